Background: an optimization exercise with open tools, aiming at small area. Do not read the settings as production practice.
Where RTL was checked, it was by simulation tests only, not by an equivalence proof against the original.
The runs stand in the order in which they began. Some may have run side by side, so a run need not build on the results above it, and the first need not be the original design.
The series may have gaps, and a smaller design here may also do less where the tests do not look.
The RTL of runs 12 to 16, 18, 19, 33, 38, 39 and 42 was laid out without a check of its function.

[design/flow/run.sh]
#!/bin/bash
# synth_recipe.tcl (not shown) runs the flow's synth.tcl, then flattens the netlist and writes it again
# the make line also repeats each setting of config.mk as NAME=value (left out here)
make -C /OpenROAD-flow-scripts/flow DESIGN_CONFIG=/design/flow/config.mk WORK_HOME=/design/flow/orfs CLKGATE_MAP_FILE= SYNTH_SCRIPT=/design/flow/synth_recipe.tcl finish
[design/flow/config.mk]
export PLATFORM = sky130hd
export DESIGN_NAME = AudioEffects
export DESIGN_NICKNAME = AudioEffects
export VERILOG_FILES = /design/flow/design.v
export SDC_FILE = /design/flow/constraint.sdc
export NUM_CORES = 4
export LEC_CHECK = 0
export CAP_MARGIN = 20
export CORE_MARGIN = 2
export CORE_UTILIZATION = 40
export SLEW_MARGIN = 20
[design/flow/design.v]
module AudioADC(
input clk, 
input rst, 
input AUD_BCLK, 
input AUD_ADCLRCK, 
input AUD_ADCDAT, 
output reg done, 
output reg [31:0]data 
);
parameter 
START = 4'd0,
WAIT = 4'd1,
BITS = 4'd2,
DONE = 4'd3,
BAD = 4'd4;
reg [3:0]s;
reg [3:0]ns;
reg [4:0]countADCBits;
reg [31:0]tempData;
always @ (posedge AUD_BCLK or negedge rst)
begin
	if(rst == 0)
		begin
			s <= START;
			countADCBits <= 5'd31;
		end
	else
		begin
			s <= ns;
			case(s)
				BITS:
					begin
						countADCBits <= countADCBits - 5'd1;
						tempData[countADCBits] <= AUD_ADCDAT;
					end	
				DONE:
					begin
						countADCBits <= 5'd31;
						data <= tempData;
					end
			endcase
		end
end
always @ (*)
begin
	done = 1'b0;
	case (s)
		START:
			begin
				ns = WAIT;
			end
		WAIT:
			begin
				ns = WAIT;
				if(AUD_ADCLRCK == 1)
					ns = BITS;
			end
		BITS:
			begin
				ns = BITS;
				if(countADCBits == 0)
					ns = DONE;
			end
		DONE:
			begin
				done = 1'b1;
				ns = WAIT;
			end
		BAD:
			begin
				ns = BAD;
			end
		default:
			begin
				ns = BAD;
			end
	endcase
end
endmodule
module AudioDAC(
input clk, 
input rst, 
input AUD_BCLK, 
input AUD_DACLRCK, 
input [31:0]data, 
output reg done, 
output reg AUD_DACDAT 
);
parameter 
START = 4'd0,
WAIT = 4'd1,
BITS = 4'd2,
DONE = 4'd3,
BAD = 4'd4;
reg [3:0]s;
reg [3:0]ns;
reg [4:0]countDACBits;
reg [31:0]dataCopy;
always @ (posedge AUD_BCLK or negedge rst)
begin
	if(rst == 0)
		begin
			s <= START;
			countDACBits <= 5'd31;
		end
	else
		begin
			s <= ns;
			case(s)
				WAIT:
					begin
						if(AUD_DACLRCK == 1)
							dataCopy <= data;
					end
				BITS:
					begin
						countDACBits <= countDACBits - 5'd1;
					end	
				DONE:
					begin
						countDACBits <= 5'd31;
					end
			endcase
		end
end
always @ (*)
begin
	done = 1'b0;
	case (s)
		START:
			begin
				ns = WAIT;
			end
		WAIT:
			begin
				ns = WAIT;
				if(AUD_DACLRCK == 1)
					ns = BITS;
			end
		BITS:
			begin
				ns = BITS;
				if(countDACBits == 0)
					ns = DONE;
			end
		DONE:
			begin
				done = 1'b1;
				ns = WAIT;
			end
		BAD:
			begin
				ns = BAD;
			end
		default:
			begin
				ns = BAD;
			end
	endcase
end
always @ (*)
begin
	AUD_DACDAT = dataCopy[countDACBits];
end
endmodule
module LowPassFilter(
input clk,
input rst,
input AUD_BCLK,
input AUD_DACLRCK,
input AUD_ADCLRCK,
input [31:0]audioIn,
output reg [31:0]audioOut
);
reg [31:0]lastAudioIn;
wire signed [31:0]leftAudio = { {16{audioIn[31]}}, audioIn[31:16]};
reg signed [256:0]delayedLeft;
reg signed [31:0]filtLeft;
wire signed [31:0]rightAudio = { {16{audioIn[15]}}, audioIn[15:0]};
reg signed [256:0]delayedRight;
reg signed [31:0]filtRight;
parameter n0 = 32'd00834,
			 n1 = 32'd12265,
			 n2 = 32'd22513,
			 n3 = 32'd37552,
			 n4 = 32'd39715,
			 den = 32'd10000;
wire		 b0 = n0/den;
wire		 b1 = n1/den;
wire		 b2 = n2/den;
wire		 b3 = n3/den;
wire		 b4 = n4/den;
always @(*)
begin
	audioOut[31:16] = filtLeft[15:0];
	audioOut[15:0] =  filtRight[15:0];
end
always @(posedge AUD_BCLK)
begin
	if (AUD_DACLRCK == 1)
		begin
			delayedLeft[255:224] <= delayedLeft[223:192];  
			delayedRight[255:224] <= delayedRight[223:192];
			delayedLeft[223:192] <= delayedLeft[191:160];  
			delayedRight[223:192] <= delayedRight[191:160];
			delayedLeft[191:160] <= delayedLeft[159:128];  
			delayedRight[191:160] <= delayedRight[159:128];
			delayedLeft[159:128] <= delayedLeft[127:96];  
			delayedRight[159:128] <= delayedRight[127:96];
			delayedLeft[127:96] <= delayedLeft[95:64];  
			delayedRight[127:96] <= delayedRight[95:64];
			delayedLeft[95:64] <= delayedLeft[63:32];  
			delayedRight[95:64] <= delayedRight[63:32];
			delayedLeft[63:32] <= delayedLeft[31:0];  
			delayedRight[63:32] <= delayedRight[31:0];
			delayedLeft[31:0] <= leftAudio;  
			delayedRight[31:0] <= rightAudio;
		end
end
always @(posedge AUD_BCLK)
begin
	if (AUD_DACLRCK == 1)
		begin
			filtLeft <= (b0*$signed(leftAudio) + b1*$signed(delayedLeft[31:0]) + b2*$signed(delayedLeft[63:32]) + b3*$signed(delayedLeft[95:64]) + b4*$signed(delayedLeft[127:96]) + b3*$signed(delayedLeft[159:128]) + b2*$signed(delayedLeft[191:160]) + b1*$signed(delayedLeft[223:192]) + b0*$signed(delayedLeft[255:224]));			
			filtRight <= (b0*$signed(rightAudio) + b1*$signed(delayedRight[31:0]) + b2*$signed(delayedRight[63:32]) + b3*$signed(delayedRight[95:64]) + b4*$signed(delayedRight[127:96]) + b3*$signed(delayedRight[159:128]) + b2*$signed(delayedRight[191:160]) + b1*$signed(delayedRight[223:192]) + b0*$signed(delayedRight[255:224]));
		end
end
endmodule
module HighPassFilter(
input clk,
input rst,
input AUD_BCLK,
input AUD_DACLRCK,
input AUD_ADCLRCK,
input [31:0]audioIn,
output reg [31:0]audioOut
);
reg [31:0]lastAudioIn;
wire signed [31:0]leftAudio = { {16{audioIn[31]}}, audioIn[31:16]};
reg signed [256:0]delayedLeft;
reg signed [31:0]filtLeft;
wire signed [31:0]rightAudio = { {16{audioIn[15]}}, audioIn[15:0]};
reg signed [256:0]delayedRight;
reg signed [31:0]filtRight;
parameter n0 = 32'd17706,
			 n1 = 32'd43962,
			 n2 = 32'd39260,
			 n3 = 32'd04301,
			 n4 = 32'd32463,
			 den = 32'd10000;
wire		 b0 = n0/den;
wire		 b1 = n1/den;
wire		 b2 = n2/den;
wire		 b3 = n3/den;
wire		 b4 = n4/den;
always @(*)
begin
	audioOut[31:16] = filtLeft[15:0];
	audioOut[15:0] =  filtRight[15:0];
end
always @(posedge AUD_BCLK)
begin
	if (AUD_DACLRCK == 1)
		begin
			delayedLeft[255:224] <= delayedLeft[223:192];  
			delayedRight[255:224] <= delayedRight[223:192];
			delayedLeft[223:192] <= delayedLeft[191:160];  
			delayedRight[223:192] <= delayedRight[191:160];
			delayedLeft[191:160] <= delayedLeft[159:128];  
			delayedRight[191:160] <= delayedRight[159:128];
			delayedLeft[159:128] <= delayedLeft[127:96];  
			delayedRight[159:128] <= delayedRight[127:96];
			delayedLeft[127:96] <= delayedLeft[95:64];  
			delayedRight[127:96] <= delayedRight[95:64];
			delayedLeft[95:64] <= delayedLeft[63:32];  
			delayedRight[95:64] <= delayedRight[63:32];
			delayedLeft[63:32] <= delayedLeft[31:0];  
			delayedRight[63:32] <= delayedRight[31:0];
			delayedLeft[31:0] <= leftAudio;  
			delayedRight[31:0] <= rightAudio;
		end
end
always @(posedge AUD_BCLK)
begin
	if (AUD_DACLRCK == 1)
		begin
			filtLeft <= (b1*$signed(delayedLeft[31:0]) - b0*$signed(leftAudio) - b2*$signed(delayedLeft[63:32]) - b3*$signed(delayedLeft[95:64]) + b4*$signed(delayedLeft[127:96]) - b3*$signed(delayedLeft[159:128]) - b2*$signed(delayedLeft[191:160]) + b1*$signed(delayedLeft[223:192]) - b0*$signed(delayedLeft[255:224]));			
			filtRight <= (b1*$signed(delayedRight[31:0]) - b0*$signed(rightAudio) - b2*$signed(delayedRight[63:32]) - b3*$signed(delayedRight[95:64]) + b4*$signed(delayedRight[127:96]) - b3*$signed(delayedRight[159:128]) - b2*$signed(delayedRight[191:160]) + b1*$signed(delayedRight[223:192]) - b0*$signed(delayedRight[255:224]));
		end
end
endmodule
module COMB(
input clk,
input rst,
input AUD_BCLK,
input AUD_DACLRCK,
input AUD_ADCLRCK,
input [31:0]audioIn,
output reg [31:0]audioOut
);
reg [31:0]lastAudioIn;
wire signed [31:0]leftAudio = { {16{audioIn[31]}}, audioIn[31:16]};
reg signed [256:0]delayedLeft;
reg signed [31:0]filtLeft;
wire signed [31:0]rightAudio = { {16{audioIn[15]}}, audioIn[15:0]};
reg signed [256:0]delayedRight;
reg signed [31:0]filtRight;
always @(*)
begin
	audioOut[31:16] = filtLeft[15:0];
	audioOut[15:0] =  filtRight[15:0];
end
always @(posedge AUD_BCLK)
begin
	if (AUD_DACLRCK == 1)
		begin
			delayedLeft[255:224] <= delayedLeft[223:192];  
			delayedRight[255:224] <= delayedRight[223:192];
			delayedLeft[223:192] <= delayedLeft[191:160];  
			delayedRight[223:192] <= delayedRight[191:160];
			delayedLeft[191:160] <= delayedLeft[159:128];  
			delayedRight[191:160] <= delayedRight[159:128];
			delayedLeft[159:128] <= delayedLeft[127:96];  
			delayedRight[159:128] <= delayedRight[127:96];
			delayedLeft[127:96] <= delayedLeft[95:64];  
			delayedRight[127:96] <= delayedRight[95:64];
			delayedLeft[95:64] <= delayedLeft[63:32];  
			delayedRight[95:64] <= delayedRight[63:32];
			delayedLeft[63:32] <= delayedLeft[31:0];  
			delayedRight[63:32] <= delayedRight[31:0];
			delayedLeft[31:0] <= leftAudio;  
			delayedRight[31:0] <= rightAudio;
		end
end
always @(posedge AUD_BCLK)
begin
	if (AUD_DACLRCK == 1)
		begin
			filtLeft <= ($signed(leftAudio) - $signed(delayedLeft[255:224]));			
			filtRight <= ($signed(rightAudio) - $signed(delayedRight[255:224]));
		end
end
endmodule
module MAVG(
input clk,
input rst,
input AUD_BCLK,
input AUD_DACLRCK,
input AUD_ADCLRCK,
input [31:0]audioIn,
output reg [31:0]audioOut
);
reg [31:0]lastAudioIn;
wire signed [31:0]leftAudio = { {16{audioIn[31]}}, audioIn[31:16]};
reg signed [256:0]delayedLeft;
reg signed [31:0]filtLeft;
wire signed [31:0]rightAudio = { {16{audioIn[15]}}, audioIn[15:0]};
reg signed [256:0]delayedRight;
reg signed [31:0]filtRight;
always @(*)
begin
	audioOut[31:16] = filtLeft[15:0];
	audioOut[15:0] =  filtRight[15:0];
end
always @(posedge AUD_BCLK)
begin
	if (AUD_DACLRCK == 1)
		begin
			delayedLeft[255:224] <= delayedLeft[223:192];  
			delayedRight[255:224] <= delayedRight[223:192];
			delayedLeft[223:192] <= delayedLeft[191:160];  
			delayedRight[223:192] <= delayedRight[191:160];
			delayedLeft[191:160] <= delayedLeft[159:128];  
			delayedRight[191:160] <= delayedRight[159:128];
			delayedLeft[159:128] <= delayedLeft[127:96];  
			delayedRight[159:128] <= delayedRight[127:96];
			delayedLeft[127:96] <= delayedLeft[95:64];  
			delayedRight[127:96] <= delayedRight[95:64];
			delayedLeft[95:64] <= delayedLeft[63:32];  
			delayedRight[95:64] <= delayedRight[63:32];
			delayedLeft[63:32] <= delayedLeft[31:0];  
			delayedRight[63:32] <= delayedRight[31:0];
			delayedLeft[31:0] <= leftAudio;  
			delayedRight[31:0] <= rightAudio;
		end
end
always @(posedge AUD_BCLK)
begin
	if (AUD_DACLRCK == 1)
		begin
			filtLeft <= ($signed(leftAudio) + $signed(delayedLeft[31:0]) + $signed(delayedLeft[63:32]) + $signed(delayedLeft[95:64]) + $signed(delayedLeft[127:96]) + $signed(delayedLeft[159:128]) + $signed(delayedLeft[191:160]) + $signed(delayedLeft[223:192]) + $signed(delayedLeft[255:224]))/$signed(32'd8);			
			filtRight <= ($signed(rightAudio) + $signed(delayedRight[31:0]) + $signed(delayedRight[63:32]) + $signed(delayedRight[95:64]) + $signed(delayedRight[127:96]) + $signed(delayedRight[159:128]) + $signed(delayedRight[191:160]) + $signed(delayedRight[223:192]) + $signed(delayedRight[255:224]))/$signed(32'd8);
		end
end
endmodule
module AudioEffects(
input AUD_BCLK,
input rst,
input sw1,
input sw2,
input sw3,
input sw4,
input sw5,
input AUD_ADCDAT,
input AUD_ADCLRCK,
input AUD_DACLRCK,
output AUD_DACDAT
);
wire DACDone;
wire ADCDone;
wire [31:0]currentADCData;
reg [31:0]currentDACData;
wire AUD_DACDATOUT;
AudioDAC myDAC(
.clk(AUD_BCLK),
.rst(rst),
.AUD_BCLK(AUD_BCLK),
.AUD_DACLRCK(AUD_DACLRCK),
.data(currentDACData),
.done(DACDone),
.AUD_DACDAT(AUD_DACDATOUT)
);
assign AUD_DACDAT = (sw1 == 1'b1) ? AUD_DACDATOUT : 1'b0;
AudioADC myADC(
.clk(AUD_BCLK),
.rst(rst),
.AUD_BCLK(AUD_BCLK),
.AUD_ADCLRCK(AUD_ADCLRCK),
.AUD_ADCDAT(AUD_ADCDAT),
.done(ADCDone),
.data(currentADCData)
);
wire [31:0]MAVGAudioOut;
MAVG myMAVG(
.clk(AUD_BCLK),
.rst(rst),
.AUD_BCLK(AUD_BCLK),
.AUD_DACLRCK(AUD_DACLRCK),
.AUD_ADCLRCK(AUD_ADCLRCK),
.audioIn(currentADCData),
.audioOut(MAVGAudioOut)
);
wire [31:0]COMBAudioOut;
COMB mycomb(
.clk(AUD_BCLK),
.rst(rst),
.AUD_BCLK(AUD_BCLK),
.AUD_DACLRCK(AUD_DACLRCK),
.AUD_ADCLRCK(AUD_ADCLRCK),
.audioIn(currentADCData),
.audioOut(COMBAudioOut)
);
wire [31:0]lowPassFilterAudioOut;
LowPassFilter lowPassFilter(
.clk(AUD_BCLK),
.rst(rst),
.AUD_BCLK(AUD_BCLK),
.AUD_DACLRCK(AUD_DACLRCK),
.AUD_ADCLRCK(AUD_ADCLRCK),
.audioIn(currentADCData),
.audioOut(lowPassFilterAudioOut)
);
wire [31:0]highPassFilterAudioOut;
HighPassFilter highPassFilter(
.clk(AUD_BCLK),
.rst(rst),
.AUD_BCLK(AUD_BCLK),
.AUD_DACLRCK(AUD_DACLRCK),
.AUD_ADCLRCK(AUD_ADCLRCK),
.audioIn(currentADCData),
.audioOut(highPassFilterAudioOut)
);
always @ (*)
begin
	currentDACData = currentADCData;
	case({sw5, sw4, sw3, sw2})
		4'b1000: currentDACData = lowPassFilterAudioOut;
		4'b0100: currentDACData = highPassFilterAudioOut;
		4'b0010: currentDACData = COMBAudioOut;
		4'b0001: currentDACData = MAVGAudioOut;
		default: currentDACData = currentADCData;
	endcase
end
endmodule
[design/flow/constraint.sdc]
create_clock -name core_clock -period 10.0 [get_ports {AUD_BCLK}]
set_input_delay 2.0000 -clock core_clock [delete_from_list [all_inputs] [get_ports {AUD_BCLK}]]
set_output_delay 2.0000 -clock core_clock [all_outputs]
set_load 0.01 [all_outputs]
==> run_results.csv, run 1 <==
group,metric,value,unit
clock_network,cts.clk_slew.worst_paths,60,ps
yosys,yosysTopAreaCell,"edfxtp_1",
worst_setup_path,crit_path_end_kind,"flip-flop",
detailed_routing,wl_per_cell,19.08,um
worst_setup_path,worst_setup_path_start_kind,"flip-flop",
clock_network,clk_latency,620,ps
clock_network,h-tree-depth,2,
yosys,synth_nets,3061,
yosys,synth-simple-area-share,5.463,%
detailed_routing,routed_wl,69650,um
placement,port_buffers,10,
yosys,synthMuxAreaShare,1.294,%
global_route,grt_usage,17.09,%
yosys,synth.top_cell.area_share,43.85,%
floorplan,io_pins,11,
global_route,grt_pass1_vias,20150,
final_layout,fillCellCount,7382,
timing,fin_crit,7017,ps
worst_setup_path,path_class,"flip-flop to flip-flop",
clock_network,ctsRootBufferMaster,"clkbuf_16",
timing,final-setup-viol-count,0,
clock_network,cts_tree,"done",
clock_network,clock-sinks,496,
yosys,avgSynthCellArea,13.18,um^2
yosys,ys_top_cells_by_count,"490 x inv_1, 480 x edfxtp_1, 410 x fa_1, 147 x ha_1, 121 x nor2_1",
detailed_routing,vias,18560,
yosys,synth_cell_type_count,72,
detailed_routing,dr.pass1.iters,5,
yosys,ys_seq_area_share,45.11,%
detailed_routing,drtIter0Drc,1194,
timing,slew_viol_final,0,
worst_setup_path,worstPathRequired,10350,ps
timing,tightestPinTransition,1091,ps
yosys,synth_xor_area_share,4.313,%
outcome,outcome,"finished clean",
floorplan,die_area,84480,um^2
detailed_routing,ant_nets,0,
yosys,synth_area_leaders,"edfxtp_1 44%, fa_1 25%, ha_1 5.6%",
placement,place_congestion,0.8446,
global_route,grt_pass1_wl,114300,um
clock_network,cts_buffer_depth,3,
clock_network,post_cts.repair.setup_buffers,0,
clock_network,cts_hold_buffers,0,
yosys,yosysWarnings,7,
timing,max_freq,142.5,MHz
timing,rsz0062_at_grt,"false",
placement,hpwl,53000,um
floorplan,die_y,290.7,um
clock_network,cts_buffers,54,
final_layout,drive_gt1_share,6.393,%
final_layout,area_delta_synth_final,9.814,%
worst_hold_path,hold_path.class,"flip-flop to flip-flop",
timing,setup_tns,0,ps
yosys,synth_cells,2494,
final_layout,multiInputGateArea,16100,um^2
worst_setup_path,rrSetupSlack,2980,ps
timing,hold_violations,0,
yosys,synth_async_sr_flop_share,3.226,%
global_route,grt-ovfl-total,0,
final_layout,nets,3103,
floorplan,num_rows,105,
detailed_routing,drc_errors,0,
yosys,yosys.area_share.adder,30.57,%
worst_setup_path,path_max_fanout,5,
global_route,antenna_found_initial,1,
worst_setup_path,cp_data_arrival_time,7370,ps
yosys,syn_area,32870,um^2
timing,fin_skew,26.53,ps
floorplan,die_w,290.7,um
yosys,ys_ff_latch,496,
yosys,synth-edff-count,480,
floorplan,core_area,81720,um^2
flow_run,cap_violations,0,
floorplan,start_util,40.22,%
yosys,synth_top_family_by_area,"adder cells",
timing,slew_headroom,26.57,%
yosys,ys.flop_type,"edfxtp_1",
yosys,post-synth-top-count-cell,"inv_1",
timing,post-route-period-util,70.17,%
yosys,synth_compound_area_share,7.229,%
final_layout,regArea,14830,um^2
final_layout,antenna_cells,0,
global_route,grt_max_degree,154,
detailed_routing,drt-vias-per-instance,5.082,
clock_network,cts_resized,0,
==> final timing paths <==
check	from	end	cells past startpoint
worst max-delay path	myADC.data[23]	myMAVG.filtLeft[15]	25
worst min-delay path	myADC.tempData[11]	myADC.data[11]	0
worst max register to register	myADC.data[23]	myMAVG.filtLeft[15]	25
worst min register to register	myADC.tempData[11]	myADC.data[11]	0
max in group asynchronous	rst	myDAC.countDACBits[4]	2
min in group asynchronous	rst	myDAC.s[2]	2
==> metal layers <==
layer	share of wire, %	vias to the layer above	wire length (um)	track usage (%)
li1	-	8505	-	-
met4	2.0	2	1404	3.791
met5	0.019	-	13	0
met1	46	9571	32350	24.97
met2	47	385	32890	27.52
met3	4.3	93	2993	2.011
==> worst max-delay path: stages (launching register included) <==
cell,delay (ps)
edfxtp_1,510
inv_1,110
fa_1,540
inv_1,50
fa_1,450
fa_1,500
inv_1,50
fa_1,470
inv_1,40
ha_1,350
a21oi_1,410
o211ai_2,190
a21oi_1,350
o21ai_1,150
a31o_2,260
a21o_1,190
a21oi_1,150
o211ai_1,90
a21oi_1,190
ha_1,200
and3_1,200
nand3b_1,130
nor3_1,440
nor4b_2,380
nand3_1,140
xnor3_1,190
==> registers in the layout, summed over array words and instances (netlist names), 32 cells and up <==
register and count:
myMAVG.delayedRight 128, highPassFilter.delayedLeft 127, myDAC.dataCopy 32, myADC.data 32, myADC.tempData 32
==> layout by cell type (no fill, tap or decap), types with 22 or more instances in the layout <==
| cell | netlist | layout |
|---|---|---|
| a21oi_1 | 82 | 82 |
| a22oi_1 | 65 | 65 |
| a31oi_1 | 37 | 37 |
| clkbuf_16 | 0 | 55 |
| edfxtp_1 | 480 | 480 |
| fa_1 | 410 | 410 |
| ha_1 | 147 | 147 |
| inv_1 | 490 | 490 |
| nand2_1 | 61 | 61 |
| nand3_1 | 40 | 40 |
| nor2_1 | 121 | 121 |
| nor2b_1 | 22 | 22 |
| nor3_1 | 38 | 38 |
| o21ai_0 | 69 | 69 |
| xnor2_1 | 114 | 114 |
| xor2_1 | 39 | 39 |
==> cell type report <==
| cell class | instances | share of cell area (%) |
|---|---|---|
| flip-flops and latches | 496 | 41.08 |
| well taps | 1070 | 3.709 |
| multi-input cells | 1472 | 44.61 |
| repair buffers | 22 | 0.5754 |
| clock inverters | 27 | 0.8042 |
| clock buffers | 74 | 4.122 |
| inverters | 490 | 5.096 |
==> cell families after synthesis <==
group / Yosys count
compound gates: 367
xor+xnor: 157
fa+ha+maj: 557
buf+inv: 526
flops: 496
mux: 28
simple gates: 363
==> stage by stage <==
stage	instances	setup WS [ps]	cell area [um^2]	util [%]	hold WS (ps)
2_1_floorplan	2494	4006	32870	-	419.5
3_3_place_gp	3550	3206	34320	41.99	410.4
3_5_place_dp	3550	3026	34320	41.99	432.0
4_1_cts	3651	3000	36090	44.17	443.3
5_1_grt	3651	2521	36090	44.17	452.1
6_report	3651	2983	36090	44.17	442.9
Power of run 1 is not shown: the default activity estimate is doubtful for this run.
## Run 2: large edit since run 1, in outline
design/flow/design.v: 484 -> 726 lines; modules unchanged: 0
  AudioADC: edited, 79 -> 37 lines
  AudioDAC: edited, 86 -> 43 lines, not shown
  FxCore: new, 591 lines, shown in part
  AudioEffects: edited, 89 -> 55 lines, not shown
  removed: LowPassFilter, HighPassFilter, COMB, MAVG
==> module AudioADC as of run 2 <==
module AudioADC(
input AUD_BCLK,
input rst,
input AUD_ADCLRCK,
input AUD_ADCDAT,
output reg [31:0] data
);
localparam START = 2'd0, WAIT = 2'd1, BITS = 2'd2, DONE = 2'd3;
reg [1:0] s;
reg [4:0] count;
reg [31:0] shift;
always @(posedge AUD_BCLK or negedge rst)
begin
	if (rst == 0)
		begin
			s <= START;
			count <= 5'd31;
		end
	else
		case (s)
			START: s <= WAIT;
			WAIT:  if (AUD_ADCLRCK) s <= BITS;
			BITS:
				begin
					count <= count - 5'd1;  
					if (count == 5'd0) s <= DONE;
				end
			DONE:  s <= WAIT;
		endcase
end
always @(posedge AUD_BCLK)
begin
	shift <= {shift[30:0], AUD_ADCDAT};
	if (s == DONE)
		data <= shift;
end
endmodule
==> module FxCore as of run 2, first 138 of 591 lines <==
module FxCore(
input [143:0] x,
input lpf,
input hpf,
input comb,
input mavg,
output [15:0] y
);
wire [15:0] u0 = {~x[15], x[14:0]};
wire [15:0] u1 = {~x[31], x[30:16]};
wire [15:0] u2 = {~x[47], x[46:32]};
wire [15:0] u3 = {~x[63], x[62:48]};
wire [15:0] u4 = {~x[79], x[78:64]};
wire [15:0] u5 = {~x[95], x[94:80]};
wire [15:0] u6 = {~x[111], x[110:96]};
wire [15:0] u7 = {~x[127], x[126:112]};
wire [15:0] u8 = {~x[143], x[142:128]};
wire ncomb = ~comb;
wire hs1;
wire hc2;
wire fs3;
wire fc4;
wire fs5;
wire fc6;
wire fs7;
wire fc8;
wire fs9;
wire fc10;
wire fs11;
wire fc12;
wire fs13;
wire fc14;
wire fs15;
wire fc16;
wire fs17;
wire fc18;
wire fs19;
wire fc20;
wire fs21;
wire fc22;
wire fs23;
wire fc24;
wire fs25;
wire fc26;
wire fs27;
wire fc28;
wire fs29;
wire fc30;
wire fs31;
wire fc32;
wire hs33;
wire hc34;
wire fs35;
wire fc36;
wire fs37;
wire fc38;
wire fs39;
wire fc40;
wire fs41;
wire fc42;
wire fs43;
wire fc44;
wire fs45;
wire fc46;
wire fs47;
wire fc48;
wire fs49;
wire fc50;
wire fs51;
wire fc52;
wire fs53;
wire fc54;
wire fs55;
wire fc56;
wire fs57;
wire fc58;
wire fs59;
wire fc60;
wire fs61;
wire fc62;
wire fs63;
wire fc64;
wire hs65;
wire hc66;
wire fs67;
wire fc68;
wire fs69;
wire fc70;
wire fs71;
wire fc72;
wire fs73;
wire fc74;
wire fs75;
wire fc76;
wire fs77;
wire fc78;
wire fs79;
wire fc80;
wire fs81;
wire fc82;
wire fs83;
wire fc84;
wire fs85;
wire fc86;
wire fs87;
wire fc88;
wire fs89;
wire fc90;
wire fs91;
wire fc92;
wire fs93;
wire fc94;
wire fs95;
wire fc96;
wire hs97;
wire hc98;
wire fs99;
wire fc100;
wire fs101;
wire fc102;
wire fs103;
wire fc104;
wire fs105;
wire fc106;
wire fs107;
wire fc108;
wire fs109;
wire fc110;
wire fs111;
wire fc112;
wire fs113;
wire fc114;
wire fs115;
wire fc116;
wire fs117;
wire fc118;
wire fs119;
wire fc120;
==> run 2 against run 1 <==
- the layout now fails its checks (setup timing)
- sequential share of layout area is 14 points higher
- critical path depth increased by 10
- global-route usage decreased by 2.2 points
- cell area shrank 38%
- die area fell by 41%
- non-clock buffer count up 58
- final cell count decreased by 49%
- worst setup slack worse by 4000 ps
- first-iteration DRC count decreased by 56%
- register-to-register slack got worse by 4000 ps
- critical path type is now input pin to flip-flop
- critical endpoint is now myDAC.dataCopy[21]
==> run_results.csv, run 2 <==
group,metric,value,unit
worst_setup_path,worstRegToRegCells,39,
timing,hold_violations,0,
global_route,grt-ovfl-total,0,
yosys,yosys.area_share.adder,15.69,%
clock_network,cts_hold_buffers,0,
global_route,grtUsageMet2,22.73,%
floorplan,die_w,222.9,um
timing,setup_slack,-976.7,ps
final_layout,largest_reg_flops,160,
global_route,grt_pass1_wl,57070,um
timing,setup_tns,-27720,ps
worst_setup_path,r2r_start,"myDAC.loadLo",
final_layout,antenna_cells,0,
yosys,synth_area_leaders,"edfxtp_1 58%, fa_1 13%, mux2i_1 6.1%",
timing,slew_headroom,33.30,%
timing,hold_slack,344.8,ps
worst_setup_path,path_max_fanout,4,
timing,slew_viol_final,0,
final_layout,reg.largest.list,"lineR: 160 flops, lineL: 144 flops",
global_route,grt_util_met1,22.08,%
detailed_routing,routed_wl,35570,um
worst_setup_path,slowest_stage,"fa_1",
timing,fin_crit,10980,ps
timing,post-route-period-util,109.8,%
worst_setup_path,r2r-end,"myDAC.dataCopy[21]",
final_layout,nets,1398,
yosys,ys_ff_latch,419,
final_layout,final_common_cell,"edfxtp_1",
clock_network,h-tree-depth,2,
yosys,avgSynthCellArea,16.76,um^2
worst_setup_path,critPathMostFrequentCell,"fa_2",
worst_setup_path,worstPathRequired,10310,ps
final_layout,top_register,"lineR",
detailed_routing,drtIter0Drc,531,
flow_run,cap_violations,0,
yosys,synth_cell_type_count,53,
timing,fin_skew,28.35,ps
clock_network,cts_buffer_depth,3,
timing,max_freq,91.10,MHz
yosys,yosysWarnings,3,
global_route,busiest_layer,"met2",
timing,rsz0062_at_grt,"true",
timing,final-setup-viol-count,32,
clock_network,clock-sinks,419,
outcome,check.faults,"setup timing",
global_route,grt_max_degree,109,
yosys,synth_top_family_by_area,"adder cells",
floorplan,core_area,47550,um^2
yosys,synth_async_sr_flop_share,3.341,%
yosys,ys_top_cells_by_count,"368 x edfxtp_1, 129 x fa_1, 117 x mux2i_1, 69 x inv_1, 60 x nor2_1",
yosys,synth_cells,1143,
global_route,use_met3,3.042,%
final_layout,drive_gt1_share,21.65,%
yosys,synth_compound_area_share,3.416,%
worst_setup_path,max_stage_delay,550,ps
clock_network,cts.clk_slew.worst_paths,60,ps
floorplan,start_util,40.29,%
clock_network,ctsRootBufferMaster,"clkbuf_16",
floorplan,num_rows,80,
yosys,syn_area,19160,um^2
worst_hold_path,holdPathStages,0,
final_layout,layout_common_cells,"368 x edfxtp_1, 116 x mux2i_1, 111 x fa_1",
yosys,synthMuxAreaShare,10.30,%
detailed_routing,dr.pass1.iters,5,
timing,tightestPinTransition,1001,ps
worst_setup_path,path_class,"input pin to flip-flop",
detailed_routing,drc_errors,0,
worst_setup_path,crit_buf_inv,5,
worst_setup_path,cp_top_family,"adder cells",
worst_setup_path,crit_path_end_kind,"flip-flop",
worst_hold_path,holdCritStartpoint,"myADC.shift[17]",
yosys,ys_seq_area_share,63.44,%
clock_network,clk_latency,590,ps
worst_setup_path,rrSetupSlack,-970,ps
floorplan,die_area,49660,um^2
yosys,synth.top_cell.area_share,57.68,%
yosys,synth_nets,1315,
global_route,grt_usage,14.91,%
yosys,ys.flop_type,"edfxtp_1",
detailed_routing,ant_nets,0,
outcome,outcome,"finished with violations",
worst_setup_path,cp_data_arrival_time,11290,ps
final_layout,area_delta_synth_final,15.94,%
yosys,post-synth-top-count-cell,"edfxtp_1",
worst_hold_path,hold_path.class,"flip-flop to flip-flop",
worst_setup_path,worst_setup_path_start_kind,"input pin",
clock_network,cts_tree,"done",
global_route,grt_pass1_vias,10130,
floorplan,io_pins,11,
placement,port_buffers,10,
global_route,antenna_found_initial,1,
yosys,synth-simple-area-share,3.775,%
yosys,synth_xor_area_share,0.9143,%
yosys,synth-edff-count,368,
floorplan,die_y,222.9,um
detailed_routing,drt-vias-per-instance,4.959,
final_layout,fillCellCount,4090,
detailed_routing,wl_per_cell,18.96,um
yosys,yosysTopAreaCell,"edfxtp_1",
detailed_routing,vias,9304,
worst_hold_path,min_to,"myADC.shift[18]",
placement,hpwl,23560,um
clock_network,cts_buffers,44,
placement,place_congestion,0.8069,
==> run 2: changes by cell type after synthesis, sizes merged, moves of 61 or more <==
cell	previous run	this run
mux2i	2	120
ha	147	33
xnor2	116	6
a22oi	65	1
nor2	121	60
fa	410	129
inv	490	70
edfxtp	480	368
o21ai	86	9
==> run 2: logic make-up (layout without fill, tap and decap cells) <==
| logic type | after synthesis | count (layout) |
|---|---|---|
| DFF | 419 | 419 |
| adders and majority gates | 163 | 163 |
| muxes | 179 | 179 |
| and+or+nand+nor | 150 | 150 |
| xor gates and xnor gates | 20 | 20 |
| buffers and inverters | 113 | 231 |
| AOI/OAI and AO/OA | 99 | 99 |
==> run 2: layout make-up <==
| type | instances | area, um^2 | area share, % |
|---|---|---|---|
| sequential | 419 | 12160 | 54.73 |
| inverter | 70 | 262.8 | 1.183 |
| tap | 615 | 769.5 | 3.464 |
| timing repair buffer | 80 | 720.7 | 3.245 |
| clock buffer | 60 | 1251 | 5.633 |
| clock inverter | 21 | 215.2 | 0.9688 |
| multi-input combinational | 611 | 6835 | 30.77 |
==> run 2: metal layers <==
metal / part of all wire (%) / wire [um]
met5: 0 / 0
met4: 1.7 / 609
met3: 4.2 / 1483
met2: 46 / 16230
met1: 48 / 17240
==> run 2: how the worst max path moves through the flow <==
| stage | slack [ps] | cells past startpoint | end | startpoint |
|---|---|---|---|---|
| after global placement | -1950 | 35 | myDAC.dataCopy[21] | sw2 |
| after global routing | -1300 | 39 | myDAC.dataCopy[9] | myDAC.loadLo |
| after CTS | -1000 | 38 | myDAC.dataCopy[9] | myDAC.loadLo |
| final | -980 | 35 | myDAC.dataCopy[21] | sw2 |
| after detailed placement | -2120 | 35 | myDAC.dataCopy[21] | sw2 |
| after floorplan | -1230 | 36 | myDAC.dataCopy[21] | sw3 |
==> run 2: metrics by stage <==
stage / cell area, um^2 / utilization (%) / setup slack, ps / instances
after detailed placement: 20370 / 42.85 / -2118 / 1777
after floorplan: 19310 / - / -1235 / 1143
after global routing: 22210 / 46.72 / -1300 / 1876
after global placement: 20370 / 42.85 / -1947 / 1777
after CTS: 22110 / 46.50 / -998.1 / 1869
final: 22210 / 46.72 / -976.7 / 1876
==> run 2: what timing repair did <==
item / 4_1_cts / 5_1_grt
gates resized for setup: 43 / 11
setup buffers: 10 / 7
gates cloned: 1 / 0
setup endpoints to repair: 32 / 32
pin swaps: 14 / 9
Power of run 2 is left out: the tool's default activity adds up to more than one toggle a clock period on the data nets, which glitch-free logic cannot reach.
==> inputs of run 3 (changes only) <==
--- a/design/flow/design.v
+++ b/design/flow/design.v
@@ -659,10 +659,3 @@
 assign sb = {fc272, fc270, fc268, fc266, fc264, fc262, fc260, fc258, fc256, fc254, fc252, fc250, fc248, fc246, fc244, fc242, fc240, fc238, hc236, comb};
-wire [20:0] cc;
-wire [19:0] s;
-assign cc[0] = 1'b0;
-genvar gi;
-generate for (gi = 0; gi < 20; gi = gi + 1) begin : rca
-	assign s[gi] = sa[gi] ^ sb[gi] ^ cc[gi];
-	assign cc[gi+1] = (sa[gi] & sb[gi]) | (cc[gi] & (sa[gi] ^ sb[gi]));
-end endgenerate
+wire [19:0] s = sa + sb;
 wire negfrac = s[19] & (s[2:0] != 3'd0);
==> run 3 against run 2 <==
- now clean on timing, DRC and antenna
- die area up 4.2%
- via count increased by 8.8%
- critical path depth decreased by 10
- clock skew fell by 3.4 ps
- critical endpoint is now myDAC.dataCopy[15]
- first-iteration DRC count rose by 31%
==> run_results.csv, run 3 <==
group,metric,value,unit
outcome,outcome,"finished clean",
worst_setup_path,path_max_fanout,16,
detailed_routing,dr.pass1.iters,5,
worst_setup_path,r2r_start,"myDAC.loadLo",
clock_network,cts.clk_slew.worst_paths,60,ps
clock_network,cts_tree,"done",
timing,rsz0062_at_grt,"false",
timing,fin_skew,24.97,ps
clock_network,clk_latency,580,ps
yosys,ys_ff_latch,419,
final_layout,nets,1509,
worst_setup_path,path_class,"input pin to flip-flop",
yosys,synth_async_sr_flop_share,3.341,%
placement,postPlaceCellArea,20890,um^2
detailed_routing,wl_per_cell,18.08,um
worst_setup_path,crit_start,"sw4",
yosys,ys_top_cells_by_count,"368 x edfxtp_1, 147 x inv_1, 112 x fa_1, 104 x mux2_2, 61 x mux2i_1",
floorplan,die_y,227.5,um
final_layout,largest_reg_flops,160,
worst_setup_path,cp_data_arrival_time,8710,ps
detailed_routing,vias,10130,
timing,post-route-period-util,84.01,%
final_layout,multiInputGateArea,7099,um^2
detailed_routing,drc_errors,0,
yosys,synth-edff-count,368,
final_layout,reg.largest.list,"lineR: 160 flops, lineL: 144 flops",
global_route,grt_max_degree,99,
final_layout,final_area,22310,um^2
final_layout,antenna_cells,0,
placement,place_congestion,0.8208,
final_layout,fillCellCount,4289,
clock_network,cts_resized,0,
timing,fin_crit,8401,ps
worst_setup_path,worstPathRequired,10310,ps
yosys,post-synth-top-count-cell,"edfxtp_1",
detailed_routing,drtIter0Drc,695,
timing,tightestPinTransition,1068,ps
timing,setup_tns,0,ps
yosys,syn_area,19970,um^2
final_layout,final_common_cell,"edfxtp_1",
timing,hold_violations,0,
timing,slew_headroom,28.79,%
yosys,synth_nets,1480,
clock_network,clock-sinks,419,
floorplan,die_w,227.5,um
yosys,synth_cell_type_count,68,
worst_setup_path,crit_path_end_kind,"flip-flop",
clock_network,h-tree-depth,2,
clock_network,post_cts.repair.setup_buffers,0,
final_layout,drive_gt1_share,16.78,%
detailed_routing,routed_wl,36780,um
detailed_routing,drt-vias-per-instance,4.976,
floorplan,core_area,49150,um^2
global_route,antenna_found_initial,0,
clock_network,cts_buffer_depth,3,
yosys,synth.top_cell.area_share,55.33,%
yosys,synth_area_leaders,"edfxtp_1 55%, fa_1 11%, mux2_2 5.9%",
clock_network,ctsRootBufferMaster,"clkbuf_16",
final_layout,layout_common_cells,"368 x edfxtp_1, 147 x inv_1, 112 x fa_1",
yosys,avgSynthCellArea,15.26,um^2
worst_setup_path,worstSetupEndpoint,"myDAC.dataCopy[15]",
yosys,synth_cells,1309,
yosys,yosysWarnings,3,
global_route,grt_usage,14.93,%
global_route,grt_pass1_wl,58640,um
final_layout,area_delta_synth_final,11.72,%
timing,max_freq,119.0,MHz
flow_run,cap_violations,0,
clock_network,cts_hold_buffers,0,
floorplan,start_util,40.63,%
placement,port_buffers,10,
worst_hold_path,hold_path.class,"flip-flop to flip-flop",
final_layout,top_register,"lineR",
final_layout,regArea,12160,um^2
global_route,grt_pass1_vias,10610,
floorplan,num_rows,81,
worst_setup_path,worstRegToRegCells,28,
floorplan,io_pins,11,
placement,hpwl,25190,um
yosys,yosysTopAreaCell,"edfxtp_1",
yosys,ys.flop_type,"edfxtp_1",
timing,slew_viol_final,0,
worst_setup_path,r2r-end,"myDAC.dataCopy[15]",
timing,final-setup-viol-count,0,
global_route,grt-ovfl-total,0,
detailed_routing,ant_nets,0,
worst_setup_path,worst_setup_path_start_kind,"input pin",
yosys,ys_seq_area_share,60.86,%
clock_network,cts_buffers,44,
worst_hold_path,holdCritStartpoint,"myADC.shift[3]",
floorplan,die_area,51730,um^2
worst_setup_path,rrSetupSlack,1720,ps
run 3: changes by cell type after synthesis, sizes merged, moves of 19 or more:
cell	delta
and2	-19
inv	+77
mux2	+52
mux2i	-59
nand2	+28
nand2b	+33
nor2	-20
o21ai	+27
run 3: worst max-delay path, cell delays in order:
cell and delay (ps):
clkdlybuf4s50_1 510, mux2_2 440, inv_1 380, buf_4 290, o221ai_1 300, ha_1 320
fa_1 500, inv_1 50, fa_1 470, inv_1 40, ha_1 350, a21o_1 170
a21oi_1 230, a31oi_1 140, o41ai_1 440, nor2b_1 90, o21a_1 180, nor3_1 250
ha_1 280, nand3_2 140, nor4_4 360, and4_4 310, nand4_1 130, xnor2_1 170
o221ai_1 150
run 3: cell type report:
type / instances / area share, %
clock buffer: 65 / 5.838
timing repair buffer: 27 / 1.099
multi-input combinational: 698 / 31.82
tap: 664 / 3.724
clock inverter: 14 / 0.5384
sequential: 419 / 54.49
inverter: 148 / 2.490
run 3: kinds of logic (layout without fill, tap and decap cells):
family          after synthesis  in the layout  synth area share, %
compound gates              148            148                4.855
xor+xnor                     36             36                1.823
fa+ha+maj                   161            161                14.30
buf+inv                     192            254                3.671
flops                       419            419                60.86
mux                         175            175                10.05
simple gates                178            178                4.448
run 3: how the worst min path moves through the flow:
stage,slack [ps],end,cells after the start
CTS,350,myADC.shift[4],0
detailed placement,330,myADC.shift[23],0
finish,350,myADC.shift[4],0
global placement,330,myADC.shift[20],0
global route,350,myADC.shift[4],0
floorplan,330,myADC.shift[10],0
run 3: stage by stage:
| step | setup slack, ps | utilization, % | instances | hold slack [ps] |
|---|---|---|---|---|
| 3_5_place_dp | 1023 | 42.50 | 1956 | 333.8 |
| 3_3_place_gp | 1082 | 42.50 | 1956 | 331.0 |
| 6_report | 1599 | 45.39 | 2035 | 346.8 |
| 2_1_floorplan | 1498 | - | 1309 | 326.5 |
| 4_1_cts | 1622 | 45.39 | 2035 | 348.6 |
| 5_1_grt | 1068 | 45.39 | 2035 | 346.4 |
run 3: per-layer routing:
metal  vias up  part of all wire (%)  global-route usage, %
met4         0                   2.3                  5.060
met1      5133                    49                  21.75
met3        54                   3.6                  2.284
met5         -                     0                      0
li1       4751                     -                      -
met2       188                    46                  22.91
Power of run 3 is left out for the same reason.
==> inputs of run 4 (changes only) <==
--- a/design/flow/design.v
+++ b/design/flow/design.v
@@ -5,3 +5,4 @@
 input AUD_ADCDAT,
-output reg [31:0] data
+output reg [15:0] dataL,
+output reg [15:0] dataR
 );
@@ -11,2 +12,3 @@
 reg [31:0] shift;
+reg doneD;
 always @(posedge AUD_BCLK or negedge rst)
@@ -33,4 +35,7 @@
 	shift <= {shift[30:0], AUD_ADCDAT};
+	doneD <= (s == DONE);
 	if (s == DONE)
-		data <= shift;
+		dataL <= shift[31:16];
+	if (doneD)
+		dataR <= shift[16:1];
 end
@@ -659,5 +664,33 @@
 assign sb = {fc272, fc270, fc268, fc266, fc264, fc262, fc260, fc258, fc256, fc254, fc252, fc250, fc248, fc246, fc244, fc242, fc240, fc238, hc236, comb};
-wire [19:0] s = sa + sb;
+wire [20:0] cc;
+wire [19:0] s0;
+wire [19:0] s;
+wire [20:10] ones;    
+assign cc[0] = 1'b0;
+assign cc[10] = 1'b0;
+genvar gi;
+generate for (gi = 0; gi < 20; gi = gi + 1) begin : rca
+	assign s0[gi] = sa[gi] ^ sb[gi] ^ cc[gi];
+	if (gi != 10 - 1)
+		assign cc[gi+1] = (sa[gi] & sb[gi]) | (cc[gi] & (sa[gi] ^ sb[gi]));
+end endgenerate
+wire clo = (sa[10-1] & sb[10-1]) | (cc[10-1] & (sa[10-1] ^ sb[10-1]));
+assign ones[10] = 1'b1;
+generate for (gi = 0; gi < 20; gi = gi + 1) begin : inc
+	if (gi < 10)
+		assign s[gi] = s0[gi];
+	else begin
+		assign ones[gi+1] = ones[gi] & s0[gi];
+		assign s[gi] = s0[gi] ^ (clo & ones[gi]);
+	end
+end endgenerate
 wire negfrac = s[19] & (s[2:0] != 3'd0);
-wire [15:0] avg = s[18:3] + negfrac;
+wire [16:0] aones;   
+wire [15:0] avg;
+assign aones[0] = 1'b1;
+genvar ai;
+generate for (ai = 0; ai < 16; ai = ai + 1) begin : div
+	assign aones[ai+1] = aones[ai] & s[ai+3];
+	assign avg[ai] = s[ai+3] ^ (negfrac & aones[ai]);
+end endgenerate
 assign y = mavg ? avg : s[15:0];
@@ -677,3 +710,3 @@
 );
-wire [31:0] adcData;
+wire [15:0] adcL, adcR;
 wire dacLoad;
@@ -686,13 +719,15 @@
 .AUD_ADCDAT(AUD_ADCDAT),
-.data(adcData)
+.dataL(adcL),
+.dataR(adcR)
 );
-reg [143:0] lineL;    
-reg [159:0] lineR;    
+reg [143:0] lineL;
+reg [143:0] lineR;
+reg shiftR;
 always @(posedge AUD_BCLK)
 begin
+	shiftR <= AUD_DACLRCK;
 	if (AUD_DACLRCK == 1)
-		begin
-			lineL <= {lineL[127:0], adcData[31:16]};
-			lineR <= {lineR[143:0], adcData[15:0]};
-		end
+		lineL <= {lineL[127:0], adcL};
+	if (shiftR == 1)
+		lineR <= {lineR[127:0], adcR};
 end
@@ -703,4 +738,4 @@
 wire isFx = (sel == 4'b1000) | (sel == 4'b0100) | (sel == 4'b0010) | (sel == 4'b0001);
-wire [143:0] x = phase ? lineR[159:16] : lineL;
-wire [15:0] dflt = phase ? lineR[15:0] : adcData[31:16];
+wire [143:0] x = phase ? lineR : lineL;
+wire [15:0] dflt = phase ? adcR : adcL;
 wire [15:0] fx;
==> run 4 against run 3 <==
- count of clock-buffer cells in the layout is 8 lower
- cell area decreased by 4.5%
- core utilization is 0.47 points higher
- worst hold slack got worse by 21 ps
- non-clock buffer count rose by 25
- worst setup slack got worse by 1100 ps
- synthesized area down 5.9%
- first-iteration DRC count fell by 8.6%
- die area is 5.8% lower
- register-to-register slack got worse by 950 ps
- via count shrank 7.5%
- routed wire length shrank 2.1%
- critical path type unchanged
==> run_results.csv, run 4 <==
group,metric,value,unit
placement,place_congestion,0.7676,
final_layout,final_common_cell,"edfxtp_1",
worst_setup_path,slowest_stage,"fa_1",
global_route,antenna_found_initial,0,
detailed_routing,drt-vias-per-instance,5.071,
global_route,grt_usage,15.57,%
worst_setup_path,rrSetupSlack,770,ps
global_route,grt_pass1_wl,57770,um
yosys,synth.top_cell.area_share,56.26,%
timing,setup_tns,0,ps
yosys,syn_area,18790,um^2
clock_network,cts_hold_buffers,0,
final_layout,fillCellCount,4021,
timing,rsz0062_at_grt,"false",
floorplan,die_w,220.7,um
timing,slew_headroom,28.82,%
clock_network,clock-sinks,405,
worst_setup_path,worstRegToRegCells,27,
clock_network,cts_resized,0,
floorplan,core_area,46460,um^2
clock_network,post_cts.repair.setup_buffers,0,
yosys,yosysWarnings,3,
clock_network,ctsRootBufferMaster,"clkbuf_16",
timing,setup_slack,513.5,ps
worst_setup_path,path_class,"input pin to flip-flop",
worst_hold_path,hold_path.class,"flip-flop to flip-flop",
yosys,ys.flop_type,"edfxtp_1",
final_layout,drive_gt1_share,15.40,%
final_layout,area_delta_synth_final,13.40,%
floorplan,die_y,220.7,um
timing,max_freq,105.4,MHz
detailed_routing,drc_errors,0,
yosys,synth_cell_type_count,54,
worst_setup_path,worstPathRequired,10320,ps
detailed_routing,ant_nets,0,
yosys,synth_nets,1320,
global_route,grt_max_degree,81,
yosys,synth-edff-count,352,
floorplan,num_rows,79,
final_layout,final_area,21310,um^2
timing,tightestPinTransition,1068,ps
clock_network,cts.clk_slew.worst_paths,60,ps
placement,dpl_worst_slack,-72.04,ps
clock_network,cts_buffers,44,
placement,postPlaceCellArea,19840,um^2
timing,slew_viol_final,0,
worst_setup_path,r2r-end,"myDAC.dataCopy[28]",
worst_setup_path,crit_start,"sw3",
detailed_routing,wl_per_cell,19.50,um
yosys,synth_area_leaders,"edfxtp_1 56%, fa_1 14%, mux2i_1 5.6%",
timing,final-setup-viol-count,0,
final_layout,antenna_cells,0,
detailed_routing,routed_wl,36010,um
detailed_routing,dr.pass1.iters,5,
timing,hold_violations,0,
worst_setup_path,crit_path_end_kind,"flip-flop",
flow_run,cap_violations,0,
timing,fin_skew,12.24,ps
final_layout,layout_common_cells,"352 x edfxtp_1, 128 x fa_1, 103 x mux2i_1",
final_layout,utilization,45.86,%
detailed_routing,vias,9367,
worst_setup_path,path_max_fanout,10,
yosys,yosysTopAreaCell,"edfxtp_1",
clock_network,clk_latency,560,ps
floorplan,io_pins,11,
global_route,grt_pass1_vias,10020,
global_route,grt-ovfl-total,0,
worst_setup_path,critPathMostFrequentCell,"fa_1",
worst_setup_path,cp_data_arrival_time,9810,ps
worst_setup_path,worst_setup_path_start_kind,"input pin",
floorplan,start_util,40.44,%
final_layout,reg.largest.list,"lineL: 144 flops, lineR: 144 flops",
placement,hpwl,24330,um
worst_setup_path,max_stage_delay,540,ps
worst_setup_path,r2r_start,"myDAC.loadLo",
yosys,synth_cells,1150,
clock_network,cts_buffer_depth,3,
yosys,ys_seq_area_share,62.35,%
yosys,ys_top_cells_by_count,"352 x edfxtp_1, 128 x fa_1, 105 x mux2i_1, 74 x inv_1, 49 x mux2_2",
yosys,post-synth-top-count-cell,"edfxtp_1",
clock_network,h-tree-depth,2,
yosys,avgSynthCellArea,16.34,um^2
timing,post-route-period-util,94.87,%
floorplan,die_area,48720,um^2
detailed_routing,drtIter0Drc,635,
yosys,synth_async_sr_flop_share,3.457,%
clock_network,cts_tree,"done",
timing,fin_crit,9487,ps
worst_setup_path,worstSetupEndpoint,"myDAC.dataCopy[28]",
outcome,outcome,"finished clean",
final_layout,nets,1374,
yosys,ys_ff_latch,405,
placement,port_buffers,10,
-- run 4: changes by cell type in the layout (fill, tap and decap cells not counted), sizes merged, moves of 16 or more --
cell / previous run / this run
inv: 149 / 74
mux2: 104 / 50
mux2i: 61 / 105
nand2b: 35 / 8
buf: 18 / 43
nand2: 57 / 35
and2: 3 / 23
ha: 49 / 32
edfxtp: 368 / 352
fa: 112 / 128
-- run 4: worst min path at each step --
stage / startpoint / to / slack [ps] / depth (start not counted)
final: myADC.shift[0] / myADC.shift[1] / 330 / 0
after global routing: myADC.shift[0] / myADC.shift[1] / 350 / 0
after CTS: myADC.shift[0] / myADC.shift[1] / 330 / 0
after detailed placement: myADC.shift[0] / myADC.shift[1] / 310 / 0
after global placement: myADC.shift[0] / myADC.shift[1] / 310 / 0
after floorplan: myADC.shift[0] / myADC.shift[1] / 310 / 0
-- run 4: logic make-up after synthesis --
logic type | after synthesis | synth area share [%]
AND/OR/NAND/NOR | 161 | 4.382
XOR/XNOR | 21 | 0.9789
AO/OA/AOI/OAI | 120 | 4.176
adder cells (fa/ha/maj) | 160 | 15.77
buffers and inverters | 118 | 2.537
flip-flops | 405 | 62.35
multiplexers | 165 | 9.810
-- run 4: routing by layer --
layer	vias up	track usage [%]	wire, um
li1	4320	-	-
met1	4843	22.90	17380
met2	151	23.78	16390
met3	53	2.323	1343
met4	0	5.133	897
met5	-	0	0
-- run 4: metrics by stage --
stage,hold slack [ps],std cells
after floorplan,309.6,1150
after CTS,325.8,1847
after detailed placement,312.1,1765
final,326.2,1847
after global routing,347.0,1847
after global placement,312.5,1765
-- run 4: layout make-up --
cell class,instances,area (um^2),share of cell area (%)
Clock buffer,57,1254,5.884
Multi-Input combinational cell,627,6616,31.05
Inverter,74,277.8,1.304
Tap cell,607,759.5,3.565
Clock inverter,25,210.2,0.9866
Timing Repair Buffer,52,466.7,2.191
Sequential cell,405,11720,55.02
-- run 4: critical path, delay by kind of cell --
family | cells | cell delay (ps)
AOI/OAI and AO/OA | 4 | 760
xor gates and xnor gates | 1 | 240
adders and majority gates | 12 | 4980
buffers and inverters | 7 | 1040
muxes | 1 | 180
and+or+nand+nor | 2 | 590
Power of run 4 is left out for the same reason.
==> inputs of run 5 (changes only) <==
--- a/design/flow/config.mk
+++ b/design/flow/config.mk
@@ -10,2 +10,3 @@
 export CORE_UTILIZATION = 40
+export CTS_BUF_LIST = sky130_fd_sc_hd__clkbuf_4 sky130_fd_sc_hd__clkbuf_8
 export SLEW_MARGIN = 20
==> run 5 against run 4 <==
- sequential cell count unchanged
- final cell count up 2.3%
- synthesized area unchanged
- highest routed layer unchanged
==> run_results.csv, run 5 <==
group,metric,value,unit
clock_network,h-tree-depth,3,
yosys,synth_top_family_by_area,"adder cells",
clock_network,cts_tree,"done",
yosys,yosysTopAreaCell,"edfxtp_1",
yosys,synthMuxAreaShare,9.810,%
timing,hold_violations,0,
timing,hold_slack,326.3,ps
final_layout,area_delta_synth_final,12.93,%
outcome,outcome,"finished clean",
placement,dpl_worst_slack,-72.04,ps
clock_network,clock-sinks,405,
yosys,synth_compound_area_share,4.176,%
global_route,grt_usage,15.72,%
timing,post-route-period-util,94.36,%
clock_network,cts.clk_slew.worst_paths,60,ps
clock_network,cts_buffers,70,
worst_setup_path,crit_path_end_kind,"flip-flop",
clock_network,cts_resized,0,
yosys,synth-edff-count,352,
worst_setup_path,max_stage_delay,540,ps
clock_network,ctsRootBufferMaster,"clkbuf_8",
timing,fin_skew,25.41,ps
yosys,ys.flop_type,"edfxtp_1",
clock_network,post_cts.repair.setup_buffers,0,
timing,tightestPinTransition,1054,ps
detailed_routing,routed_wl,36220,um
floorplan,die_w,220.7,um
detailed_routing,drt-vias-per-instance,5.040,
floorplan,die_y,220.7,um
yosys,synth_cell_type_count,54,
global_route,grtUsageMet2,23.77,%
worst_setup_path,path_class,"input pin to flip-flop",
global_route,antenna_found_initial,0,
detailed_routing,ant_nets,0,
timing,rsz0062_at_grt,"false",
final_layout,drive_gt1_share,18.49,%
yosys,yosysWarnings,3,
detailed_routing,wl_per_cell,19.17,um
worst_setup_path,slowest_stage,"fa_1",
yosys,synth_xor_area_share,0.9790,%
final_layout,final_common_cell,"edfxtp_1",
clock_network,cts_hold_buffers,0,
final_layout,final_cells,1889,
final_layout,nets,1400,
timing,max_freq,106.0,MHz
floorplan,io_pins,11,
placement,hpwl,24330,um
timing,slew_headroom,29.64,%
yosys,synth-simple-area-share,4.382,%
global_route,grt_pass1_vias,10280,
flow_run,cap_violations,0,
clock_network,clk_latency,600,ps
final_layout,reg.largest.list,"lineL: 144 flops, lineR: 144 flops",
worst_hold_path,hold_path.class,"flip-flop to flip-flop",
detailed_routing,drtIter0Drc,726,
timing,setup_tns,0,ps
yosys,synth_nets,1320,
yosys,synth.top_cell.area_share,56.26,%
floorplan,num_rows,79,
yosys,ys_top_cells_by_count,"352 x edfxtp_1, 128 x fa_1, 105 x mux2i_1, 74 x inv_1, 49 x mux2_2",
floorplan,die_area,48720,um^2
global_route,busiest_layer,"met2",
yosys,synth_async_sr_flop_share,3.457,%
yosys,avgSynthCellArea,16.34,um^2
final_layout,layout_common_cells,"352 x edfxtp_1, 128 x fa_1, 103 x mux2i_1",
yosys,ys_seq_area_share,62.35,%
detailed_routing,vias,9520,
worst_setup_path,cp_data_arrival_time,9800,ps
placement,port_buffers,10,
final_layout,antenna_cells,0,
timing,final-setup-viol-count,0,
timing,fin_crit,9436,ps
final_layout,fillCellCount,4036,
worst_setup_path,worst_setup_path_start_kind,"input pin",
global_route,use_met3,2.804,%
placement,place_congestion,0.7676,
yosys,synth_cells,1150,
global_route,grt_util_met1,22.67,%
timing,setup_slack,564.3,ps
timing,slew_viol_final,0,
placement,dp_cells,1765,
worst_setup_path,path_max_fanout,10,
global_route,grt_pass1_wl,58160,um
clock_network,cts_buffer_depth,3,
yosys,syn_area,18790,um^2
detailed_routing,dr.pass1.iters,5,
yosys,ys_ff_latch,405,
detailed_routing,drc_errors,0,
global_route,grt-ovfl-total,0,
yosys,post-synth-top-count-cell,"edfxtp_1",
yosys,synth_area_leaders,"edfxtp_1 56%, fa_1 14%, mux2i_1 5.6%",
global_route,grt_max_degree,81,
floorplan,core_area,46460,um^2
worst_setup_path,critPathMostFrequentCell,"fa_1",
worst_setup_path,crit_buf_inv,7,
worst_setup_path,worstPathRequired,10360,ps
floorplan,start_util,40.44,%
worst_setup_path,cp_top_family,"adder cells",
yosys,yosys.area_share.adder,15.77,%
-- run 5: layout make-up --
cell class                      instances  area, um^2  share of cell area, %
Sequential cell                       405       11720                  55.24
Multi-Input combinational cell        627        6616                  31.18
Clock buffer                           99        1237                  5.832
Tap cell                              607       759.5                  3.579
Timing Repair Buffer                   52       466.7                  2.200
Inverter                               74       277.8                  1.309
Clock inverter                         25       138.9                 0.6546
-- run 5: final timing paths --
check                               start                 end  slack [ps]  cells past startpoint
max                                   sw3  myDAC.dataCopy[28]         560                     27
min                        myADC.shift[0]      myADC.shift[1]         330                      0
max reg2reg                  myDAC.loadLo  myDAC.dataCopy[28]         770                     27
min reg2reg                myADC.shift[0]      myADC.shift[1]         330                      0
max in group asynchronous             rst          myDAC.s[0]        7740                      1
min in group asynchronous             rst          myADC.s[1]        1820                      1
-- run 5: per-stage QoR --
step / utilization [%] / instance area [um^2]
floorplan: - / 18790
global placement: 42.70 / 19840
detailed placement: 42.70 / 19840
CTS: 45.67 / 21220
global route: 45.67 / 21220
finish: 45.67 / 21220
-- run 5: cell families after synthesis --
| group | after synthesis |
|---|---|
| simple gates | 161 |
| compound gates | 120 |
| flops | 405 |
| mux | 165 |
| xor+xnor | 21 |
| fa+ha+maj | 160 |
| buf+inv | 118 |
-- run 5: layer usage --
layer	up-vias	share of wire (%)
li1	4380	-
met5	-	0
met3	75	4.3
met4	0	3.0
met2	192	46
met1	4873	47
-- run 5: worst register-to-register path, delay by kind of cell (launching register included) --
kind            cells  cell delay, ps
compound gates      2             460
simple gates        3             760
xor+xnor            1             240
buf+inv             6             830
flops               1             640
mux                 1             290
fa+ha+maj          14            5790
Power of run 5 is left out for the same reason.
==> inputs of run 6 (changes only) <==
--- a/design/flow/design.v
+++ b/design/flow/design.v
@@ -54,3 +54,4 @@
 reg [4:0] count;
-reg [31:0] dataCopy;
+reg [31:0] sr;
+reg msb;
 assign load = (s == WAIT) & AUD_DACLRCK;
@@ -79,7 +80,11 @@
 	if (load)
-		dataCopy[31:16] <= half;
-	if (loadLo)
-		dataCopy[15:0] <= half;
+		msb <= half[15];
+	if (load)
+		sr <= {half, sr[14:0], sr[31]};
+	else if (loadLo)
+		sr <= {sr[30:16], half, sr[31]};
+	else
+		sr <= {sr[30:0], sr[31]};
 end
-assign AUD_DACDAT = dataCopy[count];
+assign AUD_DACDAT = (s == BITS) ? sr[31] : msb;
 endmodule
@@ -87,2 +92,3 @@
 input [143:0] x,
+input [15:0] dflt,
 input lpf,
@@ -381,3 +387,3 @@
 wire [19:0] sb;
-wire [15:0] p = comb ? u0 : u4;
+wire [15:0] p = comb ? u0 : (lpf | hpf | mavg) ? u4 : {~dflt[15], dflt[14:0]};
 wire [17:0] qa = {18{lpf | mavg}} & oa;
@@ -737,8 +743,8 @@
 wire [3:0] sel = phase ? selD : {sw5, sw4, sw3, sw2};
-wire isFx = (sel == 4'b1000) | (sel == 4'b0100) | (sel == 4'b0010) | (sel == 4'b0001);
 wire [143:0] x = phase ? lineR : lineL;
 wire [15:0] dflt = phase ? adcR : adcL;
-wire [15:0] fx;
-FxCore core(.x(x), .lpf(sel[3]), .hpf(sel[2]), .comb(sel[1]), .mavg(sel[0]), .y(fx));
-wire [15:0] half = isFx ? fx : dflt;
+wire [15:0] half;
+FxCore core(.x(x), .dflt(dflt),
+	.lpf(sel == 4'b1000), .hpf(sel == 4'b0100), .comb(sel == 4'b0010), .mavg(sel == 4'b0001),
+	.y(half));
 AudioDAC myDAC(
--- a/design/flow/config.mk
+++ b/design/flow/config.mk
@@ -10,3 +10,2 @@
 export CORE_UTILIZATION = 40
-export CTS_BUF_LIST = sky130_fd_sc_hd__clkbuf_4 sky130_fd_sc_hd__clkbuf_8
 export SLEW_MARGIN = 20
==> run 6 against run 5 <==
- sequential cell count up 1
- maximum frequency is 2.6% lower
- core utilization rose by 0.66 points
- cell area is 1.9% higher
- register-to-register slack better by 190 ps
- critical endpoint is now myDAC.sr[16]
==> run_results.csv, run 6 <==
group,metric,value,unit
outcome,outcome,"finished clean",
timing,final-setup-viol-count,0,
worst_setup_path,cp_data_arrival_time,10150,ps
placement,port_buffers,10,
floorplan,die_y,221.6,um
timing,slew_headroom,35.30,%
yosys,ys_top_cells_by_count,"321 x edfxtp_1, 141 x mux2i_1, 128 x fa_1, 76 x inv_1, 71 x dfxtp_1",
worst_setup_path,worstPathRequired,10460,ps
yosys,syn_area,18950,um^2
placement,dp_cells,1865,
detailed_routing,drtIter0Drc,812,
floorplan,die_w,221.6,um
yosys,ys.flop_type,"edfxtp_1",
final_layout,final_cells,1944,
final_layout,area_delta_synth_final,14.11,%
placement,postPlaceCellArea,20160,um^2
final_layout,final_common_cell,"edfxtp_1",
clock_network,cts_buffer_depth,3,
clock_network,cts_tree,"done",
detailed_routing,dr.pass1.iters,5,
yosys,synth_cells,1223,
global_route,grt_usage,15.94,%
floorplan,die_area,49120,um^2
yosys,ys_ff_latch,406,
placement,place_congestion,0.7994,
detailed_routing,drt-vias-per-instance,5.111,
clock_network,cts.clk_slew.worst_paths,60,ps
clock_network,cts_hold_buffers,0,
worst_setup_path,crit_path_end_kind,"flip-flop",
worst_setup_path,crit_start,"sw2",
global_route,grt_max_degree,60,
timing,hold_slack,336.5,ps
final_layout,nets,1476,
floorplan,io_pins,11,
yosys,avgSynthCellArea,15.49,um^2
final_layout,antenna_cells,0,
worst_setup_path,max_stage_delay,500,ps
detailed_routing,ant_nets,0,
yosys,ys_seq_area_share,60.30,%
timing,max_freq,103.3,MHz
yosys,post-synth-top-count-cell,"edfxtp_1",
global_route,grt_pass1_wl,60380,um
yosys,synth_async_sr_flop_share,3.448,%
clock_network,cts_buffers,43,
flow_run,cap_violations,0,
worst_setup_path,slowest_stage,"fa_1",
final_layout,final_area,21620,um^2
worst_setup_path,worst_setup_path_start_kind,"input pin",
yosys,yosysTopAreaCell,"edfxtp_1",
worst_setup_path,r2r_start,"myDAC.loadLo",
timing,setup_slack,315.8,ps
yosys,synth_nets,1394,
final_layout,layout_common_cells,"321 x edfxtp_1, 140 x mux2i_1, 125 x fa_1",
yosys,yosysWarnings,3,
timing,hold_violations,0,
worst_setup_path,rrSetupSlack,960,ps
final_layout,drive_gt1_share,16.38,%
timing,post-route-period-util,96.84,%
clock_network,clock-sinks,406,
clock_network,ctsRootBufferMaster,"clkbuf_16",
global_route,grt_pass1_vias,10600,
detailed_routing,wl_per_cell,19.64,um
floorplan,num_rows,79,
yosys,synth-edff-count,321,
yosys,synth_area_leaders,"edfxtp_1 51%, fa_1 14%, dfxtp_1 7.5%",
timing,slew_viol_final,0,
yosys,synth_cell_type_count,66,
worst_setup_path,r2r-end,"myDAC.sr[16]",
floorplan,start_util,40.61,%
timing,fin_skew,16.74,ps
detailed_routing,drc_errors,0,
clock_network,clk_latency,580,ps
worst_setup_path,path_max_fanout,4,
clock_network,h-tree-depth,2,
placement,hpwl,26400,um
final_layout,fillCellCount,4045,
final_layout,reg.largest.list,"lineL: 144 flops, lineR: 144 flops",
worst_setup_path,worstSetupEndpoint,"myDAC.sr[16]",
global_route,antenna_found_initial,0,
timing,fin_crit,9684,ps
worst_setup_path,worstRegToRegCells,29,
floorplan,core_area,46650,um^2
placement,dpl_worst_slack,-664.8,ps
timing,tightestPinTransition,969.1,ps
worst_setup_path,critPathMostFrequentCell,"fa_1",
yosys,synth.top_cell.area_share,50.88,%
detailed_routing,routed_wl,38180,um
global_route,grt-ovfl-total,0,
detailed_routing,vias,9935,
worst_setup_path,path_class,"input pin to flip-flop",
worst_hold_path,hold_path.class,"flip-flop to flip-flop",
## run 6: final cells by class
class,count,area [um^2],area share [%]
flip-flops and latches,406,11430,52.88
multi-input cells,689,7041,32.57
clock buffers,63,1220,5.643
well taps,607,759.5,3.513
repair buffers,88,719.4,3.328
inverters,77,289.0,1.337
clock inverters,14,158.9,0.7350
## run 6: kinds of logic (layout without fill, tap and decap cells)
group	after synthesis	count (layout)	synth area share [%]
flops	406	406	60.30
simple gates	199	199	5.330
mux	177	177	9.708
fa+ha+maj	161	161	15.70
compound gates	129	129	4.973
buf+inv	128	242	2.926
xor+xnor	23	23	1.063
## run 6: how the worst min path moves through the flow
stage                     depth (start not counted)      startpoint              to  slack [ps]
final                                             0  myADC.shift[0]  myADC.shift[1]         340
after floorplan                                   0  myADC.shift[0]  myADC.shift[1]         310
after global placement                            0  myADC.shift[0]  myADC.shift[1]         320
after global routing                              0  myADC.shift[0]  myADC.shift[1]         340
after CTS                                         0  myADC.shift[0]  myADC.shift[1]         340
after detailed placement                          0  myADC.shift[0]  myADC.shift[1]         330
## run 6: critical path: cells and delay by family
kind | cells | cell delay, ps
multiplexers | 1 | 210
adder cells (fa/ha/maj) | 13 | 4950
AND/OR/NAND/NOR | 9 | 1400
AO/OA/AOI/OAI | 3 | 740
buffers and inverters | 4 | 810
## run 6: metrics by stage
step / setup TNS (ps) / utilization [%]
2_1_floorplan: 0 / -
3_3_place_gp: -12860 / 43.21
3_5_place_dp: -15130 / 43.21
4_1_cts: 0 / 46.17
5_1_grt: -8.182 / 46.34
6_report: 0 / 46.34
## run 6: layer usage
layer / routed length (um) / vias up / global-route usage [%]
li1: - / 4633 / -
met1: 18620 / 5013 / 23.63
met2: 16900 / 231 / 23.82
met3: 1736 / 58 / 2.478
met4: 916 / 0 / 5.732
met5: 0 / - / 0
## run 6: repair_timing
action	in CTS	in global routing
resized for setup	2	21
pin swaps	1	9
buffers inserted	0	2
setup endpoints to repair	1	31
hold endpoints to repair	0	0
Power of run 6 is left out for the same reason.
==> inputs of run 7 (changes only) <==
--- a/design/flow/config.mk
+++ b/design/flow/config.mk
@@ -10,2 +10,5 @@
 export CORE_UTILIZATION = 40
+export CTS_BUF_LIST = sky130_fd_sc_hd__clkbuf_8
+export CTS_CLUSTER_DIAMETER = 50
+export CTS_CLUSTER_SIZE = 20
 export SLEW_MARGIN = 20
==> run 7 against run 6 <==
- final cell count down 0.15%
- critical path depth unchanged
- count of clock-buffer cells in the layout down 21
- die area unchanged
- sequential share of layout area up 1.1 points
- clock skew up 16 ps
- global-route usage down 0.17 points
- highest routed layer unchanged
- register-to-register slack about the same
==> run_results.csv, run 7 <==
group,metric,value,unit
floorplan,num_rows,79,
final_layout,area_delta_synth_final,11.81,%
yosys,synth_nets,1394,
final_layout,regArea,11430,um^2
worst_setup_path,worst_setup_path_start_kind,"input pin",
final_layout,antenna_cells,0,
timing,slew_headroom,33.22,%
yosys,syn_area,18950,um^2
final_layout,fillCellCount,4086,
placement,port_buffers,10,
worst_setup_path,cp_data_arrival_time,10180,ps
floorplan,die_y,221.6,um
placement,hpwl,26400,um
timing,fin_crit,9659,ps
worst_setup_path,crit_buf_inv,4,
clock_network,h-tree-depth,2,
detailed_routing,ant_nets,0,
worst_setup_path,critPathMostFrequentCell,"fa_1",
clock_network,cts.clk_slew.worst_paths,100,ps
yosys,synth_cell_type_count,66,
worst_setup_path,max_stage_delay,500,ps
timing,setup_tns,0,ps
yosys,synth_cells,1223,
yosys,ys_ff_latch,406,
final_layout,layout_common_cells,"321 x edfxtp_1, 140 x mux2i_1, 127 x fa_1",
timing,final-setup-viol-count,0,
global_route,grt_usage,15.77,%
detailed_routing,top_layer,"met4",
timing,slew_viol_final,0,
global_route,grt-ovfl-total,0,
clock_network,cts_tree,"done",
timing,post-route-period-util,96.59,%
floorplan,io_pins,11,
global_route,antenna_found_initial,0,
yosys,avgSynthCellArea,15.49,um^2
clock_network,cts_buffers,41,
yosys,synth.top_cell.area_share,50.88,%
floorplan,die_w,221.6,um
detailed_routing,met3_length,1838,um
yosys,ys_seq_area_share,60.30,%
flow_run,cap_violations,0,
yosys,synth-edff-count,321,
clock_network,ctsRootBufferMaster,"clkbuf_8",
detailed_routing,routed_wl,37880,um
final_layout,multiInputGateArea,7023,um^2
timing,rsz0062_at_grt,"false",
final_layout,drive_gt1_share,16.79,%
detailed_routing,dr.pass1.iters,7,
detailed_routing,wl_met1,18660,um
final_layout,reg.largest.list,"lineL: 144 flops, lineR: 144 flops",
final_layout,nets,1473,
detailed_routing,drc_errors,0,
placement,place_congestion,0.7994,
worst_setup_path,path_max_fanout,4,
yosys,ys_top_cells_by_count,"321 x edfxtp_1, 141 x mux2i_1, 128 x fa_1, 76 x inv_1, 71 x dfxtp_1",
worst_setup_path,crit_path_end_kind,"flip-flop",
yosys,synth_area_leaders,"edfxtp_1 51%, fa_1 14%, dfxtp_1 7.5%",
timing,fin_skew,32.63,ps
yosys,synth_async_sr_flop_share,3.448,%
detailed_routing,drt-vias-per-instance,5.097,
global_route,grt_max_degree,60,
global_route,grt_pass1_wl,59910,um
worst_hold_path,hold_path.class,"flip-flop to flip-flop",
final_layout,final_common_cell,"edfxtp_1",
timing,tightestPinTransition,1000,ps
timing,max_freq,103.5,MHz
detailed_routing,wl_met2,16490,um
yosys,post-synth-top-count-cell,"edfxtp_1",
yosys,yosysTopAreaCell,"edfxtp_1",
outcome,outcome,"finished clean",
clock_network,clk_latency,650,ps
yosys,yosysWarnings,3,
worst_setup_path,rrSetupSlack,970,ps
detailed_routing,wl_per_cell,19.52,um
floorplan,start_util,40.61,%
worst_setup_path,cp_top_family,"adder cells",
global_route,grt_pass1_vias,10530,
floorplan,die_area,49120,um^2
clock_network,clock-sinks,406,
worst_setup_path,path_class,"input pin to flip-flop",
worst_setup_path,worstPathRequired,10520,ps
detailed_routing,vias,9893,
clock_network,cts_hold_buffers,0,
clock_network,cts_buffer_depth,3,
floorplan,core_area,46650,um^2
yosys,ys.flop_type,"edfxtp_1",
detailed_routing,drtIter0Drc,786,
worst_setup_path,slowest_stage,"fa_1",
timing,hold_violations,0,
run 7: final timing paths:
| path | cells after the start | start | to |
|---|---|---|---|
| setup / recovery | 30 | sw2 | myDAC.sr[16] |
| min in group asynchronous | 1 | rst | myDAC.s[1] |
| max in group asynchronous | 1 | rst | myADC.s[0] |
| setup reg to reg | 29 | myDAC.loadLo | myDAC.sr[16] |
| hold reg to reg | 0 | myADC.shift[18] | myADC.shift[19] |
| hold / removal | 0 | myADC.shift[18] | myADC.shift[19] |
run 7: routing by layer:
layer,track usage [%],vias up
met3,2.995,54
met1,23.54,5021
li1,-,4613
met4,4.686,0
met5,0,-
met2,23.43,205
run 7: logic make-up (layout without fill, tap and decap cells):
| family | after synthesis | in the layout | share of synthesized area [%] |
|---|---|---|---|
| AOI/OAI and AO/OA | 129 | 129 | 4.973 |
| xor gates and xnor gates | 23 | 23 | 1.063 |
| adders and majority gates | 161 | 161 | 15.70 |
| buffers and inverters | 128 | 239 | 2.926 |
| DFF | 406 | 406 | 60.30 |
| muxes | 177 | 177 | 9.708 |
| and+or+nand+nor | 199 | 199 | 5.330 |
run 7: area by class of cell:
type | instances | area share, %
Multi-Input combinational cell | 689 | 33.15
Tap cell | 607 | 3.585
Timing Repair Buffer | 87 | 3.414
Clock buffer | 42 | 2.729
Inverter | 77 | 1.364
Sequential cell | 406 | 53.96
Clock inverter | 33 | 1.796
run 7: stage by stage:
stage,instance area [um^2],util [%],setup WS (ps),hold slack [ps],instances
floorplan,18950,-,223.7,309.6,1223
global placement,20160,43.21,-575.2,321.1,1865
detailed placement,20160,43.21,-664.8,325.9,1865
CTS,21120,45.26,42.45,329.4,1940
global route,21180,45.41,0.7745,347.4,1941
finish,21180,45.41,341.2,348.3,1941
run 7: repair_timing:
action / 4_1_cts / 5_1_grt
setup buffers: 0 / 1
resized for setup: 0 / 20
setup endpoints to repair: 0 / 32
Power of run 7 is left out for the same reason.
==> inputs of run 8 (changes only) <==
--- a/design/flow/config.mk
+++ b/design/flow/config.mk
@@ -10,5 +10,4 @@
 export CORE_UTILIZATION = 40
-export CTS_BUF_LIST = sky130_fd_sc_hd__clkbuf_8
-export CTS_CLUSTER_DIAMETER = 50
-export CTS_CLUSTER_SIZE = 20
+export CTS_BUF_LIST = sky130_fd_sc_hd__clkbuf_16
+export CTS_CLUSTER_SIZE = 30
 export SLEW_MARGIN = 20
==> run 8 against run 7 <==
- sequential share of layout area shrank 0.97 points
- critical path depth down 1
- routed wire length grew 0.77%
- count of clock-buffer cells in the layout grew 2
- via count up 0.39%
- worst setup slack worse by 14 ps
- synthesized cell count unchanged
- non-clock buffer count grew 1
- die area stayed put
- synthesized area unchanged
- sequential cell count unchanged
- final cell count grew 0.15%
- critical path type unchanged
- largest cell class unchanged
==> run_results.csv, run 8 <==
group,metric,value,unit
worst_setup_path,slowest_stage,"fa_1",
floorplan,start_util,40.61,%
placement,place_congestion,0.7994,
detailed_routing,vias,9932,
floorplan,die_area,49120,um^2
yosys,synth_cells,1223,
final_layout,fillCellCount,4049,
worst_setup_path,path_class,"input pin to flip-flop",
placement,port_buffers,10,
worst_setup_path,worst_setup_path_start_kind,"input pin",
timing,post-route-period-util,96.73,%
detailed_routing,top_layer,"met4",
detailed_routing,drt-vias-per-instance,5.109,
detailed_routing,ant_nets,0,
yosys,ys.flop_type,"edfxtp_1",
detailed_routing,met3_length,1786,um
detailed_routing,drtIter0Drc,788,
detailed_routing,wl_met2,16840,um
worst_hold_path,hold_path.class,"flip-flop to flip-flop",
worst_setup_path,critPathMostFrequentCell,"fa_1",
worst_setup_path,rrSetupSlack,960,ps
global_route,grt_pass1_wl,60330,um
timing,slew_viol_final,0,
final_layout,antenna_cells,0,
placement,hpwl,26400,um
yosys,avgSynthCellArea,15.49,um^2
clock_network,cts.clk_slew.worst_paths,60,ps
clock_network,cts_buffer_depth,3,
final_layout,area_delta_synth_final,13.86,%
final_layout,multiInputGateArea,7041,um^2
floorplan,die_y,221.6,um
floorplan,num_rows,79,
yosys,ys_ff_latch,406,
yosys,post-synth-top-count-cell,"edfxtp_1",
yosys,synth-edff-count,321,
yosys,ys_seq_area_share,60.30,%
detailed_routing,wl_met1,18620,um
floorplan,io_pins,11,
worst_setup_path,worstPathRequired,10460,ps
detailed_routing,dr.pass1.iters,6,
final_layout,layout_common_cells,"321 x edfxtp_1, 140 x mux2i_1, 125 x fa_1",
timing,fin_skew,16.96,ps
floorplan,die_w,221.6,um
placement,postPlaceCellArea,20160,um^2
yosys,yosysTopAreaCell,"edfxtp_1",
clock_network,cts_tree,"done",
timing,max_freq,103.4,MHz
final_layout,nets,1476,
timing,setup_tns,0,ps
outcome,outcome,"finished clean",
yosys,synth_nets,1394,
yosys,syn_area,18950,um^2
final_layout,reg.largest.list,"lineL: 144 flops, lineR: 144 flops",
final_layout,final_common_cell,"edfxtp_1",
detailed_routing,drc_errors,0,
detailed_routing,wl_per_cell,19.63,um
clock_network,clock-sinks,406,
global_route,grt_usage,15.93,%
timing,tightestPinTransition,959.5,ps
timing,fin_crit,9673,ps
clock_network,clk_latency,580,ps
global_route,grt-ovfl-total,0,
worst_setup_path,max_stage_delay,520,ps
yosys,synth_cell_type_count,66,
timing,slew_headroom,35.94,%
global_route,grt_max_degree,60,
floorplan,core_area,46650,um^2
yosys,synth.top_cell.area_share,50.88,%
clock_network,cts_buffers,43,
worst_setup_path,path_max_fanout,4,
global_route,antenna_found_initial,0,
worst_setup_path,crit_path_end_kind,"flip-flop",
timing,final-setup-viol-count,0,
clock_network,h-tree-depth,2,
timing,hold_violations,0,
yosys,synth_area_leaders,"edfxtp_1 51%, fa_1 14%, dfxtp_1 7.5%",
final_layout,final_area,21570,um^2
yosys,ys_top_cells_by_count,"321 x edfxtp_1, 141 x mux2i_1, 128 x fa_1, 76 x inv_1, 71 x dfxtp_1",
yosys,synth_async_sr_flop_share,3.448,%
final_layout,drive_gt1_share,15.93,%
final_layout,regArea,11430,um^2
flow_run,cap_violations,0,
clock_network,ctsRootBufferMaster,"clkbuf_16",
global_route,grt_pass1_vias,10590,
worst_setup_path,cp_data_arrival_time,10140,ps
yosys,yosysWarnings,3,
detailed_routing,routed_wl,38170,um
run 8: cell counts after synthesis:
No cell type changed its count.
run 8: per-layer routing:
layer  vias up  GRT usage, %
li1       4634             -
met1      5004         23.62
met2       236         23.80
met3        58         2.478
met4         0         5.732
met5         -             0
run 8: worst paths after layout:
path | end | cells past startpoint | from
hold / removal | myADC.shift[1] | 0 | myADC.shift[0]
setup / recovery | myDAC.sr[16] | 29 | sw2
min in group asynchronous | myADC.s[1] | 1 | rst
max in group asynchronous | myDAC.s[0] | 1 | rst
hold reg to reg | myADC.shift[1] | 0 | myADC.shift[0]
setup reg to reg | myDAC.sr[16] | 29 | myDAC.loadLo
run 8: logic make-up after synthesis:
group                      share of synthesized area (%)
buffers and inverters                              2.926
AOI/OAI and AO/OA                                  4.973
xor gates and xnor gates                           1.063
DFF                                                60.30
muxes                                              9.708
adders and majority gates                          15.70
and+or+nand+nor                                    5.330
run 8: metrics by stage:
step	util [%]	std cells	hold WS, ps	setup WS (ps)
6_report	46.23	1944	337.3	327.1
5_1_grt	46.23	1944	338.3	-8.182
4_1_cts	46.07	1942	340.9	50.65
3_5_place_dp	43.21	1865	325.9	-664.8
3_3_place_gp	43.21	1865	321.1	-575.2
2_1_floorplan	-	1223	309.6	223.7
run 8: cell type report:
class / instances / share of cell area [%]
Sequential cell: 406 / 52.99
Multi-Input combinational cell: 689 / 32.64
Clock buffer: 44 / 5.104
Tap cell: 607 / 3.521
Timing Repair Buffer: 88 / 3.335
Inverter: 77 / 1.340
Clock inverter: 33 / 1.067
run 8: worst max-delay path: cells and delay by family:
family | cells | cell delay [ps]
AO/OA/AOI/OAI | 3 | 720
adder cells (fa/ha/maj) | 12 | 4970
buffers and inverters | 4 | 800
multiplexers | 1 | 210
AND/OR/NAND/NOR | 9 | 1400
run 8: what timing repair did:
item / CTS / global route
gates resized for setup: 2 / 21
hold buffers: 0 / 0
setup endpoints to repair: 1 / 31
pin swaps: 1 / 9
gates cloned: 0 / 0
setup buffers: 0 / 2
Power of run 8 is left out for the same reason.
==> inputs of run 9 (changes only) <==
--- a/design/flow/config.mk
+++ b/design/flow/config.mk
@@ -9,5 +9,3 @@
 export CORE_MARGIN = 2
-export CORE_UTILIZATION = 40
-export CTS_BUF_LIST = sky130_fd_sc_hd__clkbuf_16
-export CTS_CLUSTER_SIZE = 30
+export CORE_UTILIZATION = 60
 export SLEW_MARGIN = 20
==> run 9 against run 8 <==
- clock skew up 0.51 ps
- routed wire length up 0.30%
- highest routed layer unchanged
- still clean
- register-to-register slack worse by 50 ps
- final cell count down 9.8%
==> run_results.csv, run 9 <==
group,metric,value,unit
placement,hpwl,27020,um
worst_setup_path,crit_path_end_kind,"flip-flop",
yosys,synth.top_cell.area_share,50.88,%
worst_hold_path,hold_path.class,"flip-flop to flip-flop",
timing,fin_crit,9671,ps
worst_setup_path,critPathMostFrequentCell,"fa_1",
placement,place_congestion,0.8076,
worst_setup_path,crit_start,"sw2",
outcome,outcome,"finished clean",
floorplan,die_w,181.7,um
worst_setup_path,path_class,"input pin to flip-flop",
clock_network,cts_tree,"done",
final_layout,utilization,68.91,%
detailed_routing,dr.pass1.iters,6,
worst_hold_path,holdPathStages,0,
clock_network,h-tree-depth,2,
yosys,yosysWarnings,3,
yosys,synth_cells,1223,
global_route,grt_max_degree,57,
final_layout,multiInputGateArea,7054,um^2
clock_network,clock-sinks,406,
global_route,antenna_found_initial,1,
floorplan,num_rows,65,
timing,fin_skew,17.47,ps
global_route,grt_pass1_wl,60580,um
detailed_routing,drt-vias-per-instance,5.724,
final_layout,reg.largest.list,"lineL: 144 flops, lineR: 144 flops",
final_layout,fillCellCount,2186,
yosys,ys_ff_latch,406,
clock_network,ctsRootBufferMaster,"clkbuf_16",
worst_setup_path,max_stage_delay,540,ps
worst_setup_path,cp_data_arrival_time,10100,ps
clock_network,cts_hold_buffers,0,
worst_setup_path,r2r_start,"myDAC.loadLo",
clock_network,cts_buffer_depth,3,
yosys,synth_async_sr_flop_share,3.448,%
worst_setup_path,worstRegToRegCells,27,
detailed_routing,drc_errors,0,
timing,post-route-period-util,96.71,%
yosys,synth_nets,1394,
timing,slew_headroom,29.08,%
clock_network,cts_buffers,44,
yosys,post-synth-top-count-cell,"edfxtp_1",
global_route,grt-ovfl-total,0,
final_layout,final_common_cell,"edfxtp_1",
floorplan,core_area,31310,um^2
final_layout,final_area,21580,um^2
worst_hold_path,holdCritStartpoint,"myADC.shift[0]",
yosys,syn_area,18950,um^2
yosys,yosysTopAreaCell,"edfxtp_1",
final_layout,drive_gt1_share,17.83,%
worst_hold_path,min_to,"myADC.shift[1]",
worst_setup_path,crit_buf_inv,6,
worst_setup_path,rrSetupSlack,910,ps
worst_setup_path,cp_top_family,"adder cells",
worst_setup_path,path_max_fanout,4,
global_route,grt_usage,24.27,%
yosys,ys_seq_area_share,60.30,%
yosys,synth_cell_type_count,66,
worst_setup_path,worst_setup_path_start_kind,"input pin",
detailed_routing,ant_nets,0,
clock_network,cts.clk_slew.worst_paths,60,ps
final_layout,regArea,11430,um^2
detailed_routing,routed_wl,38290,um
yosys,ys_top_cells_by_count,"321 x edfxtp_1, 141 x mux2i_1, 128 x fa_1, 76 x inv_1, 71 x dfxtp_1",
flow_run,cap_violations,0,
final_layout,nets,1487,
timing,slew_viol_final,0,
floorplan,start_util,60.51,%
placement,port_buffers,10,
clock_network,clk_latency,550,ps
final_layout,area_delta_synth_final,13.89,%
floorplan,io_pins,11,
floorplan,die_y,181.7,um
yosys,synth_area_leaders,"edfxtp_1 51%, fa_1 14%, dfxtp_1 7.5%",
final_layout,antenna_cells,0,
final_layout,layout_common_cells,"321 x edfxtp_1, 141 x mux2i_1, 122 x fa_1",
worst_setup_path,worstPathRequired,10430,ps
timing,tightestPinTransition,1062,ps
floorplan,die_area,33010,um^2
yosys,synth-edff-count,321,
timing,hold_violations,0,
timing,max_freq,103.4,MHz
worst_setup_path,r2r-end,"myDAC.sr[19]",
timing,final-setup-viol-count,0,
worst_setup_path,slowest_stage,"fa_1",
placement,postPlaceCellArea,19960,um^2
yosys,ys.flop_type,"edfxtp_1",
yosys,avgSynthCellArea,15.49,um^2
global_route,grt_pass1_vias,10670,
detailed_routing,vias,10040,
detailed_routing,drtIter0Drc,789,
detailed_routing,wl_per_cell,21.83,um
-- run 9: cell counts after synthesis --
Identical to the previous run, type by type.
-- run 9: worst max path at each step --
stage / end / depth (start not counted) / slack, ps
5_1_grt: myDAC.sr[16] / 32 / -5
3_5_place_dp: myDAC.sr[15] / 27 / -780
4_1_cts: myDAC.sr[27] / 31 / 8
2_1_floorplan: myDAC.sr[16] / 31 / 220
6_report: myDAC.sr[16] / 32 / 330
3_3_place_gp: myDAC.sr[30] / 26 / -660
-- run 9: layer usage --
layer | global-route usage [%] | vias to the layer above | wire, um
met1 | 35.75 | 5082 | 17560
met2 | 38.74 | 241 | 18150
met3 | 3.349 | 68 | 1675
met4 | 6.374 | 0 | 896
li1 | - | 4649 | -
met5 | 0 | - | 0
-- run 9: through the flow --
step | hold WS, ps | cells | TNS (ps) | worst slack, ps
after floorplan | 309.6 | 1223 | 0 | 223.7
after global placement | 317.1 | 1665 | -17660 | -658.5
after detailed placement | 316.4 | 1665 | -20960 | -776.0
after CTS | 326.5 | 1751 | 0 | 7.805
after global routing | 328.2 | 1754 | -4.865 | -4.865
final | 326.9 | 1754 | 0 | 328.9
-- run 9: cell type report --
class	instances	area share (%)
flip-flops and latches	406	52.98
multi-input cells	689	32.69
clock buffers	67	6.118
repair buffers	98	3.769
well taps	402	2.331
inverters	77	1.340
clock inverters	15	0.7712
-- run 9: cells by family (layout without fill, tap and decap cells) --
group,count (synthesis),count (layout),synth area share [%]
mux,177,177,9.708
compound gates,129,129,4.973
xor+xnor,23,23,1.063
fa+ha+maj,161,161,15.70
simple gates,199,199,5.330
flops,406,406,60.30
buf+inv,128,257,2.926
-- run 9: repair_timing --
item | 4_1_cts | 5_1_grt
setup buffers | 4 | 3
gates resized for setup | 5 | 27
pin swaps | 5 | 11
setup endpoints to repair | 32 | 32
-- run 9: worst reg2reg max path: stages, from the launching register on --
cell	delay [ps]
dfxtp_4	730
buf_12	380
mux2_2	480
fa_1	540
inv_1	50
fa_1	550
nor2_1	50
a221o_1	270
ha_1	320
fa_1	500
inv_1	60
fa_1	560
fa_1	170
inv_1	50
fa_1	380
fa_1	420
fa_1	410
fa_1	400
fa_1	410
fa_1	410
fa_2	370
and4_2	260
and4_4	180
buf_4	150
o211ai_1	380
xnor2_1	180
mux2i_1	200
o21ai_0	90
Power of run 9 is left out for the same reason.
==> inputs of run 10 (changes only) <==
--- a/design/flow/config.mk
+++ b/design/flow/config.mk
@@ -9,3 +9,4 @@
 export CORE_MARGIN = 2
-export CORE_UTILIZATION = 60
+export CORE_UTILIZATION = 40
+export GPL_TIMING_DRIVEN = 0
 export SLEW_MARGIN = 20
==> run 10 against run 9 <==
- still clean on timing, DRC and antenna
- cell area increased by 0.78%
- routed wire length increased by 9.0%
- count of clock-buffer cells in the layout decreased by 8
- worst hold slack got worse by 0.55 ps
- global-route usage decreased by 6.9 points
- worst setup slack got worse by 0.58 ps
- core utilization decreased by 22 points
- sequential cell count unchanged
- via count increased by 1.1%
- non-clock buffer count decreased by 21
- critical endpoint is now myDAC.sr[6]
- largest cell class unchanged
- highest routed layer unchanged
==> run_results.csv, run 10 <==
group,metric,value,unit
timing,rsz0062_at_grt,"false",
final_layout,nets,1468,
final_layout,reg.largest.list,"lineL: 144 flops, lineR: 144 flops",
final_layout,fillCellCount,4087,
placement,hpwl,28380,um
final_layout,drive_gt1_share,15.83,%
detailed_routing,ant_nets,0,
worst_setup_path,crit_path_end_kind,"flip-flop",
worst_setup_path,path_class,"flip-flop to flip-flop",
worst_setup_path,critPathMostFrequentCell,"fa_1",
placement,postPlaceCellArea,19910,um^2
worst_setup_path,path_max_fanout,10,
clock_network,h-tree-depth,2,
yosys,synth_area_leaders,"edfxtp_1 51%, fa_1 14%, dfxtp_1 7.5%",
timing,slew_headroom,28.03,%
worst_hold_path,hold_path.class,"flip-flop to flip-flop",
global_route,grt_pass1_wl,64630,um
timing,hold_violations,0,
yosys,synth_async_sr_flop_share,3.448,%
detailed_routing,routed_wl,41720,um
final_layout,antenna_cells,0,
clock_network,ctsRootBufferMaster,"clkbuf_16",
yosys,ys_top_cells_by_count,"321 x edfxtp_1, 141 x mux2i_1, 128 x fa_1, 76 x inv_1, 71 x dfxtp_1",
detailed_routing,drc_errors,0,
timing,fin_crit,9672,ps
yosys,yosysTopAreaCell,"edfxtp_1",
floorplan,die_w,221.6,um
final_layout,final_common_cell,"edfxtp_1",
global_route,grt_pass1_vias,10700,
yosys,synth.top_cell.area_share,50.88,%
global_route,grt_max_degree,95,
clock_network,clock-sinks,406,
final_layout,area_delta_synth_final,14.78,%
timing,post-route-period-util,96.72,%
placement,place_congestion,0.8335,
yosys,synth-edff-count,321,
yosys,post-synth-top-count-cell,"edfxtp_1",
detailed_routing,met3_length,2524,um
yosys,syn_area,18950,um^2
yosys,synth_nets,1394,
worst_setup_path,max_stage_delay,840,ps
timing,tightestPinTransition,1079,ps
yosys,avgSynthCellArea,15.49,um^2
yosys,synth_cells,1223,
placement,port_buffers,10,
final_layout,layout_common_cells,"321 x edfxtp_1, 140 x mux2i_1, 122 x fa_1",
floorplan,core_area,46650,um^2
worst_setup_path,worst_setup_path_start_kind,"flip-flop",
floorplan,start_util,40.61,%
floorplan,die_area,49120,um^2
detailed_routing,top_layer,"met4",
worst_setup_path,worstPathRequired,10460,ps
yosys,ys_ff_latch,406,
yosys,yosysWarnings,3,
timing,hold_slack,326.3,ps
floorplan,io_pins,11,
floorplan,num_rows,79,
clock_network,cts_buffers,46,
clock_network,clk_latency,590,ps
final_layout,final_cells,1940,
global_route,antenna_found_initial,0,
floorplan,die_y,221.6,um
worst_setup_path,slowest_stage,"buf_1",
yosys,ys.flop_type,"edfxtp_1",
detailed_routing,wl_met2,19060,um
flow_run,cap_violations,0,
clock_network,cts_buffer_depth,3,
clock_network,cts.clk_slew.worst_paths,60,ps
timing,fin_skew,21.64,ps
placement,dp_cells,1843,
detailed_routing,wl_met1,19050,um
detailed_routing,drtIter0Drc,726,
global_route,grt_usage,17.40,%
detailed_routing,vias,10150,
timing,final-setup-viol-count,0,
yosys,ys_seq_area_share,60.30,%
clock_network,cts_tree,"done",
outcome,outcome,"finished clean",
clock_network,cts_hold_buffers,0,
detailed_routing,drt-vias-per-instance,5.232,
timing,slew_viol_final,0,
global_route,grt-ovfl-total,0,
yosys,synth_cell_type_count,66,
worst_setup_path,cp_data_arrival_time,10130,ps
final_layout,final_area,21750,um^2
detailed_routing,wl_per_cell,21.50,um
detailed_routing,dr.pass1.iters,6,
timing,max_freq,103.4,MHz
-- run 10: cells by family (layout without fill, tap and decap cells) --
kind of cell,after synthesis,count (layout),synth area share (%)
xor gates and xnor gates,23,23,1.063
and+or+nand+nor,199,199,5.330
adders and majority gates,161,161,15.70
muxes,177,177,9.708
DFF,406,406,60.30
buffers and inverters,128,238,2.926
AOI/OAI and AO/OA,129,129,4.973
-- run 10: layout make-up --
class / instances / area [um^2] / share of cell area [%]
Timing Repair Buffer: 28 / 325.3 / 1.496
Multi-Input combinational cell: 689 / 7081 / 32.56
Tap cell: 607 / 759.5 / 3.493
Inverter: 77 / 289.0 / 1.329
Clock buffer: 59 / 1282 / 5.898
Buffer: 49 / 312.8 / 1.438
Sequential cell: 406 / 11430 / 52.55
Clock inverter: 25 / 267.8 / 1.231
-- run 10: worst paths after layout --
path / slack (ps) / end / start / cells after the start
max reg2reg: 330 / myDAC.sr[6] / myDAC.loadLo / 30
min: 330 / myADC.shift[1] / myADC.shift[0] / 0
max in group asynchronous: 7790 / myADC.s[1] / rst / 1
max: 330 / myDAC.sr[6] / myDAC.loadLo / 30
min in group asynchronous: 1820 / myDAC.s[0] / rst / 1
min reg2reg: 330 / myADC.shift[1] / myADC.shift[0] / 0
-- run 10: worst max-delay path, delay by kind of cell (launching register included) --
family,cells,cell delay (ps)
AO/OA/AOI/OAI,3,590
multiplexers,2,720
adder cells (fa/ha/maj),14,5580
flip-flops,1,350
buffers and inverters,8,1820
AND/OR/NAND/NOR,3,500
-- run 10: what timing repair did --
item                       in CTS  in global routing
setup endpoints to repair      32                 32
setup buffers                  10                  5
gates resized for setup        35                 27
pin swaps                       7                  8
-- run 10: layer usage --
layer  vias to the layer above  track usage [%]
li1                       4617                -
met1                      5194            24.33
met2                       271            27.00
met3                        69            4.055
met4                         0            5.514
met5                         -                0
-- run 10: stage by stage --
step / utilization (%) / setup slack, ps / setup TNS [ps]
2_1_floorplan: - / 223.7 / 0
3_3_place_gp: 42.45 / -1678 / -48510
3_5_place_dp: 42.67 / -1769 / -51460
4_1_cts: 46.40 / 3.318 / 0
5_1_grt: 46.61 / 8.932 / 0
6_report: 46.61 / 328.3 / 0
Power of run 10 is left out for the same reason.
==> inputs of run 11 (changes only) <==
--- a/design/flow/config.mk
+++ b/design/flow/config.mk
@@ -10,3 +10,5 @@
 export CORE_UTILIZATION = 40
-export GPL_TIMING_DRIVEN = 0
+export CTS_BUF_LIST = sky130_fd_sc_hd__clkbuf_16
+export CTS_CLUSTER_DIAMETER = 100
+export CTS_CLUSTER_SIZE = 24
 export SLEW_MARGIN = 20
==> run 11 against run 10 <==
- clock skew is 4.9 ps lower
- register-to-register slack gained 680 ps
- count of clock-buffer cells in the layout down 37
- sequential share of layout area is 2.2 points higher
- die area unchanged
- worst setup slack better by 25 ps
- synthesized cell count unchanged
- core utilization down 1.8 points
- maximum frequency grew 0.26%
- routed wire length is 9.5% lower
- final cell count decreased by 1.9%
- critical path type is now input pin to flip-flop
==> run_results.csv, run 11 <==
group,metric,value,unit
floorplan,core_area,46650,um^2
clock_network,cts_tree,"done",
global_route,grt_max_degree,60,
clock_network,clock-sinks,406,
floorplan,die_area,49120,um^2
timing,fin_skew,16.71,ps
detailed_routing,ant_nets,0,
yosys,post-synth-top-count-cell,"edfxtp_1",
clock_network,cts_buffers,21,
worst_setup_path,crit_path_end_kind,"flip-flop",
final_layout,nets,1453,
detailed_routing,routed_wl,37730,um
final_layout,layout_common_cells,"321 x edfxtp_1, 140 x mux2i_1, 124 x fa_1",
timing,post-route-period-util,96.47,%
placement,place_congestion,0.7994,
yosys,ys_top_cells_by_count,"321 x edfxtp_1, 141 x mux2i_1, 128 x fa_1, 76 x inv_1, 71 x dfxtp_1",
global_route,grt-ovfl-total,0,
final_layout,utilization,44.78,%
worst_setup_path,cp_data_arrival_time,10090,ps
placement,dpl_worst_slack,-664.8,ps
yosys,synth_xor_area_share,1.063,%
floorplan,start_util,40.61,%
floorplan,die_w,221.6,um
clock_network,h-tree-depth,1,
yosys,synth_area_leaders,"edfxtp_1 51%, fa_1 14%, dfxtp_1 7.5%",
clock_network,cts_buffer_depth,3,
final_layout,reg.largest.list,"lineL: 144 flops, lineR: 144 flops",
final_layout,final_area,20890,um^2
floorplan,num_rows,79,
timing,hold_violations,0,
yosys,ys_ff_latch,406,
yosys,yosysWarnings,3,
yosys,synth.top_cell.area_share,50.88,%
yosys,ys.flop_type,"edfxtp_1",
placement,hpwl,26400,um
worst_setup_path,critPathMostFrequentCell,"fa_1",
floorplan,io_pins,11,
yosys,synth_top_family_by_area,"adder cells",
timing,rsz0062_at_grt,"false",
yosys,avgSynthCellArea,15.49,um^2
global_route,antenna_found_initial,0,
outcome,outcome,"finished clean",
yosys,synthMuxAreaShare,9.708,%
yosys,synth_cells,1223,
placement,postPlaceCellArea,20160,um^2
worst_hold_path,hold_path.class,"flip-flop to flip-flop",
detailed_routing,dr.pass1.iters,6,
timing,fin_crit,9647,ps
clock_network,clk_latency,560,ps
yosys,synth_async_sr_flop_share,3.448,%
worst_setup_path,worstRegToRegCells,29,
timing,slew_viol_final,0,
placement,port_buffers,10,
detailed_routing,drt-vias-per-instance,5.158,
worst_setup_path,worstPathRequired,10440,ps
worst_setup_path,slowest_stage,"fa_1",
yosys,synth_cell_type_count,66,
yosys,yosys.area_share.adder,15.70,%
floorplan,die_y,221.6,um
final_layout,drive_gt1_share,14.34,%
detailed_routing,wl_per_cell,19.82,um
timing,final-setup-viol-count,0,
yosys,synth_nets,1394,
global_route,grt_pass1_wl,59430,um
yosys,synth_compound_area_share,4.973,%
timing,slew_headroom,32.88,%
clock_network,ctsRootBufferMaster,"clkbuf_16",
final_layout,area_delta_synth_final,10.28,%
worst_hold_path,holdPathStages,0,
timing,setup_slack,353.4,ps
timing,max_freq,103.7,MHz
detailed_routing,vias,9821,
yosys,syn_area,18950,um^2
yosys,yosysTopAreaCell,"edfxtp_1",
timing,setup_tns,0,ps
final_layout,final_common_cell,"edfxtp_1",
detailed_routing,drc_errors,0,
yosys,synth-edff-count,321,
global_route,grt_usage,15.49,%
worst_setup_path,path_max_fanout,4,
final_layout,fillCellCount,4092,
yosys,ys_seq_area_share,60.30,%
clock_network,cts.clk_slew.worst_paths,100,ps
worst_setup_path,path_class,"input pin to flip-flop",
worst_setup_path,worst_setup_path_start_kind,"input pin",
global_route,grt_pass1_vias,10290,
worst_setup_path,max_stage_delay,520,ps
yosys,synth-simple-area-share,5.330,%
final_layout,antenna_cells,0,
flow_run,cap_violations,0,
detailed_routing,drtIter0Drc,826,
timing,tightestPinTransition,1005,ps
## run 11: changes by cell type in the layout (fill, tap and decap cells not counted), moves of 5 or more
cell	previous run	this run
clkbuf_16	48	22
clkbuf_2	6	0
clkinv_2	8	0
clkbuf_1	21	0
clkinvlp_4	5	0
inv_1	75	87
buf_4	13	71
buf_2	15	0
## run 11: final cells by class
class | count | area [um^2] | area share (%)
flip-flops and latches | 406 | 11430 | 54.71
multi-input cells | 689 | 7059 | 33.79
well taps | 607 | 759.5 | 3.635
repair buffers | 87 | 723.2 | 3.462
clock buffers | 22 | 550.5 | 2.635
inverters | 77 | 289.0 | 1.383
clock inverters | 16 | 80.08 | 0.3833
## run 11: metrics by stage
| stage | std cells | hold slack [ps] |
|---|---|---|
| global placement | 1865 | 321.1 |
| detailed placement | 1865 | 325.9 |
| finish | 1904 | 344.9 |
| global route | 1904 | 347.2 |
| floorplan | 1223 | 309.6 |
| CTS | 1903 | 348.7 |
## run 11: worst paths after layout
path	start	endpoint	slack, ps
worst max-delay path	sw2	myDAC.sr[16]	350
worst min-delay path	myADC.shift[0]	myADC.shift[1]	340
worst max register to register	myDAC.loadLo	myDAC.sr[16]	1010
worst min register to register	myADC.shift[0]	myADC.shift[1]	340
max in group asynchronous	rst	myDAC.s[0]	7780
min in group asynchronous	rst	myADC.s[1]	1830
## run 11: repair_timing
| action | 4_1_cts | 5_1_grt |
|---|---|---|
| endpoints found under the setup margin | 7 | 31 |
| hold buffers | 0 | 0 |
| pin swaps | 0 | 9 |
| hold endpoints to repair | 0 | 0 |
| buffers inserted | 0 | 1 |
| resized for setup | 2 | 28 |
## run 11: critical path: cells and delay by family
family | cells | cell delay [ps]
compound gates | 3 | 720
fa+ha+maj | 12 | 4930
buf+inv | 4 | 810
mux | 1 | 210
simple gates | 9 | 1380
## run 11: cells by family after synthesis
| group | Yosys count |
|---|---|
| and+or+nand+nor | 199 |
| DFF | 406 |
| adders and majority gates | 161 |
| muxes | 177 |
| buffers and inverters | 128 |
| xor gates and xnor gates | 23 |
| AOI/OAI and AO/OA | 129 |
## run 11: per-layer routing
metal | routed length (um) | GRT usage (%)
met1 | 18930 | 23.76
met2 | 16550 | 23.61
met3 | 1491 | 1.908
met4 | 757 | 3.400
met5 | 0 | 0
Power of run 11 is left out for the same reason.
==> inputs of run 12 (changes only) <==
--- a/design/flow/design.v
+++ b/design/flow/design.v
@@ -743,3 +743,10 @@
 wire [3:0] sel = phase ? selD : {sw5, sw4, sw3, sw2};
-wire [143:0] x = phase ? lineR : lineL;
+reg [8:0] phaseX;
+always @(posedge AUD_BCLK)
+	phaseX <= {9{dacLoad}};
+wire [143:0] x;
+genvar k;
+generate for (k = 0; k < 9; k = k + 1) begin : chsel
+	assign x[16*k+15:16*k] = phaseX[k] ? lineR[16*k+15:16*k] : lineL[16*k+15:16*k];
+end endgenerate
 wire [15:0] dflt = phase ? adcR : adcL;
==> run 12 against run 11 <==
- via count unchanged
- core utilization unchanged
- maximum frequency unchanged
- non-clock buffer count unchanged
==> run_results.csv, run 12 <==
group,metric,value,unit
timing,post-route-period-util,96.47,%
final_layout,utilization,44.78,%
placement,place_congestion,0.7994,
worst_setup_path,slowest_stage,"fa_1",
placement,postPlaceCellArea,20160,um^2
worst_setup_path,cp_top_family,"adder cells",
detailed_routing,routed_wl,37730,um
final_layout,final_common_cell,"edfxtp_1",
timing,slew_headroom,32.88,%
yosys,synth_compound_area_share,4.973,%
yosys,yosysWarnings,3,
global_route,grt_usage,15.49,%
worst_setup_path,worst_setup_path_start_kind,"input pin",
yosys,synth_xor_area_share,1.063,%
floorplan,start_util,40.61,%
yosys,syn_area,18950,um^2
timing,fin_skew,16.71,ps
global_route,grt-ovfl-total,0,
yosys,ys.flop_type,"edfxtp_1",
clock_network,cts_buffers,21,
worst_setup_path,crit_buf_inv,4,
timing,max_freq,103.7,MHz
placement,hpwl,26400,um
detailed_routing,drc_errors,0,
yosys,synth_cell_type_count,66,
detailed_routing,ant_nets,0,
detailed_routing,dr.pass1.iters,6,
floorplan,die_y,221.6,um
yosys,synth_top_family_by_area,"adder cells",
worst_hold_path,holdCritStartpoint,"myADC.shift[0]",
clock_network,ctsRootBufferMaster,"clkbuf_16",
worst_setup_path,r2r_start,"myDAC.loadLo",
worst_setup_path,critPathMostFrequentCell,"fa_1",
worst_setup_path,cp_data_arrival_time,10090,ps
detailed_routing,wl_per_cell,19.82,um
global_route,grt_max_degree,60,
floorplan,die_area,49120,um^2
yosys,synth-edff-count,321,
floorplan,die_w,221.6,um
final_layout,antenna_cells,0,
final_layout,final_area,20890,um^2
clock_network,cts.clk_slew.worst_paths,100,ps
yosys,avgSynthCellArea,15.49,um^2
yosys,synth.top_cell.area_share,50.88,%
worst_setup_path,path_class,"input pin to flip-flop",
yosys,yosys.area_share.adder,15.70,%
yosys,synth_cells,1223,
timing,fin_crit,9647,ps
yosys,ys_top_cells_by_count,"321 x edfxtp_1, 141 x mux2i_1, 128 x fa_1, 76 x inv_1, 71 x dfxtp_1",
yosys,synth_area_leaders,"edfxtp_1 51%, fa_1 14%, dfxtp_1 7.5%",
yosys,yosysTopAreaCell,"edfxtp_1",
global_route,antenna_found_initial,0,
flow_run,cap_violations,0,
clock_network,cts_hold_buffers,0,
final_layout,reg.largest.list,"lineL: 144 flops, lineR: 144 flops",
placement,port_buffers,10,
worst_setup_path,r2r-end,"myDAC.sr[16]",
timing,slew_viol_final,0,
floorplan,num_rows,79,
worst_hold_path,hold_path.class,"flip-flop to flip-flop",
timing,rsz0062_at_grt,"false",
floorplan,core_area,46650,um^2
worst_setup_path,worstPathRequired,10440,ps
yosys,synthMuxAreaShare,9.708,%
yosys,synth_nets,1394,
clock_network,cts_tree,"done",
final_layout,layout_common_cells,"321 x edfxtp_1, 140 x mux2i_1, 124 x fa_1",
timing,final-setup-viol-count,0,
yosys,synth-simple-area-share,5.330,%
clock_network,clk_latency,560,ps
yosys,ys_ff_latch,406,
yosys,ys_seq_area_share,60.30,%
final_layout,fillCellCount,4092,
yosys,post-synth-top-count-cell,"edfxtp_1",
detailed_routing,vias,9821,
worst_hold_path,holdPathStages,0,
clock_network,clock-sinks,406,
timing,hold_violations,0,
worst_setup_path,crit_path_end_kind,"flip-flop",
global_route,grt_pass1_vias,10290,
worst_hold_path,min_to,"myADC.shift[1]",
clock_network,h-tree-depth,1,
outcome,outcome,"finished clean",
global_route,grt_pass1_wl,59430,um
floorplan,io_pins,11,
clock_network,cts_buffer_depth,3,
final_layout,area_delta_synth_final,10.28,%
final_layout,nets,1453,
worst_setup_path,rrSetupSlack,1010,ps
worst_setup_path,max_stage_delay,520,ps
final_layout,drive_gt1_share,14.34,%
worst_setup_path,worstRegToRegCells,29,
yosys,synth_async_sr_flop_share,3.448,%
detailed_routing,drt-vias-per-instance,5.158,
detailed_routing,drtIter0Drc,826,
worst_setup_path,path_max_fanout,4,
timing,tightestPinTransition,1005,ps
-- run 12: cell counts in the layout (fill, tap and decap cells not counted) --
No cell type changed its count.
-- run 12: area by class of cell --
cell class / count / area [um^2] / area share [%]
repair buffers: 87 / 723.2 / 3.462
flip-flops and latches: 406 / 11430 / 54.71
clock inverters: 16 / 80.08 / 0.3833
clock buffers: 22 / 550.5 / 2.635
well taps: 607 / 759.5 / 3.635
inverters: 77 / 289.0 / 1.383
multi-input cells: 689 / 7059 / 33.79
-- run 12: per-layer routing --
| layer | wire (um) | share of wire (%) | vias up | global-route usage [%] |
|---|---|---|---|---|
| met3 | 1491 | 4.0 | 38 | 1.908 |
| met5 | 0 | 0 | - | 0 |
| li1 | - | - | 4554 | - |
| met4 | 757 | 2.0 | 0 | 3.400 |
| met2 | 16550 | 44 | 197 | 23.61 |
| met1 | 18930 | 50 | 5032 | 23.76 |
-- run 12: cells by family (layout without fill, tap and decap cells) --
| logic type | count (synthesis) | after routing |
|---|---|---|
| AOI/OAI and AO/OA | 129 | 129 |
| xor gates and xnor gates | 23 | 23 |
| adders and majority gates | 161 | 161 |
| buffers and inverters | 128 | 202 |
| DFF | 406 | 406 |
| muxes | 177 | 177 |
| and+or+nand+nor | 199 | 199 |
-- run 12: worst register-to-register path, delay by kind of cell (launching register included) --
family	cells	cell delay [ps]
compound gates	1	200
fa+ha+maj	15	5790
buf+inv	4	950
flops	1	540
mux	2	440
simple gates	7	940
-- run 12: how the worst max path moves through the flow --
| stage | start | endpoint | slack [ps] | depth (start not counted) |
|---|---|---|---|---|
| after floorplan | sw4 | myDAC.sr[16] | 220 | 31 |
| after global placement | sw4 | myDAC.sr[16] | -580 | 31 |
| after detailed placement | sw4 | myDAC.sr[16] | -660 | 30 |
| after CTS | sw3 | myDAC.sr[16] | 20 | 30 |
| after global routing | sw2 | myDAC.sr[16] | 20 | 31 |
| final | sw2 | myDAC.sr[16] | 350 | 29 |
-- run 12: per-stage QoR --
| step | instances | setup TNS (ps) | hold WS [ps] | setup slack, ps |
|---|---|---|---|---|
| 2_1_floorplan | 1223 | 0 | 309.6 | 223.7 |
| 3_3_place_gp | 1865 | -12860 | 321.1 | -575.2 |
| 3_5_place_dp | 1865 | -15130 | 325.9 | -664.8 |
| 4_1_cts | 1903 | 0 | 348.7 | 20.26 |
| 5_1_grt | 1904 | 0 | 347.2 | 24.99 |
| 6_report | 1904 | 0 | 344.9 | 353.4 |
-- run 12: what timing repair did --
item                                    in CTS  in global routing
pin swaps                                    0                  9
setup buffers                                0                  1
resized for setup                            2                 28
endpoints found under the setup margin       7                 31
Power of run 12 is left out for the same reason.
==> inputs of run 13 (changes only) <==
--- a/design/flow/design.v
+++ b/design/flow/design.v
@@ -673,5 +673,5 @@
 wire [19:0] s;
-wire [20:10] ones;    
+wire [20:13] ones;    
 assign cc[0] = 1'b0;
-assign cc[10] = 1'b0;
+assign cc[13] = 1'b0;
 genvar gi;
@@ -679,9 +679,9 @@
 	assign s0[gi] = sa[gi] ^ sb[gi] ^ cc[gi];
-	if (gi != 10 - 1)
+	if (gi != 13 - 1)
 		assign cc[gi+1] = (sa[gi] & sb[gi]) | (cc[gi] & (sa[gi] ^ sb[gi]));
 end endgenerate
-wire clo = (sa[10-1] & sb[10-1]) | (cc[10-1] & (sa[10-1] ^ sb[10-1]));
-assign ones[10] = 1'b1;
+wire clo = (sa[13-1] & sb[13-1]) | (cc[13-1] & (sa[13-1] ^ sb[13-1]));
+assign ones[13] = 1'b1;
 generate for (gi = 0; gi < 20; gi = gi + 1) begin : inc
-	if (gi < 10)
+	if (gi < 13)
 		assign s[gi] = s0[gi];
@@ -743,10 +743,3 @@
 wire [3:0] sel = phase ? selD : {sw5, sw4, sw3, sw2};
-reg [8:0] phaseX;
-always @(posedge AUD_BCLK)
-	phaseX <= {9{dacLoad}};
-wire [143:0] x;
-genvar k;
-generate for (k = 0; k < 9; k = k + 1) begin : chsel
-	assign x[16*k+15:16*k] = phaseX[k] ? lineR[16*k+15:16*k] : lineL[16*k+15:16*k];
-end endgenerate
+wire [143:0] x = phase ? lineR : lineL;
 wire [15:0] dflt = phase ? adcR : adcL;
==> run 13 against run 12 <==
- synthesized cell count down 4.3%
- die area shrank 1.3%
- worst setup slack worse by 76 ps
- non-clock buffer count is 28 lower
- maximum frequency shrank 0.78%
- final cell count is 4.1% lower
- count of clock-buffer cells in the layout down 1
- sequential share of layout area rose by 1.3 points
- register-to-register slack lost 400 ps
- still clean on timing, DRC and antenna
- via count down 6.3%
- core utilization fell by 0.75 points
==> run_results.csv, run 13 <==
group,metric,value,unit
detailed_routing,ant_nets,0,
timing,max_freq,102.9,MHz
yosys,synth_xor_area_share,1.077,%
yosys,avgSynthCellArea,15.97,um^2
global_route,antenna_found_initial,0,
floorplan,io_pins,11,
yosys,synth.top_cell.area_share,51.56,%
yosys,syn_area,18700,um^2
final_layout,fillCellCount,4033,
worst_setup_path,cp_data_arrival_time,10160,ps
final_layout,antenna_cells,0,
floorplan,die_area,48480,um^2
floorplan,die_w,220.2,um
floorplan,die_y,220.2,um
detailed_routing,drc_errors,0,
detailed_routing,wl_per_cell,19.57,um
yosys,yosysTopAreaCell,"edfxtp_1",
timing,slew_viol_final,0,
yosys,synth-simple-area-share,4.939,%
final_layout,drive_gt1_share,13.86,%
yosys,ys_top_cells_by_count,"321 x edfxtp_1, 128 x fa_1, 108 x mux2i_1, 79 x nand2_1, 72 x inv_1",
clock_network,clk_latency,540,ps
yosys,synth_area_leaders,"edfxtp_1 52%, fa_1 14%, dfxtp_1 7.6%",
yosys,yosysWarnings,3,
yosys,synth_cells,1171,
yosys,synthMuxAreaShare,9.758,%
worst_setup_path,path_max_fanout,4,
yosys,synth-edff-count,321,
yosys,ys_ff_latch,406,
detailed_routing,vias,9206,
placement,hpwl,24690,um
final_layout,nets,1376,
timing,final-setup-viol-count,0,
clock_network,h-tree-depth,1,
clock_network,cts_hold_buffers,0,
floorplan,start_util,40.33,%
clock_network,clock-sinks,406,
outcome,outcome,"finished clean",
timing,post-route-period-util,97.23,%
clock_network,ctsRootBufferMaster,"clkbuf_16",
clock_network,cts_buffers,20,
floorplan,core_area,46360,um^2
global_route,grt_usage,15.18,%
yosys,synth_nets,1342,
timing,fin_skew,13.36,ps
final_layout,final_area,20410,um^2
worst_setup_path,max_stage_delay,570,ps
yosys,synth_async_sr_flop_share,3.448,%
clock_network,cts_tree,"done",
yosys,ys.flop_type,"edfxtp_1",
final_layout,reg.largest.list,"lineL: 144 flops, lineR: 144 flops",
clock_network,cts.clk_slew.worst_paths,100,ps
worst_setup_path,path_class,"input pin to flip-flop",
yosys,synth_cell_type_count,64,
timing,slew_headroom,34.08,%
worst_hold_path,hold_path.class,"flip-flop to flip-flop",
floorplan,num_rows,79,
detailed_routing,drtIter0Drc,789,
clock_network,cts_buffer_depth,3,
worst_setup_path,crit_path_end_kind,"flip-flop",
detailed_routing,routed_wl,35730,um
global_route,grt_pass1_wl,56640,um
global_route,grt_max_degree,64,
placement,port_buffers,10,
detailed_routing,dr.pass1.iters,5,
worst_setup_path,critPathMostFrequentCell,"fa_2",
worst_setup_path,slowest_stage,"fa_1",
detailed_routing,drt-vias-per-instance,5.042,
worst_setup_path,worst_setup_path_start_kind,"input pin",
yosys,synth_compound_area_share,4.424,%
yosys,ys_seq_area_share,61.10,%
global_route,grt-ovfl-total,0,
final_layout,regArea,11430,um^2
final_layout,area_delta_synth_final,9.175,%
timing,tightestPinTransition,987.5,ps
final_layout,final_common_cell,"edfxtp_1",
placement,postPlaceCellArea,19750,um^2
flow_run,cap_violations,0,
timing,fin_crit,9723,ps
final_layout,layout_common_cells,"321 x edfxtp_1, 118 x fa_1, 106 x mux2i_1",
worst_setup_path,worstPathRequired,10440,ps
final_layout,multiInputGateArea,6868,um^2
yosys,post-synth-top-count-cell,"edfxtp_1",
yosys,yosys.area_share.adder,15.98,%
timing,hold_violations,0,
global_route,grt_pass1_vias,9849,
placement,place_congestion,0.8024,
yosys,synth_top_family_by_area,"adder cells",
[run 13: kinds of logic (layout without fill, tap and decap cells)]
| family | Yosys count | count (layout) |
|---|---|---|
| flops | 406 | 406 |
| buf+inv | 120 | 168 |
| compound gates | 116 | 116 |
| xor+xnor | 23 | 23 |
| mux | 158 | 158 |
| simple gates | 186 | 186 |
| fa+ha+maj | 162 | 162 |
[run 13: what timing repair did]
| item | 4_1_cts | 5_1_grt |
|---|---|---|
| setup endpoints to repair | 32 | 32 |
| gates resized for setup | 6 | 14 |
| cloned | 0 | 0 |
| setup buffers | 0 | 1 |
| pin swaps | 2 | 10 |
[run 13: area by class of cell]
class | instances | share of cell area [%]
tap | 607 | 3.721
multi-input combinational | 645 | 33.65
inverter | 73 | 1.361
sequential | 406 | 56.00
timing repair buffer | 59 | 2.348
clock buffer | 21 | 2.575
clock inverter | 15 | 0.3433
[run 13: through the flow]
step                setup TNS (ps)  utilization, %  cells  worst slack [ps]  hold WS, ps
floorplan                   -464.9               -   1171            -112.1        309.6
global placement            -17360           42.60   1789            -713.8        317.5
detailed placement          -23090           42.60   1789            -882.6        318.2
CTS                              0           43.94   1825             18.37        340.9
global route               -0.4441           44.03   1826           -0.4441        345.3
finish                           0           44.03   1826             277.1        337.4
[run 13: worst paths after layout]
kind,startpoint,end,slack (ps),depth (start not counted)
worst max-delay path,sw4,myDAC.sr[16],280,32
min in group asynchronous,rst,myADC.s[1],1850,1
worst min-delay path,myADC.shift[0],myADC.shift[1],340,0
worst max register to register,myDAC.loadLo,myDAC.sr[16],610,26
max in group asynchronous,rst,myDAC.s[1],7760,1
worst min register to register,myADC.shift[0],myADC.shift[1],340,0
[run 13: per-layer routing]
| layer | share of wire (%) | GRT usage (%) | routed length (um) |
|---|---|---|---|
| met5 | 0 | 0 | 0 |
| met4 | 1.5 | 2.819 | 521 |
| met2 | 47 | 24.46 | 16730 |
| met1 | 48 | 22.23 | 17320 |
| met3 | 3.3 | 2.076 | 1164 |
[run 13: worst max-delay path: cells and delay by family]
family                     cells  cell delay (ps)
AOI/OAI and AO/OA              5              880
adders and majority gates     15             5620
buffers and inverters          6              640
muxes                          3              530
and+or+nand+nor                3              480
Power of run 13 is not shown: the default activity estimate is doubtful for this run.
==> inputs of run 14 (changes only) <==
--- a/design/flow/design.v
+++ b/design/flow/design.v
@@ -671,22 +671,8 @@
 wire [20:0] cc;
-wire [19:0] s0;
 wire [19:0] s;
-wire [20:13] ones;    
 assign cc[0] = 1'b0;
-assign cc[13] = 1'b0;
 genvar gi;
 generate for (gi = 0; gi < 20; gi = gi + 1) begin : rca
-	assign s0[gi] = sa[gi] ^ sb[gi] ^ cc[gi];
-	if (gi != 13 - 1)
-		assign cc[gi+1] = (sa[gi] & sb[gi]) | (cc[gi] & (sa[gi] ^ sb[gi]));
-end endgenerate
-wire clo = (sa[13-1] & sb[13-1]) | (cc[13-1] & (sa[13-1] ^ sb[13-1]));
-assign ones[13] = 1'b1;
-generate for (gi = 0; gi < 20; gi = gi + 1) begin : inc
-	if (gi < 13)
-		assign s[gi] = s0[gi];
-	else begin
-		assign ones[gi+1] = ones[gi] & s0[gi];
-		assign s[gi] = s0[gi] ^ (clo & ones[gi]);
-	end
+	assign s[gi] = sa[gi] ^ sb[gi] ^ cc[gi];
+	assign cc[gi+1] = (sa[gi] & sb[gi]) | (cc[gi] & (sa[gi] ^ sb[gi]));
 end endgenerate
==> run 14 against run 13 <==
- the layout now fails its checks (setup timing)
- core utilization grew 1.5 points
- non-clock buffer count grew 60
- synthesized cell count shrank 0.51%
==> run_results.csv, run 14 <==
group,metric,value,unit
outcome,outcome,"finished with violations",
outcome,check.faults,"setup timing",
yosys,ys_top_cells_by_count,"321 x edfxtp_1, 129 x fa_1, 122 x mux2i_1, 71 x dfxtp_1, 69 x inv_1",
worst_hold_path,holdCritStartpoint,"myADC.shift[0]",
yosys,ys_ff_latch,406,
timing,fin_crit,11430,ps
worst_setup_path,rrSetupSlack,-900,ps
detailed_routing,drt-vias-per-instance,5.087,
detailed_routing,drtIter0Drc,715,
clock_network,clk_latency,560,ps
timing,tightestPinTransition,1080,ps
clock_network,clock-sinks,406,
yosys,ys.flop_type,"edfxtp_1",
timing,slew_headroom,27.91,%
worst_setup_path,critPathMostFrequentCell,"fa_2",
clock_network,cts.clk_slew.worst_paths,90,ps
yosys,avgSynthCellArea,15.97,um^2
worst_setup_path,worstRegToRegCells,35,
timing,slew_viol_final,0,
final_layout,final_common_cell,"edfxtp_1",
flow_run,cap_violations,0,
detailed_routing,routed_wl,37040,um
global_route,grt-ovfl-total,0,
timing,final-setup-viol-count,32,
clock_network,ctsRootBufferMaster,"clkbuf_16",
placement,port_buffers,10,
clock_network,h-tree-depth,1,
worst_setup_path,r2r-end,"myDAC.sr[13]",
detailed_routing,wl_per_cell,19.69,um
floorplan,num_rows,79,
floorplan,die_w,219.7,um
worst_setup_path,path_max_fanout,4,
worst_setup_path,r2r_start,"myDAC.loadLo",
global_route,grt_max_degree,66,
yosys,yosysTopAreaCell,"edfxtp_1",
yosys,yosysWarnings,3,
timing,rsz0062_at_grt,"true",
floorplan,io_pins,11,
yosys,post-synth-top-count-cell,"edfxtp_1",
global_route,grt_usage,15.64,%
worst_setup_path,crit_path_end_kind,"flip-flop",
timing,hold_slack,333.7,ps
final_layout,antenna_cells,0,
final_layout,layout_common_cells,"321 x edfxtp_1, 119 x mux2i_1, 111 x fa_1",
worst_hold_path,holdPathStages,0,
clock_network,cts_tree,"done",
yosys,synth_nets,1335,
timing,setup_slack,-1432,ps
placement,hpwl,25240,um
detailed_routing,vias,9568,
timing,post-route-period-util,114.3,%
global_route,grt_pass1_wl,58040,um
yosys,ys_seq_area_share,61.41,%
floorplan,core_area,46260,um^2
final_layout,reg.largest.list,"lineL: 144 flops, lineR: 144 flops",
yosys,synth_cell_type_count,65,
global_route,antenna_found_initial,0,
detailed_routing,drc_errors,0,
worst_setup_path,slowest_stage,"or4b_4",
timing,setup_tns,-40930,ps
yosys,syn_area,18600,um^2
final_layout,drive_gt1_share,21.04,%
timing,fin_skew,21.96,ps
clock_network,cts_buffer_depth,3,
timing,max_freq,87.47,MHz
yosys,synth.top_cell.area_share,51.82,%
worst_setup_path,cp_data_arrival_time,11900,ps
yosys,synth_async_sr_flop_share,3.448,%
detailed_routing,ant_nets,0,
yosys,synth_cells,1165,
detailed_routing,dr.pass1.iters,6,
final_layout,area_delta_synth_final,13.16,%
worst_setup_path,path_class,"input pin to flip-flop",
final_layout,nets,1430,
placement,place_congestion,0.7793,
floorplan,die_area,48250,um^2
worst_hold_path,min_to,"myADC.shift[1]",
worst_hold_path,hold_path.class,"flip-flop to flip-flop",
worst_setup_path,max_stage_delay,540,ps
floorplan,die_y,219.7,um
clock_network,cts_buffers,21,
yosys,synth-edff-count,321,
worst_setup_path,worst_setup_path_start_kind,"input pin",
global_route,grt_pass1_vias,10060,
timing,hold_violations,0,
floorplan,start_util,40.21,%
worst_setup_path,worstPathRequired,10470,ps
yosys,synth_area_leaders,"edfxtp_1 52%, fa_1 14%, dfxtp_1 7.6%",
==> run 14: changes by cell type in the layout (fill, tap and decap cells not counted), moves of 11 or more <==
cell,before,now
and2_1,26,1
o21ai_0,35,18
mux2i_1,106,119
o21a_1,13,2
buf_4,47,99
a221oi_1,0,12
mux4_2,16,2
nand2_1,79,50
nor2b_1,3,25
a221oi_2,0,12
o21ai_1,6,19
==> run 14: what timing repair did <==
action	CTS	global route
buffers inserted	4	5
hold buffers	0	0
gates resized for setup	38	32
endpoints found under the setup margin	32	32
pin swaps	17	19
==> run 14: worst max path at each step <==
stage	from	end	slack, ps
finish	sw3	myDAC.sr[13]	-1430
CTS	sw3	myDAC.sr[13]	-1430
global route	sw3	myDAC.sr[29]	-1700
floorplan	sw3	myDAC.sr[13]	-1600
detailed placement	sw4	myDAC.sr[13]	-2390
global placement	sw4	myDAC.sr[13]	-2250
==> run 14: through the flow <==
stage	cell area (um^2)	cells	util, %	setup slack [ps]
floorplan	18720	1165	-	-1604
global placement	20130	1836	43.52	-2248
detailed placement	20130	1836	43.52	-2389
CTS	20850	1876	45.07	-1425
global route	21050	1881	45.51	-1701
finish	21050	1881	45.51	-1432
==> run 14: cells by family after synthesis <==
group,after synthesis,share of synthesized area [%]
buffers and inverters,119,2.690
muxes,158,8.865
xor gates and xnor gates,19,0.8945
adders and majority gates,160,15.97
and+or+nand+nor,178,4.997
DFF,406,61.41
AOI/OAI and AO/OA,125,5.179
==> run 14: per-layer routing <==
| metal | GRT usage [%] | vias to the layer above | share of wire, % |
|---|---|---|---|
| li1 | - | 4434 | - |
| met1 | 23.06 | 4949 | 48 |
| met2 | 25.17 | 146 | 47 |
| met3 | 1.781 | 39 | 3.3 |
| met4 | 3.065 | 0 | 1.7 |
| met5 | 0 | - | 0 |
==> run 14: layout make-up <==
type	instances	area, um^2
Fill cell	4068	25210
Sequential cell	406	11430
Multi-Input combinational cell	640	7003
Timing Repair Buffer	119	970.9
Tap cell	607	759.5
Clock buffer	21	525.5
Inverter	72	270.3
Clock inverter	16	91.34
==> run 14: critical path: cells and delay by family <==
kind,cells,cell delay (ps)
adder cells (fa/ha/maj),20,7120
AND/OR/NAND/NOR,4,1380
AO/OA/AOI/OAI,3,600
buffers and inverters,7,570
multiplexers,2,260
Power of run 14 is not shown: the default activity estimate is doubtful for this run.
==> inputs of run 15 (changes only) <==
--- a/design/flow/design.v
+++ b/design/flow/design.v
@@ -671,8 +671,22 @@
 wire [20:0] cc;
+wire [19:0] s0;
 wire [19:0] s;
+wire [20:15] ones;    
 assign cc[0] = 1'b0;
+assign cc[15] = 1'b0;
 genvar gi;
 generate for (gi = 0; gi < 20; gi = gi + 1) begin : rca
-	assign s[gi] = sa[gi] ^ sb[gi] ^ cc[gi];
-	assign cc[gi+1] = (sa[gi] & sb[gi]) | (cc[gi] & (sa[gi] ^ sb[gi]));
+	assign s0[gi] = sa[gi] ^ sb[gi] ^ cc[gi];
+	if (gi != 15 - 1)
+		assign cc[gi+1] = (sa[gi] & sb[gi]) | (cc[gi] & (sa[gi] ^ sb[gi]));
+end endgenerate
+wire clo = (sa[15-1] & sb[15-1]) | (cc[15-1] & (sa[15-1] ^ sb[15-1]));
+assign ones[15] = 1'b1;
+generate for (gi = 0; gi < 20; gi = gi + 1) begin : inc
+	if (gi < 15)
+		assign s[gi] = s0[gi];
+	else begin
+		assign ones[gi+1] = ones[gi] & s0[gi];
+		assign s[gi] = s0[gi] ^ (clo & ones[gi]);
+	end
 end endgenerate
==> run 15 against run 14 <==
- highest routed layer unchanged
- global-route usage decreased by 0.75 points
- cell area is 1.7% lower
- worst hold slack got worse by 1.0 ps
- register-to-register slack improved by 730 ps
- largest cell class unchanged
- final cell count down 1.8%
- critical path depth is 2 lower
- the layout still fails its checks (setup timing)
- die area up 0.34%
- via count shrank 3.6%
- first-iteration DRC count is 5.9% lower
- synthesized area up 0.35%
- core utilization down 0.80 points
- clock skew decreased by 1.9 ps
==> run_results.csv, run 15 <==
group,metric,value,unit
timing,slew_viol_final,0,
timing,post-route-period-util,104.5,%
clock_network,cts_tree,"done",
timing,hold_violations,0,
global_route,antenna_found_initial,0,
final_layout,area_delta_synth_final,10.80,%
worst_setup_path,path_max_fanout,4,
floorplan,num_rows,79,
final_layout,reg.largest.list,"lineL: 144 flops, lineR: 144 flops",
placement,port_buffers,10,
timing,rsz0062_at_grt,"true",
floorplan,start_util,40.35,%
worst_setup_path,crit_buf_inv,4,
final_layout,utilization,44.71,%
final_layout,multiInputGateArea,6922,um^2
yosys,ys_top_cells_by_count,"321 x edfxtp_1, 128 x fa_1, 109 x mux2i_1, 73 x inv_1, 71 x dfxtp_1",
worst_setup_path,worst_setup_path_start_kind,"input pin",
worst_setup_path,critPathMostFrequentCell,"fa_2",
yosys,yosysTopAreaCell,"edfxtp_1",
final_layout,nets,1397,
yosys,synth_async_sr_flop_share,3.448,%
clock_network,ctsRootBufferMaster,"clkbuf_16",
timing,fin_skew,20.05,ps
clock_network,cts_buffer_depth,3,
clock_network,clk_latency,560,ps
final_layout,final_common_cell,"edfxtp_1",
placement,dp_cells,1803,
yosys,synth_nets,1338,
final_layout,layout_common_cells,"321 x edfxtp_1, 114 x fa_1, 108 x mux2i_1",
worst_hold_path,holdPathStages,0,
clock_network,cts_hold_buffers,0,
global_route,grt_pass1_wl,55860,um
global_route,grt_pass1_vias,9882,
worst_setup_path,cp_data_arrival_time,10940,ps
yosys,post-synth-top-count-cell,"edfxtp_1",
outcome,check.faults,"setup timing",
timing,setup_tns,-6381,ps
yosys,synth_area_leaders,"edfxtp_1 52%, fa_1 14%, dfxtp_1 7.6%",
detailed_routing,vias,9222,
worst_setup_path,crit_path_end_kind,"flip-flop",
yosys,ys.flop_type,"edfxtp_1",
yosys,ys_seq_area_share,61.19,%
yosys,yosysWarnings,3,
placement,place_congestion,0.7955,
timing,final-setup-viol-count,32,
outcome,outcome,"finished with violations",
floorplan,die_area,48410,um^2
yosys,ys_ff_latch,406,
clock_network,clock-sinks,406,
worst_setup_path,cp_top_family,"adder cells",
yosys,avgSynthCellArea,16.00,um^2
detailed_routing,ant_nets,0,
clock_network,h-tree-depth,1,
clock_network,cts.clk_slew.worst_paths,90,ps
final_layout,drive_gt1_share,17.41,%
detailed_routing,dr.pass1.iters,5,
global_route,grt_max_degree,79,
final_layout,antenna_cells,0,
floorplan,die_y,220.0,um
yosys,synth.top_cell.area_share,51.64,%
detailed_routing,drc_errors,0,
worst_setup_path,crit_cells,34,
floorplan,core_area,46260,um^2
clock_network,cts_buffers,21,
yosys,synth_cell_type_count,72,
detailed_routing,drt-vias-per-instance,4.990,
worst_setup_path,worstPathRequired,10480,ps
worst_setup_path,worstRegToRegCells,31,
placement,hpwl,24300,um
worst_setup_path,slowest_stage,"or4_4",
final_layout,final_cells,1848,
yosys,syn_area,18670,um^2
timing,tightestPinTransition,1090,ps
detailed_routing,drtIter0Drc,673,
floorplan,die_w,220.0,um
global_route,grt-ovfl-total,0,
final_layout,fillCellCount,4110,
timing,slew_headroom,27.32,%
timing,hold_slack,332.7,ps
yosys,synth-edff-count,321,
yosys,synth_cells,1167,
detailed_routing,wl_per_cell,18.91,um
worst_setup_path,max_stage_delay,530,ps
floorplan,io_pins,11,
timing,fin_crit,10450,ps
final_layout,regArea,11430,um^2
global_route,grt_usage,14.89,%
timing,max_freq,95.66,MHz
worst_setup_path,path_class,"input pin to flip-flop",
flow_run,cap_violations,0,
detailed_routing,routed_wl,34940,um
worst_hold_path,hold_path.class,"flip-flop to flip-flop",
timing,setup_slack,-453.4,ps
-- run 15: cell count changes in the layout (fill, tap and decap cells not counted), moves of 9 or more --
| cell | delta |
|---|---|
| mux2i_1 | -11 |
| a221oi_2 | -11 |
| o21ai_1 | -14 |
| nor2_1 | +14 |
| nor2b_1 | -23 |
| o21ai_0 | +22 |
| a221oi_1 | -12 |
| and2_1 | +23 |
| buf_4 | -35 |
| mux4_2 | +14 |
| nand2_1 | +16 |
| nand2b_1 | -9 |
-- run 15: timing repair --
action / 4_1_cts / 5_1_grt
gates resized for setup: 38 / 8
buffers inserted: 5 / 2
endpoints found under the setup margin: 32 / 32
pin swaps: 10 / 2
-- run 15: worst paths after layout --
kind	to	start	slack, ps
worst max-delay path	myDAC.sr[31]	sw3	-450
worst min-delay path	myADC.shift[1]	myADC.shift[0]	330
worst max register to register	myDAC.sr[31]	myDAC.loadLo	-170
worst min register to register	myADC.shift[1]	myADC.shift[0]	330
max in group asynchronous	myDAC.s[1]	rst	7740
min in group asynchronous	myADC.s[0]	rst	1840
-- run 15: area by class of cell --
cell class / count / share of cell area, %
clock inverter: 17 / 0.5384
clock buffer: 21 / 2.541
inverter: 75 / 1.373
tap: 607 / 3.672
sequential: 406 / 55.27
timing repair buffer: 77 / 3.140
multi-input combinational: 645 / 33.46
-- run 15: cell families after synthesis --
kind of cell             count (synthesis)  share of synthesized area (%)
AO/OA/AOI/OAI                          115                          4.115
flip-flops                             406                          61.19
XOR/XNOR                                22                          1.032
AND/OR/NAND/NOR                        189                          5.261
adder cells (fa/ha/maj)                161                          15.94
multiplexers                           158                          9.765
buffers and inverters                  116                          2.694
-- run 15: metal layers --
metal	wire length, um	up-vias	track usage (%)
li1	-	4328	-
met1	17150	4740	22.28
met2	16060	125	23.27
met3	1166	29	2.112
met4	562	0	2.908
met5	0	-	0
-- run 15: through the flow --
stage,instance area (um^2),setup WS (ps)
after floorplan,18750,-801.3
after global placement,19870,-1365
after detailed placement,19900,-1471
after CTS,20640,-406.1
after global routing,20680,-776.7
final,20680,-453.4
-- run 15: worst register-to-register path, delay by kind of cell (launching register included) --
kind	cells	cell delay, ps
mux	1	390
fa+ha+maj	20	7300
xor+xnor	1	120
simple gates	4	1230
compound gates	2	360
buf+inv	3	240
flops	1	440
Power of run 15 is not shown: the default activity estimate is doubtful for this run.
==> inputs of run 16 (changes only) <==
--- a/design/flow/design.v
+++ b/design/flow/design.v
@@ -92,3 +92,2 @@
 input [143:0] x,
-input [15:0] dflt,
 input lpf,
@@ -387,3 +386,3 @@
 wire [19:0] sb;
-wire [15:0] p = comb ? u0 : (lpf | hpf | mavg) ? u4 : {~dflt[15], dflt[14:0]};
+wire [15:0] p = comb ? u0 : u4;
 wire [17:0] qa = {18{lpf | mavg}} & oa;
@@ -670,8 +669,8 @@
 assign sb = {fc272, fc270, fc268, fc266, fc264, fc262, fc260, fc258, fc256, fc254, fc252, fc250, fc248, fc246, fc244, fc242, fc240, fc238, hc236, comb};
-wire [20:0] cc;
-wire [19:0] s0;
+wire [20:0] cc;    
+wire [19:0] s0;    
 wire [19:0] s;
-wire [20:15] ones;    
 assign cc[0] = 1'b0;
-assign cc[15] = 1'b0;
+assign cc[7] = 1'b0;
+assign cc[13] = 1'b0;
 genvar gi;
@@ -679,14 +678,20 @@
 	assign s0[gi] = sa[gi] ^ sb[gi] ^ cc[gi];
-	if (gi != 15 - 1)
+	if (gi != 6 && gi != 12)
 		assign cc[gi+1] = (sa[gi] & sb[gi]) | (cc[gi] & (sa[gi] ^ sb[gi]));
 end endgenerate
-wire clo = (sa[15-1] & sb[15-1]) | (cc[15-1] & (sa[15-1] ^ sb[15-1]));
-assign ones[15] = 1'b1;
-generate for (gi = 0; gi < 20; gi = gi + 1) begin : inc
-	if (gi < 15)
-		assign s[gi] = s0[gi];
-	else begin
-		assign ones[gi+1] = ones[gi] & s0[gi];
-		assign s[gi] = s0[gi] ^ (clo & ones[gi]);
-	end
+assign s[6:0] = s0[6:0];
+wire cin7 = (sa[6] & sb[6]) | (cc[6] & (sa[6] ^ sb[6]));
+wire [13:7] ones7;   
+assign ones7[7] = 1'b1;
+generate for (gi = 7; gi < 13; gi = gi + 1) begin : inc7
+	assign ones7[gi+1] = ones7[gi] & s0[gi];
+	assign s[gi] = s0[gi] ^ (cin7 & ones7[gi]);
+end endgenerate
+wire cout13 = (sa[12] & sb[12]) | (cc[12] & (sa[12] ^ sb[12]));
+wire cin13 = cout13 | (cin7 & ones7[13]);
+wire [20:13] ones13;   
+assign ones13[13] = 1'b1;
+generate for (gi = 13; gi < 20; gi = gi + 1) begin : inc13
+	assign ones13[gi+1] = ones13[gi] & s0[gi];
+	assign s[gi] = s0[gi] ^ (cin13 & ones13[gi]);
 end endgenerate
@@ -745,6 +750,6 @@
 wire [15:0] dflt = phase ? adcR : adcL;
-wire [15:0] half;
-FxCore core(.x(x), .dflt(dflt),
-	.lpf(sel == 4'b1000), .hpf(sel == 4'b0100), .comb(sel == 4'b0010), .mavg(sel == 4'b0001),
-	.y(half));
+wire isFx = (sel == 4'b1000) | (sel == 4'b0100) | (sel == 4'b0010) | (sel == 4'b0001);
+wire [15:0] fx;
+FxCore core(.x(x), .lpf(sel[3]), .hpf(sel[2]), .comb(sel[1]), .mavg(sel[0]), .y(fx));
+wire [15:0] half = isFx ? fx : dflt;
 AudioDAC myDAC(
==> run 16 against run 15 <==
- cell area is 1.4% lower
- critical endpoint is now myDAC.msb
- clock skew about the same
- worst hold slack improved by 19 ps
- maximum frequency grew 14%
- register-to-register slack improved by 1200 ps
- now clean on timing, DRC and antenna
==> run_results.csv, run 16 <==
group,metric,value,unit
yosys,synth_nets,1433,
yosys,avgSynthCellArea,15.03,um^2
detailed_routing,drc_errors,0,
floorplan,core_area,46650,um^2
final_layout,fillCellCount,4200,
global_route,antenna_found_initial,0,
floorplan,die_w,221.6,um
yosys,post-synth-top-count-cell,"edfxtp_1",
timing,rsz0062_at_grt,"false",
final_layout,multiInputGateArea,7014,um^2
yosys,ys_top_cells_by_count,"321 x edfxtp_1, 127 x fa_1, 118 x mux2i_1, 79 x inv_1, 71 x dfxtp_1",
final_layout,reg.largest.list,"lineL: 144 flops, lineR: 144 flops",
placement,place_congestion,0.8331,
yosys,yosysTopAreaCell,"edfxtp_1",
global_route,grt_max_degree,77,
detailed_routing,dr.pass1.iters,5,
timing,fin_crit,9160,ps
timing,post-route-period-util,91.60,%
timing,max_freq,109.2,MHz
floorplan,start_util,40.58,%
timing,hold_violations,0,
worst_setup_path,cp_data_arrival_time,9420,ps
detailed_routing,wl_per_cell,19.23,um
clock_network,h-tree-depth,1,
clock_network,cts.clk_slew.worst_paths,90,ps
clock_network,cts_buffer_depth,3,
worst_hold_path,hold_path.class,"flip-flop to flip-flop",
yosys,synth_cell_type_count,68,
floorplan,die_area,49090,um^2
detailed_routing,drt-vias-per-instance,5.186,
worst_setup_path,worst_setup_path_start_kind,"input pin",
placement,port_buffers,10,
worst_setup_path,path_class,"input pin to flip-flop",
timing,tightestPinTransition,1009,ps
clock_network,clock-sinks,406,
global_route,grt_pass1_vias,10120,
final_layout,drive_gt1_share,9.240,%
floorplan,num_rows,79,
final_layout,final_common_cell,"edfxtp_1",
clock_network,cts_hold_buffers,0,
yosys,ys.flop_type,"edfxtp_1",
timing,slew_viol_final,0,
outcome,outcome,"finished clean",
yosys,synth_area_leaders,"edfxtp_1 51%, fa_1 13%, dfxtp_1 7.5%",
detailed_routing,routed_wl,36240,um
detailed_routing,drtIter0Drc,789,
clock_network,ctsRootBufferMaster,"clkbuf_16",
yosys,yosysWarnings,3,
placement,hpwl,25430,um
yosys,synth_cells,1260,
worst_setup_path,crit_path_end_kind,"flip-flop",
worst_setup_path,path_max_fanout,6,
detailed_routing,ant_nets,0,
final_layout,regArea,11430,um^2
timing,slew_headroom,32.55,%
floorplan,io_pins,11,
timing,final-setup-viol-count,0,
final_layout,nets,1441,
clock_network,cts_buffers,20,
global_route,grt-ovfl-total,0,
yosys,synth.top_cell.area_share,50.91,%
clock_network,cts_tree,"done",
final_layout,area_delta_synth_final,7.765,%
yosys,ys_seq_area_share,60.34,%
clock_network,cts_resized,0,
flow_run,cap_violations,0,
worst_setup_path,worstPathRequired,10260,ps
final_layout,antenna_cells,0,
clock_network,post_cts.repair.setup_buffers,0,
detailed_routing,vias,9770,
clock_network,clk_latency,550,ps
timing,fin_skew,19.56,ps
yosys,ys_ff_latch,406,
yosys,synth-edff-count,321,
global_route,grt_usage,14.97,%
global_route,grt_pass1_wl,58290,um
floorplan,die_y,221.6,um
yosys,synth_async_sr_flop_share,3.448,%
final_layout,layout_common_cells,"321 x edfxtp_1, 127 x fa_1, 116 x mux2i_1",
yosys,syn_area,18930,um^2
timing,setup_tns,0,ps
==> run 16: critical path, cell delays in order <==
cell,delay [ps]
clkdlybuf4s50_1,440
mux2i_2,240
clkinv_1,230
a211oi_1,280
a21oi_1,100
fa_1,530
fa_1,560
inv_1,60
fa_1,540
inv_1,50
ha_1,200
fa_1,380
fa_1,380
fa_1,380
fa_1,390
fa_1,520
a41oi_2,340
inv_1,90
ha_1,210
xor2_1,290
nor3_1,80
and4_1,220
maj3_1,450
mux2i_1,320
a22oi_1,140
==> run 16: path summary, 6_finish.rpt <==
check | from | slack, ps | to | cells past startpoint
worst max-delay path | sw3 | 840 | myDAC.msb | 25
min in group asynchronous | rst | 1820 | myDAC.s[0] | 1
worst min register to register | myADC.shift[29] | 350 | myADC.shift[30] | 0
max in group asynchronous | rst | 7800 | myADC.s[0] | 1
worst min-delay path | myADC.shift[29] | 350 | myADC.shift[30] | 0
worst max register to register | myDAC.loadLo | 1020 | myDAC.msb | 26
==> run 16: logic make-up (layout without fill, tap and decap cells) <==
group           count (synthesis)  in the layout  synth area share, %
compound gates                182            182                6.258
flops                         406            406                60.34
buf+inv                       132            149                2.703
simple gates                  197            197                5.174
xor+xnor                       16             16               0.7402
fa+ha+maj                     164            164                15.86
mux                           163            163                8.928
==> run 16: cell type report <==
type                       instances  area share [%]
clock buffer                      20           2.453
clock inverter                    11          0.2637
inverter                          80           1.472
multi-input combinational        722           34.38
sequential                       406           56.03
tap                              607           3.722
timing repair buffer              38           1.686
==> run 16: routing by layer <==
metal | global-route usage, % | part of all wire [%]
met1 | 23.66 | 51
met2 | 21.89 | 43
met3 | 1.948 | 4.0
met4 | 3.466 | 2.2
met5 | 0 | 0
==> run 16: metrics by stage <==
step / std cells / hold WS [ps] / setup slack (ps) / area [um^2] / util (%)
global placement: 1852 / 332.0 / 391.0 / 19820 / 42.49
detailed placement: 1852 / 334.4 / 233.9 / 19820 / 42.49
finish: 1884 / 351.7 / 840.5 / 20400 / 43.73
CTS: 1883 / 352.2 / 852.5 / 20380 / 43.67
global route: 1884 / 356.0 / 547.0 / 20400 / 43.73
floorplan: 1260 / 309.6 / 1000 / 18930 / -
Power of run 16 is left out: the tool's default activity adds up to more than one toggle a clock period on the data nets, which glitch-free logic cannot reach.
==> inputs of run 17 (changes only) <==
--- a/design/flow/design.v
+++ b/design/flow/design.v
@@ -92,2 +92,3 @@
 input [143:0] x,
+input [15:0] dflt,
 input lpf,
@@ -386,3 +387,3 @@
 wire [19:0] sb;
-wire [15:0] p = comb ? u0 : u4;
+wire [15:0] p = comb ? u0 : (lpf | hpf | mavg) ? u4 : {~dflt[15], dflt[14:0]};
 wire [17:0] qa = {18{lpf | mavg}} & oa;
@@ -750,6 +751,6 @@
 wire [15:0] dflt = phase ? adcR : adcL;
-wire isFx = (sel == 4'b1000) | (sel == 4'b0100) | (sel == 4'b0010) | (sel == 4'b0001);
-wire [15:0] fx;
-FxCore core(.x(x), .lpf(sel[3]), .hpf(sel[2]), .comb(sel[1]), .mavg(sel[0]), .y(fx));
-wire [15:0] half = isFx ? fx : dflt;
+wire [15:0] half;
+FxCore core(.x(x), .dflt(dflt),
+	.lpf(sel == 4'b1000), .hpf(sel == 4'b0100), .comb(sel == 4'b0010), .mavg(sel == 4'b0001),
+	.y(half));
 AudioDAC myDAC(
==> run 17 against run 16 <==
- sequential cell count is the same
- clock skew decreased by 0.90 ps
- routed wire length down 5.7%
- first-iteration DRC count is 11% lower
- core utilization is 0.062 points higher
- global-route usage shrank 0.52 points
- cell area shrank 0.28%
- synthesized area down 0.75%
- worst hold slack worse by 0.68 ps
- via count is 4.1% lower
- sequential share of layout area is 0.16 points higher
- die area is 0.73% lower
- critical endpoint is now myDAC.sr[31]
==> run_results.csv, run 17 <==
group,metric,value,unit
detailed_routing,dr.pass1.iters,5,
clock_network,cts.clk_slew.worst_paths,100,ps
timing,max_freq,105.2,MHz
timing,slew_viol_final,0,
yosys,post-synth-top-count-cell,"edfxtp_1",
clock_network,ctsRootBufferMaster,"clkbuf_16",
timing,rsz0062_at_grt,"false",
worst_setup_path,worst_setup_path_start_kind,"input pin",
floorplan,start_util,40.45,%
worst_setup_path,cp_data_arrival_time,9940,ps
detailed_routing,vias,9366,
detailed_routing,routed_wl,34190,um
floorplan,die_area,48730,um^2
yosys,syn_area,18790,um^2
yosys,avgSynthCellArea,15.66,um^2
timing,fin_crit,9502,ps
timing,tightestPinTransition,1085,ps
detailed_routing,ant_nets,0,
yosys,synth_nets,1372,
final_layout,final_common_cell,"edfxtp_1",
detailed_routing,drt-vias-per-instance,5.076,
clock_network,cts_tree,"done",
final_layout,area_delta_synth_final,8.270,%
timing,post-route-period-util,95.02,%
worst_setup_path,slowest_stage,"fa_1",
yosys,synth.top_cell.area_share,51.30,%
outcome,outcome,"finished clean",
placement,place_congestion,0.7788,
global_route,grt-ovfl-total,0,
detailed_routing,drc_errors,0,
final_layout,nets,1395,
worst_setup_path,crit_path_end_kind,"flip-flop",
clock_network,cts_buffers,20,
yosys,synth_cells,1200,
detailed_routing,drtIter0Drc,706,
yosys,ys_top_cells_by_count,"321 x edfxtp_1, 127 x fa_1, 106 x mux2i_1, 81 x nand2_1, 75 x inv_1",
floorplan,die_w,220.7,um
worst_setup_path,path_class,"input pin to flip-flop",
clock_network,clock-sinks,406,
yosys,synth_area_leaders,"edfxtp_1 51%, fa_1 14%, dfxtp_1 7.6%",
yosys,ys_ff_latch,406,
detailed_routing,wl_per_cell,18.53,um
yosys,yosysTopAreaCell,"edfxtp_1",
flow_run,cap_violations,0,
worst_setup_path,cp_top_family,"adder cells",
final_layout,layout_common_cells,"321 x edfxtp_1, 127 x fa_1, 106 x mux2i_1",
yosys,synth_async_sr_flop_share,3.448,%
clock_network,post_cts.repair.setup_buffers,0,
worst_setup_path,crit_buf_inv,3,
yosys,ys.flop_type,"edfxtp_1",
placement,port_buffers,10,
worst_setup_path,worstPathRequired,10440,ps
timing,slew_headroom,27.60,%
worst_setup_path,critPathMostFrequentCell,"fa_1",
clock_network,clk_latency,540,ps
global_route,grt_max_degree,79,
timing,hold_violations,0,
worst_hold_path,hold_path.class,"flip-flop to flip-flop",
floorplan,die_y,220.7,um
timing,hold_slack,351.0,ps
yosys,synth-edff-count,321,
clock_network,cts_hold_buffers,0,
yosys,synth_cell_type_count,73,
worst_setup_path,max_stage_delay,550,ps
final_layout,fillCellCount,4173,
global_route,grt_pass1_vias,9720,
floorplan,core_area,46460,um^2
final_layout,reg.largest.list,"lineL: 144 flops, lineR: 144 flops",
timing,final-setup-viol-count,0,
clock_network,cts_buffer_depth,3,
floorplan,io_pins,11,
floorplan,num_rows,79,
placement,hpwl,23930,um
yosys,yosysWarnings,3,
worst_setup_path,path_max_fanout,8,
timing,fin_skew,18.66,ps
global_route,grt_pass1_wl,55060,um
global_route,antenna_found_initial,0,
clock_network,h-tree-depth,1,
final_layout,drive_gt1_share,11.08,%
global_route,grt_usage,14.45,%
clock_network,cts_resized,0,
final_layout,utilization,43.79,%
yosys,ys_seq_area_share,60.79,%
-- run 17: layer usage --
metal  track usage (%)  share of wire [%]  up-vias
li1                  -                  -     4366
met1             22.43                 50     4844
met2             21.94                 45      128
met3             1.938                3.6       28
met4             2.467                1.4        0
met5                 0                  0        -
-- run 17: final cells by class --
cell class | instances | area [um^2] | share of cell area, %
Clock inverter | 15 | 56.30 | 0.2767
Clock buffer | 21 | 525.5 | 2.583
Inverter | 76 | 285.3 | 1.402
Antenna cell | 1 | 2.502 | 0.01230
Sequential cell | 406 | 11430 | 56.18
Tap cell | 607 | 759.5 | 3.733
Timing Repair Buffer | 48 | 411.6 | 2.023
Multi-Input combinational cell | 671 | 6874 | 33.79
-- run 17: path summary, 6_finish.rpt --
| kind | startpoint | end | slack (ps) | cells after the start |
|---|---|---|---|---|
| setup / recovery | sw5 | myDAC.sr[31] | 500 | 27 |
| hold / removal | myADC.shift[3] | myADC.shift[4] | 350 | 0 |
| setup reg to reg | myDAC.loadLo | myDAC.sr[31] | 1300 | 25 |
| hold reg to reg | myADC.shift[3] | myADC.shift[4] | 350 | 0 |
| max in group asynchronous | rst | myDAC.s[1] | 7740 | 1 |
| min in group asynchronous | rst | myADC.s[1] | 1860 | 1 |
-- run 17: stage by stage --
stage | setup TNS (ps) | cell area (um^2) | setup WS, ps | cells
floorplan | 0 | 18790 | 300.4 | 1200
global placement | 0 | 19760 | 26.12 | 1808
detailed placement | -962.7 | 19760 | -138.3 | 1808
CTS | 0 | 20340 | 430.7 | 1844
global route | 0 | 20340 | 30.01 | 1844
finish | 0 | 20350 | 497.7 | 1845
-- run 17: logic make-up after synthesis --
kind of cell / share of synthesized area, %
AO/OA/AOI/OAI: 4.488
XOR/XNOR: 1.112
adder cells (fa/ha/maj): 15.86
buffers and inverters: 2.710
flip-flops: 60.79
multiplexers: 9.601
AND/OR/NAND/NOR: 5.440
Power of run 17 is not shown: the default activity estimate is doubtful for this run.
==> inputs of run 18 (changes only) <==
--- a/design/flow/design.v
+++ b/design/flow/design.v
@@ -92,3 +92,2 @@
 input [143:0] x,
-input [15:0] dflt,
 input lpf,
@@ -387,3 +386,3 @@
 wire [19:0] sb;
-wire [15:0] p = comb ? u0 : (lpf | hpf | mavg) ? u4 : {~dflt[15], dflt[14:0]};
+wire [15:0] p = comb ? u0 : u4;
 wire [17:0] qa = {18{lpf | mavg}} & oa;
@@ -751,6 +750,6 @@
 wire [15:0] dflt = phase ? adcR : adcL;
-wire [15:0] half;
-FxCore core(.x(x), .dflt(dflt),
-	.lpf(sel == 4'b1000), .hpf(sel == 4'b0100), .comb(sel == 4'b0010), .mavg(sel == 4'b0001),
-	.y(half));
+wire isFx = (sel == 4'b1000) | (sel == 4'b0100) | (sel == 4'b0010) | (sel == 4'b0001);
+wire [15:0] fx;
+FxCore core(.x(x), .lpf(sel[3]), .hpf(sel[2]), .comb(sel[1]), .mavg(sel[0]), .y(fx));
+wire [15:0] half = isFx ? fx : dflt;
 AudioDAC myDAC(
--- a/design/flow/config.mk
+++ b/design/flow/config.mk
@@ -7,2 +7,3 @@
 export LEC_CHECK = 0
+export ABC_AREA = 1
 export CAP_MARGIN = 20
==> run 18 against run 17 <==
- via count increased by 10%
- core utilization down 0.17 points
- non-clock buffer count down 15
- count of clock-buffer cells in the layout unchanged
- worst setup slack improved by 710 ps
==> run_results.csv, run 18 <==
group,metric,value,unit
outcome,outcome,"finished clean",
worst_setup_path,crit_buf_inv,4,
final_layout,reg.largest.list,"lineL: 144 flops, lineR: 144 flops",
floorplan,die_y,221.5,um
detailed_routing,drtIter0Drc,875,
floorplan,start_util,40.55,%
final_layout,layout_common_cells,"321 x edfxtp_1, 316 x nand2_1, 157 x inv_1",
timing,slew_viol_final,0,
clock_network,cts_buffers,20,
yosys,yosysTopAreaCell,"edfxtp_1",
timing,rsz0062_at_grt,"false",
global_route,grt_pass1_vias,10720,
final_layout,nets,1645,
timing,final-setup-viol-count,0,
worst_setup_path,worst_setup_path_start_kind,"input pin",
yosys,yosysWarnings,3,
global_route,grt_usage,15.53,%
clock_network,cts_resized,0,
floorplan,die_area,49050,um^2
worst_setup_path,crit_path_end_kind,"flip-flop",
global_route,grt-ovfl-total,0,
detailed_routing,drt-vias-per-instance,4.940,
worst_setup_path,r2r_start,"myDAC.loadLo",
worst_hold_path,holdPathStages,0,
yosys,ys_ff_latch,406,
worst_hold_path,min_to,"myADC.shift[1]",
clock_network,h-tree-depth,1,
detailed_routing,dr.pass1.iters,6,
clock_network,post_cts.repair.setup_buffers,0,
worst_setup_path,critPathMostFrequentCell,"fa_1",
detailed_routing,drc_errors,0,
final_layout,area_delta_synth_final,7.566,%
worst_setup_path,cp_data_arrival_time,9240,ps
clock_network,cts.clk_slew.worst_paths,100,ps
timing,fin_skew,24.97,ps
yosys,post-synth-top-count-cell,"edfxtp_1",
yosys,synth_cell_type_count,43,
yosys,avgSynthCellArea,12.89,um^2
placement,hpwl,25510,um
clock_network,cts_tree,"done",
clock_network,clock-sinks,406,
yosys,yosys.area_share.adder,15.82,%
yosys,syn_area,18920,um^2
placement,port_buffers,10,
worst_setup_path,max_stage_delay,540,ps
floorplan,core_area,46650,um^2
worst_hold_path,hold_path.class,"flip-flop to flip-flop",
yosys,synth-edff-count,321,
worst_setup_path,worstPathRequired,10450,ps
yosys,synth_async_sr_flop_share,3.448,%
detailed_routing,wl_per_cell,17.79,um
yosys,ys_seq_area_share,60.38,%
yosys,synth_nets,1641,
worst_setup_path,crit_cells,32,
yosys,ys.flop_type,"edfxtp_1",
worst_setup_path,worstRegToRegCells,33,
worst_setup_path,r2r-end,"myDAC.sr[16]",
worst_setup_path,rrSetupSlack,1540,ps
timing,hold_violations,0,
clock_network,cts_hold_buffers,0,
floorplan,num_rows,79,
detailed_routing,ant_nets,0,
worst_hold_path,holdCritStartpoint,"myADC.shift[0]",
detailed_routing,routed_wl,37240,um
yosys,synth_xor_area_share,0.6944,%
clock_network,cts_buffer_depth,3,
floorplan,io_pins,11,
final_layout,antenna_cells,0,
worst_setup_path,cp_top_family,"adder cells",
final_layout,drive_gt1_share,6.864,%
detailed_routing,vias,10340,
floorplan,die_w,221.5,um
yosys,synthMuxAreaShare,4.603,%
worst_setup_path,path_class,"input pin to flip-flop",
timing,setup_tns,0,ps
timing,fin_crit,8789,ps
global_route,grt_pass1_wl,60070,um
final_layout,final_common_cell,"edfxtp_1",
global_route,antenna_found_initial,0,
timing,post-route-period-util,87.89,%
timing,slew_headroom,28.45,%
yosys,synth_cells,1468,
timing,tightestPinTransition,1072,ps
yosys,synth.top_cell.area_share,50.95,%
worst_setup_path,slowest_stage,"fa_1",
clock_network,ctsRootBufferMaster,"clkbuf_16",
flow_run,cap_violations,0,
yosys,synth-simple-area-share,10.32,%
worst_setup_path,path_max_fanout,9,
yosys,synth_compound_area_share,4.120,%
yosys,synth_top_family_by_area,"adder cells",
clock_network,clk_latency,560,ps
global_route,grt_max_degree,80,
timing,max_freq,113.8,MHz
yosys,ys_top_cells_by_count,"321 x edfxtp_1, 316 x nand2_1, 143 x inv_1, 127 x fa_1, 87 x mux2i_1",
yosys,synth_area_leaders,"edfxtp_1 51%, fa_1 13%, dfxtp_1 7.5%",
placement,place_congestion,0.8196,
-- run 18: changes by cell type in the layout (fill, tap and decap cells not counted), sizes merged, moves of 25 or more --
| cell | delta |
|---|---|
| inv | +73 |
| mux2 | -34 |
| nor2 | +47 |
| nand2 | +240 |
| and2 | -25 |
| nand3 | +25 |
-- run 18: final cells by class --
type,count,area (um^2)
clock buffer,21,525.5
tap,607,759.5
clock inverter,15,56.30
sequential,406,11430
inverter,148,555.5
multi-input combinational,863,6736
fill,4290,26300
timing repair buffer,33,286.5
-- run 18: stage by stage --
| stage | hold WS (ps) | setup slack (ps) | util, % | instances | cell area, um^2 |
|---|---|---|---|---|---|
| after floorplan | 309.6 | 1282 | - | 1468 | 18920 |
| after global placement | 313.6 | 723.1 | 42.37 | 2057 | 19770 |
| after detailed placement | 314.3 | 605.4 | 42.37 | 2057 | 19770 |
| after CTS | 336.6 | 1228 | 43.62 | 2093 | 20350 |
| after global routing | 354.3 | 725.9 | 43.62 | 2093 | 20350 |
| final | 333.6 | 1211 | 43.62 | 2093 | 20350 |
-- run 18: layer usage --
metal | vias to the layer above | track usage (%) | wire [um]
met2 | 197 | 24.46 | 17040
met3 | 43 | 1.766 | 1509
met1 | 5165 | 23.18 | 18010
met5 | - | 0 | 0
li1 | 4935 | - | -
met4 | 0 | 3.596 | 680
-- run 18: worst max path at each step --
stage	startpoint	to	slack (ps)
after CTS	sw3	myDAC.sr[16]	1230
final	sw2	myDAC.sr[16]	1210
after global routing	sw3	myDAC.sr[16]	730
after detailed placement	sw3	myDAC.sr[16]	610
after floorplan	sw2	myDAC.msb	1280
after global placement	sw3	myDAC.sr[16]	720
-- run 18: cell families after synthesis --
group / count (synthesis)
and+or+nand+nor: 469
DFF: 406
buffers and inverters: 199
adders and majority gates: 163
AOI/OAI and AO/OA: 129
muxes: 87
xor gates and xnor gates: 15
Power of run 18 is not shown: default switching activity piles up to over one toggle a cycle in this logic, so the estimate is an artifact.
==> inputs of run 19 (changes only) <==
--- a/design/flow/design.v
+++ b/design/flow/design.v
@@ -92,2 +92,3 @@
 input [143:0] x,
+input [15:0] dflt,
 input lpf,
@@ -386,3 +387,3 @@
 wire [19:0] sb;
-wire [15:0] p = comb ? u0 : u4;
+wire [15:0] p = comb ? u0 : (lpf | hpf | mavg) ? u4 : {~dflt[15], dflt[14:0]};
 wire [17:0] qa = {18{lpf | mavg}} & oa;
@@ -673,4 +674,3 @@
 assign cc[0] = 1'b0;
-assign cc[7] = 1'b0;
-assign cc[13] = 1'b0;
+assign cc[12] = 1'b0;
 genvar gi;
@@ -678,20 +678,12 @@
 	assign s0[gi] = sa[gi] ^ sb[gi] ^ cc[gi];
-	if (gi != 6 && gi != 12)
+	if (gi != 11)
 		assign cc[gi+1] = (sa[gi] & sb[gi]) | (cc[gi] & (sa[gi] ^ sb[gi]));
 end endgenerate
-assign s[6:0] = s0[6:0];
-wire cin7 = (sa[6] & sb[6]) | (cc[6] & (sa[6] ^ sb[6]));
-wire [13:7] ones7;   
-assign ones7[7] = 1'b1;
-generate for (gi = 7; gi < 13; gi = gi + 1) begin : inc7
-	assign ones7[gi+1] = ones7[gi] & s0[gi];
-	assign s[gi] = s0[gi] ^ (cin7 & ones7[gi]);
-end endgenerate
-wire cout13 = (sa[12] & sb[12]) | (cc[12] & (sa[12] ^ sb[12]));
-wire cin13 = cout13 | (cin7 & ones7[13]);
-wire [20:13] ones13;   
-assign ones13[13] = 1'b1;
-generate for (gi = 13; gi < 20; gi = gi + 1) begin : inc13
-	assign ones13[gi+1] = ones13[gi] & s0[gi];
-	assign s[gi] = s0[gi] ^ (cin13 & ones13[gi]);
+assign s[11:0] = s0[11:0];
+wire cin12 = (sa[11] & sb[11]) | (cc[11] & (sa[11] ^ sb[11]));
+wire [20:12] ones12;   
+assign ones12[12] = 1'b1;
+generate for (gi = 12; gi < 20; gi = gi + 1) begin : inc12
+	assign ones12[gi+1] = ones12[gi] & s0[gi];
+	assign s[gi] = s0[gi] ^ (cin12 & ones12[gi]);
 end endgenerate
@@ -750,6 +742,6 @@
 wire [15:0] dflt = phase ? adcR : adcL;
-wire isFx = (sel == 4'b1000) | (sel == 4'b0100) | (sel == 4'b0010) | (sel == 4'b0001);
-wire [15:0] fx;
-FxCore core(.x(x), .lpf(sel[3]), .hpf(sel[2]), .comb(sel[1]), .mavg(sel[0]), .y(fx));
-wire [15:0] half = isFx ? fx : dflt;
+wire [15:0] half;
+FxCore core(.x(x), .dflt(dflt),
+	.lpf(sel == 4'b1000), .hpf(sel == 4'b0100), .comb(sel == 4'b0010), .mavg(sel == 4'b0001),
+	.y(half));
 AudioDAC myDAC(
==> run 19 against run 18 <==
- still clean on timing, DRC and antenna
- register-to-register slack got worse by 610 ps
- die area decreased by 1.4%
- synthesized area decreased by 1.4%
- routed wire length decreased by 4.1%
- core utilization increased by 0.46 points
- non-clock buffer count increased by 38
- worst hold slack improved by 11 ps
- clock skew increased by 17 ps
- worst setup slack got worse by 770 ps
- critical endpoint is now myDAC.sr[14]
- highest routed layer unchanged
==> run_results.csv, run 19 <==
group,metric,value,unit
outcome,outcome,"finished clean",
global_route,grt_max_degree,74,
timing,slew_headroom,28.49,%
placement,place_congestion,0.8125,
detailed_routing,drtIter0Drc,771,
global_route,antenna_found_initial,0,
floorplan,die_y,220.0,um
worst_setup_path,crit_path_end_kind,"flip-flop",
clock_network,cts_buffer_depth,3,
timing,post-route-period-util,95.62,%
clock_network,cts_tree,"done",
clock_network,ctsRootBufferMaster,"clkbuf_16",
yosys,ys_top_cells_by_count,"321 x edfxtp_1, 277 x nand2_1, 128 x fa_1, 127 x inv_1, 101 x mux2i_1",
global_route,grt-ovfl-total,0,
detailed_routing,vias,10100,
clock_network,clk_latency,560,ps
worst_setup_path,worstPathRequired,10450,ps
final_layout,antenna_cells,0,
worst_setup_path,cp_data_arrival_time,10020,ps
worst_setup_path,slowest_stage,"fa_1",
yosys,ys.flop_type,"edfxtp_1",
worst_setup_path,path_max_fanout,5,
floorplan,die_area,48380,um^2
yosys,yosysWarnings,3,
detailed_routing,drt-vias-per-instance,4.888,
floorplan,num_rows,79,
yosys,synth_cells,1401,
final_layout,reg.largest.list,"lineL: 144 flops, lineR: 144 flops",
yosys,syn_area,18660,um^2
clock_network,h-tree-depth,1,
yosys,synth_area_leaders,"edfxtp_1 52%, fa_1 14%, dfxtp_1 7.6%",
timing,fin_crit,9562,ps
placement,hpwl,24680,um
clock_network,cts.clk_slew.worst_paths,100,ps
clock_network,cts_hold_buffers,0,
flow_run,cap_violations,0,
timing,slew_viol_final,0,
final_layout,nets,1617,
yosys,synth.top_cell.area_share,51.67,%
timing,max_freq,104.6,MHz
detailed_routing,dr.pass1.iters,5,
yosys,avgSynthCellArea,13.32,um^2
yosys,yosysTopAreaCell,"edfxtp_1",
global_route,grt_usage,15.37,%
timing,fin_skew,41.83,ps
yosys,ys_ff_latch,406,
yosys,synth_async_sr_flop_share,3.448,%
timing,hold_violations,0,
timing,tightestPinTransition,1073,ps
placement,postPlaceCellArea,19760,um^2
final_layout,final_area,20390,um^2
final_layout,final_common_cell,"edfxtp_1",
final_layout,layout_common_cells,"321 x edfxtp_1, 275 x nand2_1, 141 x inv_1",
worst_setup_path,critPathMostFrequentCell,"fa_2",
worst_setup_path,max_stage_delay,570,ps
yosys,post-synth-top-count-cell,"edfxtp_1",
yosys,synth_cell_type_count,45,
yosys,synth_nets,1572,
floorplan,die_w,220.0,um
clock_network,clock-sinks,406,
worst_setup_path,worst_setup_path_start_kind,"input pin",
final_layout,drive_gt1_share,9.589,%
clock_network,cts_buffers,20,
yosys,synth-edff-count,321,
detailed_routing,ant_nets,0,
floorplan,start_util,40.33,%
worst_setup_path,path_class,"input pin to flip-flop",
floorplan,io_pins,11,
yosys,ys_seq_area_share,61.23,%
floorplan,core_area,46260,um^2
worst_hold_path,hold_path.class,"flip-flop to flip-flop",
timing,final-setup-viol-count,0,
detailed_routing,routed_wl,35710,um
global_route,grt_pass1_vias,10580,
global_route,grt_pass1_wl,57730,um
final_layout,area_delta_synth_final,9.309,%
detailed_routing,wl_per_cell,17.28,um
detailed_routing,drc_errors,0,
clock_network,post_cts.repair.setup_buffers,0,
placement,port_buffers,10,
run 19: cells by family (layout without fill, tap and decap cells):
| family | after synthesis | count (layout) | share of synthesized area [%] |
|---|---|---|---|
| AND/OR/NAND/NOR | 428 | 428 | 9.477 |
| buffers and inverters | 184 | 243 | 3.930 |
| adder cells (fa/ha/maj) | 161 | 161 | 15.95 |
| flip-flops | 406 | 406 | 61.23 |
| AO/OA/AOI/OAI | 107 | 107 | 3.333 |
| XOR/XNOR | 14 | 14 | 0.6573 |
| multiplexers | 101 | 101 | 5.419 |
run 19: worst max-delay path: cells and delay by family:
kind,cells,cell delay (ps)
simple gates,10,1000
compound gates,4,570
fa+ha+maj,15,5400
xor+xnor,2,290
buf+inv,6,730
run 19: layout make-up:
cell class / count / area, um^2
fill: 4215 / 25870
sequential: 406 / 11430
multi-input combinational: 811 / 6546
tap: 607 / 759.5
timing repair buffer: 71 / 559.3
clock buffer: 21 / 525.5
inverter: 136 / 514.2
clock inverter: 15 / 56.30
run 19: worst paths after layout:
path                                    to  cells after the start  slack (ps)             from
max                           myDAC.sr[14]                     37         440              sw2
min                        myADC.shift[23]                      0         340  myADC.shift[22]
max reg2reg                    myDAC.sr[3]                     33         930     myDAC.loadLo
min reg2reg                myADC.shift[23]                      0         340  myADC.shift[22]
max in group asynchronous       myADC.s[1]                      1        7800              rst
min in group asynchronous       myADC.s[0]                      1        1820              rst
run 19: timing repair:
action                     4_1_cts  5_1_grt
hold endpoints to repair         0        0
setup endpoints to repair        0       32
gates resized for setup          0       17
run 19: through the flow:
| step | setup WS (ps) | hold WS [ps] | std cells | setup TNS (ps) | util, % |
|---|---|---|---|---|---|
| floorplan | 159.4 | 309.6 | 1401 | 0 | - |
| global placement | -439.9 | 333.6 | 2031 | -10980 | 42.72 |
| detailed placement | -550.1 | 336.6 | 2031 | -14920 | 42.72 |
| CTS | 43.58 | 340.6 | 2067 | 0 | 43.98 |
| global route | -17.51 | 361.7 | 2067 | -51.78 | 44.08 |
| finish | 437.7 | 344.6 | 2067 | 0 | 44.08 |
run 19: per-layer routing:
metal,GRT usage (%),wire length (um),up-vias
li1,-,-,4825
met1,22.28,16830,5073
met2,24.93,16890,163
met3,2.264,1431,42
met4,2.662,554,0
met5,0,0,-
Power of run 19 is not shown: the default activity estimate is doubtful for this run.
==> inputs of run 20 (changes only) <==
--- a/design/flow/design.v
+++ b/design/flow/design.v
@@ -674,3 +674,4 @@
 assign cc[0] = 1'b0;
-assign cc[12] = 1'b0;
+assign cc[7] = 1'b0;
+assign cc[13] = 1'b0;
 genvar gi;
@@ -678,12 +679,20 @@
 	assign s0[gi] = sa[gi] ^ sb[gi] ^ cc[gi];
-	if (gi != 11)
+	if (gi != 6 && gi != 12)
 		assign cc[gi+1] = (sa[gi] & sb[gi]) | (cc[gi] & (sa[gi] ^ sb[gi]));
 end endgenerate
-assign s[11:0] = s0[11:0];
-wire cin12 = (sa[11] & sb[11]) | (cc[11] & (sa[11] ^ sb[11]));
-wire [20:12] ones12;   
-assign ones12[12] = 1'b1;
-generate for (gi = 12; gi < 20; gi = gi + 1) begin : inc12
-	assign ones12[gi+1] = ones12[gi] & s0[gi];
-	assign s[gi] = s0[gi] ^ (cin12 & ones12[gi]);
+assign s[6:0] = s0[6:0];
+wire cin7 = (sa[6] & sb[6]) | (cc[6] & (sa[6] ^ sb[6]));
+wire [13:7] ones7;   
+assign ones7[7] = 1'b1;
+generate for (gi = 7; gi < 13; gi = gi + 1) begin : inc7
+	assign ones7[gi+1] = ones7[gi] & s0[gi];
+	assign s[gi] = s0[gi] ^ (cin7 & ones7[gi]);
+end endgenerate
+wire cout13 = (sa[12] & sb[12]) | (cc[12] & (sa[12] ^ sb[12]));
+wire cin13 = cout13 | (cin7 & ones7[13]);
+wire [20:13] ones13;   
+assign ones13[13] = 1'b1;
+generate for (gi = 13; gi < 20; gi = gi + 1) begin : inc13
+	assign ones13[gi+1] = ones13[gi] & s0[gi];
+	assign s[gi] = s0[gi] ^ (cin13 & ones13[gi]);
 end endgenerate
==> run 20 against run 19 <==
- sequential share of layout area up 0.71 points
- routed wire length up 2.1%
- sequential cell count unchanged
- worst hold slack worse by 4.0 ps
- critical path type unchanged
==> run_results.csv, run 20 <==
group,metric,value,unit
yosys,ys_seq_area_share,60.94,%
yosys,ys.flop_type,"edfxtp_1",
yosys,yosysWarnings,3,
timing,fin_crit,8967,ps
yosys,ys_top_cells_by_count,"321 x edfxtp_1, 287 x nand2_1, 132 x inv_1, 127 x fa_1, 99 x mux2i_1",
yosys,avgSynthCellArea,13.15,um^2
timing,tightestPinTransition,1048,ps
clock_network,cts_hold_buffers,0,
clock_network,h-tree-depth,1,
yosys,synth_nets,1597,
flow_run,cap_violations,0,
global_route,grt_pass1_wl,57900,um
yosys,post-synth-top-count-cell,"edfxtp_1",
final_layout,drive_gt1_share,6.037,%
timing,final-setup-viol-count,0,
worst_setup_path,crit_buf_inv,5,
worst_setup_path,r2r-end,"myDAC.sr[16]",
yosys,ys_ff_latch,406,
worst_setup_path,max_stage_delay,560,ps
clock_network,clk_latency,560,ps
timing,post-route-period-util,89.67,%
timing,max_freq,111.5,MHz
detailed_routing,routed_wl,36460,um
worst_setup_path,crit_cells,35,
worst_setup_path,worst_setup_path_start_kind,"input pin",
floorplan,num_rows,79,
final_layout,layout_common_cells,"321 x edfxtp_1, 287 x nand2_1, 144 x inv_1",
final_layout,antenna_cells,0,
worst_setup_path,cp_data_arrival_time,9420,ps
worst_setup_path,crit_start,"sw4",
clock_network,cts_tree,"done",
floorplan,die_y,220.5,um
final_layout,final_common_cell,"edfxtp_1",
global_route,grt_usage,15.47,%
yosys,synth-edff-count,321,
global_route,grt-ovfl-total,0,
placement,place_congestion,0.8428,
yosys,synth_cells,1425,
timing,fin_skew,24.50,ps
worst_hold_path,hold_path.class,"flip-flop to flip-flop",
timing,setup_tns,0,ps
final_layout,reg.largest.list,"lineL: 144 flops, lineR: 144 flops",
worst_setup_path,worstSetupEndpoint,"myDAC.sr[16]",
worst_setup_path,path_class,"input pin to flip-flop",
detailed_routing,drt-vias-per-instance,4.904,
timing,slew_viol_final,0,
clock_network,clock-sinks,406,
detailed_routing,vias,10040,
detailed_routing,dr.pass1.iters,5,
clock_network,cts_buffer_depth,3,
clock_network,cts_resized,0,
yosys,synth_area_leaders,"edfxtp_1 51%, fa_1 14%, dfxtp_1 7.6%",
worst_setup_path,worstPathRequired,10450,ps
yosys,synth.top_cell.area_share,51.42,%
clock_network,post_cts.repair.setup_buffers,0,
final_layout,nets,1598,
outcome,outcome,"finished clean",
detailed_routing,drtIter0Drc,741,
yosys,yosysTopAreaCell,"edfxtp_1",
worst_setup_path,path_max_fanout,19,
detailed_routing,wl_per_cell,17.80,um
clock_network,cts_buffers,21,
yosys,synth_async_sr_flop_share,3.448,%
yosys,synth_cell_type_count,40,
placement,hpwl,25020,um
clock_network,cts.clk_slew.worst_paths,90,ps
final_layout,area_delta_synth_final,7.429,%
timing,slew_headroom,30.03,%
worst_setup_path,r2r_start,"myDAC.loadLo",
detailed_routing,drc_errors,0,
worst_setup_path,critPathMostFrequentCell,"fa_1",
worst_setup_path,cp_top_family,"adder cells",
worst_setup_path,worstRegToRegCells,36,
global_route,grt_max_degree,94,
floorplan,die_w,220.5,um
detailed_routing,ant_nets,0,
floorplan,die_area,48610,um^2
floorplan,core_area,46360,um^2
timing,rsz0062_at_grt,"false",
placement,port_buffers,10,
floorplan,io_pins,11,
yosys,syn_area,18750,um^2
global_route,antenna_found_initial,0,
worst_setup_path,slowest_stage,"fa_1",
worst_setup_path,rrSetupSlack,1380,ps
timing,hold_violations,0,
floorplan,start_util,40.44,%
global_route,grt_pass1_vias,10280,
final_layout,fillCellCount,4206,
worst_setup_path,crit_path_end_kind,"flip-flop",
clock_network,ctsRootBufferMaster,"clkbuf_16",
## run 20: cell types whose count changed after synthesis, sizes merged, moves of 3 or more
cell	change
nand3	+17
inv	+6
o21ai	+7
nor2	-6
xor2	-3
nand4	-4
nand2	+11
## run 20: cells by family after synthesis
logic type | synth area share (%)
buffers and inverters | 4.045
flip-flops | 60.94
XOR/XNOR | 0.6074
multiplexers | 5.286
AO/OA/AOI/OAI | 3.311
AND/OR/NAND/NOR | 9.912
adder cells (fa/ha/maj) | 15.90
## run 20: how the worst min path moves through the flow
stage | endpoint | cells after the start | start
floorplan | myADC.shift[1] | 0 | myADC.shift[0]
global placement | myADC.shift[1] | 0 | myADC.shift[0]
detailed placement | myADC.shift[1] | 0 | myADC.shift[0]
CTS | myADC.shift[1] | 0 | myADC.shift[0]
global route | myADC.shift[1] | 0 | myADC.shift[0]
finish | myADC.shift[1] | 0 | myADC.shift[0]
## run 20: area by class of cell
class / count / area [um^2] / share of cell area (%)
clock buffer: 21 / 525.5 / 2.610
multi-input combinational: 828 / 6564 / 32.59
tap: 607 / 759.5 / 3.771
timing repair buffer: 26 / 234.0 / 1.162
inverter: 143 / 539.3 / 2.678
sequential: 406 / 11430 / 56.76
clock inverter: 17 / 85.08 / 0.4225
## run 20: routing by layer
layer  wire length, um  track usage [%]  vias up
met4               544            2.886        0
met5                 0                0        -
met2             16870            24.83      155
met3              1249            2.144       32
met1             17800            22.70     5045
li1                  -                -     4811
## run 20: metrics by stage
stage / std cells / utilization [%] / hold WS (ps) / area [um^2] / setup WS (ps)
floorplan: 1425 / - / 309.6 / 18750 / 1517
global placement: 2010 / 42.12 / 318.5 / 19530 / 597.7
detailed placement: 2010 / 42.12 / 321.9 / 19530 / 444.2
CTS: 2048 / 43.44 / 343.9 / 20140 / 1016
global route: 2048 / 43.44 / 357.7 / 20140 / 537.2
finish: 2048 / 43.44 / 340.6 / 20140 / 1033
Power of run 20 is not shown: the default activity estimate is doubtful for this run.
==> inputs of run 21 (changes only) <==
--- a/design/flow/config.mk
+++ b/design/flow/config.mk
@@ -12,4 +12,4 @@
 export CTS_BUF_LIST = sky130_fd_sc_hd__clkbuf_16
-export CTS_CLUSTER_DIAMETER = 100
-export CTS_CLUSTER_SIZE = 24
+export CTS_CLUSTER_DIAMETER = 110
+export CTS_CLUSTER_SIZE = 30
 export SLEW_MARGIN = 20
==> run 21 against run 20 <==
- final cell count shrank 0.44%
- sequential share of layout area grew 0.30 points
- die area is the same
- largest cell class unchanged
==> run_results.csv, run 21 <==
group,metric,value,unit
outcome,outcome,"finished clean",
clock_network,cts_resized,0,
clock_network,cts_buffer_depth,3,
clock_network,ctsRootBufferMaster,"clkbuf_16",
floorplan,die_w,220.5,um
worst_hold_path,hold_path.class,"flip-flop to flip-flop",
global_route,grt-ovfl-total,0,
floorplan,num_rows,79,
clock_network,cts_buffers,17,
final_layout,final_area,20030,um^2
detailed_routing,drtIter0Drc,792,
clock_network,cts_hold_buffers,0,
timing,slew_viol_final,0,
final_layout,reg.largest.list,"lineL: 144 flops, lineR: 144 flops",
yosys,synth.top_cell.area_share,51.42,%
clock_network,clock-sinks,406,
floorplan,core_area,46360,um^2
global_route,grt_pass1_vias,10290,
final_layout,drive_gt1_share,5.587,%
timing,fin_crit,8974,ps
clock_network,cts_tree,"done",
yosys,syn_area,18750,um^2
global_route,grt_max_degree,94,
yosys,ys_top_cells_by_count,"321 x edfxtp_1, 287 x nand2_1, 132 x inv_1, 127 x fa_1, 99 x mux2i_1",
clock_network,post_cts.repair.setup_buffers,0,
final_layout,nets,1594,
timing,hold_violations,0,
final_layout,antenna_cells,0,
timing,post-route-period-util,89.74,%
placement,place_congestion,0.8428,
timing,max_freq,111.4,MHz
yosys,synth_cell_type_count,40,
floorplan,start_util,40.44,%
placement,postPlaceCellArea,19530,um^2
yosys,yosysWarnings,3,
detailed_routing,dr.pass1.iters,5,
worst_setup_path,path_max_fanout,19,
timing,slew_headroom,30.04,%
clock_network,clk_latency,540,ps
global_route,grt_pass1_wl,57610,um
worst_setup_path,slowest_stage,"fa_1",
yosys,synth_area_leaders,"edfxtp_1 51%, fa_1 14%, dfxtp_1 7.6%",
worst_setup_path,crit_buf_inv,6,
yosys,synth_cells,1425,
global_route,grt_usage,15.41,%
yosys,synth-edff-count,321,
yosys,post-synth-top-count-cell,"edfxtp_1",
worst_setup_path,crit_path_end_kind,"flip-flop",
yosys,ys.flop_type,"edfxtp_1",
detailed_routing,drt-vias-per-instance,4.913,
clock_network,h-tree-depth,1,
timing,tightestPinTransition,1048,ps
detailed_routing,ant_nets,0,
floorplan,die_area,48610,um^2
worst_setup_path,cp_top_family,"adder cells",
timing,setup_slack,1026,ps
floorplan,io_pins,11,
timing,final-setup-viol-count,0,
floorplan,die_y,220.5,um
timing,hold_slack,347.3,ps
timing,setup_tns,0,ps
detailed_routing,vias,10020,
global_route,antenna_found_initial,0,
placement,hpwl,25020,um
clock_network,cts.clk_slew.worst_paths,100,ps
placement,port_buffers,10,
detailed_routing,drc_errors,0,
worst_setup_path,critPathMostFrequentCell,"fa_1",
worst_setup_path,cp_data_arrival_time,9280,ps
worst_setup_path,worstPathRequired,10300,ps
yosys,avgSynthCellArea,13.15,um^2
final_layout,layout_common_cells,"321 x edfxtp_1, 287 x nand2_1, 142 x inv_1",
placement,dpl_worst_slack,444.2,ps
yosys,ys_seq_area_share,60.94,%
worst_setup_path,path_class,"input pin to flip-flop",
detailed_routing,wl_per_cell,17.78,um
worst_setup_path,max_stage_delay,550,ps
yosys,yosysTopAreaCell,"edfxtp_1",
timing,rsz0062_at_grt,"false",
final_layout,final_common_cell,"edfxtp_1",
worst_setup_path,worst_setup_path_start_kind,"input pin",
yosys,synth_async_sr_flop_share,3.448,%
timing,fin_skew,18.97,ps
yosys,synth_nets,1597,
yosys,ys_ff_latch,406,
flow_run,cap_violations,0,
final_layout,area_delta_synth_final,6.862,%
detailed_routing,routed_wl,36250,um
==> run 21: worst register-to-register path, delay by kind of cell, from the launching register on <==
kind | cells | cell delay [ps]
fa+ha+maj | 10 | 3990
simple gates | 15 | 2030
buf+inv | 6 | 1060
flops | 1 | 830
compound gates | 2 | 320
xor+xnor | 1 | 160
==> run 21: metrics by stage <==
step	util, %	cells
after floorplan	-	1425
after global placement	42.12	2010
after detailed placement	42.12	2010
after CTS	43.21	2039
after global routing	43.21	2039
final	43.21	2039
==> run 21: cell type report <==
type / count / area [um^2]
Clock buffer: 17 / 425.4
Clock inverter: 12 / 78.83
Fill cell: 4216 / 26330
Inverter: 143 / 539.3
Multi-Input combinational cell: 828 / 6564
Sequential cell: 406 / 11430
Tap cell: 607 / 759.5
Timing Repair Buffer: 26 / 234.0
==> run 21: final timing paths <==
check                               start              to  slack (ps)  cells after the start
setup / recovery                      sw4       myDAC.msb        1030                     33
hold / removal             myADC.shift[0]  myADC.shift[1]         350                      0
setup reg to reg             myDAC.loadLo       myDAC.msb        1370                     34
hold reg to reg            myADC.shift[0]  myADC.shift[1]         350                      0
max in group asynchronous             rst      myADC.s[0]        7760                      1
min in group asynchronous             rst      myDAC.s[0]        1840                      1
==> run 21: cell families after synthesis <==
kind of cell | Yosys count | share of synthesized area [%]
multiplexers | 99 | 5.286
buffers and inverters | 191 | 4.045
flip-flops | 406 | 60.94
AND/OR/NAND/NOR | 445 | 9.912
adder cells (fa/ha/maj) | 162 | 15.90
AO/OA/AOI/OAI | 109 | 3.311
XOR/XNOR | 13 | 0.6074
==> run 21: metal layers <==
metal  vias to the layer above  track usage (%)  share of wire [%]
met5                         -                0                  0
li1                       4795                -                  -
met3                        33            2.048                3.5
met2                       171            24.86                 46
met4                         0            2.841                1.5
met1                      5018            22.57                 49
Power of run 21 is not shown: the default activity estimate is doubtful for this run.
==> inputs of run 22 (changes only) <==
--- a/design/flow/config.mk
+++ b/design/flow/config.mk
@@ -12,4 +12,5 @@
 export CTS_BUF_LIST = sky130_fd_sc_hd__clkbuf_16
-export CTS_CLUSTER_DIAMETER = 110
-export CTS_CLUSTER_SIZE = 30
+export CTS_CLUSTER_DIAMETER = 100
+export CTS_CLUSTER_SIZE = 24
+export PLACE_DENSITY = 0.75
 export SLEW_MARGIN = 20
==> run 22 against run 21 <==
- via count up 2.1%
- worst setup slack worse by 110 ps
- register-to-register slack about the same
- die area stayed put
- global-route usage is 0.59 points lower
- count of clock-buffer cells in the layout is 3 higher
- non-clock buffer count unchanged
- routed wire length down 3.7%
- worst hold slack gained 3.4 ps
- maximum frequency shrank 1.2%
==> run_results.csv, run 22 <==
group,metric,value,unit
floorplan,io_pins,11,
detailed_routing,drtIter0Drc,1153,
clock_network,clk_latency,550,ps
timing,fin_crit,9088,ps
yosys,avgSynthCellArea,13.15,um^2
clock_network,cts_hold_buffers,0,
floorplan,start_util,40.44,%
detailed_routing,routed_wl,34920,um
clock_network,cts.clk_slew.worst_paths,90,ps
yosys,synth-edff-count,321,
timing,hold_violations,0,
floorplan,core_area,46360,um^2
global_route,grt_usage,14.82,%
worst_setup_path,crit_start,"sw5",
worst_setup_path,slowest_stage,"fa_1",
final_layout,reg.largest.list,"lineL: 144 flops, lineR: 144 flops",
global_route,grt_pass1_wl,56720,um
clock_network,cts_buffer_depth,3,
worst_hold_path,holdCritStartpoint,"myADC.shift[2]",
worst_setup_path,cp_data_arrival_time,9390,ps
floorplan,die_area,48610,um^2
clock_network,cts_buffers,20,
placement,hpwl,24040,um
final_layout,layout_common_cells,"321 x edfxtp_1, 287 x nand2_1, 146 x inv_1",
timing,slew_viol_final,0,
yosys,synth_nets,1597,
placement,place_congestion,0.8551,
worst_setup_path,cp_top_family,"adder cells",
yosys,synth.top_cell.area_share,51.42,%
final_layout,final_common_cell,"edfxtp_1",
worst_setup_path,crit_buf_inv,7,
outcome,outcome,"finished clean",
yosys,syn_area,18750,um^2
floorplan,die_y,220.5,um
yosys,ys_ff_latch,406,
worst_setup_path,crit_path_end_kind,"flip-flop",
clock_network,cts_resized,0,
worst_setup_path,max_stage_delay,560,ps
detailed_routing,wl_per_cell,17.07,um
worst_hold_path,hold_path.class,"flip-flop to flip-flop",
worst_setup_path,path_max_fanout,11,
timing,slew_headroom,36.41,%
yosys,yosysWarnings,3,
yosys,synth_area_leaders,"edfxtp_1 51%, fa_1 14%, dfxtp_1 7.6%",
worst_setup_path,path_class,"input pin to flip-flop",
final_layout,fillCellCount,4147,
clock_network,clock-sinks,406,
clock_network,cts_tree,"done",
yosys,synth_async_sr_flop_share,3.448,%
yosys,ys_top_cells_by_count,"321 x edfxtp_1, 287 x nand2_1, 132 x inv_1, 127 x fa_1, 99 x mux2i_1",
timing,max_freq,110.0,MHz
final_layout,nets,1597,
global_route,grt_max_degree,82,
timing,setup_tns,0,ps
final_layout,regArea,11430,um^2
detailed_routing,drt-vias-per-instance,4.999,
yosys,post-synth-top-count-cell,"edfxtp_1",
timing,final-setup-viol-count,0,
final_layout,antenna_cells,0,
worst_setup_path,critPathMostFrequentCell,"fa_1",
yosys,ys_seq_area_share,60.94,%
detailed_routing,drc_errors,0,
final_layout,multiInputGateArea,6566,um^2
floorplan,num_rows,79,
timing,rsz0062_at_grt,"false",
clock_network,ctsRootBufferMaster,"clkbuf_16",
yosys,synth_cell_type_count,40,
placement,port_buffers,10,
detailed_routing,vias,10230,
worst_setup_path,worst_setup_path_start_kind,"input pin",
yosys,yosysTopAreaCell,"edfxtp_1",
floorplan,die_w,220.5,um
timing,fin_skew,21.90,ps
yosys,ys.flop_type,"edfxtp_1",
yosys,synth_cells,1425,
timing,tightestPinTransition,953.9,ps
clock_network,post_cts.repair.setup_buffers,0,
detailed_routing,ant_nets,0,
final_layout,drive_gt1_share,5.768,%
global_route,grt_pass1_vias,10720,
detailed_routing,dr.pass1.iters,5,
global_route,grt-ovfl-total,0,
flow_run,cap_violations,0,
global_route,antenna_found_initial,0,
worst_setup_path,worstPathRequired,10300,ps
clock_network,h-tree-depth,1,
timing,post-route-period-util,90.88,%
worst_setup_path,r2r_start,"myDAC.loadLo",
final_layout,area_delta_synth_final,7.195,%
-- run 22: cell counts after synthesis --
No cell type changed its count.
-- run 22: final cells by class --
| class | count | area share, % |
|---|---|---|
| clock buffers | 20 | 2.491 |
| clock inverters | 16 | 0.3611 |
| inverters | 143 | 2.684 |
| multi-input cells | 828 | 32.68 |
| flip-flops and latches | 406 | 56.89 |
| well taps | 607 | 3.780 |
| repair buffers | 26 | 1.121 |
-- run 22: path summary, 6_finish.rpt --
kind	to	slack [ps]	cells after the start
min	myADC.shift[3]	350	0
max reg2reg	myDAC.msb	1380	34
max	myDAC.msb	910	34
min reg2reg	myADC.shift[3]	350	0
max in group asynchronous	myDAC.s[1]	7770	1
min in group asynchronous	myADC.s[0]	1830	1
-- run 22: layer usage --
layer	vias up	global-route usage [%]	routed length (um)
met2	299	23.98	16270
met4	0	2.931	602
met3	35	2.213	2227
li1	4805	-	-
met1	5088	21.40	15820
met5	-	0	0
-- run 22: per-stage QoR --
step / util, % / worst slack, ps / instances / area, um^2 / hold WS [ps]
after floorplan: - / 1517 / 1425 / 18750 / 309.6
after global placement: 42.10 / 622.2 / 2010 / 19520 / 332.3
after detailed placement: 42.10 / 358.0 / 2010 / 19520 / 334.1
after CTS: 43.34 / 939.1 / 2046 / 20090 / 353.7
after global routing: 43.35 / 503.0 / 2046 / 20090 / 359.3
final: 43.35 / 912.1 / 2046 / 20090 / 350.6
-- run 22: logic make-up (layout without fill, tap and decap cells) --
family | count (synthesis) | in the layout | share of synthesized area [%]
xor gates and xnor gates | 13 | 13 | 0.6074
muxes | 99 | 99 | 5.286
buffers and inverters | 191 | 205 | 4.045
adders and majority gates | 162 | 162 | 15.90
AOI/OAI and AO/OA | 109 | 109 | 3.311
DFF | 406 | 406 | 60.94
and+or+nand+nor | 445 | 445 | 9.912
Power of run 22 is not shown: the default activity estimate is doubtful for this run.
==> inputs of run 23 (changes only) <==
==> design/flow/flow/run.sh (new file) <==
#!/bin/bash
# Standard layout with two changes: clock tree without dummy loads, and
# ports buffered with buf_2 cells.  Each tool's output is in orfs/logs;
# standard.sh's own output goes to standard.log.
set -e
cp standard.sh standard_sh.log
export CTS_ARGS="-sink_clustering_enable -repair_clock_nets -sink_clustering_size 24 -sink_clustering_max_diameter 100 -buf_list sky130_fd_sc_hd__clkbuf_16 -dont_use_dummy_load"
export BUFFER_PORTS_ARGS="-buffer_cell sky130_fd_sc_hd__buf_2"
bash standard.sh > standard.log 2>&1
==> design/flow/standard.sh (new file) <==
#!/bin/bash
# synth_recipe.tcl (not shown) runs the flow's synth.tcl, then flattens the netlist and writes it again
# the make line also repeats each setting of config.mk as NAME=value (left out here)
make -C /OpenROAD-flow-scripts/flow DESIGN_CONFIG=/design/flow/config.mk WORK_HOME=/design/flow/orfs CLKGATE_MAP_FILE= SYNTH_SCRIPT=/design/flow/synth_recipe.tcl "${@:-finish}"
--- a/design/flow/config.mk
+++ b/design/flow/config.mk
@@ -14,3 +14,2 @@
 export CTS_CLUSTER_SIZE = 24
-export PLACE_DENSITY = 0.75
 export SLEW_MARGIN = 20
removed: design/flow/run.sh
==> run 23 against run 22 <==
- critical path depth down 3
- die area unchanged
- non-clock buffer count up 3
- worst setup slack better by 530 ps
- global-route usage up 0.44 points
==> run_results.csv, run 23 <==
group,metric,value,unit
outcome,outcome,"finished clean",
clock_network,cts.clk_slew.worst_paths,90,ps
worst_setup_path,crit_path_end_kind,"flip-flop",
placement,port_buffers,10,
floorplan,die_y,220.5,um
floorplan,die_area,48610,um^2
final_layout,layout_common_cells,"321 x edfxtp_1, 287 x nand2_1, 132 x inv_1",
final_layout,nets,1601,
final_layout,drive_gt1_share,6.587,%
clock_network,cts_tree,"done",
yosys,synthMuxAreaShare,5.286,%
final_layout,final_area,20020,um^2
global_route,grt-ovfl-total,0,
timing,post-route-period-util,85.62,%
yosys,ys_ff_latch,406,
final_layout,antenna_cells,0,
timing,final-setup-viol-count,0,
yosys,synth_area_leaders,"edfxtp_1 51%, fa_1 14%, dfxtp_1 7.6%",
worst_setup_path,critPathMostFrequentCell,"fa_1",
flow_run,cap_violations,0,
final_layout,fillCellCount,4232,
floorplan,die_w,220.5,um
floorplan,num_rows,79,
placement,hpwl,24970,um
yosys,yosys.area_share.adder,15.90,%
floorplan,io_pins,11,
yosys,synth_cell_type_count,40,
worst_setup_path,path_class,"input pin to flip-flop",
final_layout,multiInputGateArea,6564,um^2
global_route,grt_pass1_wl,57470,um
detailed_routing,drc_errors,0,
floorplan,core_area,46360,um^2
timing,tightestPinTransition,1021,ps
clock_network,cts_buffer_depth,3,
yosys,synth_xor_area_share,0.6074,%
detailed_routing,dr.pass1.iters,5,
clock_network,clk_latency,560,ps
clock_network,cts_resized,0,
timing,setup_tns,0,ps
detailed_routing,vias,10050,
yosys,synth_compound_area_share,3.311,%
yosys,synth_nets,1597,
global_route,grt_usage,15.25,%
final_layout,area_delta_synth_final,6.788,%
yosys,post-synth-top-count-cell,"edfxtp_1",
clock_network,cts_hold_buffers,0,
detailed_routing,drtIter0Drc,760,
global_route,antenna_found_initial,1,
timing,rsz0062_at_grt,"false",
yosys,synth_top_family_by_area,"adder cells",
placement,postPlaceCellArea,19490,um^2
final_layout,reg.largest.list,"lineL: 144 flops, lineR: 144 flops",
detailed_routing,wl_per_cell,17.64,um
timing,max_freq,116.8,MHz
worst_setup_path,slowest_stage,"fa_1",
timing,fin_skew,32.84,ps
timing,hold_violations,0,
global_route,grt_max_degree,64,
yosys,synth-simple-area-share,9.912,%
yosys,synth.top_cell.area_share,51.42,%
global_route,grt_pass1_vias,10380,
timing,slew_headroom,31.82,%
placement,place_congestion,0.8535,
worst_setup_path,worst_setup_path_start_kind,"input pin",
detailed_routing,drt-vias-per-instance,4.942,
yosys,synth-edff-count,321,
yosys,synth_cells,1425,
worst_setup_path,path_max_fanout,14,
floorplan,start_util,40.44,%
timing,slew_viol_final,0,
yosys,ys.flop_type,"edfxtp_1",
clock_network,post_cts.repair.setup_buffers,0,
clock_network,h-tree-depth,1,
detailed_routing,ant_nets,0,
worst_setup_path,cp_data_arrival_time,9000,ps
yosys,ys_seq_area_share,60.94,%
final_layout,final_common_cell,"edfxtp_1",
worst_setup_path,worstPathRequired,10440,ps
yosys,yosysTopAreaCell,"edfxtp_1",
worst_hold_path,hold_path.class,"flip-flop to flip-flop",
timing,hold_slack,335.3,ps
timing,fin_crit,8562,ps
worst_setup_path,max_stage_delay,540,ps
yosys,yosysWarnings,3,
yosys,avgSynthCellArea,13.15,um^2
yosys,ys_top_cells_by_count,"321 x edfxtp_1, 287 x nand2_1, 132 x inv_1, 127 x fa_1, 99 x mux2i_1",
clock_network,cts_buffers,21,
clock_network,ctsRootBufferMaster,"clkbuf_16",
final_layout,regArea,11430,um^2
yosys,syn_area,18750,um^2
clock_network,clock-sinks,406,
yosys,synth_async_sr_flop_share,3.448,%
detailed_routing,routed_wl,35880,um
[run 23: cell types whose count changed in the layout (fill, tap and decap cells not counted), moves of 4 or more]
cell	change
buf_4	+4
inv_1	-14
buf_2	+9
clkdlybuf4s50_1	-9
[run 23: final cells by class]
| cell class | instances | share of cell area, % |
|---|---|---|
| multi-input cells | 828 | 32.79 |
| repair buffers | 29 | 0.9938 |
| inverters | 143 | 2.694 |
| flip-flops and latches | 406 | 57.10 |
| well taps | 607 | 3.794 |
| clock buffers | 21 | 2.625 |
[run 23: worst max-delay path, delay by kind of cell]
kind / cells / cell delay [ps]
AO/OA/AOI/OAI: 3 / 660
adder cells (fa/ha/maj): 10 / 4070
buffers and inverters: 6 / 750
AND/OR/NAND/NOR: 12 / 1500
[run 23: metrics by stage]
stage               utilization, %  setup slack [ps]  instances
CTS                          43.18              1425       2034
detailed placement           42.05             836.7       2013
finish                       43.18              1438       2034
floorplan                        -              1517       1425
global placement             42.05              1006       2013
global route                 43.18             991.5       2034
[run 23: final timing paths]
| check | startpoint | endpoint | slack (ps) | cells past startpoint |
|---|---|---|---|---|
| max in group asynchronous | rst | myADC.count[4] | 8380 | 1 |
| worst min-delay path | myADC.shift[0] | myADC.shift[1] | 340 | 0 |
| worst min register to register | myADC.shift[0] | myADC.shift[1] | 340 | 0 |
| worst max-delay path | sw4 | myDAC.sr[16] | 1440 | 31 |
| worst max register to register | myDAC.loadLo | myDAC.sr[16] | 1540 | 26 |
| min in group asynchronous | rst | myDAC.s[1] | 1330 | 1 |
[run 23: cells by family (layout without fill, tap and decap cells)]
group	count (synthesis)	in the layout
mux	99	99
flops	406	406
fa+ha+maj	162	162
simple gates	445	445
compound gates	109	109
buf+inv	191	193
xor+xnor	13	13
[run 23: metal layers]
| metal | vias to the layer above | part of all wire (%) | global-route usage [%] |
|---|---|---|---|
| met1 | 5057 | 48 | 22.07 |
| met3 | 36 | 4.1 | 2.488 |
| li1 | 4800 | - | - |
| met4 | 0 | 1.6 | 2.908 |
| met2 | 160 | 46 | 24.51 |
| met5 | - | 0 | 0 |
Power of run 23 is not shown: the default activity estimate is doubtful for this run.
==> inputs of run 24 (changes only) <==
==> design/flow/flow/run.sh (replaced) <==
#!/bin/bash
# Standard layout with two changes: clock tree without dummy loads, and
# ports buffered with buf_1 cells.  Each tool's output is in orfs/logs;
# standard.sh's own output goes to standard.log.
set -e
cp standard.sh standard_sh.log
export CTS_ARGS="-sink_clustering_enable -repair_clock_nets -sink_clustering_size 30 -sink_clustering_max_diameter 110 -buf_list sky130_fd_sc_hd__clkbuf_16 -dont_use_dummy_load"
export BUFFER_PORTS_ARGS="-buffer_cell sky130_fd_sc_hd__buf_1"
bash standard.sh > standard.log 2>&1
--- a/design/flow/config.mk
+++ b/design/flow/config.mk
@@ -12,4 +12,4 @@
 export CTS_BUF_LIST = sky130_fd_sc_hd__clkbuf_16
-export CTS_CLUSTER_DIAMETER = 100
-export CTS_CLUSTER_SIZE = 24
+export CTS_CLUSTER_DIAMETER = 110
+export CTS_CLUSTER_SIZE = 30
 export SLEW_MARGIN = 20
==> run 24 against run 23 <==
- still clean
- maximum frequency is 1.0% lower
- sequential cell count unchanged
- worst setup slack got worse by 87 ps
- first-iteration DRC count rose by 17%
- worst hold slack gained 9.9 ps
- core utilization decreased by 0.27 points
- synthesized area did not move
- non-clock buffer count decreased by 3
- count of clock-buffer cells in the layout shrank 4
- largest cell class unchanged
- highest routed layer unchanged
==> run_results.csv, run 24 <==
group,metric,value,unit
floorplan,die_y,220.5,um
worst_setup_path,critPathMostFrequentCell,"fa_1",
clock_network,cts_hold_buffers,0,
final_layout,antenna_cells,0,
final_layout,drive_gt1_share,5.493,%
yosys,avgSynthCellArea,13.15,um^2
detailed_routing,drtIter0Drc,890,
final_layout,layout_common_cells,"321 x edfxtp_1, 287 x nand2_1, 132 x inv_1",
clock_network,clock-sinks,406,
global_route,antenna_found_initial,1,
outcome,outcome,"finished clean",
clock_network,post_cts.repair.setup_buffers,0,
worst_setup_path,crit_path_end_kind,"flip-flop",
global_route,grt_max_degree,75,
yosys,synth.top_cell.area_share,51.42,%
detailed_routing,ant_nets,0,
placement,hpwl,25360,um
timing,fin_skew,33.90,ps
global_route,grt_pass1_vias,10450,
yosys,synth-edff-count,321,
detailed_routing,drc_errors,0,
final_layout,final_area,19890,um^2
clock_network,cts_tree,"done",
clock_network,cts.clk_slew.worst_paths,120,ps
yosys,ys_top_cells_by_count,"321 x edfxtp_1, 287 x nand2_1, 132 x inv_1, 127 x fa_1, 99 x mux2i_1",
timing,post-route-period-util,86.49,%
worst_hold_path,hold_path.class,"flip-flop to flip-flop",
timing,slew_viol_final,0,
timing,rsz0062_at_grt,"false",
worst_setup_path,max_stage_delay,540,ps
timing,tightestPinTransition,1048,ps
placement,place_congestion,0.8573,
timing,fin_crit,8649,ps
timing,slew_headroom,30.15,%
placement,port_buffers,10,
timing,hold_slack,345.1,ps
yosys,synth_area_leaders,"edfxtp_1 51%, fa_1 14%, dfxtp_1 7.6%",
timing,hold_violations,0,
clock_network,cts_buffers,17,
yosys,ys_ff_latch,406,
yosys,synth_nets,1597,
worst_setup_path,worstPathRequired,10460,ps
final_layout,nets,1594,
detailed_routing,routed_wl,36380,um
floorplan,io_pins,11,
yosys,synth_async_sr_flop_share,3.448,%
global_route,grt_pass1_wl,58530,um
detailed_routing,dr.pass1.iters,7,
yosys,synth_cells,1425,
timing,setup_tns,0,ps
yosys,post-synth-top-count-cell,"edfxtp_1",
timing,final-setup-viol-count,0,
floorplan,core_area,46360,um^2
clock_network,ctsRootBufferMaster,"clkbuf_16",
worst_setup_path,path_max_fanout,12,
floorplan,start_util,40.44,%
final_layout,area_delta_synth_final,6.121,%
yosys,ys.flop_type,"edfxtp_1",
worst_setup_path,cp_data_arrival_time,9110,ps
floorplan,die_w,220.5,um
global_route,grt_usage,15.52,%
clock_network,h-tree-depth,1,
global_route,grt-ovfl-total,0,
worst_setup_path,slowest_stage,"fa_1",
worst_setup_path,path_class,"input pin to flip-flop",
placement,postPlaceCellArea,19470,um^2
timing,max_freq,115.6,MHz
detailed_routing,vias,10100,
final_layout,reg.largest.list,"lineL: 144 flops, lineR: 144 flops",
clock_network,cts_buffer_depth,3,
worst_setup_path,worst_setup_path_start_kind,"input pin",
yosys,synth_cell_type_count,40,
clock_network,cts_resized,0,
yosys,syn_area,18750,um^2
floorplan,num_rows,79,
final_layout,final_common_cell,"edfxtp_1",
floorplan,die_area,48610,um^2
flow_run,cap_violations,0,
yosys,yosysTopAreaCell,"edfxtp_1",
detailed_routing,wl_per_cell,17.95,um
yosys,ys_seq_area_share,60.94,%
clock_network,clk_latency,550,ps
detailed_routing,drt-vias-per-instance,4.982,
yosys,yosysWarnings,3,
[run 24: cell counts after synthesis]
Identical to the previous run, type by type.
[run 24: layout make-up]
class / count / area, um^2
clock buffer: 17 / 425.4
fill: 4238 / 26470
inverter: 143 / 539.3
multi-input combinational: 828 / 6564
sequential: 406 / 11430
tap: 607 / 759.5
timing repair buffer: 26 / 173.9
[run 24: path summary, 6_finish.rpt]
path,to,from,cells past startpoint,slack [ps]
hold / removal,myADC.shift[1],myADC.shift[0],0,350
setup / recovery,myDAC.sr[16],sw4,35,1350
hold reg to reg,myADC.shift[1],myADC.shift[0],0,350
setup reg to reg,myDAC.sr[16],myDAC.loadLo,36,1460
max in group asynchronous,myDAC.s[0],rst,1,8070
min in group asynchronous,myADC.s[1],rst,1,1470
[run 24: metrics by stage]
step	cells	util, %	setup WS [ps]
final	2027	42.91	1351
after global routing	2027	42.91	801.4
after detailed placement	2010	41.99	775.3
after CTS	2027	42.91	1364
after global placement	2010	41.99	929.5
after floorplan	1425	-	1517
[run 24: per-layer routing]
layer | part of all wire [%] | vias to the layer above | global-route usage (%)
li1 | - | 4779 | -
met1 | 47 | 5104 | 22.69
met2 | 47 | 187 | 25.34
met3 | 4.4 | 28 | 1.993
met4 | 1.2 | 0 | 2.394
met5 | 0 | - | 0
[run 24: cells by family (layout without fill, tap and decap cells)]
kind of cell             count (synthesis)  after routing  synth area share (%)
XOR/XNOR                                13             13                0.6074
AO/OA/AOI/OAI                          109            109                 3.311
multiplexers                            99             99                 5.286
flip-flops                             406            406                 60.94
adder cells (fa/ha/maj)                162            162                 15.90
AND/OR/NAND/NOR                        445            445                 9.912
buffers and inverters                  191            186                 4.045
[run 24: worst max-delay path: cells and delay by family]
| family | cells | cell delay [ps] |
|---|---|---|
| fa+ha+maj | 10 | 3990 |
| simple gates | 17 | 2000 |
| buf+inv | 5 | 580 |
| compound gates | 2 | 370 |
| xor+xnor | 1 | 160 |
Power of run 24 is not shown: the default activity estimate is doubtful for this run.
==> inputs of run 25 (changes only) <==
--- a/design/flow/config.mk
+++ b/design/flow/config.mk
@@ -8,3 +8,3 @@
 export ABC_AREA = 1
-export CAP_MARGIN = 20
+export CAP_MARGIN = 5
 export CORE_MARGIN = 2
@@ -14,2 +14,2 @@
 export CTS_CLUSTER_SIZE = 30
-export SLEW_MARGIN = 20
+export SLEW_MARGIN = 5
==> run 25 against run 24 <==
- still clean
- via count unchanged
- sequential cell count unchanged
- worst hold slack unchanged
- cell area unchanged
==> run_results.csv, run 25 <==
group,metric,value,unit
final_layout,fillCellCount,4238,
worst_setup_path,rrSetupSlack,1460,ps
clock_network,ctsRootBufferMaster,"clkbuf_16",
yosys,ys_ff_latch,406,
worst_setup_path,worstRegToRegCells,36,
global_route,grt-ovfl-total,0,
final_layout,reg.largest.list,"lineL: 144 flops, lineR: 144 flops",
final_layout,nets,1594,
worst_setup_path,worst_setup_path_start_kind,"input pin",
global_route,grt_usage,15.52,%
yosys,synth_nets,1597,
worst_setup_path,crit_path_end_kind,"flip-flop",
worst_setup_path,path_class,"input pin to flip-flop",
timing,slew_viol_final,0,
global_route,grt_pass1_vias,10450,
flow_run,cap_violations,0,
timing,fin_crit,8649,ps
detailed_routing,drt-vias-per-instance,4.982,
final_layout,drive_gt1_share,5.493,%
worst_setup_path,cp_data_arrival_time,9110,ps
worst_setup_path,slowest_stage,"fa_1",
final_layout,multiInputGateArea,6564,um^2
timing,setup_tns,0,ps
timing,rsz0062_at_grt,"false",
worst_setup_path,path_max_fanout,12,
yosys,avgSynthCellArea,13.15,um^2
yosys,yosysTopAreaCell,"edfxtp_1",
worst_setup_path,critPathMostFrequentCell,"fa_1",
clock_network,cts_tree,"done",
outcome,outcome,"finished clean",
floorplan,io_pins,11,
clock_network,h-tree-depth,1,
final_layout,final_common_cell,"edfxtp_1",
timing,tightestPinTransition,1048,ps
global_route,antenna_found_initial,1,
floorplan,die_area,48610,um^2
timing,max_freq,115.6,MHz
clock_network,cts_hold_buffers,0,
timing,final-setup-viol-count,0,
floorplan,core_area,46360,um^2
yosys,synth-edff-count,321,
timing,fin_skew,33.90,ps
floorplan,num_rows,79,
worst_hold_path,min_to,"myADC.shift[1]",
clock_network,clock-sinks,406,
yosys,synth_async_sr_flop_share,3.448,%
timing,post-route-period-util,86.49,%
detailed_routing,ant_nets,0,
worst_setup_path,worstPathRequired,10460,ps
yosys,syn_area,18750,um^2
detailed_routing,drc_errors,0,
detailed_routing,wl_per_cell,17.95,um
global_route,grt_pass1_wl,58530,um
detailed_routing,vias,10100,
worst_setup_path,max_stage_delay,540,ps
final_layout,area_delta_synth_final,6.121,%
final_layout,regArea,11430,um^2
clock_network,post_cts.repair.setup_buffers,0,
worst_hold_path,hold_path.class,"flip-flop to flip-flop",
placement,hpwl,25360,um
yosys,ys_seq_area_share,60.94,%
floorplan,die_y,220.5,um
yosys,ys_top_cells_by_count,"321 x edfxtp_1, 287 x nand2_1, 132 x inv_1, 127 x fa_1, 99 x mux2i_1",
yosys,synth_area_leaders,"edfxtp_1 51%, fa_1 14%, dfxtp_1 7.6%",
clock_network,cts_buffer_depth,3,
worst_hold_path,holdCritStartpoint,"myADC.shift[0]",
clock_network,clk_latency,550,ps
worst_hold_path,holdPathStages,0,
yosys,synth_cell_type_count,40,
worst_setup_path,r2r_start,"myDAC.loadLo",
worst_setup_path,r2r-end,"myDAC.sr[16]",
detailed_routing,dr.pass1.iters,7,
final_layout,antenna_cells,0,
floorplan,die_w,220.5,um
timing,slew_headroom,30.15,%
yosys,synth.top_cell.area_share,51.42,%
floorplan,start_util,40.44,%
yosys,synth_cells,1425,
yosys,ys.flop_type,"edfxtp_1",
yosys,post-synth-top-count-cell,"edfxtp_1",
placement,place_congestion,0.8573,
clock_network,cts.clk_slew.worst_paths,120,ps
yosys,yosysWarnings,3,
detailed_routing,drtIter0Drc,890,
clock_network,cts_resized,0,
global_route,grt_max_degree,75,
timing,hold_slack,345.1,ps
final_layout,layout_common_cells,"321 x edfxtp_1, 287 x nand2_1, 132 x inv_1",
clock_network,cts_buffers,17,
timing,hold_violations,0,
placement,port_buffers,10,
detailed_routing,routed_wl,36380,um
==> run 25: stage by stage <==
stage / cells / setup slack (ps) / area (um^2) / utilization [%]
final: 2027 / 1351 / 19890 / 42.91
after global routing: 2027 / 801.4 / 19890 / 42.91
after CTS: 2027 / 1364 / 19890 / 42.91
after detailed placement: 2010 / 775.3 / 19470 / 41.99
after global placement: 2010 / 929.5 / 19470 / 41.99
after floorplan: 1425 / 1517 / 18750 / -
==> run 25: cells by family (layout without fill, tap and decap cells) <==
logic type,count (synthesis),in the layout,synth area share (%)
AND/OR/NAND/NOR,445,445,9.912
buffers and inverters,191,186,4.045
flip-flops,406,406,60.94
multiplexers,99,99,5.286
AO/OA/AOI/OAI,109,109,3.311
adder cells (fa/ha/maj),162,162,15.90
XOR/XNOR,13,13,0.6074
==> run 25: how the worst max path moves through the flow <==
stage	from	end	slack, ps	cells after the start
after floorplan	sw4	myDAC.msb	1520	34
after global placement	sw4	myDAC.sr[16]	930	34
after detailed placement	sw5	myDAC.sr[16]	780	36
after CTS	sw5	myDAC.sr[16]	1360	36
after global routing	myDAC.loadLo	myDAC.sr[16]	800	36
final	sw4	myDAC.sr[16]	1350	35
==> run 25: critical path: cells and delay by family <==
kind            cells  cell delay [ps]
compound gates      2              370
xor+xnor            1              160
fa+ha+maj          10             3990
buf+inv             5              580
simple gates       17             2000
==> run 25: cell type report <==
| class | count | area share [%] |
|---|---|---|
| flip-flops and latches | 406 | 57.46 |
| multi-input cells | 828 | 33.00 |
| well taps | 607 | 3.818 |
| inverters | 143 | 2.711 |
| clock buffers | 17 | 2.139 |
| repair buffers | 26 | 0.8743 |
==> run 25: per-layer routing <==
layer	GRT usage, %	share of wire [%]	up-vias
li1	-	-	4779
met1	22.69	47	5104
met2	25.34	47	187
met3	1.993	4.4	28
met4	2.394	1.2	0
met5	0	0	-
Power of run 25 is not shown: the default activity estimate is doubtful for this run.
==> inputs of run 26 (changes only) <==
==> design/flow/flow/run.sh (replaced) <==
#!/bin/bash
# Own layout flow: the standard flow (standard.sh) with three changes.
#  - Synthesis is synth_recipe.tcl unchanged except that its ABC call (the
#    mapping of the logic between the registers to cells, after the
#    registers are mapped) uses the area-oriented script abc_amap.script.
#  - The clock tree is built without dummy loads, from clusters of up to
#    24 sinks.
#  - The ports are buffered with buf_1 cells.
# standard.sh's output goes to standard.log, each ORFS step's to orfs/logs.
set -euo pipefail
here=$(pwd)
{
  echo 'proc abc {args} {'
  echo '  set i [lsearch $args -script]'
  echo "  if {\$i >= 0} { lset args [expr {\$i + 1}] $here/flow/abc_amap.script }"
  echo '  yosys abc {*}$args'
  echo '}'
  cat synth_recipe.tcl
} > flow/area_synth.tcl
grep -q 'SYNTH_SCRIPT=' standard.sh
sed "s#SYNTH_SCRIPT=[^ ]*#SYNTH_SCRIPT=$here/flow/area_synth.tcl#" standard.sh > flow/standard_area.sh
export CTS_ARGS="-sink_clustering_enable -repair_clock_nets -sink_clustering_size 24 -sink_clustering_max_diameter 100 -buf_list sky130_fd_sc_hd__clkbuf_16 -dont_use_dummy_load"
export BUFFER_PORTS_ARGS="-buffer_cell sky130_fd_sc_hd__buf_1"
bash flow/standard_area.sh > standard.log 2>&1
==> design/flow/flow/abc_amap.script (new file) <==
strash
dch
amap
topo
==> design/flow/flow/area_synth.tcl (new file) <==
proc abc {args} {
  set i [lsearch $args -script]
  if {$i >= 0} { lset args [expr {$i + 1}] /design/flow/flow/abc_amap.script }
  yosys abc {*}$args
}
proc synth {args} { yosys synth -nofsm -noshare {*}$args }
source $::env(SCRIPTS_DIR)/synth.tcl
# left out here: clear keep_hierarchy, flatten, clean up, hide names made inside functions, write 1_2_yosys.v
==> design/flow/flow/standard_area.sh (new file) <==
#!/bin/bash
# The standard flow's own layout of this design, on the ORFS make targets given (by default finish). After
# finish it leaves the final layout's DEF at /design/flow/out/final.def.
set -euo pipefail
make -C /OpenROAD-flow-scripts/flow DESIGN_CONFIG=/design/flow/config.mk WORK_HOME=/design/flow/orfs CLKGATE_MAP_FILE= SYNTH_SCRIPT=/design/flow/flow/area_synth.tcl ABC_AREA=1 CAP_MARGIN=20 CORE_MARGIN=2 CORE_UTILIZATION=40 CTS_BUF_LIST=sky130_fd_sc_hd__clkbuf_16 CTS_CLUSTER_DIAMETER=100 CTS_CLUSTER_SIZE=24 SLEW_MARGIN=20 "${@:-finish}"
if [[ -f /design/flow/orfs/results/sky130hd/AudioEffects/base/6_final.odb ]]; then
  : # left out here: write the final layout as DEF
fi
--- a/design/flow/config.mk
+++ b/design/flow/config.mk
@@ -8,3 +8,3 @@
 export ABC_AREA = 1
-export CAP_MARGIN = 5
+export CAP_MARGIN = 20
 export CORE_MARGIN = 2
@@ -12,4 +12,4 @@
 export CTS_BUF_LIST = sky130_fd_sc_hd__clkbuf_16
-export CTS_CLUSTER_DIAMETER = 110
-export CTS_CLUSTER_SIZE = 30
-export SLEW_MARGIN = 5
+export CTS_CLUSTER_DIAMETER = 100
+export CTS_CLUSTER_SIZE = 24
+export SLEW_MARGIN = 20
==> run 26 against run 25 <==
- sequential share of layout area is 1.2 points higher
- non-clock buffer count up 31
- sequential cell count unchanged
- final cell count fell by 12%
- via count is 4.2% lower
- critical endpoint unchanged
==> run_results.csv, run 26 <==
group,metric,value,unit
detailed_routing,dr.pass1.iters,7,
detailed_routing,drt-vias-per-instance,5.437,
global_route,grt-ovfl-total,0,
yosys,synth_cells,1116,
floorplan,die_area,45710,um^2
timing,final-setup-viol-count,0,
worst_hold_path,hold_path.class,"flip-flop to flip-flop",
final_layout,final_common_cell,"edfxtp_1",
clock_network,cts_hold_buffers,0,
floorplan,num_rows,76,
placement,place_congestion,0.7878,
worst_setup_path,cp_top_family,"adder cells",
clock_network,cts_tree,"done",
timing,post-route-period-util,94.44,%
placement,hpwl,23880,um
timing,setup_slack,556.4,ps
final_layout,layout_common_cells,"321 x edfxtp_1, 120 x fa_1, 114 x o22ai_1",
detailed_routing,vias,9672,
worst_setup_path,path_max_fanout,13,
yosys,synth_nets,1288,
worst_setup_path,crit_path_end_kind,"flip-flop",
final_layout,fillCellCount,3784,
worst_setup_path,path_class,"input pin to flip-flop",
detailed_routing,drtIter0Drc,845,
final_layout,area_delta_synth_final,10.74,%
clock_network,clock-sinks,406,
flow_run,cap_violations,0,
global_route,grt_pass1_wl,57020,um
floorplan,die_y,213.8,um
clock_network,cts_buffers,20,
yosys,yosysTopAreaCell,"edfxtp_1",
timing,slew_viol_final,0,
timing,tightestPinTransition,1005,ps
yosys,syn_area,17610,um^2
yosys,ys.flop_type,"edfxtp_1",
final_layout,nets,1368,
timing,hold_violations,0,
final_layout,antenna_cells,0,
yosys,ys_top_cells_by_count,"321 x edfxtp_1, 127 x fa_1, 119 x o22ai_1, 102 x clkinv_1, 71 x dfxtp_1",
yosys,synth.top_cell.area_share,54.75,%
global_route,antenna_found_initial,0,
yosys,post-synth-top-count-cell,"edfxtp_1",
floorplan,start_util,40.69,%
floorplan,core_area,43270,um^2
yosys,avgSynthCellArea,15.78,um^2
worst_setup_path,rrSetupSlack,710,ps
timing,slew_headroom,32.76,%
detailed_routing,ant_nets,0,
worst_setup_path,max_stage_delay,540,ps
floorplan,io_pins,11,
clock_network,cts.clk_slew.worst_paths,90,ps
placement,dpl_worst_slack,-77.76,ps
detailed_routing,drc_errors,0,
final_layout,reg.largest.list,"lineL: 144 flops, lineR: 144 flops",
outcome,outcome,"finished clean",
global_route,grt_pass1_vias,10170,
final_layout,drive_gt1_share,9.883,%
placement,port_buffers,10,
timing,setup_tns,0,ps
worst_setup_path,crit_buf_inv,7,
yosys,yosysWarnings,3,
detailed_routing,routed_wl,35600,um
worst_setup_path,slowest_stage,"fa_1",
worst_setup_path,critPathMostFrequentCell,"fa_1",
clock_network,ctsRootBufferMaster,"clkbuf_16",
timing,max_freq,105.9,MHz
floorplan,die_w,213.8,um
yosys,ys_seq_area_share,64.88,%
global_route,grt_max_degree,80,
timing,fin_crit,9444,ps
yosys,ys_ff_latch,406,
clock_network,h-tree-depth,1,
timing,fin_skew,22.27,ps
clock_network,clk_latency,540,ps
yosys,synth_area_leaders,"edfxtp_1 55%, fa_1 14%, dfxtp_1 8.1%",
worst_setup_path,worst_setup_path_start_kind,"input pin",
clock_network,cts_buffer_depth,3,
worst_setup_path,worstPathRequired,10440,ps
yosys,synth-edff-count,321,
global_route,grt_usage,16.00,%
worst_setup_path,cp_data_arrival_time,9880,ps
yosys,synth_async_sr_flop_share,3.448,%
detailed_routing,wl_per_cell,20.01,um
yosys,synth_cell_type_count,36,
-- run 26: repair_timing --
item / 4_1_cts / 5_1_grt
setup endpoints to repair: 0 / 8
hold endpoints to repair: 0 / 0
setup buffers: 0 / 8
resized for setup: 0 / 7
-- run 26: cell type report --
| class | instances | area, um^2 | area share [%] |
|---|---|---|---|
| timing repair buffer | 57 | 435.4 | 2.233 |
| inverter | 102 | 420.4 | 2.156 |
| sequential | 406 | 11430 | 58.62 |
| clock buffer | 20 | 500.5 | 2.567 |
| tap | 585 | 732.0 | 3.754 |
| multi-input combinational | 609 | 5979 | 30.67 |
-- run 26: layer usage --
layer  global-route usage, %  vias up  routed length [um]
met1                   24.08     5029               17110
met5                       0        -                   0
li1                        -     4442                   -
met2                   25.32      165               16780
met3                   1.963       36                1158
met4                   2.850        0                 558
-- run 26: worst paths after layout --
kind,start,to,cells past startpoint
setup reg to reg,myDAC.loadLo,myDAC.sr[16],28
hold reg to reg,myADC.shift[0],myADC.shift[1],0
max in group asynchronous,rst,myDAC.s[1],1
setup / recovery,sw2,myDAC.sr[16],33
hold / removal,myADC.shift[0],myADC.shift[1],0
min in group asynchronous,rst,myADC.s[0],1
-- run 26: per-stage QoR --
step                      hold slack [ps]  util [%]  instance area [um^2]  instances
final                               333.6     45.07                 19500       1779
after CTS                           336.7     44.83                 19400       1770
after detailed placement            321.7     43.67                 18900       1750
after global placement              311.3     43.67                 18900       1750
after floorplan                     309.6         -                 17780       1116
after global routing                339.8     45.07                 19500       1779
-- run 26: logic make-up (layout without fill, tap and decap cells) --
family | after synthesis | in the layout | synth area share, %
XOR/XNOR | 1 | 1 | 0.04975
AO/OA/AOI/OAI | 313 | 313 | 12.46
flip-flops | 406 | 406 | 64.88
AND/OR/NAND/NOR | 132 | 133 | 3.511
adder cells (fa/ha/maj) | 162 | 162 | 16.93
buffers and inverters | 102 | 179 | 2.175
Power of run 26 is not shown: the default activity estimate is doubtful for this run.
==> inputs of run 27 (changes only) <==
removed: design/flow/flow/area_synth.tcl
removed: design/flow/flow/standard_area.sh
==> run 27 against run 26 <==
- global-route usage unchanged
- non-clock buffer count unchanged
- count of clock-buffer cells in the layout did not move
- sequential share of layout area stayed put
- sequential cell count is the same
- critical path depth did not move
- worst hold slack unchanged
- routed wire length unchanged
- synthesized area stayed put
- critical path type unchanged
==> run_results.csv, run 27 <==
group,metric,value,unit
outcome,outcome,"finished clean",
worst_setup_path,path_max_fanout,13,
timing,fin_skew,22.27,ps
floorplan,die_y,213.8,um
yosys,synth.top_cell.area_share,54.75,%
floorplan,start_util,40.69,%
floorplan,die_area,45710,um^2
timing,final-setup-viol-count,0,
final_layout,nets,1368,
detailed_routing,drt-vias-per-instance,5.437,
final_layout,final_common_cell,"edfxtp_1",
yosys,ys_ff_latch,406,
detailed_routing,vias,9672,
global_route,grt_pass1_wl,57020,um
worst_hold_path,hold_path.class,"flip-flop to flip-flop",
timing,tightestPinTransition,1005,ps
clock_network,clock-sinks,406,
timing,slew_viol_final,0,
timing,fin_crit,9444,ps
timing,post-route-period-util,94.44,%
timing,slew_headroom,32.76,%
timing,hold_violations,0,
final_layout,regArea,11430,um^2
global_route,grt-ovfl-total,0,
placement,place_congestion,0.7878,
yosys,synth_cell_type_count,36,
yosys,post-synth-top-count-cell,"edfxtp_1",
clock_network,cts_buffers,20,
yosys,synth_area_leaders,"edfxtp_1 55%, fa_1 14%, dfxtp_1 8.1%",
worst_setup_path,crit_path_end_kind,"flip-flop",
worst_setup_path,slowest_stage,"fa_1",
timing,hold_slack,333.6,ps
clock_network,clk_latency,540,ps
final_layout,reg.largest.list,"lineL: 144 flops, lineR: 144 flops",
final_layout,area_delta_synth_final,10.74,%
global_route,grt_pass1_vias,10170,
clock_network,cts_tree,"done",
worst_setup_path,path_class,"input pin to flip-flop",
timing,max_freq,105.9,MHz
worst_setup_path,worst_setup_path_start_kind,"input pin",
floorplan,die_w,213.8,um
placement,port_buffers,10,
floorplan,num_rows,76,
detailed_routing,dr.pass1.iters,7,
global_route,grt_usage,16.00,%
yosys,yosysTopAreaCell,"edfxtp_1",
worst_setup_path,worstPathRequired,10440,ps
yosys,synth_async_sr_flop_share,3.448,%
worst_setup_path,max_stage_delay,540,ps
clock_network,cts_hold_buffers,0,
floorplan,io_pins,11,
placement,hpwl,23880,um
detailed_routing,drc_errors,0,
clock_network,h-tree-depth,1,
final_layout,antenna_cells,0,
yosys,ys.flop_type,"edfxtp_1",
flow_run,cap_violations,0,
yosys,synth_nets,1288,
detailed_routing,ant_nets,0,
yosys,synth_cells,1116,
detailed_routing,routed_wl,35600,um
worst_setup_path,critPathMostFrequentCell,"fa_1",
detailed_routing,drtIter0Drc,845,
worst_setup_path,cp_data_arrival_time,9880,ps
yosys,syn_area,17610,um^2
placement,dpl_worst_slack,-77.76,ps
floorplan,core_area,43270,um^2
final_layout,multiInputGateArea,5979,um^2
yosys,synth-edff-count,321,
clock_network,ctsRootBufferMaster,"clkbuf_16",
final_layout,layout_common_cells,"321 x edfxtp_1, 120 x fa_1, 114 x o22ai_1",
detailed_routing,wl_per_cell,20.01,um
timing,setup_slack,556.4,ps
final_layout,final_cells,1779,
final_layout,drive_gt1_share,9.883,%
clock_network,cts_buffer_depth,3,
global_route,antenna_found_initial,0,
yosys,yosysWarnings,3,
yosys,avgSynthCellArea,15.78,um^2
placement,dp_cells,1750,
yosys,ys_top_cells_by_count,"321 x edfxtp_1, 127 x fa_1, 119 x o22ai_1, 102 x clkinv_1, 71 x dfxtp_1",
global_route,grt_max_degree,80,
final_layout,fillCellCount,3784,
clock_network,cts.clk_slew.worst_paths,90,ps
yosys,ys_seq_area_share,64.88,%
==> run 27: cell counts in the layout (fill, tap and decap cells not counted) <==
Identical to the previous run, type by type.
==> run 27: metrics by stage <==
stage | util [%] | setup TNS (ps) | area, um^2
finish | 45.07 | 0 | 19500
global route | 45.07 | -0.7478 | 19500
CTS | 44.83 | 0 | 19400
detailed placement | 43.67 | -147.4 | 18900
global placement | 43.67 | 0 | 18900
floorplan | - | -22870 | 17780
==> run 27: critical path: cells and delay by family <==
family | cells | cell delay, ps
buffers and inverters | 7 | 650
AOI/OAI and AO/OA | 8 | 1210
and+or+nand+nor | 9 | 2480
adders and majority gates | 9 | 3510
==> run 27: routing by layer <==
| metal | track usage [%] | part of all wire (%) | up-vias | routed length, um |
|---|---|---|---|---|
| met5 | 0 | 0 | - | 0 |
| met4 | 2.850 | 1.6 | 0 | 558 |
| met3 | 1.963 | 3.3 | 36 | 1158 |
| met2 | 25.32 | 47 | 165 | 16780 |
| met1 | 24.08 | 48 | 5029 | 17110 |
| li1 | - | - | 4442 | - |
==> run 27: area by class of cell <==
cell class,count,area share [%]
well taps,585,3.754
flip-flops and latches,406,58.62
repair buffers,57,2.233
clock buffers,20,2.567
inverters,102,2.156
multi-input cells,609,30.67
==> run 27: logic make-up after synthesis <==
logic type | after synthesis | share of synthesized area [%]
compound gates | 313 | 12.46
simple gates | 132 | 3.511
fa+ha+maj | 162 | 16.93
buf+inv | 102 | 2.175
xor+xnor | 1 | 0.04975
flops | 406 | 64.88
==> run 27: path summary, 6_finish.rpt <==
check	startpoint	endpoint	slack, ps	cells past startpoint
min	myADC.shift[0]	myADC.shift[1]	330	0
min reg2reg	myADC.shift[0]	myADC.shift[1]	330	0
max	sw2	myDAC.sr[16]	560	33
max in group asynchronous	rst	myDAC.s[1]	8030	1
min in group asynchronous	rst	myADC.s[0]	1500	1
max reg2reg	myDAC.loadLo	myDAC.sr[16]	710	28
==> run 27: what timing repair did <==
item / 4_1_cts / 5_1_grt
setup buffers: 0 / 8
gates resized for setup: 0 / 7
endpoints found under the setup margin: 0 / 8
Power of run 27 is not shown: the default activity estimate is doubtful for this run.
==> inputs of run 28 (changes only) <==
--- a/design/flow/design.v
+++ b/design/flow/design.v
@@ -47,2 +47,3 @@
 input [15:0] half,
+input inv,
 output load,
@@ -56,2 +57,3 @@
 reg msb;
+reg invert;
 assign load = (s == WAIT) & AUD_DACLRCK;
@@ -80,3 +82,6 @@
 	if (load)
-		msb <= half[15];
+		begin
+			msb <= half[15];
+			invert <= inv;
+		end
 	if (load)
@@ -88,7 +93,9 @@
 end
-assign AUD_DACDAT = (s == BITS) ? sr[31] : msb;
+assign AUD_DACDAT = ((s == BITS) ? sr[31] : msb) ^ invert;
 endmodule
 module FxCore(
-input [143:0] x,
+input [143:0] xl,
+input [143:0] xr,
 input [15:0] dflt,
+input chR,
 input lpf,
@@ -99,2 +106,6 @@
 );
+wire ncomb = ~comb;
+wire useO = lpf | mavg;           
+wire useE = hpf | mavg;           
+wire [143:0] x = chR ? xr : xl;
 wire [15:0] u0 = {~x[15], x[14:0]};
@@ -108,3 +119,3 @@
 wire [15:0] u8 = {~x[143], x[142:128]};
-wire ncomb = ~comb;
+wire [15:0] ud = {~dflt[15], dflt[14:0]};
 wire hs1;
@@ -245,28 +256,28 @@
 wire fc132;
-wire hs133;
-wire hc134;
+wire fs133;
+wire fc134;
 wire fs135;
 wire fc136;
-wire hs137;
-wire hc138;
+wire fs137;
+wire fc138;
 wire fs139;
 wire fc140;
-wire hs141;
-wire hc142;
+wire fs141;
+wire fc142;
 wire fs143;
 wire fc144;
-wire hs145;
-wire hc146;
+wire fs145;
+wire fc146;
 wire fs147;
 wire fc148;
-wire hs149;
-wire hc150;
+wire fs149;
+wire fc150;
 wire fs151;
 wire fc152;
-wire hs153;
-wire hc154;
+wire fs153;
+wire fc154;
 wire fs155;
 wire fc156;
-wire hs157;
-wire hc158;
+wire fs157;
+wire fc158;
 wire fs159;
@@ -283,18 +294,18 @@
 wire hc170;
-wire fs171;
-wire fc172;
-wire hs173;
-wire hc174;
+wire hs171;
+wire hc172;
+wire fs173;
+wire fc174;
 wire fs175;
 wire fc176;
-wire hs177;
-wire hc178;
+wire fs177;
+wire fc178;
 wire fs179;
 wire fc180;
-wire hs181;
-wire hc182;
+wire fs181;
+wire fc182;
 wire fs183;
 wire fc184;
-wire hs185;
-wire hc186;
+wire fs185;
+wire fc186;
 wire fs187;
@@ -305,10 +316,10 @@
 wire fc192;
-wire hs193;
-wire hc194;
+wire fs193;
+wire fc194;
 wire fs195;
 wire fc196;
-wire hs197;
-wire hc198;
-wire hs199;
-wire hc200;
+wire fs197;
+wire fc198;
+wire fs199;
+wire fc200;
 wire fs201;
@@ -319,4 +330,4 @@
 wire fc206;
-wire fs207;
-wire fc208;
+wire hs207;
+wire hc208;
 wire fs209;
@@ -347,4 +358,4 @@
 wire fc234;
-wire hs235;
-wire hc236;
+wire fs235;
+wire fc236;
 wire fs237;
@@ -357,37 +368,9 @@
 wire fc244;
-wire fs245;
-wire fc246;
-wire fs247;
-wire fc248;
-wire fs249;
-wire fc250;
-wire fs251;
-wire fc252;
-wire fs253;
-wire fc254;
-wire fs255;
-wire fc256;
-wire fs257;
-wire fc258;
-wire fs259;
-wire fc260;
-wire fs261;
-wire fc262;
-wire fs263;
-wire fc264;
-wire fs265;
-wire fc266;
-wire fs267;
-wire fc268;
-wire fs269;
-wire fc270;
-wire fs271;
-wire fc272;
 wire [19:0] sa;
 wire [19:0] sb;
-wire [15:0] p = comb ? u0 : (lpf | hpf | mavg) ? u4 : {~dflt[15], dflt[14:0]};
-wire [17:0] qa = {18{lpf | mavg}} & oa;
-wire [17:0] qb = {18{lpf | mavg}} & ob;
-wire [17:0] ra = {{2{mavg}} & ea[17:16], ({16{mavg}} & ea[15:0]) | ({16{hpf}} & ~ea[15:0]) | ({16{comb}} & ~u8)};
-wire [17:0] rb = {{2{mavg}} & eb[17:16], ({16{mavg}} & eb[15:0]) | ({16{hpf}} & ~eb[15:0])};
+wire [17:0] qa = {18{useO}} & oa;
+wire [17:0] qb = {18{useO}} & ob;
+wire [17:0] ra = {{2{useE}} & ea[17:16], ({16{useE}} & ea[15:0]) | ({16{comb}} & ~u8)};
+wire [17:0] rb = {18{useE}} & eb;
+wire [15:0] p = ((lpf | hpf | mavg) ? u4 : comb ? u0 : ud) ^ {16{hpf}};
 assign hs1 = u1[0] ^ u3[0];
@@ -528,144 +511,116 @@
 assign fc132 = (p[1] & qa[1]) | (qb[1] & (p[1] ^ qa[1]));
-assign hs133 = ra[1] ^ rb[1];
-assign hc134 = ra[1] & rb[1];
-assign fs135 = p[2] ^ qa[2] ^ qb[2];
-assign fc136 = (p[2] & qa[2]) | (qb[2] & (p[2] ^ qa[2]));
-assign hs137 = ra[2] ^ rb[2];
-assign hc138 = ra[2] & rb[2];
-assign fs139 = p[3] ^ qa[3] ^ qb[3];
-assign fc140 = (p[3] & qa[3]) | (qb[3] & (p[3] ^ qa[3]));
-assign hs141 = ra[3] ^ rb[3];
-assign hc142 = ra[3] & rb[3];
-assign fs143 = p[4] ^ qa[4] ^ qb[4];
-assign fc144 = (p[4] & qa[4]) | (qb[4] & (p[4] ^ qa[4]));
-assign hs145 = ra[4] ^ rb[4];
-assign hc146 = ra[4] & rb[4];
-assign fs147 = p[5] ^ qa[5] ^ qb[5];
-assign fc148 = (p[5] & qa[5]) | (qb[5] & (p[5] ^ qa[5]));
-assign hs149 = ra[5] ^ rb[5];
-assign hc150 = ra[5] & rb[5];
-assign fs151 = p[6] ^ qa[6] ^ qb[6];
-assign fc152 = (p[6] & qa[6]) | (qb[6] & (p[6] ^ qa[6]));
-assign hs153 = ra[6] ^ rb[6];
-assign hc154 = ra[6] & rb[6];
-assign fs155 = p[7] ^ qa[7] ^ qb[7];
-assign fc156 = (p[7] & qa[7]) | (qb[7] & (p[7] ^ qa[7]));
-assign hs157 = ra[7] ^ rb[7];
-assign hc158 = ra[7] & rb[7];
-assign fs159 = p[8] ^ qa[8] ^ qb[8];
-assign fc160 = (p[8] & qa[8]) | (qb[8] & (p[8] ^ qa[8]));
-assign hs161 = ra[8] ^ rb[8];
-assign hc162 = ra[8] & rb[8];
-assign fs163 = p[9] ^ qa[9] ^ qb[9];
-assign fc164 = (p[9] & qa[9]) | (qb[9] & (p[9] ^ qa[9]));
-assign hs165 = ra[9] ^ rb[9];
-assign hc166 = ra[9] & rb[9];
-assign fs167 = p[10] ^ qa[10] ^ qb[10];
-assign fc168 = (p[10] & qa[10]) | (qb[10] & (p[10] ^ qa[10]));
-assign hs169 = ra[10] ^ rb[10];
-assign hc170 = ra[10] & rb[10];
-assign fs171 = p[11] ^ qa[11] ^ qb[11];
-assign fc172 = (p[11] & qa[11]) | (qb[11] & (p[11] ^ qa[11]));
-assign hs173 = ra[11] ^ rb[11];
-assign hc174 = ra[11] & rb[11];
-assign fs175 = p[12] ^ qa[12] ^ qb[12];
-assign fc176 = (p[12] & qa[12]) | (qb[12] & (p[12] ^ qa[12]));
-assign hs177 = ra[12] ^ rb[12];
-assign hc178 = ra[12] & rb[12];
-assign fs179 = p[13] ^ qa[13] ^ qb[13];
-assign fc180 = (p[13] & qa[13]) | (qb[13] & (p[13] ^ qa[13]));
-assign hs181 = ra[13] ^ rb[13];
-assign hc182 = ra[13] & rb[13];
-assign fs183 = p[14] ^ qa[14] ^ qb[14];
-assign fc184 = (p[14] & qa[14]) | (qb[14] & (p[14] ^ qa[14]));
-assign hs185 = ra[14] ^ rb[14];
-assign hc186 = ra[14] & rb[14];
-assign fs187 = p[15] ^ qa[15] ^ qb[15];
-assign fc188 = (p[15] & qa[15]) | (qb[15] & (p[15] ^ qa[15]));
-assign fs189 = ra[15] ^ rb[15] ^ ncomb;
-assign fc190 = (ra[15] & rb[15]) | (ncomb & (ra[15] ^ rb[15]));
-assign fs191 = qa[16] ^ qb[16] ^ ra[16];
-assign fc192 = (qa[16] & qb[16]) | (ra[16] & (qa[16] ^ qb[16]));
-assign hs193 = rb[16] ^ 1'b1;
-assign hc194 = rb[16] & 1'b1;
-assign fs195 = qa[17] ^ qb[17] ^ ra[17];
-assign fc196 = (qa[17] & qb[17]) | (ra[17] & (qa[17] ^ qb[17]));
-assign hs197 = rb[17] ^ 1'b1;
-assign hc198 = rb[17] & 1'b1;
-assign hs199 = fs129 ^ ra[0];
-assign hc200 = fs129 & ra[0];
-assign fs201 = fs131 ^ hs133 ^ hpf;
-assign fc202 = (fs131 & hs133) | (hpf & (fs131 ^ hs133));
-assign fs203 = fs135 ^ hs137 ^ fc132;
-assign fc204 = (fs135 & hs137) | (fc132 & (fs135 ^ hs137));
-assign fs205 = fs139 ^ hs141 ^ fc136;
-assign fc206 = (fs139 & hs141) | (fc136 & (fs139 ^ hs141));
-assign fs207 = fs143 ^ hs145 ^ fc140;
-assign fc208 = (fs143 & hs145) | (fc140 & (fs143 ^ hs145));
-assign fs209 = fs147 ^ hs149 ^ fc144;
-assign fc210 = (fs147 & hs149) | (fc144 & (fs147 ^ hs149));
-assign fs211 = fs151 ^ hs153 ^ fc148;
-assign fc212 = (fs151 & hs153) | (fc148 & (fs151 ^ hs153));
-assign fs213 = fs155 ^ hs157 ^ fc152;
-assign fc214 = (fs155 & hs157) | (fc152 & (fs155 ^ hs157));
-assign fs215 = fs159 ^ hs161 ^ fc156;
-assign fc216 = (fs159 & hs161) | (fc156 & (fs159 ^ hs161));
-assign fs217 = fs163 ^ hs165 ^ fc160;
-assign fc218 = (fs163 & hs165) | (fc160 & (fs163 ^ hs165));
-assign fs219 = fs167 ^ hs169 ^ fc164;
-assign fc220 = (fs167 & hs169) | (fc164 & (fs167 ^ hs169));
-assign fs221 = fs171 ^ hs173 ^ fc168;
-assign fc222 = (fs171 & hs173) | (fc168 & (fs171 ^ hs173));
-assign fs223 = fs175 ^ hs177 ^ fc172;
-assign fc224 = (fs175 & hs177) | (fc172 & (fs175 ^ hs177));
-assign fs225 = fs179 ^ hs181 ^ fc176;
-assign fc226 = (fs179 & hs181) | (fc176 & (fs179 ^ hs181));
-assign fs227 = fs183 ^ hs185 ^ fc180;
-assign fc228 = (fs183 & hs185) | (fc180 & (fs183 ^ hs185));
-assign fs229 = fs187 ^ fs189 ^ fc184;
-assign fc230 = (fs187 & fs189) | (fc184 & (fs187 ^ fs189));
-assign fs231 = fs191 ^ hs193 ^ fc188;
-assign fc232 = (fs191 & hs193) | (fc188 & (fs191 ^ hs193));
-assign fs233 = fs195 ^ hs197 ^ fc192;
-assign fc234 = (fs195 & hs197) | (fc192 & (fs195 ^ hs197));
-assign hs235 = hs199 ^ rb[0];
-assign hc236 = hs199 & rb[0];
-assign fs237 = fs201 ^ fc130 ^ hc200;
-assign fc238 = (fs201 & fc130) | (hc200 & (fs201 ^ fc130));
-assign fs239 = fs203 ^ hc134 ^ fc202;
-assign fc240 = (fs203 & hc134) | (fc202 & (fs203 ^ hc134));
-assign fs241 = fs205 ^ hc138 ^ fc204;
-assign fc242 = (fs205 & hc138) | (fc204 & (fs205 ^ hc138));
-assign fs243 = fs207 ^ hc142 ^ fc206;
-assign fc244 = (fs207 & hc142) | (fc206 & (fs207 ^ hc142));
-assign fs245 = fs209 ^ hc146 ^ fc208;
-assign fc246 = (fs209 & hc146) | (fc208 & (fs209 ^ hc146));
-assign fs247 = fs211 ^ hc150 ^ fc210;
-assign fc248 = (fs211 & hc150) | (fc210 & (fs211 ^ hc150));
-assign fs249 = fs213 ^ hc154 ^ fc212;
-assign fc250 = (fs213 & hc154) | (fc212 & (fs213 ^ hc154));
-assign fs251 = fs215 ^ hc158 ^ fc214;
-assign fc252 = (fs215 & hc158) | (fc214 & (fs215 ^ hc158));
-assign fs253 = fs217 ^ hc162 ^ fc216;
-assign fc254 = (fs217 & hc162) | (fc216 & (fs217 ^ hc162));
-assign fs255 = fs219 ^ hc166 ^ fc218;
-assign fc256 = (fs219 & hc166) | (fc218 & (fs219 ^ hc166));
-assign fs257 = fs221 ^ hc170 ^ fc220;
-assign fc258 = (fs221 & hc170) | (fc220 & (fs221 ^ hc170));
-assign fs259 = fs223 ^ hc174 ^ fc222;
-assign fc260 = (fs223 & hc174) | (fc222 & (fs223 ^ hc174));
-assign fs261 = fs225 ^ hc178 ^ fc224;
-assign fc262 = (fs225 & hc178) | (fc224 & (fs225 ^ hc178));
-assign fs263 = fs227 ^ hc182 ^ fc226;
-assign fc264 = (fs227 & hc182) | (fc226 & (fs227 ^ hc182));
-assign fs265 = fs229 ^ hc186 ^ fc228;
-assign fc266 = (fs229 & hc186) | (fc228 & (fs229 ^ hc186));
-assign fs267 = fs231 ^ fc190 ^ fc230;
-assign fc268 = (fs231 & fc190) | (fc230 & (fs231 ^ fc190));
-assign fs269 = fs233 ^ hc194 ^ fc232;
-assign fc270 = (fs233 & hc194) | (fc232 & (fs233 ^ hc194));
-assign fs271 = fc196 ^ hc198 ^ fc234;
-assign fc272 = (fc196 & hc198) | (fc234 & (fc196 ^ hc198));
-assign sa = {1'b1, fs271, fs269, fs267, fs265, fs263, fs261, fs259, fs257, fs255, fs253, fs251, fs249, fs247, fs245, fs243, fs241, fs239, fs237, hs235};
-assign sb = {fc272, fc270, fc268, fc266, fc264, fc262, fc260, fc258, fc256, fc254, fc252, fc250, fc248, fc246, fc244, fc242, fc240, fc238, hc236, comb};
+assign fs133 = p[2] ^ qa[2] ^ qb[2];
+assign fc134 = (p[2] & qa[2]) | (qb[2] & (p[2] ^ qa[2]));
+assign fs135 = p[3] ^ qa[3] ^ qb[3];
+assign fc136 = (p[3] & qa[3]) | (qb[3] & (p[3] ^ qa[3]));
+assign fs137 = p[4] ^ qa[4] ^ qb[4];
+assign fc138 = (p[4] & qa[4]) | (qb[4] & (p[4] ^ qa[4]));
+assign fs139 = p[5] ^ qa[5] ^ qb[5];
+assign fc140 = (p[5] & qa[5]) | (qb[5] & (p[5] ^ qa[5]));
+assign fs141 = p[6] ^ qa[6] ^ qb[6];
+assign fc142 = (p[6] & qa[6]) | (qb[6] & (p[6] ^ qa[6]));
+assign fs143 = p[7] ^ qa[7] ^ qb[7];
+assign fc144 = (p[7] & qa[7]) | (qb[7] & (p[7] ^ qa[7]));
+assign fs145 = p[8] ^ qa[8] ^ qb[8];
+assign fc146 = (p[8] & qa[8]) | (qb[8] & (p[8] ^ qa[8]));
+assign fs147 = p[9] ^ qa[9] ^ qb[9];
+assign fc148 = (p[9] & qa[9]) | (qb[9] & (p[9] ^ qa[9]));
+assign fs149 = p[10] ^ qa[10] ^ qb[10];
+assign fc150 = (p[10] & qa[10]) | (qb[10] & (p[10] ^ qa[10]));
+assign fs151 = p[11] ^ qa[11] ^ qb[11];
+assign fc152 = (p[11] & qa[11]) | (qb[11] & (p[11] ^ qa[11]));
+assign fs153 = p[12] ^ qa[12] ^ qb[12];
+assign fc154 = (p[12] & qa[12]) | (qb[12] & (p[12] ^ qa[12]));
+assign fs155 = p[13] ^ qa[13] ^ qb[13];
+assign fc156 = (p[13] & qa[13]) | (qb[13] & (p[13] ^ qa[13]));
+assign fs157 = p[14] ^ qa[14] ^ qb[14];
+assign fc158 = (p[14] & qa[14]) | (qb[14] & (p[14] ^ qa[14]));
+assign fs159 = p[15] ^ qa[15] ^ qb[15];
+assign fc160 = (p[15] & qa[15]) | (qb[15] & (p[15] ^ qa[15]));
+assign hs161 = ra[15] ^ rb[15];
+assign hc162 = ra[15] & rb[15];
+assign fs163 = qa[16] ^ qb[16] ^ ra[16];
+assign fc164 = (qa[16] & qb[16]) | (ra[16] & (qa[16] ^ qb[16]));
+assign hs165 = rb[16] ^ 1'b1;
+assign hc166 = rb[16] & 1'b1;
+assign fs167 = qa[17] ^ qb[17] ^ ra[17];
+assign fc168 = (qa[17] & qb[17]) | (ra[17] & (qa[17] ^ qb[17]));
+assign hs169 = rb[17] ^ 1'b1;
+assign hc170 = rb[17] & 1'b1;
+assign hs171 = fs129 ^ ra[0];
+assign hc172 = fs129 & ra[0];
+assign fs173 = fs131 ^ ra[1] ^ rb[1];
+assign fc174 = (fs131 & ra[1]) | (rb[1] & (fs131 ^ ra[1]));
+assign fs175 = fs133 ^ ra[2] ^ rb[2];
+assign fc176 = (fs133 & ra[2]) | (rb[2] & (fs133 ^ ra[2]));
+assign fs177 = fs135 ^ ra[3] ^ rb[3];
+assign fc178 = (fs135 & ra[3]) | (rb[3] & (fs135 ^ ra[3]));
+assign fs179 = fs137 ^ ra[4] ^ rb[4];
+assign fc180 = (fs137 & ra[4]) | (rb[4] & (fs137 ^ ra[4]));
+assign fs181 = fs139 ^ ra[5] ^ rb[5];
+assign fc182 = (fs139 & ra[5]) | (rb[5] & (fs139 ^ ra[5]));
+assign fs183 = fs141 ^ ra[6] ^ rb[6];
+assign fc184 = (fs141 & ra[6]) | (rb[6] & (fs141 ^ ra[6]));
+assign fs185 = fs143 ^ ra[7] ^ rb[7];
+assign fc186 = (fs143 & ra[7]) | (rb[7] & (fs143 ^ ra[7]));
+assign fs187 = fs145 ^ ra[8] ^ rb[8];
+assign fc188 = (fs145 & ra[8]) | (rb[8] & (fs145 ^ ra[8]));
+assign fs189 = fs147 ^ ra[9] ^ rb[9];
+assign fc190 = (fs147 & ra[9]) | (rb[9] & (fs147 ^ ra[9]));
+assign fs191 = fs149 ^ ra[10] ^ rb[10];
+assign fc192 = (fs149 & ra[10]) | (rb[10] & (fs149 ^ ra[10]));
+assign fs193 = fs151 ^ ra[11] ^ rb[11];
+assign fc194 = (fs151 & ra[11]) | (rb[11] & (fs151 ^ ra[11]));
+assign fs195 = fs153 ^ ra[12] ^ rb[12];
+assign fc196 = (fs153 & ra[12]) | (rb[12] & (fs153 ^ ra[12]));
+assign fs197 = fs155 ^ ra[13] ^ rb[13];
+assign fc198 = (fs155 & ra[13]) | (rb[13] & (fs155 ^ ra[13]));
+assign fs199 = fs157 ^ ra[14] ^ rb[14];
+assign fc200 = (fs157 & ra[14]) | (rb[14] & (fs157 ^ ra[14]));
+assign fs201 = fs159 ^ hs161 ^ ncomb;
+assign fc202 = (fs159 & hs161) | (ncomb & (fs159 ^ hs161));
+assign fs203 = fs163 ^ hs165 ^ fc160;
+assign fc204 = (fs163 & hs165) | (fc160 & (fs163 ^ hs165));
+assign fs205 = fs167 ^ hs169 ^ fc164;
+assign fc206 = (fs167 & hs169) | (fc164 & (fs167 ^ hs169));
+assign hs207 = hs171 ^ rb[0];
+assign hc208 = hs171 & rb[0];
+assign fs209 = fs173 ^ fc130 ^ hc172;
+assign fc210 = (fs173 & fc130) | (hc172 & (fs173 ^ fc130));
+assign fs211 = fs175 ^ fc132 ^ fc174;
+assign fc212 = (fs175 & fc132) | (fc174 & (fs175 ^ fc132));
+assign fs213 = fs177 ^ fc134 ^ fc176;
+assign fc214 = (fs177 & fc134) | (fc176 & (fs177 ^ fc134));
+assign fs215 = fs179 ^ fc136 ^ fc178;
+assign fc216 = (fs179 & fc136) | (fc178 & (fs179 ^ fc136));
+assign fs217 = fs181 ^ fc138 ^ fc180;
+assign fc218 = (fs181 & fc138) | (fc180 & (fs181 ^ fc138));
+assign fs219 = fs183 ^ fc140 ^ fc182;
+assign fc220 = (fs183 & fc140) | (fc182 & (fs183 ^ fc140));
+assign fs221 = fs185 ^ fc142 ^ fc184;
+assign fc222 = (fs185 & fc142) | (fc184 & (fs185 ^ fc142));
+assign fs223 = fs187 ^ fc144 ^ fc186;
+assign fc224 = (fs187 & fc144) | (fc186 & (fs187 ^ fc144));
+assign fs225 = fs189 ^ fc146 ^ fc188;
+assign fc226 = (fs189 & fc146) | (fc188 & (fs189 ^ fc146));
+assign fs227 = fs191 ^ fc148 ^ fc190;
+assign fc228 = (fs191 & fc148) | (fc190 & (fs191 ^ fc148));
+assign fs229 = fs193 ^ fc150 ^ fc192;
+assign fc230 = (fs193 & fc150) | (fc192 & (fs193 ^ fc150));
+assign fs231 = fs195 ^ fc152 ^ fc194;
+assign fc232 = (fs195 & fc152) | (fc194 & (fs195 ^ fc152));
+assign fs233 = fs197 ^ fc154 ^ fc196;
+assign fc234 = (fs197 & fc154) | (fc196 & (fs197 ^ fc154));
+assign fs235 = fs199 ^ fc156 ^ fc198;
+assign fc236 = (fs199 & fc156) | (fc198 & (fs199 ^ fc156));
+assign fs237 = fs201 ^ fc158 ^ fc200;
+assign fc238 = (fs201 & fc158) | (fc200 & (fs201 ^ fc158));
+assign fs239 = fs203 ^ hc162 ^ fc202;
+assign fc240 = (fs203 & hc162) | (fc202 & (fs203 ^ hc162));
+assign fs241 = fs205 ^ hc166 ^ fc204;
+assign fc242 = (fs205 & hc166) | (fc204 & (fs205 ^ hc166));
+assign fs243 = fc168 ^ hc170 ^ fc206;
+assign fc244 = (fc168 & hc170) | (fc206 & (fc168 ^ hc170));
+assign sa = {1'b1, fs243, fs241, fs239, fs237, fs235, fs233, fs231, fs229, fs227, fs225, fs223, fs221, fs219, fs217, fs215, fs213, fs211, fs209, hs207};
+assign sb = {fc244, fc242, fc240, fc238, fc236, fc234, fc232, fc230, fc228, fc226, fc224, fc222, fc220, fc218, fc216, fc214, fc212, fc210, hc208, comb};
 wire [20:0] cc;    
@@ -749,7 +704,10 @@
 wire [3:0] sel = phase ? selD : {sw5, sw4, sw3, sw2};
-wire [143:0] x = phase ? lineR : lineL;
 wire [15:0] dflt = phase ? adcR : adcL;
+wire lpf  = (sel == 4'b1000);
+wire hpf  = (sel == 4'b0100);
+wire comb = (sel == 4'b0010);
+wire mavg = (sel == 4'b0001);
 wire [15:0] half;
-FxCore core(.x(x), .dflt(dflt),
-	.lpf(sel == 4'b1000), .hpf(sel == 4'b0100), .comb(sel == 4'b0010), .mavg(sel == 4'b0001),
+FxCore core(.xl(lineL), .xr(lineR), .dflt(dflt), .chR(phase),
+	.lpf(lpf), .hpf(hpf), .comb(comb), .mavg(mavg),
 	.y(half));
@@ -760,2 +718,3 @@
 .half(half),
+.inv(hpf),
 .load(dacLoad),
==> design/flow/flow/area_synth.tcl (new file) <==
proc abc {args} {
  set i [lsearch $args -script]
  if {$i >= 0} { lset args [expr {$i + 1}] /design/flow/flow/abc_amap.script }
  yosys abc {*}$args
}
proc synth {args} { yosys synth -nofsm -noshare {*}$args }
source $::env(SCRIPTS_DIR)/synth.tcl
# left out here: clear keep_hierarchy, flatten, clean up, hide names made inside functions, write 1_2_yosys.v
==> design/flow/flow/standard_area.sh (new file) <==
#!/bin/bash
# The standard flow's own layout of this design, on the ORFS make targets given (by default finish). After
# finish it leaves the final layout's DEF at /design/flow/out/final.def.
set -euo pipefail
make -C /OpenROAD-flow-scripts/flow DESIGN_CONFIG=/design/flow/config.mk WORK_HOME=/design/flow/orfs CLKGATE_MAP_FILE= SYNTH_SCRIPT=/design/flow/flow/area_synth.tcl ABC_AREA=1 CAP_MARGIN=20 CORE_MARGIN=2 CORE_UTILIZATION=40 CTS_BUF_LIST=sky130_fd_sc_hd__clkbuf_16 CTS_CLUSTER_DIAMETER=100 CTS_CLUSTER_SIZE=24 SLEW_MARGIN=20 "${@:-finish}"
if [[ -f /design/flow/orfs/results/sky130hd/AudioEffects/base/6_final.odb ]]; then
  : # left out here: write the final layout as DEF
fi
==> run 28 against run 27 <==
- still clean
- core utilization down 0.64 points
- critical path depth up 5
- worst setup slack improved by 170 ps
- count of clock-buffer cells in the layout is the same
- synthesized cell count grew 4.3%
- routed wire length is 3.2% lower
- final cell count grew 1.2%
- sequential share of layout area increased by 1.0 points
- cell area decreased by 1.4%
- via count is 0.62% lower
- critical path type unchanged
- critical endpoint unchanged
- largest cell class unchanged
==> run_results.csv, run 28 <==
group,metric,value,unit
yosys,syn_area,17590,um^2
timing,rsz0062_at_grt,"false",
worst_setup_path,max_stage_delay,520,ps
worst_setup_path,rrSetupSlack,790,ps
yosys,post-synth-top-count-cell,"edfxtp_1",
global_route,grt_usage,15.72,%
worst_setup_path,crit_path_end_kind,"flip-flop",
detailed_routing,routed_wl,34450,um
clock_network,post_cts.repair.setup_buffers,0,
detailed_routing,wl_per_cell,19.13,um
final_layout,antenna_cells,0,
detailed_routing,drtIter0Drc,766,
timing,slew_headroom,31.14,%
global_route,grt_pass1_wl,55840,um
floorplan,die_y,213.7,um
final_layout,nets,1376,
final_layout,drive_gt1_share,7.155,%
worst_setup_path,worstRegToRegCells,39,
worst_setup_path,worstSetupEndpoint,"myDAC.sr[16]",
clock_network,cts_hold_buffers,0,
yosys,synth_nets,1322,
floorplan,num_rows,76,
global_route,antenna_found_initial,0,
yosys,ys_ff_latch,407,
worst_setup_path,crit_buf_inv,7,
yosys,avgSynthCellArea,15.11,um^2
detailed_routing,drt-vias-per-instance,5.337,
worst_setup_path,cp_data_arrival_time,9680,ps
worst_setup_path,r2r_start,"myDAC.loadLo",
final_layout,area_delta_synth_final,9.252,%
floorplan,die_area,45680,um^2
worst_hold_path,hold_path.class,"flip-flop to flip-flop",
yosys,synth.top_cell.area_share,54.96,%
yosys,ys_top_cells_by_count,"322 x edfxtp_1, 145 x o22ai_1, 138 x clkinv_1, 126 x fa_1, 71 x dfxtp_1",
floorplan,die_w,213.7,um
final_layout,reg.largest.list,"lineL: 144 flops, lineR: 144 flops",
clock_network,clock-sinks,407,
clock_network,cts_tree,"done",
timing,fin_crit,9271,ps
timing,max_freq,107.9,MHz
worst_setup_path,worstPathRequired,10410,ps
final_layout,final_common_cell,"edfxtp_1",
clock_network,cts.clk_slew.worst_paths,90,ps
outcome,outcome,"finished clean",
placement,place_congestion,0.8253,
timing,tightestPinTransition,1033,ps
timing,hold_violations,0,
yosys,yosysWarnings,3,
timing,fin_skew,22.35,ps
timing,slew_viol_final,0,
detailed_routing,vias,9612,
floorplan,start_util,40.66,%
detailed_routing,ant_nets,0,
clock_network,cts_buffers,20,
detailed_routing,drc_errors,0,
worst_setup_path,r2r-end,"myDAC.sr[16]",
global_route,grt_max_degree,167,
timing,post-route-period-util,92.71,%
global_route,grt_pass1_vias,9983,
clock_network,ctsRootBufferMaster,"clkbuf_16",
yosys,ys.flop_type,"edfxtp_1",
placement,port_buffers,10,
worst_setup_path,slowest_stage,"fa_1",
floorplan,io_pins,11,
detailed_routing,dr.pass1.iters,5,
yosys,synth_area_leaders,"edfxtp_1 55%, fa_1 14%, dfxtp_1 8.1%",
worst_setup_path,cp_top_family,"adder cells",
yosys,synth_cells,1164,
final_layout,layout_common_cells,"322 x edfxtp_1, 144 x o22ai_1, 129 x clkinv_1",
timing,setup_tns,0,ps
yosys,synth-edff-count,322,
worst_setup_path,crit_cells,38,
floorplan,core_area,43270,um^2
clock_network,h-tree-depth,1,
timing,hold_slack,334.4,ps
yosys,yosysTopAreaCell,"edfxtp_1",
worst_setup_path,critPathMostFrequentCell,"fa_1",
flow_run,cap_violations,0,
clock_network,cts_buffer_depth,3,
global_route,grt-ovfl-total,0,
worst_setup_path,worst_setup_path_start_kind,"input pin",
yosys,synth_async_sr_flop_share,3.440,%
yosys,synth_cell_type_count,31,
worst_setup_path,path_max_fanout,6,
yosys,ys_seq_area_share,65.10,%
worst_setup_path,crit_start,"sw3",
timing,final-setup-viol-count,0,
clock_network,clk_latency,540,ps
placement,hpwl,22360,um
worst_setup_path,path_class,"input pin to flip-flop",
==> run 28: area by class of cell <==
class / instances / area, um^2
clock buffers: 20 / 500.5
flip-flops and latches: 407 / 11460
repair buffers: 32 / 244.0
fillers: 3839 / 24050
multi-input cells: 619 / 5719
well taps: 585 / 732.0
inverters: 138 / 564.3
==> run 28: worst min path at each step <==
| stage | from | endpoint | cells after the start |
|---|---|---|---|
| floorplan | myADC.shift[0] | myADC.shift[1] | 0 |
| global placement | myADC.shift[0] | myADC.shift[1] | 0 |
| detailed placement | myADC.shift[0] | myADC.shift[1] | 0 |
| CTS | myADC.shift[0] | myADC.shift[1] | 0 |
| finish | myADC.shift[0] | myADC.shift[1] | 0 |
| global route | myADC.shift[0] | myADC.shift[1] | 0 |
==> run 28: metrics by stage <==
step | utilization (%) | instances | instance area, um^2 | worst slack, ps
3_5_place_dp | 43.26 | 1781 | 18720 | -22.50
6_report | 44.42 | 1801 | 19220 | 728.5
3_3_place_gp | 43.26 | 1781 | 18720 | 214.3
4_1_cts | 44.42 | 1801 | 19220 | 557.4
5_1_grt | 44.42 | 1801 | 19220 | 34.25
2_1_floorplan | - | 1164 | 17730 | -709.3
==> run 28: cell families after synthesis <==
logic type / count (synthesis) / share of synthesized area, %
AOI/OAI and AO/OA: 316 / 12.10
buffers and inverters: 138 / 2.944
xor gates and xnor gates: 1 / 0.04979
DFF: 407 / 65.10
and+or+nand+nor: 154 / 3.904
adders and majority gates: 148 / 15.90
==> run 28: timing repair <==
| action | in CTS | in global routing |
|---|---|---|
| endpoints found under the hold margin | 0 | 0 |
| setup endpoints to repair | 0 | 1 |
| gates resized for setup | 0 | 1 |
==> run 28: routing by layer <==
layer  vias to the layer above  wire length [um]  part of all wire, %  global-route usage (%)
li1                       4459                 -                    -                       -
met1                      4885             16400                   48                   23.43
met2                       230             15880                   46                   24.84
met3                        38              1443                  4.2                   1.963
met4                         0               726                  2.1                   3.472
met5                         -                 0                    0                       0
==> run 28: worst register-to-register path, delay by kind of cell, from the launching register on <==
| family | cells | cell delay (ps) |
|---|---|---|
| DFF | 1 | 650 |
| adders and majority gates | 11 | 4070 |
| and+or+nand+nor | 15 | 1970 |
| buffers and inverters | 6 | 790 |
| AOI/OAI and AO/OA | 7 | 1580 |
Power of run 28 is not shown: the default activity estimate is doubtful for this run.
==> inputs of run 29 (changes only) <==
removed: design/flow/flow/area_synth.tcl
removed: design/flow/flow/standard_area.sh
==> run 29 against run 28 <==
- still clean on timing, DRC and antenna
- cell area unchanged
- core utilization unchanged
- maximum frequency is the same
- routed wire length unchanged
- sequential cell count unchanged
- non-clock buffer count unchanged
- first-iteration DRC count unchanged
- sequential share of layout area is the same
- critical path depth is the same
- critical path type unchanged
==> run_results.csv, run 29 <==
group,metric,value,unit
placement,dp_cells,1781,
clock_network,clk_latency,540,ps
final_layout,drive_gt1_share,7.155,%
detailed_routing,ant_nets,0,
worst_setup_path,rrSetupSlack,790,ps
yosys,synth_cells,1164,
final_layout,reg.largest.list,"lineL: 144 flops, lineR: 144 flops",
yosys,synth_area_leaders,"edfxtp_1 55%, fa_1 14%, dfxtp_1 8.1%",
worst_setup_path,worstPathRequired,10410,ps
floorplan,num_rows,76,
worst_setup_path,critPathMostFrequentCell,"fa_1",
yosys,yosys.area_share.adder,15.90,%
yosys,synth_compound_area_share,12.10,%
timing,fin_crit,9271,ps
yosys,syn_area,17590,um^2
worst_setup_path,worst_setup_path_start_kind,"input pin",
final_layout,antenna_cells,0,
detailed_routing,drt-vias-per-instance,5.337,
yosys,synth_async_sr_flop_share,3.440,%
final_layout,utilization,44.42,%
clock_network,post_cts.repair.setup_buffers,0,
floorplan,core_area,43270,um^2
timing,setup_slack,728.5,ps
yosys,synth_top_family_by_area,"adder cells",
floorplan,io_pins,11,
final_layout,regArea,11460,um^2
final_layout,final_common_cell,"edfxtp_1",
timing,post-route-period-util,92.71,%
final_layout,nets,1376,
yosys,synth.top_cell.area_share,54.96,%
timing,tightestPinTransition,1033,ps
placement,hpwl,22360,um
worst_hold_path,holdPathStages,0,
worst_setup_path,r2r_start,"myDAC.loadLo",
clock_network,clock-sinks,407,
yosys,synthMuxAreaShare,0,%
timing,max_freq,107.9,MHz
yosys,ys_seq_area_share,65.10,%
clock_network,cts_buffer_depth,3,
placement,port_buffers,10,
global_route,grt_pass1_wl,55840,um
worst_hold_path,hold_path.class,"flip-flop to flip-flop",
placement,place_congestion,0.8253,
timing,final-setup-viol-count,0,
worst_setup_path,path_class,"input pin to flip-flop",
timing,slew_viol_final,0,
detailed_routing,vias,9612,
final_layout,fillCellCount,3839,
final_layout,area_delta_synth_final,9.252,%
clock_network,ctsRootBufferMaster,"clkbuf_16",
yosys,synth-edff-count,322,
placement,dpl_worst_slack,-22.50,ps
worst_hold_path,holdCritStartpoint,"myADC.shift[0]",
final_layout,layout_common_cells,"322 x edfxtp_1, 144 x o22ai_1, 129 x clkinv_1",
yosys,synth_xor_area_share,0.04978,%
yosys,synth_cell_type_count,31,
yosys,avgSynthCellArea,15.11,um^2
detailed_routing,routed_wl,34450,um
clock_network,h-tree-depth,1,
worst_setup_path,path_max_fanout,6,
clock_network,cts.clk_slew.worst_paths,90,ps
floorplan,die_area,45680,um^2
detailed_routing,wl_per_cell,19.13,um
floorplan,die_w,213.7,um
worst_setup_path,crit_path_end_kind,"flip-flop",
timing,fin_skew,22.35,ps
worst_setup_path,crit_buf_inv,7,
worst_setup_path,cp_data_arrival_time,9680,ps
timing,slew_headroom,31.14,%
yosys,ys_ff_latch,407,
yosys,ys_top_cells_by_count,"322 x edfxtp_1, 145 x o22ai_1, 138 x clkinv_1, 126 x fa_1, 71 x dfxtp_1",
flow_run,cap_violations,0,
yosys,yosysWarnings,3,
worst_setup_path,cp_top_family,"adder cells",
clock_network,cts_tree,"done",
timing,hold_violations,0,
clock_network,cts_buffers,20,
yosys,ys.flop_type,"edfxtp_1",
yosys,yosysTopAreaCell,"edfxtp_1",
yosys,synth_nets,1322,
worst_setup_path,slowest_stage,"fa_1",
floorplan,start_util,40.66,%
yosys,post-synth-top-count-cell,"edfxtp_1",
detailed_routing,drtIter0Drc,766,
worst_setup_path,max_stage_delay,520,ps
detailed_routing,dr.pass1.iters,5,
clock_network,cts_hold_buffers,0,
global_route,grt_pass1_vias,9983,
detailed_routing,drc_errors,0,
global_route,antenna_found_initial,0,
global_route,grt_max_degree,167,
worst_setup_path,crit_cells,38,
final_layout,final_cells,1801,
final_layout,multiInputGateArea,5719,um^2
global_route,grt-ovfl-total,0,
worst_hold_path,min_to,"myADC.shift[1]",
worst_setup_path,r2r-end,"myDAC.sr[16]",
worst_setup_path,worstRegToRegCells,39,
timing,rsz0062_at_grt,"false",
floorplan,die_y,213.7,um
global_route,grt_usage,15.72,%
yosys,synth-simple-area-share,3.904,%
outcome,outcome,"finished clean",
==> run 29: layout make-up <==
cell class	count	area share (%)
Tap cell	585	3.808
Inverter	138	2.936
Sequential cell	407	59.63
Multi-Input combinational cell	619	29.76
Clock buffer	20	2.604
Timing Repair Buffer	32	1.269
==> run 29: kinds of logic after synthesis <==
family	Yosys count
and+or+nand+nor	154
DFF	407
AOI/OAI and AO/OA	316
buffers and inverters	138
adders and majority gates	148
xor gates and xnor gates	1
==> run 29: metrics by stage <==
| stage | area [um^2] | hold WS [ps] | setup TNS (ps) |
|---|---|---|---|
| final | 19220 | 334.4 | 0 |
| after global routing | 19220 | 342.7 | 0 |
| after CTS | 19220 | 339.4 | 0 |
| after detailed placement | 18720 | 316.5 | -22.50 |
| after global placement | 18720 | 316.0 | 0 |
| after floorplan | 17730 | 309.6 | -11030 |
==> run 29: how the worst max path moves through the flow <==
stage	start	to
5_1_grt	sw4	myDAC.sr[16]
3_3_place_gp	sw3	myDAC.sr[16]
6_report	sw3	myDAC.sr[16]
4_1_cts	sw3	myDAC.sr[16]
2_1_floorplan	sw4	myDAC.sr[16]
3_5_place_dp	sw3	myDAC.sr[16]
==> run 29: metal layers <==
metal | up-vias | wire, um | global-route usage [%]
li1 | 4459 | - | -
met1 | 4885 | 16400 | 23.43
met2 | 230 | 15880 | 24.84
met3 | 38 | 1443 | 1.963
met4 | 0 | 726 | 3.472
met5 | - | 0 | 0
==> run 29: timing repair <==
| action | in CTS | in global routing |
|---|---|---|
| hold endpoints to repair | 0 | 0 |
| setup endpoints to repair | 0 | 1 |
| gates resized for setup | 0 | 1 |
Power of run 29 is not shown: the default activity estimate is doubtful for this run.
==> inputs of run 30 (changes only) <==
==> design/flow/design.v: back to that of run 17 <==
==> design/flow/flow/area_synth.tcl (new file) <==
proc abc {args} {
  set i [lsearch $args -script]
  if {$i >= 0} { lset args [expr {$i + 1}] /design/flow/flow/abc_amap.script }
  yosys abc {*}$args
}
proc synth {args} { yosys synth -nofsm -noshare {*}$args }
source $::env(SCRIPTS_DIR)/synth.tcl
# left out here: clear keep_hierarchy, flatten, clean up, hide names made inside functions, write 1_2_yosys.v
==> design/flow/flow/standard_area.sh (new file) <==
#!/bin/bash
# The standard flow's own layout of this design, on the ORFS make targets given (by default finish). After
# finish it leaves the final layout's DEF at /design/flow/out/final.def.
set -euo pipefail
make -C /OpenROAD-flow-scripts/flow DESIGN_CONFIG=/design/flow/config.mk WORK_HOME=/design/flow/orfs CLKGATE_MAP_FILE= SYNTH_SCRIPT=/design/flow/flow/area_synth.tcl ABC_AREA=1 CAP_MARGIN=20 CORE_MARGIN=2 CORE_UTILIZATION=40 CTS_BUF_LIST=sky130_fd_sc_hd__clkbuf_16 CTS_CLUSTER_DIAMETER=100 CTS_CLUSTER_SIZE=24 GPL_TIMING_DRIVEN=0 SLEW_MARGIN=20 "${@:-finish}"
if [[ -f /design/flow/orfs/results/sky130hd/AudioEffects/base/6_final.odb ]]; then
  : # left out here: write the final layout as DEF
fi
--- a/design/flow/config.mk
+++ b/design/flow/config.mk
@@ -14,2 +14,3 @@
 export CTS_CLUSTER_SIZE = 24
+export GPL_TIMING_DRIVEN = 0
 export SLEW_MARGIN = 20
==> run 30 against run 29 <==
- synthesized area barely moved
- global-route usage barely moved
- die area barely moved
- synthesized cell count fell by 4.1%
- critical path type unchanged
- highest routed layer unchanged
==> run_results.csv, run 30 <==
group,metric,value,unit
yosys,synth_nets,1288,
detailed_routing,ant_nets,0,
global_route,grt-ovfl-total,0,
yosys,synth_async_sr_flop_share,3.448,%
timing,slew_viol_final,0,
worst_setup_path,critPathMostFrequentCell,"fa_2",
worst_setup_path,cp_top_family,"adder cells",
global_route,grt_pass1_wl,56240,um
placement,place_congestion,0.7331,
placement,hpwl,22130,um
yosys,synth_cells,1116,
outcome,outcome,"finished clean",
detailed_routing,routed_wl,36270,um
yosys,post-synth-top-count-cell,"edfxtp_1",
clock_network,cts_buffer_depth,3,
final_layout,drive_gt1_share,11.64,%
detailed_routing,drtIter0Drc,684,
yosys,synth_xor_area_share,0.04974,%
placement,port_buffers,10,
detailed_routing,vias,9669,
yosys,avgSynthCellArea,15.78,um^2
yosys,synth-edff-count,321,
worst_setup_path,crit_buf_inv,9,
timing,hold_violations,0,
clock_network,clock-sinks,406,
timing,post-route-period-util,97.74,%
final_layout,nets,1368,
floorplan,die_y,213.8,um
global_route,grt_usage,15.72,%
flow_run,cap_violations,0,
worst_setup_path,crit_path_end_kind,"flip-flop",
clock_network,cts_tree,"done",
floorplan,num_rows,76,
timing,rsz0062_at_grt,"true",
worst_setup_path,path_class,"input pin to flip-flop",
timing,final-setup-viol-count,0,
clock_network,cts.clk_slew.worst_paths,100,ps
worst_setup_path,cp_data_arrival_time,10180,ps
timing,slew_headroom,32.58,%
worst_hold_path,hold_path.class,"flip-flop to flip-flop",
clock_network,cts_buffers,20,
clock_network,clk_latency,550,ps
worst_setup_path,max_stage_delay,580,ps
yosys,yosysWarnings,3,
yosys,yosys.area_share.adder,16.93,%
detailed_routing,wl_per_cell,20.39,um
clock_network,h-tree-depth,1,
final_layout,reg.largest.list,"lineL: 144 flops, lineR: 144 flops",
timing,tightestPinTransition,1008,ps
yosys,synth-simple-area-share,3.511,%
detailed_routing,drc_errors,0,
clock_network,ctsRootBufferMaster,"clkbuf_16",
worst_setup_path,worst_setup_path_start_kind,"input pin",
floorplan,core_area,43270,um^2
final_layout,area_delta_synth_final,12.75,%
floorplan,die_area,45710,um^2
timing,fin_crit,9774,ps
yosys,ys_ff_latch,406,
detailed_routing,drt-vias-per-instance,5.435,
yosys,synth_area_leaders,"edfxtp_1 55%, fa_1 14%, dfxtp_1 8.1%",
final_layout,layout_common_cells,"321 x edfxtp_1, 118 x fa_1, 113 x o22ai_1",
floorplan,start_util,40.69,%
yosys,synthMuxAreaShare,0,%
timing,max_freq,102.3,MHz
yosys,ys.flop_type,"edfxtp_1",
placement,postPlaceCellArea,18870,um^2
yosys,synth.top_cell.area_share,54.75,%
global_route,antenna_found_initial,0,
final_layout,final_area,19850,um^2
yosys,ys_top_cells_by_count,"321 x edfxtp_1, 127 x fa_1, 119 x o22ai_1, 102 x clkinv_1, 71 x dfxtp_1",
floorplan,die_w,213.8,um
floorplan,io_pins,11,
yosys,synth_top_family_by_area,"adder cells",
worst_setup_path,worstPathRequired,10410,ps
final_layout,antenna_cells,0,
worst_setup_path,slowest_stage,"or4_4",
final_layout,final_common_cell,"edfxtp_1",
yosys,synth_compound_area_share,12.46,%
yosys,ys_seq_area_share,64.88,%
timing,fin_skew,20.92,ps
yosys,yosysTopAreaCell,"edfxtp_1",
yosys,synth_cell_type_count,36,
detailed_routing,dr.pass1.iters,4,
global_route,grt_pass1_vias,9970,
global_route,grt_max_degree,154,
yosys,syn_area,17610,um^2
worst_setup_path,path_max_fanout,6,
run 30: cell count changes after synthesis, moves of 4 or more:
cell      previous run  this run
o22ai_1            145       119
or2_0                2         6
a21oi_1             34        13
nor2_1              61        33
o22a_1              58        45
a22oi_1              4        15
clkinv_1           138       102
a22o_1              17        12
o221ai_1             0         4
o21ai_0             36        48
o32ai_1              6        18
ha_1                22        35
a221oi_1            12        28
nand2b_1             1         6
run 30: cell families after synthesis:
family	count (synthesis)
fa+ha+maj	162
xor+xnor	1
simple gates	132
flops	406
compound gates	313
buf+inv	102
run 30: per-layer routing:
layer  up-vias  track usage (%)  wire [um]
met5         -                0          0
met3        25            2.065       1506
met4         0            2.227        423
li1       4446                -          -
met2       173            24.78      16840
met1      5025            23.90      17500
run 30: worst reg2reg max path, delay by kind of cell, from the launching register on:
kind            cells  cell delay (ps)
fa+ha+maj          12             4800
flops               1              600
simple gates        8             2500
compound gates      5              780
buf+inv             4              800
run 30: repair_timing:
item / 4_1_cts / 5_1_grt
setup buffers: 6 / 21
pin swaps: 2 / 16
cloned: 1 / 5
hold endpoints to repair: 0 / 0
setup endpoints to repair: 32 / 29
resized for setup: 10 / 23
hold buffers: 0 / 0
run 30: worst paths after layout:
check                                 from              end  slack (ps)  cells after the start
setup / recovery                       sw2     myDAC.sr[16]         230                     37
hold / removal             myADC.shift[20]  myADC.shift[21]         350                      0
setup reg to reg              myDAC.loadLo     myDAC.sr[16]         410                     29
hold reg to reg            myADC.shift[20]  myADC.shift[21]         350                      0
max in group asynchronous              rst       myDAC.s[0]        8030                      1
min in group asynchronous              rst       myADC.s[0]        1490                      1
run 30: stage by stage:
stage	setup TNS [ps]	worst slack [ps]	utilization, %	hold WS [ps]	std cells
after floorplan	-22870	-1067	-	309.6	1116
after CTS	0	45.32	45.08	351.1	1753
after global placement	-147340	-4869	42.88	330.8	1711
final	0	225.6	45.88	349.8	1779
after global routing	-114.2	-106.6	45.88	360.7	1779
after detailed placement	-38430	-1545	43.61	334.1	1726
run 30: area by class of cell:
type / instances / area, um^2
Clock buffer: 20 / 500.5
Timing Repair Buffer: 53 / 609.3
Multi-Input combinational cell: 610 / 6087
Tap cell: 585 / 732.0
Timing Repair inverter: 3 / 33.78
Fill cell: 3774 / 23420
Inverter: 102 / 456.7
Sequential cell: 406 / 11430
Power of run 30 is not shown: the default activity estimate is doubtful for this run.
==> inputs of run 31 (changes only) <==
==> design/flow/design.v: back to that of run 28 <==
==> design/flow/flow/abc_amap.script (replaced) <==
strash
dch
amap
topo
stime -c
buffer -c
upsize -c
dnsize -c
==> design/flow/flow/standard_area.sh (replaced) <==
#!/bin/bash
# The standard flow's own layout of this design, on the ORFS make targets given (by default finish). After
# finish it leaves the final layout's DEF at /design/flow/out/final.def.
set -euo pipefail
make -C /OpenROAD-flow-scripts/flow DESIGN_CONFIG=/design/flow/config.mk WORK_HOME=/design/flow/orfs CLKGATE_MAP_FILE= SYNTH_SCRIPT=/design/flow/flow/area_synth.tcl ABC_AREA=1 CAP_MARGIN=20 CORE_MARGIN=2 CORE_UTILIZATION=40 CTS_BUF_LIST=sky130_fd_sc_hd__clkbuf_16 CTS_CLUSTER_DIAMETER=100 CTS_CLUSTER_SIZE=24 SLEW_MARGIN=20 "${@:-finish}"
if [[ -f /design/flow/orfs/results/sky130hd/AudioEffects/base/6_final.odb ]]; then
  : # left out here: write the final layout as DEF
fi
--- a/design/flow/config.mk
+++ b/design/flow/config.mk
@@ -14,3 +14,2 @@
 export CTS_CLUSTER_SIZE = 24
-export GPL_TIMING_DRIVEN = 0
 export SLEW_MARGIN = 20
==> run 31 against run 30 <==
- die area rose by 1.9%
- core utilization shrank 2.3 points
- first-iteration DRC count grew 15%
- synthesized area rose by 1.9%
- clock skew grew 24 ps
- count of clock-buffer cells in the layout unchanged
==> run_results.csv, run 31 <==
group,metric,value,unit
worst_setup_path,crit_path_end_kind,"flip-flop",
final_layout,antenna_cells,0,
clock_network,cts_buffers,20,
floorplan,io_pins,11,
worst_setup_path,slowest_stage,"or4bb_1",
floorplan,start_util,40.57,%
clock_network,ctsRootBufferMaster,"clkbuf_16",
clock_network,h-tree-depth,1,
worst_setup_path,r2r_start,"myDAC.loadLo",
timing,tightestPinTransition,1096,ps
global_route,grt_max_degree,132,
global_route,grt_pass1_wl,56680,um
detailed_routing,wl_per_cell,19.24,um
floorplan,die_y,215.8,um
yosys,ys.flop_type,"edfxtp_1",
yosys,ys_seq_area_share,63.85,%
worst_setup_path,path_max_fanout,4,
final_layout,final_common_cell,"edfxtp_1",
clock_network,cts.clk_slew.worst_paths,100,ps
clock_network,cts_resized,0,
global_route,antenna_found_initial,0,
final_layout,fillCellCount,3973,
yosys,synth-edff-count,322,
clock_network,cts_tree,"done",
yosys,yosysTopAreaCell,"edfxtp_1",
final_layout,nets,1383,
detailed_routing,vias,9699,
yosys,synth_area_leaders,"edfxtp_1 54%, fa_1 14%, dfxtp_1 7.9%",
global_route,grt-ovfl-total,0,
worst_hold_path,holdCritStartpoint,"myADC.shift[6]",
timing,final-setup-viol-count,0,
detailed_routing,drt-vias-per-instance,5.344,
timing,hold_violations,0,
timing,max_freq,107.6,MHz
yosys,ys_ff_latch,407,
worst_setup_path,max_stage_delay,590,ps
worst_setup_path,cp_data_arrival_time,9670,ps
clock_network,cts_buffer_depth,3,
clock_network,clk_latency,550,ps
yosys,yosysWarnings,3,
final_layout,area_delta_synth_final,7.554,%
worst_setup_path,r2r-end,"myDAC.sr[16]",
global_route,grt_usage,15.21,%
yosys,post-synth-top-count-cell,"edfxtp_1",
clock_network,post_cts.repair.setup_buffers,0,
yosys,avgSynthCellArea,14.69,um^2
worst_setup_path,worstRegToRegCells,33,
placement,place_congestion,0.7914,
detailed_routing,drtIter0Drc,787,
worst_setup_path,worstPathRequired,10380,ps
timing,slew_headroom,26.93,%
floorplan,num_rows,77,
yosys,synth_cell_type_count,47,
detailed_routing,routed_wl,34930,um
timing,rsz0062_at_grt,"false",
flow_run,cap_violations,0,
detailed_routing,dr.pass1.iters,5,
yosys,synth.top_cell.area_share,53.90,%
global_route,grt_pass1_vias,10150,
final_layout,layout_common_cells,"322 x edfxtp_1, 143 x o22ai_1, 131 x inv_1",
detailed_routing,ant_nets,0,
timing,fin_crit,9291,ps
worst_setup_path,critPathMostFrequentCell,"fa_1",
placement,hpwl,22790,um
yosys,synth_async_sr_flop_share,3.440,%
yosys,ys_top_cells_by_count,"322 x edfxtp_1, 143 x o22ai_1, 132 x inv_1, 126 x fa_1, 71 x dfxtp_1",
yosys,syn_area,17940,um^2
final_layout,utilization,43.63,%
worst_setup_path,crit_buf_inv,8,
worst_hold_path,hold_path.class,"flip-flop to flip-flop",
yosys,synth_nets,1379,
final_layout,reg.largest.list,"lineL: 144 flops, lineR: 144 flops",
worst_setup_path,path_class,"input pin to flip-flop",
worst_setup_path,cp_top_family,"adder cells",
timing,setup_tns,0,ps
floorplan,core_area,44220,um^2
clock_network,cts_hold_buffers,0,
floorplan,die_w,215.8,um
clock_network,clock-sinks,407,
floorplan,die_area,46560,um^2
final_layout,regArea,11460,um^2
placement,port_buffers,10,
yosys,synth_cells,1221,
final_layout,multiInputGateArea,5754,um^2
timing,post-route-period-util,92.91,%
worst_setup_path,worst_setup_path_start_kind,"input pin",
worst_hold_path,min_to,"myADC.shift[7]",
final_layout,drive_gt1_share,7.604,%
timing,fin_skew,44.79,ps
worst_setup_path,rrSetupSlack,1440,ps
outcome,outcome,"finished clean",
timing,slew_viol_final,0,
detailed_routing,drc_errors,0,
worst_hold_path,holdPathStages,0,
==> run 31: worst max-delay path by stage <==
stage,startpoint,to,slack (ps),cells past startpoint
CTS,sw4,myDAC.sr[16],770,36
floorplan,sw4,myDAC.sr[16],50,34
global route,sw4,myDAC.sr[16],60,36
detailed placement,sw4,myDAC.sr[16],220,36
global placement,sw4,myDAC.sr[16],330,36
finish,sw4,myDAC.sr[16],710,34
==> run 31: per-stage QoR <==
step,setup slack (ps),cell area [um^2],hold WS (ps),std cells
final,709.0,19290,325.3,1815
after global placement,325.0,18770,320.5,1794
after floorplan,46.29,17940,309.6,1221
after global routing,61.05,19290,334.0,1815
after detailed placement,220.8,18770,320.5,1794
after CTS,768.9,19270,328.0,1814
==> run 31: cell type report <==
cell class / count / share of cell area (%)
Sequential cell: 407 / 59.40
Multi-Input combinational cell: 619 / 29.82
Tap cell: 592 / 3.839
Inverter: 138 / 2.698
Clock buffer: 20 / 2.594
Timing Repair Buffer: 39 / 1.641
==> run 31: logic make-up after synthesis <==
family | after synthesis | synth area share, %
flip-flops | 407 | 63.85
AO/OA/AOI/OAI | 316 | 12.00
buffers and inverters | 195 | 4.129
AND/OR/NAND/NOR | 154 | 4.373
adder cells (fa/ha/maj) | 148 | 15.60
XOR/XNOR | 1 | 0.04883
==> run 31: routing by layer <==
metal	part of all wire (%)	up-vias	GRT usage, %
met2	46	206	24.03
met1	48	4994	22.65
met3	3.7	46	1.734
met4	2.2	0	3.563
met5	0	-	0
li1	-	4453	-
Power of run 31 is not shown: the default activity estimate is doubtful for this run.
==> inputs of run 32 (changes only) <==
==> design/flow/flow/abc_amap.script (replaced) <==
strash
dc2
dch
amap
topo
==> run 32 against run 31 <==
- non-clock buffer count is 67 higher
- register-to-register slack got worse by 1100 ps
- critical path type unchanged
- first-iteration DRC count decreased by 3.8%
- maximum frequency down 5.2%
- routed wire length increased by 0.13%
- worst hold slack better by 19 ps
- core utilization up 3.1 points
- cell area grew 4.7%
- critical endpoint is now myDAC.sr[31]
==> run_results.csv, run 32 <==
group,metric,value,unit
yosys,synth_cell_type_count,33,
floorplan,io_pins,11,
detailed_routing,drtIter0Drc,757,
timing,rsz0062_at_grt,"true",
placement,place_congestion,0.7864,
clock_network,cts.clk_slew.worst_paths,100,ps
global_route,grt_max_degree,77,
final_layout,antenna_cells,0,
timing,fin_skew,69.35,ps
worst_setup_path,path_class,"input pin to flip-flop",
timing,slew_headroom,32.93,%
detailed_routing,drt-vias-per-instance,5.196,
worst_setup_path,worstPathRequired,10450,ps
yosys,avgSynthCellArea,15.07,um^2
yosys,ys_top_cells_by_count,"322 x edfxtp_1, 134 x clkinv_1, 127 x o22ai_1, 126 x fa_1, 88 x nor2_1",
detailed_routing,dr.pass1.iters,4,
floorplan,num_rows,76,
placement,port_buffers,10,
detailed_routing,drc_errors,0,
yosys,ys_ff_latch,407,
floorplan,start_util,40.69,%
timing,final-setup-viol-count,0,
global_route,antenna_found_initial,0,
yosys,ys_seq_area_share,65.07,%
placement,hpwl,23970,um
final_layout,nets,1455,
yosys,post-synth-top-count-cell,"edfxtp_1",
detailed_routing,routed_wl,34970,um
timing,fin_crit,9796,ps
worst_setup_path,worstRegToRegCells,55,
final_layout,final_common_cell,"edfxtp_1",
placement,postPlaceCellArea,19230,um^2
clock_network,ctsRootBufferMaster,"clkbuf_16",
worst_hold_path,hold_path.class,"flip-flop to flip-flop",
yosys,yosysTopAreaCell,"edfxtp_1",
yosys,synth.top_cell.area_share,54.93,%
detailed_routing,vias,9768,
clock_network,clock-sinks,407,
yosys,yosysWarnings,3,
floorplan,die_y,213.8,um
timing,hold_slack,344.3,ps
worst_setup_path,r2r-end,"myDAC.sr[31]",
flow_run,cap_violations,0,
timing,max_freq,102.1,MHz
yosys,synth_area_leaders,"edfxtp_1 55%, fa_1 14%, dfxtp_1 8.1%",
yosys,synth_cells,1168,
worst_setup_path,worst_setup_path_start_kind,"input pin",
yosys,ys.flop_type,"edfxtp_1",
final_layout,layout_common_cells,"322 x edfxtp_1, 123 x o22ai_1, 113 x fa_1",
clock_network,h-tree-depth,1,
clock_network,clk_latency,560,ps
timing,hold_violations,0,
worst_setup_path,max_stage_delay,510,ps
worst_setup_path,r2r_start,"myDAC.loadLo",
global_route,grt_usage,15.94,%
final_layout,final_area,20200,um^2
yosys,synth_nets,1326,
worst_setup_path,rrSetupSlack,370,ps
global_route,grt_pass1_wl,56570,um
final_layout,utilization,46.68,%
final_layout,drive_gt1_share,17.61,%
timing,post-route-period-util,97.96,%
worst_setup_path,slowest_stage,"fa_1",
clock_network,cts_buffers,21,
worst_hold_path,min_to,"myADC.shift[2]",
clock_network,cts_tree,"done",
worst_hold_path,holdPathStages,0,
yosys,synth-edff-count,322,
worst_setup_path,path_max_fanout,4,
global_route,grt-ovfl-total,0,
floorplan,die_area,45700,um^2
worst_hold_path,holdCritStartpoint,"myADC.shift[1]",
yosys,syn_area,17600,um^2
final_layout,area_delta_synth_final,14.74,%
floorplan,core_area,43270,um^2
timing,slew_viol_final,0,
global_route,grt_pass1_vias,10170,
timing,tightestPinTransition,1006,ps
final_layout,reg.largest.list,"lineL: 144 flops, lineR: 144 flops",
detailed_routing,wl_per_cell,18.60,um
worst_setup_path,cp_data_arrival_time,10250,ps
final_layout,fillCellCount,3797,
final_layout,final_cells,1880,
yosys,synth_async_sr_flop_share,3.440,%
clock_network,cts_buffer_depth,3,
worst_setup_path,crit_path_end_kind,"flip-flop",
placement,dp_cells,1832,
outcome,outcome,"finished clean",
floorplan,die_w,213.8,um
detailed_routing,ant_nets,0,
run 32: cell count changes in the layout (fill, tap and decap cells not counted), sizes merged, moves of 3 or more:
| cell | previous run | this run |
|---|---|---|
| clkinv | 4 | 119 |
| a31oi | 3 | 0 |
| o21ai | 36 | 28 |
| o22a | 58 | 70 |
| a211oi | 0 | 12 |
| buf | 38 | 104 |
| inv | 134 | 15 |
| nor2 | 61 | 88 |
| a221oi | 12 | 1 |
| o22ai | 145 | 127 |
run 32: routing by layer:
layer	vias up	routed length [um]	GRT usage (%)
met5	-	0	0
met4	0	493	2.778
met3	35	1201	2.387
met2	144	16500	25.67
met1	5007	16780	23.35
li1	4582	-	-
run 32: worst max path at each step:
stage,to,cells past startpoint,from
floorplan,myDAC.sr[16],58,sw5
global placement,myDAC.sr[16],58,sw2
detailed placement,myDAC.sr[16],55,sw3
CTS,myDAC.sr[16],59,sw3
global route,myDAC.sr[16],55,sw5
finish,myDAC.sr[31],59,sw3
run 32: kinds of logic after synthesis:
kind of cell	share of synthesized area (%)
adder cells (fa/ha/maj)	15.89
buffers and inverters	2.857
XOR/XNOR	0.04976
flip-flops	65.07
AND/OR/NAND/NOR	4.322
AO/OA/AOI/OAI	11.81
run 32: worst max-delay path: cells and delay by family:
kind	cells	cell delay, ps
buffers and inverters	19	1410
AOI/OAI and AO/OA	9	1310
and+or+nand+nor	22	2170
adders and majority gates	9	3310
run 32: final cells by class:
| type | instances | area (um^2) | area share [%] |
|---|---|---|---|
| sequential | 407 | 11460 | 56.74 |
| multi-input combinational | 627 | 6018 | 29.80 |
| timing repair buffer | 106 | 882.1 | 4.367 |
| tap | 585 | 732.0 | 3.624 |
| inverter | 134 | 579.3 | 2.868 |
| clock buffer | 21 | 525.5 | 2.602 |
run 32: per-stage QoR:
| stage | setup TNS (ps) | worst slack (ps) |
|---|---|---|
| floorplan | -7384 | -920.8 |
| global route | -871.7 | -276.2 |
| CTS | 0 | 3.269 |
| global placement | -3764 | -606.1 |
| detailed placement | -5724 | -784.3 |
| finish | 0 | 204.0 |
run 32: what timing repair did:
action                     4_1_cts  5_1_grt
resized for setup               11       69
pin swaps                       25       29
hold buffers                     0        0
setup buffers                   15       13
setup endpoints to repair        5       11
Power of run 32 is not shown: the default activity estimate is doubtful for this run.
==> inputs of run 33 (changes only) <==
--- a/design/flow/design.v
+++ b/design/flow/design.v
@@ -98,3 +98,2 @@
 input [143:0] xr,
-input [15:0] dflt,
 input chR,
@@ -119,3 +118,2 @@
 wire [15:0] u8 = {~x[143], x[142:128]};
-wire [15:0] ud = {~dflt[15], dflt[14:0]};
 wire hs1;
@@ -374,3 +372,3 @@
 wire [17:0] rb = {18{useE}} & eb;
-wire [15:0] p = ((lpf | hpf | mavg) ? u4 : comb ? u0 : ud) ^ {16{hpf}};
+wire [15:0] p = (comb ? u0 : u4) ^ {16{hpf}};
 assign hs1 = u1[0] ^ u3[0];
@@ -705,10 +703,9 @@
 wire [15:0] dflt = phase ? adcR : adcL;
-wire lpf  = (sel == 4'b1000);
-wire hpf  = (sel == 4'b0100);
-wire comb = (sel == 4'b0010);
-wire mavg = (sel == 4'b0001);
-wire [15:0] half;
-FxCore core(.xl(lineL), .xr(lineR), .dflt(dflt), .chR(phase),
-	.lpf(lpf), .hpf(hpf), .comb(comb), .mavg(mavg),
-	.y(half));
+wire isFx = (sel == 4'b1000) | (sel == 4'b0100) | (sel == 4'b0010) | (sel == 4'b0001);
+wire hpf = (sel == 4'b0100);
+wire [15:0] fx;
+FxCore core(.xl(lineL), .xr(lineR), .chR(phase),
+	.lpf(sel[3]), .hpf(sel[2]), .comb(sel[1]), .mavg(sel[0]),
+	.y(fx));
+wire [15:0] half = isFx ? fx : dflt;
 AudioDAC myDAC(
==> design/flow/flow/abc_amap.script (replaced) <==
strash
dch
amap
topo
==> run 33 against run 32 <==
- still clean on timing, DRC and antenna
- global-route usage down 0.060 points
- first-iteration DRC count up 28%
- register-to-register slack better by 170 ps
- synthesized cell count up 0.94%
- via count down 0.19%
==> run_results.csv, run 33 <==
group,metric,value,unit
clock_network,cts.clk_slew.worst_paths,90,ps
timing,post-route-period-util,95.02,%
floorplan,io_pins,11,
clock_network,cts_buffers,20,
final_layout,drive_gt1_share,6.200,%
floorplan,die_w,214.0,um
timing,slew_viol_final,0,
yosys,post-synth-top-count-cell,"edfxtp_1",
yosys,synth.top_cell.area_share,54.83,%
yosys,synth-edff-count,322,
floorplan,start_util,40.76,%
floorplan,die_area,45780,um^2
flow_run,cap_violations,0,
yosys,ys_top_cells_by_count,"322 x edfxtp_1, 143 x o22ai_1, 140 x clkinv_1, 126 x fa_1, 71 x dfxtp_1",
yosys,synth_xor_area_share,0.09933,%
timing,setup_slack,498.0,ps
yosys,synth_cells,1179,
final_layout,layout_common_cells,"322 x edfxtp_1, 139 x o22ai_1, 138 x clkinv_1",
detailed_routing,wl_met2,16390,um
global_route,grt_max_degree,127,
yosys,synth_compound_area_share,11.88,%
worst_setup_path,slowest_stage,"fa_1",
worst_setup_path,worst_setup_path_start_kind,"input pin",
clock_network,clk_latency,550,ps
worst_setup_path,cp_top_family,"adder cells",
clock_network,h-tree-depth,1,
detailed_routing,routed_wl,36450,um
yosys,synth_async_sr_flop_share,3.440,%
global_route,grt-ovfl-total,0,
yosys,avgSynthCellArea,14.96,um^2
detailed_routing,drc_errors,0,
detailed_routing,met3_length,1943,um
global_route,grt_pass1_vias,10020,
floorplan,num_rows,76,
final_layout,final_common_cell,"edfxtp_1",
worst_setup_path,max_stage_delay,550,ps
global_route,antenna_found_initial,1,
worst_hold_path,hold_path.class,"flip-flop to flip-flop",
timing,final-setup-viol-count,0,
yosys,synth_area_leaders,"edfxtp_1 55%, fa_1 14%, dfxtp_1 8.1%",
timing,fin_skew,47.65,ps
yosys,ys_seq_area_share,64.95,%
timing,fin_crit,9502,ps
detailed_routing,wl_per_cell,19.95,um
placement,hpwl,24120,um
worst_setup_path,critPathMostFrequentCell,"fa_1",
timing,tightestPinTransition,1034,ps
final_layout,final_cells,1827,
detailed_routing,wl_met1,17380,um
final_layout,reg.largest.list,"lineL: 144 flops, lineR: 144 flops",
placement,place_congestion,0.9007,
yosys,yosys.area_share.adder,15.94,%
timing,hold_slack,321.6,ps
global_route,grt_usage,15.88,%
yosys,synth_nets,1338,
timing,hold_violations,0,
detailed_routing,dr.pass1.iters,5,
worst_setup_path,path_class,"input pin to flip-flop",
yosys,synth_top_family_by_area,"adder cells",
clock_network,cts_tree,"done",
worst_setup_path,crit_path_end_kind,"flip-flop",
global_route,grt_pass1_wl,57510,um
floorplan,core_area,43270,um^2
yosys,ys_ff_latch,407,
placement,dp_cells,1801,
detailed_routing,drt-vias-per-instance,5.336,
detailed_routing,drtIter0Drc,966,
yosys,ys.flop_type,"edfxtp_1",
final_layout,area_delta_synth_final,9.543,%
clock_network,ctsRootBufferMaster,"clkbuf_16",
worst_setup_path,path_max_fanout,13,
timing,max_freq,105.2,MHz
detailed_routing,vias,9749,
timing,slew_headroom,31.09,%
yosys,yosysTopAreaCell,"edfxtp_1",
detailed_routing,top_layer,"met4",
worst_setup_path,crit_buf_inv,9,
placement,port_buffers,10,
final_layout,antenna_cells,0,
worst_setup_path,cp_data_arrival_time,10000,ps
floorplan,die_y,214.0,um
clock_network,clock-sinks,407,
placement,dpl_worst_slack,-192.6,ps
yosys,yosysWarnings,3,
yosys,synth_cell_type_count,32,
yosys,synth-simple-area-share,4.151,%
yosys,synthMuxAreaShare,0,%
final_layout,fillCellCount,3906,
worst_setup_path,worstPathRequired,10500,ps
detailed_routing,ant_nets,0,
final_layout,nets,1403,
final_layout,utilization,44.65,%
outcome,outcome,"finished clean",
yosys,syn_area,17630,um^2
clock_network,cts_buffer_depth,3,
-- run 33: cell types whose count changed after synthesis, moves of 5 or more --
cell	previous run	this run
nand2_1	44	65
nor2_1	88	55
o21ai_0	28	46
clkinv_1	134	140
a22o_1	16	28
a211oi_1	12	2
o22a_1	70	43
a21oi_1	32	27
a22oi_1	2	17
o22ai_1	127	143
-- run 33: final cells by class --
class | count | area (um^2) | area share [%]
timing repair buffer | 43 | 342.8 | 1.775
tap | 585 | 732.0 | 3.789
inverter | 140 | 554.3 | 2.869
sequential | 407 | 11460 | 59.33
clock buffer | 20 | 500.5 | 2.591
multi-input combinational | 632 | 5727 | 29.65
-- run 33: final timing paths --
| kind | startpoint | endpoint | slack [ps] | cells past startpoint |
|---|---|---|---|---|
| max in group asynchronous | rst | myDAC.s[0] | 8040 | 1 |
| worst max-delay path | sw5 | myDAC.sr[9] | 500 | 41 |
| worst max register to register | myDAC.loadLo | myDAC.sr[9] | 540 | 43 |
| min in group asynchronous | rst | myDAC.s[1] | 1490 | 1 |
| worst min-delay path | myADC.shift[0] | myADC.shift[1] | 320 | 0 |
| worst min register to register | myADC.shift[0] | myADC.shift[1] | 320 | 0 |
-- run 33: cells by family after synthesis --
group / after synthesis
AOI/OAI and AO/OA: 315
xor gates and xnor gates: 2
DFF: 407
and+or+nand+nor: 166
adders and majority gates: 149
buffers and inverters: 140
-- run 33: layer usage --
metal / vias to the layer above / global-route usage, %
li1: 4487 / -
met1: 4989 / 24.36
met2: 234 / 23.87
met3: 39 / 2.513
met4: 0 / 3.427
met5: - / 0
-- run 33: metrics by stage --
stage | setup TNS, ps | instance area, um^2
CTS | 0 | 19220
detailed placement | -980.1 | 18720
floorplan | 0 | 17720
global placement | 0 | 18720
finish | 0 | 19320
global route | -159.1 | 19320
-- run 33: timing repair --
action                     CTS  global route
gates resized for setup      0             8
setup buffers                0             5
setup endpoints to repair    0            11
hold buffers                 0             0
-- run 33: worst reg2reg max path: cells and delay by family, from the launching register on --
| kind | cells | cell delay, ps |
|---|---|---|
| DFF | 1 | 550 |
| AOI/OAI and AO/OA | 6 | 1190 |
| buffers and inverters | 8 | 900 |
| and+or+nand+nor | 18 | 2150 |
| adders and majority gates | 11 | 4660 |
Power of run 33 is not shown: default switching activity piles up to over one toggle a cycle in this logic, so the estimate is an artifact.
==> inputs of run 34 (changes only) <==
--- a/design/flow/design.v
+++ b/design/flow/design.v
@@ -98,2 +98,3 @@
 input [143:0] xr,
+input [15:0] dflt,
 input chR,
@@ -118,2 +119,3 @@
 wire [15:0] u8 = {~x[143], x[142:128]};
+wire [15:0] ud = {~dflt[15], dflt[14:0]};
 wire hs1;
@@ -372,3 +374,3 @@
 wire [17:0] rb = {18{useE}} & eb;
-wire [15:0] p = (comb ? u0 : u4) ^ {16{hpf}};
+wire [15:0] p = ((lpf | hpf | mavg) ? u4 : comb ? u0 : ud) ^ {16{hpf}};
 assign hs1 = u1[0] ^ u3[0];
@@ -703,9 +705,10 @@
 wire [15:0] dflt = phase ? adcR : adcL;
-wire isFx = (sel == 4'b1000) | (sel == 4'b0100) | (sel == 4'b0010) | (sel == 4'b0001);
-wire hpf = (sel == 4'b0100);
-wire [15:0] fx;
-FxCore core(.xl(lineL), .xr(lineR), .chR(phase),
-	.lpf(sel[3]), .hpf(sel[2]), .comb(sel[1]), .mavg(sel[0]),
-	.y(fx));
-wire [15:0] half = isFx ? fx : dflt;
+wire lpf  = (sel == 4'b1000);
+wire hpf  = (sel == 4'b0100);
+wire comb = (sel == 4'b0010);
+wire mavg = (sel == 4'b0001);
+wire [15:0] half;
+FxCore core(.xl(lineL), .xr(lineR), .dflt(dflt), .chR(phase),
+	.lpf(lpf), .hpf(hpf), .comb(comb), .mavg(mavg),
+	.y(half));
 AudioDAC myDAC(
==> design/flow/flow/standard_area.sh (replaced) <==
#!/bin/bash
# The standard flow's own layout of this design, on the ORFS make targets given (by default finish). After
# finish it leaves the final layout's DEF at /design/flow/out/final.def.
set -euo pipefail
make -C /OpenROAD-flow-scripts/flow DESIGN_CONFIG=/design/flow/config.mk WORK_HOME=/design/flow/orfs CLKGATE_MAP_FILE= SYNTH_SCRIPT=/design/flow/flow/area_synth.tcl ABC_AREA=1 CAP_MARGIN=20 CORE_MARGIN=2 CORE_UTILIZATION=40 CTS_BUF_LIST=sky130_fd_sc_hd__clkbuf_16 CTS_CLUSTER_DIAMETER=100 CTS_CLUSTER_SIZE=24 PLACE_DENSITY=0.75 SLEW_MARGIN=20 "${@:-finish}"
if [[ -f /design/flow/orfs/results/sky130hd/AudioEffects/base/6_final.odb ]]; then
  : # left out here: write the final layout as DEF
fi
--- a/design/flow/config.mk
+++ b/design/flow/config.mk
@@ -14,2 +14,3 @@
 export CTS_CLUSTER_SIZE = 24
+export PLACE_DENSITY = 0.75
 export SLEW_MARGIN = 20
==> run 34 against run 33 <==
- die area down 0.23%
- final cell count fell by 1.1%
- worst hold slack improved by 17 ps
- count of clock-buffer cells in the layout stayed put
- maximum frequency rose by 0.91%
- sequential share of layout area is 0.18 points higher
- synthesized cell count down 1.3%
- cell area is 0.30% lower
- routed wire length is 5.6% lower
- via count up 1.4%
- sequential cell count unchanged
- largest cell class unchanged
==> run_results.csv, run 34 <==
group,metric,value,unit
detailed_routing,drc_errors,0,
yosys,synth_nets,1322,
timing,final-setup-viol-count,0,
floorplan,die_area,45680,um^2
global_route,grt_max_degree,147,
yosys,synth.top_cell.area_share,54.96,%
yosys,synth_xor_area_share,0.04978,%
clock_network,clock-sinks,407,
floorplan,die_y,213.7,um
worst_setup_path,critPathMostFrequentCell,"fa_1",
timing,max_freq,106.2,MHz
placement,place_congestion,0.8247,
yosys,ys_ff_latch,407,
yosys,synth_compound_area_share,12.10,%
final_layout,antenna_cells,0,
yosys,synth-edff-count,322,
timing,rsz0062_at_grt,"false",
worst_setup_path,cp_data_arrival_time,9800,ps
floorplan,io_pins,11,
yosys,ys.flop_type,"edfxtp_1",
timing,tightestPinTransition,1127,ps
placement,port_buffers,10,
worst_setup_path,path_max_fanout,16,
detailed_routing,routed_wl,34430,um
detailed_routing,drtIter0Drc,915,
final_layout,final_common_cell,"edfxtp_1",
detailed_routing,dr.pass1.iters,5,
yosys,synth_top_family_by_area,"adder cells",
clock_network,cts_tree,"done",
timing,slew_viol_final,0,
clock_network,cts.clk_slew.worst_paths,100,ps
final_layout,reg.largest.list,"lineL: 144 flops, lineR: 144 flops",
clock_network,post_cts.repair.setup_buffers,0,
yosys,synth_cell_type_count,31,
final_layout,layout_common_cells,"322 x edfxtp_1, 141 x o22ai_1, 129 x clkinv_1",
yosys,yosys.area_share.adder,15.90,%
worst_setup_path,slowest_stage,"fa_1",
yosys,yosysTopAreaCell,"edfxtp_1",
clock_network,cts_hold_buffers,0,
clock_network,clk_latency,540,ps
yosys,yosysWarnings,3,
final_layout,nets,1381,
global_route,grt_pass1_vias,10470,
yosys,avgSynthCellArea,15.11,um^2
yosys,ys_seq_area_share,65.10,%
timing,fin_crit,9417,ps
timing,hold_slack,338.3,ps
timing,hold_violations,0,
worst_setup_path,crit_path_end_kind,"flip-flop",
outcome,outcome,"finished clean",
yosys,syn_area,17590,um^2
clock_network,h-tree-depth,1,
yosys,synth_async_sr_flop_share,3.440,%
detailed_routing,wl_per_cell,19.06,um
worst_hold_path,hold_path.class,"flip-flop to flip-flop",
global_route,antenna_found_initial,0,
clock_network,ctsRootBufferMaster,"clkbuf_16",
timing,post-route-period-util,94.17,%
worst_setup_path,max_stage_delay,530,ps
final_layout,area_delta_synth_final,9.466,%
clock_network,cts_buffer_depth,3,
floorplan,core_area,43270,um^2
final_layout,utilization,44.51,%
floorplan,start_util,40.66,%
yosys,synth_cells,1164,
worst_setup_path,worst_setup_path_start_kind,"input pin",
floorplan,num_rows,76,
floorplan,die_w,213.7,um
yosys,post-synth-top-count-cell,"edfxtp_1",
detailed_routing,vias,9884,
timing,fin_skew,32.99,ps
detailed_routing,ant_nets,0,
timing,slew_headroom,24.88,%
flow_run,cap_violations,0,
worst_setup_path,worstPathRequired,10390,ps
final_layout,drive_gt1_share,7.781,%
yosys,ys_top_cells_by_count,"322 x edfxtp_1, 145 x o22ai_1, 138 x clkinv_1, 126 x fa_1, 71 x dfxtp_1",
final_layout,fillCellCount,3764,
yosys,synth-simple-area-share,3.904,%
yosys,synthMuxAreaShare,0,%
global_route,grt_pass1_wl,56460,um
detailed_routing,drt-vias-per-instance,5.473,
global_route,grt_usage,15.58,%
yosys,synth_area_leaders,"edfxtp_1 55%, fa_1 14%, dfxtp_1 8.1%",
clock_network,cts_buffers,20,
clock_network,cts_resized,0,
global_route,grt-ovfl-total,0,
placement,hpwl,22950,um
worst_setup_path,path_class,"input pin to flip-flop",
run 34: final timing paths:
check / to / cells past startpoint / slack [ps] / start
max: myDAC.sr[16] / 40 / 580 / sw4
max in group asynchronous: myDAC.s[1] / 1 / 8020 / rst
min in group asynchronous: myADC.s[1] / 1 / 1500 / rst
min reg2reg: myADC.shift[1] / 0 / 340 / myADC.shift[0]
max reg2reg: myDAC.sr[16] / 39 / 920 / myDAC.loadLo
min: myADC.shift[1] / 0 / 340 / myADC.shift[0]
run 34: stage by stage:
step           cell area, um^2  setup TNS, ps  setup WS [ps]  instances
3_5_place_dp             18730         -28.89         -28.89       1786
5_1_grt                  19260              0          2.061       1806
4_1_cts                  19230              0          494.3       1806
3_3_place_gp             18730              0          294.8       1786
6_report                 19260              0          583.4       1806
2_1_floorplan            17730         -11030         -709.3       1164
run 34: cells by family (layout without fill, tap and decap cells):
logic type               count (synthesis)  in the layout
buffers and inverters                  138            195
XOR/XNOR                                 1              1
adder cells (fa/ha/maj)                148            148
AO/OA/AOI/OAI                          316            316
flip-flops                             407            407
AND/OR/NAND/NOR                        154            154
run 34: cell type report:
class | count | area, um^2 | area share, %
timing repair buffer | 37 | 264.0 | 1.371
clock buffer | 20 | 500.5 | 2.599
multi-input combinational | 619 | 5738 | 29.79
sequential | 407 | 11460 | 59.51
inverter | 138 | 563.0 | 2.924
tap | 585 | 732.0 | 3.801
run 34: critical path: cells and delay by family:
family                   cells  cell delay (ps)
AO/OA/AOI/OAI                9             1340
AND/OR/NAND/NOR             13             2120
adder cells (fa/ha/maj)      9             3450
buffers and inverters        9              870
run 34: metal layers:
| layer | wire length (um) | GRT usage (%) | up-vias |
|---|---|---|---|
| li1 | - | - | 4451 |
| met1 | 14870 | 22.14 | 5076 |
| met2 | 16750 | 25.67 | 314 |
| met3 | 2186 | 2.270 | 43 |
| met4 | 617 | 3.305 | 0 |
| met5 | 0 | 0 | - |
Power of run 34 is not shown: the default activity estimate is doubtful for this run.
==> inputs of run 35 (changes only) <==
--- a/design/flow/flow/run.sh
+++ b/design/flow/flow/run.sh
@@ -21,3 +21,3 @@
 sed "s#SYNTH_SCRIPT=[^ ]*#SYNTH_SCRIPT=$here/flow/area_synth.tcl#" standard.sh > flow/standard_area.sh
-export CTS_ARGS="-sink_clustering_enable -repair_clock_nets -sink_clustering_size 24 -sink_clustering_max_diameter 100 -buf_list sky130_fd_sc_hd__clkbuf_16 -dont_use_dummy_load"
+export CTS_ARGS="-sink_clustering_enable -repair_clock_nets -sink_clustering_size 27 -sink_clustering_max_diameter 105 -buf_list sky130_fd_sc_hd__clkbuf_16 -dont_use_dummy_load"
 export BUFFER_PORTS_ARGS="-buffer_cell sky130_fd_sc_hd__buf_1"
==> design/flow/flow/standard_area.sh (replaced) <==
#!/bin/bash
# The standard flow's own layout of this design, on the ORFS make targets given (by default finish). After
# finish it leaves the final layout's DEF at /design/flow/out/final.def.
set -euo pipefail
make -C /OpenROAD-flow-scripts/flow DESIGN_CONFIG=/design/flow/config.mk WORK_HOME=/design/flow/orfs CLKGATE_MAP_FILE= SYNTH_SCRIPT=/design/flow/flow/area_synth.tcl ABC_AREA=1 CAP_MARGIN=20 CORE_MARGIN=2 CORE_UTILIZATION=40 CTS_BUF_LIST=sky130_fd_sc_hd__clkbuf_16 CTS_CLUSTER_DIAMETER=100 CTS_CLUSTER_SIZE=24 SLEW_MARGIN=20 "${@:-finish}"
if [[ -f /design/flow/orfs/results/sky130hd/AudioEffects/base/6_final.odb ]]; then
  : # left out here: write the final layout as DEF
fi
--- a/design/flow/config.mk
+++ b/design/flow/config.mk
@@ -14,3 +14,2 @@
 export CTS_CLUSTER_SIZE = 24
-export PLACE_DENSITY = 0.75
 export SLEW_MARGIN = 20
==> run 35 against run 34 <==
- worst hold slack worse by 5.1 ps
- final cell count down 0.33%
- highest routed layer unchanged
- count of clock-buffer cells in the layout down 1
- global-route usage up 0.21 points
- clock skew up 8.2 ps
- register-to-register slack worse by 170 ps
- first-iteration DRC count down 9.3%
- routed wire length up 0.63%
- critical path depth down 2
- cell area down 0.33%
==> run_results.csv, run 35 <==
group,metric,value,unit
outcome,outcome,"finished clean",
worst_hold_path,min_to,"myADC.shift[1]",
detailed_routing,vias,9627,
timing,tightestPinTransition,1040,ps
worst_setup_path,max_stage_delay,520,ps
worst_setup_path,r2r-end,"myDAC.sr[16]",
placement,hpwl,22360,um
yosys,yosysTopAreaCell,"edfxtp_1",
worst_setup_path,path_class,"input pin to flip-flop",
yosys,ys_ff_latch,407,
final_layout,drive_gt1_share,7.078,%
flow_run,cap_violations,0,
yosys,post-synth-top-count-cell,"edfxtp_1",
final_layout,nets,1375,
final_layout,area_delta_synth_final,9.110,%
floorplan,die_y,213.7,um
floorplan,num_rows,76,
timing,slew_headroom,30.65,%
detailed_routing,routed_wl,34640,um
global_route,grt_max_degree,167,
global_route,grt_usage,15.79,%
yosys,ys_seq_area_share,65.10,%
timing,setup_slack,727.1,ps
floorplan,core_area,43270,um^2
global_route,grt_pass1_vias,9931,
clock_network,clock-sinks,407,
yosys,synth_area_leaders,"edfxtp_1 55%, fa_1 14%, dfxtp_1 8.1%",
timing,fin_crit,9273,ps
clock_network,cts_buffers,19,
timing,max_freq,107.8,MHz
timing,post-route-period-util,92.73,%
worst_setup_path,rrSetupSlack,750,ps
worst_setup_path,critPathMostFrequentCell,"fa_1",
worst_hold_path,holdPathStages,0,
timing,hold_violations,0,
yosys,synth_cells,1164,
floorplan,start_util,40.66,%
final_layout,final_common_cell,"edfxtp_1",
worst_setup_path,cp_data_arrival_time,9690,ps
worst_setup_path,crit_path_end_kind,"flip-flop",
timing,fin_skew,41.18,ps
floorplan,die_area,45680,um^2
detailed_routing,drc_errors,0,
clock_network,h-tree-depth,1,
floorplan,io_pins,11,
global_route,antenna_found_initial,0,
timing,hold_slack,333.1,ps
worst_setup_path,worstRegToRegCells,39,
timing,slew_viol_final,0,
worst_setup_path,path_max_fanout,6,
yosys,synth.top_cell.area_share,54.96,%
worst_hold_path,holdCritStartpoint,"myADC.shift[0]",
worst_setup_path,worstPathRequired,10420,ps
floorplan,die_w,213.7,um
yosys,synth_nets,1322,
worst_setup_path,slowest_stage,"fa_1",
worst_setup_path,worst_setup_path_start_kind,"input pin",
clock_network,cts_buffer_depth,3,
global_route,grt_pass1_wl,55890,um
placement,place_congestion,0.8253,
detailed_routing,dr.pass1.iters,6,
placement,port_buffers,10,
clock_network,ctsRootBufferMaster,"clkbuf_16",
timing,rsz0062_at_grt,"false",
final_layout,reg.largest.list,"lineL: 144 flops, lineR: 144 flops",
yosys,avgSynthCellArea,15.11,um^2
final_layout,layout_common_cells,"322 x edfxtp_1, 144 x o22ai_1, 129 x clkinv_1",
clock_network,post_cts.repair.setup_buffers,0,
detailed_routing,drt-vias-per-instance,5.348,
worst_setup_path,r2r_start,"myDAC.loadLo",
clock_network,cts.clk_slew.worst_paths,100,ps
yosys,synth-edff-count,322,
yosys,synth_async_sr_flop_share,3.440,%
detailed_routing,drtIter0Drc,830,
global_route,grt-ovfl-total,0,
detailed_routing,ant_nets,0,
yosys,syn_area,17590,um^2
final_layout,antenna_cells,0,
yosys,yosysWarnings,3,
yosys,ys.flop_type,"edfxtp_1",
yosys,synth_cell_type_count,31,
clock_network,cts_tree,"done",
detailed_routing,wl_per_cell,19.25,um
clock_network,clk_latency,550,ps
yosys,ys_top_cells_by_count,"322 x edfxtp_1, 145 x o22ai_1, 138 x clkinv_1, 126 x fa_1, 71 x dfxtp_1",
timing,final-setup-viol-count,0,
placement,dpl_worst_slack,-22.50,ps
worst_hold_path,hold_path.class,"flip-flop to flip-flop",
run 35: final cells by class:
| cell class | instances | area, um^2 |
|---|---|---|
| multi-input combinational | 619 | 5719 |
| inverter | 138 | 564.3 |
| sequential | 407 | 11460 |
| clock buffer | 19 | 475.5 |
| timing repair buffer | 32 | 244.0 |
| fill | 3841 | 24070 |
| tap | 585 | 732.0 |
run 35: per-stage QoR:
step	cells	instance area [um^2]	utilization, %	setup TNS, ps
finish	1800	19200	44.37	0
global placement	1781	18720	43.26	0
global route	1800	19200	44.37	0
floorplan	1164	17730	-	-11030
CTS	1800	19190	44.36	0
detailed placement	1781	18720	43.26	-22.50
run 35: worst max-delay path, delay by kind of cell:
kind,cells,cell delay [ps]
and+or+nand+nor,11,1630
AOI/OAI and AO/OA,11,1670
adders and majority gates,9,3450
buffers and inverters,7,940
run 35: cells by family (layout without fill, tap and decap cells):
family	count (synthesis)	in the layout	synth area share (%)
compound gates	316	316	12.10
xor+xnor	1	1	0.04979
fa+ha+maj	148	148	15.90
buf+inv	138	189	2.944
flops	407	407	65.10
simple gates	154	154	3.904
run 35: layer usage:
metal	vias to the layer above	wire length [um]	global-route usage (%)
li1	4448	-	-
met2	231	15910	24.63
met5	-	0	0
met4	0	696	3.448
met3	46	1627	2.138
met1	4902	16410	23.71
run 35: worst max-delay path by stage:
stage | endpoint | cells past startpoint | from | slack [ps]
finish | myDAC.sr[16] | 38 | sw3 | 730
global route | myDAC.sr[16] | 45 | sw4 | 50
CTS | myDAC.sr[16] | 38 | sw3 | 560
detailed placement | myDAC.sr[16] | 38 | sw3 | -20
global placement | myDAC.sr[16] | 38 | sw3 | 210
floorplan | myDAC.sr[16] | 43 | sw4 | -710
run 35: repair_timing:
item / CTS / global route
endpoints found under the setup margin: 0 / 1
endpoints found under the hold margin: 0 / 0
gates resized for setup: 0 / 1
hold buffers: 0 / 0
Power of run 35 is not shown: the default activity estimate is doubtful for this run.
==> inputs of run 36 (changes only) <==
--- a/design/flow/flow/run.sh
+++ b/design/flow/flow/run.sh
@@ -21,3 +21,3 @@
 sed "s#SYNTH_SCRIPT=[^ ]*#SYNTH_SCRIPT=$here/flow/area_synth.tcl#" standard.sh > flow/standard_area.sh
-export CTS_ARGS="-sink_clustering_enable -repair_clock_nets -sink_clustering_size 27 -sink_clustering_max_diameter 105 -buf_list sky130_fd_sc_hd__clkbuf_16 -dont_use_dummy_load"
+export CTS_ARGS="-sink_clustering_enable -repair_clock_nets -sink_clustering_size 30 -sink_clustering_max_diameter 110 -buf_list sky130_fd_sc_hd__clkbuf_16 -dont_use_dummy_load"
 export BUFFER_PORTS_ARGS="-buffer_cell sky130_fd_sc_hd__buf_1"
==> run 36 against run 35 <==
- still clean
- critical path depth is 1 higher
- clock skew is 19 ps lower
- worst hold slack better by 3.3 ps
- synthesized area stayed put
- cell area is 0.25% lower
- final cell count hardly changed
- first-iteration DRC count is 12% lower
- global-route usage is 0.078 points lower
- sequential cell count stayed put
- die area stayed put
- core utilization is 0.11 points lower
- worst setup slack worse by 6.5 ps
- critical endpoint unchanged
- largest cell class unchanged
==> run_results.csv, run 36 <==
group,metric,value,unit
floorplan,die_w,213.7,um
final_layout,regArea,11460,um^2
floorplan,start_util,40.66,%
timing,hold_violations,0,
yosys,yosysTopAreaCell,"edfxtp_1",
final_layout,reg.largest.list,"lineL: 144 flops, lineR: 144 flops",
floorplan,io_pins,11,
worst_setup_path,cp_data_arrival_time,9690,ps
global_route,antenna_found_initial,0,
worst_setup_path,path_max_fanout,166,
yosys,ys_seq_area_share,65.10,%
yosys,synth_area_leaders,"edfxtp_1 55%, fa_1 14%, dfxtp_1 8.1%",
final_layout,final_common_cell,"edfxtp_1",
worst_setup_path,worstPathRequired,10410,ps
worst_hold_path,hold_path.class,"flip-flop to flip-flop",
yosys,syn_area,17590,um^2
clock_network,post_cts.repair.setup_buffers,0,
timing,post-route-period-util,92.79,%
clock_network,clock-sinks,407,
timing,final-setup-viol-count,0,
flow_run,cap_violations,0,
clock_network,cts_buffer_depth,3,
worst_setup_path,r2r_start,"myDAC.loadLo",
yosys,yosysWarnings,3,
placement,port_buffers,10,
worst_setup_path,r2r-end,"myDAC.sr[16]",
yosys,synth-edff-count,322,
yosys,synth_nets,1322,
yosys,synth_cell_type_count,31,
clock_network,cts_resized,0,
floorplan,die_area,45680,um^2
worst_hold_path,holdPathStages,0,
worst_hold_path,holdCritStartpoint,"myADC.shift[0]",
worst_setup_path,slowest_stage,"dfxtp_4",
placement,postPlaceCellArea,18720,um^2
worst_hold_path,min_to,"myADC.shift[1]",
floorplan,num_rows,76,
global_route,grt_max_degree,167,
yosys,ys.flop_type,"edfxtp_1",
yosys,avgSynthCellArea,15.11,um^2
yosys,ys_top_cells_by_count,"322 x edfxtp_1, 145 x o22ai_1, 138 x clkinv_1, 126 x fa_1, 71 x dfxtp_1",
detailed_routing,vias,9620,
final_layout,final_area,19150,um^2
placement,place_congestion,0.8253,
clock_network,clk_latency,540,ps
final_layout,fillCellCount,3847,
detailed_routing,drtIter0Drc,734,
worst_setup_path,worst_setup_path_start_kind,"flip-flop",
global_route,grt_pass1_vias,9973,
detailed_routing,routed_wl,34440,um
yosys,synth_async_sr_flop_share,3.440,%
final_layout,area_delta_synth_final,8.840,%
worst_setup_path,worstRegToRegCells,39,
detailed_routing,drc_errors,0,
global_route,grt_pass1_wl,55830,um
clock_network,h-tree-depth,1,
final_layout,multiInputGateArea,5719,um^2
timing,fin_crit,9279,ps
worst_setup_path,crit_path_end_kind,"flip-flop",
worst_setup_path,max_stage_delay,660,ps
worst_setup_path,path_class,"flip-flop to flip-flop",
detailed_routing,wl_per_cell,19.14,um
timing,rsz0062_at_grt,"false",
timing,tightestPinTransition,1032,ps
floorplan,die_y,213.7,um
clock_network,cts_tree,"done",
timing,max_freq,107.8,MHz
yosys,post-synth-top-count-cell,"edfxtp_1",
final_layout,nets,1373,
final_layout,drive_gt1_share,6.925,%
detailed_routing,drt-vias-per-instance,5.347,
yosys,synth.top_cell.area_share,54.96,%
global_route,grt_usage,15.71,%
timing,slew_headroom,31.17,%
timing,slew_viol_final,0,
floorplan,core_area,43270,um^2
detailed_routing,ant_nets,0,
yosys,ys_ff_latch,407,
clock_network,cts_buffers,17,
final_layout,layout_common_cells,"322 x edfxtp_1, 144 x o22ai_1, 129 x clkinv_1",
detailed_routing,dr.pass1.iters,5,
clock_network,cts_hold_buffers,0,
yosys,synth_cells,1164,
global_route,grt-ovfl-total,0,
clock_network,cts.clk_slew.worst_paths,110,ps
worst_setup_path,rrSetupSlack,720,ps
outcome,outcome,"finished clean",
worst_setup_path,critPathMostFrequentCell,"fa_2",
timing,fin_skew,22.13,ps
placement,hpwl,22360,um
clock_network,ctsRootBufferMaster,"clkbuf_16",
run 36: cell counts after synthesis:
No cell type changed its count.
run 36: cell type report:
cell class | instances | area share (%)
diodes | 1 | 0.01307
clock buffers | 17 | 2.222
inverters | 138 | 2.947
multi-input cells | 619 | 29.87
flip-flops and latches | 407 | 59.85
well taps | 585 | 3.823
repair buffers | 32 | 1.274
run 36: critical path: cells and delay by family, from the launching register on:
| family | cells | cell delay [ps] |
|---|---|---|
| AO/OA/AOI/OAI | 7 | 1290 |
| flip-flops | 1 | 660 |
| buffers and inverters | 6 | 780 |
| adder cells (fa/ha/maj) | 11 | 4070 |
| AND/OR/NAND/NOR | 15 | 1960 |
run 36: worst max path at each step:
stage	slack, ps	startpoint	to
2_1_floorplan	-710	sw4	myDAC.sr[16]
6_report	720	myDAC.loadLo	myDAC.sr[16]
4_1_cts	550	sw3	myDAC.sr[16]
3_3_place_gp	210	sw3	myDAC.sr[16]
5_1_grt	40	sw4	myDAC.sr[16]
3_5_place_dp	-20	sw3	myDAC.sr[16]
run 36: kinds of logic (layout without fill, tap and decap cells):
family	Yosys count	count (layout)	share of synthesized area (%)
flip-flops	407	407	65.10
AO/OA/AOI/OAI	316	316	12.10
AND/OR/NAND/NOR	154	154	3.904
adder cells (fa/ha/maj)	148	148	15.90
buffers and inverters	138	187	2.944
XOR/XNOR	1	1	0.04979
other	0	1	0
run 36: routing by layer:
layer	share of wire, %	wire length [um]	global-route usage [%]
met5	0	0	0
met4	1.8	619	3.257
met3	4.2	1457	2.124
met2	46	15950	24.83
met1	48	16420	23.38
run 36: metrics by stage:
step | hold WS, ps | worst slack, ps | util, % | setup TNS [ps] | std cells
after floorplan | 309.6 | -709.3 | - | -11030 | 1164
after CTS | 340.9 | 552.4 | 44.24 | 0 | 1798
final | 336.4 | 720.6 | 44.26 | 0 | 1799
after global routing | 344.3 | 35.01 | 44.25 | 0 | 1798
after global placement | 316.0 | 214.3 | 43.26 | 0 | 1781
after detailed placement | 316.5 | -22.50 | 43.26 | -22.50 | 1781
Power of run 36 is not shown: the default activity estimate is doubtful for this run.
==> inputs of run 37 (changes only) <==
--- a/design/flow/flow/run.sh
+++ b/design/flow/flow/run.sh
@@ -6,3 +6,3 @@
 #  - The clock tree is built without dummy loads, from clusters of up to
-#    24 sinks.
+#    30 sinks.
 #  - The ports are buffered with buf_1 cells.
--- a/design/flow/config.mk
+++ b/design/flow/config.mk
@@ -12,4 +12,4 @@
 export CTS_BUF_LIST = sky130_fd_sc_hd__clkbuf_16
-export CTS_CLUSTER_DIAMETER = 100
-export CTS_CLUSTER_SIZE = 24
+export CTS_CLUSTER_DIAMETER = 110
+export CTS_CLUSTER_SIZE = 30
 export SLEW_MARGIN = 20
removed: design/flow/flow/area_synth.tcl
removed: design/flow/flow/standard_area.sh
==> run 37 against run 36 <==
- still clean on timing, DRC and antenna
- register-to-register slack hardly changed
- synthesized cell count stayed put
- routed wire length is the same
- critical path depth stayed put
- global-route usage stayed put
- non-clock buffer count did not move
- critical endpoint unchanged
==> run_results.csv, run 37 <==
group,metric,value,unit
outcome,outcome,"finished clean",
timing,post-route-period-util,92.79,%
worst_setup_path,rrSetupSlack,720,ps
final_layout,area_delta_synth_final,8.840,%
clock_network,h-tree-depth,1,
clock_network,cts.clk_slew.worst_paths,110,ps
placement,port_buffers,10,
detailed_routing,dr.pass1.iters,5,
detailed_routing,wl_per_cell,19.14,um
global_route,grt-ovfl-total,0,
floorplan,num_rows,76,
timing,fin_crit,9279,ps
detailed_routing,drt-vias-per-instance,5.347,
detailed_routing,routed_wl,34440,um
clock_network,cts_buffers,17,
placement,dpl_worst_slack,-22.50,ps
global_route,antenna_found_initial,0,
timing,slew_headroom,31.17,%
worst_setup_path,r2r-end,"myDAC.sr[16]",
yosys,post-synth-top-count-cell,"edfxtp_1",
worst_setup_path,worstRegToRegCells,39,
worst_setup_path,worstPathRequired,10410,ps
floorplan,die_w,213.7,um
worst_setup_path,slowest_stage,"dfxtp_4",
detailed_routing,vias,9620,
final_layout,multiInputGateArea,5719,um^2
floorplan,die_area,45680,um^2
yosys,syn_area,17590,um^2
worst_setup_path,path_class,"flip-flop to flip-flop",
clock_network,clock-sinks,407,
yosys,synth_cell_type_count,31,
placement,hpwl,22360,um
timing,slew_viol_final,0,
final_layout,regArea,11460,um^2
floorplan,die_y,213.7,um
floorplan,start_util,40.66,%
timing,fin_skew,22.13,ps
timing,max_freq,107.8,MHz
clock_network,clk_latency,540,ps
detailed_routing,drc_errors,0,
final_layout,final_common_cell,"edfxtp_1",
worst_setup_path,critPathMostFrequentCell,"fa_2",
placement,dp_cells,1781,
yosys,ys_top_cells_by_count,"322 x edfxtp_1, 145 x o22ai_1, 138 x clkinv_1, 126 x fa_1, 71 x dfxtp_1",
final_layout,utilization,44.26,%
timing,final-setup-viol-count,0,
clock_network,ctsRootBufferMaster,"clkbuf_16",
worst_setup_path,path_max_fanout,166,
worst_hold_path,min_to,"myADC.shift[1]",
detailed_routing,drtIter0Drc,734,
timing,setup_slack,720.6,ps
clock_network,cts_tree,"done",
yosys,synth_async_sr_flop_share,3.440,%
detailed_routing,ant_nets,0,
worst_setup_path,r2r_start,"myDAC.loadLo",
yosys,yosysTopAreaCell,"edfxtp_1",
yosys,synth_nets,1322,
flow_run,cap_violations,0,
yosys,synth_cells,1164,
worst_setup_path,max_stage_delay,660,ps
worst_setup_path,cp_data_arrival_time,9690,ps
final_layout,final_cells,1799,
yosys,synth_area_leaders,"edfxtp_1 55%, fa_1 14%, dfxtp_1 8.1%",
final_layout,drive_gt1_share,6.925,%
yosys,ys.flop_type,"edfxtp_1",
final_layout,nets,1373,
final_layout,layout_common_cells,"322 x edfxtp_1, 144 x o22ai_1, 129 x clkinv_1",
yosys,ys_ff_latch,407,
timing,rsz0062_at_grt,"false",
yosys,yosysWarnings,3,
worst_hold_path,hold_path.class,"flip-flop to flip-flop",
floorplan,core_area,43270,um^2
placement,place_congestion,0.8253,
worst_hold_path,holdCritStartpoint,"myADC.shift[0]",
worst_setup_path,worst_setup_path_start_kind,"flip-flop",
final_layout,fillCellCount,3847,
floorplan,io_pins,11,
global_route,grt_pass1_wl,55830,um
yosys,synth.top_cell.area_share,54.96,%
worst_setup_path,crit_path_end_kind,"flip-flop",
worst_hold_path,holdPathStages,0,
global_route,grt_max_degree,167,
final_layout,reg.largest.list,"lineL: 144 flops, lineR: 144 flops",
global_route,grt_usage,15.71,%
clock_network,cts_hold_buffers,0,
yosys,avgSynthCellArea,15.11,um^2
clock_network,cts_buffer_depth,3,
timing,tightestPinTransition,1032,ps
timing,hold_violations,0,
global_route,grt_pass1_vias,9973,
yosys,synth-edff-count,322,
yosys,ys_seq_area_share,65.10,%
run 37: cell counts in the layout (fill, tap and decap cells not counted):
Identical to the previous run, type by type.
run 37: timing repair:
item	4_1_cts	5_1_grt
setup buffers	0	0
gates resized for setup	0	1
endpoints found under the setup margin	0	1
run 37: logic make-up after synthesis:
family | after synthesis | synth area share (%)
adder cells (fa/ha/maj) | 148 | 15.90
AO/OA/AOI/OAI | 316 | 12.10
AND/OR/NAND/NOR | 154 | 3.904
buffers and inverters | 138 | 2.944
XOR/XNOR | 1 | 0.04979
flip-flops | 407 | 65.10
run 37: worst max-delay path by stage:
stage / start / endpoint
after floorplan: sw4 / myDAC.sr[16]
after global placement: sw3 / myDAC.sr[16]
after detailed placement: sw3 / myDAC.sr[16]
after CTS: sw3 / myDAC.sr[16]
after global routing: sw4 / myDAC.sr[16]
final: myDAC.loadLo / myDAC.sr[16]
run 37: layout make-up:
| class | count | share of cell area, % |
|---|---|---|
| timing repair buffer | 32 | 1.274 |
| sequential | 407 | 59.85 |
| antenna | 1 | 0.01307 |
| inverter | 138 | 2.947 |
| multi-input combinational | 619 | 29.87 |
| clock buffer | 17 | 2.222 |
| tap | 585 | 3.823 |
run 37: layer usage:
layer,routed length (um),part of all wire [%],GRT usage [%]
met5,0,0,0
met1,16420,48,23.38
met3,1457,4.2,2.124
met2,15950,46,24.83
met4,619,1.8,3.257
run 37: stage by stage:
step                      hold slack (ps)  instance area (um^2)  TNS (ps)
final                               336.4                 19150         0
after global routing                344.3                 19150         0
after CTS                           340.9                 19140         0
after detailed placement            316.5                 18720    -22.50
after global placement              316.0                 18720         0
after floorplan                     309.6                 17730    -11030
run 37: worst max-delay path, delay by kind of cell, from the launching register on:
kind / cells / cell delay [ps]
buffers and inverters: 6 / 780
AO/OA/AOI/OAI: 7 / 1290
adder cells (fa/ha/maj): 11 / 4070
AND/OR/NAND/NOR: 15 / 1960
flip-flops: 1 / 660
Power of run 37 is not shown: the default activity estimate is doubtful for this run.
==> inputs of run 38 (changes only) <==
--- a/design/flow/design.v
+++ b/design/flow/design.v
@@ -629,4 +629,4 @@
 assign cc[0] = 1'b0;
-assign cc[7] = 1'b0;
-assign cc[13] = 1'b0;
+assign cc[6] = 1'b0;
+assign cc[12] = 1'b0;
 genvar gi;
@@ -634,20 +634,20 @@
 	assign s0[gi] = sa[gi] ^ sb[gi] ^ cc[gi];
-	if (gi != 6 && gi != 12)
+	if (gi != 5 && gi != 11)
 		assign cc[gi+1] = (sa[gi] & sb[gi]) | (cc[gi] & (sa[gi] ^ sb[gi]));
 end endgenerate
-assign s[6:0] = s0[6:0];
-wire cin7 = (sa[6] & sb[6]) | (cc[6] & (sa[6] ^ sb[6]));
-wire [13:7] ones7;   
-assign ones7[7] = 1'b1;
-generate for (gi = 7; gi < 13; gi = gi + 1) begin : inc7
-	assign ones7[gi+1] = ones7[gi] & s0[gi];
-	assign s[gi] = s0[gi] ^ (cin7 & ones7[gi]);
+assign s[5:0] = s0[5:0];
+wire cin6 = (sa[5] & sb[5]) | (cc[5] & (sa[5] ^ sb[5]));
+wire [12:6] ones6;   
+assign ones6[6] = 1'b1;
+generate for (gi = 6; gi < 12; gi = gi + 1) begin : inc6
+	assign ones6[gi+1] = ones6[gi] & s0[gi];
+	assign s[gi] = s0[gi] ^ (cin6 & ones6[gi]);
 end endgenerate
-wire cout13 = (sa[12] & sb[12]) | (cc[12] & (sa[12] ^ sb[12]));
-wire cin13 = cout13 | (cin7 & ones7[13]);
-wire [20:13] ones13;   
-assign ones13[13] = 1'b1;
-generate for (gi = 13; gi < 20; gi = gi + 1) begin : inc13
-	assign ones13[gi+1] = ones13[gi] & s0[gi];
-	assign s[gi] = s0[gi] ^ (cin13 & ones13[gi]);
+wire cout12 = (sa[11] & sb[11]) | (cc[11] & (sa[11] ^ sb[11]));
+wire cin12 = cout12 | (cin6 & ones6[12]);
+wire [20:12] ones12;   
+assign ones12[12] = 1'b1;
+generate for (gi = 12; gi < 20; gi = gi + 1) begin : inc12
+	assign ones12[gi+1] = ones12[gi] & s0[gi];
+	assign s[gi] = s0[gi] ^ (cin12 & ones12[gi]);
 end endgenerate
==> design/flow/flow/area_synth.tcl (new file) <==
proc abc {args} {
  set i [lsearch $args -script]
  if {$i >= 0} { lset args [expr {$i + 1}] /design/flow/flow/abc_amap.script }
  yosys abc {*}$args
}
proc synth {args} { yosys synth -nofsm -noshare {*}$args }
source $::env(SCRIPTS_DIR)/synth.tcl
# left out here: clear keep_hierarchy, flatten, clean up, hide names made inside functions, write 1_2_yosys.v
==> design/flow/flow/standard_area.sh (new file) <==
#!/bin/bash
# The standard flow's own layout of this design, on the ORFS make targets given (by default finish). After
# finish it leaves the final layout's DEF at /design/flow/out/final.def.
set -euo pipefail
make -C /OpenROAD-flow-scripts/flow DESIGN_CONFIG=/design/flow/config.mk WORK_HOME=/design/flow/orfs CLKGATE_MAP_FILE= SYNTH_SCRIPT=/design/flow/flow/area_synth.tcl ABC_AREA=1 CAP_MARGIN=20 CORE_MARGIN=2 CORE_UTILIZATION=40 CTS_BUF_LIST=sky130_fd_sc_hd__clkbuf_16 CTS_CLUSTER_DIAMETER=110 CTS_CLUSTER_SIZE=30 SLEW_MARGIN=20 "${@:-finish}"
if [[ -f /design/flow/orfs/results/sky130hd/AudioEffects/base/6_final.odb ]]; then
  : # left out here: write the final layout as DEF
fi
==> run 38 against run 37 <==
- largest cell class unchanged
- first-iteration DRC count is 10% higher
- via count rose by 0.14%
- still clean on timing, DRC and antenna
- die area up 0.41%
==> run_results.csv, run 38 <==
group,metric,value,unit
outcome,outcome,"finished clean",
worst_hold_path,holdPathStages,0,
timing,slew_headroom,27.68,%
global_route,grt_usage,15.62,%
global_route,grt_pass1_wl,57150,um
floorplan,start_util,40.21,%
yosys,ys_seq_area_share,64.83,%
global_route,grt_pass1_vias,9950,
final_layout,nets,1411,
placement,place_congestion,0.8135,
floorplan,num_rows,77,
worst_hold_path,hold_path.class,"flip-flop to flip-flop",
worst_setup_path,worst_setup_path_start_kind,"input pin",
placement,port_buffers,10,
yosys,synth.top_cell.area_share,54.73,%
yosys,ys.flop_type,"edfxtp_1",
clock_network,cts_buffers,17,
yosys,post-synth-top-count-cell,"edfxtp_1",
global_route,grt-ovfl-total,0,
worst_setup_path,worstPathRequired,10430,ps
timing,final-setup-viol-count,0,
global_route,antenna_found_initial,0,
yosys,synth_async_sr_flop_share,3.440,%
yosys,ys_top_cells_by_count,"322 x edfxtp_1, 146 x clkinv_1, 131 x o22ai_1, 126 x fa_1, 76 x nor2_1",
yosys,avgSynthCellArea,14.95,um^2
yosys,synth-edff-count,322,
floorplan,core_area,43930,um^2
worst_setup_path,r2r-end,"myDAC.sr[5]",
worst_setup_path,worstRegToRegCells,39,
worst_setup_path,r2r_start,"myDAC.loadLo",
final_layout,utilization,44.28,%
yosys,yosysWarnings,3,
worst_hold_path,holdCritStartpoint,"myADC.shift[9]",
detailed_routing,drc_errors,0,
final_layout,final_common_cell,"edfxtp_1",
worst_setup_path,crit_buf_inv,8,
flow_run,cap_violations,0,
timing,slew_viol_final,0,
floorplan,die_area,45860,um^2
yosys,yosysTopAreaCell,"edfxtp_1",
worst_setup_path,cp_top_family,"adder cells",
timing,max_freq,106.5,MHz
worst_setup_path,max_stage_delay,580,ps
worst_setup_path,path_max_fanout,18,
detailed_routing,drt-vias-per-instance,5.227,
clock_network,clk_latency,540,ps
clock_network,post_cts.repair.setup_buffers,0,
final_layout,layout_common_cells,"322 x edfxtp_1, 134 x clkinv_1, 129 x o22ai_1",
clock_network,cts_hold_buffers,0,
clock_network,cts.clk_slew.worst_paths,110,ps
floorplan,die_y,214.2,um
timing,fin_crit,9391,ps
worst_setup_path,slowest_stage,"fa_1",
worst_setup_path,cp_data_arrival_time,9820,ps
yosys,ys_ff_latch,407,
detailed_routing,vias,9633,
worst_setup_path,crit_path_end_kind,"flip-flop",
timing,rsz0062_at_grt,"false",
final_layout,drive_gt1_share,9.193,%
clock_network,clock-sinks,407,
yosys,synth_cell_type_count,33,
worst_hold_path,min_to,"myADC.shift[10]",
yosys,synth_area_leaders,"edfxtp_1 55%, fa_1 14%, dfxtp_1 8.0%",
worst_setup_path,path_class,"input pin to flip-flop",
yosys,synth_cells,1182,
detailed_routing,drtIter0Drc,810,
final_layout,antenna_cells,0,
detailed_routing,wl_per_cell,19.13,um
final_layout,area_delta_synth_final,10.11,%
timing,hold_violations,0,
floorplan,io_pins,11,
timing,setup_tns,0,ps
detailed_routing,routed_wl,35260,um
placement,hpwl,23700,um
global_route,grt_max_degree,104,
yosys,syn_area,17670,um^2
final_layout,reg.largest.list,"lineL: 144 flops, lineR: 144 flops",
floorplan,die_w,214.2,um
clock_network,h-tree-depth,1,
worst_setup_path,rrSetupSlack,930,ps
detailed_routing,ant_nets,0,
yosys,synth_nets,1340,
clock_network,cts_tree,"done",
clock_network,ctsRootBufferMaster,"clkbuf_16",
worst_setup_path,crit_cells,39,
timing,tightestPinTransition,1085,ps
timing,post-route-period-util,93.91,%
detailed_routing,dr.pass1.iters,4,
timing,fin_skew,49.57,ps
clock_network,cts_buffer_depth,3,
[run 38: metal layers]
metal,vias up,GRT usage (%),wire (um)
li1,4513,-,-
met1,4915,23.83,17170
met2,179,24.46,16180
met3,26,1.986,1399
met4,0,2.523,506
met5,-,0,0
[run 38: worst max path at each step]
stage / end / slack (ps) / start
after CTS: myDAC.sr[16] / 620 / sw5
after global routing: myDAC.sr[16] / 20 / sw5
after global placement: myDAC.sr[8] / 160 / sw5
after floorplan: myDAC.sr[16] / -270 / sw2
after detailed placement: myDAC.sr[5] / 70 / sw5
final: myDAC.sr[5] / 610 / sw5
[run 38: worst reg2reg max path: cells and delay by family, from the launching register on]
kind | cells | cell delay (ps)
adder cells (fa/ha/maj) | 8 | 3680
AO/OA/AOI/OAI | 11 | 1980
AND/OR/NAND/NOR | 12 | 1540
buffers and inverters | 8 | 1100
flip-flops | 1 | 650
[run 38: cells by family (layout without fill, tap and decap cells)]
| group | Yosys count | in the layout | share of synthesized area, % |
|---|---|---|---|
| adders and majority gates | 148 | 148 | 15.84 |
| AOI/OAI and AO/OA | 311 | 311 | 11.94 |
| xor gates and xnor gates | 3 | 3 | 0.1488 |
| DFF | 407 | 407 | 64.83 |
| buffers and inverters | 146 | 215 | 3.102 |
| and+or+nand+nor | 167 | 167 | 4.143 |
[run 38: layout make-up]
| cell class | instances | area (um^2) |
|---|---|---|
| fill | 3957 | 24480 |
| timing repair buffer | 52 | 381.6 |
| multi-input combinational | 629 | 5854 |
| clock buffer | 17 | 425.4 |
| sequential | 407 | 11460 |
| inverter | 146 | 590.6 |
| tap | 592 | 740.7 |
[run 38: metrics by stage]
step | hold WS, ps | std cells | setup slack [ps] | cell area [um^2]
3_3_place_gp | 314.0 | 1826 | 158.1 | 19020
6_report | 329.4 | 1843 | 609.4 | 19450
4_1_cts | 333.8 | 1843 | 619.5 | 19450
3_5_place_dp | 320.6 | 1826 | 67.25 | 19020
5_1_grt | 341.6 | 1843 | 15.87 | 19450
2_1_floorplan | 309.6 | 1182 | -273.3 | 17890
[run 38: repair_timing]
item	CTS	global route
gates resized for setup	0	3
endpoints found under the hold margin	0	0
setup endpoints to repair	0	1
Power of run 38 is not shown: the default activity estimate is doubtful for this run.
==> inputs of run 39 (changes only) <==
--- a/design/flow/design.v
+++ b/design/flow/design.v
@@ -629,4 +629,4 @@
 assign cc[0] = 1'b0;
-assign cc[6] = 1'b0;
-assign cc[12] = 1'b0;
+assign cc[8] = 1'b0;
+assign cc[14] = 1'b0;
 genvar gi;
@@ -634,20 +634,20 @@
 	assign s0[gi] = sa[gi] ^ sb[gi] ^ cc[gi];
-	if (gi != 5 && gi != 11)
+	if (gi != 7 && gi != 13)
 		assign cc[gi+1] = (sa[gi] & sb[gi]) | (cc[gi] & (sa[gi] ^ sb[gi]));
 end endgenerate
-assign s[5:0] = s0[5:0];
-wire cin6 = (sa[5] & sb[5]) | (cc[5] & (sa[5] ^ sb[5]));
-wire [12:6] ones6;   
-assign ones6[6] = 1'b1;
-generate for (gi = 6; gi < 12; gi = gi + 1) begin : inc6
-	assign ones6[gi+1] = ones6[gi] & s0[gi];
-	assign s[gi] = s0[gi] ^ (cin6 & ones6[gi]);
+assign s[7:0] = s0[7:0];
+wire cin8 = (sa[7] & sb[7]) | (cc[7] & (sa[7] ^ sb[7]));
+wire [14:8] ones8;   
+assign ones8[8] = 1'b1;
+generate for (gi = 8; gi < 14; gi = gi + 1) begin : inc8
+	assign ones8[gi+1] = ones8[gi] & s0[gi];
+	assign s[gi] = s0[gi] ^ (cin8 & ones8[gi]);
 end endgenerate
-wire cout12 = (sa[11] & sb[11]) | (cc[11] & (sa[11] ^ sb[11]));
-wire cin12 = cout12 | (cin6 & ones6[12]);
-wire [20:12] ones12;   
-assign ones12[12] = 1'b1;
-generate for (gi = 12; gi < 20; gi = gi + 1) begin : inc12
-	assign ones12[gi+1] = ones12[gi] & s0[gi];
-	assign s[gi] = s0[gi] ^ (cin12 & ones12[gi]);
+wire cout14 = (sa[13] & sb[13]) | (cc[13] & (sa[13] ^ sb[13]));
+wire cin14 = cout14 | (cin8 & ones8[14]);
+wire [20:14] ones14;   
+assign ones14[14] = 1'b1;
+generate for (gi = 14; gi < 20; gi = gi + 1) begin : inc14
+	assign ones14[gi+1] = ones14[gi] & s0[gi];
+	assign s[gi] = s0[gi] ^ (cin14 & ones14[gi]);
 end endgenerate
==> run 39 against run 38 <==
- still clean on timing, DRC and antenna
- worst hold slack better by 22 ps
- synthesized cell count up 0.68%
- final cell count up 0.43%
- worst setup slack worse by 110 ps
- core utilization up 0.74 points
- non-clock buffer count up 7
- register-to-register slack worse by 280 ps
- clock skew down 20 ps
- cell area up 0.34%
==> run_results.csv, run 39 <==
group,metric,value,unit
outcome,outcome,"finished clean",
worst_setup_path,crit_path_end_kind,"flip-flop",
detailed_routing,ant_nets,0,
clock_network,h-tree-depth,1,
yosys,ys.flop_type,"edfxtp_1",
clock_network,cts_resized,0,
worst_setup_path,rrSetupSlack,650,ps
detailed_routing,drtIter0Drc,921,
yosys,synth-edff-count,322,
final_layout,final_common_cell,"edfxtp_1",
final_layout,final_area,19520,um^2
detailed_routing,drc_errors,0,
yosys,yosysTopAreaCell,"edfxtp_1",
clock_network,clock-sinks,407,
yosys,synth_nets,1348,
yosys,synth_cell_type_count,35,
detailed_routing,top_layer,"met4",
global_route,grt_pass1_vias,10160,
yosys,syn_area,17670,um^2
yosys,synth-simple-area-share,4.590,%
final_layout,layout_common_cells,"322 x edfxtp_1, 138 x clkinv_1, 128 x o22ai_1",
final_layout,antenna_cells,0,
placement,hpwl,23930,um
floorplan,die_w,214.2,um
detailed_routing,met3_length,1211,um
worst_setup_path,critPathMostFrequentCell,"fa_2",
floorplan,core_area,43360,um^2
yosys,synth_top_family_by_area,"adder cells",
placement,postPlaceCellArea,19040,um^2
detailed_routing,vias,9721,
global_route,grt_max_degree,91,
worst_setup_path,path_class,"input pin to flip-flop",
floorplan,die_area,45860,um^2
clock_network,ctsRootBufferMaster,"clkbuf_16",
clock_network,cts.clk_slew.worst_paths,110,ps
yosys,synth_area_leaders,"edfxtp_1 55%, fa_1 14%, dfxtp_1 8.0%",
timing,max_freq,105.3,MHz
final_layout,nets,1426,
worst_setup_path,path_max_fanout,8,
floorplan,io_pins,11,
clock_network,cts_tree,"done",
detailed_routing,wl_met1,17550,um
yosys,yosysWarnings,3,
worst_setup_path,slowest_stage,"fa_1",
flow_run,cap_violations,0,
clock_network,cts_buffer_depth,3,
detailed_routing,dr.pass1.iters,4,
worst_hold_path,hold_path.class,"flip-flop to flip-flop",
global_route,antenna_found_initial,0,
placement,port_buffers,10,
detailed_routing,routed_wl,35030,um
yosys,synth_xor_area_share,0.1487,%
final_layout,reg.largest.list,"lineL: 144 flops, lineR: 144 flops",
yosys,ys_seq_area_share,64.83,%
yosys,synth_async_sr_flop_share,3.440,%
timing,slew_viol_final,0,
yosys,ys_top_cells_by_count,"322 x edfxtp_1, 143 x clkinv_1, 133 x o22ai_1, 126 x fa_1, 75 x nor2_1",
timing,post-route-period-util,94.98,%
global_route,grt_pass1_wl,57440,um
worst_setup_path,max_stage_delay,540,ps
worst_setup_path,cp_top_family,"adder cells",
yosys,synthMuxAreaShare,0,%
final_layout,area_delta_synth_final,10.50,%
worst_setup_path,cp_data_arrival_time,9960,ps
timing,rsz0062_at_grt,"false",
yosys,synth_compound_area_share,11.55,%
placement,place_congestion,0.7992,
yosys,synth.top_cell.area_share,54.73,%
worst_setup_path,worstPathRequired,10460,ps
worst_setup_path,crit_buf_inv,7,
final_layout,drive_gt1_share,8.610,%
yosys,yosys.area_share.adder,15.84,%
clock_network,post_cts.repair.setup_buffers,0,
yosys,synth_cells,1190,
timing,final-setup-viol-count,0,
floorplan,num_rows,76,
clock_network,cts_buffers,17,
clock_network,clk_latency,540,ps
clock_network,cts_hold_buffers,0,
detailed_routing,wl_per_cell,18.93,um
worst_setup_path,worst_setup_path_start_kind,"input pin",
timing,hold_violations,0,
detailed_routing,wl_met2,15730,um
timing,tightestPinTransition,965.2,ps
global_route,grt_usage,15.57,%
yosys,post-synth-top-count-cell,"edfxtp_1",
timing,fin_skew,29.25,ps
timing,fin_crit,9498,ps
yosys,avgSynthCellArea,14.85,um^2
timing,setup_tns,0,ps
floorplan,die_y,214.2,um
floorplan,start_util,40.74,%
global_route,grt-ovfl-total,0,
yosys,ys_ff_latch,407,
detailed_routing,drt-vias-per-instance,5.252,
timing,slew_headroom,35.41,%
run 39: final timing paths:
kind,from,end,cells after the start
max,sw3,myDAC.sr[15],34
min,myADC.shift[0],myADC.shift[1],0
max reg2reg,myDAC.loadLo,myDAC.sr[15],27
min reg2reg,myADC.shift[0],myADC.shift[1],0
max in group asynchronous,rst,myDAC.s[0],1
min in group asynchronous,rst,myADC.s[0],1
run 39: cell families (layout without fill, tap and decap cells):
family | Yosys count | in the layout
AOI/OAI and AO/OA | 308 | 308
xor gates and xnor gates | 3 | 3
adders and majority gates | 148 | 148
buffers and inverters | 143 | 219
DFF | 407 | 407
and+or+nand+nor | 181 | 181
run 39: cell type report:
| cell class | instances | area, um^2 |
|---|---|---|
| Clock buffer | 17 | 425.4 |
| Timing Repair Buffer | 59 | 475.5 |
| Multi-Input combinational cell | 640 | 5858 |
| Fill cell | 3932 | 23840 |
| Inverter | 143 | 568.0 |
| Sequential cell | 407 | 11460 |
| Tap cell | 585 | 732.0 |
run 39: through the flow:
step           cells  setup WS, ps  util, %  hold WS [ps]
5_1_grt         1851         21.25    45.02         353.5
3_5_place_dp    1833        -104.9    43.91         340.4
2_1_floorplan   1190        -304.7        -         309.6
4_1_cts         1850         447.6    44.89         347.4
6_report        1851         502.3    45.02         351.0
3_3_place_gp    1833         7.656    43.91         334.5
run 39: per-layer routing:
layer,track usage (%),up-vias
met2,23.83,159
met5,0,-
li1,-,4543
met3,1.787,29
met1,24.25,4990
met4,2.778,0
Power of run 39 is not shown: the default activity estimate is doubtful for this run.
==> inputs of run 40 (changes only) <==
--- a/design/flow/design.v
+++ b/design/flow/design.v
@@ -629,4 +629,4 @@
 assign cc[0] = 1'b0;
-assign cc[8] = 1'b0;
-assign cc[14] = 1'b0;
+assign cc[7] = 1'b0;
+assign cc[13] = 1'b0;
 genvar gi;
@@ -634,20 +634,20 @@
 	assign s0[gi] = sa[gi] ^ sb[gi] ^ cc[gi];
-	if (gi != 7 && gi != 13)
+	if (gi != 6 && gi != 12)
 		assign cc[gi+1] = (sa[gi] & sb[gi]) | (cc[gi] & (sa[gi] ^ sb[gi]));
 end endgenerate
-assign s[7:0] = s0[7:0];
-wire cin8 = (sa[7] & sb[7]) | (cc[7] & (sa[7] ^ sb[7]));
-wire [14:8] ones8;   
-assign ones8[8] = 1'b1;
-generate for (gi = 8; gi < 14; gi = gi + 1) begin : inc8
-	assign ones8[gi+1] = ones8[gi] & s0[gi];
-	assign s[gi] = s0[gi] ^ (cin8 & ones8[gi]);
+assign s[6:0] = s0[6:0];
+wire cin7 = (sa[6] & sb[6]) | (cc[6] & (sa[6] ^ sb[6]));
+wire [13:7] ones7;   
+assign ones7[7] = 1'b1;
+generate for (gi = 7; gi < 13; gi = gi + 1) begin : inc7
+	assign ones7[gi+1] = ones7[gi] & s0[gi];
+	assign s[gi] = s0[gi] ^ (cin7 & ones7[gi]);
 end endgenerate
-wire cout14 = (sa[13] & sb[13]) | (cc[13] & (sa[13] ^ sb[13]));
-wire cin14 = cout14 | (cin8 & ones8[14]);
-wire [20:14] ones14;   
-assign ones14[14] = 1'b1;
-generate for (gi = 14; gi < 20; gi = gi + 1) begin : inc14
-	assign ones14[gi+1] = ones14[gi] & s0[gi];
-	assign s[gi] = s0[gi] ^ (cin14 & ones14[gi]);
+wire cout13 = (sa[12] & sb[12]) | (cc[12] & (sa[12] ^ sb[12]));
+wire cin13 = cout13 | (cin7 & ones7[13]);
+wire [20:13] ones13;   
+assign ones13[13] = 1'b1;
+generate for (gi = 13; gi < 20; gi = gi + 1) begin : inc13
+	assign ones13[gi+1] = ones13[gi] & s0[gi];
+	assign s[gi] = s0[gi] ^ (cin13 & ones13[gi]);
 end endgenerate
--- a/design/flow/flow/run.sh
+++ b/design/flow/flow/run.sh
@@ -1,3 +1,3 @@
 #!/bin/bash
-# Own layout flow: the standard flow (standard.sh) with three changes.
+# Own layout flow: the standard flow (standard.sh) with four changes.
 #  - Synthesis is synth_recipe.tcl unchanged except that its ABC call (the
@@ -5,2 +5,5 @@
 #    registers are mapped) uses the area-oriented script abc_amap.script.
+#  - polopt.py then removes inverters left next to the full adders, by
+#    complementing full adders (self-dual) and swapping gates for their
+#    complementary cells; the netlist's function and registers stay.
 #  - The clock tree is built without dummy loads, from clusters of up to
@@ -8,3 +11,4 @@
 #  - The ports are buffered with buf_1 cells.
-# standard.sh's output goes to standard.log, each ORFS step's to orfs/logs.
+# Output: standard_synth.log and standard.log (standard.sh), polopt.log;
+# each ORFS step's own log is in orfs/logs.
 set -euo pipefail
@@ -23,2 +27,6 @@
 export BUFFER_PORTS_ARGS="-buffer_cell sky130_fd_sc_hd__buf_1"
+res=$here/orfs/results/${FLOW_PLATFORM:-sky130hd}/AudioEffects/base
+bash flow/standard_area.sh "$res/1_2_yosys.v" > standard_synth.log 2>&1
+python3 flow/polopt.py "$FLOW_HOME/platforms/${FLOW_PLATFORM:-sky130hd}/lib/sky130_fd_sc_hd__tt_025C_1v80.lib" \
+  "$res/1_2_yosys.v" > polopt.log 2>&1
 bash flow/standard_area.sh > standard.log 2>&1
==> design/flow/flow/polopt.py (new file) <==
#!/usr/bin/env python3
"""Inverter clean-up on a mapped sky130hd netlist written by yosys.

Synthesis leaves inverters next to the full adders it extracted (a full
adder is a black box to the later logic mapping).  This chooses, for every
full adder and for every gate that has a complementary cell with the same
pins (a22o/a22oi, o22a/o22ai, and2/nand2, ...), whether to complement it:
  - a full adder is self-dual, FA(~a,~b,~c) = (~sum,~cout), so it is
    complemented by complementing its inputs and its outputs;
  - a gate is complemented by swapping it for its complementary cell,
    which complements its output.
Every signal then needs at most one inverter, shared by the loads that
want it complemented.  A local search minimises the cell area; the netlist
is rewritten in place.  The function is unchanged, and registers, half
adders, buffers and all other cells keep their type and connections.
usage: polopt.py LIBERTY NETLIST
"""
import random
import re
import sys
from collections import defaultdict
from itertools import product

libpath, path = sys.argv[1], sys.argv[2]
lib = open(libpath).read()
P = "sky130_fd_sc_hd__"

# --- liberty: area, pins and output function of each cell -------------------
cells = {}
for m in re.finditer(r'\n\s*cell\s*\(\s*"?(\w+)"?\s*\)\s*\{', lib):
    name = m.group(1)
    start = m.end()
    depth, i = 1, start
    while depth:
        c = lib[i]
        depth += (c == "{") - (c == "}")
        i += 1
    body = lib[start:i]
    am = re.search(r"\barea\s*:\s*([\d.]+)", body)
    pins = {}
    for pm in re.finditer(r'\bpin\s*\(\s*"?(\w+)"?\s*\)\s*\{', body):
        j, d = pm.end(), 1
        while d:
            d += (body[j] == "{") - (body[j] == "}")
            j += 1
        pb = body[pm.end():j]
        dm = re.search(r"\bdirection\s*:\s*\"?(\w+)", pb)
        fm = re.search(r'\bfunction\s*:\s*"([^"]*)"', pb)
        pins[pm.group(1)] = (dm.group(1) if dm else "", fm.group(1) if fm else None)
    cells[name] = {"area": float(am.group(1)) if am else 0.0, "pins": pins,
                   "ff": "ff" in body[:2000] and re.search(r"\bff\s*\(", body) is not None}


def truth(cell):
    pins = cells[cell]["pins"]
    ins = sorted(p for p, (d, f) in pins.items() if d == "input")
    outs = [(p, f) for p, (d, f) in pins.items() if d == "output" and f]
    if len(outs) != 1:
        return None
    op, f = outs[0]
    expr = f.replace("!", " not ").replace("&", " and ").replace("|", " or ").replace("^", " != ")
    expr = re.sub(r"(\w+)'", r"(not \1)", expr)
    tt = []
    for vals in product([False, True], repeat=len(ins)):
        env = dict(zip(ins, vals))
        try:
            tt.append(bool(eval(expr, {}, env)))
        except Exception:
            return None
    return (tuple(ins), op, tuple(tt))


tts = {}
for c in cells:
    if c.startswith(P) and not cells[c]["ff"]:
        t = truth(c)
        if t:
            tts[c] = t
# complementary partner: same input pins, complemented function, same size
partner = {}
for a, ta in tts.items():
    sa = a.rsplit("_", 1)[1]
    for b, tb in tts.items():
        if b == a or b.rsplit("_", 1)[1] != sa or ta[0] != tb[0]:
            continue
        if all(x != y for x, y in zip(ta[2], tb[2])) and len(ta[0]) >= 2:
            partner[a] = (b, ta[1], tb[1])
dont = re.compile(r"(probe|lpflow|clk|dly|buf|inv|conb|tap|fill|decap|diode|ha_|fa_)")
partner = {a: v for a, v in partner.items() if not dont.search(a) and not dont.search(v[0])}

# --- netlist -------------------------------------------------------------------
text = open(path).read()
inst_re = re.compile(r"^([ \t]*)(" + P + r"\w+)\s+(\S+)\s*\((.*?)\);[ \t]*$", re.M | re.S)
pin_re = re.compile(r"\.(\w+)\(([^()]*)\)")
insts = {}
for mm in inst_re.finditer(text):
    pins = {p: n.strip() for p, n in pin_re.findall(mm.group(4))}
    insts[mm.group(3)] = {"type": mm.group(2), "pins": pins, "span": mm.span()}

frozen = set()
tokre = r"\\\S+|[A-Za-z_][\w$]*"
for a in re.finditer(r"^\s*assign\s+(.*?);", text, re.M | re.S):
    frozen.update(re.findall(tokre, a.group(1)))
for d in re.finditer(r"^\s*(input|output|inout)\b(.*?);", text, re.M | re.S):
    frozen.update(re.findall(tokre, d.group(2)))


def is_frozen(n):
    b = n if n.startswith("\\") else n.split("[")[0]
    return n in frozen or b in frozen or n.startswith("1'b") or n == ""


def outpins(t):
    return {p for p, (d, f) in cells[t]["pins"].items() if d == "output"}


def is_inv(t):
    return re.search(r"__(inv|clkinv)_\d+$", t) is not None


def is_fa(t):
    return re.search(r"__fa_\d+$", t) is not None


driver = {}
loads = defaultdict(list)
for name, c in insts.items():
    op = outpins(c["type"])
    for p, n in c["pins"].items():
        if p in op:
            driver[n] = (name, p)
        else:
            loads[n].append((name, p))

# variables: full adders (kind 'fa') and gates with a partner (kind 'g')
kind = {}
for name, c in insts.items():
    if is_fa(c["type"]):
        kind[name] = "fa"
    elif c["type"] in partner:
        kind[name] = "g"

# signals: a net not driven by an inverter, with its consumers (inst, pin, q):
# q = 1 when the consumer takes it through an inverter.
signals = {}
fixed = set()
for n, (dn, dp) in driver.items():
    if is_inv(insts[dn]["type"]):
        continue
    cons, invs, bad = [], [], is_frozen(n)
    for (li, lp) in loads[n]:
        if is_inv(insts[li]["type"]):
            y = insts[li]["pins"]["Y"]
            invs.append(li)
            if is_frozen(y):
                bad = True
            for (ki, kp) in loads[y]:
                if is_inv(insts[ki]["type"]):
                    bad = True
                cons.append((ki, kp, 1))
        else:
            cons.append((li, lp, 0))
    signals[n] = {"drv": dn, "cons": cons, "invs": invs, "bad": bad}
    if bad:
        fixed.add(dn)
        for (ci, cp, q) in cons:
            fixed.add(ci)
# a variable must see all its pins in known signals
pin_in_sig = set()
for n, s in signals.items():
    for (ci, cp, q) in s["cons"]:
        pin_in_sig.add((ci, cp))
for name in list(kind):
    c = insts[name]
    op = outpins(c["type"])
    ok = name not in fixed
    for p, n in c["pins"].items():
        if p in op:
            ok = ok and n in signals
        elif kind[name] == "fa":
            ok = ok and (name, p) in pin_in_sig
    if not ok:
        del kind[name]
var = list(kind)
pol = {v: 0 for v in var}
touch = defaultdict(set)
for n, s in signals.items():
    if s["drv"] in kind:
        touch[s["drv"]].add(n)
    for (ci, cp, q) in s["cons"]:
        if kind.get(ci) == "fa":
            touch[ci].add(n)
INV = cells[P + "inv_1"]["area"]


def need(s, ci, q):
    # does consumer ci need the complement of what its driver puts out?
    return pol.get(s["drv"], 0) ^ q ^ (pol.get(ci, 0) if kind.get(ci) == "fa" else 0)


def scost(n):
    s = signals[n]
    return INV if any(need(s, ci, q) for (ci, cp, q) in s["cons"]) else 0.0


def vcost(v):
    if kind[v] == "g" and pol[v]:
        return cells[partner[insts[v]["type"]][0]]["area"] - cells[insts[v]["type"]]["area"]
    return 0.0


def delta(v):
    before = sum(scost(n) for n in touch[v]) + vcost(v)
    pol[v] ^= 1
    after = sum(scost(n) for n in touch[v]) + vcost(v)
    pol[v] ^= 1
    return after - before


def total():
    return sum(scost(n) for n in signals if not signals[n]["bad"]) + sum(vcost(v) for v in var)


start = total()
rng = random.Random(7)
best, bestc, cur = dict(pol), start, start
for it in range(300):
    improved = True
    while improved:
        improved = False
        for v in var:
            d = delta(v)
            if d < -1e-9 or (abs(d) < 1e-9 and rng.random() < 0.2):
                pol[v] ^= 1
                cur += d
                improved = improved or d < -1e-9
    if cur < bestc - 1e-9:
        bestc, best = cur, dict(pol)
    pol, cur = dict(best), bestc
    for v in rng.sample(var, max(1, len(var) // 8)):
        cur += delta(v)
        pol[v] ^= 1
pol = best
assert abs(total() - bestc) < 1e-6

# --- rewrite ------------------------------------------------------------------
dead, new_insts, cnt = set(), [], [0]


def fresh(prefix):
    cnt[0] += 1
    return "_polopt_%s%d_" % (prefix, cnt[0])


for v in var:
    if kind[v] == "g" and pol[v]:
        c = insts[v]
        nb, oa, ob = partner[c["type"]]
        c["type"] = nb
        c["pins"][ob] = c["pins"].pop(oa)
for n, s in signals.items():
    if s["bad"]:
        continue
    involved = s["drv"] in kind or any(ci in kind for (ci, cp, q) in s["cons"])
    if not involved:
        continue
    needers = [(ci, cp) for (ci, cp, q) in s["cons"] if need(s, ci, q)]
    invs = list(s["invs"])
    if needers:
        if invs:
            keep = invs.pop(0)
            y = insts[keep]["pins"]["Y"]
        else:
            y = fresh("n")
            new_insts.append((fresh("i"), n, y))
        for (ci, cp) in needers:
            insts[ci]["pins"][cp] = y
    dead.update(invs)
    for (ci, cp, q) in s["cons"]:
        if not need(s, ci, q):
            insts[ci]["pins"][cp] = n


def fmt(v):
    return v + " " if v.startswith("\\") else v


out, pos = [], 0
for s0, e0, name in sorted((c["span"][0], c["span"][1], nm) for nm, c in insts.items()):
    out.append(text[pos:s0])
    c = insts[name]
    if name not in dead:
        ind = re.match(r"[ \t]*", text[s0:e0]).group(0)
        conns = ",\n".join("%s    .%s(%s)" % (ind, p, fmt(v)) for p, v in c["pins"].items())
        out.append("%s%s %s (\n%s\n%s);" % (ind, c["type"], name, conns, ind))
    pos = e0
tail = text[pos:]
extra = "".join("  wire %s;\n" % y for (nm, a, y) in new_insts)
extra += "".join("  %sinv_1 %s (\n    .A(%s),\n    .Y(%s)\n  );\n" % (P, nm, fmt(a), fmt(y)) for (nm, a, y) in new_insts)
k = tail.rindex("endmodule")
open(path, "w").write("".join(out) + tail[:k] + extra + tail[k:])
nfl = sum(pol[v] for v in var if kind[v] == "fa")
ngl = sum(pol[v] for v in var if kind[v] == "g")
print("polopt: %d full adders and %d gates complemented (of %d and %d); %d inverters removed, %d added; "
      "area %.1f -> %.1f of the cost counted" % (nfl, ngl, sum(1 for v in var if kind[v] == "fa"),
      sum(1 for v in var if kind[v] == "g"), len(dead), len(new_insts), start, bestc))
==> run 40 against run 39 <==
- worst hold slack got worse by 13 ps
- count of clock-buffer cells in the layout did not move
- sequential share of layout area rose by 2.0 points
- largest cell class unchanged
- clock skew rose by 11 ps
- via count fell by 3.8%
==> run_results.csv, run 40 <==
group,metric,value,unit
final_layout,antenna_cells,0,
final_layout,area_delta_synth_final,8.754,%
final_layout,fillCellCount,3862,
clock_network,clk_latency,530,ps
detailed_routing,vias,9350,
floorplan,start_util,40.40,%
timing,slew_viol_final,0,
worst_setup_path,worstRegToRegCells,33,
timing,post-route-period-util,93.42,%
timing,final-setup-viol-count,0,
timing,fin_skew,39.83,ps
worst_setup_path,critPathMostFrequentCell,"o22ai_1",
worst_hold_path,holdCritStartpoint,"myADC.shift[0]",
final_layout,multiInputGateArea,5737,um^2
floorplan,core_area,42980,um^2
detailed_routing,routed_wl,33810,um
worst_setup_path,path_class,"input pin to flip-flop",
final_layout,regArea,11460,um^2
worst_setup_path,rrSetupSlack,960,ps
timing,fin_crit,9342,ps
worst_setup_path,r2r-end,"myDAC.sr[16]",
clock_network,cts_tree,"done",
clock_network,ctsRootBufferMaster,"clkbuf_16",
timing,slew_headroom,36.37,%
detailed_routing,drtIter0Drc,826,
worst_setup_path,r2r_start,"myDAC.loadLo",
worst_setup_path,path_max_fanout,30,
clock_network,cts_buffers,17,
clock_network,cts_hold_buffers,0,
global_route,grt-ovfl-total,0,
worst_hold_path,holdPathStages,0,
timing,hold_violations,0,
worst_setup_path,worst_setup_path_start_kind,"input pin",
clock_network,clock-sinks,407,
placement,port_buffers,10,
worst_setup_path,crit_path_end_kind,"flip-flop",
global_route,grt_max_degree,167,
final_layout,nets,1306,
timing,tightestPinTransition,954.4,ps
worst_setup_path,max_stage_delay,500,ps
detailed_routing,drc_errors,0,
floorplan,die_w,212.4,um
timing,max_freq,107.0,MHz
detailed_routing,drt-vias-per-instance,5.402,
worst_setup_path,slowest_stage,"fa_2",
outcome,outcome,"finished clean",
clock_network,post_cts.repair.setup_buffers,0,
flow_run,cap_violations,0,
global_route,grt_pass1_wl,54880,um
global_route,grt_pass1_vias,9714,
clock_network,cts_buffer_depth,3,
placement,place_congestion,0.7728,
worst_setup_path,cp_data_arrival_time,9750,ps
final_layout,reg.largest.list,"lineL: 144 flops, lineR: 144 flops",
timing,setup_tns,0,ps
timing,rsz0062_at_grt,"false",
floorplan,die_y,212.4,um
clock_network,h-tree-depth,1,
floorplan,io_pins,11,
final_layout,layout_common_cells,"322 x edfxtp_1, 142 x o22ai_1, 115 x fa_1",
detailed_routing,wl_per_cell,19.53,um
final_layout,drive_gt1_share,6.894,%
yosys,synth_cells,1100,
worst_hold_path,min_to,"myADC.shift[1]",
yosys,avgSynthCellArea,15.79,um^2
worst_setup_path,crit_start,"sw3",
clock_network,cts_resized,0,
worst_setup_path,worstPathRequired,10410,ps
yosys,synth_nets,1258,
placement,dp_cells,1714,
clock_network,cts.clk_slew.worst_paths,110,ps
final_layout,final_common_cell,"edfxtp_1",
yosys,yosysWarnings,3,
detailed_routing,ant_nets,0,
floorplan,num_rows,76,
final_layout,final_cells,1731,
detailed_routing,dr.pass1.iters,5,
global_route,grt_usage,15.57,%
worst_hold_path,hold_path.class,"flip-flop to flip-flop",
floorplan,die_area,45100,um^2
yosys,syn_area,17370,um^2
global_route,antenna_found_initial,0,
placement,hpwl,21950,um
## run 40: changes by cell type in the layout (fill, tap and decap cells not counted), sizes merged, moves of 3 or more
cell,delta
nand2,-6
o22a,+16
a22oi,+8
or3,-3
a21oi,-19
o22ai,+10
nand2b,-5
nor2,-14
a21o,+3
a22o,-6
and2,+4
clkinv,-92
buf,-30
inv,+23
## run 40: stage by stage
step	setup WS (ps)	hold WS (ps)	utilization, %	area, um^2
after global routing	158.5	345.7	43.94	18890
final	657.7	338.4	43.94	18890
after detailed placement	110.7	313.8	42.95	18460
after global placement	221.6	313.0	42.94	18460
after CTS	666.3	340.6	43.94	18890
after floorplan	6.114	309.6	-	17510
## run 40: layout make-up
cell class	count	share of cell area, %
flip-flops and latches	407	60.69
multi-input cells	619	30.38
well taps	585	3.876
clock buffers	17	2.253
inverters	74	1.703
repair buffers	29	1.106
## run 40: worst max path at each step
stage / end / slack [ps] / cells past startpoint
after global routing: myDAC.sr[16] / 160 / 36
after CTS: myDAC.sr[16] / 670 / 36
after detailed placement: myDAC.sr[16] / 110 / 36
after global placement: myDAC.sr[16] / 220 / 36
after floorplan: myDAC.sr[16] / 6 / 40
final: myDAC.sr[16] / 660 / 36
## run 40: worst max-delay path: cells and delay by family
kind | cells | cell delay [ps]
AOI/OAI and AO/OA | 10 | 1450
adders and majority gates | 9 | 3470
buffers and inverters | 6 | 1150
and+or+nand+nor | 11 | 1670
## run 40: per-layer routing
metal / GRT usage [%] / share of wire, % / vias up
li1: - / - / 4304
met2: 24.60 / 47 / 161
met3: 2.408 / 4.4 / 26
met4: 2.484 / 1.4 / 0
met5: 0 / 0 / -
met1: 23.25 / 47 / 4859
Power of run 40 is not shown: the default activity estimate is doubtful for this run.
==> inputs of run 41 (changes only) <==
removed: design/flow/flow/area_synth.tcl
removed: design/flow/flow/standard_area.sh
==> run 41 against run 40 <==
- first-iteration DRC count is the same
- die area is the same
- non-clock buffer count is the same
- core utilization is the same
- global-route usage is the same
- sequential cell count is the same
- sequential share of layout area is the same
- still clean
- cell area is the same
- largest cell class unchanged
- worst hold slack is the same
==> run_results.csv, run 41 <==
group,metric,value,unit
global_route,grt_usage,15.57,%
global_route,antenna_found_initial,0,
timing,hold_violations,0,
final_layout,layout_common_cells,"322 x edfxtp_1, 142 x o22ai_1, 115 x fa_1",
worst_setup_path,cp_data_arrival_time,9750,ps
worst_hold_path,hold_path.class,"flip-flop to flip-flop",
timing,slew_viol_final,0,
clock_network,clk_latency,530,ps
timing,max_freq,107.0,MHz
detailed_routing,ant_nets,0,
worst_setup_path,crit_path_end_kind,"flip-flop",
final_layout,antenna_cells,0,
worst_hold_path,holdPathStages,0,
timing,fin_crit,9342,ps
floorplan,start_util,40.40,%
detailed_routing,drc_errors,0,
timing,final-setup-viol-count,0,
placement,dpl_worst_slack,110.7,ps
timing,hold_slack,338.4,ps
global_route,grt_pass1_wl,54880,um
yosys,synth_cells,1100,
final_layout,reg.largest.list,"lineL: 144 flops, lineR: 144 flops",
final_layout,nets,1306,
yosys,avgSynthCellArea,15.79,um^2
yosys,yosysWarnings,3,
detailed_routing,drtIter0Drc,826,
worst_setup_path,r2r_start,"myDAC.loadLo",
clock_network,h-tree-depth,1,
worst_setup_path,worst_setup_path_start_kind,"input pin",
worst_setup_path,path_max_fanout,30,
final_layout,final_common_cell,"edfxtp_1",
floorplan,core_area,42980,um^2
placement,hpwl,21950,um
outcome,outcome,"finished clean",
floorplan,io_pins,11,
global_route,grt_pass1_vias,9714,
worst_setup_path,path_class,"input pin to flip-flop",
placement,place_congestion,0.7728,
yosys,syn_area,17370,um^2
yosys,synth_nets,1258,
global_route,grt-ovfl-total,0,
clock_network,cts.clk_slew.worst_paths,110,ps
clock_network,cts_hold_buffers,0,
worst_setup_path,max_stage_delay,500,ps
timing,setup_slack,657.7,ps
worst_setup_path,slowest_stage,"fa_2",
clock_network,cts_buffers,17,
placement,port_buffers,10,
clock_network,cts_resized,0,
worst_setup_path,worstRegToRegCells,33,
timing,fin_skew,39.83,ps
timing,post-route-period-util,93.42,%
floorplan,die_w,212.4,um
final_layout,drive_gt1_share,6.894,%
clock_network,cts_buffer_depth,3,
worst_setup_path,critPathMostFrequentCell,"o22ai_1",
worst_setup_path,r2r-end,"myDAC.sr[16]",
worst_setup_path,rrSetupSlack,960,ps
timing,rsz0062_at_grt,"false",
timing,tightestPinTransition,954.4,ps
detailed_routing,wl_per_cell,19.53,um
detailed_routing,vias,9350,
worst_setup_path,worstPathRequired,10410,ps
floorplan,die_y,212.4,um
floorplan,die_area,45100,um^2
detailed_routing,routed_wl,33810,um
clock_network,clock-sinks,407,
worst_setup_path,cp_top_family,"adder cells",
clock_network,post_cts.repair.setup_buffers,0,
floorplan,num_rows,76,
clock_network,ctsRootBufferMaster,"clkbuf_16",
placement,dp_cells,1714,
final_layout,final_cells,1731,
timing,slew_headroom,36.37,%
worst_hold_path,min_to,"myADC.shift[1]",
worst_setup_path,crit_buf_inv,6,
timing,setup_tns,0,ps
global_route,grt_max_degree,167,
final_layout,area_delta_synth_final,8.754,%
clock_network,cts_tree,"done",
flow_run,cap_violations,0,
detailed_routing,drt-vias-per-instance,5.402,
detailed_routing,dr.pass1.iters,5,
worst_hold_path,holdCritStartpoint,"myADC.shift[0]",
## run 41: cell counts in the layout (fill, tap and decap cells not counted)
No cell type changed its count.
## run 41: metal layers
layer	track usage, %	vias up	wire (um)
li1	-	4304	-
met1	23.25	4859	16030
met2	24.60	161	15800
met3	2.408	26	1491
met4	2.484	0	485
met5	0	-	0
## run 41: worst max-delay path by stage
stage / startpoint / end / slack (ps) / cells after the start
floorplan: sw4 / myDAC.sr[16] / 6 / 40
finish: sw3 / myDAC.sr[16] / 660 / 36
global route: sw3 / myDAC.sr[16] / 160 / 36
global placement: sw3 / myDAC.sr[16] / 220 / 36
CTS: sw3 / myDAC.sr[16] / 670 / 36
detailed placement: sw3 / myDAC.sr[16] / 110 / 36
## run 41: area by class of cell
cell class | instances | area (um^2)
clock buffers | 17 | 425.4
fillers | 3862 | 24100
inverters | 74 | 321.6
multi-input cells | 619 | 5737
flip-flops and latches | 407 | 11460
well taps | 585 | 732.0
repair buffers | 29 | 209.0
## run 41: per-stage QoR
stage               area (um^2)  utilization (%)
floorplan                 17510                -
global placement          18460            42.94
detailed placement        18460            42.95
CTS                       18890            43.94
global route              18890            43.94
finish                    18890            43.94
Power of run 41 is not shown: the default activity estimate is doubtful for this run.
==> inputs of run 42 (changes only) <==
--- a/design/flow/design.v
+++ b/design/flow/design.v
@@ -98,3 +98,2 @@
 input [143:0] xr,
-input [15:0] dflt,
 input chR,
@@ -119,3 +118,2 @@
 wire [15:0] u8 = {~x[143], x[142:128]};
-wire [15:0] ud = {~dflt[15], dflt[14:0]};
 wire hs1;
@@ -374,3 +372,3 @@
 wire [17:0] rb = {18{useE}} & eb;
-wire [15:0] p = ((lpf | hpf | mavg) ? u4 : comb ? u0 : ud) ^ {16{hpf}};
+wire [15:0] p = (comb ? u0 : u4) ^ {16{hpf}};
 assign hs1 = u1[0] ^ u3[0];
@@ -705,10 +703,9 @@
 wire [15:0] dflt = phase ? adcR : adcL;
-wire lpf  = (sel == 4'b1000);
-wire hpf  = (sel == 4'b0100);
-wire comb = (sel == 4'b0010);
-wire mavg = (sel == 4'b0001);
-wire [15:0] half;
-FxCore core(.xl(lineL), .xr(lineR), .dflt(dflt), .chR(phase),
-	.lpf(lpf), .hpf(hpf), .comb(comb), .mavg(mavg),
-	.y(half));
+wire isFx = (sel == 4'b1000) | (sel == 4'b0100) | (sel == 4'b0010) | (sel == 4'b0001);
+wire hpf = (sel == 4'b0100);
+wire [15:0] fx;
+FxCore core(.xl(lineL), .xr(lineR), .chR(phase),
+	.lpf(sel[3]), .hpf(sel[2]), .comb(sel[1]), .mavg(sel[0]),
+	.y(fx));
+wire [15:0] half = isFx ? fx : dflt;
 AudioDAC myDAC(
==> design/flow/flow/area_synth.tcl (new file) <==
proc abc {args} {
  set i [lsearch $args -script]
  if {$i >= 0} { lset args [expr {$i + 1}] /design/flow/flow/abc_amap.script }
  yosys abc {*}$args
}
proc synth {args} { yosys synth -nofsm -noshare {*}$args }
source $::env(SCRIPTS_DIR)/synth.tcl
# left out here: clear keep_hierarchy, flatten, clean up, hide names made inside functions, write 1_2_yosys.v
==> design/flow/flow/standard_area.sh (new file) <==
#!/bin/bash
# The standard flow's own layout of this design, on the ORFS make targets given (by default finish). After
# finish it leaves the final layout's DEF at /design/flow/out/final.def.
set -euo pipefail
make -C /OpenROAD-flow-scripts/flow DESIGN_CONFIG=/design/flow/config.mk WORK_HOME=/design/flow/orfs CLKGATE_MAP_FILE= SYNTH_SCRIPT=/design/flow/flow/area_synth.tcl ABC_AREA=1 CAP_MARGIN=20 CORE_MARGIN=2 CORE_UTILIZATION=40 CTS_BUF_LIST=sky130_fd_sc_hd__clkbuf_16 CTS_CLUSTER_DIAMETER=110 CTS_CLUSTER_SIZE=30 SLEW_MARGIN=20 "${@:-finish}"
if [[ -f /design/flow/orfs/results/sky130hd/AudioEffects/base/6_final.odb ]]; then
  : # left out here: write the final layout as DEF
fi
==> run 42 against run 41 <==
- critical endpoint is now myDAC.sr[23]
- via count rose by 0.17%
- first-iteration DRC count increased by 12%
- sequential share of layout area down 0.41 points
- die area up 0.11%
- clock skew up 4.7 ps
- final cell count up 1.8%
==> run_results.csv, run 42 <==
group,metric,value,unit
worst_setup_path,worst_setup_path_start_kind,"input pin",
detailed_routing,dr.pass1.iters,5,
detailed_routing,wl_per_cell,19.58,um
detailed_routing,drt-vias-per-instance,5.316,
worst_setup_path,worstPathRequired,10430,ps
timing,slew_headroom,29.03,%
clock_network,clock-sinks,407,
clock_network,h-tree-depth,1,
yosys,synth_cells,1114,
yosys,avgSynthCellArea,15.61,um^2
global_route,grt_max_degree,98,
worst_setup_path,slowest_stage,"fa_1",
floorplan,io_pins,11,
worst_setup_path,crit_path_end_kind,"flip-flop",
yosys,synth_nets,1273,
placement,postPlaceCellArea,18550,um^2
final_layout,drive_gt1_share,7.392,%
final_layout,multiInputGateArea,5757,um^2
final_layout,final_common_cell,"edfxtp_1",
floorplan,die_w,212.5,um
timing,max_freq,106.3,MHz
detailed_routing,ant_nets,0,
detailed_routing,drc_errors,0,
global_route,grt-ovfl-total,0,
yosys,yosysWarnings,3,
clock_network,cts_buffers,17,
final_layout,regArea,11460,um^2
timing,fin_crit,9411,ps
worst_setup_path,max_stage_delay,560,ps
flow_run,cap_violations,0,
final_layout,layout_common_cells,"322 x edfxtp_1, 141 x o22ai_1, 126 x fa_1",
final_layout,nets,1338,
clock_network,cts_tree,"done",
global_route,grt_pass1_vias,9519,
placement,place_congestion,0.8098,
clock_network,ctsRootBufferMaster,"clkbuf_16",
final_layout,reg.largest.list,"lineL: 144 flops, lineR: 144 flops",
worst_hold_path,hold_path.class,"flip-flop to flip-flop",
worst_setup_path,cp_data_arrival_time,9840,ps
timing,hold_violations,0,
placement,port_buffers,10,
final_layout,fillCellCount,3894,
global_route,grt_pass1_wl,55210,um
clock_network,cts_hold_buffers,0,
placement,hpwl,23520,um
floorplan,die_area,45150,um^2
timing,post-route-period-util,94.11,%
global_route,antenna_found_initial,0,
floorplan,start_util,40.45,%
floorplan,num_rows,76,
outcome,outcome,"finished clean",
final_layout,antenna_cells,0,
global_route,grt_usage,15.84,%
floorplan,core_area,42980,um^2
floorplan,die_y,212.5,um
final_layout,final_area,19010,um^2
clock_network,cts_buffer_depth,3,
detailed_routing,drtIter0Drc,924,
worst_setup_path,path_max_fanout,4,
worst_setup_path,path_class,"input pin to flip-flop",
clock_network,cts.clk_slew.worst_paths,110,ps
timing,setup_tns,0,ps
clock_network,clk_latency,530,ps
final_layout,utilization,44.24,%
detailed_routing,routed_wl,34500,um
timing,slew_viol_final,0,
timing,tightestPinTransition,1065,ps
timing,fin_skew,44.55,ps
detailed_routing,vias,9366,
worst_setup_path,critPathMostFrequentCell,"fa_1",
yosys,syn_area,17390,um^2
timing,final-setup-viol-count,0,
final_layout,area_delta_synth_final,9.370,%
==> run 42: cell type report <==
class | count | share of cell area (%)
Tap cell | 585 | 3.849
Inverter | 75 | 1.658
Clock buffer | 17 | 2.237
Multi-Input combinational cell | 632 | 30.28
Sequential cell | 407 | 60.28
Timing Repair Buffer | 46 | 1.704
==> run 42: timing repair <==
| action | in CTS | in global routing |
|---|---|---|
| setup buffers | 0 | 3 |
| gates resized for setup | 0 | 7 |
| setup endpoints to repair | 0 | 14 |
==> run 42: layer usage <==
layer	routed length, um	GRT usage [%]
met5	0	0
met2	15620	23.88
met3	1729	1.994
met1	16620	24.71
met4	533	3.159
==> run 42: path summary, 6_finish.rpt <==
check	start	endpoint	slack [ps]	cells past startpoint
max	sw3	myDAC.sr[23]	590	40
min	myADC.shift[20]	myADC.shift[21]	330	0
max reg2reg	myDAC.loadLo	myDAC.sr[23]	610	39
min reg2reg	myADC.shift[20]	myADC.shift[21]	330	0
max in group asynchronous	rst	myDAC.s[1]	7990	1
min in group asynchronous	rst	myDAC.s[0]	1520	1
==> run 42: through the flow <==
step | setup slack [ps] | std cells | hold WS [ps]
finish | 589.2 | 1762 | 328.8
detailed placement | -188.8 | 1742 | 322.0
global placement | 70.80 | 1742 | 317.8
CTS | 410.5 | 1759 | 331.3
floorplan | 5.245 | 1114 | 309.6
global route | -17.42 | 1762 | 331.7
==> run 42: critical path: cells and delay by family <==
kind            cells  cell delay [ps]
fa+ha+maj           9             3940
buf+inv             6              630
simple gates       17             2000
compound gates      8             1260
Power of run 42 is left out: the tool's default activity adds up to more than one toggle a clock period on the data nets, which glitch-free logic cannot reach.
==> inputs of run 43 (changes only) <==
==> design/flow/design.v: back to that of run 17 <==
==> run 43 against run 42 <==
- via count grew 0.74%
- clock skew decreased by 15 ps
- first-iteration DRC count grew 3.7%
- synthesized area grew 0.78%
- global-route usage shrank 0.060 points
- critical endpoint is now myDAC.sr[16]
==> run_results.csv, run 43 <==
group,metric,value,unit
yosys,synth_cells,1093,
clock_network,cts_buffer_depth,3,
worst_setup_path,worst_setup_path_start_kind,"input pin",
timing,tightestPinTransition,1061,ps
worst_setup_path,max_stage_delay,560,ps
clock_network,clk_latency,530,ps
timing,post-route-period-util,94.81,%
final_layout,final_common_cell,"edfxtp_1",
timing,setup_slack,518.5,ps
worst_setup_path,r2r-end,"myDAC.sr[16]",
final_layout,antenna_cells,0,
yosys,synth_nets,1265,
placement,port_buffers,10,
clock_network,cts_buffers,17,
global_route,grt_pass1_vias,9764,
detailed_routing,drt-vias-per-instance,5.401,
flow_run,cap_violations,0,
placement,dpl_worst_slack,-63.23,ps
worst_setup_path,cp_data_arrival_time,9890,ps
final_layout,nets,1336,
detailed_routing,drtIter0Drc,958,
timing,slew_viol_final,0,
worst_setup_path,rrSetupSlack,1080,ps
worst_hold_path,holdPathStages,0,
floorplan,num_rows,76,
detailed_routing,routed_wl,34580,um
final_layout,area_delta_synth_final,9.683,%
clock_network,cts.clk_slew.worst_paths,120,ps
timing,hold_violations,0,
worst_setup_path,slowest_stage,"or4_4",
placement,hpwl,23210,um
floorplan,die_area,45490,um^2
worst_setup_path,path_max_fanout,18,
final_layout,multiInputGateArea,5928,um^2
worst_setup_path,crit_path_end_kind,"flip-flop",
global_route,antenna_found_initial,0,
floorplan,die_y,213.3,um
timing,slew_headroom,29.00,%
worst_setup_path,r2r_start,"myDAC.loadLo",
detailed_routing,wl_per_cell,19.79,um
worst_hold_path,min_to,"myADC.shift[19]",
detailed_routing,vias,9435,
worst_setup_path,critPathMostFrequentCell,"fa_2",
clock_network,cts_resized,0,
floorplan,core_area,43170,um^2
global_route,grt-ovfl-total,0,
timing,fin_skew,29.95,ps
worst_setup_path,worstRegToRegCells,38,
worst_setup_path,path_class,"input pin to flip-flop",
worst_hold_path,hold_path.class,"flip-flop to flip-flop",
timing,fin_crit,9481,ps
outcome,outcome,"finished clean",
global_route,grt_usage,15.78,%
placement,place_congestion,0.7946,
clock_network,ctsRootBufferMaster,"clkbuf_16",
floorplan,die_w,213.3,um
clock_network,post_cts.repair.setup_buffers,0,
clock_network,cts_tree,"done",
clock_network,h-tree-depth,1,
detailed_routing,ant_nets,0,
global_route,grt_max_degree,109,
global_route,grt_pass1_wl,55810,um
timing,rsz0062_at_grt,"false",
final_layout,regArea,11430,um^2
final_layout,reg.largest.list,"lineL: 144 flops, lineR: 144 flops",
yosys,yosysWarnings,3,
worst_hold_path,holdCritStartpoint,"myADC.shift[18]",
detailed_routing,drc_errors,0,
final_layout,layout_common_cells,"321 x edfxtp_1, 120 x fa_1, 114 x o22ai_1",
timing,final-setup-viol-count,0,
worst_setup_path,worstPathRequired,10410,ps
clock_network,cts_hold_buffers,0,
clock_network,clock-sinks,406,
detailed_routing,dr.pass1.iters,7,
yosys,avgSynthCellArea,16.03,um^2
timing,max_freq,105.5,MHz
final_layout,fillCellCount,3853,
floorplan,start_util,40.59,%
yosys,syn_area,17520,um^2
final_layout,drive_gt1_share,8.520,%
floorplan,io_pins,11,
## run 43: stage by stage
step	instances	area, um^2	utilization, %	hold WS [ps]	TNS [ps]
floorplan	1093	17680	-	309.6	-22470
global placement	1730	18790	43.52	334.2	0
detailed placement	1730	18790	43.52	332.7	-166.5
CTS	1747	19210	44.51	353.4	0
global route	1747	19220	44.52	362.9	0
finish	1747	19220	44.52	354.4	0
## run 43: worst max-delay path: cells and delay by family
family,cells,cell delay [ps]
buffers and inverters,10,940
adders and majority gates,9,3450
and+or+nand+nor,14,2040
AOI/OAI and AO/OA,10,1390
## run 43: layer usage
layer / track usage (%) / up-vias / share of wire, %
met4: 2.610 / 0 / 1.4
met3: 2.147 / 33 / 4.2
li1: - / 4384 / -
met1: 24.44 / 4846 / 49
met2: 24.09 / 172 / 46
met5: 0 / - / 0
## run 43: final cells by class
class / count / area share (%)
Clock buffer: 17 / 2.214
Inverter: 79 / 1.712
Multi-Input combinational cell: 608 / 30.85
Sequential cell: 406 / 59.48
Tap cell: 585 / 3.809
Timing Repair Buffer: 52 / 1.940
## run 43: worst max path at each step
| stage | end | slack, ps | cells after the start | start |
|---|---|---|---|---|
| floorplan | myDAC.sr[16] | -1030 | 42 | sw2 |
| global placement | myDAC.sr[5] | 10 | 39 | sw2 |
| detailed placement | myDAC.sr[16] | -60 | 43 | sw2 |
| CTS | myDAC.sr[5] | 510 | 39 | sw2 |
| global route | myDAC.sr[16] | 7 | 43 | sw2 |
| finish | myDAC.sr[16] | 520 | 43 | sw2 |
Power of run 43 is not shown: the default activity estimate is doubtful for this run.
==> inputs of run 44 (changes only) <==
==> design/flow/design.v: back to that of run 28 <==
--- a/design/flow/flow/run.sh
+++ b/design/flow/flow/run.sh
@@ -1,3 +1,3 @@
 #!/bin/bash
-# Own layout flow: the standard flow (standard.sh) with four changes.
+# Own layout flow: the standard flow (standard.sh) with these changes.
 #  - Synthesis is synth_recipe.tcl unchanged except that its ABC call (the
@@ -7,3 +7,6 @@
 #    complementing full adders (self-dual) and swapping gates for their
-#    complementary cells; the netlist's function and registers stay.
+#    complementary cells, and absorb.py folds remaining inverters into the
+#    gates they drive (nor2 -> nor2b, ...).  Registers stay as they are.
+#    Yosys then proves the edited netlist equivalent to the one synthesis
+#    wrote; if it cannot, the flow goes on with synthesis's netlist.
 #  - The clock tree is built without dummy loads, from clusters of up to
@@ -11,6 +14,8 @@
 #  - The ports are buffered with buf_1 cells.
-# Output: standard_synth.log and standard.log (standard.sh), polopt.log;
-# each ORFS step's own log is in orfs/logs.
+# Logs: standard_synth.log and standard.log (standard.sh), polopt.log,
+# absorb.log, equiv.log; each ORFS step's own log is in orfs/logs.
 set -euo pipefail
 here=$(pwd)
+plat=${FLOW_PLATFORM:-sky130hd}
+lib=$FLOW_HOME/platforms/$plat/lib/sky130_fd_sc_hd__tt_025C_1v80.lib
 {
@@ -27,6 +32,37 @@
 export BUFFER_PORTS_ARGS="-buffer_cell sky130_fd_sc_hd__buf_1"
-res=$here/orfs/results/${FLOW_PLATFORM:-sky130hd}/AudioEffects/base
+res=$here/orfs/results/$plat/AudioEffects/base
 bash flow/standard_area.sh "$res/1_2_yosys.v" > standard_synth.log 2>&1
-python3 flow/polopt.py "$FLOW_HOME/platforms/${FLOW_PLATFORM:-sky130hd}/lib/sky130_fd_sc_hd__tt_025C_1v80.lib" \
-  "$res/1_2_yosys.v" > polopt.log 2>&1
+
+cp "$res/1_2_yosys.v" synth_netlist.v
+edited=1
+python3 flow/polopt.py "$lib" "$res/1_2_yosys.v" > polopt.log 2>&1 || edited=0
+if [ $edited = 1 ]; then
+  python3 flow/absorb.py "$lib" "$res/1_2_yosys.v" > absorb.log 2>&1 || edited=0
+fi
+if [ $edited = 1 ]; then
+  cat > equiv.ys <<EOF
+read_liberty -ignore_miss_func $lib
+read_verilog $here/synth_netlist.v
+rename $FLOW_TOP gold
+read_verilog $res/1_2_yosys.v
+rename $FLOW_TOP gate
+hierarchy -check
+flatten
+proc
+async2sync
+opt_clean
+rename -hide gold/w:_*
+rename -hide gate/w:_*
+equiv_make gold gate equiv
+hierarchy -top equiv
+equiv_simple -seq 1
+equiv_induct
+equiv_status -assert
+EOF
+  yosys -s equiv.ys > equiv.log 2>&1 || edited=0
+fi
+if [ $edited = 0 ]; then
+  echo "netlist edit not used" >> equiv.log
+  cp synth_netlist.v "$res/1_2_yosys.v"
+fi
 bash flow/standard_area.sh > standard.log 2>&1
==> design/flow/flow/absorb.py (new file) <==
#!/usr/bin/env python3
"""Absorbs inverters into the gates they drive, on a mapped sky130hd netlist.

For a gate input driven by an inverter, the gate is swapped for a cell that
computes the same function with that input complemented (nor2 -> nor2b,
nor2b -> nor2, nand2 -> nand2b, ...), with its inputs permuted as needed,
and the input is connected to the inverter's input instead.  A swap is made
when it lowers the cell area (counting the inverter, removed once nothing
uses it).  The function is unchanged; registers and all cells other than
the swapped gates and removed inverters keep their type and connections.
usage: absorb.py LIBERTY NETLIST
"""
import re
import sys
from collections import defaultdict
from itertools import permutations, product

libpath, path = sys.argv[1], sys.argv[2]
lib = open(libpath).read()
P = "sky130_fd_sc_hd__"

cells = {}
for m in re.finditer(r'\n\s*cell\s*\(\s*"?(\w+)"?\s*\)\s*\{', lib):
    name = m.group(1)
    start = m.end()
    depth, i = 1, start
    while depth:
        depth += (lib[i] == "{") - (lib[i] == "}")
        i += 1
    body = lib[start:i]
    am = re.search(r"\barea\s*:\s*([\d.]+)", body)
    pins = {}
    for pm in re.finditer(r'\bpin\s*\(\s*"?(\w+)"?\s*\)\s*\{', body):
        j, d = pm.end(), 1
        while d:
            d += (body[j] == "{") - (body[j] == "}")
            j += 1
        pb = body[pm.end():j]
        dm = re.search(r"\bdirection\s*:\s*\"?(\w+)", pb)
        fm = re.search(r'\bfunction\s*:\s*"([^"]*)"', pb)
        pins[pm.group(1)] = (dm.group(1) if dm else "", fm.group(1) if fm else None)
    seq = re.search(r"\b(ff|latch|statetable)\s*\(", body) is not None
    cells[name] = {"area": float(am.group(1)) if am else 0.0, "pins": pins, "seq": seq}


def func(cell):
    c = cells[cell]
    if c["seq"]:
        return None
    ins = sorted(p for p, (d, f) in c["pins"].items() if d == "input")
    outs = [(p, f) for p, (d, f) in c["pins"].items() if d == "output" and f]
    if len(outs) != 1 or not (1 <= len(ins) <= 4):
        return None
    op, f = outs[0]
    expr = f.replace("!", " not ").replace("&", " and ").replace("|", " or ").replace("^", " != ")
    expr = re.sub(r"(\w+)'", r"(not \1)", expr)
    code = compile(expr, cell, "eval")
    return ins, op, code


dont = re.compile(r"(probe|lpflow|clk|dly|buf|inv|conb|tap|fill|decap|diode|ha_|fa_|mux4|einv|ebuf)")
funcs = {}
for c in cells:
    if c.startswith(P) and not dont.search(c):
        f = func(c)
        if f:
            funcs[c] = f


def table(cell, order, neg=None):
    ins, op, code = funcs[cell]
    out = []
    for vals in product([False, True], repeat=len(order)):
        env = dict(zip(order, vals))
        if neg is not None:
            env[neg] = not env[neg]
        out.append(bool(eval(code, {}, env)))
    return tuple(out)


byn = defaultdict(list)
for c, (ins, op, code) in funcs.items():
    byn[(len(ins), c.rsplit("_", 1)[1])].append(c)
best = {}
for g, (ins, op, code) in funcs.items():
    suf = g.rsplit("_", 1)[1]
    for p in ins:
        want = table(g, ins, neg=p)
        cand = None
        for g2 in byn[(len(ins), suf)]:
            ins2, op2, code2 = funcs[g2]
            for perm in permutations(ins2):
                m = dict(zip(ins, perm))
                # g2 evaluated with g2 pin m[q] = value of g's q
                ins_, op_, code_ = funcs[g2]
                tt = []
                for vals in product([False, True], repeat=len(ins)):
                    env = {m[q]: v for q, v in zip(ins, vals)}
                    tt.append(bool(eval(code2, {}, env)))
                if tuple(tt) == want:
                    a = cells[g2]["area"]
                    if cand is None or a < cand[0]:
                        cand = (a, g2, m, op2)
                    break
        if cand:
            best[(P + g if not g.startswith(P) else g, p)] = cand

text = open(path).read()
inst_re = re.compile(r"^([ \t]*)(" + P + r"\w+)\s+(\S+)\s*\((.*?)\);[ \t]*$", re.M | re.S)
pin_re = re.compile(r"\.(\w+)\(([^()]*)\)")
insts = {}
for mm in inst_re.finditer(text):
    pins = {p: n.strip() for p, n in pin_re.findall(mm.group(4))}
    insts[mm.group(3)] = {"type": mm.group(2), "pins": pins, "span": mm.span()}
frozen = set()
tokre = r"\\\S+|[A-Za-z_][\w$]*"
for a in re.finditer(r"^\s*assign\s+(.*?);", text, re.M | re.S):
    frozen.update(re.findall(tokre, a.group(1)))
for d in re.finditer(r"^\s*(input|output|inout)\b(.*?);", text, re.M | re.S):
    frozen.update(re.findall(tokre, d.group(2)))


def is_frozen(n):
    b = n if n.startswith("\\") else n.split("[")[0]
    return n in frozen or b in frozen


def outpins(t):
    return {p for p, (d, f) in cells[t]["pins"].items() if d == "output"}


loads = defaultdict(list)
for name, c in insts.items():
    op = outpins(c["type"])
    for p, n in c["pins"].items():
        if p not in op:
            loads[n].append((name, p))
INV = cells[P + "inv_1"]["area"]
dead = set()
swaps = 0
saved = 0.0
for name in list(insts):
    c = insts[name]
    if not re.search(r"__(inv|clkinv)_\d+$", c["type"]) or name in dead:
        continue
    x, y = c["pins"]["A"], c["pins"]["Y"]
    if is_frozen(y) or is_frozen(x) or x.startswith("1'b"):
        continue
    ls = loads[y]
    plan = []
    for (g, p) in ls:
        gt = insts[g]["type"]
        k = (gt, p)
        if g in dead or k not in best or any(g == h for (h, _) in plan):
            plan.append((g, None))
            continue
        a2, g2, m, op2 = best[k]
        plan.append((g, (a2 - cells[gt]["area"], g2, m, op2, p)))
    allc = all(v is not None for (g, v) in plan)
    gain = sum(v[0] for (g, v) in plan if v is not None) - (cells[c["type"]]["area"] if allc else 0.0)
    chosen = [(g, v) for (g, v) in plan if v is not None and (allc and gain < -1e-9 or v[0] < -1e-9)]
    if not chosen:
        continue
    for (g, v) in chosen:
        d, g2, m, op2, p = v
        gc = insts[g]
        oldop = next(iter(outpins(gc["type"])))
        newpins = {}
        for q, n in gc["pins"].items():
            if q == oldop:
                continue
            newpins[m[q]] = x if q == p else n
        newpins[op2] = gc["pins"][oldop]
        gc["type"], gc["pins"] = g2, newpins
        swaps += 1
        saved -= d
    if len(chosen) == len(ls):
        dead.add(name)
        saved += cells[c["type"]]["area"]
    loads.clear()
    for nm, cc in insts.items():
        if nm in dead:
            continue
        op = outpins(cc["type"])
        for q, n in cc["pins"].items():
            if q not in op:
                loads[n].append((nm, q))


def fmt(v):
    return v + " " if v.startswith("\\") else v


out, pos = [], 0
for s0, e0, name in sorted((c["span"][0], c["span"][1], nm) for nm, c in insts.items()):
    out.append(text[pos:s0])
    c = insts[name]
    if name not in dead:
        ind = re.match(r"[ \t]*", text[s0:e0]).group(0)
        conns = ",\n".join("%s    .%s(%s)" % (ind, q, fmt(v)) for q, v in c["pins"].items())
        out.append("%s%s %s (\n%s\n%s);" % (ind, c["type"], name, conns, ind))
    pos = e0
out.append(text[pos:])
open(path, "w").write("".join(out))
print("absorb: %d gates swapped, %d inverters removed, %.1f um2 saved" % (swaps, len(dead), saved))
==> run 44 against run 43 <==
- global-route usage fell by 0.22 points
- die area fell by 1.4%
- sequential cell count rose by 1
- critical path depth fell by 7
- cell area fell by 2.1%
- non-clock buffer count fell by 21
- count of clock-buffer cells in the layout did not move
- maximum frequency rose by 2.3%
- largest cell class unchanged
==> run_results.csv, run 44 <==
group,metric,value,unit
detailed_routing,vias,9280,
final_layout,final_common_cell,"edfxtp_1",
global_route,grt_max_degree,139,
timing,fin_crit,9265,ps
clock_network,cts.clk_slew.worst_paths,110,ps
placement,dpl_worst_slack,142.3,ps
worst_setup_path,slowest_stage,"nor2_2",
floorplan,num_rows,76,
floorplan,core_area,42890,um^2
floorplan,start_util,40.28,%
yosys,yosysWarnings,3,
clock_network,ctsRootBufferMaster,"clkbuf_16",
worst_setup_path,cp_data_arrival_time,9660,ps
clock_network,cts_hold_buffers,0,
flow_run,cap_violations,0,
detailed_routing,routed_wl,33760,um
worst_setup_path,path_max_fanout,19,
floorplan,die_area,44870,um^2
worst_setup_path,critPathMostFrequentCell,"fa_2",
floorplan,die_y,211.8,um
detailed_routing,drtIter0Drc,880,
floorplan,die_w,211.8,um
worst_setup_path,path_class,"input pin to flip-flop",
global_route,antenna_found_initial,0,
timing,max_freq,107.9,MHz
final_layout,final_area,18810,um^2
outcome,outcome,"finished clean",
final_layout,antenna_cells,0,
placement,postPlaceCellArea,18380,um^2
detailed_routing,ant_nets,0,
clock_network,clk_latency,520,ps
detailed_routing,drt-vias-per-instance,5.402,
detailed_routing,dr.pass1.iters,5,
timing,setup_tns,0,ps
yosys,synth_nets,1243,
timing,rsz0062_at_grt,"false",
placement,place_congestion,0.7988,
timing,final-setup-viol-count,0,
timing,slew_viol_final,0,
detailed_routing,drc_errors,0,
yosys,syn_area,17280,um^2
final_layout,area_delta_synth_final,8.872,%
clock_network,post_cts.repair.setup_buffers,0,
worst_setup_path,worstPathRequired,10400,ps
final_layout,drive_gt1_share,7.061,%
global_route,grt-ovfl-total,0,
worst_setup_path,max_stage_delay,680,ps
clock_network,cts_resized,0,
timing,post-route-period-util,92.65,%
final_layout,reg.largest.list,"lineL: 144 flops, lineR: 144 flops",
clock_network,clock-sinks,407,
yosys,synth_cells,1085,
worst_setup_path,worst_setup_path_start_kind,"input pin",
timing,hold_slack,344.8,ps
placement,port_buffers,10,
timing,tightestPinTransition,1013,ps
clock_network,cts_buffers,17,
global_route,grt_pass1_vias,9699,
clock_network,cts_buffer_depth,3,
timing,hold_violations,0,
global_route,grt_usage,15.56,%
worst_hold_path,hold_path.class,"flip-flop to flip-flop",
worst_setup_path,crit_path_end_kind,"flip-flop",
floorplan,io_pins,11,
timing,setup_slack,735.5,ps
final_layout,layout_common_cells,"322 x edfxtp_1, 142 x o22ai_1, 115 x fa_1",
final_layout,nets,1293,
timing,fin_skew,22.85,ps
clock_network,cts_tree,"done",
worst_setup_path,rrSetupSlack,1230,ps
yosys,avgSynthCellArea,15.92,um^2
detailed_routing,wl_per_cell,19.65,um
clock_network,h-tree-depth,1,
global_route,grt_pass1_wl,54720,um
timing,slew_headroom,32.48,%
placement,hpwl,22230,um
[run 44: cell types whose count changed in the layout (fill, tap and decap cells not counted), moves of 11 or more]
cell	delta
a22oi_1	-13
o32ai_1	-12
nor2_1	+39
clkinv_1	-15
o22ai_1	+28
a21oi_1	+18
nor2b_1	-11
ha_1	-13
o22a_1	+12
a221oi_1	-16
buf_4	-21
[run 44: through the flow]
stage,utilization [%],cells
5_1_grt,43.86,1718
3_5_place_dp,42.87,1701
4_1_cts,43.86,1718
3_3_place_gp,42.87,1701
6_report,43.86,1718
2_1_floorplan,-,1085
[run 44: metal layers]
metal / wire (um) / global-route usage [%] / vias to the layer above / part of all wire (%)
met5: 0 / 0 / - / 0
li1: - / - / 4276 / -
met1: 16300 / 23.41 / 4833 / 48
met2: 15760 / 24.64 / 140 / 47
met4: 520 / 2.623 / 0 / 1.5
met3: 1182 / 2.003 / 31 / 3.5
[run 44: path summary, 6_finish.rpt]
kind,start,endpoint,cells past startpoint
min in group asynchronous,rst,myDAC.s[0],1
max in group asynchronous,rst,myADC.s[1],1
min,myADC.shift[0],myADC.shift[1],0
max,sw5,myDAC.sr[16],36
min reg2reg,myADC.shift[0],myADC.shift[1],0
max reg2reg,myDAC.loadLo,myDAC.sr[16],37
[run 44: critical path: cells and delay by family]
family                     cells  cell delay (ps)
adders and majority gates      9             3600
and+or+nand+nor               17             2590
AOI/OAI and AO/OA              6              960
buffers and inverters          4              510
[run 44: cell type report]
cell class                      instances  area [um^2]
Clock buffer                           17        425.4
Inverter                               59        265.3
Fill cell                            3861        24080
Sequential cell                       407        11460
Multi-Input combinational cell        619         5702
Tap cell                              585        732.0
Timing Repair Buffer                   31        224.0
Power of run 44 is not shown: the default activity estimate is doubtful for this run.
==> inputs of run 45 (changes only) <==
removed: design/flow/flow/area_synth.tcl
removed: design/flow/flow/standard_area.sh
==> run 45 against run 44 <==
- maximum frequency is the same
- global-route usage is the same
- via count is the same
- routed wire length is the same
- critical path type unchanged
- highest routed layer unchanged
==> run_results.csv, run 45 <==
group,metric,value,unit
detailed_routing,drt-vias-per-instance,5.402,
placement,place_congestion,0.7988,
timing,fin_skew,22.85,ps
placement,dpl_worst_slack,142.3,ps
timing,slew_viol_final,0,
timing,slew_headroom,32.48,%
timing,post-route-period-util,92.65,%
timing,final-setup-viol-count,0,
yosys,avgSynthCellArea,15.92,um^2
timing,rsz0062_at_grt,"false",
yosys,synth_cells,1085,
global_route,grt_pass1_vias,9699,
timing,setup_slack,735.5,ps
worst_setup_path,worstRegToRegCells,37,
global_route,grt_max_degree,139,
floorplan,die_y,211.8,um
final_layout,layout_common_cells,"322 x edfxtp_1, 142 x o22ai_1, 115 x fa_1",
clock_network,cts.clk_slew.worst_paths,110,ps
detailed_routing,dr.pass1.iters,5,
yosys,syn_area,17280,um^2
final_layout,final_area,18810,um^2
worst_hold_path,holdPathStages,0,
global_route,antenna_found_initial,0,
timing,fin_crit,9265,ps
detailed_routing,wl_per_cell,19.65,um
floorplan,io_pins,11,
timing,setup_tns,0,ps
timing,hold_violations,0,
worst_setup_path,cp_data_arrival_time,9660,ps
outcome,outcome,"finished clean",
yosys,synth_nets,1243,
flow_run,cap_violations,0,
worst_setup_path,path_class,"input pin to flip-flop",
floorplan,start_util,40.28,%
detailed_routing,drc_errors,0,
timing,max_freq,107.9,MHz
final_layout,drive_gt1_share,7.061,%
clock_network,cts_resized,0,
final_layout,reg.largest.list,"lineL: 144 flops, lineR: 144 flops",
global_route,grt-ovfl-total,0,
final_layout,final_common_cell,"edfxtp_1",
clock_network,cts_buffers,17,
worst_setup_path,worst_setup_path_start_kind,"input pin",
worst_setup_path,crit_path_end_kind,"flip-flop",
worst_setup_path,path_max_fanout,19,
clock_network,cts_buffer_depth,3,
clock_network,h-tree-depth,1,
final_layout,antenna_cells,0,
final_layout,nets,1293,
clock_network,ctsRootBufferMaster,"clkbuf_16",
placement,port_buffers,10,
floorplan,die_area,44870,um^2
clock_network,cts_tree,"done",
clock_network,clock-sinks,407,
floorplan,num_rows,76,
final_layout,area_delta_synth_final,8.872,%
clock_network,cts_hold_buffers,0,
placement,postPlaceCellArea,18380,um^2
timing,hold_slack,344.8,ps
yosys,yosysWarnings,3,
timing,tightestPinTransition,1013,ps
placement,hpwl,22230,um
worst_setup_path,max_stage_delay,680,ps
floorplan,core_area,42890,um^2
clock_network,clk_latency,520,ps
worst_setup_path,worstPathRequired,10400,ps
clock_network,post_cts.repair.setup_buffers,0,
detailed_routing,vias,9280,
global_route,grt_usage,15.56,%
detailed_routing,drtIter0Drc,880,
floorplan,die_w,211.8,um
detailed_routing,ant_nets,0,
worst_hold_path,hold_path.class,"flip-flop to flip-flop",
worst_setup_path,slowest_stage,"nor2_2",
detailed_routing,routed_wl,33760,um
global_route,grt_pass1_wl,54720,um
worst_setup_path,critPathMostFrequentCell,"fa_2",
## run 45: path summary, 6_finish.rpt
path	slack, ps	start	end
setup / recovery	740	sw5	myDAC.sr[16]
hold / removal	340	myADC.shift[0]	myADC.shift[1]
setup reg to reg	1230	myDAC.loadLo	myDAC.sr[16]
hold reg to reg	340	myADC.shift[0]	myADC.shift[1]
max in group asynchronous	8030	rst	myADC.s[1]
min in group asynchronous	1500	rst	myDAC.s[0]
## run 45: cell type report
type | instances | area (um^2)
clock buffer | 17 | 425.4
tap | 585 | 732.0
inverter | 59 | 265.3
sequential | 407 | 11460
multi-input combinational | 619 | 5702
fill | 3861 | 24080
timing repair buffer | 31 | 224.0
## run 45: metrics by stage
stage / std cells / utilization (%)
global placement: 1701 / 42.87
finish: 1718 / 43.86
detailed placement: 1701 / 42.87
global route: 1718 / 43.86
CTS: 1718 / 43.86
floorplan: 1085 / -
## run 45: worst max-delay path, delay by kind of cell
| kind | cells | cell delay (ps) |
|---|---|---|
| simple gates | 17 | 2590 |
| buf+inv | 4 | 510 |
| fa+ha+maj | 9 | 3600 |
| compound gates | 6 | 960 |
## run 45: per-layer routing
layer	track usage (%)	wire, um	vias up
li1	-	-	4276
met1	23.41	16300	4833
met2	24.64	15760	140
met3	2.003	1182	31
met4	2.623	520	0
met5	0	0	-
Power of run 45 is not shown: the default activity estimate is doubtful for this run.
==> inputs of run 46 (changes only) <==
--- a/design/flow/flow/run.sh
+++ b/design/flow/flow/run.sh
@@ -12,3 +12,3 @@
 #  - The clock tree is built without dummy loads, from clusters of up to
-#    30 sinks.
+#    24 sinks.
 #  - The ports are buffered with buf_1 cells.
@@ -30,3 +30,3 @@
 sed "s#SYNTH_SCRIPT=[^ ]*#SYNTH_SCRIPT=$here/flow/area_synth.tcl#" standard.sh > flow/standard_area.sh
-export CTS_ARGS="-sink_clustering_enable -repair_clock_nets -sink_clustering_size 30 -sink_clustering_max_diameter 110 -buf_list sky130_fd_sc_hd__clkbuf_16 -dont_use_dummy_load"
+export CTS_ARGS="-sink_clustering_enable -repair_clock_nets -sink_clustering_size 24 -sink_clustering_max_diameter 100 -buf_list sky130_fd_sc_hd__clkbuf_16 -dont_use_dummy_load"
 export BUFFER_PORTS_ARGS="-buffer_cell sky130_fd_sc_hd__buf_1"
--- a/design/flow/config.mk
+++ b/design/flow/config.mk
@@ -12,4 +12,4 @@
 export CTS_BUF_LIST = sky130_fd_sc_hd__clkbuf_16
-export CTS_CLUSTER_DIAMETER = 110
-export CTS_CLUSTER_SIZE = 30
+export CTS_CLUSTER_DIAMETER = 100
+export CTS_CLUSTER_SIZE = 24
 export SLEW_MARGIN = 20
==> run 46 against run 45 <==
- final cell count is 0.17% higher
- global-route usage hardly changed
- synthesized cell count stayed put
- worst setup slack better by 5.4 ps
- routed wire length hardly changed
- worst hold slack worse by 19 ps
- core utilization is 0.17 points higher
- non-clock buffer count stayed put
- clock skew is 2.7 ps lower
- highest routed layer unchanged
==> run_results.csv, run 46 <==
group,metric,value,unit
outcome,outcome,"finished clean",
timing,fin_crit,9259,ps
timing,final-setup-viol-count,0,
detailed_routing,ant_nets,0,
final_layout,layout_common_cells,"322 x edfxtp_1, 142 x o22ai_1, 115 x fa_1",
detailed_routing,vias,9245,
placement,place_congestion,0.7988,
worst_setup_path,worstPathRequired,10410,ps
worst_setup_path,worstRegToRegCells,37,
worst_setup_path,rrSetupSlack,1230,ps
global_route,antenna_found_initial,0,
yosys,avgSynthCellArea,15.92,um^2
floorplan,die_area,44870,um^2
floorplan,start_util,40.28,%
detailed_routing,drtIter0Drc,805,
worst_setup_path,critPathMostFrequentCell,"fa_2",
worst_setup_path,crit_buf_inv,4,
timing,slew_viol_final,0,
timing,slew_headroom,32.84,%
clock_network,cts_buffer_depth,3,
final_layout,reg.largest.list,"lineL: 144 flops, lineR: 144 flops",
global_route,busiest_layer,"met2",
final_layout,area_delta_synth_final,9.306,%
clock_network,h-tree-depth,1,
worst_setup_path,r2r-end,"myDAC.sr[16]",
final_layout,antenna_cells,0,
worst_hold_path,hold_path.class,"flip-flop to flip-flop",
worst_setup_path,worst_setup_path_start_kind,"input pin",
worst_setup_path,r2r_start,"myDAC.loadLo",
timing,max_freq,108.0,MHz
clock_network,cts.clk_slew.worst_paths,100,ps
final_layout,final_common_cell,"edfxtp_1",
flow_run,cap_violations,0,
global_route,grt_usage,15.58,%
detailed_routing,routed_wl,33790,um
clock_network,clk_latency,540,ps
clock_network,ctsRootBufferMaster,"clkbuf_16",
final_layout,final_area,18880,um^2
global_route,grt_pass1_vias,9673,
yosys,syn_area,17280,um^2
worst_setup_path,crit_start,"sw5",
clock_network,cts_hold_buffers,0,
timing,setup_tns,0,ps
detailed_routing,drc_errors,0,
timing,setup_slack,740.9,ps
timing,tightestPinTransition,1007,ps
clock_network,cts_tree,"done",
floorplan,die_w,211.8,um
placement,port_buffers,10,
detailed_routing,wl_per_cell,19.63,um
final_layout,nets,1296,
worst_setup_path,crit_cells,36,
worst_setup_path,cp_top_family,"adder cells",
worst_setup_path,crit_path_end_kind,"flip-flop",
floorplan,io_pins,11,
worst_setup_path,max_stage_delay,680,ps
worst_setup_path,slowest_stage,"nor2_2",
placement,postPlaceCellArea,18380,um^2
placement,hpwl,22230,um
final_layout,drive_gt1_share,7.306,%
final_layout,final_cells,1721,
clock_network,post_cts.repair.setup_buffers,0,
placement,dpl_worst_slack,142.3,ps
yosys,synth_nets,1243,
floorplan,num_rows,76,
clock_network,cts_resized,0,
worst_setup_path,path_class,"input pin to flip-flop",
yosys,yosysWarnings,3,
detailed_routing,drt-vias-per-instance,5.372,
yosys,synth_cells,1085,
worst_setup_path,path_max_fanout,19,
global_route,grt_pass1_wl,54720,um
global_route,grt_max_degree,139,
timing,hold_violations,0,
floorplan,core_area,42890,um^2
global_route,grt-ovfl-total,0,
timing,post-route-period-util,92.59,%
placement,dp_cells,1701,
global_route,grtUsageMet2,24.60,%
clock_network,cts_buffers,20,
detailed_routing,dr.pass1.iters,5,
worst_setup_path,worstSetupEndpoint,"myDAC.sr[16]",
timing,rsz0062_at_grt,"false",
timing,fin_skew,20.11,ps
floorplan,die_y,211.8,um
global_route,use_met3,2.062,%
global_route,grt_util_met1,23.27,%
worst_setup_path,cp_data_arrival_time,9660,ps
clock_network,clock-sinks,407,
## run 46: cell count changes in the layout (fill, tap and decap cells not counted)
cell and change:
clkbuf_16 +3
## run 46: cell type report
class | count | area, um^2
Multi-Input combinational cell | 619 | 5702
Fill cell | 3854 | 24000
Sequential cell | 407 | 11460
Inverter | 59 | 265.3
Clock buffer | 20 | 500.5
Tap cell | 585 | 732.0
Timing Repair Buffer | 31 | 224.0
## run 46: how the worst min path moves through the flow
stage / from / to / slack (ps) / depth (start not counted)
after floorplan: myADC.shift[0] / myADC.shift[1] / 310 / 0
after global placement: myADC.shift[0] / myADC.shift[1] / 320 / 0
after detailed placement: myADC.shift[0] / myADC.shift[1] / 320 / 0
after CTS: myADC.shift[0] / myADC.shift[1] / 330 / 0
after global routing: myADC.shift[0] / myADC.shift[1] / 340 / 0
final: myADC.shift[0] / myADC.shift[1] / 330 / 0
## run 46: through the flow
stage | utilization, % | hold slack, ps
6_report | 44.03 | 325.8
5_1_grt | 44.03 | 344.8
4_1_cts | 44.03 | 327.5
3_5_place_dp | 42.87 | 318.4
3_3_place_gp | 42.87 | 315.1
2_1_floorplan | - | 309.6
## run 46: per-layer routing
metal	share of wire, %	routed length (um)
met5	0	0
met4	2.0	675
met1	49	16480
met3	3.0	1015
met2	46	15620
## run 46: worst register-to-register path: cells and delay by family (launching register included)
family	cells	cell delay (ps)
AO/OA/AOI/OAI	6	980
adder cells (fa/ha/maj)	9	3600
flip-flops	1	450
AND/OR/NAND/NOR	18	2650
buffers and inverters	4	970
Power of run 46 is not shown: the default activity estimate is doubtful for this run.

## re-timing with driven ports
How much do the figures lean on ideal ports? The routed layouts below were timed once more, with nothing changed but the port constraints.
Step 1, drivers: a clkbuf_16 drives AUD_BCLK and a buf_2 each remaining input, both assumed.
Step 2 also shifts input and output timing later by t, the mid clock arrival at the registers, as if the neighbouring blocks saw the same clock.
a / b / c = ideal ports / drivers / drivers and shift; a / b = the first two.
run | t, ns | slack for setup (ns) | hold WS [ns] | worst data-port slew with drivers (ns)
run 1 | 0.673 | 2.983 / 2.983 / 2.983 | 0.443 / 0.443 / 0.443 | 0.08
run 2 | 0.625 | -0.977 / -0.970 / -1.579 | 0.345 / 0.345 / 0.345 | 0.05
run 3 | 0.625 | 1.599 / 1.620 / 0.994 | 0.347 / 0.347 / 0.347 | 0.05
run 4 | 0.607 | 0.513 / 0.543 / -0.064 | 0.326 / 0.326 / 0.326 | 0.05
run 5 | 0.639 | 0.564 / 0.592 / -0.047 | 0.326 / 0.326 / 0.326 | 0.05
run 6 | 0.631 | 0.316 / 0.347 / -0.285 | 0.336 / 0.336 / 0.336 | 0.06
run 7 | 0.675 | 0.341 / 0.367 / -0.309 | 0.348 / 0.348 / 0.348 | 0.06
run 8 | 0.631 | 0.327 / 0.358 / -0.272 | 0.337 / 0.337 / 0.337 | 0.06
run 9 | 0.594 | 0.329 / 0.330 / -0.264 | 0.327 / 0.327 / 0.327 | 0.07
run 10 | 0.632 | 0.328 / 0.328 / -0.238 | 0.326 / 0.326 / 0.326 | 0.05
run 11 | 0.609 | 0.353 / 0.385 / -0.224 | 0.345 / 0.345 / 0.345 | 0.06
run 12 | 0.609 | 0.353 / 0.385 / -0.224 | 0.345 / 0.345 / 0.345 | 0.06
run 13 | 0.587 | 0.277 / 0.312 / -0.275 | 0.337 / 0.337 / 0.337 | 0.05
run 14 | 0.599 | -1.432 / -1.410 / -2.009 | 0.334 / 0.334 / 0.334 | 0.04
run 15 | 0.605 | -0.453 / -0.440 / -1.045 | 0.333 / 0.333 / 0.333 | 0.05
run 16 | 0.597 | 0.840 / 0.874 / 0.277 | 0.352 / 0.352 / 0.352 | 0.04
run 17 | 0.585 | 0.498 / 0.527 / -0.057 | 0.351 / 0.351 / 0.351 | 0.05
run 18 | 0.601 | 1.211 / 1.245 / 0.645 | 0.334 / 0.334 / 0.334 | 0.05
run 19 | 0.597 | 0.438 / 0.471 / -0.126 | 0.345 / 0.345 / 0.345 | 0.04
run 20 | 0.601 | 1.033 / 1.060 / 0.459 | 0.341 / 0.341 / 0.341 | 0.04
run 21 | 0.591 | 1.026 / 1.055 / 0.464 | 0.347 / 0.347 / 0.347 | 0.04
run 22 | 0.594 | 0.912 / 0.934 / 0.340 | 0.351 / 0.351 / 0.351 | 0.05
run 23 | 0.596 | 1.438 / 1.458 / 0.862 | 0.335 / 0.335 / 0.335 | 0.04
run 24 | 0.586 | 1.351 / 1.378 / 0.792 | 0.345 / 0.345 / 0.345 | 0.04
run 25 | 0.586 | 1.351 / 1.378 / 0.792 | 0.345 / 0.345 / 0.345 | 0.04
run 26 | 0.581 | 0.556 / 0.585 / 0.004 | 0.334 / 0.334 / 0.334 | 0.03
run 27 | 0.581 | 0.556 / 0.585 / 0.004 | 0.334 / 0.334 / 0.334 | 0.03
run 28 | 0.583 | 0.729 / 0.758 / 0.176 | 0.334 / 0.334 / 0.334 | 0.04
run 29 | 0.583 | 0.729 / 0.758 / 0.176 | 0.334 / 0.334 / 0.334 | 0.04
run 30 | 0.588 | 0.226 / 0.257 / -0.331 | 0.350 / 0.350 / 0.350 | 0.03
run 31 | 0.577 | 0.709 / 0.741 / 0.164 | 0.325 / 0.325 / 0.325 | 0.03
run 32 | 0.574 | 0.204 / 0.224 / -0.350 | 0.344 / 0.344 / 0.344 | 0.04
run 33 | 0.581 | 0.498 / 0.525 / -0.055 | 0.322 / 0.322 / 0.322 | 0.04
run 34 | 0.570 | 0.583 / 0.612 / 0.042 | 0.338 / 0.338 / 0.338 | 0.04
run 35 | 0.578 | 0.727 / 0.745 / 0.180 | 0.333 / 0.333 / 0.333 | 0.03
run 36 | 0.577 | 0.721 / 0.721 / 0.175 | 0.336 / 0.336 / 0.336 | 0.04
run 37 | 0.577 | 0.721 / 0.721 / 0.175 | 0.336 / 0.336 / 0.336 | 0.04
run 38 | 0.571 | 0.609 / 0.639 / 0.069 | 0.329 / 0.329 / 0.329 | 0.05
run 39 | 0.576 | 0.502 / 0.532 / -0.044 | 0.351 / 0.351 / 0.351 | 0.04
run 40 | 0.569 | 0.658 / 0.691 / 0.122 | 0.338 / 0.338 / 0.338 | 0.03
run 41 | 0.569 | 0.658 / 0.691 / 0.122 | 0.338 / 0.338 / 0.338 | 0.03
run 42 | 0.568 | 0.589 / 0.612 / 0.045 | 0.329 / 0.329 / 0.329 | 0.04
run 43 | 0.573 | 0.519 / 0.550 / -0.023 | 0.354 / 0.354 / 0.354 | 0.03
run 44 | 0.567 | 0.735 / 0.767 / 0.200 | 0.345 / 0.345 / 0.345 | 0.04
run 45 | 0.567 | 0.735 / 0.767 / 0.200 | 0.345 / 0.345 / 0.345 | 0.04
run 46 | 0.579 | 0.741 / 0.772 / 0.193 | 0.326 / 0.326 / 0.326 | 0.04
Met with ideal ports but missed after step 2: setup timing in 17 of these runs. The setup slack of run 7, which loses most, moves by +0.026 ns with the drivers and by -0.650 ns with both steps.
